Source: an optimization exercise on an open RTL-to-GDS flow (aim: small area and a short achievable clock period). Production flows keep margins and buffers that such runs may drop. RTL that was checked went through simulation tests only; none was proved equivalent to the original. The runs stand in the order in which they began. Some may have run side by side, so a run need not build on the results above it, and the first need not be the original design. The series may have gaps, and a smaller design here may also do less where the tests do not look. The RTL of runs 1 to 8, 11, 13, 15 to 19, 22, 24, 27 to 29, 32, 34 and 36 was laid out without a check of its function. Power and IR drop assume default switching activity.

==> design/flow/design.v <==
`timescale 1ns / 1ps
module ram64bytes(
    input clk,
    input [5:0] a,
    input [7:0] din,
    output [7:0] dout,
    input we
    );
	 reg [7:0] mem[0:63];
	 assign dout = mem[a];	 
	 always @(posedge clk) begin
		if (we)
			mem[a] <= din;
	 end
endmodule
`timescale 1ns / 1ps
module ula(
    input clk14,			 
	 input reset,			 
    input [15:0] a,		 
    input [7:0] din,		 
	 output [7:0] dout,	 
    input mreq_n,			 
    input iorq_n,			 
    input rd_n,			 
    input wr_n,			 
	 input rfsh_n,			 
	 output clkcpu,		 
	 output msk_int_n,	 
    output [13:0] va,	  
	 input [7:0] vramdout, 
	 output [7:0] vramdin, 
    output vramoe,		 
    output vramcs,		  
    output vramwe,		 
    input ear,				   
    output mic,			    
    output spk,            
	 output [7:0] kbrows,    
    input [4:0] kbcolumns,	 
    output r,				
    output g,				 
    output b,				 
    output i,				 
	 output [7:0] rgbulaplus,	 
	 output ulaplus_enabled,	 
    output csync,			
    output hsync,
    output vsync
    );
	reg [2:0] BorderColor;
	reg TimexHiColorMode;
	reg ULAPlusConfig;	 
	reg [7:0] ULAPlusAddrReg;	 
	assign ulaplus_enabled = ULAPlusConfig;
	wire addrportsel = !iorq_n && a[0] && !a[2] && (a[7:6]==2'b00) && (a[15:14]==2'b10);  
	wire dataportsel = !iorq_n && a[0] && !a[2] && (a[7:6]==2'b00) && (a[15:14]==2'b11);  
	wire cpu_writes_palette = dataportsel && !wr_n && (ULAPlusAddrReg[7:6]==2'b00);   
	reg [5:0] paletteaddr;	 
	wire [7:0] palettedout;	 
	reg palettewe;				 
	ram64bytes palette (
		.clk(clk14),	 
		.a(paletteaddr),
		.din(din),
		.dout(palettedout),
		.we(palettewe)	 
		);
	reg clk7;
	always @(posedge clk14)
		if (reset)
			clk7 <= 0;
		else
			clk7 <= !clk7;
	wire clk7_rise = !clk7;	 
	wire clk7_fall = clk7;	 
	reg [8:0] hc;
	always @(posedge clk14) begin
		if (reset)
			hc <= 0;
		else if (clk7_rise) begin
			if (hc==447)
				hc <= 0;
			else
				hc <= hc + 1;
		end
	end
	reg [8:0] vc;
	always @(posedge clk14) begin
		if (reset)
			vc <= 0;
		else if (clk7_rise && hc==447) begin
			if (vc == 311)
				vc <= 0;
			else
				vc <= vc + 1;
		end
	end
	reg HBlank_n;
	always @(posedge clk14) begin
		if (reset)
			HBlank_n <= 1;
		else if (clk7_fall) begin
			if (((hc)==(320)))
				HBlank_n <= 0;
			else if (((hc)==(415+1)))
				HBlank_n <= 1;
		end
	end
	reg HSync_n;
	always @(posedge clk14) begin
		if (reset)
			HSync_n <= 1;
		else if (clk7_fall) begin
			if (((hc)==(344)))
				HSync_n <= 0;
			else if (((hc)==(375+1)))
				HSync_n <= 1;
		end
	end
	reg VBlank_n;
	always @(posedge clk14) begin
		if (reset)
			VBlank_n <= 1;
		else if (clk7_fall) begin
			if (((vc)==(248)))
				VBlank_n <= 0;
			else if (((vc)==(255+1)))
				VBlank_n <= 1;
		end
	end
	reg VSync_n;
	wire VSync_fall = clk7_fall && VSync_n && ((vc)==(248));
	always @(posedge clk14) begin
		if (reset)
			VSync_n <= 1;
		else if (clk7_fall) begin
			if (((vc)==(248)))
				VSync_n <= 0;
			else if (((vc)==(251+1)))
				VSync_n <= 1;
		end
	end
	reg INT_n;
	assign msk_int_n = INT_n;
	always @(posedge clk14) begin
		if (reset)
			INT_n <= 1;
		else if (clk7_fall) begin
			if (((vc)==(248)) && ((hc)==(0)))
				INT_n <= 0;
			else if (((vc)==(248)) && ((hc)==(31+1)))
				INT_n <= 1;
		end
	end
	reg Border_n;
	always @(posedge clk14) begin
		if (reset)
			Border_n <= 1;
		else if (clk7_fall) begin
			if ( (vc[7] & vc[6]) | vc[8] | hc[8])
				Border_n <= 0;
			else
				Border_n <= 1;
		end
	end
	reg VidEN_n;
	always @(posedge clk14) begin
		if (reset)
			VidEN_n <= 1;
		else if (clk7_fall && hc[3])
			VidEN_n <= !Border_n;
	end
	reg DataLatch_n;
	wire DataLatch_set = hc[0] & hc[1] & Border_n & hc[3];
	wire DataLatch_fall = clk7_fall && DataLatch_n && DataLatch_set;
	always @(posedge clk14) begin
		if (reset)
			DataLatch_n <= 1;
		else if (clk7_fall) begin
			if (DataLatch_set)
				DataLatch_n <= 0;
			else
				DataLatch_n <= 1;
		end
	end
	reg AttrLatch_n;
	wire AttrLatch_set = hc[0] & !hc[1] & Border_n & hc[3];
	wire AttrLatch_fall = clk7_fall && AttrLatch_n && AttrLatch_set;
	always @(posedge clk14) begin
		if (reset)
			AttrLatch_n <= 1;
		else if (clk7_fall) begin
			if (AttrLatch_set)
				AttrLatch_n <= 0;
			else
				AttrLatch_n <= 1;
		end
	end
	reg SLoad;
	always @(posedge clk14) begin
		if (reset)
			SLoad <= 0;
		else if (clk7_fall) begin
			if (!hc[0] & !hc[1] & hc[2] & !VidEN_n)
				SLoad <= 1;
			else
				SLoad <= 0;
		end
	end
	reg AOLatch_n;
	wire AOLatch_set = hc[0] & !hc[1] & hc[2];
	wire AOLatch_fall = clk7_fall && AOLatch_n && AOLatch_set;
	always @(posedge clk14) begin
		if (reset)
			AOLatch_n <= 1;
		else if (clk7_fall) begin
			if (AOLatch_set)
				AOLatch_n <= 0;
			else
				AOLatch_n <= 1;
		end
	end
	reg [7:0] BitmapReg;
	always @(posedge clk14) begin
		if (reset)
			BitmapReg <= 0;
		else if (DataLatch_fall)
			BitmapReg <= vramdout;
	end
	reg [7:0] SRegister;
	always @(posedge clk14) begin
		if (reset)
			SRegister <= 0;
		else if (clk7_fall) begin
			if (SLoad)
				SRegister <= BitmapReg;
			else
				SRegister <= {SRegister[6:0],1'b0};
		end
	end
	reg [7:0] AttrReg;
	always @(posedge clk14) begin
		if (reset)
			AttrReg <= 0;
		else if (AttrLatch_fall)
			AttrReg <= vramdout;
	end
	reg [7:0] AttrOut;
	always @(posedge clk14) begin
		if (reset)
			AttrOut <= 0;
		else if (AOLatch_fall) begin
			if (!VidEN_n)
				AttrOut <= AttrReg;
			else
				AttrOut <= {2'b00,BorderColor,BorderColor};
		end
	end
	reg [4:0] FlashCnt;
	always @(posedge clk14) begin
		if (reset)
			FlashCnt <= 0;
		else if (VSync_fall)
			FlashCnt <= FlashCnt + 1;
	end
	wire Pixel = SRegister[7] ^ (AttrOut[7] & FlashCnt[4]);
	reg rI,rG,rR,rB;
	assign r = rR;
	assign g = rG;
	assign b = rB;
	assign i = rI;
	always @(*) begin
		if (HBlank_n && VBlank_n)
			{rI,rG,rR,rB} = (Pixel)? {AttrOut[6],AttrOut[2:0]} : {AttrOut[6],AttrOut[5:3]};
		else
			{rI,rG,rR,rB} = 4'b0000;
	end
	assign csync = HSync_n & VSync_n;
	assign vsync = VSync_n;
	assign hsync = HSync_n;
	reg [13:0] rVA;
	reg rVCS;
	reg rVOE;
	reg rVWE;
	assign va = rVA;
	assign vramcs = rVCS;
	assign vramoe = rVOE;
	assign vramwe = rVWE;
	reg [8:0] v;
	reg [8:0] c;
	always @(posedge clk14) begin
		if (reset) begin
			c <= 0;
			v <= 0;
		end
		else if (clk7_fall && Border_n && (hc[3:0]==4'b0111 || hc[3:0]==4'b1011)) begin	 
			c <= hc;
			v <= vc;
		end
	end
	always @(*) begin
		if (Border_n && (hc[3:0]==4'b1000 || hc[3:0]==4'b1001 || hc[3:0]==4'b1100 || hc[3:0]==4'b1101)) begin	 
			rVA = (TimexHiColorMode)? 	{1'b1,v[7:6],v[2:0],v[5:3],c[7:3]} : 														 
												{4'b0110,v[7:3],c[7:3]};																		 
			rVCS = 1;
			rVOE = !hc[0];
			rVWE = 0;
		end
		else if (Border_n && (hc[3:0]==4'b1010 || hc[3:0]==4'b1011 || hc[3:0]==4'b1110 || hc[3:0]==4'b1111)) begin	 
			rVA = {1'b0,v[7:6],v[2:0],v[5:3],c[7:3]};						 
			rVCS = 1;
			rVOE = !hc[0];
			rVWE = 0;
		end
		else if (Border_n && hc[3:0]==4'b0000) begin
			rVA = a[13:0];
			rVCS = 0;
			rVOE = 0;
			rVWE = 0;
		end
		else begin	 
			rVA = a[13:0];
			rVCS = !a[15] & a[14] & !mreq_n;
			rVOE = !rd_n;
			rVWE = !wr_n;
		end
	end
	always @(*) begin
		if (Border_n && (hc[3:0]==10 || hc[3:0]==14)) begin	   
			palettewe = 0;
			paletteaddr = { AttrReg[7:6],1'b1,AttrReg[5:3] };
		end
		else if (Border_n && (hc[3:0]==11 || hc[3:0]==15)) begin	   
			palettewe = 0;
			paletteaddr = { AttrReg[7:6],1'b0,AttrReg[2:0] };
		end
		else if (dataportsel) begin										 
			paletteaddr = ULAPlusAddrReg[5:0];
			palettewe = cpu_writes_palette;
		end
		else begin		 
			palettewe = 0;		 
			paletteaddr = {3'b001, BorderColor};   
		end
	end
	reg [7:0] ULAPlusPaper;
	reg [7:0] ULAPlusInk;
	reg [7:0] ULAPlusBorder;
	wire ULAPlusPixel = SRegister[7];
	always @(posedge clk14) begin
		if (reset) begin
			ULAPlusPaper <= 0;
			ULAPlusInk <= 0;
			ULAPlusBorder <= 0;
		end
		else if (Border_n && (hc[3:0]==10 || hc[3:0]==14) && !clk7)	 
			ULAPlusPaper <= palettedout;
		else if (Border_n && (hc[3:0]==11 || hc[3:0]==15) && !clk7)	 
			ULAPlusInk <= palettedout;
		else if (hc[3:0]==12 && !dataportsel)	 
			ULAPlusBorder <= palettedout; 			 
	end													 
	reg [7:0] ULAPlusPaperOut;
	reg [7:0] ULAPlusInkOut;
	always @(posedge clk14) begin
		if (reset) begin
			ULAPlusPaperOut <= 0;
			ULAPlusInkOut <= 0;
		end
		else if (AOLatch_fall) begin
			if (!VidEN_n) begin	 
				ULAPlusPaperOut <= ULAPlusPaper;
				ULAPlusInkOut <= ULAPlusInk;
			end
			else begin	 
				ULAPlusPaperOut <= ULAPlusBorder;
				ULAPlusInkOut <= ULAPlusBorder;
			end
		end
	end
	reg [7:0] rRGBULAPlus;
	assign rgbulaplus = rRGBULAPlus;
	always @(*) begin
		if (HBlank_n && VBlank_n)
			rRGBULAPlus = (ULAPlusPixel)? ULAPlusInkOut : ULAPlusPaperOut;
		else
			rRGBULAPlus = 8'h00;
	end
	reg CPUClk;
	assign clkcpu = CPUClk;
	reg ioreqtw3;
	reg mreqt23;
	wire ioreq_n = a[0] | iorq_n;
	wire Nor1 = (~(a[14] | ~ioreq_n)) |
	            (~(~a[15] | ~ioreq_n)) |
					(~(hc[2] | hc[3])) |
					(~Border_n | ~ioreqtw3 | ~CPUClk | ~mreqt23);
	wire Nor2 = (~(hc[2] | hc[3])) |
	            ~Border_n |
					~CPUClk |
					ioreq_n |
					~ioreqtw3;
	wire CLKContention = ~Nor1 | ~Nor2;
	always @(posedge clk14) begin
		if (reset) begin
			ioreqtw3 <= 0;
			mreqt23 <= 0;
		end
		else if (clk7_rise && !CPUClk) begin
			ioreqtw3 <= ioreq_n;
			mreqt23 <= mreq_n;
		end
	end
	always @(posedge clk14) begin	 
		if (reset)
			CPUClk <= 0;
		else if (clk7_rise) begin
			if (CPUClk && !CLKContention)    
				CPUClk <= 0;
			else
				CPUClk <= 1;
		end
	end
	always @(posedge clk14) begin
		if (reset) begin
			ULAPlusConfig <= 0;
			ULAPlusAddrReg <= 0;
		end
		else if (clk7_rise) begin
			if (addrportsel && !wr_n)
				ULAPlusAddrReg <= din;
			else if (dataportsel && !wr_n && ULAPlusAddrReg[7:6]==2'b01)
				ULAPlusConfig <= din[0];
		end
	end
	assign dout = (!a[15] && a[14] && !mreq_n && !rd_n)? vramdout :  
	              (!iorq_n && !a[0] && !rd_n)?          {1'b1,ear,1'b1,kbcolumns} :	 
					  (!iorq_n && a[7:0]==8'hFF && !rd_n)? {6'b000000,TimexHiColorMode,1'b0} :  
					  (addrportsel && !rd_n)? ULAPlusAddrReg :   
					  (dataportsel && !rd_n && ULAPlusAddrReg[7:6]==2'b01)? {7'b0000000, ULAPlusConfig} :
					  (dataportsel && !rd_n && ULAPlusAddrReg[7:6]==2'b00)? palettedout :
					  (Border_n)?                  AttrReg :   
					                              8'hFF;      
	assign vramdin = din;		 
	assign kbrows = {a[11], a[10], a[9], a[12], a[13], a[8], a[14], a[15]};
	reg rMic;
	reg rSpk;
	assign mic = rMic;
	assign spk = rSpk;
	always @(posedge clk14) begin
		if (reset) begin
			TimexHiColorMode <= 0;
			rSpk <= 0;
			rMic <= 0;
			BorderColor <= 3'b100;
		end
		else if (clk7_fall) begin
			if (!iorq_n && a[7:0]==8'hFF && !wr_n)
				TimexHiColorMode <= din[1];
			else if (!iorq_n & !a[0] & !wr_n)
				{rSpk,rMic,BorderColor} <= din[5:0];
		end
	end
endmodule
==> design/flow/config.mk <==
export PLATFORM = sky130hd
export DESIGN_NAME = ula
export DESIGN_NICKNAME = ula
export VERILOG_FILES = /design/flow/design.v
export SDC_FILE = /design/flow/constraint.sdc
export NUM_CORES = 4
export LEC_CHECK = 0
export CAP_MARGIN = 20
export CORE_MARGIN = 2
export CORE_UTILIZATION = 40
export PLACE_DENSITY = 0.6
export SLEW_MARGIN = 20
==> design/flow/constraint.sdc <==
create_clock -name core_clock -period 10.0 [get_ports {clk14}]
set_input_delay 2.0000 -clock core_clock [delete_from_list [all_inputs] [get_ports {clk14}]]
set_output_delay 2.0000 -clock core_clock [all_outputs]
set_load 0.01 [all_outputs]
==> design/flow/run.sh <==
#!/bin/bash
# synth_recipe.tcl (not shown) runs the flow's synth.tcl, then flattens the netlist and writes it again
# the make line also repeats each setting of config.mk as NAME=value (left out here)
make -C /OpenROAD-flow-scripts/flow DESIGN_CONFIG=/design/flow/config.mk WORK_HOME=/design/flow/orfs CLKGATE_MAP_FILE= SYNTH_SCRIPT=/design/flow/synth_recipe.tcl finish
==> summary.txt, run 1 <==
Route
  • Residual DRC: 0
  • ANT nets after route: 0
  • Routed len/inst: 26.0 um
  • Drt pass-1 iters: 8
  • DR vias/cell: 6.01
  • Detailed Route WL: 83100 um
  • Via count: 19200
  • Initial drt markers: 2185

Setup path
  • Max FO, Critical Path: 52
  • Setup crit end kind: output port
  • Cells on worst reg2reg path: 11
  • CP required: 8000 ps
  • End of the critical path: dout[6]
  • R2r setup slk: 5020 ps
  • Worst R2R End: ULAPlusInk[7]$_SDFFE_PP0P_
  • Worst Setup SP: a[15]
  • Crit Path Category: primary input to output port
  • Critical Path AT: 7430 ps
  • Worst setup SP type: primary input
  • Start of the worst register-to-register path: hc[0]$_SDFFE_PP0N_

Hold path
  • Hold path cells: 2
  • HP Start: AttrOut[7]$_SDFFE_PP0P_
  • Hold/Removal Path Class: flip-flop to flip-flop

Clock network
  • Clk root buf: clkbuf_16
  • Hold buffers post-CTS: 0
  • CTS Sinks: 650
  • Clk latency of the worst-skew pair: 610 ps
  • Longest Clk Path Bufs: 3
  • Reg clk slew, reported paths: 60 ps
  • Post_cts resized: 0
  • CTS tree: yes
  • # H-tree levels: 3
  • Postcts setup bufs: 0
  • Inserted Clock Buffers: 68

Layout
  • Highest-count cells in the layout ignoring fill and taps: 512 x edfxtp_1, 238 x nand2_1, 235 x nor2_1
  • Largest regs: palette.mem: 512 flops, hc: 9 flops, vc: 9 flops
  • Final core utilization: 46.8%
  • Design area: 0.0316 sq mm
  • # diodes: 0
  • Most flops, register: palette.mem
  • Max FFs per register: 512
  • Commonest non-fill, non-tap cell in the layout: edfxtp_1
  • Fin cells: 3194
  • Area Overhead vs Synth: 15.3%
  • Final net count: 2327
  • Share of post-route cells with drive strength above 1: 11.1%

GRT
  • Pin count of the biggest net entering global routing: 76
  • Total GRT Usage: 23.2%
  • GRT overflow: 0
  • First-pass GRT wire length: 122000 um
  • Vias in the first global route: 18200
  • Initial antenna violation count: 0

Yosys
  • Fraction of registers with async set/reset: 0%
  • Post-synthesis mux area share: 5.79%
  • Post-synth top area cell: edfxtp_1
  • Compound-Gate Fraction of Synth Area: 12.1%
  • Adder-cell share of the synthesized area: 0.365%
  • Mean Syn Cell Area: 12.6 sq um
  • Library cells used by synthesis: 95
  • Largest family of logic cells by synthesized area: compound AO/OA/AOI/OAI gates
  • Ys flop type: edfxtp_1
  • Post-Synth XOR/XNOR Area: 0.511%
  • Sequential fraction of the synthesis area: 66.2%
  • YS warnings: 2
  • Cell Area, Synth: 0.0274 sq mm
  • Seq cells post-synth: 650
  • Synth area leaders: edfxtp_1 56%, dfxtp_1 10%, mux2i_1 4.6%, nand2_1 3.3%, nor2_1 3.2%
  • Cells after Synth: 2169
  • Number of synthesized flops with an enable pin: 512
  • Post-synthesis simple-gate area fraction: 11.9%
  • Yosys top cell area share: 56.1%

Floorplanning
  • Core area: 0.0675 sq mm
  • Die Y-Extent: 266 um
  • Starting density of the core: 40.6%
  • Die area: 0.0706 sq mm
  • Row count: 95
  • DIE WIDTH: 266 um
  • # IOs: 106

Status
  • Status: finished clean

STA
  • Relative slew slack: 24.5%
  • Final Critical Period: 9430 ps
  • Least-Margin Pin Slew: 1130 ps
  • Setup Viol. Count Final: 0
  • Final Max Slew Viols: 0
  • FMAX: 106 MHz
  • Setup TNS: 0 ps
  • Smallest setup slack after layout: 571 ps
  • Clk_skew: 36.4 ps
  • Final Hold Fails: 0
  • RSZ-0062 raised after global routing: false
  • Worst hold slack: 460 ps
  • Final worst-path cycle share: 94.3%

Place
  • Placed Area: 0.0294 sq mm
  • DP HPWL: 53800 um
  • Placed cell count: 3077
  • Place WS: 812 ps
  • Port bufs: 104
  • GPL Wtd Cong: 0.948

Pwr
  • Total Power: 5.65 mW
  • Worst vdd ir: 0.000124 V
  • Power density over the cells: 179 mW/mm^2
  • Leakage power: 10.5 nW

Job
  • Max-cap viol count: 0
[how the worst min path moves through the flow]
stage                                    endpoint  slack [ps]
after global placement    AttrOut[7]$_SDFFE_PP0P_         450
after CTS                 AttrOut[7]$_SDFFE_PP0P_         470
after global routing      AttrOut[7]$_SDFFE_PP0P_         490
final                     AttrOut[7]$_SDFFE_PP0P_         460
after floorplan           AttrOut[6]$_SDFFE_PP0P_         430
after detailed placement  AttrOut[7]$_SDFFE_PP0P_         460
[layout make-up]
type                       instances  area, sq um
clock buffer                      92         1940
clock inverter                    25          215
inverter                          12         45.0
multi-input combinational       1350         8440
tap                              873         1090
timing repair buffer             192         1730
fill                            6004        35900
sequential                       650        18100
[worst max-delay path, stage by stage]
cell             delay [ps]
clkdlybuf4s50_1         580
nor4b_2                 580
a21boi_0                340
o21ai_4                 480
nand2_8                 360
buf_12                  320
nor2_1                  690
a22oi_1                 150
o2bb2ai_1               450
a2111oi_0               190
buf_4                   210
and4_1                  230
o21ai_1                 180
clkdlybuf4s50_1         590
[power by group]
| group | internal (mW) | switching [mW] | total, mW |
|---|---|---|---|
| logic | 0.0859 | 0.165 | 0.251 |
| clock network | 1.44 | 1.04 | 2.48 |
| registers | 2.92 | 0.00865 | 2.93 |
| total | 4.44 | 1.21 | 5.65 |
[cell families (layout without fill, tap and decap cells)]
group / count (synthesis) / in the layout
AND/OR/NAND/NOR: 703 / 703
AO/OA/AOI/OAI: 474 / 474
XOR/XNOR: 16 / 16
adder cells (fa/ha/maj): 8 / 8
multiplexers: 149 / 149
buffers and inverters: 169 / 321
flip-flops: 650 / 650
[per-layer routing]
layer | vias up | global-route usage, % | wire length, um
met5 | - | 0 | 0
met4 | 0 | 8.37 | 3110
met3 | 192 | 4.90 | 7410
met2 | 926 | 37.0 | 38500
met1 | 9598 | 31.4 | 34000
li1 | 8467 | - | -
[cells in the mapped netlist (all sizes together), types with 45 or more instances]
master,count
a21oi,56
edfxtp,512
clkbuf,73
nand2,243
a211oi,75
a31oi,45
o22ai,67
and3,48
mux2i,126
nor2,239
o21ai,81
dfxtp,138
buf,84
==> inputs of run 2 (changes only) <==
--- a/design/flow/design.v
+++ b/design/flow/design.v
@@ -3,13 +3,17 @@
     input clk,
-    input [5:0] a,
+    input [5:0] wa,
     input [7:0] din,
-    output [7:0] dout,
-    input we
+    input we,
+    input [5:0] ra,
+    output [7:0] douta,
+    input [2:0] rb,
+    output [7:0] doutb
     );
-	 reg [7:0] mem[0:63];
-	 assign dout = mem[a];	 
-	 always @(posedge clk) begin
+	reg [7:0] mem[0:63];
+	assign douta = mem[ra];
+	assign doutb = mem[{3'b001, rb}];
+	always @(posedge clk) begin
 		if (we)
-			mem[a] <= din;
-	 end
+			mem[wa] <= din;
+	end
 endmodule
@@ -58,12 +62,2 @@
 	wire cpu_writes_palette = dataportsel && !wr_n && (ULAPlusAddrReg[7:6]==2'b00);   
-	reg [5:0] paletteaddr;	 
-	wire [7:0] palettedout;	 
-	reg palettewe;				 
-	ram64bytes palette (
-		.clk(clk14),	 
-		.a(paletteaddr),
-		.din(din),
-		.dout(palettedout),
-		.we(palettewe)	 
-		);
 	reg clk7;
@@ -328,20 +322,18 @@
 	end
-	always @(*) begin
-		if (Border_n && (hc[3:0]==10 || hc[3:0]==14)) begin	   
-			palettewe = 0;
-			paletteaddr = { AttrReg[7:6],1'b1,AttrReg[5:3] };
-		end
-		else if (Border_n && (hc[3:0]==11 || hc[3:0]==15)) begin	   
-			palettewe = 0;
-			paletteaddr = { AttrReg[7:6],1'b0,AttrReg[2:0] };
-		end
-		else if (dataportsel) begin										 
-			paletteaddr = ULAPlusAddrReg[5:0];
-			palettewe = cpu_writes_palette;
-		end
-		else begin		 
-			palettewe = 0;		 
-			paletteaddr = {3'b001, BorderColor};   
-		end
-	end
+	wire fetchslot = Border_n && hc[3] && hc[1];	 
+	wire [5:0] fetchaddr = hc[0] ? { AttrReg[7:6],1'b0,AttrReg[2:0] } : { AttrReg[7:6],1'b1,AttrReg[5:3] };
+	wire [5:0] paletteaddr = fetchslot ? fetchaddr : ULAPlusAddrReg[5:0];
+	wire palettewe = cpu_writes_palette && !fetchslot;
+	wire [7:0] palettedout;		 
+	wire [7:0] paletteborder;	 
+	ram64bytes palette (
+		.clk(clk14),
+		.wa(ULAPlusAddrReg[5:0]),
+		.din(din),
+		.we(palettewe),
+		.ra(paletteaddr),
+		.douta(palettedout),
+		.rb(BorderColor),
+		.doutb(paletteborder)
+		);
 	reg [7:0] ULAPlusPaper;
@@ -361,3 +353,3 @@
 		else if (hc[3:0]==12 && !dataportsel)	 
-			ULAPlusBorder <= palettedout; 			 
+			ULAPlusBorder <= paletteborder; 		 
 	end													 
--- a/design/flow/config.mk
+++ b/design/flow/config.mk
@@ -11,2 +11,3 @@
 export PLACE_DENSITY = 0.6
+export SETUP_SLACK_MARGIN = 5
 export SLEW_MARGIN = 20
==> run 2 against run 1 <==
  * Still clean
  * Non-clock buffer count grew 31
  * Global-route usage increased by 1.0 points
  * Sequential share of layout area fell by 3.9 points
  * Fmax rose by 53%
  * Clock skew down 2.6 ps
  * Cell count increased by 7.0%
  * Critical path depth down 3
==> summary.txt, run 2 <==
Status
  • Status: finished clean

Route
  • Drt pass-1 iters: 7 (-1)
  • Detailed Route WL: 89400 um (+7.6%)
  • DR vias/cell: 5.88 (-2.2%)
  • ANT nets after route: 0 (unchanged)
  • Via count: 20100 (+4.6%)
  • Residual DRC: 0 (unchanged)
  • Routed len/inst: 26.2 um (+0.61%)
  • Initial drt markers: 2358 (+7.9%)

Clock network
  • # H-tree levels: 3 (unchanged)
  • CTS tree: yes
  • CTS Sinks: 650 (unchanged)
  • Longest Clk Path Bufs: 3 (unchanged)
  • Reg clk slew, reported paths: 60 ps (about the same)
  • Inserted Clock Buffers: 70 (+2.9%)
  • Clk root buf: clkbuf_16
  • Clk latency of the worst-skew pair: 640 ps (+30 ps)

Layout
  • Multi-input gate area: 0.00965 sq mm (+14%)
  • # diodes: 0 (unchanged)
  • Largest regs: palette.mem: 512 flops, hc: 9 flops, vc: 9 flops
  • Highest-count cells in the layout ignoring fill and taps: 512 x edfxtp_1, 379 x nand2_1, 236 x nor2_1
  • Commonest non-fill, non-tap cell in the layout: edfxtp_1
  • Max FFs per register: 512 (unchanged)
  • Fill cell count: 6036 (+0.53%)
  • Design area: 0.0339 sq mm (+7.4%)
  • Area Overhead vs Synth: 20.7%
  • Register area: 0.0182 sq mm (about the same)
  • Share of post-route cells with drive strength above 1: 16.1% (+5.0 points)
  • Final net count: 2473 (+6.3%)
  • Most flops, register: palette.mem

Setup path
  • Slowest cell on crit path: or4_4
  • CP required: 8000 ps (about the same)
  • Ordered list of cells on the worst path: buf_8, nor4b_4, buf_6, a41o_4, nor2_1, or4_4, a21o_1, a221o_1, a21oi_2, o2bb2ai_2, buf_2
  • Buf/Inv on CP: 3 (-1)
  • Crit path max-delay family: compound AO/OA/AOI/OAI gates
  • Worst setup SP type: primary input
  • Max FO, Critical Path: 4 (-92%)
  • Setup crit end kind: output port
  • Crit-path max cell delay: 420 ps (-270 ps)
  • Crit Path Category: primary input to output port
  • Critical Path AT: 4170 ps (-3260 ps)

STA
  • Worst hold slack: 447 ps (-13.6 ps)
  • Setup Viol. Count Final: 0 (unchanged)
  • Least-Margin Pin Slew: 1100 ps (-26.2 ps)
  • RSZ-0062 raised after global routing: true
  • Final Max Slew Viols: 0 (unchanged)
  • Clk_skew: 33.8 ps (-2.60 ps)
  • Setup TNS: 0 ps (unchanged)
  • FMAX: 162 MHz (+53%)
  • Final Critical Period: 6170 ps (-3260 ps)
  • Relative slew slack: 26.2% (+1.7 points)
  • Final worst-path cycle share: 61.7% (-33 points)
  • Final Hold Fails: 0 (unchanged)

Yosys
  • Number of synthesized flops with an enable pin: 512 (unchanged)
  • Ys flop type: edfxtp_1
  • Post-synth top area cell: edfxtp_1
  • YS warnings: 2 (unchanged)
  • Mean Syn Cell Area: 12.4 sq um (-2.2%)
  • Seq cells post-synth: 650 (unchanged)
  • Library cells used by synthesis: 80 (-16%)
  • Sequential fraction of the synthesis area: 64.5% (-1.6 points)
  • Count leader, synth: edfxtp_1
  • Cell Area, Synth: 0.0281 sq mm (+2.5%)
  • Fraction of registers with async set/reset: 0% (unchanged)
  • Cells after Synth: 2274 (+4.8%)
  • Yosys top cell area share: 54.7% (-1.4 points)
  • Synth top cells by count: 512 x edfxtp_1, 381 x nand2_1, 245 x nor2_1, 157 x mux2i_1, 138 x dfxtp_1
  • Synth area leaders: edfxtp_1 55%, dfxtp_1 9.8%, mux2i_1 5.6%, nand2_1 5.1%, nor2_1 3.3%

Floorplanning
  • DIE WIDTH: 269 um (+1.2%)
  • Die area: 0.0724 sq mm (+2.5%)
  • Starting density of the core: 40.3% (-0.33 points)
  • Row count: 97 (+2.1%)
  • # IOs: 106 (unchanged)
  • Core area: 0.0698 sq mm (+3.4%)
  • Die Y-Extent: 269 um (+1.2%)

Job
  • Max-cap viol count: 0 (unchanged)

GRT
  • Vias in the first global route: 19000 (+4.3%)
  • First-pass GRT wire length: 127000 um (+4.7%)
  • Pin count of the biggest net entering global routing: 73 (-3.9%)
  • Total GRT Usage: 24.2% (+1.0 points)
  • Initial antenna violation count: 2 (+2)
  • GRT overflow: 0 (unchanged)

Place
  • Placed Area: 0.0300 sq mm (+1.7%)
  • GPL Wtd Cong: 0.891 (-6.0%)
  • Port bufs: 104 (unchanged)
  • DP HPWL: 50000 um (-7.1%)

Pwr
  • Worst vdd ir: 0.000127 V (+3.1%)
  • Switching Fraction: 21.5% (+0.049 points)
  • Clock share of power: 45.1% (+1.3 points)
  • Leakage power: 11.6 nW (+10%)
  • Pint: 4.52 mW (+1.7%)
  • Gate power share: 4.1% (-0.3 points)
  • Seq pwr share: 50.9% (-0.9 points)
  • Switching pwr: 1.24 mW (+2.0%)
  • Power density over the cells: 170 mW/mm^2 (-5.2%)

Hold path
  • Hold/Removal Path Class: flip-flop to flip-flop
run 2: changes by cell type in the layout (fill, tap and decap cells not counted), sizes merged, moves of 22 or more:
cell / before / now
a211oi: 75 / 47
and3: 48 / 14
buf: 97 / 125
clkdlybuf4s50: 95 / 54
mux2i: 126 / 159
mux4: 6 / 36
nand2: 243 / 382
nand2b: 34 / 12
nand3: 30 / 125
o21ai: 81 / 20
o221ai: 36 / 5
o22ai: 67 / 12
run 2: worst paths after layout:
| kind | end | depth (start not counted) | startpoint | slack (ps) |
|---|---|---|---|---|
| max | dout[2] | 11 | a[7] | 3830 |
| min | AttrOut[6]$_SDFFE_PP0P_ | 2 | AttrOut[6]$_SDFFE_PP0P_ | 450 |
| max reg2reg | palette.mem[55][4]$_DFFE_PP_ | 4 | ULAPlusAddrReg[7]$_SDFFE_PP0P_ | 6610 |
| min reg2reg | AttrOut[6]$_SDFFE_PP0P_ | 2 | AttrOut[6]$_SDFFE_PP0P_ | 450 |
run 2: stage by stage:
step           instances  power (mW)  worst slack, ps  utilization [%]
5_1_grt             3416        5.89             3760             48.6
6_report            3416        5.75             3830             48.6
3_3_place_gp        3200        3.16             2480             42.9
4_1_cts             3408        5.77             3880             48.3
2_1_floorplan       2274        3.06             4240                -
3_5_place_dp        3200        3.17             2390             42.9
run 2: worst reg2reg max path, delay by kind of cell, from the launching register on:
family	cells	cell delay [ps]
AND/OR/NAND/NOR	4	2570
flip-flops	1	440
run 2: final cells by class:
cell class	instances	share of cell area (%)
sequential	650	53.5
multi-input combinational	1456	28.4
timing repair buffer	223	7.59
clock buffer	93	5.69
tap	940	3.47
clock inverter	34	1.08
inverter	20	0.221
run 2: power by group through the flow:
stage	Clock (mW)	Sequential, mW	Combinational [mW]
finish	2.59	2.93	0.234
global route	2.72	2.93	0.246
CTS	2.62	2.93	0.225
detailed placement	0	2.98	0.182
global placement	0	2.98	0.178
floorplan	0	2.98	0.0835
run 2: cell families after synthesis:
kind of cell	share of synthesized area, %
DFF	64.5
xor gates and xnor gates	0.561
muxes	9.21
AOI/OAI and AO/OA	7.66
adders and majority gates	0.312
buffers and inverters	3.08
and+or+nand+nor	14.6
run 2: what timing repair did:
action | CTS | global route
hold buffers | 0 | 0
pin swaps | 37 | 12
hold endpoints to repair | 0 | 0
gates resized for setup | 224 | 34
setup buffers | 59 | 5
setup endpoints to repair | 552 | 41
gates cloned | 22 | 3
run 2: per-layer routing:
layer / share of wire, % / vias to the layer above / global-route usage [%] / wire (um)
met2: 46 / 1105 / 38.4 / 40900
met1: 40 / 9922 / 32.5 / 35800
li1: - / 8819 / - / -
met4: 4.6 / 2 / 11.2 / 4130
met5: 0.017 / - / 0 / 15
met3: 9.5 / 224 / 4.20 / 8490
==> inputs of run 3 (changes only) <==
--- a/design/flow/design.v
+++ b/design/flow/design.v
@@ -1,2 +1 @@
-`timescale 1ns / 1ps
 module ram64bytes(
@@ -12,8 +11,18 @@
 	reg [7:0] mem[0:63];
-	assign douta = mem[ra];
-	assign doutb = mem[{3'b001, rb}];
-	always @(posedge clk) begin
-		if (we)
-			mem[wa] <= din;
+	always @(posedge clk) if (we) mem[wa] <= din;
+	wire [7:0] hi = 8'b1 << ra[5:3];
+	wire [7:0] lo = 8'b1 << ra[2:0];
+	wire [7:0] lb = 8'b1 << rb;
+	reg [7:0] a, b;
+	integer k;
+	always @(*) begin
+		a = 8'h00;
+		for (k = 0; k < 64; k = k + 1)
+			a = a | (mem[k] & {8{hi[k/8] & lo[k%8]}});
+		b = 8'h00;
+		for (k = 0; k < 8; k = k + 1)
+			b = b | (mem[8+k] & {8{lb[k]}});
 	end
+	assign douta = a;
+	assign doutb = b;
 endmodule
@@ -59,5 +68,5 @@
 	assign ulaplus_enabled = ULAPlusConfig;
-	wire addrportsel = !iorq_n && a[0] && !a[2] && (a[7:6]==2'b00) && (a[15:14]==2'b10);  
-	wire dataportsel = !iorq_n && a[0] && !a[2] && (a[7:6]==2'b00) && (a[15:14]==2'b11);  
-	wire cpu_writes_palette = dataportsel && !wr_n && (ULAPlusAddrReg[7:6]==2'b00);   
+	wire ulaplusport = !iorq_n && a[0] && !a[2] && (a[7:6]==2'b00) && a[15];	 
+	wire addrportsel = ulaplusport && !a[14];	 
+	wire dataportsel = ulaplusport && a[14];		 
 	reg clk7;
@@ -275,55 +284,19 @@
 	assign hsync = HSync_n;
-	reg [13:0] rVA;
-	reg rVCS;
-	reg rVOE;
-	reg rVWE;
-	assign va = rVA;
-	assign vramcs = rVCS;
-	assign vramoe = rVOE;
-	assign vramwe = rVWE;
-	reg [8:0] v;
-	reg [8:0] c;
-	always @(posedge clk14) begin
-		if (reset) begin
-			c <= 0;
-			v <= 0;
-		end
-		else if (clk7_fall && Border_n && (hc[3:0]==4'b0111 || hc[3:0]==4'b1011)) begin	 
-			c <= hc;
-			v <= vc;
-		end
-	end
-	always @(*) begin
-		if (Border_n && (hc[3:0]==4'b1000 || hc[3:0]==4'b1001 || hc[3:0]==4'b1100 || hc[3:0]==4'b1101)) begin	 
-			rVA = (TimexHiColorMode)? 	{1'b1,v[7:6],v[2:0],v[5:3],c[7:3]} : 														 
-												{4'b0110,v[7:3],c[7:3]};																		 
-			rVCS = 1;
-			rVOE = !hc[0];
-			rVWE = 0;
-		end
-		else if (Border_n && (hc[3:0]==4'b1010 || hc[3:0]==4'b1011 || hc[3:0]==4'b1110 || hc[3:0]==4'b1111)) begin	 
-			rVA = {1'b0,v[7:6],v[2:0],v[5:3],c[7:3]};						 
-			rVCS = 1;
-			rVOE = !hc[0];
-			rVWE = 0;
-		end
-		else if (Border_n && hc[3:0]==4'b0000) begin
-			rVA = a[13:0];
-			rVCS = 0;
-			rVOE = 0;
-			rVWE = 0;
-		end
-		else begin	 
-			rVA = a[13:0];
-			rVCS = !a[15] & a[14] & !mreq_n;
-			rVOE = !rd_n;
-			rVWE = !wr_n;
-		end
-	end
-	wire fetchslot = Border_n && hc[3] && hc[1];	 
+	wire ulaslot = Border_n && hc[3];
+	wire cpublock = Border_n && (hc[3:0]==4'b0000);
+	wire c3 = hc[2] | (hc[1] & hc[0] & !clk7);
+	wire [4:0] col = {hc[7:4], c3};
+	wire [12:0] dispaddr = {vc[7:6], vc[2:0], vc[5:3], col};
+	wire [13:0] ulaaddr = hc[1] ? {1'b0, dispaddr} :
+	                      TimexHiColorMode ? {1'b1, dispaddr} : {4'b0110, vc[7:3], col};
+	assign va = ulaslot ? ulaaddr : a[13:0];
+	assign vramcs = ulaslot | (!cpublock & !a[15] & a[14] & !mreq_n);
+	assign vramoe = ulaslot ? !hc[0] : (!cpublock & !rd_n);
+	assign vramwe = !ulaslot & !cpublock & !wr_n;
+	wire fetchslot = Border_n && hc[3] && hc[1];
 	wire [5:0] fetchaddr = hc[0] ? { AttrReg[7:6],1'b0,AttrReg[2:0] } : { AttrReg[7:6],1'b1,AttrReg[5:3] };
 	wire [5:0] paletteaddr = fetchslot ? fetchaddr : ULAPlusAddrReg[5:0];
-	wire palettewe = cpu_writes_palette && !fetchslot;
-	wire [7:0] palettedout;		 
-	wire [7:0] paletteborder;	 
+	wire palettewe = dataportsel && !wr_n && (ULAPlusAddrReg[7:6]==2'b00) && !fetchslot;
+	wire [7:0] palettedout;
+	wire [7:0] paletteborder;
 	ram64bytes palette (
@@ -348,9 +321,9 @@
 		end
-		else if (Border_n && (hc[3:0]==10 || hc[3:0]==14) && !clk7)	 
+		else if (fetchslot && !hc[0] && !clk7)
 			ULAPlusPaper <= palettedout;
-		else if (Border_n && (hc[3:0]==11 || hc[3:0]==15) && !clk7)	 
+		else if (fetchslot && hc[0] && !clk7)
 			ULAPlusInk <= palettedout;
-		else if (hc[3:0]==12 && !dataportsel)	 
-			ULAPlusBorder <= paletteborder; 		 
-	end													 
+		else if (hc[3:0]==12 && !dataportsel)
+			ULAPlusBorder <= paletteborder;
+	end
 	reg [7:0] ULAPlusPaperOut;
@@ -363,3 +336,3 @@
 		else if (AOLatch_fall) begin
-			if (!VidEN_n) begin	 
+			if (!VidEN_n) begin
 				ULAPlusPaperOut <= ULAPlusPaper;
@@ -367,3 +340,3 @@
 			end
-			else begin	 
+			else begin
 				ULAPlusPaperOut <= ULAPlusBorder;
@@ -373,10 +346,3 @@
 	end
-	reg [7:0] rRGBULAPlus;
-	assign rgbulaplus = rRGBULAPlus;
-	always @(*) begin
-		if (HBlank_n && VBlank_n)
-			rRGBULAPlus = (ULAPlusPixel)? ULAPlusInkOut : ULAPlusPaperOut;
-		else
-			rRGBULAPlus = 8'h00;
-	end
+	assign rgbulaplus = (HBlank_n && VBlank_n) ? (ULAPlusPixel ? ULAPlusInkOut : ULAPlusPaperOut) : 8'h00;
 	reg CPUClk;
@@ -428,10 +394,13 @@
 	end
+	wire [7:0] idle_dout = Border_n ? AttrReg : 8'hFF;	 
+	wire [7:0] data_dout = (ULAPlusAddrReg[7:6]==2'b01) ? {7'b0000000, ULAPlusConfig} :
+	                       (ULAPlusAddrReg[7:6]==2'b00) ? palettedout : idle_dout;
+	wire [7:0] ulap_dout = a[14] ? data_dout : ULAPlusAddrReg;
+	wire io_rd = !iorq_n && !rd_n;
 	assign dout = (!a[15] && a[14] && !mreq_n && !rd_n)? vramdout :  
-	              (!iorq_n && !a[0] && !rd_n)?          {1'b1,ear,1'b1,kbcolumns} :	 
-					  (!iorq_n && a[7:0]==8'hFF && !rd_n)? {6'b000000,TimexHiColorMode,1'b0} :  
-					  (addrportsel && !rd_n)? ULAPlusAddrReg :   
-					  (dataportsel && !rd_n && ULAPlusAddrReg[7:6]==2'b01)? {7'b0000000, ULAPlusConfig} :
-					  (dataportsel && !rd_n && ULAPlusAddrReg[7:6]==2'b00)? palettedout :
-					  (Border_n)?                  AttrReg :   
-					                              8'hFF;      
+	              !io_rd ?                              idle_dout :
+	              !a[0] ?                               {1'b1,ear,1'b1,kbcolumns} :	 
+	              (a[7:1]==7'h7F) ?                     {6'b000000,TimexHiColorMode,1'b0} :  
+	              (!a[2] && a[7:6]==2'b00 && a[15]) ?   ulap_dout :	 
+	                                                    idle_dout;
 	assign vramdin = din;		 
@@ -453,3 +422,3 @@
 			else if (!iorq_n & !a[0] & !wr_n)
-				{rSpk,rMic,BorderColor} <= din[5:0];
+				{rSpk,rMic,BorderColor} <= din[4:0];
 		end
==> run 3 against run 2 <==
  * Critical path depth up 2
  * Global-route usage increased by 4.6 points
  * Largest cell class unchanged
  * Register-to-register slack worse by 480 ps
  * Clock power about the same
  * Cell count is 6.1% lower
  * Sequential share of layout area is 0.76 points lower
  * Clock skew increased by 1.2 ps
  * Still clean
  * Count of clock-buffer cells in the layout shrank 6
  * Via count up 1.9%
  * Worst hold slack improved by 6.2 ps
==> summary.txt, run 3 <==
GRT
  • GRT overflow: 0 (unchanged)
  • Total GRT Usage: 28.9% (+4.6 points)
  • Initial antenna violation count: 4 (+2)
  • Pin count of the biggest net entering global routing: 100 (+37%)
  • Vias in the first global route: 19200 (+1.1%)
  • First-pass GRT wire length: 143000 um (+13%)

Yosys
  • Synth top cells by count: 512 x edfxtp_1, 269 x nor2_1, 132 x a22oi_1, 125 x dfxtp_1, 105 x mux2i_1
  • Synth area leaders: edfxtp_1 58%, dfxtp_1 9.4%, mux2i_1 3.9%, nor2_1 3.8%, a22oi_1 3.7%
  • Cell Area, Synth: 0.0267 sq mm (-5.0%)
  • Seq cells post-synth: 637 (-2.0%)
  • Ys flop type: edfxtp_1
  • Library cells used by synthesis: 79 (-1.3%)
  • Post-synth top area cell: edfxtp_1
  • Yosys top cell area share: 57.6% (+2.9 points)
  • Cells after Synth: 2028 (-11%)
  • Fraction of registers with async set/reset: 0% (unchanged)
  • Sequential fraction of the synthesis area: 67.0% (+2.5 points)
  • Count leader, synth: edfxtp_1
  • YS warnings: 2 (unchanged)
  • Mean Syn Cell Area: 13.2 sq um (+6.5%)
  • Number of synthesized flops with an enable pin: 512 (unchanged)

Setup path
  • Setup crit end kind: output port
  • Worst setup SP type: flip-flop
  • Cells on worst reg2reg path: 5 (+1)
  • Max FO, Critical Path: 4 (unchanged)
  • CP required: 8000 ps (about the same)
  • R2r setup slk: 6130 ps (-480 ps)
  • Crit Path Category: flip-flop to output port
  • Start of the worst register-to-register path: ULAPlusAddrReg[7]$_SDFFE_PP0P_
  • Critical Path AT: 3850 ps (-320 ps)
  • Worst R2R End: palette.mem[43][6]$_DFFE_PP_

Clock network
  • Hold buffers post-CTS: 0 (unchanged)
  • Inserted Clock Buffers: 70 (unchanged)
  • CTS Sinks: 637 (-2.0%)
  • CTS tree: yes
  • Clk root buf: clkbuf_16
  • Clk latency of the worst-skew pair: 640 ps (about the same)
  • Longest Clk Path Bufs: 3 (unchanged)
  • # H-tree levels: 3 (unchanged)
  • Reg clk slew, reported paths: 60 ps (about the same)

Route
  • Detailed Route WL: 103000 um (+15%)
  • ANT nets after route: 0 (unchanged)
  • Via count: 20400 (+1.9%)
  • DR vias/cell: 6.37 (+8.4%)
  • Drt pass-1 iters: 8 (+1)
  • Residual DRC: 0 (unchanged)
  • Initial drt markers: 3014 (+28%)
  • Routed len/inst: 31.9 um (+22%)

Layout
  • Area Overhead vs Synth: 27.2%
  • Multi-input gate area: 0.00919 sq mm (-4.8%)
  • Fin cells: 3209 (-6.1%)
  • Highest-count cells in the layout ignoring fill and taps: 512 x edfxtp_1, 240 x nor2_1, 169 x buf_4
  • Largest regs: palette.mem: 512 flops, hc: 9 flops, vc: 9 flops
  • Most flops, register: palette.mem
  • Share of post-route cells with drive strength above 1: 24.5% (+8.4 points)
  • Max FFs per register: 512 (unchanged)
  • Fill cell count: 5618 (-6.9%)
  • Commonest non-fill, non-tap cell in the layout: edfxtp_1
  • Final net count: 2340 (-5.4%)
  • Register area: 0.0179 sq mm (-1.4%)

Place
  • Port bufs: 104 (unchanged)
  • GPL Wtd Cong: 0.952 (+6.9%)
  • DP HPWL: 61200 um (+22%)
  • Placed cell count: 2914 (-8.9%)

Job
  • Max-cap viol count: 0 (unchanged)

Floorplanning
  • Row count: 94 (-3.1%)
  • Die area: 0.0688 sq mm (-5.0%)
  • Die Y-Extent: 262 um (-2.5%)
  • Starting density of the core: 40.5% (+0.25 points)
  • DIE WIDTH: 262 um (-2.5%)
  • Core area: 0.0659 sq mm (-5.6%)
  • # IOs: 106 (unchanged)

Pwr
  • Seq pwr share: 50.5% (-0.4 points)
  • Worst vdd ir: 0.000134 V (+5.4%)
  • Switching pwr: 1.26 mW (+1.6%)
  • Gate power share: 4.2% (about the same)
  • Pint: 4.44 mW (-1.8%)
  • Switching Fraction: 22.1% (+0.57 points)
  • Power density over the cells: 168 mW/mm^2 (-1.1%)
  • Clock share of power: 45.3% (+0.2 points)
  • Leakage power: 11.4 nW (-2.2%)

STA
  • Setup Viol. Count Final: 0 (unchanged)
  • FMAX: 171 MHz (+5.6%)
  • Final Max Slew Viols: 0 (unchanged)
  • Relative slew slack: 21.9% (-4.3 points)
  • Least-Margin Pin Slew: 1170 ps (+64.7 ps)
  • Final Hold Fails: 0 (unchanged)
  • Setup TNS: 0 ps (unchanged)
  • Final Critical Period: 5850 ps (-326 ps)
  • Final worst-path cycle share: 58.5% (-3.3 points)
  • Clk_skew: 35.1 ps (+1.24 ps)
  • RSZ-0062 raised after global routing: true

Hold path
  • Hold/Removal Path Class: flip-flop to flip-flop
  • Hold endpoint: AttrOut[7]$_SDFFE_PP0P_
  • Hold path cells: 2 (unchanged)
  • HP Start: AttrOut[7]$_SDFFE_PP0P_

Status
  • Status: finished clean
-- run 3: cell count changes in the layout (fill, tap and decap cells not counted), sizes merged, moves of 33 or more --
cell    previous run  this run
mux2i            159       107
a222oi             0        33
a22oi             12       132
nand3            125        45
nand2            382        91
buf              125       245
-- run 3: how the worst max path moves through the flow --
stage	start	to	slack, ps	depth (start not counted)
floorplan	a[2]	dout[2]	4750	6
global placement	Border_n$_SDFFE_PP1P_	dout[7]	2430	11
detailed placement	Border_n$_SDFFE_PP1P_	dout[7]	2310	11
CTS	Border_n$_SDFFE_PP1P_	dout[5]	4220	12
global route	Border_n$_SDFFE_PP1P_	dout[5]	4140	13
finish	hc[1]$_SDFFE_PP0N_	dout[5]	4150	13
-- run 3: routing by layer --
metal | routed length [um] | share of wire (%) | global-route usage (%) | vias up
met5 | 36 | 0.035 | 0 | -
met4 | 6860 | 6.7 | 15.8 | 6
met3 | 13700 | 13 | 9.06 | 379
met2 | 44100 | 43 | 42.3 | 1565
met1 | 37900 | 37 | 38.1 | 10000
li1 | - | - | - | 8485
-- run 3: layout make-up --
type	count	share of cell area (%)
Multi-Input combinational cell	1233	27.1
Timing Repair Buffer	338	10.1
Antenna cell	1	0.00737
Clock buffer	87	5.50
Sequential cell	637	52.7
Tap cell	864	3.18
Clock inverter	40	1.28
Inverter	9	0.111
-- run 3: power groups by stage --
stage | combinational (mW) | clock (mW) | sequential, mW
after floorplan | 0.0846 | 0 | 2.93
after global placement | 0.187 | 0 | 2.93
after detailed placement | 0.190 | 0 | 2.93
after CTS | 0.233 | 2.59 | 2.87
after global routing | 0.251 | 2.70 | 2.87
final | 0.240 | 2.58 | 2.87
-- run 3: cells by family after synthesis --
kind of cell	Yosys count	share of synthesized area (%)
flops	637	67.0
simple gates	567	10.1
compound gates	511	13.9
buf+inv	163	2.91
mux	125	5.22
xor+xnor	19	0.624
fa+ha+maj	6	0.281
-- run 3: worst max-delay path: stages (launching register included) --
cell      delay, ps
dfxtp_4         360
and3_4          200
buf_8           130
mux2i_4         200
buf_6           160
buf_12          120
a222oi_1        840
nor2_1           90
a311oi_1        230
nand4_1         250
nor4_4          220
buf_6           190
o21ai_4          70
buf_6           140
-- run 3: repair_timing --
action | in CTS | in global routing
hold endpoints to repair | 0 | 0
pin swaps | 74 | 26
buffers inserted | 125 | 20
setup endpoints to repair | 369 | 11
resized for setup | 351 | 30
cloned | 14 | 3
-- run 3: metrics by stage --
step	util [%]	hold slack [ps]	setup slack (ps)	area (sq um)	total power [mW]
6_report	51.5	453	4150	33900	5.69
5_1_grt	51.5	487	4140	33900	5.82
3_3_place_gp	43.7	449	2430	28800	3.12
2_1_floorplan	-	428	4750	26800	3.01
4_1_cts	50.9	457	4220	33500	5.70
3_5_place_dp	43.7	448	2310	28800	3.12
==> inputs of run 4 (changes only) <==
--- a/design/flow/config.mk
+++ b/design/flow/config.mk
@@ -9,4 +9,6 @@
 export CORE_MARGIN = 2
-export CORE_UTILIZATION = 40
-export PLACE_DENSITY = 0.6
+export CORE_UTILIZATION = 60
+export CTS_BUF_LIST = sky130_fd_sc_hd__clkbuf_8
+export CTS_CLUSTER_SIZE = 20
+export PLACE_DENSITY = 0.7
 export SETUP_SLACK_MARGIN = 5
==> run 4 against run 3 <==
  * Still clean on timing, DRC and antenna
  * Sequential cell count unchanged
  * Cell area decreased by 3.4%
  * Sequential share of layout area increased by 1.9 points
  * First-iteration DRC count increased by 23%
  * Non-clock buffer count decreased by 21
  * Utilization increased by 23 points
  * Sequential power about the same
  * Largest power group unchanged
==> summary.txt, run 4 <==
Status
  • Status: finished clean

STA
  • RSZ-0062 raised after global routing: true
  • Final worst-path cycle share: 61.9% (+3.4 points)
  • Clk_skew: 36.5 ps (+1.43 ps)
  • Setup TNS: 0 ps (unchanged)
  • Final Hold Fails: 0 (unchanged)
  • Final Critical Period: 6190 ps (+341 ps)
  • Worst hold slack: 462 ps (+8.99 ps)
  • Setup Viol. Count Final: 0 (unchanged)
  • Final Max Slew Viols: 0 (unchanged)
  • Relative slew slack: 15.3% (-6.6 points)
  • FMAX: 162 MHz (-5.5%)
  • Least-Margin Pin Slew: 1270 ps (+99.2 ps)

Yosys
  • Cells after Synth: 2028 (unchanged)
  • YS warnings: 2 (unchanged)
  • Sequential fraction of the synthesis area: 67.0% (unchanged)
  • Synth top cells by count: 512 x edfxtp_1, 269 x nor2_1, 132 x a22oi_1, 125 x dfxtp_1, 105 x mux2i_1
  • Count leader, synth: edfxtp_1
  • Post-synth top area cell: edfxtp_1
  • Seq cells post-synth: 637 (unchanged)
  • Number of synthesized flops with an enable pin: 512 (unchanged)
  • Yosys top cell area share: 57.6% (unchanged)
  • Mean Syn Cell Area: 13.2 sq um (unchanged)
  • Cell Area, Synth: 0.0267 sq mm (unchanged)
  • Synth area leaders: edfxtp_1 58%, dfxtp_1 9.4%, mux2i_1 3.9%, nor2_1 3.8%, a22oi_1 3.7%
  • Library cells used by synthesis: 79 (unchanged)
  • Ys flop type: edfxtp_1
  • Fraction of registers with async set/reset: 0% (unchanged)

Layout
  • Fin cells: 2967 (-7.5%)
  • Area Overhead vs Synth: 22.9%
  • Fill cell count: 2933 (-48%)
  • Most flops, register: palette.mem
  • Share of post-route cells with drive strength above 1: 24.5% (about the same)
  • Multi-input gate area: 0.00918 sq mm (-0.11%)
  • Register area: 0.0179 sq mm (about the same)
  • Commonest non-fill, non-tap cell in the layout: edfxtp_1
  • Final net count: 2346 (+0.26%)
  • Highest-count cells in the layout ignoring fill and taps: 512 x edfxtp_1, 248 x nor2_1, 157 x buf_4
  • Max FFs per register: 512 (unchanged)
  • Largest regs: palette.mem: 512 flops, hc: 9 flops, vc: 9 flops

Route
  • Detailed Route WL: 99900 um (-2.5%)
  • Routed len/inst: 33.7 um (+5.5%)
  • Via count: 21000 (+2.7%)
  • ANT nets after route: 0 (unchanged)
  • Initial drt markers: 3705 (+23%)
  • DR vias/cell: 7.08 (+11%)
  • Drt pass-1 iters: 9 (+1)
  • Residual DRC: 0 (unchanged)

Place
  • DP HPWL: 60900 um (-0.44%)
  • GPL Wtd Cong: 1.01 (+5.6%)
  • Placed cell count: 2632 (-9.7%)
  • Port bufs: 104 (unchanged)

Clock network
  • Reg clk slew, reported paths: 60 ps (about the same)
  • Inserted Clock Buffers: 99 (+41%)
  • # H-tree levels: 3 (unchanged)
  • CTS tree: yes
  • Hold buffers post-CTS: 0 (unchanged)
  • Clk latency of the worst-skew pair: 720 ps (+80 ps)
  • CTS Sinks: 637 (unchanged)
  • Clk root buf: clkbuf_8
  • Longest Clk Path Bufs: 3 (unchanged)

Hold path
  • Hold/Removal Path Class: flip-flop to flip-flop

GRT
  • Vias in the first global route: 19800 (+3.1%)
  • First-pass GRT wire length: 141000 um (-1.8%)
  • Total GRT Usage: 42.9% (+14 points)
  • GRT overflow: 0 (unchanged)
  • Pin count of the biggest net entering global routing: 100 (unchanged)
  • Initial antenna violation count: 6 (+2)

Pwr
  • Total Power: 5.22 mW (-8.2%)
  • Worst vdd ir: 0.000145 V (+8.1%)
  • Power density over the cells: 159 mW/mm^2 (-5.0%)
  • Leakage power: 11.1 nW (-2.4%)

Setup path
  • Critical Path AT: 4190 ps (+340 ps)
  • Most common cell on crit path: buf_12
  • Slowest cell on crit path: nand4_1
  • Crit path max-delay family: simple AND/OR/NAND/NOR gates
  • Setup crit end kind: output port
  • Crit Path Category: flip-flop to output port
  • CP required: 8000 ps (about the same)
  • Max FO, Critical Path: 6 (+2)
  • Buf/Inv on CP: 5 (unchanged)
  • Worst setup SP type: flip-flop
  • Ordered list of cells on the worst path: and3_4, buf_12, mux2i_4, buf_12, buf_8, a222oi_1, nor2_1, a31oi_1, nand4_1, nor3_4, buf_12, o21ai_2, buf_2
  • Crit-path max cell delay: 580 ps (-260 ps)

Floorplanning
  • Starting density of the core: 60.6% (+20 points)
  • Die Y-Extent: 215 um (-18%)
  • DIE WIDTH: 215 um (-18%)
  • # IOs: 106 (unchanged)
  • Die area: 0.0462 sq mm (-33%)
  • Row count: 77 (-18%)
  • Core area: 0.0440 sq mm (-33%)

Job
  • Max-cap viol count: 0 (unchanged)
[run 4: area by class of cell]
cell class                 instances  area share [%]
antenna                            3          0.0229
clock buffer                     105            4.41
clock inverter                    73            1.36
inverter                           9           0.114
multi-input combinational       1231            28.0
sequential                       637            54.6
tap                              592            2.26
timing repair buffer             317            9.26
[run 4: per-stage QoR]
| stage | util [%] | setup slack, ps | area [sq um] |
|---|---|---|---|
| floorplan | - | 4750 | 26800 |
| finish | 74.5 | 3810 | 32800 |
| global route | 74.5 | 3870 | 32800 |
| CTS | 73.4 | 4060 | 32300 |
| global placement | 64.4 | 2800 | 28300 |
| detailed placement | 64.4 | 2810 | 28400 |
[run 4: repair_timing]
action                     4_1_cts  5_1_grt
setup buffers                  115       28
gates resized for setup        306       67
setup endpoints to repair      318       13
gates cloned                    10        1
pin swaps                       80       49
[run 4: worst reg2reg max path, delay by kind of cell, from the launching register on]
family	cells	cell delay, ps
and+or+nand+nor	5	2930
DFF	1	480
[run 4: where the power goes]
part / leakage (nW) / internal (mW) / total [mW] / switching [mW]
sequential: 5.62 / 2.86 / 2.87 / 0.00780
combinational: 4.37 / 0.0764 / 0.213 / 0.137
clock: 1.10 / 1.10 / 2.14 / 1.04
[run 4: metal layers]
metal / GRT usage, % / vias up / part of all wire [%] / wire length [um]
met4: 31.0 / 4 / 8.7 / 8740
met2: 63.5 / 1894 / 44 / 43500
li1: - / 8514 / - / -
met1: 53.6 / 10100 / 34 / 33500
met5: 0 / - / 0.030 / 30
met3: 13.7 / 477 / 14 / 14100
[run 4: path summary, 6_finish.rpt]
kind	start	to	slack (ps)	cells after the start
max reg2reg	ULAPlusAddrReg[7]$_SDFFE_PP0P_	palette.mem[23][4]$_DFFE_PP_	6210	5
min reg2reg	AttrOut[7]$_SDFFE_PP0P_	AttrOut[7]$_SDFFE_PP0P_	460	2
max	hc[3]$_SDFFE_PP0N_	dout[4]	3810	13
min	AttrOut[7]$_SDFFE_PP0P_	AttrOut[7]$_SDFFE_PP0P_	460	2
[run 4: cells by family (layout without fill, tap and decap cells)]
logic type                 count (synthesis)  in the layout  synth area share [%]
AOI/OAI and AO/OA                        511            511                  13.9
xor gates and xnor gates                  19             19                 0.624
adders and majority gates                  6              6                 0.281
buffers and inverters                    163            504                  2.91
DFF                                      637            637                  67.0
muxes                                    125            125                  5.22
other                                      0              3                     0
and+or+nand+nor                          567            570                  10.1
==> inputs of run 5 (changes only) <==
--- a/design/flow/design.v
+++ b/design/flow/design.v
@@ -296,7 +296,16 @@
 	wire fetchslot = Border_n && hc[3] && hc[1];
-	wire [5:0] fetchaddr = hc[0] ? { AttrReg[7:6],1'b0,AttrReg[2:0] } : { AttrReg[7:6],1'b1,AttrReg[5:3] };
-	wire [5:0] paletteaddr = fetchslot ? fetchaddr : ULAPlusAddrReg[5:0];
 	wire palettewe = dataportsel && !wr_n && (ULAPlusAddrReg[7:6]==2'b00) && !fetchslot;
-	wire [7:0] palettedout;
+	wire [8:0] hc_next = reset ? 9'd0 : !clk7_rise ? hc : (hc==447) ? 9'd0 : hc + 9'd1;
+	wire Border_n_next = reset ? 1'b1 : !clk7_fall ? Border_n : !((vc[7] & vc[6]) | vc[8] | hc[8]);
+	wire fetchslot_next = Border_n_next && hc_next[3] && hc_next[1];
+	wire [5:0] fetchaddr_next = hc_next[0] ? { AttrReg[7:6],1'b0,AttrReg[2:0] } : { AttrReg[7:6],1'b1,AttrReg[5:3] };
+	wire addrreg_wr = !reset && clk7_rise && addrportsel && !wr_n;
+	wire [5:0] addrreg_next = reset ? 6'd0 : addrreg_wr ? din[5:0] : ULAPlusAddrReg[5:0];
+	wire [5:0] paletteaddr_next = fetchslot_next ? fetchaddr_next : addrreg_next;
+	wire palette_bypass = palettewe && (!fetchslot_next || fetchaddr_next == ULAPlusAddrReg[5:0]);
+	wire [7:0] paletteread;
 	wire [7:0] paletteborder;
+	reg [7:0] palettedout;
+	always @(posedge clk14)
+		palettedout <= palette_bypass ? din : paletteread;
 	ram64bytes palette (
@@ -306,4 +315,4 @@
 		.we(palettewe),
-		.ra(paletteaddr),
-		.douta(palettedout),
+		.ra(paletteaddr_next),
+		.douta(paletteread),
 		.rb(BorderColor),
--- a/design/flow/config.mk
+++ b/design/flow/config.mk
@@ -9,7 +9,7 @@
 export CORE_MARGIN = 2
-export CORE_UTILIZATION = 60
+export CORE_UTILIZATION = 40
 export CTS_BUF_LIST = sky130_fd_sc_hd__clkbuf_8
-export CTS_CLUSTER_SIZE = 20
-export PLACE_DENSITY = 0.7
+export PLACE_DENSITY = 0.6
 export SETUP_SLACK_MARGIN = 5
 export SLEW_MARGIN = 20
+export TNS_END_PERCENT = 10
==> run 5 against run 4 <==
  * Still clean
  * Clock skew grew 27 ps
  * Count of clock-buffer cells in the layout grew 2
  * Cell count grew 11%
  * Total power grew 3.3%
  * Largest cell class unchanged
  * Critical path type is now primary input to output port
  * Area after synthesis grew 2.3%
  * Via count grew 0.94%
  * Combinational power grew 15%
==> summary.txt, run 5 <==
STA
  • Least-Margin Pin Slew: 1160 ps (-102 ps)
  • Final Max Slew Viols: 0 (unchanged)
  • Setup TNS: 0 ps (unchanged)
  • Relative slew slack: 22.1% (+6.8 points)
  • RSZ-0062 raised after global routing: true
  • Worst hold slack: 466 ps (+3.84 ps)
  • Final Hold Fails: 0 (unchanged)
  • Smallest setup slack after layout: 4060 ps (+242 ps)
  • Final worst-path cycle share: 59.4% (-2.4 points)
  • Final Critical Period: 5940 ps (-242 ps)
  • Clk_skew: 63.1 ps (+26.6 ps)
  • FMAX: 168 MHz (+4.1%)
  • Setup Viol. Count Final: 0 (unchanged)

Route
  • Drt pass-1 iters: 6 (-3)
  • Detailed Route WL: 109000 um (+9.2%)
  • DR vias/cell: 6.44 (-8.9%)
  • ANT nets after route: 0 (unchanged)
  • Via count: 21200 (+0.94%)
  • Initial drt markers: 3532 (-4.7%)
  • Residual DRC: 0 (unchanged)
  • Routed len/inst: 33.2 um (-1.5%)

Yosys
  • Yosys top cell area share: 56.3% (-1.3 points)
  • Count leader, synth: edfxtp_1
  • Cells after Synth: 2111 (+4.1%)
  • Cell Area, Synth: 0.0273 sq mm (+2.3%)
  • Number of synthesized flops with an enable pin: 512 (unchanged)
  • Post-synth top area cell: edfxtp_1
  • Sequential fraction of the synthesis area: 66.1% (-0.94 points)
  • Mean Syn Cell Area: 12.9 sq um (-1.7%)
  • Fraction of registers with async set/reset: 0% (unchanged)
  • Synth top cells by count: 512 x edfxtp_1, 247 x nor2_1, 166 x nand2_1, 133 x dfxtp_1, 119 x mux2i_1
  • Ys flop type: edfxtp_1
  • Library cells used by synthesis: 80 (+1.3%)
  • YS warnings: 2 (unchanged)
  • Synth area leaders: edfxtp_1 56%, dfxtp_1 9.8%, mux2i_1 4.4%, nor2_1 3.4%, a22oi_1 3.1%
  • Seq cells post-synth: 645 (+1.3%)

Layout
  • Final net count: 2385 (+1.7%)
  • Max FFs per register: 512 (unchanged)
  • Share of post-route cells with drive strength above 1: 20.1% (-4.4 points)
  • Commonest non-fill, non-tap cell in the layout: edfxtp_1
  • Area Overhead vs Synth: 21.2%
  • Highest-count cells in the layout ignoring fill and taps: 512 x edfxtp_1, 216 x nor2_1, 159 x nand2_1
  • Fin cells: 3288 (+11%)
  • Most flops, register: palette.mem
  • Fill cell count: 5950 (+100%)
  • Largest regs: palette.mem: 512 flops, hc: 9 flops, vc: 9 flops

Pwr
  • Power density over the cells: 163 mW/mm^2 (+2.4%)
  • Leakage power: 11.1 nW (+0.45%)
  • Worst vdd ir: 0.000110 V (-24%)

Place
  • GPL Wtd Cong: 0.988 (-1.7%)
  • Place WS: 2420 ps (-391 ps)
  • DP HPWL: 70700 um (+16%)
  • Port bufs: 104 (unchanged)
  • Placed cell count: 3022 (+15%)

Clock network
  • Clk latency of the worst-skew pair: 770 ps (+50 ps)
  • CTS Sinks: 645 (+1.3%)
  • Inserted Clock Buffers: 104 (+5.1%)
  • Reg clk slew, reported paths: 50 ps (about the same)
  • Longest Clk Path Bufs: 3 (unchanged)
  • Clk root buf: clkbuf_8
  • CTS tree: yes
  • # H-tree levels: 3 (unchanged)

Floorplanning
  • Die area: 0.0704 sq mm (+52%)
  • Row count: 95 (+23%)
  • Starting density of the core: 40.5% (-20 points)
  • DIE WIDTH: 265 um (+23%)
  • Die Y-Extent: 265 um (+23%)
  • # IOs: 106 (unchanged)
  • Core area: 0.0674 sq mm (+53%)

Hold path
  • Hold/Removal Path Class: flip-flop to flip-flop

Setup path
  • Critical Path AT: 3940 ps (-250 ps)
  • Buf/Inv on CP: 3 (-2)
  • Setup crit end kind: output port
  • Most common cell on crit path: a211oi_2
  • Max FO, Critical Path: 4 (-2)
  • CP required: 8000 ps (about the same)
  • Crit Path Category: primary input to output port
  • Ordered list of cells on the worst path: buf_8, or4b_4, buf_4, nor2_4, nand2_1, a211oi_2, o41ai_2, o21ai_1, a211oi_2, a21o_1, buf_2
  • Crit-path max cell delay: 580 ps (about the same)
  • Crit path max-delay family: simple AND/OR/NAND/NOR gates
  • Worst setup SP type: primary input
  • Slowest cell on crit path: or4b_4

Job
  • Max-cap viol count: 0 (unchanged)

GRT
  • Pin count of the biggest net entering global routing: 82 (-18%)
  • Initial antenna violation count: 6 (unchanged)
  • GRT overflow: 0 (unchanged)
  • Total GRT Usage: 29.7% (-13 points)
  • Vias in the first global route: 19700 (-0.49%)
  • First-pass GRT wire length: 148000 um (+5.4%)

Status
  • Status: finished clean
run 5: cell types whose count changed after synthesis, moves of 17 or more:
cell | previous run | this run
a222oi_1 | 33 | 11
buf_2 | 37 | 7
a22o_1 | 22 | 39
nand4_1 | 13 | 34
a22oi_1 | 132 | 112
nand2_1 | 91 | 166
o22ai_1 | 33 | 16
nor2_1 | 269 | 247
a211oi_1 | 64 | 43
a21oi_1 | 70 | 50
a221oi_1 | 12 | 39
run 5: logic make-up (layout without fill, tap and decap cells):
group                      count (synthesis)  in the layout  share of synthesized area (%)
DFF                                      645            645                           66.1
muxes                                    152            153                           6.09
other                                      0              2                              0
xor gates and xnor gates                  22             22                          0.706
and+or+nand+nor                          662            663                           11.4
AOI/OAI and AO/OA                        472            472                           13.0
adders and majority gates                  6              6                          0.275
buffers and inverters                    152            452                           2.52
run 5: repair_timing:
item,CTS,global route
hold endpoints to repair,0,0
endpoints found under the setup margin,560,402
hold buffers,0,0
cloned,1,10
resized for setup,159,136
setup buffers,31,36
pin swaps,22,36
run 5: path summary, 6_finish.rpt:
kind                                 from                 endpoint  slack (ps)  cells past startpoint
setup / recovery                     a[7]                  dout[0]        4060                     11
hold / removal    AttrOut[7]$_SDFFE_PP0P_  AttrOut[7]$_SDFFE_PP0P_         470                      2
setup reg to reg          clk7$_SDFF_PP0_   palettedout[5]$_DFF_P_        4910                     11
hold reg to reg   AttrOut[7]$_SDFFE_PP0P_  AttrOut[7]$_SDFFE_PP0P_         470                      2
run 5: worst min-delay path, stage by stage (launching register included):
cell     delay (ps)
dfxtp_1         310
nand2_1          50
a21oi_1          50
run 5: layout make-up:
cell class / count / area (sq um) / area share, %
flip-flops and latches: 645 / 18000 / 54.5
multi-input cells: 1316 / 9490 / 28.7
repair buffers: 252 / 2430 / 7.33
clock buffers: 107 / 1470 / 4.45
well taps: 873 / 1090 / 3.30
clock inverters: 78 / 514 / 1.55
inverters: 15 / 65.1 / 0.197
diodes: 2 / 5.00 / 0.0151
run 5: routing by layer:
| layer | part of all wire, % | routed length [um] | track usage, % |
|---|---|---|---|
| met1 | 37 | 40600 | 39.3 |
| met2 | 44 | 47600 | 44.3 |
| met3 | 13 | 13700 | 8.27 |
| met4 | 6.6 | 7150 | 16.0 |
| met5 | 0.024 | 26 | 0 |
run 5: where the power goes:
group | total, mW | leakage, nW | internal [mW] | switching, mW
clock | 2.25 | 1.13 | 1.13 | 1.11
sequential | 2.91 | 5.68 | 2.90 | 0.00965
combinational | 0.245 | 4.33 | 0.0889 | 0.156
run 5: metrics by stage:
step | cell area (sq um) | total power [mW] | utilization [%]
floorplan | 27400 | 3.05 | -
global placement | 29400 | 3.17 | 43.6
detailed placement | 29400 | 3.17 | 43.7
CTS | 32000 | 5.38 | 47.5
global route | 33100 | 5.53 | 49.1
finish | 33100 | 5.40 | 49.1
==> inputs of run 6 (changes only) <==
--- a/design/flow/config.mk
+++ b/design/flow/config.mk
@@ -14,2 +14,2 @@
 export SLEW_MARGIN = 20
-export TNS_END_PERCENT = 10
+export TNS_END_PERCENT = 0
==> run 6 against run 5 <==
  * Die area unchanged
  * Fmax decreased by 1.1%
  * Count of clock-buffer cells in the layout unchanged
  * Area after synthesis unchanged
  * Utilization decreased by 2.0 points
  * Via count fell by 2.5%
  * Cell area shrank 4.1%
  * Sequential cell count did not move
  * Sequential share of layout area is 2.3 points higher
==> summary.txt, run 6 <==
Floorplanning
  • Starting density of the core: 40.5% (unchanged)
  • Row count: 95 (unchanged)
  • DIE WIDTH: 265 um (unchanged)
  • Die area: 0.0704 sq mm (unchanged)
  • Die Y-Extent: 265 um (unchanged)
  • # IOs: 106 (unchanged)
  • Core area: 0.0674 sq mm (unchanged)

Route
  • Detailed Route WL: 105000 um (-3.8%)
  • Residual DRC: 0 (unchanged)
  • Drt pass-1 iters: 19 (+13)
  • Routed len/inst: 32.5 um (-2.2%)
  • Initial drt markers: 3185 (-9.8%)
  • ANT nets after route: 0 (unchanged)
  • Via count: 20700 (-2.5%)
  • DR vias/cell: 6.39 (-0.88%)

GRT
  • First-pass GRT wire length: 147000 um (-0.84%)
  • Initial antenna violation count: 8 (+2)
  • Pin count of the biggest net entering global routing: 82 (unchanged)
  • GRT overflow: 0 (unchanged)
  • Vias in the first global route: 19600 (-0.68%)
  • Total GRT Usage: 29.5% (-0.21 points)

Layout
  • Commonest non-fill, non-tap cell in the layout: edfxtp_1
  • Area Overhead vs Synth: 16.3%
  • Final core utilization: 47.1% (-2.0 points)
  • Most flops, register: palette.mem
  • Max FFs per register: 512 (unchanged)
  • Fill cell count: 6062 (+1.9%)
  • Share of post-route cells with drive strength above 1: 14.9% (-5.2 points)
  • Highest-count cells in the layout ignoring fill and taps: 512 x edfxtp_1, 232 x nor2_1, 165 x nand2_1
  • Largest regs: palette.mem: 512 flops, hc: 9 flops, vc: 9 flops
  • Final net count: 2327 (-2.4%)

STA
  • Worst hold slack: 465 ps (-0.146 ps)
  • RSZ-0062 raised after global routing: true
  • Final Max Slew Viols: 0 (unchanged)
  • Final Hold Fails: 0 (unchanged)
  • Least-Margin Pin Slew: 1230 ps (+69.4 ps)
  • FMAX: 166 MHz (-1.1%)
  • Final worst-path cycle share: 60.1% (+0.69 points)
  • Relative slew slack: 17.4% (-4.6 points)
  • Final Critical Period: 6010 ps (+69.1 ps)
  • Setup Viol. Count Final: 0 (unchanged)
  • Setup TNS: 0 ps (unchanged)
  • Clk_skew: 69.2 ps (+6.09 ps)

Place
  • DP HPWL: 70700 um (unchanged)
  • GPL Wtd Cong: 0.988 (unchanged)
  • Port bufs: 104 (unchanged)

Setup path
  • Slowest cell on crit path: mux2i_2
  • Buf/Inv on CP: 3 (unchanged)
  • Crit-path max cell delay: 790 ps (+210 ps)
  • Crit path max-delay family: compound AO/OA/AOI/OAI gates
  • Worst setup SP type: primary input
  • Max FO, Critical Path: 81 (+77)
  • CP required: 10590 ps (+2590 ps)
  • Crit Path Category: primary input to flip-flop
  • Setup crit end kind: flip-flop
  • Critical Path AT: 6610 ps (+2670 ps)
  • Ordered list of cells on the worst path: buf_4, buf_6, nand3b_1, a31oi_1, or2_2, mux2i_2, nor3_1, buf_4, a22o_1, a221o_1, a211o_1, or4_1, o32a_1
  • Most common cell on crit path: buf_4

Yosys
  • YS warnings: 2 (unchanged)
  • Fraction of registers with async set/reset: 0% (unchanged)
  • Mean Syn Cell Area: 12.9 sq um (unchanged)
  • Ys flop type: edfxtp_1
  • Cell Area, Synth: 0.0273 sq mm (unchanged)
  • Cells after Synth: 2111 (unchanged)
  • Yosys top cell area share: 56.3% (unchanged)
  • Seq cells post-synth: 645 (unchanged)
  • Number of synthesized flops with an enable pin: 512 (unchanged)
  • Synth area leaders: edfxtp_1 56%, dfxtp_1 9.8%, mux2i_1 4.4%, nor2_1 3.4%, a22oi_1 3.1%
  • Post-synth top area cell: edfxtp_1
  • Synth top cells by count: 512 x edfxtp_1, 247 x nor2_1, 166 x nand2_1, 133 x dfxtp_1, 119 x mux2i_1
  • Sequential fraction of the synthesis area: 66.1% (unchanged)
  • Count leader, synth: edfxtp_1
  • Library cells used by synthesis: 80 (unchanged)

Pwr
  • Seq pwr share: 54.1% (+0.2 points)
  • Gate power share: 4.0% (-0.5 points)
  • Clock share of power: 41.9% (+0.3 points)
  • Pint: 4.10 mW (-0.38%)
  • Power density over the cells: 169 mW/mm^2 (+3.7%)
  • Switching pwr: 1.27 mW (-0.87%)
  • Leakage power: 10.6 nW (-5.3%)
  • Worst vdd ir: 0.000110 V (about the same)
  • Switching Fraction: 23.6% (-0.088 points)

Clock network
  • Clk root buf: clkbuf_8
  • # H-tree levels: 3 (unchanged)
  • Reg clk slew, reported paths: 70 ps (+20 ps)
  • CTS tree: yes
  • Longest Clk Path Bufs: 3 (unchanged)
  • Clk latency of the worst-skew pair: 780 ps (about the same)
  • CTS Sinks: 645 (unchanged)
  • Inserted Clock Buffers: 104 (unchanged)

Hold path
  • Hold/Removal Path Class: flip-flop to flip-flop

Job
  • Max-cap viol count: 0 (unchanged)

Status
  • Status: finished clean
run 6: changes by cell type in the layout (fill, tap and decap cells not counted), sizes merged:
cell,change
buf,-50
clkdlybuf4s15,+2
or4,-1
diode,+3
clkbuf,-12
mux2,-1
dlygate4sd2,-2
clkdlybuf4s50,+6
run 6: cells by family (layout without fill, tap and decap cells):
logic type      Yosys count  count (layout)  synth area share, %
other cells               0               5                    0
xor+xnor                 22              22                0.706
compound gates          472             472                 13.0
simple gates            662             662                 11.4
mux                     152             152                 6.09
buf+inv                 152             396                 2.52
flops                   645             645                 66.1
fa+ha+maj                 6               6                0.275
run 6: per-stage QoR:
step	cell area [sq um]	std cells	total power [mW]	setup slack, ps
2_1_floorplan	27400	2111	3.05	4340
3_3_place_gp	29400	3022	3.17	2410
3_5_place_dp	29400	3022	3.17	2420
4_1_cts	31600	3225	5.37	3990
5_1_grt	31700	3229	5.50	3950
6_report	31800	3233	5.37	3990
run 6: power groups by stage:
| stage | registers [mW] | clock network (mW) | logic, mW |
|---|---|---|---|
| after floorplan | 2.96 | 0 | 0.0899 |
| after global placement | 2.96 | 0 | 0.202 |
| after detailed placement | 2.96 | 0 | 0.204 |
| after CTS | 2.91 | 2.26 | 0.208 |
| after global routing | 2.91 | 2.37 | 0.225 |
| final | 2.91 | 2.25 | 0.215 |
run 6: worst paths after layout:
| path | start | endpoint | slack (ps) | cells past startpoint |
|---|---|---|---|---|
| worst max register to register | hc[0]$_SDFFE_PP0N_ | palettedout[0]$_DFF_P_ | 4520 | 13 |
| worst min register to register | AttrOut[7]$_SDFFE_PP0P_ | AttrOut[7]$_SDFFE_PP0P_ | 470 | 2 |
| worst max-delay path | reset | palettedout[0]$_DFF_P_ | 3990 | 13 |
| worst min-delay path | AttrOut[7]$_SDFFE_PP0P_ | AttrOut[7]$_SDFFE_PP0P_ | 470 | 2 |
run 6: worst min-delay path, stage by stage, from the launching register on:
cell and delay (ps):
dfxtp_1 310, nand2_1 50, a21oi_1 50
run 6: cell type report:
cell class                      count  area (sq um)  share of cell area [%]
Antenna cell                        5          12.5                  0.0394
Clock buffer                      107          1470                    4.64
Clock inverter                     78           514                    1.62
Inverter                           15          61.3                   0.193
Multi-Input combinational cell   1314          8870                    28.0
Sequential cell                   645         18000                    56.8
Tap cell                          873          1090                    3.44
Timing Repair Buffer              196          1690                    5.31
run 6: metal layers:
layer | wire length [um] | global-route usage, % | up-vias
met5 | 72 | 0.347 | -
li1 | - | - | 8584
met1 | 40500 | 39.4 | 10300
met2 | 45900 | 43.7 | 1463
met4 | 6360 | 15.7 | 8
met3 | 12100 | 8.12 | 335
run 6: timing repair:
item | 4_1_cts | 5_1_grt
endpoints found under the setup margin | 560 | 416
buffers inserted | 18 | 3
gates resized for setup | 84 | 18
pin swaps | 13 | 12
hold buffers | 0 | 0
==> inputs of run 7 (changes only) <==
--- a/design/flow/design.v
+++ b/design/flow/design.v
@@ -406,10 +406,16 @@
 	                       (ULAPlusAddrReg[7:6]==2'b00) ? palettedout : idle_dout;
-	wire [7:0] ulap_dout = a[14] ? data_dout : ULAPlusAddrReg;
+	wire s_vram = !a[15] && a[14] && !mreq_n && !rd_n;	 
 	wire io_rd = !iorq_n && !rd_n;
-	assign dout = (!a[15] && a[14] && !mreq_n && !rd_n)? vramdout :  
-	              !io_rd ?                              idle_dout :
-	              !a[0] ?                               {1'b1,ear,1'b1,kbcolumns} :	 
-	              (a[7:1]==7'h7F) ?                     {6'b000000,TimexHiColorMode,1'b0} :  
-	              (!a[2] && a[7:6]==2'b00 && a[15]) ?   ulap_dout :	 
-	                                                    idle_dout;
+	wire s_kb = io_rd && !a[0] && !s_vram;	 
+	wire s_tmx = io_rd && (a[7:0]==8'hFF) && !s_vram;	 
+	wire s_ulap = io_rd && a[0] && !a[2] && (a[7:6]==2'b00) && a[15];	 
+	wire s_addr = s_ulap && !a[14];
+	wire s_data = s_ulap && a[14];
+	wire s_idle = !(s_vram || s_kb || s_tmx || s_ulap);
+	assign dout = ({8{s_vram}} & vramdout) |
+	              ({8{s_kb}} & {1'b1,ear,1'b1,kbcolumns}) |
+	              ({8{s_tmx}} & {6'b000000,TimexHiColorMode,1'b0}) |
+	              ({8{s_addr}} & ULAPlusAddrReg) |
+	              ({8{s_data}} & data_dout) |
+	              ({8{s_idle}} & idle_dout);
 	assign vramdin = din;		 
--- a/design/flow/config.mk
+++ b/design/flow/config.mk
@@ -10,3 +10,5 @@
 export CORE_UTILIZATION = 40
-export CTS_BUF_LIST = sky130_fd_sc_hd__clkbuf_8
+export CTS_BUF_LIST = sky130_fd_sc_hd__clkbuf_16
+export CTS_CLUSTER_DIAMETER = 50
+export CTS_CLUSTER_SIZE = 30
 export PLACE_DENSITY = 0.6
@@ -14,2 +16,2 @@
 export SLEW_MARGIN = 20
-export TNS_END_PERCENT = 0
+export TNS_END_PERCENT = 10
==> run 7 against run 6 <==
  * Via count up 1.7%
  * Cell count down 1.4%
  * Register-to-register slack better by 750 ps
  * Setup slack better by 470 ps
  * Critical path depth down 3
  * Synthesized cell count down 0.57%
  * Total power up 11%
  * Sequential power about the same
  * Combinational power up 8%
  * Critical path type is now primary input to output port
  * Largest power group unchanged
==> summary.txt, run 7 <==
Route
  • Residual DRC: 0 (unchanged)
  • Via count: 21000 (+1.7%)
  • Detailed Route WL: 110000 um (+4.3%)
  • Routed met1 length: 41000 um (+1.2%)
  • ANT nets after route: 0 (unchanged)
  • Drt pass-1 iters: 8 (-11)
  • Met3 WL: 14000 um (+15%)
  • Top sig layer: met5
  • DR vias/cell: 6.59 (+3.1%)
  • Initial drt markers: 3358 (+5.4%)
  • Routed len/inst: 34.4 um (+5.8%)
  • Met2 WL: 48800 um (+6.2%)

Yosys
  • Cells after Synth: 2099 (-0.57%)
  • YS warnings: 2 (unchanged)
  • Seq cells post-synth: 645 (unchanged)
  • Cell Area, Synth: 0.0275 sq mm (+0.70%)
  • Mean Syn Cell Area: 13.1 sq um (+1.3%)
  • Ys flop type: edfxtp_1
  • Library cells used by synthesis: 98 (+23%)
  • Fraction of registers with async set/reset: 0% (unchanged)
  • Sequential fraction of the synthesis area: 65.6% (-0.46 points)
  • Count leader, synth: edfxtp_1
  • Post-synth top area cell: edfxtp_1
  • Yosys top cell area share: 55.9% (-0.39 points)
  • Number of synthesized flops with an enable pin: 512 (unchanged)
  • Synth area leaders: edfxtp_1 56%, dfxtp_1 9.7%, mux2i_1 4.0%, nor2_1 3.0%, a22oi_1 2.4%
  • Synth top cells by count: 512 x edfxtp_1, 220 x nor2_1, 144 x nand2_1, 133 x dfxtp_1, 110 x mux2i_1

Floorplanning
  • Starting density of the core: 40.2% (-0.28 points)
  • Row count: 96 (+1.1%)
  • # IOs: 106 (unchanged)
  • Die area: 0.0709 sq mm (+0.69%)
  • DIE WIDTH: 266 um (+0.34%)
  • Core area: 0.0683 sq mm (+1.4%)
  • Die Y-Extent: 266 um (+0.34%)

Status
  • Status: finished clean

Setup path
  • CP required: 8000 ps (-2590 ps)
  • Max FO, Critical Path: 3 (-96%)
  • Crit Path Category: primary input to output port
  • Ordered list of cells on the worst path: buf_8, nor4b_4, buf_4, buf_6, nand2_8, a41oi_4, a21oi_2, a221oi_2, o31ai_2, buf_2
  • Critical Path AT: 3550 ps (-3060 ps)
  • Worst setup SP type: primary input
  • Crit-path max cell delay: 280 ps (-510 ps)
  • Setup crit end kind: output port
  • Slowest cell on crit path: a41oi_4

GRT
  • Initial antenna violation count: 7 (-1)
  • Total GRT Usage: 30.0% (+0.57 points)
  • Vias in the first global route: 19700 (+0.47%)
  • GRT overflow: 0 (unchanged)
  • Pin count of the biggest net entering global routing: 68 (-17%)
  • First-pass GRT wire length: 150000 um (+2.2%)

STA
  • Setup TNS: 0 ps (unchanged)
  • Final Max Slew Viols: 0 (unchanged)
  • FMAX: 180 MHz (+8.4%)
  • Final Critical Period: 5550 ps (-467 ps)
  • Final worst-path cycle share: 55.5% (-4.7 points)
  • Relative slew slack: 20.9% (+3.5 points)
  • Setup Viol. Count Final: 0 (unchanged)
  • RSZ-0062 raised after global routing: true
  • Clk_skew: 56.9 ps (-12.3 ps)
  • Final Hold Fails: 0 (unchanged)
  • Least-Margin Pin Slew: 1180 ps (-52.5 ps)

Layout
  • Commonest non-fill, non-tap cell in the layout: edfxtp_1
  • Share of post-route cells with drive strength above 1: 18.9% (+4.1 points)
  • Max FFs per register: 512 (unchanged)
  • Fill cell count: 5931 (-2.2%)
  • Highest-count cells in the layout ignoring fill and taps: 512 x edfxtp_1, 202 x nor2_1, 138 x nand2_1
  • Most flops, register: palette.mem
  • Largest regs: palette.mem: 512 flops, hc: 9 flops, vc: 9 flops
  • Area Overhead vs Synth: 21.6%
  • Final net count: 2298 (-1.2%)

Clock network
  • Reg clk slew, reported paths: 60 ps (about the same)
  • Clk latency of the worst-skew pair: 660 ps (-120 ps)
  • CTS tree: yes
  • CTS Sinks: 645 (unchanged)
  • Hold buffers post-CTS: 0 (unchanged)
  • Longest Clk Path Bufs: 3 (unchanged)
  • Inserted Clock Buffers: 70 (-33%)
  • Clk root buf: clkbuf_16
  • # H-tree levels: 3 (unchanged)

Pwr
  • Worst vdd ir: 0.000137 V (+24%)
  • Leakage power: 11.1 nW (+5.1%)
  • Power density over the cells: 178 mW/mm^2 (+5.0%)
  • Total Power: 5.93 mW (+11%)

Place
  • DP HPWL: 71900 um (+1.7%)
  • GPL Wtd Cong: 0.996 (+0.80%)
  • Port bufs: 104 (unchanged)

Job
  • Max-cap viol count: 0 (unchanged)

Hold path
  • Hold/Removal Path Class: flip-flop to flip-flop
[run 7: cell types whose count changed after synthesis, sizes merged, moves of 16 or more]
| cell | change |
|---|---|
| nand2 | -22 |
| a22oi | -21 |
| buf | +20 |
| a32oi | +20 |
| nand4 | +18 |
| nor2 | -26 |
| a21oi | +16 |
[run 7: final timing paths]
path                                start  depth (start not counted)  slack, ps                       to
hold reg to reg   AttrOut[7]$_SDFFE_PP0P_                          2        460  AttrOut[7]$_SDFFE_PP0P_
hold / removal    AttrOut[7]$_SDFFE_PP0P_                          2        460  AttrOut[7]$_SDFFE_PP0P_
setup / recovery                     a[7]                         10       4450                  dout[0]
setup reg to reg          clk7$_SDFF_PP0_                         12       5270   palettedout[7]$_DFF_P_
[run 7: kinds of logic after synthesis]
group | Yosys count | synth area share (%)
multiplexers | 133 | 5.38
flip-flops | 645 | 65.6
AND/OR/NAND/NOR | 642 | 11.4
XOR/XNOR | 20 | 0.664
adder cells (fa/ha/maj) | 6 | 0.273
AO/OA/AOI/OAI | 495 | 14.0
buffers and inverters | 158 | 2.68
[run 7: final cells by class]
cell class / count / area (sq um) / share of cell area, %
diodes: 2 / 5.00 / 0.0150
clock buffers: 75 / 1880 / 5.61
clock inverters: 53 / 646 / 1.93
inverters: 14 / 53.8 / 0.161
multi-input cells: 1298 / 9480 / 28.4
flip-flops and latches: 645 / 18000 / 54.0
well taps: 882 / 1100 / 3.30
repair buffers: 218 / 2220 / 6.66
[run 7: critical path, delay by kind of cell]
| family | cells | cell delay (ps) |
|---|---|---|
| compound gates | 4 | 670 |
| simple gates | 2 | 310 |
| buf+inv | 4 | 570 |
[run 7: layer usage]
metal	vias up	global-route usage, %
li1	8630	-
met1	10500	39.5
met2	1583	45.9
met3	289	8.89
met4	4	13.7
met5	-	0
[run 7: timing repair]
| action | CTS | global route |
|---|---|---|
| gates cloned | 3 | 8 |
| resized for setup | 245 | 56 |
| setup endpoints to repair | 561 | 355 |
| buffers inserted | 38 | 3 |
| pin swaps | 31 | 5 |
[run 7: where the power goes]
part	internal, mW	switching [mW]	total [mW]
registers	2.89	0.0102	2.90
clock network	1.58	1.22	2.80
logic	0.0842	0.147	0.232
[run 7: stage by stage]
| stage | hold WS [ps] | std cells | util, % | setup slack (ps) | cell area [sq um] |
|---|---|---|---|---|---|
| floorplan | 427 | 2099 | - | 4720 | 27500 |
| global placement | 448 | 3003 | 43.2 | 2410 | 29500 |
| detailed placement | 453 | 3005 | 43.2 | 2660 | 29500 |
| CTS | 463 | 3174 | 48.3 | 4480 | 33000 |
| global route | 489 | 3185 | 48.9 | 4390 | 33400 |
| finish | 462 | 3187 | 48.9 | 4450 | 33400 |
==> inputs of run 8 (changes only) <==
--- a/design/flow/config.mk
+++ b/design/flow/config.mk
@@ -11,4 +11,4 @@
 export CTS_BUF_LIST = sky130_fd_sc_hd__clkbuf_16
-export CTS_CLUSTER_DIAMETER = 50
-export CTS_CLUSTER_SIZE = 30
+export CTS_CLUSTER_DIAMETER = 70
+export CTS_CLUSTER_SIZE = 24
 export PLACE_DENSITY = 0.6
==> run 8 against run 7 <==
  * Critical endpoint is now dout[6]
  * Largest power group unchanged
  * Combinational power barely moved
  * First-iteration DRC count is 16% lower
  * Area after synthesis is the same
  * Total power down 16%
  * Global-route usage down 0.45 points
==> summary.txt, run 8 <==
Yosys
  • YS warnings: 2 (unchanged)
  • Library cells used by synthesis: 98 (unchanged)
  • Seq cells post-synth: 645 (unchanged)
  • Count leader, synth: edfxtp_1
  • Cells after Synth: 2099 (unchanged)
  • Post-synth top area cell: edfxtp_1
  • Synth top cells by count: 512 x edfxtp_1, 220 x nor2_1, 144 x nand2_1, 133 x dfxtp_1, 110 x mux2i_1
  • Mean Syn Cell Area: 13.1 sq um (unchanged)
  • Ys flop type: edfxtp_1
  • Number of synthesized flops with an enable pin: 512 (unchanged)
  • Synth area leaders: edfxtp_1 56%, dfxtp_1 9.7%, mux2i_1 4.0%, nor2_1 3.0%, a22oi_1 2.4%
  • Yosys top cell area share: 55.9% (unchanged)
  • Sequential fraction of the synthesis area: 65.6% (unchanged)
  • Cell Area, Synth: 0.0275 sq mm (unchanged)
  • Fraction of registers with async set/reset: 0% (unchanged)

Clock network
  • Reg clk slew, reported paths: 80 ps (+20 ps)
  • Longest Clk Path Bufs: 3 (unchanged)
  • Clk latency of the worst-skew pair: 610 ps (-50 ps)
  • # H-tree levels: 2 (-1)
  • Inserted Clock Buffers: 40 (-43%)
  • CTS Sinks: 645 (unchanged)
  • Hold buffers post-CTS: 0 (unchanged)
  • CTS tree: yes
  • Clk root buf: clkbuf_16

Setup path
  • Crit path max-delay family: buffers and inverters
  • Worst Setup SP: a[15]
  • Worst setup SP type: primary input
  • Max FO, Critical Path: 4 (+1)
  • Slowest cell on crit path: a222oi_1
  • Crit path depth: 10 (unchanged)
  • Cells on worst reg2reg path: 12 (unchanged)
  • Crit Path Category: primary input to output port
  • CP required: 8000 ps (about the same)
  • Ordered list of cells on the worst path: buf_12, nor4b_4, buf_4, buf_6, nand2_8, nor3_4, buf_6, a222oi_1, nand3_2, buf_6
  • Buf/Inv on CP: 5 (+1)
  • Crit-path max cell delay: 460 ps (+180 ps)
  • Setup crit end kind: output port
  • Worst R2R End: palettedout[1]$_DFF_P_
  • R2r setup slk: 5260 ps (about the same)
  • End of the critical path: dout[6]
  • Critical Path AT: 3550 ps (about the same)
  • Start of the worst register-to-register path: clk7$_SDFF_PP0_
  • Most common cell on crit path: buf_6

Place
  • Port bufs: 104 (unchanged)
  • DP HPWL: 71900 um (unchanged)
  • GPL Wtd Cong: 0.996 (unchanged)
  • Place WS: 2660 ps (unchanged)

GRT
  • GRT overflow: 0 (unchanged)
  • Pin count of the biggest net entering global routing: 68 (unchanged)
  • Initial antenna violation count: 5 (-2)
  • First-pass GRT wire length: 148000 um (-1.3%)
  • Total GRT Usage: 29.6% (-0.45 points)
  • Vias in the first global route: 19400 (-1.3%)

STA
  • Final Max Slew Viols: 0 (unchanged)
  • Least-Margin Pin Slew: 1190 ps (+6.59 ps)
  • Final Critical Period: 5550 ps (+0.440 ps)
  • Setup Viol. Count Final: 0 (unchanged)
  • Worst hold slack: 465 ps (+3.51 ps)
  • Relative slew slack: 20.5% (-0.44 points)
  • Final worst-path cycle share: 55.5% (about the same)
  • Final Hold Fails: 0 (unchanged)
  • Smallest setup slack after layout: 4450 ps (-0.440 ps)
  • FMAX: 180 MHz (about the same)
  • Clk_skew: 30.6 ps (-26.2 ps)
  • RSZ-0062 raised after global routing: true
  • Setup TNS: 0 ps (unchanged)

Pwr
  • Leakage power: 10.5 nW (-5.2%)
  • Total Power: 4.97 mW (-16%)
  • Worst vdd ir: 0.000123 V (-9.9%)
  • Power density over the cells: 154 mW/mm^2 (-13%)

Hold path
  • HP Start: AttrOut[7]$_SDFFE_PP0P_
  • Hold/Removal Path Class: flip-flop to flip-flop

Floorplanning
  • Die Y-Extent: 266 um (unchanged)
  • Starting density of the core: 40.2% (unchanged)
  • Row count: 96 (unchanged)
  • DIE WIDTH: 266 um (unchanged)
  • # IOs: 106 (unchanged)
  • Core area: 0.0683 sq mm (unchanged)
  • Die area: 0.0709 sq mm (unchanged)

Layout
  • Highest-count cells in the layout ignoring fill and taps: 512 x edfxtp_1, 202 x nor2_1, 139 x nand2_1
  • Largest regs: palette.mem: 512 flops, hc: 9 flops, vc: 9 flops
  • Most flops, register: palette.mem
  • Share of post-route cells with drive strength above 1: 16.8% (-2.1 points)
  • Final core utilization: 47.2% (-1.7 points)
  • Commonest non-fill, non-tap cell in the layout: edfxtp_1
  • # diodes: 0 (-2)
  • Max FFs per register: 512 (unchanged)
  • Final net count: 2270 (-1.2%)
  • Area Overhead vs Synth: 17.4%

Route
  • DR vias/cell: 6.56 (-0.37%)
  • Drt pass-1 iters: 8 (unchanged)
  • Residual DRC: 0 (unchanged)
  • Routed len/inst: 34.7 um (+0.80%)
  • Detailed Route WL: 108000 um (-1.1%)
  • ANT nets after route: 0 (unchanged)
  • Initial drt markers: 2829 (-16%)
  • Via count: 20500 (-2.3%)

Job
  • Max-cap viol count: 0 (unchanged)

Status
  • Status: finished clean
==> run 8: how the worst min path moves through the flow <==
| stage | end | cells after the start |
|---|---|---|
| floorplan | AttrOut[6]$_SDFFE_PP0P_ | 2 |
| finish | AttrOut[7]$_SDFFE_PP0P_ | 2 |
| global placement | AttrOut[7]$_SDFFE_PP0P_ | 2 |
| global route | SRegister[0]$_SDFFE_PP0P_ | 2 |
| CTS | AttrOut[7]$_SDFFE_PP0P_ | 2 |
| detailed placement | AttrOut[7]$_SDFFE_PP0P_ | 2 |
==> run 8: kinds of logic after synthesis <==
group                    count (synthesis)  synth area share [%]
flip-flops                             645                  65.6
AND/OR/NAND/NOR                        642                  11.4
AO/OA/AOI/OAI                          495                  14.0
buffers and inverters                  158                  2.68
multiplexers                           133                  5.38
XOR/XNOR                                20                 0.664
adder cells (fa/ha/maj)                  6                 0.273
==> run 8: tightest hold or removal path: cells and delay by family (launching register included) <==
| family | cells | cell delay [ps] |
|---|---|---|
| compound gates | 1 | 50 |
| simple gates | 1 | 50 |
| flops | 1 | 320 |
==> run 8: cell type report <==
type	instances	area, sq um
clock buffer	41	1030
fill	5996	36100
tap	882	1100
multi-input combinational	1298	9520
clock inverter	26	303
sequential	645	18000
timing repair buffer	220	2240
inverter	14	53.8
==> run 8: per-stage QoR <==
stage / instance area, sq um / instances
2_1_floorplan: 27500 / 2099
3_3_place_gp: 29500 / 3003
3_5_place_dp: 29500 / 3005
4_1_cts: 31800 / 3112
5_1_grt: 32300 / 3126
6_report: 32300 / 3126
==> run 8: report_power, final <==
group / switching, mW / internal [mW] / leakage, nW
logic: 0.147 / 0.0851 / 4.18
clock network: 0.977 / 0.859 / 0.658
registers: 0.0101 / 2.89 / 5.68
total: 1.13 / 3.84 / 10.5
==> run 8: timing repair <==
item | CTS | global route
resized for setup | 245 | 67
buffers inserted | 37 | 5
pin swaps | 32 | 9
setup endpoints to repair | 561 | 394
gates cloned | 3 | 8
==> run 8: routing by layer <==
layer / share of wire [%] / GRT usage [%] / wire [um] / up-vias
met5: 0.049 / 0 / 53 / -
met4: 5.5 / 13.7 / 5980 / 8
met3: 12 / 8.17 / 13300 / 284
met2: 44 / 45.3 / 47800 / 1418
met1: 38 / 39.1 / 41100 / 10300
li1: - / - / - / 8527
==> inputs of run 9 (changes only) <==
--- a/design/flow/design.v
+++ b/design/flow/design.v
@@ -176,28 +176,5 @@
 	end
-	reg DataLatch_n;
-	wire DataLatch_set = hc[0] & hc[1] & Border_n & hc[3];
-	wire DataLatch_fall = clk7_fall && DataLatch_n && DataLatch_set;
-	always @(posedge clk14) begin
-		if (reset)
-			DataLatch_n <= 1;
-		else if (clk7_fall) begin
-			if (DataLatch_set)
-				DataLatch_n <= 0;
-			else
-				DataLatch_n <= 1;
-		end
-	end
-	reg AttrLatch_n;
-	wire AttrLatch_set = hc[0] & !hc[1] & Border_n & hc[3];
-	wire AttrLatch_fall = clk7_fall && AttrLatch_n && AttrLatch_set;
-	always @(posedge clk14) begin
-		if (reset)
-			AttrLatch_n <= 1;
-		else if (clk7_fall) begin
-			if (AttrLatch_set)
-				AttrLatch_n <= 0;
-			else
-				AttrLatch_n <= 1;
-		end
-	end
+	wire DataLatch_fall = clk7_fall && hc[0] && hc[1] && Border_n && hc[3];
+	wire AttrLatch_fall = clk7_fall && hc[0] && !hc[1] && Border_n && hc[3];
+	wire AOLatch_fall = clk7_fall && hc[0] && !hc[1] && hc[2];
 	reg SLoad;
@@ -213,15 +190,2 @@
 	end
-	reg AOLatch_n;
-	wire AOLatch_set = hc[0] & !hc[1] & hc[2];
-	wire AOLatch_fall = clk7_fall && AOLatch_n && AOLatch_set;
-	always @(posedge clk14) begin
-		if (reset)
-			AOLatch_n <= 1;
-		else if (clk7_fall) begin
-			if (AOLatch_set)
-				AOLatch_n <= 0;
-			else
-				AOLatch_n <= 1;
-		end
-	end
 	reg [7:0] BitmapReg;
@@ -297,10 +261,12 @@
 	wire palettewe = dataportsel && !wr_n && (ULAPlusAddrReg[7:6]==2'b00) && !fetchslot;
-	wire [8:0] hc_next = reset ? 9'd0 : !clk7_rise ? hc : (hc==447) ? 9'd0 : hc + 9'd1;
-	wire Border_n_next = reset ? 1'b1 : !clk7_fall ? Border_n : !((vc[7] & vc[6]) | vc[8] | hc[8]);
-	wire fetchslot_next = Border_n_next && hc_next[3] && hc_next[1];
-	wire [5:0] fetchaddr_next = hc_next[0] ? { AttrReg[7:6],1'b0,AttrReg[2:0] } : { AttrReg[7:6],1'b1,AttrReg[5:3] };
-	wire addrreg_wr = !reset && clk7_rise && addrportsel && !wr_n;
+	wire Border_n_load = !((vc[7] & vc[6]) | vc[8] | hc[8]);
+	wire fetchslot_next = !reset && (clk7 ? (Border_n_load && hc[3] && hc[1]) :
+	                                        (Border_n && hc[3] && (hc[1] ^ hc[0])));
+	wire ink_next = hc[0] ^ !clk7;
+	wire [5:0] fetchaddr_next = ink_next ? { AttrReg[7:6],1'b0,AttrReg[2:0] } : { AttrReg[7:6],1'b1,AttrReg[5:3] };
+	wire addrreg_wr = clk7_rise && addrportsel && !wr_n;
 	wire [5:0] addrreg_next = reset ? 6'd0 : addrreg_wr ? din[5:0] : ULAPlusAddrReg[5:0];
 	wire [5:0] paletteaddr_next = fetchslot_next ? fetchaddr_next : addrreg_next;
-	wire palette_bypass = palettewe && (!fetchslot_next || fetchaddr_next == ULAPlusAddrReg[5:0]);
+	wire palette_bypass = palettewe && (reset ? (ULAPlusAddrReg[5:0] == 6'd0) :
+	                                    (!fetchslot_next || fetchaddr_next == ULAPlusAddrReg[5:0]));
 	wire [7:0] paletteread;
@@ -328,8 +294,13 @@
 			ULAPlusInk <= 0;
-			ULAPlusBorder <= 0;
 		end
-		else if (fetchslot && !hc[0] && !clk7)
-			ULAPlusPaper <= palettedout;
-		else if (fetchslot && hc[0] && !clk7)
-			ULAPlusInk <= palettedout;
+		else begin
+			if (fetchslot && !hc[0] && !clk7)
+				ULAPlusPaper <= palettedout;
+			if (fetchslot && hc[0] && !clk7)
+				ULAPlusInk <= palettedout;
+		end
+	end
+	always @(posedge clk14) begin
+		if (reset)
+			ULAPlusBorder <= 0;
 		else if (hc[3:0]==12 && !dataportsel)
@@ -413,3 +384,3 @@
 	wire s_data = s_ulap && a[14];
-	wire s_idle = !(s_vram || s_kb || s_tmx || s_ulap);
+	wire s_idle = !s_vram && !(io_rd && (!a[0] || (&a[7:1]) || (!a[2] && a[7:6]==2'b00 && a[15])));
 	assign dout = ({8{s_vram}} & vramdout) |
==> design/flow/flow/run.sh (new file) <==
#!/bin/bash
# Layout flow: the standard flow (standard.sh, ORFS) with three changes
# made through ORFS's own variables:
#  - ports are buffered with sky130_fd_sc_hd__buf_1 rather than the delay
#    buffer buffer_ports picks by default;
#  - clock tree synthesis uses clkbuf_16 sink clusters and no dummy loads;
#  - everything else as in the standard flow (synthesis unchanged).
# Each step's full output goes to a log file in this folder.
set -euo pipefail
export BUFFER_PORTS_ARGS="-buffer_cell sky130_fd_sc_hd__buf_1"
export CTS_ARGS="-sink_clustering_enable -repair_clock_nets -dont_use_dummy_load -buf_list sky130_fd_sc_hd__clkbuf_16 -sink_clustering_size 24 -sink_clustering_max_diameter 70"
bash standard.sh synth > synth.log 2>&1
bash standard.sh floorplan > floorplan.log 2>&1
bash standard.sh place > place.log 2>&1
bash standard.sh cts > cts.log 2>&1
bash standard.sh route > route.log 2>&1
bash standard.sh finish > finish.log 2>&1
==> design/flow/standard.sh (new file) <==
#!/bin/bash
# synth_recipe.tcl (not shown) runs the flow's synth.tcl, then flattens the netlist and writes it again
# the make line also repeats each setting of config.mk as NAME=value (left out here)
make -C /OpenROAD-flow-scripts/flow DESIGN_CONFIG=/design/flow/config.mk WORK_HOME=/design/flow/orfs CLKGATE_MAP_FILE= SYNTH_SCRIPT=/design/flow/synth_recipe.tcl "${@:-finish}"
--- a/design/flow/config.mk
+++ b/design/flow/config.mk
@@ -10,5 +10,2 @@
 export CORE_UTILIZATION = 40
-export CTS_BUF_LIST = sky130_fd_sc_hd__clkbuf_16
-export CTS_CLUSTER_DIAMETER = 70
-export CTS_CLUSTER_SIZE = 24
 export PLACE_DENSITY = 0.6
removed: design/flow/run.sh
==> run 9 against run 8 <==
  * Sequential power is essentially flat
  * Worst hold slack got worse by 3.5 ps
  * Combinational power shrank 25%
  * Fmax shrank 0.58%
  * Wire length fell by 5.5%
  * Largest cell class unchanged
  * Synthesized cell count about the same
  * Setup slack worse by 32 ps
  * Global-route usage shrank 0.95 points
  * Critical path type is now primary input to flip-flop
  * Utilization shrank 1.4 points
  * Sequential cell count down 3
==> summary.txt, run 9 <==
Status
  • Status: finished clean

Setup path
  • CP required: 10420 ps (+2420 ps)
  • Cells on worst reg2reg path: 13 (+1)
  • Crit Path Category: primary input to flip-flop
  • R2r setup slk: 4960 ps (-300 ps)
  • Critical Path AT: 6000 ps (+2450 ps)
  • Setup crit end kind: flip-flop
  • Worst Setup SP: a[6]
  • Crit path max-delay family: simple AND/OR/NAND/NOR gates
  • Crit path depth: 14 (+4)
  • Max FO, Critical Path: 14 (+10)
  • Ordered list of cells on the worst path: buf_8, or4b_4, buf_4, buf_12, nor3_4, buf_6, o311a_1, or2_2, buf_4, nand2_1, o21ai_0, a221oi_1, and4_1, a21oi_1
  • Buf/Inv on CP: 5 (unchanged)
  • Worst R2R End: palettedout[4]$_DFF_P_
  • End of the critical path: palettedout[4]$_DFF_P_
  • Start of the worst register-to-register path: hc[1]$_SDFFE_PP0N_
  • Most common cell on crit path: buf_4
  • Slowest cell on crit path: o21ai_0
  • Crit-path max cell delay: 630 ps (+170 ps)
  • Worst setup SP type: primary input

GRT
  • Total GRT Usage: 28.6% (-0.95 points)
  • Initial antenna violation count: 5 (unchanged)
  • Pin count of the biggest net entering global routing: 73 (+7.4%)
  • Vias in the first global route: 18500 (-4.9%)
  • GRT overflow: 0 (unchanged)
  • First-pass GRT wire length: 141000 um (-4.8%)

Yosys
  • Library cells used by synthesis: 79 (-19%)
  • Yosys top cell area share: 57.1% (+1.2 points)
  • Cell Area, Synth: 0.0269 sq mm (-2.1%)
  • Mean Syn Cell Area: 12.8 sq um (-2.0%)
  • Synth area leaders: edfxtp_1 57%, dfxtp_1 9.7%, mux2i_1 3.2%, nor2_1 3.0%, a22oi_1 2.7%
  • Cells after Synth: 2098 (-0.048%)
  • Count leader, synth: edfxtp_1
  • YS warnings: 2 (unchanged)
  • Ys flop type: edfxtp_1
  • Sequential fraction of the synthesis area: 66.8% (+1.2 points)
  • Seq cells post-synth: 642 (-0.47%)
  • Post-synth top area cell: edfxtp_1
  • Fraction of registers with async set/reset: 0% (unchanged)
  • Number of synthesized flops with an enable pin: 512 (unchanged)
  • Synth top cells by count: 512 x edfxtp_1, 215 x nor2_1, 183 x nand2_1, 130 x dfxtp_1, 101 x clkbuf_1

STA
  • Final Critical Period: 5580 ps (+32.5 ps)
  • Final Max Slew Viols: 0 (unchanged)
  • Final Hold Fails: 0 (unchanged)
  • Smallest setup slack after layout: 4420 ps (-32.5 ps)
  • Relative slew slack: 13.4% (-7.1 points)
  • Setup Viol. Count Final: 0 (unchanged)
  • Least-Margin Pin Slew: 1290 ps (+105 ps)
  • FMAX: 179 MHz (-0.58%)
  • Setup TNS: 0 ps (unchanged)
  • Worst hold slack: 462 ps (-3.53 ps)
  • Clk_skew: 83.9 ps (+53.3 ps)
  • RSZ-0062 raised after global routing: true
  • Final worst-path cycle share: 55.8% (+0.32 points)

Layout
  • Share of post-route cells with drive strength above 1: 14.8% (-2.0 points)
  • Highest-count cells in the layout ignoring fill and taps: 512 x edfxtp_1, 198 x nor2_1, 180 x nand2_1
  • Largest regs: palette.mem: 512 flops, hc: 9 flops, vc: 9 flops
  • Register area: 0.0180 sq mm (-0.34%)
  • Commonest non-fill, non-tap cell in the layout: edfxtp_1
  • Area Overhead vs Synth: 13.9%
  • Most flops, register: palette.mem
  • Multi-input gate area: 0.00896 sq mm (-5.9%)
  • Design area: 0.0306 sq mm (-5.1%)
  • Max FFs per register: 512 (unchanged)
  • Final net count: 2274 (+0.18%)
  • Fill cell count: 5978 (-0.30%)

Floorplanning
  • Row count: 95 (-1.0%)
  • Die area: 0.0694 sq mm (-2.1%)
  • Starting density of the core: 40.2% (about the same)
  • Die Y-Extent: 263 um (-1.0%)
  • DIE WIDTH: 263 um (-1.0%)
  • Core area: 0.0669 sq mm (-2.1%)
  • # IOs: 106 (unchanged)

Clock network
  • Inserted Clock Buffers: 39 (-2.5%)
  • # H-tree levels: 2 (unchanged)
  • CTS tree: yes
  • Clk latency of the worst-skew pair: 620 ps (about the same)
  • CTS Sinks: 642 (-0.47%)
  • Longest Clk Path Bufs: 3 (unchanged)
  • Reg clk slew, reported paths: 90 ps (about the same)
  • Clk root buf: clkbuf_16

Hold path
  • Hold/Removal Path Class: flip-flop to flip-flop
  • HP Start: BitmapReg[7]$_SDFFE_PP0P_

Route
  • Detailed Route WL: 102000 um (-5.5%)
  • Drt pass-1 iters: 6 (-2)
  • Residual DRC: 0 (unchanged)
  • Initial drt markers: 3285 (+16%)
  • Routed len/inst: 33.1 um (-4.6%)
  • ANT nets after route: 0 (unchanged)
  • Via count: 20100 (-1.8%)
  • DR vias/cell: 6.51 (-0.86%)

Place
  • DP HPWL: 68400 um (-5.0%)
  • Place WS: 3160 ps (+501 ps)
  • Port bufs: 104 (unchanged)
  • GPL Wtd Cong: 0.981 (-1.6%)
  • Placed Area: 0.0285 sq mm (-3.5%)

Job
  • Max-cap viol count: 0 (unchanged)

Pwr
  • Power density over the cells: 151 mW/mm^2 (-2.2%)
  • Leakage power: 9.89 nW (-5.9%)
  • Worst vdd ir: 0.000132 V (+7.2%)
run 9: changes by cell type after synthesis, sizes merged, moves of 9 or more:
cell	delta
nand4	-16
a22o	-11
and2	+17
nand2	+39
buf	-20
a21oi	+13
a221oi	+10
clkbuf	+21
nor3b	-10
a32o	-12
mux2i	-24
o21ai	+9
run 9: metrics by stage:
step | std cells | utilization [%] | total power [mW]
CTS | 3067 | 44.9 | 4.61
finish | 3096 | 45.8 | 4.61
global route | 3094 | 45.8 | 4.72
floorplan | 2098 | - | 3.02
global placement | 3005 | 42.5 | 3.10
detailed placement | 3006 | 42.6 | 3.11
run 9: cells by family (layout without fill, tap and decap cells):
family	Yosys count	count (layout)	synth area share, %
multiplexers	99	99	3.99
adder cells (fa/ha/maj)	6	6	0.279
flip-flops	642	642	66.8
XOR/XNOR	24	24	0.781
buffers and inverters	162	285	2.59
other	0	2	0
AND/OR/NAND/NOR	659	659	11.6
AO/OA/AOI/OAI	506	506	14.0
run 9: final cells by class:
| class | count | area share (%) |
|---|---|---|
| Sequential cell | 642 | 58.7 |
| Multi-Input combinational cell | 1294 | 29.2 |
| Timing Repair Buffer | 228 | 5.10 |
| Tap cell | 873 | 3.56 |
| Clock buffer | 39 | 3.18 |
| Inverter | 17 | 0.229 |
| Timing Repair inverter | 1 | 0.0163 |
| Antenna cell | 2 | 0.0163 |
run 9: worst min-delay path: cells and delay by family (launching register included):
kind / cells / cell delay (ps)
simple gates: 1 / 50
compound gates: 1 / 60
flops: 1 / 310
run 9: how the worst min path moves through the flow:
stage | end | slack, ps | cells past startpoint
2_1_floorplan | BitmapReg[1]$_SDFFE_PP0P_ | 440 | 2
3_3_place_gp | BitmapReg[6]$_SDFFE_PP0P_ | 440 | 2
3_5_place_dp | BitmapReg[7]$_SDFFE_PP0P_ | 450 | 2
4_1_cts | BitmapReg[7]$_SDFFE_PP0P_ | 460 | 2
5_1_grt | BitmapReg[5]$_SDFFE_PP0P_ | 480 | 2
6_report | BitmapReg[7]$_SDFFE_PP0P_ | 460 | 2
run 9: metal layers:
metal  global-route usage [%]  up-vias  part of all wire (%)
met1                     38.6    10100                    38
met5                        0        -                 0.018
met2                     43.1     1396                    44
met3                     7.61      264                    13
met4                     13.4        2                   5.3
li1                         -     8374                     -
run 9: power by group:
part | internal [mW] | switching (mW)
Combinational | 0.0479 | 0.128
Clock | 0.695 | 0.855
Sequential | 2.88 | 0.00839
Total | 3.62 | 0.991
run 9: what timing repair did:
item,4_1_cts,5_1_grt
hold buffers,0,0
setup endpoints to repair,135,122
gates resized for setup,104,98
cloned,2,0
pin swaps,24,38
buffers inserted,20,27
==> inputs of run 10 (changes only) <==
--- a/design/flow/config.mk
+++ b/design/flow/config.mk
@@ -13,2 +13,3 @@
 export SLEW_MARGIN = 20
+export SYNTH_HIERARCHICAL = 1
 export TNS_END_PERCENT = 10
==> run 10 against run 9 <==
  * Utilization increased by 1.1 points
  * Cell area grew 0.38%
  * First-iteration DRC count shrank 26%
  * Die area decreased by 1.5%
  * Wire length down 3.6%
  * Count of clock-buffer cells in the layout increased by 1
  * Clock power about the same
  * Setup slack worse by 440 ps
==> summary.txt, run 10 <==
Status
  • Status: finished clean

Route
  • Met3 WL: 8890 um (-32%)
  • Top sig layer: met5
  • ANT nets after route: 0 (unchanged)
  • Via count: 18800 (-6.8%)
  • Met2 WL: 45200 um (+0.79%)
  • Routed met1 length: 39800 um (+2.0%)
  • Drt pass-1 iters: 6 (unchanged)
  • Routed len/inst: 32.6 um (-1.3%)
  • Initial drt markers: 2441 (-26%)
  • Detailed Route WL: 98700 um (-3.6%)
  • DR vias/cell: 6.21 (-4.5%)
  • Residual DRC: 0 (unchanged)

Hold path
  • Hold/Removal Path Class: flip-flop to flip-flop
  • Hold path cells: 2 (unchanged)
  • HP Start: BitmapReg[4]$_SDFFE_PP0P_
  • Hold endpoint: BitmapReg[4]$_SDFFE_PP0P_

Yosys
  • Seq cells post-synth: 642 (unchanged)
  • Library cells used by synthesis: 77 (-2.5%)
  • Mean Syn Cell Area: 13.4 sq um (+4.4%)
  • Ys flop type: edfxtp_1
  • Yosys top cell area share: 58.0% (+0.91 points)
  • YS warnings: 8 (+6)
  • Synth area leaders: edfxtp_1 58%, dfxtp_1 9.8%, a22oi_1 4.6%, mux2i_1 4.5%, nor2_1 3.6%
  • Synth top cells by count: 512 x edfxtp_1, 252 x nor2_1, 161 x a22oi_1, 130 x dfxtp_1, 121 x nand2_1
  • Sequential fraction of the synthesis area: 67.8% (+1.1 points)
  • Count leader, synth: edfxtp_1
  • Number of synthesized flops with an enable pin: 512 (unchanged)
  • Cell Area, Synth: 0.0265 sq mm (-1.6%)
  • Post-synth top area cell: edfxtp_1
  • Fraction of registers with async set/reset: 0% (unchanged)
  • Cells after Synth: 1978 (-5.7%)

Layout
  • Commonest non-fill, non-tap cell in the layout: edfxtp_1
  • Share of post-route cells with drive strength above 1: 18.5% (+3.7 points)
  • Final net count: 2211 (-2.8%)
  • Highest-count cells in the layout ignoring fill and taps: 512 x edfxtp_1, 218 x nor2_1, 130 x dfxtp_1
  • Most flops, register: palette.mem
  • Largest regs: palette.mem: 512 flops, hc: 9 flops, vc: 9 flops
  • Max FFs per register: 512 (unchanged)
  • Area Overhead vs Synth: 16.1%

STA
  • FMAX: 166 MHz (-7.3%)
  • Setup TNS: 0 ps (unchanged)
  • Relative slew slack: 22.4% (+9.0 points)
  • Setup Viol. Count Final: 0 (unchanged)
  • Least-Margin Pin Slew: 1160 ps (-134 ps)
  • RSZ-0062 raised after global routing: true
  • Final Critical Period: 6020 ps (+437 ps)
  • Final Hold Fails: 0 (unchanged)
  • Final worst-path cycle share: 60.2% (+4.4 points)
  • Final Max Slew Viols: 0 (unchanged)
  • Clk_skew: 94.8 ps (+10.9 ps)

GRT
  • GRT overflow: 0 (unchanged)
  • Pin count of the biggest net entering global routing: 68 (-6.8%)
  • Vias in the first global route: 17800 (-3.7%)
  • First-pass GRT wire length: 136000 um (-3.6%)
  • Total GRT Usage: 28.7% (about the same)
  • Initial antenna violation count: 7 (+2)

Setup path
  • Start of the worst register-to-register path: hc[1]$_SDFFE_PP0N_
  • Buf/Inv on CP: 5 (unchanged)
  • Crit-path max cell delay: 620 ps (about the same)
  • Worst R2R End: palettedout[0]$_DFF_P_
  • Critical Path AT: 6460 ps (+460 ps)
  • Crit Path Category: primary input to flip-flop
  • Ordered list of cells on the worst path: buf_6, or4b_4, or2_4, nor4_4, buf_4, buf_6, mux2i_4, a211oi_4, buf_6, nand3b_4, nor2_1, buf_6, a22o_4, nor4_4, nand4_1, or4_4, mux2_2
  • R2r setup slk: 4620 ps (-340 ps)
  • Cells on worst reg2reg path: 15 (+2)
  • Setup crit end kind: flip-flop
  • Crit path max-delay family: simple AND/OR/NAND/NOR gates
  • Max FO, Critical Path: 7 (-7)
  • Worst setup SP type: primary input
  • CP required: 10440 ps (+20 ps)
  • Most common cell on crit path: buf_6
  • Slowest cell on crit path: or4_4

Pwr
  • Worst vdd ir: 0.000127 V (-3.7%)
  • Power density over the cells: 150 mW/mm^2 (-0.46%)
  • Leakage power: 9.94 nW (+0.50%)
  • Total Power: 4.61 mW (about the same)

Clock network
  • Inserted Clock Buffers: 40 (+2.6%)
  • Longest Clk Path Bufs: 3 (unchanged)
  • Reg clk slew, reported paths: 80 ps (about the same)
  • Clk root buf: clkbuf_16
  • Clk latency of the worst-skew pair: 620 ps (about the same)
  • # H-tree levels: 2 (unchanged)
  • CTS tree: yes
  • Hold buffers post-CTS: 0 (unchanged)
  • CTS Sinks: 642 (unchanged)

Place
  • DP HPWL: 68200 um (-0.23%)
  • Port bufs: 104 (unchanged)
  • GPL Wtd Cong: 1.05 (+7.4%)

Floorplanning
  • Row count: 94 (-1.1%)
  • Starting density of the core: 40.4% (+0.15 points)
  • Die area: 0.0683 sq mm (-1.5%)
  • Core area: 0.0656 sq mm (-1.9%)
  • Die Y-Extent: 261 um (-0.77%)
  • DIE WIDTH: 261 um (-0.77%)
  • # IOs: 106 (unchanged)

Job
  • Max-cap viol count: 0 (unchanged)
## run 10: changes by cell type after synthesis, moves of 14 or more
cell and delta:
o21ai_0 -14, nor2_1 +37, a22o_1 -21, mux2i_1 +31, a21oi_1 -33, a32oi_1 -30
nand2_1 -62, a221oi_1 -18, and2_1 -26, a22oi_1 +64, clkbuf_1 -38
## run 10: metal layers
layer / vias up / track usage [%]
li1: 7985 / -
met1: 9622 / 38.5
met2: 969 / 45.6
met3: 206 / 5.58
met4: 4 / 11.9
met5: - / 0
## run 10: worst max path at each step
stage,start,endpoint,cells after the start
final,a[6],palettedout[0]$_DFF_P_,17
after floorplan,a[2],palettedout[4]$_DFF_P_,15
after global routing,a[6],palettedout[0]$_DFF_P_,17
after detailed placement,a[15],palettedout[2]$_DFF_P_,15
after global placement,a[15],palettedout[2]$_DFF_P_,15
after CTS,a[6],palettedout[0]$_DFF_P_,17
## run 10: layout make-up
cell class / count / area [sq um]
clock buffer: 40 / 1000
fill: 5845 / 34900
inverter: 17 / 63.8
timing repair buffer: 254 / 1830
multi-input combinational: 1205 / 8810
sequential: 642 / 18000
tap: 864 / 1080
antenna: 1 / 2.50
## run 10: modules after synthesis, one instance, submodules excluded
module / area (sq um) / flip-flops and latches / cells / times used
ram64bytes: 20000 / 512 / 1217 / 1
ula: 6470 / 130 / 761 / 1
## run 10: worst reg2reg max path, delay by kind of cell (launching register included)
kind	cells	cell delay (ps)
AO/OA/AOI/OAI	3	1650
AND/OR/NAND/NOR	7	1820
buffers and inverters	3	550
flip-flops	1	630
multiplexers	1	270
adder cells (fa/ha/maj)	1	290
## run 10: through the flow
step                setup slack, ps  area [sq um]  instances  hold WS (ps)  utilization, %
detailed placement             1930         27900       2896           457            42.6
global placement               1940         27900       2895           444            42.5
finish                         3980         30800       3023           466            46.9
global route                   4040         30800       3022           494            46.9
floorplan                      4110         26500       1978           436               -
CTS                            4200         30400       3012           471            46.4
## run 10: power by group
part	switching [mW]	internal (mW)	leakage, nW	total [mW]
clock network	0.856	0.711	0.493	1.57
registers	0.00872	2.88	5.65	2.89
logic	0.115	0.0390	3.80	0.154
total	0.980	3.63	9.94	4.61
## run 10: cell families after synthesis
family | Yosys count | synth area share [%]
XOR/XNOR | 22 | 0.727
AND/OR/NAND/NOR | 626 | 11.6
adder cells (fa/ha/maj) | 6 | 0.283
flip-flops | 642 | 67.8
buffers and inverters | 131 | 2.53
AO/OA/AOI/OAI | 411 | 11.4
multiplexers | 140 | 5.65
## run 10: what timing repair did
action | in CTS | in global routing
endpoints found under the hold margin | 0 | 0
gates resized for setup | 184 | 51
setup endpoints to repair | 21 | 117
pin swaps | 45 | 27
cloned | 3 | 0
buffers inserted | 73 | 10
==> inputs of run 11 (changes only) <==
--- a/design/flow/design.v
+++ b/design/flow/design.v
@@ -1 +1,2 @@
+`timescale 1ns / 1ps
 module ram64bytes(
@@ -5,3 +6,4 @@
     input we,
-    input [5:0] ra,
+    input [7:0] ra_hi,	 
+    input [7:0] ra_lo,	 
     output [7:0] douta,
@@ -12,4 +14,2 @@
 	always @(posedge clk) if (we) mem[wa] <= din;
-	wire [7:0] hi = 8'b1 << ra[5:3];
-	wire [7:0] lo = 8'b1 << ra[2:0];
 	wire [7:0] lb = 8'b1 << rb;
@@ -20,3 +20,3 @@
 		for (k = 0; k < 64; k = k + 1)
-			a = a | (mem[k] & {8{hi[k/8] & lo[k%8]}});
+			a = a | (mem[k] & {8{ra_hi[k/8] & ra_lo[k%8]}});
 		b = 8'h00;
@@ -267,4 +267,6 @@
 	wire addrreg_wr = clk7_rise && addrportsel && !wr_n;
-	wire [5:0] addrreg_next = reset ? 6'd0 : addrreg_wr ? din[5:0] : ULAPlusAddrReg[5:0];
-	wire [5:0] paletteaddr_next = fetchslot_next ? fetchaddr_next : addrreg_next;
+	wire next_from_din = addrreg_wr && !fetchslot_next && !reset;
+	wire [5:0] paletteaddr_reg = reset ? 6'd0 : fetchslot_next ? fetchaddr_next : ULAPlusAddrReg[5:0];
+	wire [7:0] ra_hi = next_from_din ? (8'b1 << din[5:3]) : (8'b1 << paletteaddr_reg[5:3]);
+	wire [7:0] ra_lo = next_from_din ? (8'b1 << din[2:0]) : (8'b1 << paletteaddr_reg[2:0]);
 	wire palette_bypass = palettewe && (reset ? (ULAPlusAddrReg[5:0] == 6'd0) :
@@ -281,3 +283,4 @@
 		.we(palettewe),
-		.ra(paletteaddr_next),
+		.ra_hi(ra_hi),
+		.ra_lo(ra_lo),
 		.douta(paletteread),
--- a/design/flow/config.mk
+++ b/design/flow/config.mk
@@ -13,3 +13,2 @@
 export SLEW_MARGIN = 20
-export SYNTH_HIERARCHICAL = 1
 export TNS_END_PERCENT = 10
==> run 11 against run 10 <==
  * Sequential share of layout area is 0.21 points higher
  * Wire length is 1.4% lower
  * Still clean
  * First-iteration DRC count increased by 39%
  * Largest cell class unchanged
  * Sequential cell count did not move
  * Combinational power up 14%
  * Utilization shrank 2.1 points
==> summary.txt, run 11 <==
Status
  • Status: finished clean

Setup path
  • Critical Path AT: 3720 ps (-2740 ps)
  • Max FO, Critical Path: 7 (unchanged)
  • Ordered list of cells on the worst path: buf_8, or4b_4, a31oi_1, nor2_1, a311o_2, o21ai_0, nand3_1, buf_2
  • Crit Path Category: primary input to output port
  • Worst setup SP type: primary input
  • Crit-path max cell delay: 550 ps (-70 ps)
  • Setup crit end kind: output port
  • Crit path max-delay family: simple AND/OR/NAND/NOR gates
  • R2r setup slk: 4970 ps (+350 ps)
  • CP required: 8000 ps (-2440 ps)
  • Buf/Inv on CP: 2 (-3)
  • Slowest cell on crit path: or4b_4

Layout
  • Share of post-route cells with drive strength above 1: 11.5% (-7.1 points)
  • Area Overhead vs Synth: 11.1%
  • Highest-count cells in the layout ignoring fill and taps: 512 x edfxtp_1, 192 x nor2_1, 164 x nand2_1
  • Final net count: 2310 (+4.5%)
  • # diodes: 0 (-1)
  • Most flops, register: palette.mem
  • Fin cells: 3139 (+3.8%)
  • Max FFs per register: 512 (unchanged)
  • Commonest non-fill, non-tap cell in the layout: edfxtp_1
  • Largest regs: palette.mem: 512 flops, hc: 9 flops, vc: 9 flops

Floorplanning
  • # IOs: 106 (unchanged)
  • Core area: 0.0685 sq mm (+4.3%)
  • Row count: 96 (+2.1%)
  • Die area: 0.0711 sq mm (+4.0%)
  • DIE WIDTH: 267 um (+2.0%)
  • Starting density of the core: 40.3% (-0.084 points)
  • Die Y-Extent: 267 um (+2.0%)

STA
  • RSZ-0062 raised after global routing: true
  • Least-Margin Pin Slew: 1160 ps (+2.39 ps)
  • Final Max Slew Viols: 0 (unchanged)
  • Setup Viol. Count Final: 0 (unchanged)
  • Clk_skew: 101 ps (+5.76 ps)
  • FMAX: 175 MHz (+5.2%)
  • Final worst-path cycle share: 57.2% (-3.0 points)
  • Relative slew slack: 22.3% (-0.16 points)
  • Final Critical Period: 5720 ps (-295 ps)
  • Final Hold Fails: 0 (unchanged)
  • Setup TNS: 0 ps (unchanged)

Clock network
  • Clk root buf: clkbuf_16
  • Reg clk slew, reported paths: 60 ps (-20 ps)
  • CTS tree: yes
  • Longest Clk Path Bufs: 3 (unchanged)
  • Clk latency of the worst-skew pair: 610 ps (about the same)
  • # H-tree levels: 2 (unchanged)
  • Hold buffers post-CTS: 0 (unchanged)
  • CTS Sinks: 642 (unchanged)
  • Inserted Clock Buffers: 37 (-7.5%)

Route
  • Routed len/inst: 31.0 um (-5.1%)
  • ANT nets after route: 0 (unchanged)
  • DR vias/cell: 6.48 (+4.3%)
  • Initial drt markers: 3382 (+39%)
  • Detailed Route WL: 97200 um (-1.4%)
  • Residual DRC: 0 (unchanged)
  • Via count: 20300 (+8.3%)
  • Drt pass-1 iters: 6 (unchanged)

Yosys
  • Number of synthesized flops with an enable pin: 512 (unchanged)
  • Post-synth top area cell: edfxtp_1
  • Cells after Synth: 2190 (+11%)
  • Library cells used by synthesis: 77 (unchanged)
  • Synth area leaders: edfxtp_1 56%, dfxtp_1 9.4%, mux2i_1 3.4%, nor2_1 2.7%, nand2_1 2.3%
  • Fraction of registers with async set/reset: 0% (unchanged)
  • Post-Synth XOR/XNOR Area: 0.762% (+0.035 points)
  • Mean Syn Cell Area: 12.6 sq um (-6.0%)
  • YS warnings: 2 (-6)
  • Count leader, synth: edfxtp_1
  • Post-synthesis simple-gate area fraction: 12.9% (+1.3 points)
  • Post-synthesis mux area share: 4.81% (-0.84 points)
  • Largest family of logic cells by synthesized area: compound AO/OA/AOI/OAI gates
  • Ys flop type: edfxtp_1
  • Yosys top cell area share: 55.7% (-2.3 points)
  • Sequential fraction of the synthesis area: 65.2% (-2.7 points)
  • Seq cells post-synth: 642 (unchanged)
  • Synth top cells by count: 512 x edfxtp_1, 200 x nor2_1, 167 x nand2_1, 130 x dfxtp_1
  • Adder-cell share of the synthesized area: 0.272% (-0.011 points)
  • Compound-Gate Fraction of Synth Area: 13.1% (+1.8 points)
  • Cell Area, Synth: 0.0276 sq mm (+4.1%)

GRT
  • Total GRT Usage: 26.9% (-1.7 points)
  • Pin count of the biggest net entering global routing: 76 (+12%)
  • GRT overflow: 0 (unchanged)
  • Initial antenna violation count: 3 (-4)
  • Vias in the first global route: 18900 (+6.3%)
  • First-pass GRT wire length: 137000 um (+1.1%)

Job
  • Max-cap viol count: 0 (unchanged)

Pwr
  • Leakage power: 9.82 nW (-1.2%)
  • Worst vdd ir: 0.000121 V (-4.9%)
  • Power density over the cells: 149 mW/mm^2 (-0.67%)

Place
  • GPL Wtd Cong: 0.922 (-12%)
  • DP HPWL: 63600 um (-6.8%)
  • Placed cell count: 3072 (+6.1%)
  • Port bufs: 104 (unchanged)

Hold path
  • Hold/Removal Path Class: flip-flop to flip-flop
[run 11: changes by cell type after synthesis, sizes merged, moves of 26 or more]
cell    before  now
a21oi       46   74
nor2       254  200
nand2      121  167
clkbuf      63  114
a22o        20   55
a32oi       10   36
nand3       47  113
a22oi      161   76
[run 11: cell families after synthesis]
kind of cell | after synthesis
buffers and inverters | 189
AND/OR/NAND/NOR | 728
AO/OA/AOI/OAI | 485
flip-flops | 642
XOR/XNOR | 24
adder cells (fa/ha/maj) | 6
multiplexers | 116
[run 11: final cells by class]
type / instances / area [sq um]
timing repair buffer: 203 / 1340
sequential: 642 / 18000
multi-input combinational: 1360 / 9250
tap: 882 / 1100
fill: 6236 / 37800
clock buffer: 37 / 926
inverter: 15 / 60.1
[run 11: final timing paths]
check                                          startpoint                   endpoint  depth (start not counted)
worst max-delay path                                 a[2]                    dout[6]                          8
worst min-delay path            BitmapReg[5]$_SDFFE_PP0P_  BitmapReg[5]$_SDFFE_PP0P_                          2
worst max register to register         hc[1]$_SDFFE_PP0N_     palettedout[0]$_DFF_P_                         11
worst min register to register  BitmapReg[5]$_SDFFE_PP0P_  BitmapReg[5]$_SDFFE_PP0P_                          2
[run 11: repair_timing]
action                     CTS  global route
resized for setup          101            14
pin swaps                   20             5
cloned                       1             0
setup buffers               25             2
setup endpoints to repair  215            69
[run 11: layer usage]
metal	vias to the layer above	track usage (%)	part of all wire (%)
met4	4	10.9	4.4
met5	-	1.25	0.12
met3	191	5.16	11
li1	8598	-	-
met2	1346	41.8	45
met1	10200	37.1	39
[run 11: worst min-delay path, delay by kind of cell, from the launching register on]
kind	cells	cell delay (ps)
DFF	1	310
AOI/OAI and AO/OA	1	50
and+or+nand+nor	1	50
[run 11: power by group]
part	leakage, nW	internal (mW)	total, mW	switching [mW]
logic	3.71	0.0473	0.175	0.127
registers	5.65	2.88	2.89	0.00961
clock network	0.456	0.661	1.50	0.838
total	9.82	3.59	4.56	0.975
[run 11: metrics by stage]
step	hold slack (ps)	area, sq um	util [%]	total power [mW]	setup WS (ps)
6_report	456	30700	44.8	4.56	4280
5_1_grt	484	30700	44.8	4.68	4190
4_1_cts	457	30600	44.7	4.57	4260
3_5_place_dp	448	29100	42.4	3.11	3040
3_3_place_gp	441	29000	42.4	3.11	3060
2_1_floorplan	436	27600	-	3.03	4490
==> inputs of run 12 (changes only) <==
--- a/design/flow/design.v
+++ b/design/flow/design.v
@@ -1,2 +1 @@
-`timescale 1ns / 1ps
 module ram64bytes(
@@ -6,4 +5,3 @@
     input we,
-    input [7:0] ra_hi,	 
-    input [7:0] ra_lo,	 
+    input [5:0] ra,
     output [7:0] douta,
@@ -14,2 +12,4 @@
 	always @(posedge clk) if (we) mem[wa] <= din;
+	wire [7:0] hi = 8'b1 << ra[5:3];
+	wire [7:0] lo = 8'b1 << ra[2:0];
 	wire [7:0] lb = 8'b1 << rb;
@@ -20,3 +20,3 @@
 		for (k = 0; k < 64; k = k + 1)
-			a = a | (mem[k] & {8{ra_hi[k/8] & ra_lo[k%8]}});
+			a = a | (mem[k] & {8{hi[k/8] & lo[k%8]}});
 		b = 8'h00;
@@ -267,6 +267,4 @@
 	wire addrreg_wr = clk7_rise && addrportsel && !wr_n;
-	wire next_from_din = addrreg_wr && !fetchslot_next && !reset;
-	wire [5:0] paletteaddr_reg = reset ? 6'd0 : fetchslot_next ? fetchaddr_next : ULAPlusAddrReg[5:0];
-	wire [7:0] ra_hi = next_from_din ? (8'b1 << din[5:3]) : (8'b1 << paletteaddr_reg[5:3]);
-	wire [7:0] ra_lo = next_from_din ? (8'b1 << din[2:0]) : (8'b1 << paletteaddr_reg[2:0]);
+	wire [5:0] addrreg_next = reset ? 6'd0 : addrreg_wr ? din[5:0] : ULAPlusAddrReg[5:0];
+	wire [5:0] paletteaddr_next = fetchslot_next ? fetchaddr_next : addrreg_next;
 	wire palette_bypass = palettewe && (reset ? (ULAPlusAddrReg[5:0] == 6'd0) :
@@ -283,4 +281,3 @@
 		.we(palettewe),
-		.ra_hi(ra_hi),
-		.ra_lo(ra_lo),
+		.ra(paletteaddr_next),
 		.douta(paletteread),
--- a/design/flow/config.mk
+++ b/design/flow/config.mk
@@ -9,5 +9,5 @@
 export CORE_MARGIN = 2
-export CORE_UTILIZATION = 40
-export PLACE_DENSITY = 0.6
-export SETUP_SLACK_MARGIN = 5
+export CORE_UTILIZATION = 65
+export PLACE_DENSITY = 0.75
+export SETUP_SLACK_MARGIN = 4.6
 export SLEW_MARGIN = 20
==> run 12 against run 11 <==
  * Via count is 0.51% higher
  * Register-to-register slack better by 100 ps
  * Global-route usage is 17 points higher
  * Cell count is 14% lower
  * Critical path depth is 6 higher
  * Sequential share of layout area is 2.8 points higher
  * Cell area is 4.5% lower
  * Die area is 39% lower
  * Critical path type is now primary input to flip-flop
  * Highest routed layer unchanged
==> summary.txt, run 12 <==
Setup path
  • R2r setup slk: 5070 ps (+100 ps)
  • Cells on worst reg2reg path: 13 (+2)
  • Crit Path Category: primary input to flip-flop
  • Start of the worst register-to-register path: hc[1]$_SDFFE_PP0N_
  • Max FO, Critical Path: 14 (+7)
  • Worst R2R End: palettedout[4]$_DFF_P_
  • CP required: 10440 ps (+2440 ps)
  • Critical Path AT: 6160 ps (+2440 ps)
  • Setup crit end kind: flip-flop
  • Worst setup SP type: primary input

GRT
  • Initial antenna violation count: 7 (+4)
  • Vias in the first global route: 18900 (+0.27%)
  • Total GRT Usage: 43.8% (+17 points)
  • Pin count of the biggest net entering global routing: 76 (unchanged)
  • First-pass GRT wire length: 134000 um (-2.7%)
  • GRT overflow: 0 (unchanged)

Route
  • Initial drt markers: 4271 (+26%)
  • Detailed Route WL: 94900 um (-2.4%)
  • ANT nets after route: 0 (unchanged)
  • DR vias/cell: 7.55 (+17%)
  • Drt pass-1 iters: 10 (+4)
  • Via count: 20400 (+0.51%)
  • Residual DRC: 0 (unchanged)
  • Routed len/inst: 35.1 um (+13%)

Clock network
  • CTS Sinks: 642 (unchanged)
  • Clk latency of the worst-skew pair: 610 ps (about the same)
  • # H-tree levels: 2 (unchanged)
  • Clk root buf: clkbuf_16
  • Reg clk slew, reported paths: 100 ps (+40 ps)
  • Longest Clk Path Bufs: 3 (unchanged)
  • CTS tree: yes
  • Inserted Clock Buffers: 36 (-2.7%)

Yosys
  • Fraction of registers with async set/reset: 0% (unchanged)
  • Seq cells post-synth: 642 (unchanged)
  • Count leader, synth: edfxtp_1
  • Library cells used by synthesis: 79 (+2.6%)
  • Synth area leaders: edfxtp_1 57%, dfxtp_1 9.7%, mux2i_1 3.2%, nor2_1 3.0%, a22oi_1 2.7%
  • YS warnings: 2 (unchanged)
  • Mean Syn Cell Area: 12.8 sq um (+1.9%)
  • Ys flop type: edfxtp_1
  • Number of synthesized flops with an enable pin: 512 (unchanged)
  • Yosys top cell area share: 57.1% (+1.4 points)
  • Post-synth top area cell: edfxtp_1
  • Sequential fraction of the synthesis area: 66.8% (+1.6 points)
  • Cells after Synth: 2098 (-4.2%)
  • Cell Area, Synth: 0.0269 sq mm (-2.4%)
  • Synth top cells by count: 512 x edfxtp_1, 215 x nor2_1, 183 x nand2_1, 130 x dfxtp_1, 101 x clkbuf_1

Hold path
  • Hold path cells: 2 (unchanged)
  • Hold endpoint: BitmapReg[0]$_SDFFE_PP0P_
  • Hold/Removal Path Class: flip-flop to flip-flop
  • HP Start: BitmapReg[0]$_SDFFE_PP0P_

Layout
  • Most flops, register: palette.mem
  • Commonest non-fill, non-tap cell in the layout: edfxtp_1
  • Area Overhead vs Synth: 8.75%
  • Largest regs: palette.mem: 512 flops, hc: 9 flops, vc: 9 flops
  • Fin cells: 2707 (-14%)
  • Max FFs per register: 512 (unchanged)
  • Highest-count cells in the layout ignoring fill and taps: 512 x edfxtp_1, 198 x nor2_1, 181 x nand2_1
  • Final net count: 2226 (-3.6%)
  • Share of post-route cells with drive strength above 1: 10.2% (-1.3 points)

Place
  • DP HPWL: 62600 um (-1.5%)
  • Port bufs: 104 (unchanged)
  • Placed cell count: 2656 (-14%)
  • GPL Wtd Cong: 1.09 (+18%)

Floorplanning
  • # IOs: 106 (unchanged)
  • Die area: 0.0431 sq mm (-39%)
  • Row count: 74 (-23%)
  • Die Y-Extent: 208 um (-22%)
  • DIE WIDTH: 208 um (-22%)
  • Core area: 0.0408 sq mm (-40%)
  • Starting density of the core: 65.9% (+26 points)

STA
  • Final worst-path cycle share: 57.2% (about the same)
  • RSZ-0062 raised after global routing: true
  • Relative slew slack: 21.6% (-0.62 points)
  • Least-Margin Pin Slew: 1170 ps (+9.31 ps)
  • Setup TNS: 0 ps (unchanged)
  • Worst hold slack: 460 ps (+3.60 ps)
  • Setup Viol. Count Final: 0 (unchanged)
  • Final Hold Fails: 0 (unchanged)
  • Final Critical Period: 5720 ps (-0.970 ps)
  • Final Max Slew Viols: 0 (unchanged)
  • Clk_skew: 66.9 ps (-33.6 ps)
  • FMAX: 175 MHz (about the same)

Job
  • Max-cap viol count: 0 (unchanged)

Pwr
  • Total Power: 4.52 mW (-0.98%)
  • Leakage power: 9.46 nW (-3.7%)
  • Power density over the cells: 154 mW/mm^2 (+3.7%)
  • Worst vdd ir: 0.000188 V (+55%)

Status
  • Status: finished clean
[run 12: changes by cell type after synthesis, sizes merged, moves of 16 or more]
cell and change:
and2 +20, a22oi +22, buf -16, nand3 -58, a222oi -19, nand2 +16
[run 12: power breakdown]
part | total (mW) | internal [mW] | switching [mW]
Sequential | 2.89 | 2.88 | 0.00828
Combinational | 0.163 | 0.0419 | 0.121
Clock | 1.47 | 0.644 | 0.824
[run 12: layer usage]
metal  vias to the layer above  track usage, %  share of wire, %
li1                       8286               -                 -
met4                        12            28.6               8.2
met1                      9768            55.6                33
met3                       471            15.0                15
met5                         -           0.779             0.093
met2                      1907            64.2                43
[run 12: worst max path at each step]
stage / start / to / slack (ps) / depth (start not counted)
global route: a[6] / dout[2] / 4390 / 8
finish: a[2] / palettedout[6]$_DFF_P_ / 4280 / 14
floorplan: a[2] / dout[2] / 4600 / 7
CTS: a[6] / dout[5] / 4490 / 8
global placement: a[0] / palettedout[2]$_DFF_P_ / 3390 / 12
detailed placement: a[0] / palettedout[2]$_DFF_P_ / 3260 / 12
[run 12: cells by family (layout without fill, tap and decap cells)]
family | count (synthesis) | in the layout | synth area share (%)
AO/OA/AOI/OAI | 506 | 506 | 14.0
flip-flops | 642 | 642 | 66.8
multiplexers | 99 | 99 | 3.99
AND/OR/NAND/NOR | 659 | 659 | 11.6
XOR/XNOR | 24 | 24 | 0.781
adder cells (fa/ha/maj) | 6 | 6 | 0.279
other | 0 | 2 | 0
buffers and inverters | 162 | 237 | 2.59
[run 12: area by class of cell]
class / count / area, sq um
sequential: 642 / 18000
fill: 2781 / 11600
multi-input combinational: 1294 / 8590
timing repair buffer: 184 / 1080
clock buffer: 36 / 901
tap: 532 / 666
inverter: 17 / 63.8
antenna: 2 / 5.00
[run 12: through the flow]
| stage | util (%) | setup slack (ps) | area, sq um |
|---|---|---|---|
| 6_report | 71.7 | 4280 | 29300 |
| 3_5_place_dp | 68.5 | 3260 | 28000 |
| 2_1_floorplan | - | 4600 | 27000 |
| 3_3_place_gp | 68.4 | 3390 | 27900 |
| 4_1_cts | 71.4 | 4490 | 29100 |
| 5_1_grt | 71.7 | 4390 | 29300 |
[run 12: timing repair]
item | 4_1_cts | 5_1_grt
hold buffers | 0 | 0
buffers inserted | 11 | 1
resized for setup | 50 | 25
endpoints found under the setup margin | 16 | 16
pin swaps | 11 | 4
[run 12: critical path: stages]
cell and delay, ps:
buf_2 130, nor4b_2 270, buf_4 200, buf_12 110, nand3_2 280, mux2i_1 290
a21oi_1 350, nor2_1 260, buf_4 290, a22oi_1 200, o22ai_1 100, a221oi_1 810
o2111ai_1 460, o22a_1 390
==> inputs of run 13 (changes only) <==
--- a/design/flow/design.v
+++ b/design/flow/design.v
@@ -1 +1,2 @@
+`timescale 1ns / 1ps
 module ram64bytes(
@@ -5,3 +6,4 @@
     input we,
-    input [5:0] ra,
+    input [7:0] ra_hi,	 
+    input [7:0] ra_lo,	 
     output [7:0] douta,
@@ -12,4 +14,2 @@
 	always @(posedge clk) if (we) mem[wa] <= din;
-	wire [7:0] hi = 8'b1 << ra[5:3];
-	wire [7:0] lo = 8'b1 << ra[2:0];
 	wire [7:0] lb = 8'b1 << rb;
@@ -20,3 +20,3 @@
 		for (k = 0; k < 64; k = k + 1)
-			a = a | (mem[k] & {8{hi[k/8] & lo[k%8]}});
+			a = a | (mem[k] & {8{ra_hi[k/8] & ra_lo[k%8]}});
 		b = 8'h00;
@@ -267,4 +267,6 @@
 	wire addrreg_wr = clk7_rise && addrportsel && !wr_n;
-	wire [5:0] addrreg_next = reset ? 6'd0 : addrreg_wr ? din[5:0] : ULAPlusAddrReg[5:0];
-	wire [5:0] paletteaddr_next = fetchslot_next ? fetchaddr_next : addrreg_next;
+	wire next_from_din = addrreg_wr && !fetchslot_next && !reset;
+	wire [5:0] paletteaddr_reg = reset ? 6'd0 : fetchslot_next ? fetchaddr_next : ULAPlusAddrReg[5:0];
+	wire [7:0] ra_hi = next_from_din ? (8'b1 << din[5:3]) : (8'b1 << paletteaddr_reg[5:3]);
+	wire [7:0] ra_lo = next_from_din ? (8'b1 << din[2:0]) : (8'b1 << paletteaddr_reg[2:0]);
 	wire palette_bypass = palettewe && (reset ? (ULAPlusAddrReg[5:0] == 6'd0) :
@@ -281,3 +283,4 @@
 		.we(palettewe),
-		.ra(paletteaddr_next),
+		.ra_hi(ra_hi),
+		.ra_lo(ra_lo),
 		.douta(paletteread),
==> run 13 against run 12 <==
  * First-iteration DRC count down 7.7%
  * Utilization down 0.89 points
  * Fmax down 2.3%
  * Critical path type is now primary input to output port
==> summary.txt, run 13 <==
Status
  • Status: finished clean

GRT
  • Total GRT Usage: 41.6% (-2.2 points)
  • Initial antenna violation count: 1 (-6)
  • Vias in the first global route: 19100 (+0.81%)
  • First-pass GRT wire length: 131000 um (-2.1%)
  • GRT overflow: 0 (unchanged)
  • Pin count of the biggest net entering global routing: 69 (-9.2%)

Pwr
  • Leakage power: 9.56 nW (+1.1%)
  • Total Power: 4.56 mW (+0.98%)
  • Worst vdd ir: 0.000143 V (-24%)
  • Power density over the cells: 154 mW/mm^2 (-0.47%)

Hold path
  • Hold/Removal Path Class: flip-flop to flip-flop

Layout
  • Max FFs per register: 512 (unchanged)
  • Multi-input gate area: 0.00908 sq mm (+5.8%)
  • Highest-count cells in the layout ignoring fill and taps: 512 x edfxtp_1, 185 x nor2_1, 165 x nand2_1
  • Commonest non-fill, non-tap cell in the layout: edfxtp_1
  • Largest regs: palette.mem: 512 flops, hc: 9 flops, vc: 9 flops
  • Register area: 0.0180 sq mm (unchanged)
  • Most flops, register: palette.mem
  • Area Overhead vs Synth: 7.66%
  • Share of post-route cells with drive strength above 1: 9.48% (-0.74 points)
  • Final net count: 2279 (+2.4%)
  • Fill cell count: 2917 (+4.9%)

Job
  • Max-cap viol count: 0 (unchanged)

STA
  • Clk_skew: 92.5 ps (+25.6 ps)
  • Relative slew slack: 15.3% (-6.4 points)
  • Final Hold Fails: 0 (unchanged)
  • Least-Margin Pin Slew: 1270 ps (+95.3 ps)
  • Final Critical Period: 5860 ps (+137 ps)
  • Final worst-path cycle share: 58.6% (+1.4 points)
  • Setup TNS: 0 ps (unchanged)
  • Setup Viol. Count Final: 0 (unchanged)
  • RSZ-0062 raised after global routing: true
  • Smallest setup slack after layout: 4140 ps (-137 ps)
  • Final Max Slew Viols: 0 (unchanged)
  • FMAX: 171 MHz (-2.3%)

Setup path
  • CP required: 8000 ps (-2440 ps)
  • R2r setup slk: 4710 ps (-360 ps)
  • Critical Path AT: 3860 ps (-2300 ps)
  • Crit Path Category: primary input to output port
  • Max FO, Critical Path: 7 (-7)
  • Setup crit end kind: output port
  • Worst setup SP type: primary input

Floorplanning
  • DIE WIDTH: 210 um (+1.2%)
  • Row count: 75 (+1.4%)
  • # IOs: 106 (unchanged)
  • Core area: 0.0419 sq mm (+2.7%)
  • Die area: 0.0441 sq mm (+2.4%)
  • Starting density of the core: 65.8% (-0.16 points)
  • Die Y-Extent: 210 um (+1.2%)

Yosys
  • Synth area leaders: edfxtp_1 56%, dfxtp_1 9.4%, mux2i_1 3.4%, nor2_1 2.7%, nand2_1 2.3%
  • Cell Area, Synth: 0.0276 sq mm (+2.5%)
  • Synth top cells by count: 512 x edfxtp_1, 200 x nor2_1, 167 x nand2_1, 130 x dfxtp_1
  • Number of synthesized flops with an enable pin: 512 (unchanged)
  • Mean Syn Cell Area: 12.6 sq um (-1.8%)
  • Fraction of registers with async set/reset: 0% (unchanged)
  • YS warnings: 2 (unchanged)
  • Ys flop type: edfxtp_1
  • Sequential fraction of the synthesis area: 65.2% (-1.6 points)
  • Count leader, synth: edfxtp_1
  • Library cells used by synthesis: 77 (-2.5%)
  • Cells after Synth: 2190 (+4.4%)
  • Seq cells post-synth: 642 (unchanged)
  • Yosys top cell area share: 55.7% (-1.4 points)
  • Post-synth top area cell: edfxtp_1

Route
  • Initial drt markers: 3941 (-7.7%)
  • ANT nets after route: 0 (unchanged)
  • Via count: 20500 (+0.11%)
  • DR vias/cell: 7.40 (-2.0%)
  • Routed len/inst: 33.0 um (-6.0%)
  • Detailed Route WL: 91200 um (-3.9%)
  • Residual DRC: 0 (unchanged)
  • Drt pass-1 iters: 9 (-1)

Clock network
  • Clk root buf: clkbuf_16
  • Longest Clk Path Bufs: 3 (unchanged)
  • Reg clk slew, reported paths: 60 ps (-40 ps)
  • # H-tree levels: 2 (unchanged)
  • CTS tree: yes
  • Clk latency of the worst-skew pair: 630 ps (+20 ps)
  • CTS Sinks: 642 (unchanged)
  • Inserted Clock Buffers: 38 (+5.6%)

Place
  • GPL Wtd Cong: 0.972 (-11%)
  • Port bufs: 104 (unchanged)
  • Place WS: 2700 ps (-562 ps)
  • DP HPWL: 59400 um (-5.1%)
[run 13: cell count changes after synthesis, moves of 11 or more]
cell	change
a221oi_1	-15
a222oi_1	+19
a22o_1	+14
a22oi_1	-22
a31oi_1	+14
and2_1	-18
buf_2	+14
clkbuf_1	+12
nand2_1	-16
nand2b_1	+11
nand3_1	+58
nor2_1	-15
[run 13: repair_timing]
action	in CTS	in global routing
hold buffers	0	0
resized for setup	20	29
pin swaps	3	9
setup buffers	5	1
setup endpoints to repair	17	17
[run 13: worst max-delay path: stages]
cell	delay [ps]
buf_8	100
or4b_4	590
a31oi_1	200
nor2_1	90
a311o_1	430
o21ai_1	140
nand3_1	120
buf_2	170
[run 13: final timing paths]
kind                             start  cells past startpoint                   endpoint
max                               a[2]                      8                    dout[7]
min          BitmapReg[1]$_SDFFE_PP0P_                      2  BitmapReg[1]$_SDFFE_PP0P_
max reg2reg            clk7$_SDFF_PP0_                     11     palettedout[0]$_DFF_P_
min reg2reg  BitmapReg[1]$_SDFFE_PP0P_                      2  BitmapReg[1]$_SDFFE_PP0P_
[run 13: logic make-up (layout without fill, tap and decap cells)]
| family | count (synthesis) | after routing | share of synthesized area (%) |
|---|---|---|---|
| AND/OR/NAND/NOR | 728 | 728 | 12.9 |
| flip-flops | 642 | 642 | 65.2 |
| AO/OA/AOI/OAI | 485 | 485 | 13.1 |
| buffers and inverters | 189 | 225 | 2.93 |
| multiplexers | 116 | 116 | 4.81 |
| XOR/XNOR | 24 | 24 | 0.762 |
| adder cells (fa/ha/maj) | 6 | 6 | 0.272 |
| other | 0 | 1 | 0 |
[run 13: power by group]
group / switching, mW / leakage [nW] / internal (mW) / total (mW)
Sequential: 0.00900 / 5.65 / 2.88 / 2.89
Combinational: 0.123 / 3.44 / 0.0428 / 0.166
Clock: 0.830 / 0.468 / 0.678 / 1.51
[run 13: area by class of cell]
cell class | count | share of cell area (%)
timing repair buffer | 172 | 3.21
clock buffer | 38 | 3.20
antenna | 1 | 0.00842
multi-input combinational | 1359 | 30.6
tap | 539 | 2.27
sequential | 642 | 60.5
inverter | 15 | 0.202
[run 13: metal layers]
metal	up-vias	wire (um)	global-route usage [%]
li1	8548	-	-
met1	9819	31700	54.5
met2	1775	40400	62.3
met3	323	12900	12.1
met5	-	56	1.11
met4	2	6130	24.4
[run 13: through the flow]
stage	hold slack [ps]	instance area, sq um	utilization, %	std cells
final	460	29700	70.8	2766
after floorplan	436	27600	-	2190
after CTS	461	29600	70.6	2761
after global routing	481	29700	70.8	2765
after detailed placement	450	28500	68.0	2718
after global placement	441	28500	68.0	2717
==> inputs of run 14 (changes only) <==
--- a/design/flow/design.v
+++ b/design/flow/design.v
@@ -1,2 +1 @@
-`timescale 1ns / 1ps
 module ram64bytes(
@@ -6,4 +5,3 @@
     input we,
-    input [7:0] ra_hi,	 
-    input [7:0] ra_lo,	 
+    input [5:0] ra,
     output [7:0] douta,
@@ -14,2 +12,4 @@
 	always @(posedge clk) if (we) mem[wa] <= din;
+	wire [7:0] hi = 8'b1 << ra[5:3];
+	wire [7:0] lo = 8'b1 << ra[2:0];
 	wire [7:0] lb = 8'b1 << rb;
@@ -20,3 +20,3 @@
 		for (k = 0; k < 64; k = k + 1)
-			a = a | (mem[k] & {8{ra_hi[k/8] & ra_lo[k%8]}});
+			a = a | (mem[k] & {8{hi[k/8] & lo[k%8]}});
 		b = 8'h00;
@@ -267,6 +267,4 @@
 	wire addrreg_wr = clk7_rise && addrportsel && !wr_n;
-	wire next_from_din = addrreg_wr && !fetchslot_next && !reset;
-	wire [5:0] paletteaddr_reg = reset ? 6'd0 : fetchslot_next ? fetchaddr_next : ULAPlusAddrReg[5:0];
-	wire [7:0] ra_hi = next_from_din ? (8'b1 << din[5:3]) : (8'b1 << paletteaddr_reg[5:3]);
-	wire [7:0] ra_lo = next_from_din ? (8'b1 << din[2:0]) : (8'b1 << paletteaddr_reg[2:0]);
+	wire [5:0] addrreg_next = reset ? 6'd0 : addrreg_wr ? din[5:0] : ULAPlusAddrReg[5:0];
+	wire [5:0] paletteaddr_next = fetchslot_next ? fetchaddr_next : addrreg_next;
 	wire palette_bypass = palettewe && (reset ? (ULAPlusAddrReg[5:0] == 6'd0) :
@@ -283,4 +281,3 @@
 		.we(palettewe),
-		.ra_hi(ra_hi),
-		.ra_lo(ra_lo),
+		.ra(paletteaddr_next),
 		.douta(paletteread),
--- a/design/flow/config.mk
+++ b/design/flow/config.mk
@@ -9,4 +9,4 @@
 export CORE_MARGIN = 2
-export CORE_UTILIZATION = 65
-export PLACE_DENSITY = 0.75
+export CORE_UTILIZATION = 40
+export PLACE_DENSITY = 0.6
 export SETUP_SLACK_MARGIN = 4.6
==> run 14 against run 13 <==
  * Still clean
  * Via count down 1.7%
  * Setup slack better by 180 ps
  * Clock power about the same
  * Fmax up 3.1%
  * Wire length up 12%
  * Worst hold slack better by 5.7 ps
  * Die area up 57%
  * Global-route usage down 13 points
  * Register-to-register slack better by 220 ps
  * Synthesized cell count down 4.2%
  * Sequential power about the same
  * Critical path type is now primary input to flip-flop
==> summary.txt, run 14 <==
STA
  • Final Hold Fails: 0 (unchanged)
  • Relative slew slack: 16.0% (+0.71 points)
  • Setup Viol. Count Final: 0 (unchanged)
  • Worst hold slack: 466 ps (+5.71 ps)
  • RSZ-0062 raised after global routing: true
  • Clk_skew: 81.6 ps (-10.9 ps)
  • Final worst-path cycle share: 56.8% (-1.8 points)
  • Final Max Slew Viols: 0 (unchanged)
  • Least-Margin Pin Slew: 1260 ps (-10.5 ps)
  • Setup TNS: 0 ps (unchanged)
  • FMAX: 176 MHz (+3.1%)
  • Smallest setup slack after layout: 4320 ps (+176 ps)
  • Final Critical Period: 5680 ps (-176 ps)

Job
  • Max-cap viol count: 0 (unchanged)

Layout
  • Max FFs per register: 512 (unchanged)
  • Commonest non-fill, non-tap cell in the layout: edfxtp_1
  • Area Overhead vs Synth: 10.9%
  • Final net count: 2242 (-1.6%)
  • Largest regs: palette.mem: 512 flops, hc: 9 flops, vc: 9 flops
  • Highest-count cells in the layout ignoring fill and taps: 512 x edfxtp_1, 199 x nor2_1, 180 x nand2_1
  • Final core utilization: 44.6% (-26 points)
  • Fill cell count: 6088 (+110%)
  • Most flops, register: palette.mem
  • Share of post-route cells with drive strength above 1: 11.1% (+1.7 points)

GRT
  • First-pass GRT wire length: 142000 um (+8.2%)
  • Initial antenna violation count: 5 (+4)
  • Pin count of the biggest net entering global routing: 75 (+8.7%)
  • Vias in the first global route: 18900 (-1.1%)
  • GRT overflow: 0 (unchanged)
  • Total GRT Usage: 28.8% (-13 points)

Yosys
  • YS warnings: 2 (unchanged)
  • Ys flop type: edfxtp_1
  • Fraction of registers with async set/reset: 0% (unchanged)
  • Library cells used by synthesis: 79 (+2.6%)
  • Cells after Synth: 2098 (-4.2%)
  • Mean Syn Cell Area: 12.8 sq um (+1.9%)
  • Number of synthesized flops with an enable pin: 512 (unchanged)
  • Seq cells post-synth: 642 (unchanged)
  • Synth area leaders: edfxtp_1 57%, dfxtp_1 9.7%, mux2i_1 3.2%, nor2_1 3.0%, a22oi_1 2.7%
  • Post-synth top area cell: edfxtp_1
  • Sequential fraction of the synthesis area: 66.8% (+1.6 points)
  • Count leader, synth: edfxtp_1
  • Cell Area, Synth: 0.0269 sq mm (-2.4%)
  • Yosys top cell area share: 57.1% (+1.4 points)
  • Synth top cells by count: 512 x edfxtp_1, 215 x nor2_1, 183 x nand2_1, 130 x dfxtp_1, 101 x clkbuf_1

Setup path
  • R2r setup slk: 4930 ps (+220 ps)
  • Crit Path Category: primary input to flip-flop
  • Setup crit end kind: flip-flop
  • CP required: 10400 ps (+2400 ps)
  • Buf/Inv on CP: 3 (+1)
  • Max FO, Critical Path: 9 (+2)
  • Ordered list of cells on the worst path: buf_6, or4b_4, buf_4, buf_4, o31ai_1, nand2_1, a21oi_1, nor2_1, a31oi_1, nand4_1, a2111oi_1, and4_1, a21oi_1
  • Crit path max-delay family: compound AO/OA/AOI/OAI gates
  • Crit-path max cell delay: 790 ps (+200 ps)
  • Worst setup SP type: primary input
  • Slowest cell on crit path: a2111oi_1
  • Critical Path AT: 6080 ps (+2220 ps)
  • Start of the worst register-to-register path: hc[1]$_SDFFE_PP0N_
  • Worst R2R End: palettedout[4]$_DFF_P_
  • Cells on worst reg2reg path: 13 (+2)

Status
  • Status: finished clean

Hold path
  • Hold/Removal Path Class: flip-flop to flip-flop
  • Hold path cells: 2 (unchanged)
  • Hold endpoint: BitmapReg[2]$_SDFFE_PP0P_
  • HP Start: BitmapReg[2]$_SDFFE_PP0P_

Floorplanning
  • # IOs: 106 (unchanged)
  • Starting density of the core: 40.2% (-26 points)
  • Core area: 0.0669 sq mm (+60%)
  • Row count: 95 (+27%)
  • Die Y-Extent: 263 um (+25%)
  • Die area: 0.0694 sq mm (+57%)
  • DIE WIDTH: 263 um (+25%)

Place
  • GPL Wtd Cong: 0.992 (+2.1%)
  • DP HPWL: 68000 um (+14%)
  • Place WS: 3170 ps (+479 ps)
  • Port bufs: 104 (unchanged)

Pwr
  • Switching pwr: 990 uW (+2.9%)
  • Power density over the cells: 154 mW/mm^2 (+0.12%)
  • Switching Fraction: 21.6% (+0.47 points)
  • Worst vdd ir: 0.000133 V (-7.3%)
  • Gate power share: 3.6% (about the same)
  • Leakage power: 9.54 nW (-0.18%)
  • Clock share of power: 33.4% (+0.4 points)
  • Pint: 3.60 mW (about the same)
  • Seq pwr share: 62.9% (-0.4 points)

Route
  • Residual DRC: 0 (unchanged)
  • Detailed Route WL: 102000 um (+12%)
  • Initial drt markers: 3095 (-21%)
  • Drt pass-1 iters: 6 (-3)
  • DR vias/cell: 6.57 (-11%)
  • Via count: 20100 (-1.7%)
  • Routed len/inst: 33.4 um (+1.3%)
  • ANT nets after route: 0 (unchanged)

Clock network
  • Reg clk slew, reported paths: 100 ps (+40 ps)
  • Clk latency of the worst-skew pair: 620 ps (about the same)
  • CTS tree: yes
  • Hold buffers post-CTS: 0 (unchanged)
  • Longest Clk Path Bufs: 3 (unchanged)
  • Clk root buf: clkbuf_16
  • CTS Sinks: 642 (unchanged)
  • Inserted Clock Buffers: 38 (unchanged)
  • # H-tree levels: 2 (unchanged)
[run 14: cell types whose count changed after synthesis, moves of 15 or more]
| cell | previous run | this run |
|---|---|---|
| nand3_1 | 113 | 55 |
| a22oi_1 | 75 | 97 |
| a222oi_1 | 30 | 11 |
| and2_1 | 17 | 35 |
| nand2_1 | 167 | 183 |
| a221oi_1 | 20 | 35 |
| nor2_1 | 200 | 215 |
[run 14: worst max-delay path by stage]
stage               startpoint                endpoint  slack (ps)  depth (start not counted)
floorplan                 a[2]                 dout[2]        4600                          7
global placement          a[0]  palettedout[4]$_DFF_P_        3210                         11
detailed placement        a[0]  palettedout[4]$_DFF_P_        3170                         11
CTS                       a[6]  palettedout[2]$_DFF_P_        4450                         14
finish                    a[6]  palettedout[4]$_DFF_P_        4320                         13
global route              a[6]                 dout[2]        4420                          8
[run 14: through the flow]
step	instance area (sq um)	total power, mW	instances
6_report	29800	4.59	3063
5_1_grt	29800	4.69	3062
4_1_cts	29700	4.59	3057
3_5_place_dp	28400	3.11	3003
3_3_place_gp	28400	3.10	3002
2_1_floorplan	27000	3.02	2098
[run 14: power by group through the flow]
stage	combinational, mW	sequential (mW)	clock [mW]
floorplan	0.0755	2.94	0
global placement	0.153	2.95	0
detailed placement	0.156	2.95	0
CTS	0.163	2.89	1.54
global route	0.176	2.89	1.62
finish	0.167	2.89	1.53
[run 14: cells by family (layout without fill, tap and decap cells)]
group           after synthesis  in the layout  synth area share [%]
compound gates              506            506                  14.0
buf+inv                     162            253                  2.59
xor+xnor                     24             24                 0.781
other cells                   0              1                     0
mux                          99             99                  3.99
fa+ha+maj                     6              6                 0.279
flops                       642            642                  66.8
simple gates                659            659                  11.6
[run 14: final cells by class]
class                           instances  area (sq um)  share of cell area, %
Inverter                               17          70.1                  0.235
Timing Repair inverter                  1          5.00                 0.0168
Tap cell                              873          1090                   3.66
Sequential cell                       642         18000                   60.2
Antenna cell                            1          2.50                0.00839
Timing Repair Buffer                  197          1160                   3.88
Multi-Input combinational cell       1294          8590                   28.8
Clock buffer                           38           951                   3.19
[run 14: routing by layer]
layer	GRT usage, %	part of all wire [%]	routed length, um
met5	0	0.026	27
met4	14.6	5.9	5990
met3	8.69	13	13000
met2	43.8	44	44700
met1	37.2	38	38500
[run 14: what timing repair did]
item,4_1_cts,5_1_grt
setup buffers,15,3
resized for setup,62,32
pin swaps,11,8
endpoints found under the setup margin,75,16
gates cloned,1,0
[run 14: worst min-delay path, cell delays in order (launching register included)]
cell     delay, ps
dfxtp_1        320
nand2_1         50
a21oi_1         50
==> inputs of run 15 (changes only) <==
--- a/design/flow/design.v
+++ b/design/flow/design.v
@@ -1 +1,2 @@
+`timescale 1ns / 1ps
 module ram64bytes(
@@ -5,3 +6,4 @@
     input we,
-    input [5:0] ra,
+    input [7:0] ra_hi,	 
+    input [7:0] ra_lo,	 
     output [7:0] douta,
@@ -12,4 +14,2 @@
 	always @(posedge clk) if (we) mem[wa] <= din;
-	wire [7:0] hi = 8'b1 << ra[5:3];
-	wire [7:0] lo = 8'b1 << ra[2:0];
 	wire [7:0] lb = 8'b1 << rb;
@@ -20,3 +20,3 @@
 		for (k = 0; k < 64; k = k + 1)
-			a = a | (mem[k] & {8{hi[k/8] & lo[k%8]}});
+			a = a | (mem[k] & {8{ra_hi[k/8] & ra_lo[k%8]}});
 		b = 8'h00;
@@ -261,5 +261,3 @@
 	wire palettewe = dataportsel && !wr_n && (ULAPlusAddrReg[7:6]==2'b00) && !fetchslot;
-	wire Border_n_load = !((vc[7] & vc[6]) | vc[8] | hc[8]);
-	wire fetchslot_next = !reset && (clk7 ? (Border_n_load && hc[3] && hc[1]) :
-	                                        (Border_n && hc[3] && (hc[1] ^ hc[0])));
+	wire fetchslot_next = !reset && (clk7 ? fetchslot : (Border_n && hc[3] && (hc[1] ^ hc[0])));
 	wire ink_next = hc[0] ^ !clk7;
@@ -267,4 +265,6 @@
 	wire addrreg_wr = clk7_rise && addrportsel && !wr_n;
-	wire [5:0] addrreg_next = reset ? 6'd0 : addrreg_wr ? din[5:0] : ULAPlusAddrReg[5:0];
-	wire [5:0] paletteaddr_next = fetchslot_next ? fetchaddr_next : addrreg_next;
+	wire next_from_din = addrreg_wr && !fetchslot_next && !reset;
+	wire [5:0] paletteaddr_reg = reset ? 6'd0 : fetchslot_next ? fetchaddr_next : ULAPlusAddrReg[5:0];
+	wire [7:0] ra_hi = next_from_din ? (8'b1 << din[5:3]) : (8'b1 << paletteaddr_reg[5:3]);
+	wire [7:0] ra_lo = next_from_din ? (8'b1 << din[2:0]) : (8'b1 << paletteaddr_reg[2:0]);
 	wire palette_bypass = palettewe && (reset ? (ULAPlusAddrReg[5:0] == 6'd0) :
@@ -281,3 +281,4 @@
 		.we(palettewe),
-		.ra(paletteaddr_next),
+		.ra_hi(ra_hi),
+		.ra_lo(ra_lo),
 		.douta(paletteread),
==> run 15 against run 14 <==
  * Count of clock-buffer cells in the layout up 1
  * Cell count rose by 1.9%
  * Combinational power is 7% higher
  * Critical path type unchanged
  * Largest power group unchanged
  * Highest routed layer is now met4
==> summary.txt, run 15 <==
Yosys
  • Ys flop type: edfxtp_1
  • Cells after Synth: 2168 (+3.3%)
  • Mean Syn Cell Area: 12.6 sq um (-1.7%)
  • Sequential fraction of the synthesis area: 65.8% (-1.0 points)
  • Post-Synth XOR/XNOR Area: 0.865% (+0.084 points)
  • Compound-Gate Fraction of Synth Area: 14.4% (+0.38 points)
  • Seq cells post-synth: 642 (unchanged)
  • Largest family of logic cells by synthesized area: compound AO/OA/AOI/OAI gates
  • Synth top cells by count: 512 x edfxtp_1, 226 x nor2_1, 178 x nand2_1, 130 x dfxtp_1, 108 x clkbuf_1
  • Post-synthesis mux area share: 4.06% (+0.071 points)
  • Cell Area, Synth: 0.0273 sq mm (+1.6%)
  • Post-synthesis simple-gate area fraction: 12.0% (+0.40 points)
  • Synth area leaders: edfxtp_1 56%, dfxtp_1 9.5%, mux2i_1 3.1%, nor2_1 3.1%, nand2_1 2.4%
  • Fraction of registers with async set/reset: 0% (unchanged)
  • Adder-cell share of the synthesized area: 0.275% (-0.0043 points)
  • Count leader, synth: edfxtp_1
  • Library cells used by synthesis: 77 (-2.5%)
  • Post-synth top area cell: edfxtp_1
  • Number of synthesized flops with an enable pin: 512 (unchanged)
  • Yosys top cell area share: 56.2% (-0.88 points)
  • YS warnings: 2 (unchanged)

Place
  • Port bufs: 104 (unchanged)
  • GPL Wtd Cong: 0.959 (-3.3%)
  • DP HPWL: 63800 um (-6.2%)

Clock network
  • Clk root buf: clkbuf_16
  • Clk latency of the worst-skew pair: 620 ps (about the same)
  • CTS Sinks: 642 (unchanged)
  • Reg clk slew, reported paths: 70 ps (-30 ps)
  • Inserted Clock Buffers: 39 (+2.6%)
  • # H-tree levels: 2 (unchanged)
  • Longest Clk Path Bufs: 3 (unchanged)
  • Hold buffers post-CTS: 0 (unchanged)
  • CTS tree: yes

Pwr
  • Clock share of power: 33.4% (about the same)
  • Worst vdd ir: 0.000170 V (+28%)
  • Seq pwr share: 62.7% (-0.2 points)
  • Gate power share: 3.9% (+0.3 points)
  • Total Power: 4.61 mW (+0.48%)
  • Switching pwr: 989 uW (-0.11%)
  • Leakage power: 9.51 nW (-0.36%)
  • Power density over the cells: 152 mW/mm^2 (-0.88%)
  • Switching Fraction: 21.4% (-0.13 points)
  • Pint: 3.62 mW (+0.64%)

Layout
  • Area Overhead vs Synth: 10.7%
  • Commonest non-fill, non-tap cell in the layout: edfxtp_1
  • Most flops, register: palette.mem
  • Highest-count cells in the layout ignoring fill and taps: 512 x edfxtp_1, 209 x nor2_1, 175 x nand2_1
  • Largest regs: palette.mem: 512 flops, hc: 9 flops, vc: 9 flops
  • Max FFs per register: 512 (unchanged)
  • Final core utilization: 44.9% (+0.29 points)
  • Fill cell count: 6156 (+1.1%)
  • Share of post-route cells with drive strength above 1: 11.0% (-0.19 points)
  • Final net count: 2299 (+2.5%)

STA
  • Worst hold slack: 457 ps (-9.28 ps)
  • RSZ-0062 raised after global routing: true
  • Clk_skew: 86.2 ps (+4.61 ps)
  • Final Max Slew Viols: 0 (unchanged)
  • Setup TNS: 0 ps (unchanged)
  • Final Hold Fails: 0 (unchanged)
  • Relative slew slack: 16.3% (+0.34 points)
  • Setup Viol. Count Final: 0 (unchanged)
  • FMAX: 172 MHz (-2.1%)
  • Final Critical Period: 5800 ps (+122 ps)
  • Least-Margin Pin Slew: 1250 ps (-5.06 ps)
  • Final worst-path cycle share: 58.0% (+1.2 points)

Setup path
  • R2r setup slk: 4760 ps (-170 ps)
  • Max FO, Critical Path: 15 (+6)
  • Worst setup SP type: primary input
  • Critical Path AT: 6170 ps (+90 ps)
  • Crit Path Category: primary input to flip-flop
  • Setup crit end kind: flip-flop
  • CP required: 10370 ps (-30 ps)

GRT
  • Vias in the first global route: 19100 (+1.0%)
  • Initial antenna violation count: 1 (-4)
  • Total GRT Usage: 27.2% (-1.5 points)
  • GRT overflow: 0 (unchanged)
  • Pin count of the biggest net entering global routing: 77 (+2.7%)
  • First-pass GRT wire length: 139000 um (-2.2%)

Route
  • DR vias/cell: 6.55 (-0.25%)
  • Via count: 20400 (+1.6%)
  • Detailed Route WL: 98200 um (-3.9%)
  • Drt pass-1 iters: 9 (+3)
  • Residual DRC: 0 (unchanged)
  • ANT nets after route: 0 (unchanged)
  • Initial drt markers: 3658 (+18%)
  • Routed len/inst: 31.5 um (-5.7%)

Status
  • Status: finished clean

Floorplanning
  • Row count: 95 (unchanged)
  • Core area: 0.0674 sq mm (+0.71%)
  • Starting density of the core: 40.6% (+0.34 points)
  • Die Y-Extent: 265 um (+0.77%)
  • Die area: 0.0705 sq mm (+1.5%)
  • DIE WIDTH: 265 um (+0.77%)
  • # IOs: 106 (unchanged)

Job
  • Max-cap viol count: 0 (unchanged)

Hold path
  • Hold/Removal Path Class: flip-flop to flip-flop
run 15: cell types whose count changed after synthesis, moves of 13 or more:
cell | previous run | this run
a21oi_1 | 79 | 92
a222oi_1 | 11 | 29
a22oi_1 | 97 | 80
a31oi_1 | 8 | 30
and2_1 | 35 | 13
nand3_1 | 55 | 96
nand4_1 | 36 | 23
nor3_1 | 33 | 17
run 15: power by group through the flow:
stage                     combinational, mW  clock [mW]  sequential, mW
after floorplan                      0.0903           0            2.95
after global placement                0.166           0            2.95
after detailed placement              0.170           0            2.95
after CTS                             0.174        1.55            2.89
after global routing                  0.189        1.63            2.89
final                                 0.178        1.54            2.89
run 15: per-layer routing:
layer | vias up | global-route usage, % | wire length (um)
met5 | - | 0 | 0
met4 | 0 | 11.7 | 4940
met3 | 277 | 5.84 | 12400
met2 | 1506 | 42.1 | 43700
met1 | 10100 | 37.1 | 37200
li1 | 8552 | - | -
run 15: area by class of cell:
class                      count  area [sq um]  share of cell area (%)
antenna                        2          5.00                  0.0165
tap                          873          1090                    3.61
inverter                      12          45.0                   0.149
multi-input combinational   1354          8970                    29.7
sequential                   642         18000                    59.4
timing repair buffer         199          1180                    3.91
clock buffer                  39           976                    3.23
run 15: worst max-delay path: stages:
cell and delay (ps):
buf_8 90, or4b_4 610, or4_4 630, or3_2 730, a21oi_4 570, mux2_2 390
a32oi_1 240, o2111ai_1 280, nor4_1 370, a31oi_1 230
run 15: final timing paths:
kind,startpoint,end,cells after the start
setup reg to reg,clk7$_SDFF_PP0_,palettedout[0]$_DFF_P_,11
setup / recovery,a[6],palettedout[4]$_DFF_P_,10
hold / removal,BitmapReg[4]$_SDFFE_PP0P_,BitmapReg[4]$_SDFFE_PP0P_,2
hold reg to reg,BitmapReg[4]$_SDFFE_PP0P_,BitmapReg[4]$_SDFFE_PP0P_,2
run 15: cells by family after synthesis:
family,after synthesis
simple gates,686
flops,642
compound gates,535
buf+inv,172
mux,100
xor+xnor,27
fa+ha+maj,6
run 15: timing repair:
| item | in CTS | in global routing |
|---|---|---|
| resized for setup | 34 | 9 |
| setup buffers | 6 | 8 |
| setup endpoints to repair | 17 | 17 |
| pin swaps | 7 | 1 |
run 15: per-stage QoR:
step	cells	setup WS (ps)	cell area, sq um
2_1_floorplan	2168	4590	27500
3_3_place_gp	3065	2710	28900
3_5_place_dp	3065	2640	29000
4_1_cts	3110	4220	30100
5_1_grt	3119	4130	30200
6_report	3121	4200	30300
==> inputs of run 16 (changes only) <==
--- a/design/flow/design.v
+++ b/design/flow/design.v
@@ -10,3 +10,4 @@
     input [2:0] rb,
-    output [7:0] doutb
+    output [7:0] doutb,
+    output [7:0] dout0	 
     );
@@ -27,2 +28,3 @@
 	assign doutb = b;
+	assign dout0 = mem[0];
 endmodule
@@ -261,3 +263,3 @@
 	wire palettewe = dataportsel && !wr_n && (ULAPlusAddrReg[7:6]==2'b00) && !fetchslot;
-	wire fetchslot_next = !reset && (clk7 ? fetchslot : (Border_n && hc[3] && (hc[1] ^ hc[0])));
+	wire fetchslot_next = (clk7 ? fetchslot : (Border_n && hc[3] && (hc[1] ^ hc[0])));
 	wire ink_next = hc[0] ^ !clk7;
@@ -265,4 +267,4 @@
 	wire addrreg_wr = clk7_rise && addrportsel && !wr_n;
-	wire next_from_din = addrreg_wr && !fetchslot_next && !reset;
-	wire [5:0] paletteaddr_reg = reset ? 6'd0 : fetchslot_next ? fetchaddr_next : ULAPlusAddrReg[5:0];
+	wire next_from_din = addrreg_wr && !fetchslot_next;
+	wire [5:0] paletteaddr_reg = fetchslot_next ? fetchaddr_next : ULAPlusAddrReg[5:0];
 	wire [7:0] ra_hi = next_from_din ? (8'b1 << din[5:3]) : (8'b1 << paletteaddr_reg[5:3]);
@@ -273,5 +275,6 @@
 	wire [7:0] paletteborder;
+	wire [7:0] palettefirst;	 
 	reg [7:0] palettedout;
 	always @(posedge clk14)
-		palettedout <= palette_bypass ? din : paletteread;
+		palettedout <= palette_bypass ? din : reset ? palettefirst : paletteread;
 	ram64bytes palette (
@@ -285,3 +288,4 @@
 		.rb(BorderColor),
-		.doutb(paletteborder)
+		.doutb(paletteborder),
+		.dout0(palettefirst)
 		);
==> run 16 against run 15 <==
  * Wire length rose by 12%
  * Die area fell by 1.1%
  * Clock power rose by 5%
  * Critical path type unchanged
  * Largest cell class unchanged
==> summary.txt, run 16 <==
Clock network
  • CTS tree: yes
  • Clk latency of the worst-skew pair: 620 ps (about the same)
  • Reg clk slew, reported paths: 90 ps (+20 ps)
  • Inserted Clock Buffers: 41 (+5.1%)
  • Clk root buf: clkbuf_16
  • # H-tree levels: 2 (unchanged)
  • Longest Clk Path Bufs: 3 (unchanged)
  • CTS Sinks: 642 (unchanged)

STA
  • RSZ-0062 raised after global routing: true
  • Final Critical Period: 5620 ps (-179 ps)
  • Final Hold Fails: 0 (unchanged)
  • Final Max Slew Viols: 0 (unchanged)
  • Clk_skew: 94.5 ps (+8.30 ps)
  • Final worst-path cycle share: 56.2% (-1.8 points)
  • Relative slew slack: 13.9% (-2.4 points)
  • Least-Margin Pin Slew: 1280 ps (+30.6 ps)
  • FMAX: 178 MHz (+3.2%)
  • Setup TNS: 0 ps (unchanged)
  • Setup Viol. Count Final: 0 (unchanged)

Yosys
  • Mean Syn Cell Area: 13.0 sq um (+2.8%)
  • Count leader, synth: edfxtp_1
  • Cell Area, Synth: 0.0270 sq mm (-1.1%)
  • Synth top cells by count: 512 x edfxtp_1, 210 x nor2_1, 172 x nand2_1, 130 x dfxtp_1, 94 x mux2i_1
  • Cells after Synth: 2086 (-3.8%)
  • Sequential fraction of the synthesis area: 66.5% (+0.71 points)
  • Synth area leaders: edfxtp_1 57%, dfxtp_1 9.6%, mux2i_1 3.5%, nor2_1 2.9%, nand2_1 2.4%
  • Fraction of registers with async set/reset: 0% (unchanged)
  • Library cells used by synthesis: 81 (+5.2%)
  • YS warnings: 2 (unchanged)
  • Yosys top cell area share: 56.8% (+0.61 points)
  • Ys flop type: edfxtp_1
  • Number of synthesized flops with an enable pin: 512 (unchanged)
  • Post-synth top area cell: edfxtp_1
  • Seq cells post-synth: 642 (unchanged)

Route
  • Detailed Route WL: 110000 um (+12%)
  • Via count: 20600 (+0.68%)
  • Initial drt markers: 3311 (-9.5%)
  • Routed len/inst: 35.9 um (+14%)
  • Residual DRC: 0 (unchanged)
  • Drt pass-1 iters: 6 (-3)
  • ANT nets after route: 0 (unchanged)
  • DR vias/cell: 6.70 (+2.3%)

Place
  • DP HPWL: 75100 um (+18%)
  • GPL Wtd Cong: 1.03 (+7.5%)
  • Port bufs: 104 (unchanged)

Floorplanning
  • Die Y-Extent: 264 um (-0.53%)
  • Row count: 95 (unchanged)
  • Die area: 0.0697 sq mm (-1.1%)
  • Core area: 0.0670 sq mm (-0.53%)
  • # IOs: 106 (unchanged)
  • DIE WIDTH: 264 um (-0.53%)
  • Starting density of the core: 40.3% (-0.22 points)

GRT
  • First-pass GRT wire length: 151000 um (+8.8%)
  • GRT overflow: 0 (unchanged)
  • Pin count of the biggest net entering global routing: 96 (+25%)
  • Initial antenna violation count: 7 (+6)
  • Vias in the first global route: 18800 (-1.3%)
  • Total GRT Usage: 30.8% (+3.6 points)

Layout
  • Area Overhead vs Synth: 12.5%
  • Highest-count cells in the layout ignoring fill and taps: 512 x edfxtp_1, 187 x nor2_1, 167 x nand2_1
  • Share of post-route cells with drive strength above 1: 13.8% (+2.9 points)
  • Most flops, register: palette.mem
  • Commonest non-fill, non-tap cell in the layout: edfxtp_1
  • Max FFs per register: 512 (unchanged)
  • Final core utilization: 45.4% (+0.52 points)
  • Final net count: 2247 (-2.3%)
  • Largest regs: palette.mem: 512 flops, hc: 9 flops, vc: 9 flops

Pwr
  • Worst vdd ir: 0.000115 V (-33%)
  • Total Power: 4.70 mW (+1.9%)
  • Power density over the cells: 154 mW/mm^2 (+1.3%)
  • Leakage power: 9.69 nW (+1.9%)

Setup path
  • Crit Path Category: primary input to flip-flop
  • Setup crit end kind: flip-flop
  • Critical Path AT: 6080 ps (-90 ps)
  • CP required: 10460 ps (+90 ps)
  • Max FO, Critical Path: 11 (-4)
  • Worst setup SP type: primary input

Hold path
  • Hold/Removal Path Class: flip-flop to flip-flop

Status
  • Status: finished clean

Job
  • Max-cap viol count: 0 (unchanged)
-- run 16: cell count changes in the layout (fill, tap and decap cells not counted), sizes merged, moves of 18 or more --
cell	delta
a21oi	-36
a222oi	-18
a32oi	+22
nand3	-32
nand4	+21
nor3	+35
-- run 16: critical path, stage by stage --
cell and delay, ps:
buf_8 100, or4b_4 570, buf_4 190, o311ai_1 480
a31o_4 490, nor3_1 120, buf_4 280, and3_1 230
a2111oi_1 640, nand3_1 230, nor4_2 490, a21oi_1 250
-- run 16: where the power goes --
group          switching, mW  total [mW]  internal [mW]
Sequential           0.00991        2.89           2.88
Clock                  0.891        1.62          0.728
Combinational          0.138       0.189         0.0508
-- run 16: timing repair --
item,in CTS,in global routing
hold buffers,0,0
resized for setup,62,70
buffers inserted,6,16
pin swaps,8,18
endpoints found under the setup margin,416,16
-- run 16: path summary, 6_finish.rpt --
| kind | from | endpoint | slack (ps) | cells past startpoint |
|---|---|---|---|---|
| worst max-delay path | a[7] | palettedout[4]$_DFF_P_ | 4380 | 12 |
| worst max register to register | hc[3]$_SDFFE_PP0N_ | palettedout[4]$_DFF_P_ | 4520 | 10 |
| worst min-delay path | BitmapReg[5]$_SDFFE_PP0P_ | BitmapReg[5]$_SDFFE_PP0P_ | 460 | 2 |
| worst min register to register | BitmapReg[5]$_SDFFE_PP0P_ | BitmapReg[5]$_SDFFE_PP0P_ | 460 | 2 |
-- run 16: cells by family (layout without fill, tap and decap cells) --
| group | after synthesis | count (layout) | synth area share [%] |
|---|---|---|---|
| simple gates | 668 | 668 | 11.9 |
| flops | 642 | 642 | 66.5 |
| compound gates | 471 | 471 | 13.3 |
| buf+inv | 166 | 274 | 2.67 |
| mux | 110 | 110 | 4.65 |
| xor+xnor | 23 | 23 | 0.745 |
| fa+ha+maj | 6 | 6 | 0.278 |
| other cells | 0 | 5 | 0 |
-- run 16: layout make-up --
type	instances	area (sq um)
timing repair buffer	215	1350
tap	873	1090
clock buffer	41	1030
antenna	5	12.5
inverter	18	67.6
multi-input combinational	1278	8910
fill	6077	36600
sequential	642	18000
-- run 16: through the flow --
stage	area, sq um	hold WS, ps	instances	setup slack [ps]
floorplan	27100	436	2086	4640
CTS	30000	459	3050	4290
finish	30400	459	3072	4380
global route	30400	480	3067	4390
global placement	28700	444	3001	3060
detailed placement	28700	447	3003	3070
-- run 16: metal layers --
| metal | GRT usage [%] | part of all wire, % |
|---|---|---|
| met1 | 41.2 | 38 |
| met2 | 47.1 | 44 |
| met3 | 7.84 | 12 |
| met4 | 14.6 | 6.1 |
| met5 | 0 | 0 |
==> inputs of run 17 (changes only) <==
--- a/design/flow/design.v
+++ b/design/flow/design.v
@@ -263,12 +263,23 @@
 	wire palettewe = dataportsel && !wr_n && (ULAPlusAddrReg[7:6]==2'b00) && !fetchslot;
-	wire fetchslot_next = (clk7 ? fetchslot : (Border_n && hc[3] && (hc[1] ^ hc[0])));
-	wire ink_next = hc[0] ^ !clk7;
-	wire [5:0] fetchaddr_next = ink_next ? { AttrReg[7:6],1'b0,AttrReg[2:0] } : { AttrReg[7:6],1'b1,AttrReg[5:3] };
+	reg fetchslot_next;
+	reg [5:0] paletteaddr_reg;
+	wire fetchslot_next2 = Border_n && hc[3] && (hc[1] ^ hc[0]);
+	wire [7:0] AttrReg_next = AttrLatch_fall ? vramdout : AttrReg;
+	wire [5:0] fetchaddr_next2 = hc[0] ? { AttrReg_next[7:6],1'b1,AttrReg_next[5:3] } : { AttrReg_next[7:6],1'b0,AttrReg_next[2:0] };
+	always @(posedge clk14) begin
+		if (reset) begin
+			fetchslot_next <= 0;
+			paletteaddr_reg <= 0;
+		end
+		else begin
+			fetchslot_next <= fetchslot_next2;
+			paletteaddr_reg <= fetchslot_next2 ? fetchaddr_next2 :
+			                   (clk7_rise && addrportsel && !wr_n) ? din[5:0] : ULAPlusAddrReg[5:0];
+		end
+	end
 	wire addrreg_wr = clk7_rise && addrportsel && !wr_n;
 	wire next_from_din = addrreg_wr && !fetchslot_next;
-	wire [5:0] paletteaddr_reg = fetchslot_next ? fetchaddr_next : ULAPlusAddrReg[5:0];
 	wire [7:0] ra_hi = next_from_din ? (8'b1 << din[5:3]) : (8'b1 << paletteaddr_reg[5:3]);
 	wire [7:0] ra_lo = next_from_din ? (8'b1 << din[2:0]) : (8'b1 << paletteaddr_reg[2:0]);
-	wire palette_bypass = palettewe && (reset ? (ULAPlusAddrReg[5:0] == 6'd0) :
-	                                    (!fetchslot_next || fetchaddr_next == ULAPlusAddrReg[5:0]));
+	wire palette_bypass = palettewe && ((reset ? 6'd0 : paletteaddr_reg) == ULAPlusAddrReg[5:0]);
 	wire [7:0] paletteread;
@@ -379,3 +390,9 @@
 	end
-	wire [7:0] idle_dout = Border_n ? AttrReg : 8'hFF;	 
+	reg [7:0] idle_dout;
+	wire Border_n_next = clk7_fall ? !((vc[7] & vc[6]) | vc[8] | hc[8]) : Border_n;
+	always @(posedge clk14)
+		if (reset)
+			idle_dout <= 0;
+		else
+			idle_dout <= Border_n_next ? AttrReg_next : 8'hFF;
 	wire [7:0] data_dout = (ULAPlusAddrReg[7:6]==2'b01) ? {7'b0000000, ULAPlusConfig} :
==> run 17 against run 16 <==
  * Die area increased by 2.0%
  * Utilization decreased by 0.91 points
  * Total power decreased by 0.24%
  * Register-to-register slack improved by 1300 ps
  * Area after synthesis increased by 2.0%
  * Non-clock buffer count decreased by 24
  * Via count decreased by 4.2%
  * First-iteration DRC count decreased by 3.9%
  * Clock power decreased by 4%
  * Sequential cell count increased by 15
  * Count of clock-buffer cells in the layout decreased by 2
  * Synthesized cell count decreased by 0.67%
  * Critical path type is now primary input to output port
==> summary.txt, run 17 <==
STA
  • Setup TNS: 0 ps (unchanged)
  • Clk_skew: 102 ps (+7.28 ps)
  • Final Max Slew Viols: 0 (unchanged)
  • RSZ-0062 raised after global routing: true
  • Relative slew slack: 17.1% (+3.2 points)
  • FMAX: 175 MHz (-1.3%)
  • Final Critical Period: 5700 ps (+74.1 ps)
  • Final worst-path cycle share: 57.0% (+0.74 points)
  • Least-Margin Pin Slew: 1220 ps (-61.7 ps)
  • Setup Viol. Count Final: 0 (unchanged)
  • Final Hold Fails: 0 (unchanged)
  • Smallest setup slack after layout: 4300 ps (-74.1 ps)

Floorplanning
  • # IOs: 106 (unchanged)
  • Starting density of the core: 40.3% (about the same)
  • Die Y-Extent: 267 um (+0.99%)
  • Row count: 96 (+1.1%)
  • Die area: 0.0711 sq mm (+2.0%)
  • DIE WIDTH: 267 um (+0.99%)
  • Core area: 0.0685 sq mm (+2.1%)

Yosys
  • Fraction of registers with async set/reset: 0% (unchanged)
  • Number of synthesized flops with an enable pin: 512 (unchanged)
  • Seq cells post-synth: 657 (+2.3%)
  • Yosys top cell area share: 55.7% (-1.1 points)
  • Post-synth top area cell: edfxtp_1
  • YS warnings: 2 (unchanged)
  • Ys flop type: edfxtp_1
  • Library cells used by synthesis: 81 (unchanged)
  • Sequential fraction of the synthesis area: 66.2% (-0.23 points)
  • Mean Syn Cell Area: 13.3 sq um (+2.7%)
  • Synth top cells by count: 512 x edfxtp_1, 218 x nor2_1, 182 x nand2_1, 154 x a22oi_1, 145 x dfxtp_1
  • Synth area leaders: edfxtp_1 56%, dfxtp_1 11%, mux2i_1 4.6%, a22oi_1 4.2%, nor2_1 3.0%
  • Cells after Synth: 2072 (-0.67%)
  • Cell Area, Synth: 0.0276 sq mm (+2.0%)
  • Count leader, synth: edfxtp_1

Layout
  • Highest-count cells in the layout ignoring fill and taps: 512 x edfxtp_1, 197 x nor2_1, 182 x nand2_1
  • Largest regs: palette.mem: 512 flops, hc: 9 flops, vc: 9 flops
  • Commonest non-fill, non-tap cell in the layout: edfxtp_1
  • Most flops, register: palette.mem
  • Final net count: 2239 (-0.36%)
  • Design area: 0.0305 sq mm (about the same)
  • Final core utilization: 44.5% (-0.91 points)
  • Area Overhead vs Synth: 10.4%
  • Max FFs per register: 512 (unchanged)
  • # diodes: 0 (-5)
  • Share of post-route cells with drive strength above 1: 12.1% (-1.7 points)

Place
  • Port bufs: 104 (unchanged)
  • Placed Area: 0.0292 sq mm (+1.8%)
  • Place WS: 3080 ps (+1.58 ps)
  • DP HPWL: 70100 um (-6.7%)
  • GPL Wtd Cong: 1.02 (-1.1%)

Setup path
  • CP required: 8000 ps (-2460 ps)
  • Crit Path Category: primary input to output port
  • Max FO, Critical Path: 6 (-5)
  • Critical Path AT: 3700 ps (-2380 ps)
  • Setup crit end kind: output port
  • Worst setup SP type: primary input
  • R2r setup slk: 5850 ps (+1330 ps)

Route
  • ANT nets after route: 0 (unchanged)
  • DR vias/cell: 6.42 (-4.1%)
  • Detailed Route WL: 102000 um (-7.5%)
  • Residual DRC: 0 (unchanged)
  • Routed len/inst: 33.2 um (-7.4%)
  • Via count: 19700 (-4.2%)
  • Initial drt markers: 3183 (-3.9%)
  • Drt pass-1 iters: 6 (unchanged)

Clock network
  • Inserted Clock Buffers: 39 (-4.9%)
  • Longest Clk Path Bufs: 3 (unchanged)
  • # H-tree levels: 2 (unchanged)
  • Clk latency of the worst-skew pair: 620 ps (about the same)
  • CTS tree: yes
  • Reg clk slew, reported paths: 80 ps (about the same)
  • CTS Sinks: 657 (+2.3%)
  • Hold buffers post-CTS: 0 (unchanged)
  • Clk root buf: clkbuf_16

GRT
  • GRT overflow: 0 (unchanged)
  • First-pass GRT wire length: 141000 um (-6.8%)
  • Pin count of the biggest net entering global routing: 84 (-13%)
  • Total GRT Usage: 28.3% (-2.5 points)
  • Initial antenna violation count: 4 (-3)
  • Vias in the first global route: 18200 (-3.5%)

Job
  • Max-cap viol count: 0 (unchanged)

Pwr
  • Power density over the cells: 154 mW/mm^2 (-0.31%)
  • Worst vdd ir: 0.000166 V (+44%)
  • Total Power: 4.69 mW (-0.24%)
  • Leakage power: 9.76 nW (+0.75%)

Hold path
  • Hold/Removal Path Class: flip-flop to flip-flop

Status
  • Status: finished clean
[run 17: cell types whose count changed after synthesis, sizes merged, moves of 15 or more]
cell / change
a32oi: -65
a221oi: +46
mux2i: +59
clkbuf: -24
a22oi: +82
nor3: -32
dfxtp: +15
nor2b: +15
a21oi: -32
[run 17: path summary, 6_finish.rpt]
path	startpoint	to	cells after the start
min	SRegister[0]$_SDFFE_PP0P_	SRegister[0]$_SDFFE_PP0P_	2
max reg2reg	paletteaddr_reg[3]$_SDFF_PP0_	palettedout[0]$_DFF_P_	9
max	a[3]	dout[5]	8
min reg2reg	SRegister[0]$_SDFFE_PP0P_	SRegister[0]$_SDFFE_PP0P_	2
[run 17: per-stage QoR]
stage / std cells / hold slack, ps
final: 3069 / 471
after global routing: 3069 / 487
after CTS: 3063 / 473
after detailed placement: 3017 / 460
after global placement: 3016 / 448
after floorplan: 2072 / 440
[run 17: repair_timing]
item	CTS	global route
buffers inserted	6	5
endpoints found under the setup margin	16	16
gates resized for setup	20	15
pin swaps	9	6
gates cloned	1	0
[run 17: where the power goes]
| group | leakage [nW] | switching [mW] | total (mW) | internal [mW] |
|---|---|---|---|---|
| logic | 3.50 | 0.128 | 0.172 | 0.0444 |
| clock network | 0.481 | 0.866 | 1.56 | 0.695 |
| registers | 5.78 | 0.0115 | 2.96 | 2.94 |
| total | 9.76 | 1.01 | 4.69 | 3.68 |
[run 17: final cells by class]
type                    instances  area [sq um]
clock buffers                  39           976
fillers                      6194         38000
inverters                      17          66.3
multi-input cells            1283          8930
flip-flops and latches        657         18300
well taps                     882          1100
repair buffers                191          1110
[run 17: per-layer routing]
metal	share of wire [%]	GRT usage, %	routed length [um]	up-vias
li1	-	-	-	8280
met1	40	39.2	40300	9934
met2	44	43.1	44700	1249
met3	11	5.31	11200	244
met4	5.6	13.5	5670	6
met5	0.040	0	41	-
[run 17: logic make-up (layout without fill, tap and decap cells)]
family	after synthesis	after routing	share of synthesized area [%]
AND/OR/NAND/NOR	669	670	11.9
buffers and inverters	133	247	2.34
XOR/XNOR	17	17	0.540
adder cells (fa/ha/maj)	5	5	0.227
multiplexers	167	167	7.00
flip-flops	657	657	66.2
AO/OA/AOI/OAI	424	424	11.7
[run 17: critical path: stages]
cell	delay (ps)
buf_1	90
and4_1	180
nand4_1	250
a31oi_4	260
o21bai_1	110
a21o_1	250
a221o_1	400
buf_2	150
==> inputs of run 18 (changes only) <==
--- a/design/flow/config.mk
+++ b/design/flow/config.mk
@@ -13,2 +13,2 @@
 export SLEW_MARGIN = 20
-export TNS_END_PERCENT = 10
+export TNS_END_PERCENT = 100
==> run 18 against run 17 <==
  * Largest cell class unchanged
  * Cell area grew 0.28%
  * Sequential cell count stayed put
  * Highest routed layer unchanged
  * Critical path type unchanged
  * Sequential share of layout area down 0.16 points
  * Count of clock-buffer cells in the layout did not move
==> summary.txt, run 18 <==
STA
  • Clk_skew: 106 ps (+3.73 ps)
  • FMAX: 177 MHz (+0.62%)
  • Least-Margin Pin Slew: 1180 ps (-37.6 ps)
  • Final Max Slew Viols: 0 (unchanged)
  • RSZ-0062 raised after global routing: true
  • Final Hold Fails: 0 (unchanged)
  • Setup Viol. Count Final: 0 (unchanged)
  • Relative slew slack: 19.6% (+2.6 points)
  • Final worst-path cycle share: 56.6% (-0.35 points)
  • Final Critical Period: 5660 ps (-34.9 ps)
  • Setup TNS: 0 ps (unchanged)

Pwr
  • Switching Fraction: 21.5% (+0.054 points)
  • Clock share of power: 33.3% (about the same)
  • Switching pwr: 1.01 mW (+0.39%)
  • Pint: 3.69 mW (about the same)
  • Worst vdd ir: 0.000169 V (+1.9%)
  • Gate power share: 3.7% (about the same)
  • Leakage power: 9.81 nW (+0.52%)
  • Seq pwr share: 62.9% (about the same)
  • Power density over the cells: 154 mW/mm^2 (-0.14%)

Layout
  • Final net count: 2241 (+0.089%)
  • Share of post-route cells with drive strength above 1: 12.5% (+0.40 points)
  • Max FFs per register: 512 (unchanged)
  • Fin cells: 3071 (+0.065%)
  • Area Overhead vs Synth: 10.7%
  • Most flops, register: palette.mem
  • Largest regs: palette.mem: 512 flops, hc: 9 flops, vc: 9 flops
  • Commonest non-fill, non-tap cell in the layout: edfxtp_1
  • Highest-count cells in the layout ignoring fill and taps: 512 x edfxtp_1, 197 x nor2_1, 180 x nand2_1
  • # diodes: 0 (unchanged)

Yosys
  • Count leader, synth: edfxtp_1
  • Synth top cells by count: 512 x edfxtp_1, 218 x nor2_1, 182 x nand2_1, 154 x a22oi_1, 145 x dfxtp_1
  • Cells after Synth: 2072 (unchanged)
  • Number of synthesized flops with an enable pin: 512 (unchanged)
  • Synth area leaders: edfxtp_1 56%, dfxtp_1 11%, mux2i_1 4.6%, a22oi_1 4.2%, nor2_1 3.0%
  • Ys flop type: edfxtp_1
  • Mean Syn Cell Area: 13.3 sq um (unchanged)
  • YS warnings: 2 (unchanged)
  • Sequential fraction of the synthesis area: 66.2% (unchanged)
  • Yosys top cell area share: 55.7% (unchanged)
  • Post-synth top area cell: edfxtp_1
  • Library cells used by synthesis: 81 (unchanged)
  • Cell Area, Synth: 0.0276 sq mm (unchanged)
  • Seq cells post-synth: 657 (unchanged)
  • Fraction of registers with async set/reset: 0% (unchanged)

GRT
  • GRT overflow: 0 (unchanged)
  • Vias in the first global route: 18200 (+0.061%)
  • Pin count of the biggest net entering global routing: 84 (unchanged)
  • First-pass GRT wire length: 141000 um (about the same)
  • Initial antenna violation count: 4 (unchanged)
  • Total GRT Usage: 28.4% (about the same)

Setup path
  • Setup crit end kind: output port
  • Crit Path Category: primary input to output port
  • Slowest cell on crit path: a221o_1
  • CP required: 8000 ps (about the same)
  • Ordered list of cells on the worst path: buf_1, and4_1, nand4_1, a31oi_2, o21bai_1, a21o_1, a221o_1, buf_2
  • Crit-path max cell delay: 360 ps (-40 ps)
  • Max FO, Critical Path: 6 (unchanged)
  • Worst setup SP type: primary input
  • Critical Path AT: 3660 ps (-40 ps)

Clock network
  • # H-tree levels: 2 (unchanged)
  • Clk latency of the worst-skew pair: 620 ps (about the same)
  • Longest Clk Path Bufs: 3 (unchanged)
  • CTS Sinks: 657 (unchanged)
  • Clk root buf: clkbuf_16
  • Inserted Clock Buffers: 39 (unchanged)
  • Hold buffers post-CTS: 0 (unchanged)
  • CTS tree: yes
  • Reg clk slew, reported paths: 80 ps (about the same)

Route
  • Residual DRC: 0 (unchanged)
  • Via count: 19700 (-0.15%)
  • ANT nets after route: 0 (unchanged)
  • Drt pass-1 iters: 6 (unchanged)
  • Routed len/inst: 33.2 um (about the same)
  • DR vias/cell: 6.41 (-0.21%)
  • Detailed Route WL: 102000 um (about the same)
  • Initial drt markers: 3089 (-3.0%)

Job
  • Max-cap viol count: 0 (unchanged)

Floorplanning
  • # IOs: 106 (unchanged)
  • Die area: 0.0711 sq mm (unchanged)
  • Core area: 0.0685 sq mm (unchanged)
  • Die Y-Extent: 267 um (unchanged)
  • DIE WIDTH: 267 um (unchanged)
  • Starting density of the core: 40.3% (unchanged)
  • Row count: 96 (unchanged)

Place
  • DP HPWL: 70100 um (unchanged)
  • Placed cell count: 3017 (unchanged)
  • Port bufs: 104 (unchanged)
  • GPL Wtd Cong: 1.02 (unchanged)

Hold path
  • Hold/Removal Path Class: flip-flop to flip-flop

Status
  • Status: finished clean
run 18: metal layers:
metal | GRT usage, % | part of all wire, % | wire, um
met1 | 39.1 | 40 | 40300
met2 | 43.3 | 44 | 44900
met3 | 5.38 | 11 | 11300
met4 | 13.4 | 5.5 | 5580
met5 | 0 | 0.033 | 34
run 18: path summary, 6_finish.rpt:
kind,start,end,slack [ps],cells past startpoint
worst min register to register,SRegister[0]$_SDFFE_PP0P_,SRegister[0]$_SDFFE_PP0P_,470,2
worst min-delay path,SRegister[0]$_SDFFE_PP0P_,SRegister[0]$_SDFFE_PP0P_,470,2
worst max register to register,paletteaddr_reg[3]$_SDFF_PP0_,palettedout[0]$_DFF_P_,5810,9
worst max-delay path,a[3],dout[5],4340,8
run 18: through the flow:
stage | area (sq um) | utilization, % | hold WS [ps] | worst slack [ps] | power (mW)
floorplan | 27600 | - | 440 | 4680 | 3.09
finish | 30500 | 44.6 | 469 | 4340 | 4.69
CTS | 30400 | 44.4 | 473 | 4380 | 4.69
global placement | 29200 | 42.6 | 448 | 3140 | 3.18
global route | 30500 | 44.6 | 487 | 4270 | 4.81
detailed placement | 29200 | 42.7 | 460 | 3080 | 3.18
run 18: power by group through the flow:
| stage | clock (mW) | combinational [mW] | sequential [mW] |
|---|---|---|---|
| after CTS | 1.57 | 0.170 | 2.95 |
| after global placement | 0 | 0.161 | 3.02 |
| final | 1.56 | 0.176 | 2.95 |
| after global routing | 1.66 | 0.187 | 2.96 |
| after floorplan | 0 | 0.0815 | 3.01 |
| after detailed placement | 0 | 0.164 | 3.02 |
run 18: worst max-delay path: cells and delay by family:
kind / cells / cell delay (ps)
AO/OA/AOI/OAI: 4 / 990
AND/OR/NAND/NOR: 2 / 420
buffers and inverters: 2 / 250
run 18: repair_timing:
action	4_1_cts	5_1_grt
endpoints found under the hold margin	0	0
gates resized for setup	32	20
gates cloned	1	0
pin swaps	9	10
setup endpoints to repair	16	13
buffers inserted	9	4
run 18: cells by family after synthesis:
logic type / after synthesis / synth area share, %
AOI/OAI and AO/OA: 424 / 11.7
and+or+nand+nor: 669 / 11.9
buffers and inverters: 133 / 2.34
muxes: 167 / 7.00
DFF: 657 / 66.2
xor gates and xnor gates: 17 / 0.540
adders and majority gates: 5 / 0.227
run 18: cell type report:
type                       instances  area [sq um]
sequential                       657         18300
clock buffer                      39           976
tap                              882          1100
fill                            6178         37900
timing repair buffer             193          1140
inverter                          17          63.8
multi-input combinational       1283          8980
==> inputs of run 19 (changes only) <==
--- a/design/flow/config.mk
+++ b/design/flow/config.mk
@@ -11,3 +11,3 @@
 export PLACE_DENSITY = 0.6
-export SETUP_SLACK_MARGIN = 4.6
+export SETUP_SLACK_MARGIN = 5.0
 export SLEW_MARGIN = 20
==> run 19 against run 18 <==
  * Critical path depth increased by 1
  * Sequential share of layout area decreased by 1.2 points
  * Total power grew 0.15%
  * Worst hold slack is essentially flat
  * Clock skew fell by 13 ps
==> summary.txt, run 19 <==
STA
  • Least-Margin Pin Slew: 1180 ps (-4.57 ps)
  • Setup TNS: 0 ps (unchanged)
  • Clk_skew: 92.2 ps (-13.4 ps)
  • Final Hold Fails: 0 (unchanged)
  • Setup Viol. Count Final: 0 (unchanged)
  • Relative slew slack: 21.2% (+1.6 points)
  • Final Max Slew Viols: 0 (unchanged)
  • Final Critical Period: 5670 ps (+10.9 ps)
  • FMAX: 176 MHz (-0.19%)
  • Final worst-path cycle share: 56.7% (+0.11 points)
  • RSZ-0062 raised after global routing: true

Route
  • DR vias/cell: 6.45 (+0.66%)
  • Residual DRC: 0 (unchanged)
  • Routed len/inst: 33.6 um (+1.1%)
  • Initial drt markers: 3310 (+7.2%)
  • Detailed Route WL: 104000 um (+2.0%)
  • Drt pass-1 iters: 6 (unchanged)
  • ANT nets after route: 0 (unchanged)
  • Via count: 20000 (+1.6%)

Yosys
  • Number of synthesized flops with an enable pin: 512 (unchanged)
  • Cells after Synth: 2072 (unchanged)
  • Library cells used by synthesis: 81 (unchanged)
  • Synth top cells by count: 512 x edfxtp_1, 218 x nor2_1, 182 x nand2_1, 154 x a22oi_1, 145 x dfxtp_1
  • YS warnings: 2 (unchanged)
  • Seq cells post-synth: 657 (unchanged)
  • Yosys top cell area share: 55.7% (unchanged)
  • Synth area leaders: edfxtp_1 56%, dfxtp_1 11%, mux2i_1 4.6%, a22oi_1 4.2%, nor2_1 3.0%
  • Sequential fraction of the synthesis area: 66.2% (unchanged)
  • Count leader, synth: edfxtp_1
  • Cell Area, Synth: 0.0276 sq mm (unchanged)
  • Fraction of registers with async set/reset: 0% (unchanged)
  • Mean Syn Cell Area: 13.3 sq um (unchanged)
  • Post-synth top area cell: edfxtp_1
  • Ys flop type: edfxtp_1

Place
  • GPL Wtd Cong: 1.02 (-0.19%)
  • Placed cell count: 3032 (+0.50%)
  • Port bufs: 104 (unchanged)
  • DP HPWL: 70900 um (+1.2%)

Setup path
  • Worst setup SP type: primary input
  • Max FO, Critical Path: 6 (unchanged)
  • Crit Path Category: primary input to output port
  • CP required: 8000 ps (about the same)
  • Slowest cell on crit path: a221o_1
  • Setup crit end kind: output port
  • Critical Path AT: 3670 ps (about the same)
  • Ordered list of cells on the worst path: buf_8, nor4b_4, buf_4, inv_2, a31oi_1, o21bai_1, a21o_2, a221o_1, buf_2
  • Crit-path max cell delay: 360 ps (about the same)

Floorplanning
  • # IOs: 106 (unchanged)
  • DIE WIDTH: 267 um (unchanged)
  • Core area: 0.0685 sq mm (unchanged)
  • Die area: 0.0711 sq mm (unchanged)
  • Die Y-Extent: 267 um (unchanged)
  • Starting density of the core: 40.3% (unchanged)
  • Row count: 96 (unchanged)

Pwr
  • Worst vdd ir: 0.000149 V (-12%)
  • Power density over the cells: 151 mW/mm^2 (-1.9%)
  • Switching pwr: 1.01 mW (-0.23%)
  • Clock share of power: 33.1% (-0.2 points)
  • Pint: 3.69 mW (+0.26%)
  • Switching Fraction: 21.4% (-0.082 points)
  • Seq pwr share: 62.9% (about the same)
  • Leakage power: 10.1 nW (+3.1%)
  • Gate power share: 4.0% (+0.3 points)

GRT
  • Pin count of the biggest net entering global routing: 87 (+3.6%)
  • First-pass GRT wire length: 144000 um (+2.4%)
  • Vias in the first global route: 18600 (+2.5%)
  • GRT overflow: 0 (unchanged)
  • Initial antenna violation count: 2 (-2)
  • Total GRT Usage: 28.9% (+0.50 points)

Layout
  • Final net count: 2268 (+1.2%)
  • Highest-count cells in the layout ignoring fill and taps: 512 x edfxtp_1, 203 x nor2_1, 176 x nand2_1
  • Area Overhead vs Synth: 13.0%
  • Max FFs per register: 512 (unchanged)
  • Fin cells: 3099 (+0.91%)
  • Share of post-route cells with drive strength above 1: 14.7% (+2.2 points)
  • Commonest non-fill, non-tap cell in the layout: edfxtp_1
  • Fill cell count: 6119 (-0.96%)
  • Most flops, register: palette.mem
  • Largest regs: palette.mem: 512 flops, hc: 9 flops, vc: 9 flops

Status
  • Status: finished clean

Clock network
  • # H-tree levels: 2 (unchanged)
  • Inserted Clock Buffers: 39 (unchanged)
  • Longest Clk Path Bufs: 3 (unchanged)
  • CTS tree: yes
  • Clk root buf: clkbuf_16
  • CTS Sinks: 657 (unchanged)
  • Clk latency of the worst-skew pair: 620 ps (about the same)
  • Reg clk slew, reported paths: 90 ps (about the same)

Hold path
  • Hold/Removal Path Class: flip-flop to flip-flop

Job
  • Max-cap viol count: 0 (unchanged)
[run 19: critical path, delay by kind of cell]
family	cells	cell delay (ps)
AO/OA/AOI/OAI	4	890
buffers and inverters	4	490
AND/OR/NAND/NOR	1	290
[run 19: final timing paths]
kind,startpoint,endpoint,slack [ps],cells after the start
min,SRegister[0]$_SDFFE_PP0P_,SRegister[0]$_SDFFE_PP0P_,470,2
max,a[2],dout[7],4330,9
min reg2reg,SRegister[0]$_SDFFE_PP0P_,SRegister[0]$_SDFFE_PP0P_,470,2
max reg2reg,hc[3]$_SDFFE_PP0N_,palettedout[0]$_DFF_P_,5900,8
[run 19: timing repair]
action,CTS,global route
pin swaps,7,10
hold buffers,0,0
setup endpoints to repair,51,20
gates cloned,0,2
setup buffers,22,3
resized for setup,64,69
[run 19: cell families after synthesis]
logic type | Yosys count | share of synthesized area, %
AO/OA/AOI/OAI | 424 | 11.7
XOR/XNOR | 17 | 0.540
adder cells (fa/ha/maj) | 5 | 0.227
buffers and inverters | 133 | 2.34
flip-flops | 657 | 66.2
multiplexers | 167 | 7.00
AND/OR/NAND/NOR | 669 | 11.9
[run 19: power groups by stage]
| stage | clock [mW] | combinational [mW] | sequential [mW] |
|---|---|---|---|
| 2_1_floorplan | 0 | 0.0819 | 3.01 |
| 3_3_place_gp | 0 | 0.161 | 3.02 |
| 3_5_place_dp | 0 | 0.164 | 3.02 |
| 4_1_cts | 1.56 | 0.177 | 2.96 |
| 5_1_grt | 1.65 | 0.199 | 2.96 |
| 6_report | 1.56 | 0.188 | 2.96 |
[run 19: stage by stage]
step                util [%]  power, mW  hold slack (ps)  worst slack, ps  instance area (sq um)
floorplan                  -       3.09              440             4790                  27600
global placement        42.9       3.18              454             3940                  29300
detailed placement      42.9       3.18              460             3920                  29400
CTS                     44.9       4.69              472             4390                  30800
global route            45.6       4.81              502             4240                  31200
finish                  45.6       4.70              469             4330                  31200
[run 19: layout make-up]
type / count / area [sq um] / share of cell area, %
flip-flops and latches: 657 / 18300 / 58.6
inverters: 17 / 63.8 / 0.205
multi-input cells: 1282 / 9220 / 29.6
clock buffers: 39 / 976 / 3.13
well taps: 882 / 1100 / 3.54
diodes: 1 / 2.50 / 0.00802
repair buffers: 221 / 1550 / 4.97
[run 19: layer usage]
layer / GRT usage (%) / up-vias / wire, um
li1: - / 8336 / -
met1: 38.6 / 10100 / 39900
met2: 44.8 / 1326 / 46500
met3: 7.23 / 253 / 12300
met4: 12.1 / 4 / 5390
met5: 0 / - / 23
==> inputs of run 20 (changes only) <==
--- a/design/flow/design.v
+++ b/design/flow/design.v
@@ -399,16 +399,8 @@
 	                       (ULAPlusAddrReg[7:6]==2'b00) ? palettedout : idle_dout;
-	wire s_vram = !a[15] && a[14] && !mreq_n && !rd_n;	 
-	wire io_rd = !iorq_n && !rd_n;
-	wire s_kb = io_rd && !a[0] && !s_vram;	 
-	wire s_tmx = io_rd && (a[7:0]==8'hFF) && !s_vram;	 
-	wire s_ulap = io_rd && a[0] && !a[2] && (a[7:6]==2'b00) && a[15];	 
-	wire s_addr = s_ulap && !a[14];
-	wire s_data = s_ulap && a[14];
-	wire s_idle = !s_vram && !(io_rd && (!a[0] || (&a[7:1]) || (!a[2] && a[7:6]==2'b00 && a[15])));
-	assign dout = ({8{s_vram}} & vramdout) |
-	              ({8{s_kb}} & {1'b1,ear,1'b1,kbcolumns}) |
-	              ({8{s_tmx}} & {6'b000000,TimexHiColorMode,1'b0}) |
-	              ({8{s_addr}} & ULAPlusAddrReg) |
-	              ({8{s_data}} & data_dout) |
-	              ({8{s_idle}} & idle_dout);
+	ula_dout cpu_dout (
+		.a(a), .mreq_n(mreq_n), .iorq_n(iorq_n), .rd_n(rd_n),
+		.vramdout(vramdout), .ear(ear), .kbcolumns(kbcolumns),
+		.timex(TimexHiColorMode), .addrreg(ULAPlusAddrReg), .data_dout(data_dout), .idle_dout(idle_dout),
+		.dout(dout)
+		);
 	assign vramdin = din;		 
@@ -434 +426,30 @@
 endmodule
+module ula_dout(
+	input [15:0] a,
+	input mreq_n,
+	input iorq_n,
+	input rd_n,
+	input [7:0] vramdout,
+	input ear,
+	input [4:0] kbcolumns,
+	input timex,
+	input [7:0] addrreg,
+	input [7:0] data_dout,
+	input [7:0] idle_dout,
+	output [7:0] dout
+	);
+	wire s_vram = !a[15] && a[14] && !mreq_n && !rd_n;	 
+	wire io_rd = !iorq_n && !rd_n;
+	wire s_kb = io_rd && !a[0] && !s_vram;	 
+	wire s_tmx = io_rd && (a[7:0]==8'hFF) && !s_vram;	 
+	wire s_ulap = io_rd && a[0] && !a[2] && (a[7:6]==2'b00) && a[15];	 
+	wire s_addr = s_ulap && !a[14];
+	wire s_data = s_ulap && a[14];
+	wire s_idle = !s_vram && !(io_rd && (!a[0] || (&a[7:1]) || (!a[2] && a[7:6]==2'b00 && a[15])));
+	assign dout = ({8{s_vram}} & vramdout) |
+	              ({8{s_kb}} & {1'b1,ear,1'b1,kbcolumns}) |
+	              ({8{s_tmx}} & {6'b000000,timex,1'b0}) |
+	              ({8{s_addr}} & addrreg) |
+	              ({8{s_data}} & data_dout) |
+	              ({8{s_idle}} & idle_dout);
+endmodule
--- a/design/flow/flow/run.sh
+++ b/design/flow/flow/run.sh
@@ -5,3 +5,3 @@
 #    buffer buffer_ports picks by default;
-#  - clock tree synthesis uses clkbuf_16 sink clusters and no dummy loads;
+#  - clock tree synthesis uses clkbuf_8 sink clusters and no dummy loads;
 #  - everything else as in the standard flow (synthesis unchanged).
@@ -10,3 +10,3 @@
 export BUFFER_PORTS_ARGS="-buffer_cell sky130_fd_sc_hd__buf_1"
-export CTS_ARGS="-sink_clustering_enable -repair_clock_nets -dont_use_dummy_load -buf_list sky130_fd_sc_hd__clkbuf_16 -sink_clustering_size 24 -sink_clustering_max_diameter 70"
+export CTS_ARGS="-sink_clustering_enable -repair_clock_nets -dont_use_dummy_load -buf_list sky130_fd_sc_hd__clkbuf_8 -sink_clustering_size 16 -sink_clustering_max_diameter 50"
 bash standard.sh synth > synth.log 2>&1
--- a/design/flow/config.mk
+++ b/design/flow/config.mk
@@ -7,3 +7,3 @@
 export LEC_CHECK = 0
-export CAP_MARGIN = 20
+export CAP_MARGIN = 0
 export CORE_MARGIN = 2
@@ -11,4 +11,6 @@
 export PLACE_DENSITY = 0.6
-export SETUP_SLACK_MARGIN = 5.0
-export SLEW_MARGIN = 20
+export SETUP_SLACK_MARGIN = 4.6
+export SLEW_MARGIN = 0
+export SYNTH_HIERARCHICAL = 1
+export SYNTH_MINIMUM_KEEP_SIZE = 0
 export TNS_END_PERCENT = 100
==> run 20 against run 19 <==
  * Utilization shrank 1.8 points
  * Critical path type unchanged
  * Cell count fell by 5.7%
  * Register-to-register slack lost 180 ps
  * Clock skew grew 15 ps
  * Wire length is 27% lower
  * Non-clock buffer count fell by 71
  * Setup slack better by 200 ps
  * Area after synthesis shrank 2.3%
  * Largest cell class unchanged
  * Worst hold slack got worse by 14 ps
  * Sequential power about the same
==> summary.txt, run 20 <==
Route
  • ANT nets after route: 0 (unchanged)
  • Initial drt markers: 2104 (-36%)
  • DR vias/cell: 6.00 (-7.0%)
  • Routed len/inst: 26.1 um (-22%)
  • Drt pass-1 iters: 6 (unchanged)
  • Detailed Route WL: 76300 um (-27%)
  • Via count: 17500 (-12%)
  • Residual DRC: 0 (unchanged)

STA
  • Final Critical Period: 5470 ps (-204 ps)
  • Final Max Slew Viols: 0 (unchanged)
  • Smallest setup slack after layout: 4530 ps (+204 ps)
  • Final Hold Fails: 0 (unchanged)
  • Relative slew slack: 23.4% (+2.2 points)
  • RSZ-0062 raised after global routing: true
  • Setup TNS: 0 ps (unchanged)
  • Final worst-path cycle share: 54.7% (-2.0 points)
  • Setup Viol. Count Final: 0 (unchanged)
  • Clk_skew: 107 ps (+14.6 ps)
  • FMAX: 183 MHz (+3.7%)
  • Least-Margin Pin Slew: 1140 ps (-33.1 ps)

Yosys
  • Mean Syn Cell Area: 13.6 sq um (+1.9%)
  • Sequential fraction of the synthesis area: 67.8% (+1.5 points)
  • Cells after Synth: 1988 (-4.1%)
  • Library cells used by synthesis: 78 (-3.7%)
  • Synth top cells by count: 512 x edfxtp_1, 234 x nor2_1, 156 x a22oi_1, 145 x dfxtp_1
  • Seq cells post-synth: 657 (unchanged)
  • Post-synth top area cell: edfxtp_1
  • Ys flop type: edfxtp_1
  • Cell Area, Synth: 0.0270 sq mm (-2.3%)
  • Yosys top cell area share: 57.0% (+1.3 points)
  • Number of synthesized flops with an enable pin: 512 (unchanged)
  • Fraction of registers with async set/reset: 0% (unchanged)
  • Synth area leaders: edfxtp_1 57%, dfxtp_1 11%, mux2i_1 4.4%, a22oi_1 4.3%, nor2_1 3.3%
  • YS warnings: 8 (+6)
  • Count leader, synth: edfxtp_1

Pwr
  • Leakage power: 9.39 nW (-7.1%)
  • Worst vdd ir: 0.0000886 V (-40%)
  • Power density over the cells: 154 mW/mm^2 (+1.9%)
  • Total Power: 4.49 mW (-4.4%)

Hold path
  • Hold/Removal Path Class: flip-flop to flip-flop
  • HP Start: AttrOut[7]$_SDFFE_PP0P_

GRT
  • Total GRT Usage: 21.2% (-7.6 points)
  • Initial antenna violation count: 2 (unchanged)
  • Pin count of the biggest net entering global routing: 83 (-4.6%)
  • Vias in the first global route: 16900 (-9.4%)
  • First-pass GRT wire length: 111000 um (-23%)
  • GRT overflow: 0 (unchanged)

Layout
  • Final net count: 2101 (-7.4%)
  • # diodes: 0 (-1)
  • Most flops, register: palette.mem
  • Area Overhead vs Synth: 8.48%
  • Largest regs: palette.mem: 512 flops, hc: 9 flops, vc: 9 flops
  • Highest-count cells in the layout ignoring fill and taps: 512 x edfxtp_1, 218 x nor2_1, 156 x a22oi_1
  • Register area: 0.0183 sq mm (unchanged)
  • Final core utilization: 43.7% (-1.8 points)
  • Max FFs per register: 512 (unchanged)
  • Commonest non-fill, non-tap cell in the layout: edfxtp_1
  • Share of post-route cells with drive strength above 1: 10.9% (-3.8 points)
  • Fill cell count: 6058 (-1.0%)
  • Multi-input gate area: 0.00815 sq mm (-12%)

Setup path
  • Crit Path Category: primary input to output port
  • Worst Setup SP: a[6]
  • Max FO, Critical Path: 8 (+2)
  • Setup crit end kind: output port
  • Worst R2R End: palettedout[7]$_DFF_P_
  • CP required: 8000 ps (about the same)
  • Critical Path AT: 3470 ps (-200 ps)
  • Cells on worst reg2reg path: 12 (+4)
  • Start of the worst register-to-register path: clk7$_SDFF_PP0_
  • End of the critical path: dout[5]
  • Worst setup SP type: primary input
  • R2r setup slk: 5720 ps (-180 ps)

Clock network
  • Inserted Clock Buffers: 61 (+56%)
  • Longest Clk Path Bufs: 3 (unchanged)
  • Clk root buf: clkbuf_8
  • Hold buffers post-CTS: 0 (unchanged)
  • Reg clk slew, reported paths: 50 ps (-40 ps)
  • Clk latency of the worst-skew pair: 740 ps (+120 ps)
  • # H-tree levels: 2 (unchanged)
  • CTS tree: yes
  • CTS Sinks: 657 (unchanged)

Job
  • Max-cap viol count: 0 (unchanged)

Floorplanning
  • Core area: 0.0669 sq mm (-2.3%)
  • Starting density of the core: 40.3% (about the same)
  • DIE WIDTH: 264 um (-1.1%)
  • Die area: 0.0695 sq mm (-2.2%)
  • Row count: 95 (-1.0%)
  • Die Y-Extent: 264 um (-1.1%)
  • # IOs: 106 (unchanged)

Status
  • Status: finished clean

Place
  • Port bufs: 104 (unchanged)
  • DP HPWL: 48300 um (-32%)
  • Place WS: 3000 ps (-924 ps)
  • GPL Wtd Cong: 0.881 (-14%)
==> run 20: critical path: stages <==
cell	delay (ps)
buf_8	100
or4b_4	580
o211ai_2	120
a21oi_4	140
a221o_1	370
buf_2	150
==> run 20: cells by family after synthesis <==
logic type | synth area share (%)
AOI/OAI and AO/OA | 13.4
xor gates and xnor gates | 0.649
adders and majority gates | 0.232
buffers and inverters | 2.87
DFF | 67.8
muxes | 5.80
and+or+nand+nor | 9.31
==> run 20: worst min-delay path by stage <==
| stage | end | cells after the start |
|---|---|---|
| after floorplan | AttrOut[6]$_SDFFE_PP0P_ | 2 |
| after CTS | AttrOut[7]$_SDFFE_PP0P_ | 2 |
| after detailed placement | AttrOut[7]$_SDFFE_PP0P_ | 2 |
| after global placement | AttrOut[7]$_SDFFE_PP0P_ | 2 |
| after global routing | AttrOut[6]$_SDFFE_PP0P_ | 2 |
| final | AttrOut[7]$_SDFFE_PP0P_ | 2 |
==> run 20: cell type report <==
cell class              instances  share of cell area, %
well taps                     873                   3.73
repair buffers                150                   2.87
multi-input cells            1164                   27.8
flip-flops and latches        657                   62.5
inverters                      17                  0.218
clock buffers                  61                   2.87
==> run 20: Yosys stat by module, one instance, submodules excluded <==
module / cells inside / cell area [sq um] / copies in the design / flip-flops and latches
ram64bytes: 1158 / 19600 / 1 / 512
ula: 793 / 6960 / 1 / 145
ula_dout: 37 / 364 / 1 / 0
==> run 20: what timing repair did <==
item,in CTS,in global routing
pin swaps,14,10
setup endpoints to repair,16,15
gates cloned,1,1
buffers inserted,9,2
resized for setup,32,24
==> run 20: through the flow <==
stage	cell area, sq um	hold WS (ps)	std cells
after global routing	29300	470	2922
after CTS	29100	454	2919
after floorplan	27000	428	1988
after global placement	28100	445	2848
after detailed placement	28100	448	2848
final	29300	455	2922
==> run 20: power breakdown <==
part / internal (mW) / leakage (nW) / switching, mW
clock: 0.539 / 0.439 / 0.842
combinational: 0.0449 / 3.18 / 0.111
sequential: 2.94 / 5.78 / 0.0127
total: 3.53 / 9.39 / 0.965
==> run 20: routing by layer <==
metal,part of all wire [%],global-route usage [%],vias to the layer above
li1,-,-,7789
met1,41,28.8,8804
met2,47,34.4,805
met3,8.5,4.05,133
met4,2.9,6.89,4
met5,0.041,0,-
==> inputs of run 21 (changes only) <==
--- a/design/flow/flow/run.sh
+++ b/design/flow/flow/run.sh
@@ -5,3 +5,3 @@
 #    buffer buffer_ports picks by default;
-#  - clock tree synthesis uses clkbuf_8 sink clusters and no dummy loads;
+#  - clock tree synthesis uses clkbuf_16 sink clusters and no dummy loads;
 #  - everything else as in the standard flow (synthesis unchanged).
@@ -10,3 +10,3 @@
 export BUFFER_PORTS_ARGS="-buffer_cell sky130_fd_sc_hd__buf_1"
-export CTS_ARGS="-sink_clustering_enable -repair_clock_nets -dont_use_dummy_load -buf_list sky130_fd_sc_hd__clkbuf_8 -sink_clustering_size 16 -sink_clustering_max_diameter 50"
+export CTS_ARGS="-sink_clustering_enable -repair_clock_nets -dont_use_dummy_load -buf_list sky130_fd_sc_hd__clkbuf_16 -sink_clustering_size 24 -sink_clustering_max_diameter 70"
 bash standard.sh synth > synth.log 2>&1
--- a/design/flow/config.mk
+++ b/design/flow/config.mk
@@ -7,3 +7,3 @@
 export LEC_CHECK = 0
-export CAP_MARGIN = 0
+export CAP_MARGIN = 20
 export CORE_MARGIN = 2
@@ -12,3 +12,3 @@
 export SETUP_SLACK_MARGIN = 4.6
-export SLEW_MARGIN = 0
+export SLEW_MARGIN = 20
 export SYNTH_HIERARCHICAL = 1
==> run 21 against run 20 <==
  * Clock power is 9% higher
  * Critical path depth stayed put
  * Count of clock-buffer cells in the layout is 23 lower
  * Critical path type unchanged
  * Worst hold slack better by 5.9 ps
  * Synthesized cell count stayed put
  * Largest cell class unchanged
  * Sequential share of layout area is 0.45 points lower
  * Still clean on timing, DRC and antenna
  * First-iteration DRC count is 0.14% higher
  * Total power is 3.0% higher
  * Clock skew is 69 ps lower
  * Largest power group unchanged
  * Wire length is 0.66% lower
==> summary.txt, run 21 <==
Clock network
  • Clk root buf: clkbuf_16
  • Reg clk slew, reported paths: 80 ps (+30 ps)
  • Longest Clk Path Bufs: 3 (unchanged)
  • CTS tree: yes
  • Inserted Clock Buffers: 38 (-38%)
  • # H-tree levels: 2 (unchanged)
  • Clk latency of the worst-skew pair: 570 ps (-170 ps)
  • Hold buffers post-CTS: 0 (unchanged)
  • CTS Sinks: 657 (unchanged)

Status
  • Status: finished clean

Layout
  • Design area: 0.0295 sq mm (+0.73%)
  • Fill cell count: 6004 (-0.89%)
  • Max FFs per register: 512 (unchanged)
  • Largest regs: palette.mem: 512 flops, hc: 9 flops, vc: 9 flops
  • Share of post-route cells with drive strength above 1: 10.4% (-0.49 points)
  • Most flops, register: palette.mem
  • Fin cells: 2903 (-0.65%)
  • Area Overhead vs Synth: 9.27%
  • Commonest non-fill, non-tap cell in the layout: edfxtp_1
  • # diodes: 0 (unchanged)
  • Highest-count cells in the layout ignoring fill and taps: 512 x edfxtp_1, 218 x nor2_1, 155 x a22oi_1
  • Final net count: 2082 (-0.90%)

Place
  • Port bufs: 104 (unchanged)
  • DP HPWL: 48300 um (unchanged)
  • Placed cell count: 2848 (unchanged)
  • Placed Area: 0.0281 sq mm (unchanged)
  • GPL Wtd Cong: 0.881 (unchanged)

Setup path
  • Crit-path max cell delay: 580 ps (about the same)
  • R2r setup slk: 5970 ps (+250 ps)
  • Worst R2R End: palettedout[2]$_DFF_P_
  • CP required: 8000 ps (about the same)
  • Cells on worst reg2reg path: 13 (+1)
  • Worst setup SP type: primary input
  • Critical Path AT: 3480 ps (about the same)
  • Max FO, Critical Path: 8 (unchanged)
  • Ordered list of cells on the worst path: buf_12, or4b_4, o211ai_2, a21oi_4, a221o_1, buf_2
  • Start of the worst register-to-register path: clk7$_SDFF_PP0_
  • Crit Path Category: primary input to output port
  • Setup crit end kind: output port
  • Slowest cell on crit path: or4b_4

Floorplanning
  • DIE WIDTH: 264 um (unchanged)
  • Starting density of the core: 40.3% (unchanged)
  • Row count: 95 (unchanged)
  • # IOs: 106 (unchanged)
  • Die area: 0.0695 sq mm (unchanged)
  • Core area: 0.0669 sq mm (unchanged)
  • Die Y-Extent: 264 um (unchanged)

STA
  • Final Max Slew Viols: 0 (unchanged)
  • Relative slew slack: 24.7% (+1.3 points)
  • Final worst-path cycle share: 54.8% (+0.10 points)
  • Final Hold Fails: 0 (unchanged)
  • Setup Viol. Count Final: 0 (unchanged)
  • Clk_skew: 37.5 ps (-69.4 ps)
  • Setup TNS: 0 ps (unchanged)
  • FMAX: 182 MHz (-0.18%)
  • Final Critical Period: 5480 ps (+10.1 ps)
  • RSZ-0062 raised after global routing: true
  • Least-Margin Pin Slew: 1120 ps (-19.7 ps)

Yosys
  • Synth area leaders: edfxtp_1 57%, dfxtp_1 11%, mux2i_1 4.4%, a22oi_1 4.3%, nor2_1 3.3%
  • Ys flop type: edfxtp_1
  • Cell Area, Synth: 0.0270 sq mm (unchanged)
  • Number of synthesized flops with an enable pin: 512 (unchanged)
  • Post-synth top area cell: edfxtp_1
  • Library cells used by synthesis: 78 (unchanged)
  • Count leader, synth: edfxtp_1
  • Sequential fraction of the synthesis area: 67.8% (unchanged)
  • Cells after Synth: 1988 (unchanged)
  • Fraction of registers with async set/reset: 0% (unchanged)
  • Seq cells post-synth: 657 (unchanged)
  • YS warnings: 8 (unchanged)
  • Mean Syn Cell Area: 13.6 sq um (unchanged)
  • Yosys top cell area share: 57.0% (unchanged)
  • Synth top cells by count: 512 x edfxtp_1, 234 x nor2_1, 156 x a22oi_1, 145 x dfxtp_1

Hold path
  • HP Start: AttrOut[7]$_SDFFE_PP0P_
  • Hold/Removal Path Class: flip-flop to flip-flop
  • Hold path cells: 2 (unchanged)
  • Hold endpoint: AttrOut[7]$_SDFFE_PP0P_

Route
  • Initial drt markers: 2107 (+0.14%)
  • ANT nets after route: 0 (unchanged)
  • Routed len/inst: 26.1 um (about the same)
  • Via count: 17400 (-0.87%)
  • Top sig layer: met5
  • DR vias/cell: 5.99 (-0.22%)
  • Routed met1 length: 31300 um (-0.80%)
  • Residual DRC: 0 (unchanged)
  • Detailed Route WL: 75800 um (-0.66%)
  • Met2 WL: 35900 um (-0.23%)
  • Drt pass-1 iters: 6 (unchanged)
  • Met3 WL: 6370 um (-2.1%)

Job
  • Max-cap viol count: 0 (unchanged)

GRT
  • Total GRT Usage: 21.2% (+0.036 points)
  • First-pass GRT wire length: 111000 um (about the same)
  • Pin count of the biggest net entering global routing: 83 (unchanged)
  • Vias in the first global route: 16800 (-0.58%)
  • Initial antenna violation count: 2 (unchanged)
  • GRT overflow: 0 (unchanged)

Pwr
  • Power density over the cells: 157 mW/mm^2 (+2.2%)
  • Worst vdd ir: 0.000118 V (+33%)
  • Leakage power: 9.46 nW (+0.74%)
[run 21: cell counts after synthesis]
Identical to the previous run, type by type.
[run 21: layer usage]
layer  up-vias  GRT usage, %
met5         -             0
met4         4          6.41
met3       125          3.88
met2       753          34.7
met1      8731          28.9
li1       7770             -
[run 21: layout make-up]
class | count | area, sq um | share of cell area [%]
well taps | 873 | 1090 | 3.71
clock buffers | 38 | 951 | 3.23
multi-input cells | 1164 | 8200 | 27.8
repair buffers | 154 | 888 | 3.01
flip-flops and latches | 657 | 18300 | 62.0
inverters | 17 | 63.8 | 0.217
[run 21: cells by family after synthesis]
| kind of cell | synth area share (%) |
|---|---|
| compound gates | 13.4 |
| xor+xnor | 0.649 |
| fa+ha+maj | 0.232 |
| buf+inv | 2.87 |
| flops | 67.8 |
| mux | 5.80 |
| simple gates | 9.31 |
[run 21: per-module statistics from Yosys, one instance, submodules excluded]
| module | flops+latches | area, sq um | times used |
|---|---|---|---|
| ula_dout | 0 | 364 | 1 |
| ram64bytes | 512 | 19600 | 1 |
| ula | 145 | 6960 | 1 |
[run 21: repair_timing]
item,4_1_cts,5_1_grt
setup buffers,9,6
setup endpoints to repair,16,15
gates resized for setup,38,34
gates cloned,2,0
hold endpoints to repair,0,0
pin swaps,17,14
[run 21: worst max-delay path by stage]
stage	start	to	depth (start not counted)
6_report	a[6]	dout[5]	6
5_1_grt	a[6]	dout[5]	6
4_1_cts	a[6]	dout[5]	6
3_5_place_dp	a[0]	palettedout[0]$_DFF_P_	13
3_3_place_gp	a[0]	palettedout[4]$_DFF_P_	13
2_1_floorplan	a[2]	dout[0]	4
[run 21: power by group]
group	internal, mW	switching (mW)	leakage, nW
clock network	0.679	0.835	0.468
registers	2.94	0.0127	5.78
logic	0.0453	0.111	3.22
total	3.67	0.959	9.46
[run 21: critical path, delay by kind of cell]
family | cells | cell delay [ps]
simple gates | 1 | 580
buf+inv | 2 | 260
compound gates | 3 | 630
[run 21: through the flow]
stage | worst slack [ps] | total power, mW | hold slack [ps] | util (%)
5_1_grt | 4520 | 4.76 | 475 | 44.0
6_report | 4520 | 4.63 | 461 | 44.0
2_1_floorplan | 4810 | 3.08 | 428 | -
3_5_place_dp | 3000 | 3.17 | 448 | 42.0
4_1_cts | 4530 | 4.65 | 459 | 43.8
3_3_place_gp | 3020 | 3.16 | 445 | 42.0
==> inputs of run 22 (changes only) <==
--- a/design/flow/design.v
+++ b/design/flow/design.v
@@ -441,15 +441,8 @@
 	wire s_vram = !a[15] && a[14] && !mreq_n && !rd_n;	 
-	wire io_rd = !iorq_n && !rd_n;
-	wire s_kb = io_rd && !a[0] && !s_vram;	 
-	wire s_tmx = io_rd && (a[7:0]==8'hFF) && !s_vram;	 
-	wire s_ulap = io_rd && a[0] && !a[2] && (a[7:6]==2'b00) && a[15];	 
-	wire s_addr = s_ulap && !a[14];
-	wire s_data = s_ulap && a[14];
-	wire s_idle = !s_vram && !(io_rd && (!a[0] || (&a[7:1]) || (!a[2] && a[7:6]==2'b00 && a[15])));
-	assign dout = ({8{s_vram}} & vramdout) |
-	              ({8{s_kb}} & {1'b1,ear,1'b1,kbcolumns}) |
-	              ({8{s_tmx}} & {6'b000000,timex,1'b0}) |
-	              ({8{s_addr}} & addrreg) |
-	              ({8{s_data}} & data_dout) |
-	              ({8{s_idle}} & idle_dout);
+	wire [7:0] ulap_dout = a[14] ? data_dout : addrreg;	 
+	wire [7:0] io1_dout = (a[7:1]==7'h7F) ? {6'b000000,timex,1'b0} :	 
+	                      (!a[2] && a[7:6]==2'b00 && a[15]) ? ulap_dout : idle_dout;	 
+	wire [7:0] io_dout = a[0] ? io1_dout : {1'b1,ear,1'b1,kbcolumns};	 
+	wire [7:0] cpu_dout = (!iorq_n && !rd_n) ? io_dout : idle_dout;
+	assign dout = s_vram ? vramdout : cpu_dout;
 endmodule
==> run 22 against run 21 <==
  * Fmax is 1.1% higher
  * Wire length shrank 0.88%
  * Synthesized cell count grew 1.8%
  * Global-route usage is 0.44 points lower
  * Critical path type is now primary input to flip-flop
  * Still clean on timing, DRC and antenna
  * Count of clock-buffer cells in the layout did not move
  * Setup slack better by 58 ps
  * Area after synthesis rose by 0.49%
==> summary.txt, run 22 <==
Yosys
  • Yosys top cell area share: 56.7% (-0.28 points)
  • Synth area leaders: edfxtp_1 57%, dfxtp_1 11%, mux2i_1 4.7%, a22oi_1 4.3%, nor2_1 3.3%
  • Ys flop type: edfxtp_1
  • Mean Syn Cell Area: 13.4 sq um (-1.3%)
  • Library cells used by synthesis: 73 (-6.4%)
  • Seq cells post-synth: 657 (unchanged)
  • Sequential fraction of the synthesis area: 67.4% (-0.33 points)
  • Fraction of registers with async set/reset: 0% (unchanged)
  • Post-synth top area cell: edfxtp_1
  • Synth top cells by count: 512 x edfxtp_1, 237 x nor2_1, 156 x a22oi_1, 145 x dfxtp_1, 129 x nand2_1
  • Count leader, synth: edfxtp_1
  • YS warnings: 8 (unchanged)
  • Cells after Synth: 2023 (+1.8%)
  • Number of synthesized flops with an enable pin: 512 (unchanged)
  • Cell Area, Synth: 0.0271 sq mm (+0.49%)

Pwr
  • Power density over the cells: 156 mW/mm^2 (-0.58%)
  • Worst vdd ir: 0.0000982 V (-16%)
  • Leakage power: 9.54 nW (+0.76%)
  • Total Power: 4.63 mW (about the same)

Setup path
  • Start of the worst register-to-register path: clk7$_SDFF_PP0_
  • Crit Path Category: primary input to flip-flop
  • CP required: 10440 ps (+2440 ps)
  • Max FO, Critical Path: 29 (+21)
  • Worst Setup SP: iorq_n
  • Slowest cell on crit path: a222oi_1
  • Buf/Inv on CP: 3 (+1)
  • Crit path max-delay family: compound AO/OA/AOI/OAI gates
  • Setup crit end kind: flip-flop
  • Critical Path AT: 5860 ps (+2380 ps)
  • Ordered list of cells on the worst path: buf_1, nor4b_4, and4b_4, buf_4, nor3b_1, a31oi_1, nor2_2, buf_6, a22o_1, a222oi_1, o2111ai_1, a21oi_1, nand4_1, mux2i_1, mux2i_1
  • Most common cell on crit path: mux2i_1
  • Worst setup SP type: primary input
  • Crit-path max cell delay: 470 ps (-110 ps)

Floorplanning
  • Die area: 0.0699 sq mm (+0.48%)
  • # IOs: 106 (unchanged)
  • Row count: 95 (unchanged)
  • Core area: 0.0672 sq mm (+0.36%)
  • DIE WIDTH: 264 um (+0.24%)
  • Die Y-Extent: 264 um (+0.24%)
  • Starting density of the core: 40.4% (+0.053 points)

Route
  • Initial drt markers: 1952 (-7.4%)
  • Drt pass-1 iters: 9 (+3)
  • Detailed Route WL: 75200 um (-0.88%)
  • Routed len/inst: 25.5 um (-2.4%)
  • DR vias/cell: 5.99 (about the same)
  • Via count: 17700 (+1.6%)
  • ANT nets after route: 0 (unchanged)
  • Residual DRC: 0 (unchanged)

STA
  • Final Max Slew Viols: 0 (unchanged)
  • Relative slew slack: 28.1% (+3.3 points)
  • FMAX: 184 MHz (+1.1%)
  • Least-Margin Pin Slew: 1080 ps (-49.7 ps)
  • Final worst-path cycle share: 54.2% (-0.58 points)
  • Final Hold Fails: 0 (unchanged)
  • Worst hold slack: 471 ps (+9.76 ps)
  • Setup Viol. Count Final: 0 (unchanged)
  • Final Critical Period: 5420 ps (-57.6 ps)
  • Setup TNS: 0 ps (unchanged)
  • Clk_skew: 45.4 ps (+7.97 ps)
  • RSZ-0062 raised after global routing: true

Clock network
  • Inserted Clock Buffers: 38 (unchanged)
  • Clk latency of the worst-skew pair: 600 ps (+30 ps)
  • CTS tree: yes
  • # H-tree levels: 2 (unchanged)
  • CTS Sinks: 657 (unchanged)
  • Reg clk slew, reported paths: 90 ps (about the same)
  • Longest Clk Path Bufs: 3 (unchanged)
  • Clk root buf: clkbuf_16
  • Hold buffers post-CTS: 0 (unchanged)

GRT
  • First-pass GRT wire length: 109000 um (-1.6%)
  • Total GRT Usage: 20.8% (-0.44 points)
  • Pin count of the biggest net entering global routing: 93 (+12%)
  • Initial antenna violation count: 1 (-1)
  • Vias in the first global route: 16600 (-1.0%)
  • GRT overflow: 0 (unchanged)

Layout
  • Area Overhead vs Synth: 9.45%
  • Highest-count cells in the layout ignoring fill and taps: 512 x edfxtp_1, 221 x nor2_1, 156 x a22oi_1
  • Final net count: 2127 (+2.2%)
  • Largest regs: palette.mem: 512 flops, hc: 9 flops, vc: 9 flops
  • Most flops, register: palette.mem
  • Max FFs per register: 512 (unchanged)
  • Share of post-route cells with drive strength above 1: 9.54% (-0.90 points)
  • Commonest non-fill, non-tap cell in the layout: edfxtp_1

Job
  • Max-cap viol count: 0 (unchanged)

Hold path
  • Hold/Removal Path Class: flip-flop to flip-flop
  • HP Start: AttrOut[7]$_SDFFE_PP0P_

Place
  • DP HPWL: 48000 um (-0.54%)
  • Port bufs: 104 (unchanged)
  • GPL Wtd Cong: 0.884 (+0.34%)

Status
  • Status: finished clean
-- run 22: cell count changes after synthesis, sizes merged, moves of 4 or more --
cell / previous run / this run
o21ai: 49 / 55
o2111ai: 6 / 11
nand2b: 19 / 23
or3: 5 / 11
mux2i: 118 / 126
a31oi: 12 / 17
nand2: 119 / 130
and2: 13 / 8
a221o: 17 / 2
-- run 22: final timing paths --
path                                  end  slack [ps]  cells past startpoint
setup / recovery   palettedout[3]$_DFF_P_        4580                     15
hold / removal    AttrOut[7]$_SDFFE_PP0P_         470                      2
setup reg to reg   palettedout[3]$_DFF_P_        5950                     14
hold reg to reg   AttrOut[7]$_SDFFE_PP0P_         470                      2
-- run 22: report_power, final --
part | leakage, nW | total, mW | switching [mW] | internal (mW)
clock network | 0.468 | 1.51 | 0.834 | 0.678
registers | 5.78 | 2.96 | 0.0131 | 2.94
logic | 3.29 | 0.160 | 0.114 | 0.0467
total | 9.54 | 4.63 | 0.961 | 3.67
-- run 22: what timing repair did --
item	4_1_cts	5_1_grt
resized for setup	22	41
pin swaps	5	14
buffers inserted	12	9
cloned	1	3
setup endpoints to repair	16	16
-- run 22: layer usage --
| layer | track usage [%] | vias up | part of all wire (%) |
|---|---|---|---|
| met5 | 0 | - | 0.016 |
| met2 | 33.9 | 793 | 48 |
| met3 | 3.51 | 126 | 8.3 |
| met4 | 6.54 | 2 | 3.0 |
| li1 | - | 7900 | - |
| met1 | 28.5 | 8834 | 41 |
-- run 22: cell families after synthesis --
| group | count (synthesis) | share of synthesized area (%) |
|---|---|---|
| XOR/XNOR | 20 | 0.646 |
| flip-flops | 657 | 67.4 |
| buffers and inverters | 173 | 2.95 |
| adder cells (fa/ha/maj) | 5 | 0.231 |
| AND/OR/NAND/NOR | 543 | 9.48 |
| AO/OA/AOI/OAI | 473 | 13.2 |
| multiplexers | 152 | 6.07 |
-- run 22: layout make-up --
cell class              instances  area, sq um
diodes                          1         2.50
clock buffers                  38          951
fillers                      6026        37500
inverters                      18         67.6
multi-input cells            1196         8320
flip-flops and latches        657        18300
well taps                     873         1090
repair buffers                166          950
-- run 22: metrics by stage --
step / cell area [sq um] / cells / worst slack (ps) / util (%)
floorplan: 27100 / 2023 / 4950 / -
global placement: 28200 / 2885 / 3250 / 42.0
detailed placement: 28200 / 2885 / 3090 / 42.1
CTS: 29400 / 2936 / 4520 / 43.8
global route: 29700 / 2948 / 4540 / 44.2
finish: 29700 / 2949 / 4580 / 44.2
-- run 22: Yosys stat by module, one instance, submodules excluded --
module      cell area, sq um  flops+latches  times used
ram64bytes             19700            512           1
ula                     6960            145           1
ula_dout                 488              0           1
-- run 22: tightest hold or removal path: cells and delay by family (launching register included) --
| kind | cells | cell delay, ps |
|---|---|---|
| AOI/OAI and AO/OA | 1 | 50 |
| and+or+nand+nor | 1 | 60 |
| DFF | 1 | 320 |
==> inputs of run 23 (changes only) <==
--- a/design/flow/design.v
+++ b/design/flow/design.v
@@ -441,8 +441,15 @@
 	wire s_vram = !a[15] && a[14] && !mreq_n && !rd_n;	 
-	wire [7:0] ulap_dout = a[14] ? data_dout : addrreg;	 
-	wire [7:0] io1_dout = (a[7:1]==7'h7F) ? {6'b000000,timex,1'b0} :	 
-	                      (!a[2] && a[7:6]==2'b00 && a[15]) ? ulap_dout : idle_dout;	 
-	wire [7:0] io_dout = a[0] ? io1_dout : {1'b1,ear,1'b1,kbcolumns};	 
-	wire [7:0] cpu_dout = (!iorq_n && !rd_n) ? io_dout : idle_dout;
-	assign dout = s_vram ? vramdout : cpu_dout;
+	wire io_rd = !iorq_n && !rd_n;
+	wire s_kb = io_rd && !a[0] && !s_vram;	 
+	wire s_tmx = io_rd && (a[7:0]==8'hFF) && !s_vram;	 
+	wire s_ulap = io_rd && a[0] && !a[2] && (a[7:6]==2'b00) && a[15];	 
+	wire s_addr = s_ulap && !a[14];
+	wire s_data = s_ulap && a[14];
+	wire s_idle = !s_vram && !(io_rd && (!a[0] || (&a[7:1]) || (!a[2] && a[7:6]==2'b00 && a[15])));
+	assign dout = ({8{s_vram}} & vramdout) |
+	              ({8{s_kb}} & {1'b1,ear,1'b1,kbcolumns}) |
+	              ({8{s_tmx}} & {6'b000000,timex,1'b0}) |
+	              ({8{s_addr}} & addrreg) |
+	              ({8{s_data}} & data_dout) |
+	              ({8{s_idle}} & idle_dout);
 endmodule
--- a/design/flow/config.mk
+++ b/design/flow/config.mk
@@ -10,3 +10,3 @@
 export CORE_UTILIZATION = 40
-export PLACE_DENSITY = 0.6
+export PLACE_DENSITY = 0.8
 export SETUP_SLACK_MARGIN = 4.6
==> run 23 against run 22 <==
  * Still clean
  * Count of clock-buffer cells in the layout down 4
  * Via count up 0.68%
  * Setup slack worse by 60 ps
  * Critical endpoint is now palettedout[5]$_DFF_P_
  * Largest power group unchanged
==> summary.txt, run 23 <==
Clock network
  • CTS Sinks: 657 (unchanged)
  • Longest Clk Path Bufs: 3 (unchanged)
  • Clk latency of the worst-skew pair: 600 ps (about the same)
  • Hold buffers post-CTS: 0 (unchanged)
  • CTS tree: yes
  • Inserted Clock Buffers: 34 (-11%)
  • Clk root buf: clkbuf_16
  • # H-tree levels: 2 (unchanged)
  • Reg clk slew, reported paths: 90 ps (about the same)

Place
  • DP HPWL: 44700 um (-6.9%)
  • GPL Wtd Cong: 0.905 (+2.4%)
  • Port bufs: 104 (unchanged)

Pwr
  • Total Power: 4.51 mW (-2.5%)
  • Seq pwr share: 65.5% (+1.6 points)
  • Gate power share: 3.4% (about the same)
  • Worst vdd ir: 0.0000994 V (+1.3%)
  • Power density over the cells: 154 mW/mm^2 (-1.3%)
  • Switching pwr: 915 uW (-4.8%)
  • Leakage power: 9.41 nW (-1.3%)
  • Pint: 3.60 mW (-1.9%)
  • Clock share of power: 31.2% (-1.5 points)
  • Switching Fraction: 20.3% (-0.49 points)

Floorplanning
  • DIE WIDTH: 264 um (-0.24%)
  • Core area: 0.0669 sq mm (-0.35%)
  • Die area: 0.0695 sq mm (-0.48%)
  • Starting density of the core: 40.3% (-0.053 points)
  • # IOs: 106 (unchanged)
  • Die Y-Extent: 264 um (-0.24%)
  • Row count: 95 (unchanged)

STA
  • Relative slew slack: 22.7% (-5.3 points)
  • FMAX: 182 MHz (-1.1%)
  • Setup TNS: 0 ps (unchanged)
  • RSZ-0062 raised after global routing: true
  • Clk_skew: 75.5 ps (+30.1 ps)
  • Least-Margin Pin Slew: 1150 ps (+79.7 ps)
  • Final Critical Period: 5480 ps (+60.5 ps)
  • Final worst-path cycle share: 54.8% (+0.60 points)
  • Final Max Slew Viols: 0 (unchanged)
  • Setup Viol. Count Final: 0 (unchanged)
  • Final Hold Fails: 0 (unchanged)

Yosys
  • Post-synth top area cell: edfxtp_1
  • Library cells used by synthesis: 78 (+6.8%)
  • Fraction of registers with async set/reset: 0% (unchanged)
  • Synth top cells by count: 512 x edfxtp_1, 234 x nor2_1, 156 x a22oi_1, 145 x dfxtp_1
  • Ys flop type: edfxtp_1
  • Count leader, synth: edfxtp_1
  • Cell Area, Synth: 0.0270 sq mm (-0.48%)
  • Mean Syn Cell Area: 13.6 sq um (+1.3%)
  • YS warnings: 8 (unchanged)
  • Sequential fraction of the synthesis area: 67.8% (+0.33 points)
  • Seq cells post-synth: 657 (unchanged)
  • Number of synthesized flops with an enable pin: 512 (unchanged)
  • Cells after Synth: 1988 (-1.7%)
  • Synth area leaders: edfxtp_1 57%, dfxtp_1 11%, mux2i_1 4.4%, a22oi_1 4.3%, nor2_1 3.3%
  • Yosys top cell area share: 57.0% (+0.28 points)

Setup path
  • Max FO, Critical Path: 25 (-14%)
  • CP required: 10420 ps (-20 ps)
  • Crit Path Category: primary input to flip-flop
  • Start of the worst register-to-register path: clk7$_SDFF_PP0_
  • Worst R2R End: palettedout[5]$_DFF_P_
  • Worst Setup SP: a[7]
  • Critical Path AT: 5900 ps (+40 ps)
  • Cells on worst reg2reg path: 11 (-3)
  • Crit-path max cell delay: 660 ps (+190 ps)
  • Slowest cell on crit path: a222oi_1
  • Ordered list of cells on the worst path: buf_8, buf_4, buf_4, nor2b_2, and4b_4, mux2i_4, nor2_1, buf_4, a222oi_1, o22ai_1, a211oi_1, nand4_1, mux2i_1, mux2i_1
  • Most common cell on crit path: buf_4
  • Worst setup SP type: primary input
  • R2r setup slk: 5900 ps (-50 ps)
  • Setup crit end kind: flip-flop

GRT
  • GRT overflow: 0 (unchanged)
  • Vias in the first global route: 17000 (+2.2%)
  • GR Util met1: 25.6% (-2.8 points)
  • Busiest layer in global routing: met2
  • Pin count of the biggest net entering global routing: 100 (+7.5%)
  • Met2 usage: 31.6% (-2.3 points)
  • Total GRT Usage: 19.5% (-1.3 points)
  • Initial antenna violation count: 0 (-1)
  • Met3 Track Usage GR: 3.76% (+0.24 points)
  • First-pass GRT wire length: 104000 um (-4.3%)

Status
  • Status: finished clean

Route
  • Initial drt markers: 2691 (+38%)
  • DR vias/cell: 6.14 (+2.5%)
  • Routed len/inst: 24.2 um (-5.0%)
  • Residual DRC: 0 (unchanged)
  • ANT nets after route: 0 (unchanged)
  • Via count: 17800 (+0.68%)
  • Detailed Route WL: 70100 um (-6.8%)
  • Drt pass-1 iters: 8 (-1)

Layout
  • Commonest non-fill, non-tap cell in the layout: edfxtp_1
  • Max FFs per register: 512 (unchanged)
  • Largest regs: palette.mem: 512 flops, hc: 9 flops, vc: 9 flops
  • Fill cell count: 5779 (-4.1%)
  • Share of post-route cells with drive strength above 1: 9.79% (+0.25 points)
  • Area Overhead vs Synth: 8.61%
  • # diodes: 0 (-1)
  • Final net count: 2075 (-2.4%)
  • Most flops, register: palette.mem
  • Highest-count cells in the layout ignoring fill and taps: 512 x edfxtp_1, 220 x nor2_1, 155 x a22oi_1

Hold path
  • Hold/Removal Path Class: flip-flop to flip-flop
  • Hold path cells: 2 (unchanged)
  • Hold endpoint: AttrOut[7]$_SDFFE_PP0P_
  • HP Start: AttrOut[7]$_SDFFE_PP0P_

Job
  • Max-cap viol count: 0 (unchanged)
[run 23: power groups by stage]
stage	Combinational [mW]	Sequential (mW)	Clock, mW
final	0.152	2.95	1.41
after CTS	0.149	2.95	1.42
after floorplan	0.0720	3.01	0
after detailed placement	0.142	3.02	0
after global placement	0.138	3.02	0
after global routing	0.163	2.96	1.50
[run 23: layout make-up]
| cell class | instances | area (sq um) | area share [%] |
|---|---|---|---|
| Multi-Input combinational cell | 1163 | 8130 | 27.8 |
| Sequential cell | 657 | 18300 | 62.4 |
| Timing Repair Buffer | 152 | 873 | 2.98 |
| Clock buffer | 34 | 851 | 2.90 |
| Inverter | 17 | 67.6 | 0.231 |
| Tap cell | 873 | 1090 | 3.73 |
[run 23: kinds of logic (layout without fill, tap and decap cells)]
logic type / after synthesis / in the layout / synth area share (%)
flops: 657 / 657 / 67.8
simple gates: 524 / 525 / 9.31
compound gates: 469 / 469 / 13.4
buf+inv: 169 / 203 / 2.87
mux: 144 / 144 / 5.80
xor+xnor: 20 / 20 / 0.649
fa+ha+maj: 5 / 5 / 0.232
[run 23: what timing repair did]
| item | 4_1_cts | 5_1_grt |
|---|---|---|
| hold endpoints to repair | 0 | 0 |
| setup endpoints to repair | 16 | 16 |
| resized for setup | 41 | 22 |
| gates cloned | 1 | 0 |
| pin swaps | 17 | 6 |
| buffers inserted | 9 | 6 |
[run 23: per-stage QoR]
step / area (sq um) / setup slack [ps] / hold slack, ps / std cells / util [%]
after floorplan: 27000 / 4810 / 428 / 1988 / -
after global placement: 28100 / 3240 / 444 / 2846 / 42.0
after detailed placement: 28100 / 3050 / 453 / 2846 / 42.0
after CTS: 29200 / 4560 / 466 / 2890 / 43.6
after global routing: 29300 / 4490 / 486 / 2896 / 43.8
final: 29300 / 4520 / 471 / 2896 / 43.8
[run 23: worst max path at each step]
stage,endpoint,cells past startpoint,slack [ps]
2_1_floorplan,dout[0],4,4810
3_3_place_gp,palettedout[0]$_DFF_P_,13,3240
3_5_place_dp,palettedout[0]$_DFF_P_,13,3050
4_1_cts,dout[5],6,4560
5_1_grt,dout[3],6,4490
6_report,palettedout[5]$_DFF_P_,14,4520
[run 23: Yosys stat by module, one instance, submodules excluded]
module / flip-flops and latches / copies in the design / area [sq um]
ram64bytes: 512 / 1 / 19600
ula_dout: 0 / 1 / 364
ula: 145 / 1 / 6960
[run 23: metal layers]
metal  up-vias  wire length (um)
met3       160              7480
met4         0              2950
li1       7757                 -
met2      1160             32800
met5         -                 0
met1      8698             26900
[run 23: critical path, delay by kind of cell]
family | cells | cell delay (ps)
multiplexers | 3 | 860
buffers and inverters | 4 | 640
AO/OA/AOI/OAI | 3 | 1370
AND/OR/NAND/NOR | 4 | 1000
==> inputs of run 24 (changes only) <==
--- a/design/flow/design.v
+++ b/design/flow/design.v
@@ -13,18 +13,39 @@
     );
-	reg [7:0] mem[0:63];
-	always @(posedge clk) if (we) mem[wa] <= din;
+	wire [63:0] wsel = we ? (64'b1 << wa) : 64'b0;
 	wire [7:0] lb = 8'b1 << rb;
-	reg [7:0] a, b;
-	integer k;
-	always @(*) begin
-		a = 8'h00;
-		for (k = 0; k < 64; k = k + 1)
-			a = a | (mem[k] & {8{ra_hi[k/8] & ra_lo[k%8]}});
-		b = 8'h00;
-		for (k = 0; k < 8; k = k + 1)
-			b = b | (mem[8+k] & {8{lb[k]}});
-	end
-	assign douta = a;
-	assign doutb = b;
-	assign dout0 = mem[0];
+	wire [63:0] asel;
+	genvar k;
+	generate
+		for (k = 0; k < 64; k = k + 1) begin : sel
+			assign asel[k] = ra_hi[k/8] & ra_lo[k%8];
+		end
+		for (k = 0; k < 8; k = k + 1) begin : slice
+			ram64bits bits (
+				.clk(clk), .wsel(wsel), .d(din[k]),
+				.asel(asel), .qa(douta[k]),
+				.bsel(lb), .qb(doutb[k]),
+				.q0(dout0[k])
+				);
+		end
+	endgenerate
+endmodule
+module ram64bits(
+    input clk,
+    input [63:0] wsel,	 
+    input d,
+    input [63:0] asel,	 
+    output qa,
+    input [7:0] bsel,	 
+    output qb,
+    output q0
+    );
+	reg [63:0] mem;
+	integer i;
+	always @(posedge clk)
+		for (i = 0; i < 64; i = i + 1)
+			if (wsel[i])
+				mem[i] <= d;
+	assign qa = |(mem & asel);
+	assign qb = |(mem[15:8] & bsel);
+	assign q0 = mem[0];
 endmodule
@@ -281,4 +302,5 @@
 	wire next_from_din = addrreg_wr && !fetchslot_next;
-	wire [7:0] ra_hi = next_from_din ? (8'b1 << din[5:3]) : (8'b1 << paletteaddr_reg[5:3]);
-	wire [7:0] ra_lo = next_from_din ? (8'b1 << din[2:0]) : (8'b1 << paletteaddr_reg[2:0]);
+	wire [5:0] ra = next_from_din ? din[5:0] : paletteaddr_reg;
+	wire [7:0] ra_hi = 8'b1 << ra[5:3];
+	wire [7:0] ra_lo = 8'b1 << ra[2:0];
 	wire palette_bypass = palettewe && ((reset ? 6'd0 : paletteaddr_reg) == ULAPlusAddrReg[5:0]);
@@ -441,15 +463,8 @@
 	wire s_vram = !a[15] && a[14] && !mreq_n && !rd_n;	 
-	wire io_rd = !iorq_n && !rd_n;
-	wire s_kb = io_rd && !a[0] && !s_vram;	 
-	wire s_tmx = io_rd && (a[7:0]==8'hFF) && !s_vram;	 
-	wire s_ulap = io_rd && a[0] && !a[2] && (a[7:6]==2'b00) && a[15];	 
-	wire s_addr = s_ulap && !a[14];
-	wire s_data = s_ulap && a[14];
-	wire s_idle = !s_vram && !(io_rd && (!a[0] || (&a[7:1]) || (!a[2] && a[7:6]==2'b00 && a[15])));
-	assign dout = ({8{s_vram}} & vramdout) |
-	              ({8{s_kb}} & {1'b1,ear,1'b1,kbcolumns}) |
-	              ({8{s_tmx}} & {6'b000000,timex,1'b0}) |
-	              ({8{s_addr}} & addrreg) |
-	              ({8{s_data}} & data_dout) |
-	              ({8{s_idle}} & idle_dout);
+	wire [7:0] ulap_dout = a[14] ? data_dout : addrreg;	 
+	wire [7:0] io1_dout = (a[7:1]==7'h7F) ? {6'b000000,timex,1'b0} :	 
+	                      (!a[2] && a[7:6]==2'b00 && a[15]) ? ulap_dout : idle_dout;	 
+	wire [7:0] io_dout = a[0] ? io1_dout : {1'b1,ear,1'b1,kbcolumns};	 
+	wire [7:0] cpu_dout = (!iorq_n && !rd_n) ? io_dout : idle_dout;
+	assign dout = s_vram ? vramdout : cpu_dout;
 endmodule
--- a/design/flow/config.mk
+++ b/design/flow/config.mk
@@ -10,3 +10,3 @@
 export CORE_UTILIZATION = 40
-export PLACE_DENSITY = 0.8
+export PLACE_DENSITY = 0.6
 export SETUP_SLACK_MARGIN = 4.6
==> run 24 against run 23 <==
  * Global-route usage is 1.4 points higher
  * Cell area is 1.2% higher
  * Fmax is 1.6% higher
  * First-iteration DRC count is 25% lower
  * Synthesized cell count is 4.6% lower
  * Critical endpoint is now palettedout[0]$_DFF_P_
  * Die area is 0.14% lower
  * Critical path type unchanged
==> summary.txt, run 24 <==
Yosys
  • Post-synthesis simple-gate area fraction: 10.9% (+1.6 points)
  • Library cells used by synthesis: 71 (-9.0%)
  • Sequential fraction of the synthesis area: 67.9% (+0.094 points)
  • Post-Synth XOR/XNOR Area: 0.585% (-0.064 points)
  • Mean Syn Cell Area: 14.2 sq um (+4.7%)
  • Yosys top cell area share: 57.1% (+0.079 points)
  • Synth top cells by count: 512 x edfxtp_1, 223 x nor2_1, 145 x dfxtp_1, 120 x a22o_1, 113 x mux2i_1
  • Ys flop type: edfxtp_1
  • Adder-cell share of the synthesized area: 0.232% (+0.00032 points)
  • Number of synthesized flops with an enable pin: 512 (unchanged)
  • Cells after Synth: 1896 (-4.6%)
  • Largest family of logic cells by synthesized area: compound AO/OA/AOI/OAI gates
  • Seq cells post-synth: 657 (unchanged)
  • Fraction of registers with async set/reset: 0% (unchanged)
  • Synth area leaders: edfxtp_1 57%, dfxtp_1 11%, mux2i_1 4.2%, a22o_1 3.9%, nor2_1 3.1%
  • Cell Area, Synth: 0.0269 sq mm (-0.14%)
  • Compound-Gate Fraction of Synth Area: 14.1% (+0.71 points)
  • Post-synth top area cell: edfxtp_1
  • Post-synthesis mux area share: 4.62% (-1.2 points)
  • YS warnings: 8 (unchanged)
  • Count leader, synth: edfxtp_1

Floorplanning
  • Die Y-Extent: 263 um (about the same)
  • Die area: 0.0694 sq mm (-0.14%)
  • Core area: 0.0669 sq mm (unchanged)
  • DIE WIDTH: 263 um (about the same)
  • Row count: 95 (unchanged)
  • # IOs: 106 (unchanged)
  • Starting density of the core: 40.2% (-0.056 points)

GRT
  • First-pass GRT wire length: 109000 um (+4.1%)
  • Vias in the first global route: 16700 (-1.4%)
  • GRT overflow: 0 (unchanged)
  • Busiest layer in global routing: met2
  • GR Util met1: 28.6% (+3.0 points)
  • Pin count of the biggest net entering global routing: 88 (-12%)
  • Met2 usage: 33.7% (+2.1 points)
  • Initial antenna violation count: 2 (+2)
  • Met3 Track Usage GR: 3.38% (-0.38 points)
  • Total GRT Usage: 20.9% (+1.4 points)

STA
  • Setup TNS: 0 ps (unchanged)
  • Relative slew slack: 38.3% (+16 points)
  • RSZ-0062 raised after global routing: true
  • Final Critical Period: 5400 ps (-86.4 ps)
  • Final worst-path cycle share: 54.0% (-0.86 points)
  • Least-Margin Pin Slew: 924 ps (-231 ps)
  • FMAX: 185 MHz (+1.6%)
  • Final Hold Fails: 0 (unchanged)
  • Clk_skew: 31.2 ps (-44.3 ps)
  • Setup Viol. Count Final: 0 (unchanged)
  • Final Max Slew Viols: 0 (unchanged)

Route
  • ANT nets after route: 0 (unchanged)
  • Residual DRC: 0 (unchanged)
  • Drt pass-1 iters: 7 (-1)
  • Via count: 17400 (-2.3%)
  • Initial drt markers: 2022 (-25%)
  • Detailed Route WL: 74800 um (+6.8%)
  • DR vias/cell: 6.04 (-1.6%)
  • Routed len/inst: 26.0 um (+7.6%)

Setup path
  • Buf/Inv on CP: 4 (unchanged)
  • Critical Path AT: 5860 ps (-40 ps)
  • Crit Path Category: primary input to flip-flop
  • Max FO, Critical Path: 8 (-68%)
  • Ordered list of cells on the worst path: buf_2, nor4b_4, buf_4, and4b_2, buf_4, mux2_2, nor2_1, buf_4, and2_2, a22o_1, a221oi_1, nand4_1, or4_4, mux2_2, mux2_2
  • Crit path max-delay family: simple AND/OR/NAND/NOR gates
  • Slowest cell on crit path: or4_4
  • Worst setup SP type: primary input
  • CP required: 10460 ps (+40 ps)
  • Setup crit end kind: flip-flop
  • Crit-path max cell delay: 580 ps (-80 ps)

Pwr
  • Total Power: 4.59 mW (+1.7%)
  • Worst vdd ir: 0.000109 V (+10%)
  • Leakage power: 9.43 nW (+0.20%)
  • Power density over the cells: 155 mW/mm^2 (+0.50%)

Clock network
  • Clk latency of the worst-skew pair: 570 ps (-30 ps)
  • Longest Clk Path Bufs: 3 (unchanged)
  • CTS tree: yes
  • CTS Sinks: 657 (unchanged)
  • # H-tree levels: 2 (unchanged)
  • Clk root buf: clkbuf_16
  • Reg clk slew, reported paths: 100 ps (about the same)
  • Hold buffers post-CTS: 0 (unchanged)
  • Inserted Clock Buffers: 36 (+5.9%)

Layout
  • Max FFs per register: 512 (unchanged)
  • Fin cells: 2874 (-0.76%)
  • Commonest non-fill, non-tap cell in the layout: edfxtp_1
  • Area Overhead vs Synth: 10.0%
  • Share of post-route cells with drive strength above 1: 12.6% (+2.8 points)
  • Largest regs: palette.slice.bits.mem: 512 flops, hc: 9 flops, vc: 9 flops
  • Most flops, register: palette.slice.bits.mem
  • Final net count: 2051 (-1.2%)
  • Design area: 0.0296 sq mm (+1.2%)
  • Highest-count cells in the layout ignoring fill and taps: 512 x edfxtp_1, 208 x nor2_1, 145 x dfxtp_1
  • Fill cell count: 5945 (+2.9%)

Hold path
  • Hold/Removal Path Class: flip-flop to flip-flop

Place
  • Placed cell count: 2813 (-1.2%)
  • Placed Area: 0.0282 sq mm (+0.30%)
  • Port bufs: 104 (unchanged)
  • GPL Wtd Cong: 0.944 (+4.3%)
  • DP HPWL: 50700 um (+14%)

Status
  • Status: finished clean

Job
  • Max-cap viol count: 0 (unchanged)
## run 24: changes by cell type in the layout (fill, tap and decap cells not counted), moves of 32 or more
cell	before	now
a22oi_1	155	32
a221oi_2	1	73
a22o_1	66	120
and2_1	7	52
a221oi_1	13	55
nand2_1	118	77
a222oi_1	37	0
nand3_1	42	10
## run 24: final timing paths
kind	start	to	slack, ps	cells after the start
setup / recovery	a[2]	palettedout[0]$_DFF_P_	4600	15
hold / removal	BitmapReg[6]$_SDFFE_PP0P_	BitmapReg[6]$_SDFFE_PP0P_	480	2
setup reg to reg	clk7$_SDFF_PP0_	palettedout[0]$_DFF_P_	6010	14
hold reg to reg	BitmapReg[6]$_SDFFE_PP0P_	BitmapReg[6]$_SDFFE_PP0P_	480	2
## run 24: layer usage
metal  vias up  part of all wire [%]  routed length, um
li1       7723                     -                  -
met1      8748                    42              31400
met2       763                    46              34800
met3       127                   7.9               5920
met4         0                   3.6               2700
met5         -                     0                  0
## run 24: power breakdown
part           switching, mW  total, mW  internal [mW]
Combinational          0.115      0.161         0.0453
Clock                  0.827       1.47          0.645
Sequential            0.0133       2.96           2.94
Total                  0.955       4.59           3.63
## run 24: stage by stage
stage | utilization [%] | hold WS, ps | setup slack, ps
after floorplan | - | 445 | 4950
after global placement | 42.1 | 456 | 3330
after detailed placement | 42.1 | 470 | 3300
after CTS | 43.9 | 478 | 4590
after global routing | 44.3 | 503 | 4560
final | 44.3 | 476 | 4600
## run 24: per-module statistics from Yosys, one instance, submodules excluded
| module | cells | area [sq um] |
|---|---|---|
| ula_dout | 69 | 488 |
| ula | 808 | 7010 |
| ram64bytes | 171 | 956 |
| ram64bits | 106 | 2310 |
## run 24: logic make-up after synthesis
family                   after synthesis
buffers and inverters                 93
XOR/XNOR                              18
AO/OA/AOI/OAI                        445
adder cells (fa/ha/maj)                5
flip-flops                           657
multiplexers                         123
AND/OR/NAND/NOR                      555
## run 24: worst reg2reg max path, delay by kind of cell (launching register included)
family	cells	cell delay (ps)
multiplexers	3	790
flip-flops	1	340
AO/OA/AOI/OAI	2	520
AND/OR/NAND/NOR	6	1710
buffers and inverters	3	530
## run 24: cell type report
cell class / count / area (sq um) / area share (%)
diodes: 2 / 5.00 / 0.0169
clock buffers: 36 / 901 / 3.04
inverters: 12 / 45.0 / 0.152
multi-input cells: 1147 / 8570 / 28.9
flip-flops and latches: 657 / 18300 / 61.7
well taps: 873 / 1090 / 3.69
repair buffers: 147 / 743 / 2.51
## run 24: what timing repair did
item                       in CTS  in global routing
pin swaps                      13                 19
resized for setup              51                 48
gates cloned                    1                  1
setup buffers                  15                  6
setup endpoints to repair      16                 15
==> inputs of run 25 (changes only) <==
--- a/design/flow/design.v
+++ b/design/flow/design.v
@@ -13,39 +13,18 @@
     );
-	wire [63:0] wsel = we ? (64'b1 << wa) : 64'b0;
+	reg [7:0] mem[0:63];
+	always @(posedge clk) if (we) mem[wa] <= din;
 	wire [7:0] lb = 8'b1 << rb;
-	wire [63:0] asel;
-	genvar k;
-	generate
-		for (k = 0; k < 64; k = k + 1) begin : sel
-			assign asel[k] = ra_hi[k/8] & ra_lo[k%8];
-		end
-		for (k = 0; k < 8; k = k + 1) begin : slice
-			ram64bits bits (
-				.clk(clk), .wsel(wsel), .d(din[k]),
-				.asel(asel), .qa(douta[k]),
-				.bsel(lb), .qb(doutb[k]),
-				.q0(dout0[k])
-				);
-		end
-	endgenerate
-endmodule
-module ram64bits(
-    input clk,
-    input [63:0] wsel,	 
-    input d,
-    input [63:0] asel,	 
-    output qa,
-    input [7:0] bsel,	 
-    output qb,
-    output q0
-    );
-	reg [63:0] mem;
-	integer i;
-	always @(posedge clk)
-		for (i = 0; i < 64; i = i + 1)
-			if (wsel[i])
-				mem[i] <= d;
-	assign qa = |(mem & asel);
-	assign qb = |(mem[15:8] & bsel);
-	assign q0 = mem[0];
+	reg [7:0] a, b;
+	integer k;
+	always @(*) begin
+		a = 8'h00;
+		for (k = 0; k < 64; k = k + 1)
+			a = a | (mem[k] & {8{ra_hi[k/8] & ra_lo[k%8]}});
+		b = 8'h00;
+		for (k = 0; k < 8; k = k + 1)
+			b = b | (mem[8+k] & {8{lb[k]}});
+	end
+	assign douta = a;
+	assign doutb = b;
+	assign dout0 = mem[0];
 endmodule
--- a/design/flow/config.mk
+++ b/design/flow/config.mk
@@ -11,3 +11,3 @@
 export PLACE_DENSITY = 0.6
-export SETUP_SLACK_MARGIN = 4.6
+export SETUP_SLACK_MARGIN = 4.9
 export SLEW_MARGIN = 20
==> run 25 against run 24 <==
  * Via count up 4.9%
  * Total power grew 1.3%
  * Cell count increased by 4.7%
  * First-iteration DRC count grew 27%
  * Sequential cell count unchanged
  * Die area is 0.97% higher
  * Highest routed layer is now met5
  * Largest power group unchanged
  * Utilization rose by 1.6 points
  * Register-to-register slack better by 200 ps
==> summary.txt, run 25 <==
Status
  • Status: finished clean

Yosys
  • Cells after Synth: 2033 (+7.2%)
  • Ys flop type: edfxtp_1
  • Mean Syn Cell Area: 13.4 sq um (-5.8%)
  • Largest family of logic cells by synthesized area: compound AO/OA/AOI/OAI gates
  • Cell Area, Synth: 0.0272 sq mm (+0.98%)
  • Fraction of registers with async set/reset: 0% (unchanged)
  • Library cells used by synthesis: 75 (+5.6%)
  • Post-synthesis mux area share: 5.68% (+1.1 points)
  • Post-Synth XOR/XNOR Area: 0.708% (+0.12 points)
  • Count leader, synth: edfxtp_1
  • Synth top cells by count: 512 x edfxtp_1, 228 x nor2_1, 156 x a22oi_1, 145 x dfxtp_1, 137 x nand2_1
  • YS warnings: 8 (unchanged)
  • Synth area leaders: edfxtp_1 57%, dfxtp_1 11%, a22oi_1 4.3%, mux2i_1 4.3%, nor2_1 3.1%
  • Yosys top cell area share: 56.5% (-0.55 points)
  • Post-synthesis simple-gate area fraction: 9.67% (-1.2 points)
  • Adder-cell share of the synthesized area: 0.230% (-0.0023 points)
  • Sequential fraction of the synthesis area: 67.2% (-0.66 points)
  • Number of synthesized flops with an enable pin: 512 (unchanged)
  • Compound-Gate Fraction of Synth Area: 13.4% (-0.67 points)
  • Seq cells post-synth: 657 (unchanged)
  • Post-synth top area cell: edfxtp_1

Setup path
  • Crit Path Category: primary input to output port
  • Buf/Inv on CP: 4 (unchanged)
  • Crit path max-delay family: buffers and inverters
  • Worst setup SP type: primary input
  • Critical Path AT: 3310 ps (-2550 ps)
  • CP required: 8000 ps (-2460 ps)
  • Crit-path max cell delay: 360 ps (-220 ps)
  • Ordered list of cells on the worst path: buf_8, nor4b_4, buf_4, clkbuf_16, o211ai_1, a22oi_2, buf_2
  • Slowest cell on crit path: nor4b_4
  • Max FO, Critical Path: 6 (-2)
  • Setup crit end kind: output port

Hold path
  • Hold/Removal Path Class: flip-flop to flip-flop

STA
  • Final Hold Fails: 0 (unchanged)
  • Least-Margin Pin Slew: 1150 ps (+227 ps)
  • Relative slew slack: 23.0% (-15 points)
  • Clk_skew: 97.0 ps (+65.8 ps)
  • Final worst-path cycle share: 53.1% (-0.88 points)
  • FMAX: 188 MHz (+1.7%)
  • Final Max Slew Viols: 0 (unchanged)
  • Setup TNS: 0 ps (unchanged)
  • Setup Viol. Count Final: 0 (unchanged)
  • Final Critical Period: 5310 ps (-87.6 ps)
  • RSZ-0062 raised after global routing: true

Route
  • Top sig layer: met5
  • Routed met1 length: 32600 um (+3.8%)
  • Detailed Route WL: 79900 um (+6.7%)
  • ANT nets after route: 0 (unchanged)
  • DR vias/cell: 6.05 (+0.21%)
  • Via count: 18200 (+4.9%)
  • Routed len/inst: 26.5 um (+1.9%)
  • Drt pass-1 iters: 9 (+2)
  • Initial drt markers: 2564 (+27%)
  • Residual DRC: 0 (unchanged)
  • Met3 WL: 6760 um (+14%)
  • Met2 WL: 38000 um (+9.3%)

Clock network
  • Longest Clk Path Bufs: 3 (unchanged)
  • CTS Sinks: 657 (unchanged)
  • Clk latency of the worst-skew pair: 610 ps (+40 ps)
  • Clk root buf: clkbuf_16
  • Reg clk slew, reported paths: 70 ps (-30 ps)
  • # H-tree levels: 2 (unchanged)
  • Hold buffers post-CTS: 0 (unchanged)
  • Inserted Clock Buffers: 38 (+5.6%)
  • CTS tree: yes

Pwr
  • Power density over the cells: 151 mW/mm^2 (-2.6%)
  • Worst vdd ir: 0.000161 V (+48%)
  • Leakage power: 10.0 nW (+6.5%)

Layout
  • Share of post-route cells with drive strength above 1: 14.6% (+2.1 points)
  • Final net count: 2185 (+6.5%)
  • Area Overhead vs Synth: 13.4%
  • Most flops, register: palette.mem
  • Max FFs per register: 512 (unchanged)
  • Fin cells: 3009 (+4.7%)
  • Largest regs: palette.mem: 512 flops, hc: 9 flops, vc: 9 flops
  • Commonest non-fill, non-tap cell in the layout: edfxtp_1
  • Highest-count cells in the layout ignoring fill and taps: 512 x edfxtp_1, 207 x nor2_1, 152 x a22oi_1

Floorplanning
  • Die area: 0.0701 sq mm (+0.97%)
  • DIE WIDTH: 265 um (+0.48%)
  • Starting density of the core: 40.4% (+0.18 points)
  • Core area: 0.0673 sq mm (+0.53%)
  • Die Y-Extent: 265 um (+0.48%)
  • Row count: 95 (unchanged)
  • # IOs: 106 (unchanged)

GRT
  • Pin count of the biggest net entering global routing: 90 (+2.3%)
  • Vias in the first global route: 17000 (+1.4%)
  • GRT overflow: 0 (unchanged)
  • First-pass GRT wire length: 112000 um (+3.3%)
  • Initial antenna violation count: 5 (+3)
  • Total GRT Usage: 21.4% (+0.50 points)

Place
  • Placed cell count: 2894 (+2.9%)
  • Port bufs: 104 (unchanged)
  • DP HPWL: 49500 um (-2.5%)
  • GPL Wtd Cong: 0.911 (-3.5%)

Job
  • Max-cap viol count: 0 (unchanged)
[run 25: changes by cell type in the layout (fill, tap and decap cells not counted), sizes merged, moves of 31 or more]
cell	before	now
a22oi	33	157
a221oi	128	14
a22o	128	65
and2	67	8
nand2	79	138
buf	140	193
a222oi	0	37
nand3	11	43
nand4	51	20
[run 25: per-layer routing]
layer / vias up / GRT usage, %
li1: 8038 / -
met1: 9179 / 29.2
met2: 868 / 35.0
met3: 128 / 3.41
met4: 2 / 6.95
met5: - / 0
[run 25: path summary, 6_finish.rpt]
path | from | to | slack (ps) | depth (start not counted)
setup / recovery | a[6] | dout[1] | 4690 | 7
hold / removal | HBlank_n$_SDFFE_PP1P_ | HBlank_n$_SDFFE_PP1P_ | 460 | 2
setup reg to reg | clk7$_SDFF_PP0_ | palettedout[2]$_DFF_P_ | 6210 | 16
hold reg to reg | HBlank_n$_SDFFE_PP1P_ | HBlank_n$_SDFFE_PP1P_ | 460 | 2
[run 25: cells by family after synthesis]
logic type,count (synthesis)
and+or+nand+nor,544
xor gates and xnor gates,22
adders and majority gates,5
buffers and inverters,173
AOI/OAI and AO/OA,490
DFF,657
muxes,142
[run 25: area by class of cell]
cell class | instances | area (sq um)
fillers | 5954 | 36400
flip-flops and latches | 657 | 18300
inverters | 19 | 71.3
diodes | 3 | 7.51
multi-input cells | 1205 | 8700
clock buffers | 38 | 951
well taps | 873 | 1090
repair buffers | 214 | 1750
[run 25: report_power, final]
group          total, mW  switching (mW)  internal [mW]
clock network       1.51           0.831          0.678
logic              0.184           0.125         0.0589
registers           2.96          0.0137           2.94
[run 25: worst register-to-register path, stage by stage (launching register included)]
cell       delay (ps)
dfxtp_2           360
nor3_4             50
buf_4             150
and4b_2           260
buf_4             150
buf_4             150
nand3_1            90
o31a_1            230
buf_4             140
nor2_2             30
buf_6             190
a222oi_1          660
o2111ai_1         220
a21oi_2           260
nand4_1           130
mux2_4            320
mux2_4            270
[run 25: timing repair]
action,CTS,global route
buffers inserted,21,39
setup endpoints to repair,16,16
cloned,3,11
pin swaps,20,46
resized for setup,76,114
[run 25: per-module statistics from Yosys, one instance, submodules excluded]
module / times used / flip-flops and latches / cells
ula: 1 / 145 / 803
ram64bytes: 1 / 512 / 1161
ula_dout: 1 / 0 / 69
[run 25: through the flow]
| step | cell area, sq um | setup WS, ps | hold slack [ps] | utilization [%] | power, mW |
|---|---|---|---|---|---|
| finish | 30800 | 4690 | 457 | 45.8 | 4.65 |
| global route | 30800 | 4690 | 496 | 45.8 | 4.78 |
| CTS | 29700 | 4710 | 461 | 44.2 | 4.66 |
| detailed placement | 28300 | 3180 | 448 | 42.0 | 3.18 |
| global placement | 28300 | 3200 | 455 | 42.0 | 3.17 |
| floorplan | 27200 | 4950 | 431 | - | 3.09 |
==> inputs of run 26 (changes only) <==
--- a/design/flow/config.mk
+++ b/design/flow/config.mk
@@ -11,3 +11,3 @@
 export PLACE_DENSITY = 0.6
-export SETUP_SLACK_MARGIN = 4.9
+export SETUP_SLACK_MARGIN = 4.6
 export SLEW_MARGIN = 20
==> run 26 against run 25 <==
  * Count of clock-buffer cells in the layout stayed put
  * Non-clock buffer count shrank 52
  * Total power fell by 0.43%
  * Sequential cell count did not move
  * Clock power about the same
  * Sequential share of layout area increased by 2.5 points
  * Area after synthesis is the same
  * Cell area down 4.0%
  * Critical path depth did not move
  * Global-route usage shrank 0.19 points
  * Setup slack got worse by 81 ps
  * Cell count is 1.9% lower
  * Still clean
==> summary.txt, run 26 <==
Route
  • DR vias/cell: 5.96 (-1.5%)
  • ANT nets after route: 0 (unchanged)
  • Via count: 17600 (-3.4%)
  • Detailed Route WL: 75900 um (-5.0%)
  • Initial drt markers: 2285 (-11%)
  • Drt pass-1 iters: 8 (-1)
  • Routed len/inst: 25.7 um (-3.2%)
  • Residual DRC: 0 (unchanged)

Pwr
  • Worst vdd ir: 0.000161 V (-0.22%)
  • Power density over the cells: 156 mW/mm^2 (+3.8%)
  • Leakage power: 9.54 nW (-5.0%)

Layout
  • Area Overhead vs Synth: 8.82%
  • # diodes: 0 (-3)
  • Max FFs per register: 512 (unchanged)
  • Final net count: 2132 (-2.4%)
  • Highest-count cells in the layout ignoring fill and taps: 512 x edfxtp_1, 209 x nor2_1, 156 x a22oi_1
  • Share of post-route cells with drive strength above 1: 9.81% (-4.8 points)
  • Largest regs: palette.mem: 512 flops, hc: 9 flops, vc: 9 flops
  • Fin cells: 2953 (-1.9%)
  • Design area: 0.0296 sq mm (-4.0%)
  • Most flops, register: palette.mem
  • Commonest non-fill, non-tap cell in the layout: edfxtp_1

Hold path
  • HP Start: HBlank_n$_SDFFE_PP1P_
  • Hold/Removal Path Class: flip-flop to flip-flop
  • Hold path cells: 2 (unchanged)
  • Hold endpoint: HBlank_n$_SDFFE_PP1P_

Clock network
  • Clk root buf: clkbuf_16
  • Inserted Clock Buffers: 38 (unchanged)
  • CTS tree: yes
  • Hold buffers post-CTS: 0 (unchanged)
  • Longest Clk Path Bufs: 3 (unchanged)
  • Clk latency of the worst-skew pair: 600 ps (about the same)
  • Reg clk slew, reported paths: 70 ps (about the same)
  • # H-tree levels: 2 (unchanged)
  • CTS Sinks: 657 (unchanged)

STA
  • Clk_skew: 90.9 ps (-6.17 ps)
  • Final Critical Period: 5390 ps (+81.2 ps)
  • RSZ-0062 raised after global routing: true
  • Relative slew slack: 24.4% (+1.4 points)
  • Setup Viol. Count Final: 0 (unchanged)
  • Least-Margin Pin Slew: 1130 ps (-20.8 ps)
  • Final Max Slew Viols: 0 (unchanged)
  • Setup TNS: 0 ps (unchanged)
  • Final worst-path cycle share: 53.9% (+0.81 points)
  • Final Hold Fails: 0 (unchanged)
  • Smallest setup slack after layout: 4610 ps (-81.2 ps)
  • FMAX: 186 MHz (-1.5%)

Yosys
  • Cells after Synth: 2033 (unchanged)
  • Synth top cells by count: 512 x edfxtp_1, 228 x nor2_1, 156 x a22oi_1, 145 x dfxtp_1, 137 x nand2_1
  • Number of synthesized flops with an enable pin: 512 (unchanged)
  • Count leader, synth: edfxtp_1
  • Largest family of logic cells by synthesized area: compound AO/OA/AOI/OAI gates
  • Post-synthesis mux area share: 5.68% (unchanged)
  • Cell Area, Synth: 0.0272 sq mm (unchanged)
  • Post-synthesis simple-gate area fraction: 9.67% (unchanged)
  • Post-synth top area cell: edfxtp_1
  • Fraction of registers with async set/reset: 0% (unchanged)
  • Synth area leaders: edfxtp_1 57%, dfxtp_1 11%, a22oi_1 4.3%, mux2i_1 4.3%, nor2_1 3.1%
  • Ys flop type: edfxtp_1
  • Adder-cell share of the synthesized area: 0.230% (unchanged)
  • Seq cells post-synth: 657 (unchanged)
  • Mean Syn Cell Area: 13.4 sq um (unchanged)
  • Sequential fraction of the synthesis area: 67.2% (unchanged)
  • Post-Synth XOR/XNOR Area: 0.708% (unchanged)
  • YS warnings: 8 (unchanged)
  • Library cells used by synthesis: 75 (unchanged)
  • Yosys top cell area share: 56.5% (unchanged)
  • Compound-Gate Fraction of Synth Area: 13.4% (unchanged)

Floorplanning
  • Core area: 0.0673 sq mm (unchanged)
  • DIE WIDTH: 265 um (unchanged)
  • Row count: 95 (unchanged)
  • Die area: 0.0701 sq mm (unchanged)
  • Starting density of the core: 40.4% (unchanged)
  • Die Y-Extent: 265 um (unchanged)
  • # IOs: 106 (unchanged)

GRT
  • Initial antenna violation count: 5 (unchanged)
  • Vias in the first global route: 16800 (-0.98%)
  • First-pass GRT wire length: 111000 um (-0.99%)
  • Pin count of the biggest net entering global routing: 90 (unchanged)
  • Total GRT Usage: 21.2% (-0.19 points)
  • GRT overflow: 0 (unchanged)

Setup path
  • CP required: 8000 ps (about the same)
  • Setup crit end kind: output port
  • R2r setup slk: 6010 ps (-200 ps)
  • Start of the worst register-to-register path: clk7$_SDFF_PP0_
  • Crit Path Category: primary input to output port
  • Worst R2R End: palettedout[2]$_DFF_P_
  • Worst setup SP type: primary input
  • Cells on worst reg2reg path: 12 (-4)
  • Max FO, Critical Path: 12 (+6)
  • Critical Path AT: 3390 ps (+80 ps)

Job
  • Max-cap viol count: 0 (unchanged)

Place
  • Placed Area: 0.0283 sq mm (unchanged)
  • Placed cell count: 2894 (unchanged)
  • GPL Wtd Cong: 0.911 (unchanged)
  • Port bufs: 104 (unchanged)
  • Place WS: 3180 ps (unchanged)
  • DP HPWL: 49500 um (unchanged)

Status
  • Status: finished clean
run 26: cell count changes in the layout (fill, tap and decap cells not counted), moves of 6 or more:
| cell | delta |
|---|---|
| buf_12 | -11 |
| buf_8 | -7 |
| clkbuf_16 | -12 |
| buf_1 | +6 |
| a221oi_2 | -7 |
| mux2_4 | -8 |
| buf_6 | -10 |
| mux2_2 | +8 |
| a221oi_1 | +7 |
| buf_4 | -17 |
run 26: stage by stage:
| stage | utilization, % | power [mW] | hold slack, ps |
|---|---|---|---|
| 4_1_cts | 43.7 | 4.65 | 461 |
| 2_1_floorplan | - | 3.09 | 431 |
| 3_3_place_gp | 42.0 | 3.17 | 455 |
| 6_report | 44.0 | 4.63 | 458 |
| 3_5_place_dp | 42.0 | 3.18 | 448 |
| 5_1_grt | 44.0 | 4.76 | 496 |
run 26: per-module statistics from Yosys (local to each module, per instance):
module / cell area [sq um] / flops+latches / cells inside
ram64bytes: 19700 / 512 / 1161
ula_dout: 488 / 0 / 69
ula: 7050 / 145 / 803
run 26: critical path, cell delays in order:
cell and delay, ps:
buf_2 160, nor4b_4 360, buf_12 170, buf_4 110
o2111ai_1 110, a31oi_1 280, buf_1 200
run 26: cell type report:
class	instances	area [sq um]
repair buffers	162	897
multi-input cells	1204	8310
fillers	6070	37700
well taps	873	1090
clock buffers	38	951
inverters	19	71.3
flip-flops and latches	657	18300
run 26: timing repair:
action                     in CTS  in global routing
cloned                          1                  0
gates resized for setup        19                 24
buffers inserted               11                  9
hold endpoints to repair        0                  0
pin swaps                       4                 10
setup endpoints to repair      16                 16
run 26: kinds of logic after synthesis:
group,Yosys count
buf+inv,173
flops,657
simple gates,544
compound gates,490
mux,142
xor+xnor,22
fa+ha+maj,5
run 26: worst max path at each step:
stage	from	end	slack [ps]
after CTS	rd_n	dout[1]	4610
after detailed placement	a[0]	palettedout[2]$_DFF_P_	3180
after global placement	a[15]	palettedout[2]$_DFF_P_	3200
final	a[2]	dout[6]	4610
after floorplan	a[14]	dout[5]	4950
after global routing	a[2]	dout[4]	4560
run 26: report_power, final:
part	total [mW]	leakage, nW	internal [mW]	switching [mW]
clock network	1.51	0.468	0.678	0.828
logic	0.167	3.29	0.0494	0.118
registers	2.96	5.78	2.94	0.0132
total	4.63	9.54	3.67	0.959
run 26: per-layer routing:
layer / track usage (%) / vias to the layer above / part of all wire [%]
met4: 6.38 / 4 / 2.9
met1: 29.1 / 8827 / 41
met5: 0 / - / 0.041
li1: - / 7920 / -
met2: 35.0 / 744 / 48
met3: 3.02 / 105 / 7.8
==> inputs of run 27 (changes only) <==
--- a/design/flow/design.v
+++ b/design/flow/design.v
@@ -289,4 +289,6 @@
 	reg [7:0] palettedout;
+	wire palette_useread = !palette_bypass && !reset;
+	wire [7:0] palette_other = palette_bypass ? din : palettefirst;
 	always @(posedge clk14)
-		palettedout <= palette_bypass ? din : reset ? palettefirst : paletteread;
+		palettedout <= palette_useread ? paletteread : palette_other;
 	ram64bytes palette (
==> run 27 against run 26 <==
  * Wire length is 1.0% lower
  * Still clean
  * Clock skew is 29 ps lower
  * Via count is 0.43% lower
  * Worst hold slack better by 15 ps
  * Non-clock buffer count is 4 lower
  * Die area is 0.34% lower
  * Fmax hardly changed
  * Area after synthesis is 0.35% lower
  * Count of clock-buffer cells in the layout is 3 higher
  * Synthesized cell count is 1.4% lower
  * Utilization is 0.091 points higher
  * Sequential share of layout area hardly changed
==> summary.txt, run 27 <==
Status
  • Status: finished clean

Yosys
  • Mean Syn Cell Area: 13.5 sq um (+1.1%)
  • Number of synthesized flops with an enable pin: 512 (unchanged)
  • YS warnings: 8 (unchanged)
  • Yosys top cell area share: 56.7% (+0.20 points)
  • Cells after Synth: 2004 (-1.4%)
  • Synth area leaders: edfxtp_1 57%, dfxtp_1 11%, mux2i_1 4.6%, a22oi_1 4.3%, nor2_1 3.3%
  • Library cells used by synthesis: 74 (-1.3%)
  • Seq cells post-synth: 657 (unchanged)
  • Cell Area, Synth: 0.0271 sq mm (-0.35%)
  • Post-synth top area cell: edfxtp_1
  • Ys flop type: edfxtp_1
  • Count leader, synth: edfxtp_1
  • Synth top cells by count: 512 x edfxtp_1, 235 x nor2_1, 156 x a22oi_1, 145 x dfxtp_1, 124 x mux2i_1
  • Fraction of registers with async set/reset: 0% (unchanged)
  • Sequential fraction of the synthesis area: 67.4% (+0.24 points)

Route
  • ANT nets after route: 0 (unchanged)
  • Via count: 17500 (-0.43%)
  • Detailed Route WL: 75100 um (-1.0%)
  • Routed len/inst: 25.6 um (-0.19%)
  • Initial drt markers: 2190 (-4.2%)
  • Residual DRC: 0 (unchanged)
  • DR vias/cell: 5.98 (+0.38%)
  • Drt pass-1 iters: 9 (+1)

STA
  • Final Max Slew Viols: 0 (unchanged)
  • Final Critical Period: 5400 ps (+4.95 ps)
  • Smallest setup slack after layout: 4600 ps (-4.95 ps)
  • RSZ-0062 raised after global routing: true
  • Worst hold slack: 473 ps (+15.3 ps)
  • Least-Margin Pin Slew: 1120 ps (-7.09 ps)
  • Setup TNS: 0 ps (unchanged)
  • Final worst-path cycle share: 54.0% (about the same)
  • Clk_skew: 61.7 ps (-29.2 ps)
  • Relative slew slack: 24.9% (+0.47 points)
  • Setup Viol. Count Final: 0 (unchanged)
  • Final Hold Fails: 0 (unchanged)
  • FMAX: 185 MHz (about the same)

Setup path
  • Cells on worst reg2reg path: 12 (unchanged)
  • Max FO, Critical Path: 42 (+30)
  • CP required: 10440 ps (+2440 ps)
  • Worst setup SP type: primary input
  • Setup crit end kind: flip-flop
  • Critical Path AT: 5840 ps (+2450 ps)
  • Crit Path Category: primary input to flip-flop

Layout
  • Commonest non-fill, non-tap cell in the layout: edfxtp_1
  • Area Overhead vs Synth: 9.24%
  • Highest-count cells in the layout ignoring fill and taps: 512 x edfxtp_1, 219 x nor2_1, 156 x a22oi_1
  • Final net count: 2107 (-1.2%)
  • Final core utilization: 44.1% (+0.091 points)
  • Max FFs per register: 512 (unchanged)
  • Most flops, register: palette.mem
  • Fill cell count: 5952 (-1.9%)
  • Multi-input gate area: 0.00827 sq mm (-0.42%)
  • Largest regs: palette.mem: 512 flops, hc: 9 flops, vc: 9 flops
  • Register area: 0.0183 sq mm (about the same)
  • Design area: 0.0296 sq mm (about the same)
  • Fin cells: 2929 (-0.81%)
  • Share of post-route cells with drive strength above 1: 9.93% (+0.12 points)

Hold path
  • Hold path cells: 2 (unchanged)
  • Hold/Removal Path Class: flip-flop to flip-flop

Pwr
  • Worst vdd ir: 0.0000867 V (-46%)
  • Power density over the cells: 158 mW/mm^2 (+1.3%)
  • Total Power: 4.69 mW (+1.3%)
  • Leakage power: 9.43 nW (-1.1%)

Floorplanning
  • Starting density of the core: 40.4% (-0.070 points)
  • Row count: 95 (unchanged)
  • # IOs: 106 (unchanged)
  • Die area: 0.0699 sq mm (-0.34%)
  • DIE WIDTH: 264 um (-0.17%)
  • Die Y-Extent: 264 um (-0.17%)
  • Core area: 0.0672 sq mm (-0.18%)

Clock network
  • CTS tree: yes
  • CTS Sinks: 657 (unchanged)
  • Longest Clk Path Bufs: 3 (unchanged)
  • # H-tree levels: 2 (unchanged)
  • Clk root buf: clkbuf_16
  • Clk latency of the worst-skew pair: 600 ps (about the same)
  • Inserted Clock Buffers: 41 (+7.9%)
  • Reg clk slew, reported paths: 60 ps (about the same)

Place
  • GPL Wtd Cong: 0.891 (-2.1%)
  • Place WS: 3230 ps (+48.1 ps)
  • Port bufs: 104 (unchanged)
  • DP HPWL: 48400 um (-2.3%)
  • Placed cell count: 2871 (-0.79%)
  • Placed Area: 0.0282 sq mm (-0.17%)

GRT
  • GRT overflow: 0 (unchanged)
  • Total GRT Usage: 21.1% (-0.11 points)
  • Vias in the first global route: 16600 (-1.4%)
  • First-pass GRT wire length: 110000 um (-0.58%)
  • Initial antenna violation count: 1 (-4)
  • Pin count of the biggest net entering global routing: 100 (+11%)

Job
  • Max-cap viol count: 0 (unchanged)
-- run 27: cell types whose count changed in the layout (fill, tap and decap cells not counted), sizes merged, moves of 5 or more --
cell,delta
nand2,-31
mux2i,+8
mux2,+7
nor2,+7
nor3,-5
o21ai,-5
-- run 27: cell families after synthesis --
| family | share of synthesized area [%] |
|---|---|
| and+or+nand+nor | 9.24 |
| AOI/OAI and AO/OA | 13.3 |
| adders and majority gates | 0.231 |
| DFF | 67.4 |
| buffers and inverters | 2.92 |
| xor gates and xnor gates | 0.614 |
| muxes | 6.28 |
-- run 27: what timing repair did --
action                     CTS  global route
cloned                       1             0
setup endpoints to repair   16            14
pin swaps                    3             9
buffers inserted             8             7
hold buffers                 0             0
gates resized for setup     17            32
-- run 27: worst max-delay path, stage by stage --
cell	delay, ps
buf_1	110
buf_8	190
nor4b_4	280
buf_4	190
and4b_4	340
mux2i_4	310
nor2_2	40
buf_4	300
a22o_1	300
a222oi_1	580
o2111ai_1	310
a21oi_2	250
nand4_1	200
mux2i_1	240
mux2i_1	140
-- run 27: path summary, 6_finish.rpt --
kind	from	end	slack, ps
hold reg to reg	AttrOut[7]$_SDFFE_PP0P_	AttrOut[7]$_SDFFE_PP0P_	470
hold / removal	AttrOut[7]$_SDFFE_PP0P_	AttrOut[7]$_SDFFE_PP0P_	470
setup / recovery	a[0]	palettedout[3]$_DFF_P_	4600
setup reg to reg	clk7$_SDFF_PP0_	palettedout[3]$_DFF_P_	6060
-- run 27: metal layers --
metal | vias up | part of all wire [%] | global-route usage (%)
met5 | - | 0.18 | 0
met4 | 4 | 3.4 | 7.40
met3 | 120 | 7.9 | 3.58
met2 | 794 | 47 | 33.5
met1 | 8768 | 42 | 29.3
li1 | 7838 | - | -
-- run 27: per-module statistics from Yosys (local to each module, per instance) --
module	times used	cells inside	cell area, sq um	flops+latches
ram64bytes	1	1161	19700	512
ula	1	774	6960	145
ula_dout	1	69	488	0
-- run 27: area by class of cell --
| cell class | count | share of cell area (%) |
|---|---|---|
| Sequential cell | 657 | 61.7 |
| Multi-Input combinational cell | 1182 | 27.9 |
| Tap cell | 873 | 3.69 |
| Clock buffer | 41 | 3.47 |
| Timing Repair Buffer | 158 | 2.95 |
| Inverter | 17 | 0.216 |
| Antenna cell | 1 | 0.00845 |
-- run 27: where the power goes --
group | internal, mW | switching [mW]
Combinational | 0.0469 | 0.113
Clock | 0.729 | 0.847
Sequential | 2.94 | 0.0130
==> inputs of run 28 (changes only) <==
--- a/design/flow/design.v
+++ b/design/flow/design.v
@@ -443,9 +443,39 @@
 	);
-	wire s_vram = !a[15] && a[14] && !mreq_n && !rd_n;	 
-	wire [7:0] ulap_dout = a[14] ? data_dout : addrreg;	 
-	wire [7:0] io1_dout = (a[7:1]==7'h7F) ? {6'b000000,timex,1'b0} :	 
-	                      (!a[2] && a[7:6]==2'b00 && a[15]) ? ulap_dout : idle_dout;	 
-	wire [7:0] io_dout = a[0] ? io1_dout : {1'b1,ear,1'b1,kbcolumns};	 
-	wire [7:0] cpu_dout = (!iorq_n && !rd_n) ? io_dout : idle_dout;
-	assign dout = s_vram ? vramdout : cpu_dout;
+	wire [7:0] kb = {1'b1,ear,1'b1,kbcolumns};
+	wire [7:0] tmx = {6'b000000,timex,1'b0};
+	genvar k;
+	generate
+		for (k = 0; k < 8; k = k + 1) begin : dbit
+			ula_dout_bit m (
+				.a15(a[15]), .a14(a[14]), .a7(a[7]), .a6(a[6]), .a5(a[5]), .a4(a[4]),
+				.a3(a[3]), .a2(a[2]), .a1(a[1]), .a0(a[0]),
+				.mreq_n(mreq_n), .iorq_n(iorq_n), .rd_n(rd_n),
+				.vram(vramdout[k]), .kb(kb[k]), .tmx(tmx[k]), .addrreg(addrreg[k]),
+				.data(data_dout[k]), .idle(idle_dout[k]),
+				.dout(dout[k])
+				);
+		end
+	endgenerate
+endmodule
+module ula_dout_bit(
+	input a15, input a14, input a7, input a6, input a5, input a4,
+	input a3, input a2, input a1, input a0,
+	input mreq_n,
+	input iorq_n,
+	input rd_n,
+	input vram,		 
+	input kb,		 
+	input tmx,		 
+	input addrreg,	 
+	input data,		 
+	input idle,		 
+	output dout
+	);
+	wire s_vram = !a15 && a14 && !mreq_n && !rd_n;	 
+	wire ulap = a14 ? data : addrreg;	 
+	wire io1 = (a7 && a6 && a5 && a4 && a3 && a2 && a1) ? tmx :	 
+	           (!a2 && !a7 && !a6 && a15) ? ulap : idle;	 
+	wire io = a0 ? io1 : kb;	 
+	wire cpu = (!iorq_n && !rd_n) ? io : idle;
+	assign dout = s_vram ? vram : cpu;
 endmodule
==> run 28 against run 27 <==
  * Still clean on timing, DRC and antenna
  * Critical path depth stayed put
  * Sequential cell count stayed put
  * Combinational power is 15% higher
  * Synthesized cell count is 2.6% higher
  * Global-route usage is 0.43 points higher
  * Wire length is 3.6% higher
  * Sequential share of layout area is 1.1 points lower
  * Clock power hardly changed
  * Worst hold slack better by 3.3 ps
  * Cell count is 2.5% higher
  * Sequential power hardly changed
  * First-iteration DRC count is 12% lower
  * Critical path type unchanged
  * Largest power group unchanged
==> summary.txt, run 28 <==
Place
  • DP HPWL: 49700 um (+2.8%)
  • Place WS: 3260 ps (+28.9 ps)
  • Port bufs: 104 (unchanged)
  • GPL Wtd Cong: 0.870 (-2.4%)
  • Placed Area: 0.0288 sq mm (+2.2%)

Yosys
  • Count leader, synth: edfxtp_1
  • Number of synthesized flops with an enable pin: 512 (unchanged)
  • Fraction of registers with async set/reset: 0% (unchanged)
  • Cells after Synth: 2057 (+2.6%)
  • Synth area leaders: edfxtp_1 56%, dfxtp_1 11%, mux2i_1 4.5%, a22oi_1 4.2%, nor2_1 3.4%
  • Synth top cells by count: 512 x edfxtp_1, 247 x nor2_1, 156 x a22oi_1, 145 x dfxtp_1, 124 x mux2i_1
  • Seq cells post-synth: 657 (unchanged)
  • YS warnings: 8 (unchanged)
  • Library cells used by synthesis: 74 (unchanged)
  • Cell Area, Synth: 0.0276 sq mm (+1.9%)
  • Yosys top cell area share: 55.7% (-1.0 points)
  • Sequential fraction of the synthesis area: 66.2% (-1.2 points)
  • Mean Syn Cell Area: 13.4 sq um (-0.74%)
  • Post-synth top area cell: edfxtp_1
  • Ys flop type: edfxtp_1

Setup path
  • Cells on worst reg2reg path: 12 (unchanged)
  • Worst R2R End: palettedout[0]$_DFF_P_
  • Worst setup SP type: primary input
  • Crit-path max cell delay: 760 ps (+180 ps)
  • Crit Path Category: primary input to flip-flop
  • Critical Path AT: 5840 ps (about the same)
  • Buf/Inv on CP: 5 (+1)
  • R2r setup slk: 5910 ps (-150 ps)
  • CP required: 10420 ps (-20 ps)
  • Start of the worst register-to-register path: clk7$_SDFF_PP0_
  • Max FO, Critical Path: 39 (-7.1%)
  • Crit path depth: 15 (unchanged)
  • Slowest cell on crit path: a211oi_1
  • Worst Setup SP: a[6]
  • End of the critical path: palettedout[5]$_DFF_P_
  • Crit path max-delay family: compound AO/OA/AOI/OAI gates
  • Ordered list of cells on the worst path: buf_1, buf_6, nor4b_4, buf_4, and4b_4, mux2i_4, buf_4, nor2_2, buf_6, a222oi_1, o22ai_1, a211oi_1, nand4_1, mux2i_1, mux2i_1
  • Setup crit end kind: flip-flop

Layout
  • # diodes: 0 (-1)
  • Design area: 0.0302 sq mm (+1.9%)
  • Max FFs per register: 512 (unchanged)
  • Highest-count cells in the layout ignoring fill and taps: 512 x edfxtp_1, 229 x nor2_1, 156 x a22oi_1
  • Final net count: 2172 (+3.1%)
  • Area Overhead vs Synth: 9.23% (about the same)
  • Largest regs: palette.mem: 512 flops, hc: 9 flops, vc: 9 flops
  • Most flops, register: palette.mem
  • Commonest non-fill, non-tap cell in the layout: edfxtp_1
  • Share of post-route cells with drive strength above 1: 11.5% (+1.5 points)
  • Fill cell count: 6160 (+3.5%)

Clock network
  • Reg clk slew, reported paths: 80 ps (+20 ps)
  • Inserted Clock Buffers: 40 (-2.4%)
  • Clk latency of the worst-skew pair: 590 ps (about the same)
  • Hold buffers post-CTS: 0 (unchanged)
  • Longest Clk Path Bufs: 3 (unchanged)
  • CTS Sinks: 657 (unchanged)
  • CTS tree: yes
  • # H-tree levels: 2 (unchanged)
  • Clk root buf: clkbuf_16

Status
  • Status: finished clean

Route
  • Initial drt markers: 1928 (-12%)
  • Drt pass-1 iters: 8 (-1)
  • Residual DRC: 0 (unchanged)
  • Detailed Route WL: 77800 um (+3.6%)
  • DR vias/cell: 5.97 (-0.20%)
  • Routed len/inst: 25.9 um (+1.1%)
  • ANT nets after route: 0 (unchanged)
  • Via count: 17900 (+2.3%)

STA
  • Final Critical Period: 5420 ps (+26.1 ps)
  • Worst hold slack: 476 ps (+3.26 ps)
  • Final worst-path cycle share: 54.2% (+0.26 points)
  • Clk_skew: 89.4 ps (+27.7 ps)
  • Relative slew slack: 23.0% (-1.9 points)
  • Setup TNS: 0 ps (unchanged)
  • FMAX: 184 MHz (-0.48%)
  • Least-Margin Pin Slew: 1150 ps (+27.7 ps)
  • Final Max Slew Viols: 0 (unchanged)
  • Setup Viol. Count Final: 0 (unchanged)
  • Smallest setup slack after layout: 4580 ps (-26.1 ps)
  • RSZ-0062 raised after global routing: true
  • Final Hold Fails: 0 (unchanged)

Floorplanning
  • Die Y-Extent: 267 um (+0.92%)
  • # IOs: 106 (unchanged)
  • DIE WIDTH: 267 um (+0.92%)
  • Starting density of the core: 40.3% (about the same)
  • Core area: 0.0685 sq mm (+1.9%)
  • Die area: 0.0712 sq mm (+1.9%)
  • Row count: 96 (+1.1%)

GRT
  • Vias in the first global route: 17200 (+3.9%)
  • First-pass GRT wire length: 114000 um (+2.9%)
  • Total GRT Usage: 21.5% (+0.43 points)
  • Initial antenna violation count: 0 (-1)
  • GRT overflow: 0 (unchanged)
  • Pin count of the biggest net entering global routing: 102 (+2.0%)

Pwr
  • Total Power: 4.70 mW (+0.24%)
  • Power density over the cells: 156 mW/mm^2 (-1.6%)
  • Leakage power: 9.56 nW (+1.4%)
  • Worst vdd ir: 0.000125 V (+44%)

Job
  • Max-cap viol count: 0 (unchanged)

Hold path
  • Hold/Removal Path Class: flip-flop to flip-flop
-- run 28: cell count changes after synthesis, moves of 10 or more --
cell / before / now
nor4b_2: 0 / 16
o21ai_0: 59 / 69
nor2_1: 235 / 247
nand2_1: 105 / 95
a21oi_1: 31 / 47
mux2_2: 25 / 41
-- run 28: worst min-delay path by stage --
stage                           endpoint  depth (start not counted)                 startpoint  slack [ps]
5_1_grt          AttrOut[6]$_SDFFE_PP0P_                          2    AttrOut[6]$_SDFFE_PP0P_         500
3_5_place_dp     AttrOut[7]$_SDFFE_PP0P_                          2    AttrOut[7]$_SDFFE_PP0P_         470
3_3_place_gp   SRegister[0]$_SDFFE_PP0P_                          2  SRegister[0]$_SDFFE_PP0P_         460
6_report         AttrOut[7]$_SDFFE_PP0P_                          2    AttrOut[7]$_SDFFE_PP0P_         480
4_1_cts            ioreqtw3$_SDFFE_PP0P_                          2      ioreqtw3$_SDFFE_PP0P_         480
2_1_floorplan    AttrOut[6]$_SDFFE_PP0P_                          2    AttrOut[6]$_SDFFE_PP0P_         440
-- run 28: through the flow --
| step | cells | utilization [%] |
|---|---|---|
| 6_report | 3002 | 44.1 |
| 5_1_grt | 3002 | 44.1 |
| 4_1_cts | 2996 | 43.8 |
| 3_5_place_dp | 2948 | 42.1 |
| 3_3_place_gp | 2948 | 42.1 |
| 2_1_floorplan | 2064 | - |
-- run 28: tightest hold or removal path, cell delays in order, from the launching register on --
cell and delay, ps:
dfxtp_1 320, nand2b_1 60, a21oi_1 50
-- run 28: area by class of cell --
type / instances / area (sq um) / share of cell area [%]
flip-flops and latches: 657 / 18300 / 60.6
clock buffers: 40 / 1000 / 3.32
multi-input cells: 1247 / 8820 / 29.2
well taps: 882 / 1100 / 3.66
repair buffers: 160 / 900 / 2.98
inverters: 16 / 60.1 / 0.199
-- run 28: report_power, final --
part | total, mW | switching (mW) | internal, mW | leakage (nW)
sequential | 2.96 | 0.0140 | 2.94 | 5.78
clock | 1.56 | 0.850 | 0.712 | 0.493
combinational | 0.183 | 0.128 | 0.0554 | 3.29
total | 4.70 | 0.992 | 3.71 | 9.56
-- run 28: what timing repair did --
| item | CTS | global route |
|---|---|---|
| buffers inserted | 7 | 6 |
| gates cloned | 1 | 0 |
| pin swaps | 4 | 7 |
| gates resized for setup | 21 | 33 |
| endpoints found under the setup margin | 18 | 16 |
-- run 28: logic make-up after synthesis --
logic type                 Yosys count  share of synthesized area, %
DFF                                657                          66.2
buffers and inverters              161                          2.76
muxes                              173                          6.82
adders and majority gates            5                         0.227
xor gates and xnor gates            19                         0.603
AOI/OAI and AO/OA                  496                          13.3
other                                2                        0.0272
and+or+nand+nor                    544                          10.0
-- run 28: per-module statistics from Yosys, one instance, submodules excluded --
| module | cells | flip-flops and latches | area (sq um) | times used |
|---|---|---|---|---|
| ram64bytes | 1161 | 512 | 19700 | 1 |
| ula | 774 | 145 | 6960 | 1 |
| ula_dout_bit | 15 | 0 | 124 | 8 |
| ula_dout | 2 | 0 | 7.51 | 1 |
-- run 28: layer usage --
metal | track usage, % | vias to the layer above | part of all wire (%)
li1 | - | 8103 | -
met1 | 29.2 | 8950 | 41
met2 | 34.3 | 749 | 47
met3 | 4.11 | 121 | 8.1
met4 | 7.53 | 2 | 3.4
met5 | 1.52 | - | 0.19
==> inputs of run 29 (changes only) <==
--- a/design/flow/design.v
+++ b/design/flow/design.v
@@ -280,3 +280,9 @@
 	wire addrreg_wr = clk7_rise && addrportsel && !wr_n;
-	wire next_from_din = addrreg_wr && !fetchslot_next;
+	reg din_may_be_next;
+	always @(posedge clk14)
+		if (reset)
+			din_may_be_next <= 1;
+		else
+			din_may_be_next <= clk7 && !fetchslot_next2;
+	wire next_from_din = din_may_be_next && addrportsel && !wr_n;
 	wire [5:0] ra = next_from_din ? din[5:0] : paletteaddr_reg;
@@ -289,6 +295,4 @@
 	reg [7:0] palettedout;
-	wire palette_useread = !palette_bypass && !reset;
-	wire [7:0] palette_other = palette_bypass ? din : palettefirst;
 	always @(posedge clk14)
-		palettedout <= palette_useread ? paletteread : palette_other;
+		palettedout <= palette_bypass ? din : reset ? palettefirst : paletteread;
 	ram64bytes palette (
@@ -443,39 +447,9 @@
 	);
-	wire [7:0] kb = {1'b1,ear,1'b1,kbcolumns};
-	wire [7:0] tmx = {6'b000000,timex,1'b0};
-	genvar k;
-	generate
-		for (k = 0; k < 8; k = k + 1) begin : dbit
-			ula_dout_bit m (
-				.a15(a[15]), .a14(a[14]), .a7(a[7]), .a6(a[6]), .a5(a[5]), .a4(a[4]),
-				.a3(a[3]), .a2(a[2]), .a1(a[1]), .a0(a[0]),
-				.mreq_n(mreq_n), .iorq_n(iorq_n), .rd_n(rd_n),
-				.vram(vramdout[k]), .kb(kb[k]), .tmx(tmx[k]), .addrreg(addrreg[k]),
-				.data(data_dout[k]), .idle(idle_dout[k]),
-				.dout(dout[k])
-				);
-		end
-	endgenerate
-endmodule
-module ula_dout_bit(
-	input a15, input a14, input a7, input a6, input a5, input a4,
-	input a3, input a2, input a1, input a0,
-	input mreq_n,
-	input iorq_n,
-	input rd_n,
-	input vram,		 
-	input kb,		 
-	input tmx,		 
-	input addrreg,	 
-	input data,		 
-	input idle,		 
-	output dout
-	);
-	wire s_vram = !a15 && a14 && !mreq_n && !rd_n;	 
-	wire ulap = a14 ? data : addrreg;	 
-	wire io1 = (a7 && a6 && a5 && a4 && a3 && a2 && a1) ? tmx :	 
-	           (!a2 && !a7 && !a6 && a15) ? ulap : idle;	 
-	wire io = a0 ? io1 : kb;	 
-	wire cpu = (!iorq_n && !rd_n) ? io : idle;
-	assign dout = s_vram ? vram : cpu;
+	wire s_vram = !a[15] && a[14] && !mreq_n && !rd_n;	 
+	wire [7:0] ulap_dout = a[14] ? data_dout : addrreg;	 
+	wire [7:0] io1_dout = (a[7:1]==7'h7F) ? {6'b000000,timex,1'b0} :	 
+	                      (!a[2] && a[7:6]==2'b00 && a[15]) ? ulap_dout : idle_dout;	 
+	wire [7:0] io_dout = a[0] ? io1_dout : {1'b1,ear,1'b1,kbcolumns};	 
+	wire [7:0] cpu_dout = (!iorq_n && !rd_n) ? io_dout : idle_dout;
+	assign dout = s_vram ? vramdout : cpu_dout;
 endmodule
==> run 29 against run 28 <==
  * Still clean on timing, DRC and antenna
  * Synthesized cell count shrank 1.9%
  * Total power shrank 0.55%
  * Global-route usage down 0.54 points
==> summary.txt, run 29 <==
Layout
  • Fill cell count: 6029 (-2.1%)
  • Design area: 0.0297 sq mm (-1.7%)
  • Highest-count cells in the layout ignoring fill and taps: 512 x edfxtp_1, 220 x nor2_1, 154 x a22oi_1
  • Max FFs per register: 512 (unchanged)
  • Largest regs: palette.mem: 512 flops, hc: 9 flops, vc: 9 flops
  • Area Overhead vs Synth: 8.83%
  • Share of post-route cells with drive strength above 1: 9.68% (-1.8 points)
  • Final net count: 2108 (-2.9%)
  • # diodes: 0 (unchanged)
  • Commonest non-fill, non-tap cell in the layout: edfxtp_1
  • Final core utilization: 44.1% (about the same)
  • Most flops, register: palette.mem

Hold path
  • Hold/Removal Path Class: flip-flop to flip-flop
  • HP Start: SRegister[0]$_SDFFE_PP0P_

Clock network
  • Clk root buf: clkbuf_16
  • Longest Clk Path Bufs: 3 (unchanged)
  • Hold buffers post-CTS: 0 (unchanged)
  • Clk latency of the worst-skew pair: 610 ps (+20 ps)
  • CTS Sinks: 657 (unchanged)
  • CTS tree: yes
  • Inserted Clock Buffers: 40 (unchanged)
  • Reg clk slew, reported paths: 90 ps (about the same)
  • # H-tree levels: 2 (unchanged)

Yosys
  • YS warnings: 8 (unchanged)
  • Yosys top cell area share: 56.4% (+0.74 points)
  • Cell Area, Synth: 0.0272 sq mm (-1.3%)
  • Post-Synth XOR/XNOR Area: 0.611% (+0.0081 points)
  • Post-synthesis simple-gate area fraction: 9.08% (-0.95 points)
  • Count leader, synth: edfxtp_1
  • Mean Syn Cell Area: 13.5 sq um (+0.64%)
  • Cells after Synth: 2017 (-1.9%)
  • Adder-cell share of the synthesized area: 0.230% (+0.0030 points)
  • Seq cells post-synth: 657 (unchanged)
  • Fraction of registers with async set/reset: 0% (unchanged)
  • Synth area leaders: edfxtp_1 56%, dfxtp_1 11%, mux2i_1 4.8%, a22oi_1 4.3%, nor2_1 3.2%
  • Ys flop type: edfxtp_1
  • Compound-Gate Fraction of Synth Area: 13.4% (+0.027 points)
  • Synth top cells by count: 512 x edfxtp_1, 235 x nor2_1, 155 x a22oi_1, 145 x dfxtp_1, 131 x mux2i_1
  • Post-synth top area cell: edfxtp_1
  • Sequential fraction of the synthesis area: 67.1% (+0.88 points)
  • Post-synthesis mux area share: 6.63% (-0.19 points)
  • Largest family of logic cells by synthesized area: compound AO/OA/AOI/OAI gates
  • Library cells used by synthesis: 74 (unchanged)
  • Number of synthesized flops with an enable pin: 512 (unchanged)

STA
  • Final Hold Fails: 0 (unchanged)
  • Final Critical Period: 5340 ps (-85.9 ps)
  • Worst hold slack: 475 ps (-0.807 ps)
  • Smallest setup slack after layout: 4660 ps (+85.9 ps)
  • Least-Margin Pin Slew: 1090 ps (-59.6 ps)
  • Final worst-path cycle share: 53.4% (-0.86 points)
  • Final Max Slew Viols: 0 (unchanged)
  • RSZ-0062 raised after global routing: false
  • Setup TNS: 0 ps (unchanged)
  • Relative slew slack: 27.0% (+4.0 points)
  • Setup Viol. Count Final: 0 (unchanged)
  • FMAX: 187 MHz (+1.6%)
  • Clk_skew: 82.2 ps (-7.18 ps)

Setup path
  • Start of the worst register-to-register path: din_may_be_next$_SDFF_PP1_
  • Setup crit end kind: flip-flop
  • Crit Path Category: primary input to flip-flop
  • Max FO, Critical Path: 35 (-10%)
  • Critical Path AT: 5790 ps (-50 ps)
  • CP required: 10460 ps (+40 ps)
  • Worst Setup SP: a[6]
  • Worst setup SP type: primary input

Place
  • Placed Area: 0.0283 sq mm (-1.8%)
  • DP HPWL: 48500 um (-2.5%)
  • GPL Wtd Cong: 0.884 (+1.6%)
  • Port bufs: 104 (unchanged)
  • Place WS: 3360 ps (+97.9 ps)

Route
  • Residual DRC: 0 (unchanged)
  • Drt pass-1 iters: 6 (-2)
  • Initial drt markers: 2244 (+16%)
  • ANT nets after route: 0 (unchanged)
  • Detailed Route WL: 75600 um (-2.9%)
  • Routed len/inst: 25.8 um (-0.43%)
  • Via count: 17600 (-1.8%)
  • DR vias/cell: 6.01 (+0.65%)

GRT
  • GRT overflow: 0 (unchanged)
  • Pin count of the biggest net entering global routing: 90 (-12%)
  • Vias in the first global route: 16800 (-2.5%)
  • First-pass GRT wire length: 111000 um (-2.3%)
  • Total GRT Usage: 21.0% (-0.54 points)
  • Initial antenna violation count: 2 (+2)

Pwr
  • Leakage power: 9.47 nW (-0.95%)
  • Power density over the cells: 158 mW/mm^2 (+1.2%)
  • Worst vdd ir: 0.0000926 V (-26%)

Status
  • Status: finished clean

Floorplanning
  • Starting density of the core: 40.5% (+0.17 points)
  • Die Y-Extent: 265 um (-0.65%)
  • Row count: 95 (-1.0%)
  • Core area: 0.0673 sq mm (-1.7%)
  • Die area: 0.0702 sq mm (-1.3%)
  • DIE WIDTH: 265 um (-0.65%)
  • # IOs: 106 (unchanged)

Job
  • Max-cap viol count: 0 (unchanged)
==> run 29: changes by cell type after synthesis, moves of 8 or more <==
cell / before / now
nand3_1: 51 / 37
a21oi_1: 47 / 25
nor4b_2: 16 / 0
nand2_1: 95 / 110
o21ai_0: 69 / 55
nor2_1: 247 / 235
o31ai_2: 8 / 0
==> run 29: final cells by class <==
class | instances | area (sq um) | area share, %
well taps | 873 | 1090 | 3.68
repair buffers | 155 | 877 | 2.96
flip-flops and latches | 657 | 18300 | 61.6
inverters | 15 | 56.3 | 0.190
multi-input cells | 1189 | 8350 | 28.2
clock buffers | 40 | 1000 | 3.38
==> run 29: cell families after synthesis <==
group / count (synthesis)
buffers and inverters: 172
DFF: 657
xor gates and xnor gates: 19
AOI/OAI and AO/OA: 477
and+or+nand+nor: 516
muxes: 171
adders and majority gates: 5
==> run 29: critical path, cell delays in order <==
cell	delay, ps
buf_1	180
nor4b_4	370
and4bb_4	300
nand3b_4	90
buf_12	170
mux2_2	280
nor2_2	60
buf_8	200
a222oi_1	700
o22ai_1	200
a211oi_2	480
nand4_1	140
mux2_2	330
mux2_2	280
==> run 29: repair_timing <==
| action | in CTS | in global routing |
|---|---|---|
| setup buffers | 9 | 4 |
| setup endpoints to repair | 17 | 12 |
| pin swaps | 6 | 8 |
| cloned | 0 | 1 |
| gates resized for setup | 20 | 22 |
==> run 29: power by group <==
group | switching, mW | internal, mW | leakage [nW]
clock | 0.848 | 0.712 | 0.493
combinational | 0.114 | 0.0484 | 3.20
sequential | 0.0118 | 2.94 | 5.78
==> run 29: routing by layer <==
layer  track usage, %  vias to the layer above  part of all wire [%]
met4             5.74                        2                   3.0
li1                 -                     7854                     -
met5                0                        -                 0.017
met2             33.8                      759                    47
met1             29.2                     8872                    42
met3             3.68                      116                   8.4
==> run 29: path summary, 6_finish.rpt <==
path	endpoint	slack (ps)	cells after the start
min	SRegister[0]$_SDFFE_PP0P_	480	2
min reg2reg	SRegister[0]$_SDFFE_PP0P_	480	2
max reg2reg	palettedout[5]$_DFF_P_	6570	12
max	palettedout[1]$_DFF_P_	4660	14
==> run 29: per-stage QoR <==
step	power, mW	std cells
after floorplan	3.09	2017
after global placement	3.17	2875
after detailed placement	3.18	2875
after CTS	4.70	2924
after global routing	4.81	2929
final	4.68	2929
==> run 29: Yosys stat by module (local to each module, per instance) <==
module / flops+latches / copies in the design
ram64bytes: 512 / 1
ula: 145 / 1
ula_dout: 0 / 1
==> inputs of run 30 (changes only) <==
--- a/design/flow/design.v
+++ b/design/flow/design.v
@@ -280,9 +280,3 @@
 	wire addrreg_wr = clk7_rise && addrportsel && !wr_n;
-	reg din_may_be_next;
-	always @(posedge clk14)
-		if (reset)
-			din_may_be_next <= 1;
-		else
-			din_may_be_next <= clk7 && !fetchslot_next2;
-	wire next_from_din = din_may_be_next && addrportsel && !wr_n;
+	wire next_from_din = addrreg_wr && !fetchslot_next;
 	wire [5:0] ra = next_from_din ? din[5:0] : paletteaddr_reg;
--- a/design/flow/config.mk
+++ b/design/flow/config.mk
@@ -9,4 +9,4 @@
 export CORE_MARGIN = 2
-export CORE_UTILIZATION = 40
-export PLACE_DENSITY = 0.6
+export CORE_UTILIZATION = 50
+export PLACE_DENSITY = 0.65
 export SETUP_SLACK_MARGIN = 4.6
==> run 30 against run 29 <==
  * Still clean
  * Cell area decreased by 0.92%
  * Clock skew increased by 4.4 ps
  * Sequential cell count unchanged
  * Utilization increased by 11 points
  * Sequential share of layout area increased by 0.57 points
  * Clock power about the same
  * Setup slack got worse by 65 ps
  * Fmax decreased by 1.2%
  * Die area decreased by 20%
  * Critical path type unchanged
  * Largest power group unchanged
  * Highest routed layer unchanged
==> summary.txt, run 30 <==
Status
  • Status: finished clean

Clock network
  • Clk latency of the worst-skew pair: 620 ps (about the same)
  • Longest Clk Path Bufs: 3 (unchanged)
  • Hold buffers post-CTS: 0 (unchanged)
  • CTS Sinks: 657 (unchanged)
  • CTS tree: yes
  • Clk root buf: clkbuf_16
  • Reg clk slew, reported paths: 70 ps (-20 ps)
  • # H-tree levels: 2 (unchanged)
  • Inserted Clock Buffers: 39 (-2.5%)

GRT
  • GRT overflow: 0 (unchanged)
  • Met3 Track Usage GR: 4.22% (+0.54 points)
  • Met2 usage: 43.7% (+9.8 points)
  • Busiest layer in global routing: met2
  • First-pass GRT wire length: 111000 um (+0.29%)
  • GR Util met1: 36.9% (+7.7 points)
  • Initial antenna violation count: 1 (-1)
  • Vias in the first global route: 17100 (+1.8%)
  • Pin count of the biggest net entering global routing: 69 (-23%)
  • Total GRT Usage: 26.6% (+5.7 points)

Layout
  • Commonest non-fill, non-tap cell in the layout: edfxtp_1
  • Max FFs per register: 512 (unchanged)
  • Fill cell count: 4423 (-27%)
  • Area Overhead vs Synth: 8.04%
  • Design area: 0.0294 sq mm (-0.92%)
  • Most flops, register: palette.mem
  • Highest-count cells in the layout ignoring fill and taps: 512 x edfxtp_1, 212 x nor2_1, 156 x a22oi_1
  • Share of post-route cells with drive strength above 1: 9.54% (-0.14 points)
  • Largest regs: palette.mem: 512 flops, hc: 9 flops, vc: 9 flops
  • Final net count: 2128 (+0.95%)

Route
  • Residual DRC: 0 (unchanged)
  • Initial drt markers: 2398 (+6.9%)
  • ANT nets after route: 0 (unchanged)
  • Via count: 17900 (+1.7%)
  • Drt pass-1 iters: 8 (+2)
  • Routed len/inst: 27.4 um (+6.1%)
  • DR vias/cell: 6.46 (+7.4%)
  • Detailed Route WL: 76000 um (+0.48%)

Yosys
  • Synth area leaders: edfxtp_1 57%, dfxtp_1 11%, a22oi_1 4.3%, mux2i_1 4.3%, nor2_1 3.1%
  • Compound-Gate Fraction of Synth Area: 13.4% (+0.053 points)
  • Sequential fraction of the synthesis area: 67.2% (+0.13 points)
  • Cells after Synth: 2033 (+0.79%)
  • YS warnings: 8 (unchanged)
  • Post-synthesis simple-gate area fraction: 9.67% (+0.59 points)
  • Count leader, synth: edfxtp_1
  • Number of synthesized flops with an enable pin: 512 (unchanged)
  • Seq cells post-synth: 657 (unchanged)
  • Largest family of logic cells by synthesized area: compound AO/OA/AOI/OAI gates
  • Post-synthesis mux area share: 5.68% (-0.95 points)
  • Cell Area, Synth: 0.0272 sq mm (-0.19%)
  • Ys flop type: edfxtp_1
  • Fraction of registers with async set/reset: 0% (unchanged)
  • Yosys top cell area share: 56.5% (+0.11 points)
  • Adder-cell share of the synthesized area: 0.230% (+0.00043 points)
  • Mean Syn Cell Area: 13.4 sq um (-0.97%)
  • Synth top cells by count: 512 x edfxtp_1, 228 x nor2_1, 156 x a22oi_1, 145 x dfxtp_1, 137 x nand2_1
  • Post-Synth XOR/XNOR Area: 0.708% (+0.098 points)
  • Post-synth top area cell: edfxtp_1
  • Library cells used by synthesis: 75 (+1.4%)

Hold path
  • Hold/Removal Path Class: flip-flop to flip-flop

Floorplanning
  • Row count: 85 (-11%)
  • DIE WIDTH: 237 um (-10%)
  • # IOs: 106 (unchanged)
  • Die Y-Extent: 237 um (-10%)
  • Core area: 0.0538 sq mm (-20%)
  • Die area: 0.0563 sq mm (-20%)
  • Starting density of the core: 50.5% (+10 points)

STA
  • Setup TNS: 0 ps (unchanged)
  • Final Critical Period: 5400 ps (+65.3 ps)
  • Relative slew slack: 28.9% (+1.8 points)
  • Setup Viol. Count Final: 0 (unchanged)
  • Worst hold slack: 474 ps (-1.53 ps)
  • Least-Margin Pin Slew: 1060 ps (-27.5 ps)
  • Clk_skew: 86.6 ps (+4.41 ps)
  • Final worst-path cycle share: 54.0% (+0.65 points)
  • Final Max Slew Viols: 0 (unchanged)
  • RSZ-0062 raised after global routing: true
  • FMAX: 185 MHz (-1.2%)
  • Final Hold Fails: 0 (unchanged)

Setup path
  • CP required: 10430 ps (-30 ps)
  • Critical Path AT: 5830 ps (+40 ps)
  • Worst setup SP type: primary input
  • Max FO, Critical Path: 35 (unchanged)
  • Setup crit end kind: flip-flop
  • Crit Path Category: primary input to flip-flop

Pwr
  • Leakage power: 9.53 nW (+0.64%)
  • Worst vdd ir: 0.000160 V (+72%)
  • Power density over the cells: 159 mW/mm^2 (+0.63%)

Place
  • Port bufs: 104 (unchanged)
  • DP HPWL: 48200 um (-0.57%)
  • Placed Area: 0.0280 sq mm (-1.1%)
  • GPL Wtd Cong: 0.941 (+6.5%)

Job
  • Max-cap viol count: 0 (unchanged)
## run 30: cell count changes after synthesis, sizes merged, moves of 8 or more
cell,previous run,this run
a21oi,25,35
a31oi,11,19
mux2,36,18
mux2i,131,116
nand2,110,138
o21ai,55,64
## run 30: cell families (layout without fill, tap and decap cells)
logic type / Yosys count / count (layout)
multiplexers: 142 / 142
AND/OR/NAND/NOR: 544 / 545
flip-flops: 657 / 657
buffers and inverters: 173 / 215
adder cells (fa/ha/maj): 5 / 5
XOR/XNOR: 22 / 22
other: 0 / 1
AO/OA/AOI/OAI: 490 / 490
## run 30: through the flow
stage	setup slack [ps]	util, %	total power [mW]	std cells
floorplan	4950	-	3.09	2033
global placement	2720	52.1	3.17	2714
detailed placement	2570	52.1	3.18	2714
CTS	4550	54.3	4.68	2766
global route	4570	54.6	4.79	2772
finish	4600	54.6	4.66	2773
## run 30: area by class of cell
type / count / area [sq um] / share of cell area (%)
repair buffers: 157 / 900 / 3.06
clock buffers: 39 / 976 / 3.32
diodes: 1 / 2.50 / 0.00852
well taps: 696 / 871 / 2.96
multi-input cells: 1204 / 8280 / 28.2
inverters: 19 / 71.3 / 0.243
flip-flops and latches: 657 / 18300 / 62.2
## run 30: modules after synthesis, one instance, submodules excluded
module	cell area, sq um	copies in the design	flip-flops and latches
ula_dout	488	1	0
ula	7050	1	145
ram64bytes	19700	1	512
## run 30: power by group
part	total (mW)	internal, mW	leakage, nW	switching, mW
Sequential	2.96	2.94	5.78	0.0177
Clock	1.54	0.695	0.481	0.846
Combinational	0.161	0.0474	3.27	0.113
Total	4.66	3.69	9.53	0.977
## run 30: worst paths after layout
kind,start,to,slack (ps),cells past startpoint
max,iorq_n,palettedout[2]$_DFF_P_,4600,14
min,SRegister[0]$_SDFFE_PP0P_,SRegister[0]$_SDFFE_PP0P_,470,2
max reg2reg,clk7$_SDFF_PP0_,palettedout[2]$_DFF_P_,5360,14
min reg2reg,SRegister[0]$_SDFFE_PP0P_,SRegister[0]$_SDFFE_PP0P_,470,2
## run 30: worst max-delay path, stage by stage
cell      delay, ps
buf_1           210
nor4b_4         310
and4b_4         320
buf_12          140
buf_4           160
mux2i_2         350
nor2_2           50
buf_4           310
a222oi_1        660
o22ai_1         170
a211oi_1        390
nand4_1         130
mux2_2          330
mux2_2          270
## run 30: what timing repair did
item / in CTS / in global routing
hold endpoints to repair: 0 / 0
pin swaps: 6 / 12
setup endpoints to repair: 16 / 16
gates resized for setup: 32 / 33
setup buffers: 13 / 5
cloned: 0 / 1
## run 30: layer usage
metal | part of all wire (%) | wire, um
met1 | 41 | 31000
met2 | 48 | 36300
met3 | 8.5 | 6490
met4 | 2.9 | 2220
met5 | 0.017 | 13
==> inputs of run 31 (changes only) <==
--- a/design/flow/config.mk
+++ b/design/flow/config.mk
@@ -9,5 +9,5 @@
 export CORE_MARGIN = 2
-export CORE_UTILIZATION = 50
-export PLACE_DENSITY = 0.65
-export SETUP_SLACK_MARGIN = 4.6
+export CORE_UTILIZATION = 40
+export PLACE_DENSITY = 0.6
+export SETUP_SLACK_MARGIN = 4.7
 export SLEW_MARGIN = 20
==> run 31 against run 30 <==
  * Combinational power up 7%
  * Non-clock buffer count is 7 higher
  * Utilization shrank 10 points
  * Critical endpoint is now dout[0]
  * Via count down 1.7%
  * Largest cell class unchanged
==> summary.txt, run 31 <==
Status
  • Status: finished clean

Clock network
  • Reg clk slew, reported paths: 70 ps (about the same)
  • Inserted Clock Buffers: 38 (-2.6%)
  • # H-tree levels: 2 (unchanged)
  • CTS tree: yes
  • Clk root buf: clkbuf_16
  • Clk latency of the worst-skew pair: 600 ps (-20 ps)
  • CTS Sinks: 657 (unchanged)
  • Longest Clk Path Bufs: 3 (unchanged)
  • Hold buffers post-CTS: 0 (unchanged)

Pwr
  • Switching Fraction: 20.8% (-0.15 points)
  • Gate power share: 3.7% (+0.3 points)
  • Clock share of power: 32.6% (-0.5 points)
  • Pint: 3.67 mW (-0.30%)
  • Total Power: 4.64 mW (-0.49%)
  • Switching pwr: 966 uW (-1.2%)
  • Worst vdd ir: 0.000162 V (+1.3%)
  • Seq pwr share: 63.7% (+0.2 points)
  • Leakage power: 9.59 nW (+0.70%)
  • Power density over the cells: 156 mW/mm^2 (-1.7%)

Yosys
  • Post-Synth XOR/XNOR Area: 0.708% (unchanged)
  • Cell Area, Synth: 0.0272 sq mm (unchanged)
  • Synth top cells by count: 512 x edfxtp_1, 228 x nor2_1, 156 x a22oi_1, 145 x dfxtp_1, 137 x nand2_1
  • YS warnings: 8 (unchanged)
  • Sequential fraction of the synthesis area: 67.2% (unchanged)
  • Fraction of registers with async set/reset: 0% (unchanged)
  • Cells after Synth: 2033 (unchanged)
  • Count leader, synth: edfxtp_1
  • Post-synthesis mux area share: 5.68% (unchanged)
  • Yosys top cell area share: 56.5% (unchanged)
  • Seq cells post-synth: 657 (unchanged)
  • Mean Syn Cell Area: 13.4 sq um (unchanged)
  • Adder-cell share of the synthesized area: 0.230% (unchanged)
  • Post-synth top area cell: edfxtp_1
  • Compound-Gate Fraction of Synth Area: 13.4% (unchanged)
  • Library cells used by synthesis: 75 (unchanged)
  • Largest family of logic cells by synthesized area: compound AO/OA/AOI/OAI gates
  • Ys flop type: edfxtp_1
  • Number of synthesized flops with an enable pin: 512 (unchanged)
  • Post-synthesis simple-gate area fraction: 9.67% (unchanged)
  • Synth area leaders: edfxtp_1 57%, dfxtp_1 11%, a22oi_1 4.3%, mux2i_1 4.3%, nor2_1 3.1%

Route
  • Detailed Route WL: 76100 um (about the same)
  • DR vias/cell: 5.96 (-7.8%)
  • Initial drt markers: 2242 (-6.5%)
  • Routed len/inst: 25.7 um (-6.1%)
  • ANT nets after route: 0 (unchanged)
  • Via count: 17600 (-1.7%)
  • Residual DRC: 0 (unchanged)
  • Drt pass-1 iters: 8 (unchanged)

GRT
  • First-pass GRT wire length: 111000 um (about the same)
  • Vias in the first global route: 16800 (-1.6%)
  • Pin count of the biggest net entering global routing: 90 (+30%)
  • Initial antenna violation count: 5 (+4)
  • Total GRT Usage: 21.2% (-5.4 points)
  • GRT overflow: 0 (unchanged)

Layout
  • Highest-count cells in the layout ignoring fill and taps: 512 x edfxtp_1, 209 x nor2_1, 156 x a22oi_1
  • Share of post-route cells with drive strength above 1: 10.6% (+1.1 points)
  • Largest regs: palette.mem: 512 flops, hc: 9 flops, vc: 9 flops
  • Fill cell count: 6063 (+37%)
  • # diodes: 0 (-1)
  • Commonest non-fill, non-tap cell in the layout: edfxtp_1
  • Area Overhead vs Synth: 9.39%
  • Most flops, register: palette.mem
  • Fin cells: 2955 (+6.6%)
  • Final net count: 2134 (+0.28%)
  • Max FFs per register: 512 (unchanged)

STA
  • Setup Viol. Count Final: 0 (unchanged)
  • Setup TNS: 0 ps (unchanged)
  • Final Critical Period: 5330 ps (-67.5 ps)
  • RSZ-0062 raised after global routing: true
  • Clk_skew: 90.9 ps (+4.29 ps)
  • Final Max Slew Viols: 0 (unchanged)
  • Relative slew slack: 23.6% (-5.3 points)
  • Final Hold Fails: 0 (unchanged)
  • FMAX: 187 MHz (+1.3%)
  • Worst hold slack: 458 ps (-16.1 ps)
  • Final worst-path cycle share: 53.3% (-0.67 points)
  • Least-Margin Pin Slew: 1140 ps (+79.2 ps)

Place
  • DP HPWL: 49500 um (+2.7%)
  • GPL Wtd Cong: 0.911 (-3.2%)
  • Placed cell count: 2894 (+6.6%)
  • Port bufs: 104 (unchanged)

Hold path
  • Hold/Removal Path Class: flip-flop to flip-flop

Floorplanning
  • # IOs: 106 (unchanged)
  • Die area: 0.0701 sq mm (+25%)
  • Die Y-Extent: 265 um (+12%)
  • Core area: 0.0673 sq mm (+25%)
  • Row count: 95 (+12%)
  • DIE WIDTH: 265 um (+12%)
  • Starting density of the core: 40.4% (-10 points)

Setup path
  • Max FO, Critical Path: 6 (-83%)
  • Worst setup SP type: primary input
  • Buf/Inv on CP: 5 (+1)
  • Slowest cell on crit path: nor4b_4
  • Critical Path AT: 3330 ps (-2500 ps)
  • Most common cell on crit path: buf_4
  • Ordered list of cells on the worst path: buf_6, nor4b_4, buf_4, buf_12, buf_4, o2111ai_2, a31oi_1, buf_2
  • R2r setup slk: 6080 ps (+720 ps)
  • CP required: 8000 ps (-2430 ps)
  • Crit path max-delay family: buffers and inverters
  • Crit Path Category: primary input to output port
  • Setup crit end kind: output port
  • Crit-path max cell delay: 260 ps (-400 ps)

Job
  • Max-cap viol count: 0 (unchanged)
run 31: timing repair:
action,in CTS,in global routing
gates cloned,1,1
endpoints found under the setup margin,16,16
gates resized for setup,29,58
pin swaps,7,17
setup buffers,11,10
run 31: worst paths after layout:
path / from / end / cells after the start
setup / recovery: a[2] / dout[0] / 8
hold reg to reg: HBlank_n$_SDFFE_PP1P_ / HBlank_n$_SDFFE_PP1P_ / 2
hold / removal: HBlank_n$_SDFFE_PP1P_ / HBlank_n$_SDFFE_PP1P_ / 2
setup reg to reg: clk7$_SDFF_PP0_ / palettedout[2]$_DFF_P_ / 12
run 31: cells by family after synthesis:
| logic type | Yosys count |
|---|---|
| buffers and inverters | 173 |
| AND/OR/NAND/NOR | 544 |
| AO/OA/AOI/OAI | 490 |
| adder cells (fa/ha/maj) | 5 |
| multiplexers | 142 |
| flip-flops | 657 |
| XOR/XNOR | 22 |
run 31: per-module statistics from Yosys, one instance, submodules excluded:
module,cells inside,copies in the design
ram64bytes,1161,1
ula_dout,69,1
ula,803,1
run 31: layout make-up:
class | count | area [sq um] | area share, %
flip-flops and latches | 657 | 18300 | 61.4
multi-input cells | 1204 | 8360 | 28.1
well taps | 873 | 1090 | 3.67
repair buffers | 164 | 998 | 3.36
clock buffers | 38 | 951 | 3.20
inverters | 19 | 71.3 | 0.240
run 31: per-stage QoR:
stage	util, %	instance area (sq um)	setup slack [ps]
5_1_grt	44.2	29800	4630
6_report	44.2	29800	4670
4_1_cts	43.8	29500	4640
2_1_floorplan	-	27200	4950
3_3_place_gp	42.0	28300	3200
3_5_place_dp	42.0	28300	3180
run 31: power groups by stage:
stage               logic, mW  clock network (mW)  registers, mW
floorplan              0.0809                   0           3.01
global placement        0.156                   0           3.02
detailed placement      0.159                   0           3.02
CTS                     0.165                1.53           2.96
global route            0.186                1.62           2.96
finish                  0.173                1.51           2.96
run 31: layer usage:
metal | global-route usage [%] | up-vias | wire, um
met5 | 0 | - | 31
met4 | 6.17 | 4 | 2240
met3 | 2.94 | 118 | 5480
met2 | 35.0 | 712 | 36500
met1 | 29.2 | 8848 | 31800
li1 | - | 7918 | -
run 31: tightest hold or removal path: stages, from the launching register on:
cell and delay [ps]:
dfxtp_1 320, nand2_1 60, nand2_1 40
==> inputs of run 32 (changes only) <==
--- a/design/flow/design.v
+++ b/design/flow/design.v
@@ -73,21 +73,14 @@
 	wire dataportsel = ulaplusport && a[14];		 
-	reg clk7;
+	reg [9:0] hcount;
 	always @(posedge clk14)
 		if (reset)
-			clk7 <= 0;
+			hcount <= 10'd1;
+		else if (hcount == 10'd895)
+			hcount <= 10'd0;
 		else
-			clk7 <= !clk7;
+			hcount <= hcount + 10'd1;
+	wire clk7 = !hcount[0];
+	wire [8:0] hc = hcount[9:1];
 	wire clk7_rise = !clk7;	 
 	wire clk7_fall = clk7;	 
-	reg [8:0] hc;
-	always @(posedge clk14) begin
-		if (reset)
-			hc <= 0;
-		else if (clk7_rise) begin
-			if (hc==447)
-				hc <= 0;
-			else
-				hc <= hc + 1;
-		end
-	end
 	reg [8:0] vc;
@@ -391,9 +384,3 @@
 	end
-	reg [7:0] idle_dout;
-	wire Border_n_next = clk7_fall ? !((vc[7] & vc[6]) | vc[8] | hc[8]) : Border_n;
-	always @(posedge clk14)
-		if (reset)
-			idle_dout <= 0;
-		else
-			idle_dout <= Border_n_next ? AttrReg_next : 8'hFF;
+	wire [7:0] idle_dout = Border_n ? AttrReg : 8'hFF;	 
 	wire [7:0] data_dout = (ULAPlusAddrReg[7:6]==2'b01) ? {7'b0000000, ULAPlusConfig} :
==> run 32 against run 31 <==
  * Global-route usage barely moved
  * Clock power barely moved
  * Wire length fell by 0.56%
  * Register-to-register slack improved by 60 ps
  * Cell area fell by 0.91%
  * Critical path type unchanged
  * Setup slack improved by 45 ps
==> summary.txt, run 32 <==
Route
  • Routed len/inst: 25.5 um (-0.83%)
  • Via count: 17600 (+0.23%)
  • DR vias/cell: 5.95 (about the same)
  • ANT nets after route: 0 (unchanged)
  • Drt pass-1 iters: 6 (-2)
  • Detailed Route WL: 75600 um (-0.56%)
  • Residual DRC: 0 (unchanged)
  • Initial drt markers: 2276 (+1.5%)

Clock network
  • Reg clk slew, reported paths: 90 ps (+20 ps)
  • Inserted Clock Buffers: 38 (unchanged)
  • CTS Sinks: 649 (-1.2%)
  • CTS tree: yes
  • Hold buffers post-CTS: 0 (unchanged)
  • Longest Clk Path Bufs: 3 (unchanged)
  • Clk latency of the worst-skew pair: 590 ps (about the same)
  • # H-tree levels: 2 (unchanged)
  • Clk root buf: clkbuf_16

Layout
  • Final net count: 2145 (+0.52%)
  • Largest regs: palette.mem: 512 flops, hcount: 10 flops, vc: 9 flops
  • Fill cell count: 6119 (+0.92%)
  • Highest-count cells in the layout ignoring fill and taps: 512 x edfxtp_1, 225 x nor2_1, 156 x a22oi_1
  • Most flops, register: palette.mem
  • Max FFs per register: 512 (unchanged)
  • Commonest non-fill, non-tap cell in the layout: edfxtp_1
  • Area Overhead vs Synth: 9.15%
  • Design area: 0.0295 sq mm (-0.91%)
  • Share of post-route cells with drive strength above 1: 9.47% (-1.1 points)
  • Fin cells: 2963 (+0.27%)
  • # diodes: 0 (unchanged)

Yosys
  • Post-synth top area cell: edfxtp_1
  • Library cells used by synthesis: 76 (+1.3%)
  • Cell Area, Synth: 0.0270 sq mm (-0.69%)
  • Cells after Synth: 2045 (+0.59%)
  • Ys flop type: edfxtp_1
  • YS warnings: 8 (unchanged)
  • Count leader, synth: edfxtp_1
  • Fraction of registers with async set/reset: 0% (unchanged)
  • Synth area leaders: edfxtp_1 57%, dfxtp_1 10%, mux2i_1 4.4%, a22oi_1 4.3%, nor2_1 3.3%
  • Synth top cells by count: 512 x edfxtp_1, 241 x nor2_1, 156 x a22oi_1, 146 x nand2_1, 137 x dfxtp_1
  • Sequential fraction of the synthesis area: 67.1% (-0.12 points)
  • Yosys top cell area share: 56.9% (+0.40 points)
  • Seq cells post-synth: 649 (-1.2%)
  • Mean Syn Cell Area: 13.2 sq um (-1.3%)
  • Number of synthesized flops with an enable pin: 512 (unchanged)

Place
  • Port bufs: 104 (unchanged)
  • Placed cell count: 2903 (+0.31%)
  • Place WS: 2970 ps (-214 ps)
  • DP HPWL: 48300 um (-2.4%)
  • GPL Wtd Cong: 0.935 (+2.6%)
  • Placed Area: 0.0281 sq mm (-0.59%)

Setup path
  • Max FO, Critical Path: 5 (-1)
  • CP required: 8000 ps (about the same)
  • Cells on worst reg2reg path: 14 (+2)
  • Start of the worst register-to-register path: hcount[0]$_SDFF_PP1_
  • Critical Path AT: 3290 ps (-40 ps)
  • Crit Path Category: primary input to output port
  • R2r setup slk: 6140 ps (+60 ps)
  • Setup crit end kind: output port
  • Worst setup SP type: primary input
  • Worst R2R End: palettedout[7]$_DFF_P_

STA
  • Least-Margin Pin Slew: 1170 ps (+25.4 ps)
  • Final Hold Fails: 0 (unchanged)
  • Final worst-path cycle share: 52.9% (-0.45 points)
  • Final Critical Period: 5290 ps (-45.1 ps)
  • Smallest setup slack after layout: 4710 ps (+45.1 ps)
  • Setup TNS: 0 ps (unchanged)
  • Relative slew slack: 21.9% (-1.7 points)
  • RSZ-0062 raised after global routing: true
  • Clk_skew: 37.0 ps (-53.9 ps)
  • Setup Viol. Count Final: 0 (unchanged)
  • Final Max Slew Viols: 0 (unchanged)
  • FMAX: 189 MHz (+0.85%)

Hold path
  • Hold endpoint: BitmapReg[5]$_SDFFE_PP0P_
  • HP Start: BitmapReg[5]$_SDFFE_PP0P_
  • Hold/Removal Path Class: flip-flop to flip-flop
  • Hold path cells: 2 (unchanged)

GRT
  • First-pass GRT wire length: 112000 um (+0.28%)
  • Pin count of the biggest net entering global routing: 92 (+2.2%)
  • GRT overflow: 0 (unchanged)
  • Total GRT Usage: 21.2% (+0.047 points)
  • Vias in the first global route: 17200 (+2.0%)
  • Initial antenna violation count: 1 (-4)

Floorplanning
  • DIE WIDTH: 264 um (-0.34%)
  • # IOs: 106 (unchanged)
  • Die Y-Extent: 264 um (-0.34%)
  • Starting density of the core: 40.3% (-0.14 points)
  • Row count: 95 (unchanged)
  • Core area: 0.0670 sq mm (-0.35%)
  • Die area: 0.0696 sq mm (-0.68%)

Job
  • Max-cap viol count: 0 (unchanged)

Pwr
  • Power density over the cells: 156 mW/mm^2 (-0.28%)
  • Worst vdd ir: 0.0000966 V (-40%)
  • Leakage power: 9.66 nW (+0.65%)

Status
  • Status: finished clean
==> run 32: metal layers <==
layer	GRT usage [%]	share of wire (%)	vias to the layer above
met5	0	0	-
met4	7.85	3.6	0
met3	3.47	7.8	145
met2	33.7	46	812
met1	29.4	42	8752
li1	-	-	7932
==> run 32: logic make-up (layout without fill, tap and decap cells) <==
| group | after synthesis | in the layout | share of synthesized area [%] |
|---|---|---|---|
| buffers and inverters | 178 | 220 | 3.05 |
| AOI/OAI and AO/OA | 484 | 484 | 13.6 |
| xor gates and xnor gates | 23 | 23 | 0.746 |
| DFF | 649 | 649 | 67.1 |
| and+or+nand+nor | 566 | 569 | 9.92 |
| adders and majority gates | 8 | 8 | 0.371 |
| muxes | 137 | 137 | 5.22 |
==> run 32: repair_timing <==
item / 4_1_cts / 5_1_grt
setup endpoints to repair: 16 / 17
gates resized for setup: 38 / 37
pin swaps: 5 / 15
gates cloned: 2 / 1
setup buffers: 15 / 4
==> run 32: report_power, final <==
group / total, mW / internal (mW) / switching (mW)
Clock: 1.50 / 0.678 / 0.822
Combinational: 0.167 / 0.0491 / 0.118
Sequential: 2.92 / 2.91 / 0.0102
Total: 4.59 / 3.63 / 0.950
==> run 32: worst max path at each step <==
| stage | start | end | slack (ps) | depth (start not counted) |
|---|---|---|---|---|
| global placement | a[0] | palettedout[3]$_DFF_P_ | 2980 | 12 |
| CTS | rd_n | dout[1] | 4710 | 5 |
| detailed placement | a[0] | palettedout[3]$_DFF_P_ | 2970 | 12 |
| finish | a[14] | dout[1] | 4710 | 6 |
| global route | a[0] | palettedout[4]$_DFF_P_ | 4670 | 14 |
| floorplan | a[14] | dout[5] | 4950 | 4 |
==> run 32: Yosys stat by module, one instance, submodules excluded <==
module	cells	cell area, sq um	times used
ram64bytes	1182	19700	1
ula	794	6840	1
ula_dout	69	488	1
==> run 32: cell type report <==
class	instances	area (sq um)	area share [%]
inverters	18	67.6	0.229
clock buffers	38	951	3.23
well taps	873	1090	3.71
multi-input cells	1221	8290	28.1
flip-flops and latches	649	18100	61.5
repair buffers	164	963	3.27
==> run 32: stage by stage <==
stage          util (%)  power [mW]  hold WS [ps]
2_1_floorplan         -        3.05           432
3_3_place_gp       41.9        3.13           444
3_5_place_dp       41.9        3.14           452
4_1_cts            43.8        4.61           463
5_1_grt            44.0        4.71           491
6_report           44.0        4.59           464
==> run 32: worst max-delay path: stages <==
cell and delay (ps):
buf_2 120, buf_6 120, or4b_4 510, o2111a_1 180, a22oi_2 180, buf_2 170
==> inputs of run 33 (changes only) <==
--- a/design/flow/design.v
+++ b/design/flow/design.v
@@ -73,14 +73,21 @@
 	wire dataportsel = ulaplusport && a[14];		 
-	reg [9:0] hcount;
+	reg clk7;
 	always @(posedge clk14)
 		if (reset)
-			hcount <= 10'd1;
-		else if (hcount == 10'd895)
-			hcount <= 10'd0;
+			clk7 <= 0;
 		else
-			hcount <= hcount + 10'd1;
-	wire clk7 = !hcount[0];
-	wire [8:0] hc = hcount[9:1];
+			clk7 <= !clk7;
 	wire clk7_rise = !clk7;	 
 	wire clk7_fall = clk7;	 
+	reg [8:0] hc;
+	always @(posedge clk14) begin
+		if (reset)
+			hc <= 0;
+		else if (clk7_rise) begin
+			if (hc==447)
+				hc <= 0;
+			else
+				hc <= hc + 1;
+		end
+	end
 	reg [8:0] vc;
==> run 33 against run 32 <==
  * Via count rose by 0.48%
  * Utilization rose by 0.35 points
  * Total power rose by 1.2%
  * Sequential cell count did not move
  * Clock power rose by 3%
  * Critical path type unchanged
  * Setup slack improved by 2.1 ps
  * Combinational power rose by 3%
  * Count of clock-buffer cells in the layout rose by 2
  * First-iteration DRC count fell by 4.1%
  * Global-route usage fell by 0.080 points
  * Fmax barely moved
  * Largest cell class unchanged
  * Register-to-register slack got worse by 160 ps
==> summary.txt, run 33 <==
Clock network
  • Clk root buf: clkbuf_16
  • # H-tree levels: 2 (unchanged)
  • CTS Sinks: 649 (unchanged)
  • Clk latency of the worst-skew pair: 620 ps (+30 ps)
  • Reg clk slew, reported paths: 60 ps (-30 ps)
  • Longest Clk Path Bufs: 3 (unchanged)
  • Inserted Clock Buffers: 40 (+5.3%)
  • CTS tree: yes

Yosys
  • Ys flop type: edfxtp_1
  • YS warnings: 8 (unchanged)
  • Seq cells post-synth: 649 (unchanged)
  • Cell Area, Synth: 0.0270 sq mm (-0.14%)
  • Mean Syn Cell Area: 13.3 sq um (+0.75%)
  • Sequential fraction of the synthesis area: 67.2% (+0.093 points)
  • Library cells used by synthesis: 73 (-3.9%)
  • Count leader, synth: edfxtp_1
  • Synth top cells by count: 512 x edfxtp_1, 224 x nor2_1, 157 x a22oi_1, 137 x dfxtp_1, 136 x nand2_1
  • Cells after Synth: 2027 (-0.88%)
  • Synth area leaders: edfxtp_1 57%, dfxtp_1 10%, mux2i_1 4.4%, a22oi_1 4.4%, nor2_1 3.1%
  • Yosys top cell area share: 57.0% (+0.079 points)
  • Number of synthesized flops with an enable pin: 512 (unchanged)
  • Post-synth top area cell: edfxtp_1
  • Fraction of registers with async set/reset: 0% (unchanged)

STA
  • Setup TNS: 0 ps (unchanged)
  • Setup Viol. Count Final: 0 (unchanged)
  • FMAX: 189 MHz (about the same)
  • Final Critical Period: 5290 ps (-2.06 ps)
  • Worst hold slack: 469 ps (+4.59 ps)
  • Final Max Slew Viols: 0 (unchanged)
  • Final worst-path cycle share: 52.9% (about the same)
  • Final Hold Fails: 0 (unchanged)
  • Relative slew slack: 27.2% (+5.4 points)
  • Smallest setup slack after layout: 4710 ps (+2.06 ps)
  • Clk_skew: 91.9 ps (+54.9 ps)
  • RSZ-0062 raised after global routing: true
  • Least-Margin Pin Slew: 1090 ps (-80.0 ps)

Route
  • Via count: 17700 (+0.48%)
  • Routed len/inst: 25.7 um (+0.72%)
  • DR vias/cell: 6.01 (+0.99%)
  • Detailed Route WL: 75800 um (+0.21%)
  • Initial drt markers: 2183 (-4.1%)
  • Drt pass-1 iters: 7 (+1)
  • ANT nets after route: 0 (unchanged)
  • Residual DRC: 0 (unchanged)

Layout
  • Most flops, register: palette.mem
  • # diodes: 0 (unchanged)
  • Commonest non-fill, non-tap cell in the layout: edfxtp_1
  • Multi-input gate area: 0.00835 sq mm (+0.74%)
  • Largest regs: palette.mem: 512 flops, hc: 9 flops, vc: 9 flops
  • Final net count: 2127 (-0.84%)
  • Highest-count cells in the layout ignoring fill and taps: 512 x edfxtp_1, 208 x nor2_1, 157 x a22oi_1
  • Design area: 0.0297 sq mm (+0.62%)
  • Fill cell count: 6102 (-0.28%)
  • Share of post-route cells with drive strength above 1: 9.69% (+0.21 points)
  • Area Overhead vs Synth: 9.98%
  • Max FFs per register: 512 (unchanged)
  • Register area: 0.0181 sq mm (unchanged)

GRT
  • GRT overflow: 0 (unchanged)
  • Pin count of the biggest net entering global routing: 81 (-12%)
  • GR Util met1: 29.6% (+0.19 points)
  • Vias in the first global route: 16900 (-1.6%)
  • Initial antenna violation count: 1 (unchanged)
  • Total GRT Usage: 21.2% (-0.080 points)
  • Met3 Track Usage GR: 3.42% (-0.047 points)
  • First-pass GRT wire length: 111000 um (-0.48%)
  • Met2 usage: 34.0% (+0.23 points)
  • Busiest layer in global routing: met2

Floorplanning
  • Starting density of the core: 40.3% (about the same)
  • Die Y-Extent: 264 um (about the same)
  • Die area: 0.0695 sq mm (-0.14%)
  • # IOs: 106 (unchanged)
  • Row count: 95 (unchanged)
  • Core area: 0.0669 sq mm (-0.18%)
  • DIE WIDTH: 264 um (about the same)

Job
  • Max-cap viol count: 0 (unchanged)

Setup path
  • Crit Path Category: primary input to output port
  • Worst setup SP type: primary input
  • Setup crit end kind: output port
  • CP required: 8000 ps (about the same)
  • Max FO, Critical Path: 8 (+3)
  • Critical Path AT: 3290 ps (about the same)

Pwr
  • Seq pwr share: 62.9% (-0.7 points)
  • Worst vdd ir: 0.000127 V (+31%)
  • Pint: 3.67 mW (+1.0%)
  • Leakage power: 9.64 nW (-0.14%)
  • Clock share of power: 33.4% (+0.7 points)
  • Power density over the cells: 156 mW/mm^2 (+0.59%)
  • Switching Fraction: 20.9% (+0.16 points)
  • Switching pwr: 970 uW (+2.0%)
  • Gate power share: 3.7% (about the same)

Place
  • DP HPWL: 48200 um (about the same)
  • Place WS: 3070 ps (+101 ps)
  • GPL Wtd Cong: 0.880 (-5.9%)
  • Placed Area: 0.0281 sq mm (about the same)
  • Port bufs: 104 (unchanged)

Hold path
  • Hold/Removal Path Class: flip-flop to flip-flop

Status
  • Status: finished clean
## run 33: cell count changes after synthesis, sizes merged, moves of 4 or more
cell,change
a21oi,-8
o21ai,+7
nor3,+10
and2,+7
nor2,-16
buf,-7
a211oi,+6
nand3,-5
nand2,-10
xnor2,-4
mux4,+6
## run 33: Yosys stat by module, one instance, submodules excluded
module	times used	cells	flip-flops and latches
ram64bytes	1	1162	512
ula	1	796	137
ula_dout	1	69	0
## run 33: worst max-delay path, cell delays in order
cell and delay [ps]:
buf_12 110, nor4b_4 290, buf_4 160, buf_12 110
o211ai_1 100, a311oi_2 310, buf_2 190
## run 33: metal layers
metal	vias to the layer above	routed length (um)
li1	7919	-
met1	8941	32300
met2	744	35400
met3	121	5780
met4	0	2290
met5	-	0
## run 33: cell type report
cell class / count / area share (%)
Multi-Input combinational cell: 1205 / 28.1
Timing Repair Buffer: 162 / 3.47
Sequential cell: 649 / 61.1
Tap cell: 873 / 3.68
Clock buffer: 40 / 3.37
Inverter: 19 / 0.253
## run 33: final timing paths
check	from	cells after the start	slack (ps)	end
worst max-delay path	a[7]	7	4710	dout[5]
worst min-delay path	AttrOut[7]$_SDFFE_PP0P_	2	470	AttrOut[7]$_SDFFE_PP0P_
worst max register to register	Border_n$_SDFFE_PP1P_	6	5980	palette.mem[14][4]$_DFFE_PP_
worst min register to register	AttrOut[7]$_SDFFE_PP0P_	2	470	AttrOut[7]$_SDFFE_PP0P_
## run 33: stage by stage
| stage | power, mW | std cells | utilization [%] |
|---|---|---|---|
| 2_1_floorplan | 3.05 | 2027 | - |
| 3_3_place_gp | 3.14 | 2886 | 42.0 |
| 3_5_place_dp | 3.14 | 2886 | 42.0 |
| 4_1_cts | 4.66 | 2938 | 43.9 |
| 5_1_grt | 4.76 | 2948 | 44.3 |
| 6_report | 4.64 | 2948 | 44.3 |
## run 33: cells by family after synthesis
logic type,after synthesis,share of synthesized area (%)
flip-flops,649,67.2
adder cells (fa/ha/maj),5,0.232
multiplexers,145,5.75
XOR/XNOR,19,0.617
AND/OR/NAND/NOR,550,9.64
AO/OA/AOI/OAI,484,13.6
buffers and inverters,175,2.98
## run 33: repair_timing
action | in CTS | in global routing
setup endpoints to repair | 17 | 16
hold buffers | 0 | 0
gates cloned | 2 | 1
resized for setup | 37 | 59
buffers inserted | 10 | 9
pin swaps | 7 | 16
## run 33: power by group through the flow
stage	Sequential, mW	Combinational (mW)	Clock [mW]
finish	2.92	0.172	1.55
global route	2.92	0.184	1.66
CTS	2.92	0.164	1.58
detailed placement	2.98	0.159	0
global placement	2.98	0.155	0
floorplan	2.97	0.0784	0
==> inputs of run 34 (changes only) <==
--- a/design/flow/design.v
+++ b/design/flow/design.v
@@ -193,8 +193,5 @@
 	reg [7:0] BitmapReg;
-	always @(posedge clk14) begin
-		if (reset)
-			BitmapReg <= 0;
-		else if (DataLatch_fall)
+	always @(posedge clk14)
+		if (DataLatch_fall)
 			BitmapReg <= vramdout;
-	end
 	reg [7:0] SRegister;
@@ -308,12 +305,6 @@
 	always @(posedge clk14) begin
-		if (reset) begin
-			ULAPlusPaper <= 0;
-			ULAPlusInk <= 0;
-		end
-		else begin
-			if (fetchslot && !hc[0] && !clk7)
-				ULAPlusPaper <= palettedout;
-			if (fetchslot && hc[0] && !clk7)
-				ULAPlusInk <= palettedout;
-		end
+		if (fetchslot && !hc[0] && !clk7)
+			ULAPlusPaper <= palettedout;
+		if (fetchslot && hc[0] && !clk7)
+			ULAPlusInk <= palettedout;
 	end
==> run 34 against run 33 <==
  * Highest routed layer unchanged
  * Worst hold slack got worse by 2.3 ps
  * Die area fell by 0.69%
  * Largest cell class unchanged
  * Register-to-register slack barely moved
  * First-iteration DRC count fell by 3.7%
  * Sequential share of layout area rose by 1.4 points
==> summary.txt, run 34 <==
Setup path
  • CP required: 8000 ps (about the same)
  • Crit-path max cell delay: 360 ps (+50 ps)
  • Max FO, Critical Path: 7 (-1)
  • R2r setup slk: 5970 ps (about the same)
  • Worst setup SP type: primary input
  • Cells on worst reg2reg path: 12 (+6)
  • Slowest cell on crit path: a311oi_2
  • Ordered list of cells on the worst path: buf_1, and4_1, nand4_1, buf_4, o211ai_1, a311oi_2, buf_1
  • Setup crit end kind: output port
  • Worst R2R End: palettedout[7]$_DFF_P_
  • Critical Path AT: 3350 ps (+60 ps)
  • Crit Path Category: primary input to output port
  • Most common cell on crit path: buf_1
  • Start of the worst register-to-register path: clk7$_SDFF_PP0_

GRT
  • Initial antenna violation count: 1 (unchanged)
  • GRT overflow: 0 (unchanged)
  • Pin count of the biggest net entering global routing: 94 (+16%)
  • Vias in the first global route: 16600 (-1.6%)
  • First-pass GRT wire length: 110000 um (-1.3%)
  • Total GRT Usage: 21.1% (-0.10 points)

Yosys
  • Number of synthesized flops with an enable pin: 536 (+4.7%)
  • Post-synth top area cell: edfxtp_1
  • Synth top cells by count: 536 x edfxtp_1, 205 x nor2_1, 156 x a22oi_1, 125 x nand2_1, 113 x dfxtp_1
  • Fraction of registers with async set/reset: 0% (unchanged)
  • Library cells used by synthesis: 73 (unchanged)
  • Yosys top cell area share: 60.1% (+3.1 points)
  • YS warnings: 8 (unchanged)
  • Synth area leaders: edfxtp_1 60%, dfxtp_1 8.4%, a22oi_1 4.4%, mux2i_1 3.9%, nor2_1 2.9%
  • Cells after Synth: 1961 (-3.3%)
  • Sequential fraction of the synthesis area: 68.5% (+1.4 points)
  • Ys flop type: edfxtp_1
  • Count leader, synth: edfxtp_1
  • Cell Area, Synth: 0.0268 sq mm (-0.70%)
  • Mean Syn Cell Area: 13.7 sq um (+2.6%)
  • Seq cells post-synth: 649 (unchanged)

Route
  • Routed len/inst: 26.1 um (+1.7%)
  • DR vias/cell: 6.06 (+0.79%)
  • Residual DRC: 0 (unchanged)
  • Detailed Route WL: 75200 um (-0.75%)
  • ANT nets after route: 0 (unchanged)
  • Drt pass-1 iters: 6 (-1)
  • Initial drt markers: 2103 (-3.7%)
  • Via count: 17400 (-1.6%)

Clock network
  • Clk root buf: clkbuf_16
  • # H-tree levels: 2 (unchanged)
  • CTS Sinks: 649 (unchanged)
  • Inserted Clock Buffers: 37 (-7.5%)
  • Longest Clk Path Bufs: 3 (unchanged)
  • Reg clk slew, reported paths: 70 ps (about the same)
  • Hold buffers post-CTS: 0 (unchanged)
  • CTS tree: yes
  • Clk latency of the worst-skew pair: 580 ps (-40 ps)

Floorplanning
  • Core area: 0.0660 sq mm (-1.4%)
  • Starting density of the core: 40.6% (+0.29 points)
  • DIE WIDTH: 263 um (-0.34%)
  • Row count: 94 (-1.1%)
  • Die area: 0.0690 sq mm (-0.69%)
  • # IOs: 106 (unchanged)
  • Die Y-Extent: 263 um (-0.34%)

Layout
  • Largest regs: palette.mem: 512 flops, hc: 9 flops, vc: 9 flops
  • Highest-count cells in the layout ignoring fill and taps: 536 x edfxtp_1, 190 x nor2_1, 156 x a22oi_1
  • Final net count: 2064 (-3.0%)
  • Register area: 0.0184 sq mm (+1.3%)
  • Max FFs per register: 512 (unchanged)
  • Area Overhead vs Synth: 9.68%
  • Fill cell count: 5911 (-3.1%)
  • Final core utilization: 44.5% (+0.20 points)
  • Commonest non-fill, non-tap cell in the layout: edfxtp_1
  • Multi-input gate area: 0.00800 sq mm (-4.2%)
  • Share of post-route cells with drive strength above 1: 10.2% (+0.55 points)
  • Most flops, register: palette.mem

STA
  • Final worst-path cycle share: 53.5% (+0.68 points)
  • Final Hold Fails: 0 (unchanged)
  • Final Max Slew Viols: 0 (unchanged)
  • RSZ-0062 raised after global routing: true
  • Setup TNS: 0 ps (unchanged)
  • Final Critical Period: 5350 ps (+67.8 ps)
  • FMAX: 187 MHz (-1.3%)
  • Setup Viol. Count Final: 0 (unchanged)
  • Clk_skew: 83.8 ps (-8.07 ps)
  • Least-Margin Pin Slew: 1120 ps (+34.9 ps)
  • Relative slew slack: 25.0% (-2.2 points)

Pwr
  • Power density over the cells: 156 mW/mm^2 (-0.12%)
  • Leakage power: 9.41 nW (-2.4%)
  • Worst vdd ir: 0.000161 V (+27%)

Status
  • Status: finished clean

Hold path
  • Hold endpoint: SRegister[0]$_SDFFE_PP0P_
  • HP Start: SRegister[0]$_SDFFE_PP0P_
  • Hold/Removal Path Class: flip-flop to flip-flop
  • Hold path cells: 2 (unchanged)

Place
  • GPL Wtd Cong: 0.950 (+8.0%)
  • Port bufs: 104 (unchanged)
  • DP HPWL: 49700 um (+3.1%)

Job
  • Max-cap viol count: 0 (unchanged)
run 34: worst max path at each step:
stage	slack [ps]	depth (start not counted)	from	to
final	4650	7	a[5]	dout[7]
after global routing	4620	14	a[0]	palettedout[7]$_DFF_P_
after CTS	4660	14	a[0]	palettedout[7]$_DFF_P_
after detailed placement	2920	13	a[0]	palettedout[7]$_DFF_P_
after global placement	2970	13	a[0]	palettedout[7]$_DFF_P_
after floorplan	4950	4	a[14]	dout[5]
run 34: cells by family (layout without fill, tap and decap cells):
kind of cell | count (synthesis) | in the layout | share of synthesized area, %
other | 0 | 1 | 0
AND/OR/NAND/NOR | 513 | 516 | 9.08
AO/OA/AOI/OAI | 480 | 480 | 13.8
buffers and inverters | 168 | 216 | 2.91
flip-flops | 649 | 649 | 68.5
XOR/XNOR | 19 | 19 | 0.621
multiplexers | 127 | 127 | 4.85
adder cells (fa/ha/maj) | 5 | 5 | 0.234
run 34: Yosys stat by module (local to each module, per instance):
module      cells inside  cell area (sq um)  flip-flops and latches
ram64bytes          1185              19700                     512
ula                  707               6600                     137
ula_dout              69                488                       0
run 34: critical path, delay by kind of cell:
family	cells	cell delay (ps)
and+or+nand+nor	2	370
AOI/OAI and AO/OA	2	480
buffers and inverters	3	500
run 34: metrics by stage:
stage / setup slack (ps) / power [mW] / instances / hold slack, ps / instance area (sq um)
2_1_floorplan: 4950 / 3.07 / 1961 / 425 / 26800
3_3_place_gp: 2970 / 3.15 / 2818 / 451 / 27900
3_5_place_dp: 2920 / 3.16 / 2819 / 458 / 28000
4_1_cts: 4660 / 4.61 / 2871 / 468 / 29200
5_1_grt: 4620 / 4.70 / 2876 / 488 / 29400
6_report: 4650 / 4.59 / 2877 / 466 / 29400
run 34: where the power goes:
part | internal, mW | leakage (nW) | switching, mW
logic | 0.0501 | 3.22 | 0.121
clock network | 0.661 | 0.456 | 0.824
registers | 2.92 | 5.73 | 0.0107
total | 3.63 | 9.41 | 0.956
run 34: per-layer routing:
| metal | track usage, % | wire length [um] | vias up |
|---|---|---|---|
| li1 | - | - | 7740 |
| met1 | 28.8 | 31800 | 8813 |
| met2 | 33.7 | 35000 | 757 |
| met3 | 3.74 | 5750 | 124 |
| met4 | 7.81 | 2680 | 0 |
| met5 | 0 | 0 | - |
run 34: layout make-up:
| type | count | share of cell area [%] |
|---|---|---|
| Antenna cell | 1 | 0.00852 |
| Clock buffer | 37 | 3.15 |
| Inverter | 16 | 0.204 |
| Multi-Input combinational cell | 1147 | 27.2 |
| Sequential cell | 649 | 62.5 |
| Tap cell | 864 | 3.68 |
| Timing Repair Buffer | 163 | 3.23 |
run 34: repair_timing:
action	CTS	global route
pin swaps	14	13
gates cloned	4	0
resized for setup	60	31
buffers inserted	11	5
setup endpoints to repair	16	17
==> inputs of run 35 (changes only) <==
--- a/design/flow/design.v
+++ b/design/flow/design.v
@@ -193,5 +193,8 @@
 	reg [7:0] BitmapReg;
-	always @(posedge clk14)
-		if (DataLatch_fall)
+	always @(posedge clk14) begin
+		if (reset)
+			BitmapReg <= 0;
+		else if (DataLatch_fall)
 			BitmapReg <= vramdout;
+	end
 	reg [7:0] SRegister;
@@ -305,6 +308,12 @@
 	always @(posedge clk14) begin
-		if (fetchslot && !hc[0] && !clk7)
-			ULAPlusPaper <= palettedout;
-		if (fetchslot && hc[0] && !clk7)
-			ULAPlusInk <= palettedout;
+		if (reset) begin
+			ULAPlusPaper <= 0;
+			ULAPlusInk <= 0;
+		end
+		else begin
+			if (fetchslot && !hc[0] && !clk7)
+				ULAPlusPaper <= palettedout;
+			if (fetchslot && hc[0] && !clk7)
+				ULAPlusInk <= palettedout;
+		end
 	end
--- a/design/flow/flow/run.sh
+++ b/design/flow/flow/run.sh
@@ -5,3 +5,3 @@
 #    buffer buffer_ports picks by default;
-#  - clock tree synthesis uses clkbuf_16 sink clusters and no dummy loads;
+#  - clock tree synthesis uses clkbuf_8 sink clusters and no dummy loads;
 #  - everything else as in the standard flow (synthesis unchanged).
@@ -10,3 +10,3 @@
 export BUFFER_PORTS_ARGS="-buffer_cell sky130_fd_sc_hd__buf_1"
-export CTS_ARGS="-sink_clustering_enable -repair_clock_nets -dont_use_dummy_load -buf_list sky130_fd_sc_hd__clkbuf_16 -sink_clustering_size 24 -sink_clustering_max_diameter 70"
+export CTS_ARGS="-sink_clustering_enable -repair_clock_nets -dont_use_dummy_load -buf_list sky130_fd_sc_hd__clkbuf_8 -sink_clustering_size 16 -sink_clustering_max_diameter 50"
 bash standard.sh synth > synth.log 2>&1
==> run 35 against run 34 <==
  * Combinational power hardly changed
  * Via count rose by 2.5%
  * Clock skew rose by 42 ps
  * Fmax rose by 0.66%
  * Sequential power about the same
  * Count of clock-buffer cells in the layout up 34
  * Sequential share of layout area shrank 1.3 points
  * Total power about the same
  * Critical path depth shrank 1
  * Critical path type unchanged
==> summary.txt, run 35 <==
STA
  • Final Critical Period: 5320 ps (-34.9 ps)
  • FMAX: 188 MHz (+0.66%)
  • Least-Margin Pin Slew: 1120 ps (+0.0220 ps)
  • Smallest setup slack after layout: 4680 ps (+34.9 ps)
  • Clk_skew: 126 ps (+42.2 ps)
  • Final Hold Fails: 0 (unchanged)
  • Setup TNS: 0 ps (unchanged)
  • Final Max Slew Viols: 0 (unchanged)
  • Setup Viol. Count Final: 0 (unchanged)
  • Final worst-path cycle share: 53.2% (-0.35 points)
  • RSZ-0062 raised after global routing: false
  • Relative slew slack: 24.9% (-0.10 points)

Yosys
  • Count leader, synth: edfxtp_1
  • Number of synthesized flops with an enable pin: 512 (-4.5%)
  • Fraction of registers with async set/reset: 0% (unchanged)
  • Cell Area, Synth: 0.0270 sq mm (+0.70%)
  • Synth top cells by count: 512 x edfxtp_1, 224 x nor2_1, 157 x a22oi_1, 137 x dfxtp_1, 136 x nand2_1
  • Sequential fraction of the synthesis area: 67.2% (-1.4 points)
  • Yosys top cell area share: 57.0% (-3.1 points)
  • Seq cells post-synth: 649 (unchanged)
  • Mean Syn Cell Area: 13.3 sq um (-2.6%)
  • Cells after Synth: 2027 (+3.4%)
  • Library cells used by synthesis: 73 (unchanged)
  • YS warnings: 8 (unchanged)
  • Ys flop type: edfxtp_1
  • Post-synth top area cell: edfxtp_1
  • Synth area leaders: edfxtp_1 57%, dfxtp_1 10%, mux2i_1 4.4%, a22oi_1 4.4%, nor2_1 3.1%

Route
  • Initial drt markers: 2211 (+5.1%)
  • DR vias/cell: 5.99 (-1.1%)
  • ANT nets after route: 0 (unchanged)
  • Via count: 17900 (+2.5%)
  • Drt pass-1 iters: 9 (+3)
  • Routed len/inst: 25.7 um (-1.7%)
  • Detailed Route WL: 76600 um (+1.9%)
  • Residual DRC: 0 (unchanged)

Pwr
  • Total Power: 4.59 mW (about the same)
  • Leakage power: 9.65 nW (+2.6%)
  • Power density over the cells: 155 mW/mm^2 (-0.83%)
  • Worst vdd ir: 0.000125 V (-22%)

Setup path
  • Cells on worst reg2reg path: 5 (-7)
  • Ordered list of cells on the worst path: buf_1, or4b_4, buf_12, o211ai_1, a22oi_2, clkbuf_2
  • Setup crit end kind: output port
  • Start of the worst register-to-register path: Border_n$_SDFFE_PP1P_
  • Worst setup SP type: primary input
  • Slowest cell on crit path: or4b_4
  • Crit-path max cell delay: 550 ps (+190 ps)
  • Max FO, Critical Path: 8 (+1)
  • Buf/Inv on CP: 3 (unchanged)
  • R2r setup slk: 5880 ps (-90 ps)
  • Crit Path Category: primary input to output port
  • Critical Path AT: 3320 ps (-30 ps)
  • Crit path max-delay family: simple AND/OR/NAND/NOR gates
  • Worst R2R End: palette.mem[7][1]$_DFFE_PP_
  • CP required: 8000 ps (about the same)
  • Worst Setup SP: mreq_n

Floorplanning
  • # IOs: 106 (unchanged)
  • Die Y-Extent: 264 um (+0.34%)
  • DIE WIDTH: 264 um (+0.34%)
  • Core area: 0.0669 sq mm (+1.4%)
  • Starting density of the core: 40.3% (-0.29 points)
  • Die area: 0.0695 sq mm (+0.69%)
  • Row count: 95 (+1.1%)

Layout
  • Final net count: 2160 (+4.7%)
  • Share of post-route cells with drive strength above 1: 11.1% (+0.86 points)
  • Max FFs per register: 512 (unchanged)
  • Most flops, register: palette.mem
  • Commonest non-fill, non-tap cell in the layout: edfxtp_1
  • Final core utilization: 44.2% (-0.29 points)
  • Largest regs: palette.mem: 512 flops, hc: 9 flops, vc: 9 flops
  • Area Overhead vs Synth: 9.74% (about the same)
  • Fill cell count: 6107 (+3.3%)
  • Design area: 0.0296 sq mm (+0.75%)
  • Highest-count cells in the layout ignoring fill and taps: 512 x edfxtp_1, 208 x nor2_1, 157 x a22oi_1

GRT
  • Initial antenna violation count: 1 (unchanged)
  • Pin count of the biggest net entering global routing: 81 (-14%)
  • Total GRT Usage: 21.4% (+0.40 points)
  • GRT overflow: 0 (unchanged)
  • Vias in the first global route: 17000 (+2.5%)
  • First-pass GRT wire length: 112000 um (+2.1%)

Clock network
  • Inserted Clock Buffers: 71 (+92%)
  • Longest Clk Path Bufs: 3 (unchanged)
  • Clk latency of the worst-skew pair: 720 ps (+140 ps)
  • Reg clk slew, reported paths: 70 ps (about the same)
  • CTS tree: yes
  • Hold buffers post-CTS: 0 (unchanged)
  • Clk root buf: clkbuf_8
  • CTS Sinks: 649 (unchanged)
  • # H-tree levels: 3 (+1)

Place
  • DP HPWL: 48200 um (-3.0%)
  • GPL Wtd Cong: 0.880 (-7.4%)
  • Place WS: 3070 ps (+143 ps)
  • Placed Area: 0.0281 sq mm (+0.55%)
  • Port bufs: 104 (unchanged)

Hold path
  • Hold endpoint: SRegister[0]$_SDFFE_PP0P_
  • Hold/Removal Path Class: flip-flop to flip-flop
  • Hold path cells: 2 (unchanged)
  • HP Start: SRegister[0]$_SDFFE_PP0P_

Status
  • Status: finished clean

Job
  • Max-cap viol count: 0 (unchanged)
-- run 35: kinds of logic (layout without fill, tap and decap cells) --
group	after synthesis	count (layout)	share of synthesized area (%)
DFF	649	649	67.2
xor gates and xnor gates	19	19	0.617
adders and majority gates	5	5	0.232
AOI/OAI and AO/OA	484	484	13.6
and+or+nand+nor	550	552	9.64
other	0	1	0
muxes	145	145	5.75
buffers and inverters	175	254	2.98
-- run 35: timing repair --
action / in CTS / in global routing
endpoints found under the setup margin: 17 / 15
pin swaps: 7 / 16
setup buffers: 10 / 11
resized for setup: 28 / 49
cloned: 1 / 2
-- run 35: cell type report --
type	count	area (sq um)	area share (%)
Sequential cell	649	18100	61.2
Multi-Input combinational cell	1205	8330	28.2
Tap cell	873	1090	3.69
Timing Repair Buffer	164	1000	3.39
Clock buffer	71	977	3.30
Inverter	19	71.3	0.241
Antenna cell	1	2.50	0.00845
-- run 35: how the worst max path moves through the flow --
| stage | endpoint | cells past startpoint |
|---|---|---|
| after CTS | palettedout[7]$_DFF_P_ | 14 |
| after global routing | dout[1] | 6 |
| after global placement | palettedout[7]$_DFF_P_ | 14 |
| final | dout[1] | 6 |
| after floorplan | dout[5] | 4 |
| after detailed placement | palettedout[7]$_DFF_P_ | 14 |
-- run 35: routing by layer --
| metal | vias to the layer above | routed length [um] | part of all wire, % | GRT usage (%) |
|---|---|---|---|---|
| li1 | 7950 | - | - | - |
| met2 | 847 | 35500 | 46 | 34.0 |
| met1 | 8929 | 32000 | 42 | 29.7 |
| met3 | 149 | 6530 | 8.5 | 4.25 |
| met4 | 0 | 2560 | 3.3 | 6.95 |
| met5 | - | 0 | 0 | 0 |
-- run 35: through the flow --
step | hold WS, ps | cells
2_1_floorplan | 440 | 2027
3_3_place_gp | 453 | 2886
3_5_place_dp | 455 | 2886
4_1_cts | 470 | 2968
5_1_grt | 495 | 2982
6_report | 466 | 2982
-- run 35: Yosys stat by module, one instance, submodules excluded --
module	flip-flops and latches	cells	copies in the design	cell area, sq um
ram64bytes	512	1162	1	19700
ula	137	796	1	6830
ula_dout	0	69	1	488
-- run 35: worst register-to-register path, stage by stage, from the launching register on --
cell	delay, ps
dfxtp_1	520
and2_1	440
nand2_1	460
and3b_1	520
nand4_1	640
nor2_1	1090
-- run 35: power by group --
group / switching [mW] / leakage (nW) / internal (mW) / total [mW]
clock: 0.863 / 0.510 / 0.630 / 1.49
sequential: 0.0103 / 5.71 / 2.91 / 2.92
combinational: 0.121 / 3.43 / 0.0517 / 0.173
total: 0.995 / 9.65 / 3.59 / 4.59
==> inputs of run 36 (changes only) <==
--- a/design/flow/design.v
+++ b/design/flow/design.v
@@ -263,18 +263,6 @@
 	wire palettewe = dataportsel && !wr_n && (ULAPlusAddrReg[7:6]==2'b00) && !fetchslot;
-	reg fetchslot_next;
-	reg [5:0] paletteaddr_reg;
-	wire fetchslot_next2 = Border_n && hc[3] && (hc[1] ^ hc[0]);
-	wire [7:0] AttrReg_next = AttrLatch_fall ? vramdout : AttrReg;
-	wire [5:0] fetchaddr_next2 = hc[0] ? { AttrReg_next[7:6],1'b1,AttrReg_next[5:3] } : { AttrReg_next[7:6],1'b0,AttrReg_next[2:0] };
-	always @(posedge clk14) begin
-		if (reset) begin
-			fetchslot_next <= 0;
-			paletteaddr_reg <= 0;
-		end
-		else begin
-			fetchslot_next <= fetchslot_next2;
-			paletteaddr_reg <= fetchslot_next2 ? fetchaddr_next2 :
-			                   (clk7_rise && addrportsel && !wr_n) ? din[5:0] : ULAPlusAddrReg[5:0];
-		end
-	end
+	wire fetchslot_next = clk7 ? fetchslot : (Border_n && hc[3] && (hc[1] ^ hc[0]));
+	wire ink_next = hc[0] ^ !clk7;
+	wire [5:0] fetchaddr_next = ink_next ? { AttrReg[7:6],1'b0,AttrReg[2:0] } : { AttrReg[7:6],1'b1,AttrReg[5:3] };
+	wire [5:0] paletteaddr_reg = fetchslot_next ? fetchaddr_next : ULAPlusAddrReg[5:0];
 	wire addrreg_wr = clk7_rise && addrportsel && !wr_n;
--- a/design/flow/flow/run.sh
+++ b/design/flow/flow/run.sh
@@ -5,3 +5,3 @@
 #    buffer buffer_ports picks by default;
-#  - clock tree synthesis uses clkbuf_8 sink clusters and no dummy loads;
+#  - clock tree synthesis uses clkbuf_16 sink clusters and no dummy loads;
 #  - everything else as in the standard flow (synthesis unchanged).
@@ -10,3 +10,3 @@
 export BUFFER_PORTS_ARGS="-buffer_cell sky130_fd_sc_hd__buf_1"
-export CTS_ARGS="-sink_clustering_enable -repair_clock_nets -dont_use_dummy_load -buf_list sky130_fd_sc_hd__clkbuf_8 -sink_clustering_size 16 -sink_clustering_max_diameter 50"
+export CTS_ARGS="-sink_clustering_enable -repair_clock_nets -dont_use_dummy_load -buf_list sky130_fd_sc_hd__clkbuf_16 -sink_clustering_size 24 -sink_clustering_max_diameter 70"
 bash standard.sh synth > synth.log 2>&1
==> run 36 against run 35 <==
  * Register-to-register slack got worse by 1100 ps
  * Clock skew fell by 74 ps
  * Largest power group unchanged
  * Still clean
  * Critical path depth rose by 10
  * Wire length is 3.3% higher
  * Non-clock buffer count increased by 41
  * Largest cell class unchanged
  * Sequential power about the same
  * Synthesized cell count grew 0.15%
  * First-iteration DRC count fell by 2.0%
==> summary.txt, run 36 <==
Layout
  • Area Overhead vs Synth: 13.1%
  • Fin cells: 2985 (+0.10%)
  • Most flops, register: palette.mem
  • Share of post-route cells with drive strength above 1: 14.8% (+3.7 points)
  • Largest regs: palette.mem: 512 flops, hc: 9 flops, vc: 9 flops
  • Fill cell count: 5794 (-5.1%)
  • Highest-count cells in the layout ignoring fill and taps: 512 x edfxtp_1, 172 x nor2_1, 156 x a22oi_1
  • # diodes: 0 (-1)
  • Commonest non-fill, non-tap cell in the layout: edfxtp_1
  • Max FFs per register: 512 (unchanged)
  • Final net count: 2174 (+0.65%)

Pwr
  • Worst vdd ir: 0.000143 V (+14%)
  • Power density over the cells: 153 mW/mm^2 (-1.4%)
  • Leakage power: 9.81 nW (+1.6%)

Place
  • GPL Wtd Cong: 0.907 (+3.1%)
  • DP HPWL: 49200 um (+2.0%)
  • Port bufs: 104 (unchanged)
  • Placed cell count: 2879 (-0.24%)

Route
  • Residual DRC: 0 (unchanged)
  • Routed len/inst: 26.5 um (+3.2%)
  • DR vias/cell: 6.01 (+0.29%)
  • Drt pass-1 iters: 9 (unchanged)
  • Via count: 17900 (+0.39%)
  • Initial drt markers: 2166 (-2.0%)
  • ANT nets after route: 0 (unchanged)
  • Detailed Route WL: 79200 um (+3.3%)

STA
  • Final Critical Period: 5410 ps (+93.2 ps)
  • Clk_skew: 51.8 ps (-74.2 ps)
  • FMAX: 185 MHz (-1.7%)
  • Final Max Slew Viols: 0 (unchanged)
  • Setup Viol. Count Final: 0 (unchanged)
  • Relative slew slack: 30.4% (+5.5 points)
  • Final Hold Fails: 0 (unchanged)
  • Setup TNS: 0 ps (unchanged)
  • Least-Margin Pin Slew: 1040 ps (-82.5 ps)
  • RSZ-0062 raised after global routing: true
  • Final worst-path cycle share: 54.1% (+0.93 points)

Yosys
  • Number of synthesized flops with an enable pin: 512 (unchanged)
  • YS warnings: 8 (unchanged)
  • Cell Area, Synth: 0.0268 sq mm (-0.68%)
  • Ys flop type: edfxtp_1
  • Count leader, synth: edfxtp_1
  • Sequential fraction of the synthesis area: 67.1% (about the same)
  • Cells after Synth: 2030 (+0.15%)
  • Fraction of registers with async set/reset: 0% (unchanged)
  • Synth top cells by count: 512 x edfxtp_1, 199 x nor2_1, 160 x nand2_1, 156 x a22oi_1, 130 x dfxtp_1
  • Synth area leaders: edfxtp_1 57%, dfxtp_1 9.7%, a22oi_1 4.4%, mux2i_1 4.0%, nor2_1 2.8%
  • Mean Syn Cell Area: 13.2 sq um (-0.82%)
  • Library cells used by synthesis: 67 (-8.2%)
  • Post-synth top area cell: edfxtp_1
  • Seq cells post-synth: 642 (-1.1%)
  • Yosys top cell area share: 57.4% (+0.39 points)

Setup path
  • Max FO, Critical Path: 6 (-2)
  • Worst Setup SP: a[0]
  • Critical Path AT: 5870 ps (+2550 ps)
  • Setup crit end kind: flip-flop
  • Start of the worst register-to-register path: Border_n$_SDFFE_PP1P_
  • Crit Path Category: primary input to flip-flop
  • Worst setup SP type: primary input
  • CP required: 10460 ps (+2460 ps)

Floorplanning
  • Die area: 0.0691 sq mm (-0.67%)
  • DIE WIDTH: 263 um (-0.33%)
  • Row count: 94 (-1.1%)
  • # IOs: 106 (unchanged)
  • Die Y-Extent: 263 um (-0.33%)
  • Starting density of the core: 40.6% (+0.30 points)
  • Core area: 0.0660 sq mm (-1.4%)

Clock network
  • Longest Clk Path Bufs: 3 (unchanged)
  • # H-tree levels: 2 (-1)
  • Clk latency of the worst-skew pair: 600 ps (-120 ps)
  • Inserted Clock Buffers: 40 (-44%)
  • Reg clk slew, reported paths: 90 ps (+20 ps)
  • CTS Sinks: 642 (-1.1%)
  • CTS tree: yes
  • Hold buffers post-CTS: 0 (unchanged)
  • Clk root buf: clkbuf_16

GRT
  • First-pass GRT wire length: 113000 um (+0.64%)
  • Pin count of the biggest net entering global routing: 76 (-6.2%)
  • Initial antenna violation count: 1 (unchanged)
  • Vias in the first global route: 16900 (-0.86%)
  • GRT overflow: 0 (unchanged)
  • Total GRT Usage: 21.7% (+0.27 points)

Hold path
  • HP Start: BitmapReg[6]$_SDFFE_PP0P_
  • Hold/Removal Path Class: flip-flop to flip-flop

Job
  • Max-cap viol count: 0 (unchanged)

Status
  • Status: finished clean
==> run 36: cell count changes after synthesis, moves of 6 or more <==
cell | previous run | this run
mux2i_1 | 119 | 106
nand2_1 | 136 | 160
mux4_2 | 6 | 0
nor2_1 | 224 | 199
dfxtp_1 | 137 | 130
a21oi_1 | 32 | 45
a211oi_1 | 42 | 36
mux2_4 | 0 | 8
buf_2 | 39 | 32
nand2b_1 | 31 | 37
==> run 36: stage by stage <==
stage	power (mW)	hold WS, ps	area [sq um]	worst slack, ps	utilization (%)
after global placement	3.12	447	27900	3070	42.3
after CTS	4.64	461	29400	4500	44.6
after global routing	4.75	479	30300	4540	45.9
final	4.63	461	30300	4590	45.9
after floorplan	3.03	436	26800	4790	-
after detailed placement	3.12	453	27900	3030	42.3
==> run 36: kinds of logic after synthesis <==
logic type / synth area share, %
mux: 5.04
simple gates: 10.2
xor+xnor: 0.654
compound gates: 13.7
fa+ha+maj: 0.280
flops: 67.1
buf+inv: 3.01
==> run 36: layout make-up <==
class | instances | area [sq um] | area share (%)
clock buffers | 40 | 1000 | 3.30
inverters | 19 | 75.1 | 0.248
multi-input cells | 1215 | 8710 | 28.7
flip-flops and latches | 642 | 18000 | 59.3
well taps | 864 | 1080 | 3.57
repair buffers | 205 | 1450 | 4.78
==> run 36: power breakdown <==
group          switching (mW)  internal [mW]
clock network           0.835          0.711
registers              0.0110           2.88
logic                   0.129         0.0590
==> run 36: critical path, cell delays in order <==
cell,delay [ps]
buf_8,70
buf_6,110
or4b_4,540
nor3_4,260
buf_6,150
nand2b_4,150
a31oi_4,120
and3b_2,310
buf_12,150
a222oi_1,420
nor2b_1,140
a2111oi_4,380
nand4_1,170
a211o_1,290
mux2_4,310
mux2_4,260
==> run 36: layer usage <==
metal / GRT usage (%) / up-vias / share of wire, % / routed length (um)
met4: 7.11 / 0 / 3.4 / 2730
met3: 3.61 / 134 / 8.3 / 6580
li1: - / 8006 / - / -
met1: 30.1 / 8970 / 42 / 33000
met5: 0 / - / 0 / 0
met2: 34.9 / 834 / 47 / 36900
==> run 36: worst paths after layout <==
path	end	slack (ps)	cells after the start
worst max-delay path	palettedout[7]$_DFF_P_	4590	16
worst min-delay path	BitmapReg[6]$_SDFFE_PP0P_	460	2
worst max register to register	palettedout[7]$_DFF_P_	4770	13
worst min register to register	BitmapReg[6]$_SDFFE_PP0P_	460	2
==> run 36: per-module statistics from Yosys (local to each module, per instance) <==
module      times used  area (sq um)  cells  flops+latches
ram64bytes           1         19700   1182            512
ula_dout             1           488     69              0
ula                  1          6620    779            130
==> run 36: timing repair <==
action / in CTS / in global routing
buffers inserted: 15 / 40
endpoints found under the setup margin: 330 / 510
cloned: 4 / 7
resized for setup: 90 / 134
pin swaps: 27 / 53

-- what the ideal ports hide --
The results above use ideal ports. As a check the final layouts listed here were re-extracted and re-timed, cells and wires unchanged.
Step 1 sets driving cells, clkbuf_16 on the clock port and buf_2 on the other inputs (assumed; they add their load-dependent delay and slew).
Step 2 times the ports against the registers' clock, not the clock port: input delays grow and output delays shrink by t, the midpoint of the rising clock arrivals with the driver on.
a / b / c = ideal ports / drivers / drivers and shift; a / b = the first two.
| run | t, ns | setup WS [ns] | cell pins on the clock port's net |
|---|---|---|---|
| run 1 | 0.659 | 0.571 / 0.539 / 0.539 | 1 |
| run 2 | 0.680 | 3.828 / 3.786 / 3.786 | 1 |
| run 3 | 0.691 | 4.154 / 4.088 / 4.258 | 1 |
| run 4 | 0.770 | 3.813 / 3.750 / 4.254 | 1 |
| run 5 | 0.806 | 4.055 / 4.008 / 3.559 | 1 |
| run 6 | 0.808 | 3.986 / 3.983 / 3.218 | 1 |
| run 7 | 0.692 | 4.454 / 4.412 / 4.047 | 1 |
| run 8 | 0.659 | 4.453 / 4.407 / 4.034 | 1 |
| run 9 | 0.643 | 4.421 / 4.378 / 3.797 | 1 |
| run 10 | 0.640 | 3.983 / 4.012 / 3.371 | 1 |
| run 11 | 0.627 | 4.279 / 4.238 / 4.126 | 1 |
| run 12 | 0.637 | 4.280 / 4.301 / 3.664 | 1 |
| run 13 | 0.648 | 4.143 / 4.088 / 3.548 | 1 |
| run 14 | 0.637 | 4.318 / 4.352 / 3.715 | 1 |
| run 15 | 0.640 | 4.196 / 4.156 / 3.579 | 1 |
| run 16 | 0.646 | 4.375 / 4.393 / 3.747 | 1 |
| run 17 | 0.627 | 4.301 / 4.271 / 3.749 | 1 |
| run 18 | 0.629 | 4.336 / 4.310 / 4.039 | 1 |
| run 19 | 0.643 | 4.325 / 4.285 / 4.285 | 1 |
| run 20 | 0.735 | 4.529 / 4.484 / 3.835 | 1 |
| run 21 | 0.623 | 4.519 / 4.465 / 4.039 | 1 |
| run 22 | 0.633 | 4.577 / 4.613 / 3.980 | 1 |
| run 23 | 0.629 | 4.516 / 4.503 / 3.918 | 1 |
| run 24 | 0.624 | 4.603 / 4.630 / 4.018 | 1 |
| run 25 | 0.625 | 4.690 / 4.643 / 4.187 | 1 |
| run 26 | 0.622 | 4.609 / 4.587 / 4.113 | 1 |
| run 27 | 0.635 | 4.604 / 4.645 / 4.011 | 1 |
| run 28 | 0.613 | 4.578 / 4.584 / 4.003 | 1 |
| run 29 | 0.627 | 4.664 / 4.643 / 4.074 | 1 |
| run 30 | 0.643 | 4.599 / 4.634 / 4.000 | 1 |
| run 31 | 0.621 | 4.666 / 4.635 / 4.202 | 1 |
| run 32 | 0.628 | 4.711 / 4.686 / 4.168 | 1 |
| run 33 | 0.638 | 4.714 / 4.658 / 4.149 | 1 |
| run 34 | 0.609 | 4.646 / 4.623 / 4.116 | 1 |
| run 35 | 0.714 | 4.681 / 4.652 / 4.055 | 1 |
| run 36 | 0.637 | 4.587 / 4.595 / 3.961 | 1 |
After both steps every run listed still meets setup and hold. The setup slack of run 6, which loses most, moves by -0.003 ns with the drivers and by -0.768 ns with both steps.
